This is an optimization exercise on Yosys and OpenROAD, whose aim is small area and a short achievable clock period, not a production implementation.
RTL that was checked went through simulation tests only; none was proved equivalent to the original.
The runs stand in the order in which they began. Some may have run side by side, so a run need not build on the results above it, and the first need not be the original design.
The series may have gaps, and a smaller design here may also do less where the tests do not look.
For runs 7, 14, 17 to 19, 27, 34 to 36 and 39, only the layout was checked, not whether the RTL still works.
Power is estimated from default activity; no workload was simulated.

--- run.sh ---
#!/bin/bash
# synth_recipe.tcl (not shown) runs the flow's synth.tcl, then flattens the netlist and writes it again
# the make line also repeats each setting of config.mk as NAME=value (left out here)
make -C /OpenROAD-flow-scripts/flow DESIGN_CONFIG=/design/flow/config.mk WORK_HOME=/design/flow/orfs CLKGATE_MAP_FILE= SYNTH_SCRIPT=/design/flow/synth_recipe.tcl finish
--- config.mk ---
export PLATFORM = sky130hd
export DESIGN_NAME = fp_mul
export DESIGN_NICKNAME = fp_mul
export VERILOG_FILES = /design/flow/design.v
export SDC_FILE = /design/flow/constraint.sdc
export NUM_CORES = 4
export LEC_CHECK = 0
export CAP_MARGIN = 20
export CORE_MARGIN = 2
export CORE_UTILIZATION = 40
export SLEW_MARGIN = 20
--- constraint.sdc ---
create_clock -name core_clock -period 4.0 [get_ports {clk}]
set_input_delay 0.8000 -clock core_clock [delete_from_list [all_inputs] [get_ports {clk}]]
set_output_delay 0.8000 -clock core_clock [all_outputs]
set_load 0.01 [all_outputs]
--- design.v ---
module  unsigned_seq_multiplier #(parameter N = 24) ( input clk,
    input rst,
    input start_s ,
    input signed [N-1:0] a, b,
    output   [2*N-1:0] c);
    reg  [N-1:0] A_r, B_r ;
    reg   [N-1:0] Accumulator;
    reg  [N-1:0] A_n, B_n ;
    reg   [N:0] Acc_n;
    assign c = {Accumulator,B_r};
    always @(*)
    begin
        A_n = A_r;
        B_n = B_r;
        Acc_n = {1'b0, Accumulator};
        if(start_s)
        begin
            A_n = a;
            B_n = b;
            Acc_n = 0;
        end
        if (B_n[0] == 1)
        begin
            Acc_n = Acc_n + A_n;
        end
        {Acc_n,B_n} = {Acc_n,B_n} >> 1;
    end
    always @(posedge clk)
    begin
        if (rst==1'b1)
            Accumulator <= 0;
        else
        begin
            A_r <= A_n;
            B_r <= B_n;
            Accumulator <= Acc_n[N-1:0];
        end
    end
endmodule
module fp_mul(
    input clk,
    input rst,
    input [31:0] a_s,
    input [31:0] b_s,
    output reg [31:0] c_out,
    output reg overflow
);
    reg [31:0] a;
    reg [31:0] b;
    reg [31:0] c;
    wire of_s;
    wire [7:0] a_exp, b_exp;
    wire [23:0] a_mant, b_mant;
    wire a_sign, b_sign;
    assign a_exp = a[30:23];
    assign b_exp = b[30:23];
    assign a_mant = {1'b1,a[22:0]};
    assign b_mant = {1'b1,b[22:0]};
    assign a_sign = a[31];
    assign b_sign = b[31];
    wire[8:0] res_exp ;
    assign  res_exp = a_exp + b_exp - 127;
    wire res_sign;
    assign res_sign = a_sign ^ b_sign;
    wire [25:0] res_mant;
    wire [47:0] tmp;
    assign res_mant = tmp[47:22];
    assign of_s = (res_exp[8]) ||(res_mant[25] == 1 && res_exp[7:0] == 255) ;
    always @(*) begin
        if (a_exp == 0 || b_exp == 0) begin
            c = {a_sign, 8'h0, 23'h0};
        end else begin
            c[31] = res_sign;
            if(res_mant[25] == 1) begin
                c[30:23] = res_exp[7:0] + 1;
                c[22:0] = res_mant[24:2];
            end else begin
                c[30:23] = res_exp[7:0];
                c[22:0] = res_mant[23:1];
            end
        end
    end
    reg [4:0] counter;
    wire start;
    assign start = (counter ==  0);
    wire done;
    assign done = (counter ==  25);
    reg mul_start;
    unsigned_seq_multiplier
    #(
    .N (
    24 )
    )
    unsigned_seq_multiplier_dut (
        .start_s (mul_start ),
        .clk (clk ),
        .rst (rst),
        .a (a_mant ),
        .b (b_mant ),
        .c  ( tmp)
    );
    always @(posedge clk) begin
        if(rst) begin
            counter <= 0;
            c_out <= 0;
            overflow <= 0;
        end
        else begin
            mul_start <= start;
            if(start) begin
                a <= a_s;
                b <= b_s;
            end
            if(done) begin
                c_out <= c;
                overflow <= of_s;
                counter <= 0;
            end
            else
                counter <= counter+1;
        end
    end
endmodule
==> results of run 1 <==
-- power by group through the flow --
stage               clock (W)  sequential, W  combinational, W
floorplan                   0        0.00216          0.000567
global placement            0        0.00219          0.000775
detailed placement          0        0.00219          0.000786
CTS                   0.00167        0.00215          0.000792
global route          0.00175        0.00217          0.000880
finish                0.00163        0.00215          0.000787
-- synthesized netlist by cell type, types with 2 or more instances --
cell       instances  area, sq um
fa_1               2         40.0
a21o_1            10         75.1
clkbuf_1          23         86.3
dfxtp_1           62         1240
or2_2              4         25.0
nor4_1             2         12.5
mux2i_1           28          280
a21boi_0           3         22.5
mux2_2            45          507
nor2_1            25         93.8
a211o_1            2         17.5
a32o_1             4         40.0
o21a_1             4         30.0
xnor2_1           13          114
inv_1             19         71.3
edfxtp_1         113         3390
xor2_1            13          114
nand2_1           67          251
a21oi_1           29          145
nand3b_1           2         15.0
o211ai_1           4         30.0
buf_1              3         11.3
or3_1              7         43.8
a2111oi_0          2         17.5
nand2b_1           3         18.8
a31oi_1            6         37.5
nand3_1           15         75.1
nand4_1            6         37.5
o21ai_0           61          305
nor4b_1            2         17.5
or4_1              3         22.5
nand4b_1           2         17.5
nor3b_1            3         22.5
nor2b_1           28          175
nor3_1             7         35.0
ha_1              43          538
buf_2              3         15.0
and3_1             4         25.0
a211oi_1           6         45.0
and2_1             3         18.8
-- layer usage --
layer,wire [um],up-vias
met5,0,-
met4,212,0
met3,718,10
met2,8140,101
met1,8930,2692
li1,-,2787
-- flip-flops by register name (all words and copies together), names as in the netlist --
signal	cells
a	32
b	32
c_out	32
counter	5
mul_start	1
overflow	1
unsigned_seq_multiplier_dut.A_r	24
unsigned_seq_multiplier_dut.Accumulator	24
unsigned_seq_multiplier_dut.B_r	24
-- cells by family (layout without fill, tap and decap cells) --
| kind of cell | Yosys count | after routing |
|---|---|---|
| xor gates and xnor gates | 26 | 26 |
| buffers and inverters | 49 | 158 |
| muxes | 73 | 73 |
| DFF | 175 | 175 |
| AOI/OAI and AO/OA | 147 | 147 |
| and+or+nand+nor | 188 | 188 |
| adders and majority gates | 45 | 45 |
-- area by class of cell --
class                   count  area [sq um]  share of cell area, %
flip-flops and latches    175          4630                   45.5
clock inverters            15           163                   1.60
repair buffers            107          1070                   10.5
well taps                 270           338                   3.32
clock buffers              17           425                   4.18
inverters                  19          71.3                  0.701
multi-input cells         479          3480                   34.1
-- worst min-delay path, stage by stage (launching register included) --
cell and delay [ps]:
dfxtp_1 310, nand2_1 50, nand2_1 40
-- per-stage QoR --
step                instances  setup WS, ps  total power [W]
global route             1082           439          0.00480
detailed placement       1050           813          0.00298
finish                   1082           774          0.00457
floorplan                 703           110          0.00273
global placement         1050           863          0.00297
CTS                      1082           781          0.00461
-- worst min-delay path by stage --
stage	to	slack [ps]	cells after the start
after detailed placement	c_out[30]	440	2
after CTS	c_out[30]	450	2
after global routing	c_out[30]	460	2
after global placement	c_out[30]	440	2
final	c_out[30]	450	2
after floorplan	counter[0]	440	1
==> impl_metrics.py, run 1 <==
metrics = {
    "final_layout": {
        "layout-drive-gt1-share_pct": 12.7,
        "antennaDiodeCount": 0,
        "layout_commonest_cell": "edfxtp_1",
        "final_util_pct": 50.2,
        "final_cell_area_sq_um": 10200,
        "final_cell_mix": "edfxtp_1, clkdlybuf4s50_1, nand2_1",
        "area_growth_pct": 22.8,
        "nNetsFinal": 910,
        "fill_cells": 1843,
    },
    "grt": {
        "grt_busiest_layer": "met2",
        "grtUsageMet3_pct": 3.67,
        "grt_max_degree": 51,
        "track_usage_pct": 16.9,
        "use_met1_pct": 23.2,
        "antenna_found_initial": 0,
        "overflow": 0,
        "grt_use_met2_pct": 27.5,
        "grt_pass1_wl_um": 29400,
        "grt_pass1_vias": 5768,
    },
    "clock_tree": {
        "cts.sinks": 175,
        "htree_levels": 4,
        "clk_path_buf_depth": 2,
        "clkTransAtPathRegs_ps": 70,
        "tritoncts.num_buffers": 17,
        "cts_tree": "built",
        "post_cts_buffers": 0,
        "root_buffer": "clkbuf_16",
        "cts_resized": 0,
        "ctsHoldBuffers": 0,
        "clock_latency_ps": 420,
    },
    "logic_synthesis": {
        "ys_types": 62,
        "syn_area_sq_um": 8290,
        "async_reset_ff_share_pct": 0,
        "syn-instance-count": 703,
        "syn_area_per_cell_sq_um": 11.8,
        "synth_simple_gate_area_share_pct": 11.5,
        "ys_seq_elements": 175,
        "ys_seq_area_share_pct": 55.9,
        "synth_top_family_by_area": "simple AND/OR/NAND/NOR gates",
        "synthFlopType": "edfxtp_1",
        "synth_nets": 814,
        "synth_enable_flop_cells": 113,
        "synth_compound_area_share_pct": 11.1,
        "ys_warn_count": 2,
        "synth_mux_area_share_pct": 9.49,
        "synth_adder_area_share_pct": 6.97,
        "synth-xor-area-share_pct": 2.75,
    },
    "worst_hold_path": {
        "hold_path.class": "flop to flop",
        "min_from": "c_out[30]",
    },
    "power": {
        "p_int_w": 0.00328,
        "leakage_nw": 3.67,
        "p_clk_share_pct": 35.7,
        "p_switching_w": 0.00129,
        "power_frac_seq_pct": 47.1,
        "vdd_drop_max_mv": 0.315,
        "powerDensity_nw_per_um2": 449,
        "p_sw_share_pct": 28.2,
        "comb_power_share_pct": 17.2,
    },
    "timing": {
        "fin_crit_sh_pct": 80.7,
        "min_period_ps": 3230,
        "fmaxAchievable_mhz": 310,
        "worstMarginPinSlew_ps": 891,
        "holdWs_ps": 446,
        "setup_viol": 0,
        "rsz0062_at_grt": "no",
        "fin_tns_setup_ps": 0,
        "clock-skew-final_ps": 13.2,
        "finalHoldViolCount": 0,
        "slew_viol_final": 0,
        "slew-limit-headroom_pct": 40.3,
    },
    "detailed_routing": {
        "dr.pass1.iters": 4,
        "first_iter_violations": 388,
        "drc": 0,
        "wirelength_um": 18000,
        "ant_nets": 0,
        "post_drt_wl_per_cell_um": 16.6,
        "vias": 5590,
        "vias_per_cell": 5.17,
    },
    "critical_path": {
        "startpoint_type": "flop",
        "crit-reg2reg-capture": "unsigned_seq_multiplier_dut.Accumulator[21]",
        "critPathLaunch": "mul_start",
        "end_kind": "flop",
        "crit_fanout": 50,
        "path_delay_family": "compound AO/OA/AOI/OAI gates",
        "worstPathCellList": "buf_12 -> mux2_2 -> ha_1 -> and3_1 -> a221oi_1 -> o2111a_1 -> or3_1 -> a32o_1 -> a31o_2",
        "r2r_start": "mul_start",
        "critPathCapture": "unsigned_seq_multiplier_dut.Accumulator[21]",
        "path_buf_inv": 1,
        "cp_slowest_stage_delay_ps": 460,
        "path_depth": 9,
        "rrSetupSlack_ps": 770,
        "crit_required_ps": 4310,
        "slowest_stage": "edfxtp_1",
        "crit_type": "flop to flop",
        "worstPathArrival_ps": 3540,
        "reg2reg_depth": 9,
    },
    "floorplan": {
        "die_height_um": 148,
        "ios": 99,
        "die_area_sq_um": 21900,
        "initial_core_util_pct": 40.9,
        "die_w_um": 148,
        "placement_rows": 52,
        "fp.coreArea_sq_um": 20300,
    },
    "placed_design": {
        "detailed_place_hpwl_um": 12400,
        "portBuffers": 98,
        "gp_congestion": 0.887,
        "postPlaceCellArea_sq_um": 9590,
    },
    "outcome": {
        "status": "complete, no violations",
    },
    "flow_run": {
        "maxCapViolCount": 0,
    },
}
==> run 2: changes to the inputs <==
==> design.v (replaced) <==
module fp_mul(
    input clk,
    input rst,
    input [31:0] a_s,
    input [31:0] b_s,
    output reg [31:0] c_out,
    output reg overflow
);
    reg [4:0] cnt;
    wire start = (cnt == 5'd0);
    wire done  = (cnt == 5'd25);
    wire eadd  = (cnt != 5'd0) && (cnt <= 5'd8);
    reg [22:0] A;         
    reg [22:0] B;         
    reg [23:0] P;         
    reg        p23;       
    reg [7:0]  X;         
    reg [7:0]  Y;         
    reg        cy;        
    reg        Z;         
    reg        sx, sr;    
    wire [23:0] pp = B[0] ? {1'b1, A} : 24'd0;
    wire [24:0] T  = {1'b0, P} + {1'b0, pp};
    wire es = X[0] ^ Y[0] ^ (cy & eadd);
    wire ec = (X[0] & Y[0]) | (X[0] & cy) | (Y[0] & cy);
    always @(posedge clk) begin
        if (start) begin
            A  <= a_s[22:0];
            B  <= b_s[22:0];
            X  <= a_s[30:23];
            Y  <= b_s[30:23];
            cy <= 1'b1;
            sx <= a_s[31];
            sr <= a_s[31] ^ b_s[31];
            P  <= 24'd0;
        end else begin
            B  <= {1'b1, B[22:1]};
            X  <= {es, X[7:1]};
            Y  <= {1'b0, Y[7:1]};
            if (eadd) cy <= ec;
            P  <= T[24:1];
        end
        p23 <= T[0];
        if (cnt == 5'd1) Z <= (X == 8'd0) || (Y == 8'd0);
    end
    wire        p47 = P[23];
    wire [7:0]  e   = {~X[7], X[6:0]};
    wire        e8  = ~(cy ^ X[7]);
    wire [7:0]  eo  = e + {7'd0, p47};
    wire        of  = e8 | (p47 & (&e));
    wire [22:0] fr  = p47 ? P[22:0] : {P[21:0], p23};
    always @(posedge clk) begin
        if (rst || done)
            cnt <= 5'd0;
        else
            cnt <= cnt + 5'd1;
        if (rst) begin
            c_out    <= 32'd0;
            overflow <= 1'b0;
        end else if (done) begin
            c_out    <= Z ? {sx, 31'd0} : {sr, eo, fr};
            overflow <= of;
        end
    end
endmodule
==> run 2 against run 1 <==
  * Clock power is essentially flat
  * Power shrank 6.8%
  * Critical path type unchanged
  * Clock-buffer cell count grew 4
  * First-iteration DRC count shrank 35%
==> impl_metrics.py, run 2 <==
metrics = {
    "critical_path": {
        "end_kind": "flop",
        "worstPathArrival_ps": 3100,
        "startpoint_type": "flop",
        "crit_type": "flop to flop",
        "rrSetupSlack_ps": 1240,
        "crit_fanout": 24,
        "worstPathCellList": "and2_1 -> ha_1 -> fa_1 -> a21oi_2 -> o211ai_2 -> a41oi_2 -> o21a_1 -> or3_1 -> a21oi_1",
        "slowest_stage": "dfxtp_1",
        "cp_slowest_stage_delay_ps": 790,
        "path_buf_inv": 0,
        "path_delay_family": "compound AO/OA/AOI/OAI gates",
        "crit_required_ps": 4350,
    },
    "placed_design": {
        "portBuffers": 98,
        "gp_congestion": 0.866,
        "detailed_place_hpwl_um": 9410,
    },
    "detailed_routing": {
        "ant_nets": 0,
        "dr.pass1.iters": 4,
        "vias": 4690,
        "vias_per_cell": 5.00,
        "drc": 0,
        "first_iter_violations": 253,
        "wirelength_um": 13000,
        "post_drt_wl_per_cell_um": 13.8,
    },
    "timing": {
        "fin_tns_setup_ps": 0,
        "finalHoldViolCount": 0,
        "fmaxAchievable_mhz": 363,
        "min_period_ps": 2760,
        "fin_crit_sh_pct": 68.9,
        "rsz0062_at_grt": "no",
        "clock-skew-final_ps": 6.80,
        "slew_viol_final": 0,
        "setup_viol": 0,
        "worstMarginPinSlew_ps": 1020,
        "slew-limit-headroom_pct": 32.3,
    },
    "logic_synthesis": {
        "ys_seq_area_share_pct": 48.3,
        "synth-xor-area-share_pct": 3.57,
        "synth_adder_area_share_pct": 6.72,
        "ys_seq_elements": 129,
        "syn_area_sq_um": 5880,
        "synth_top_family_by_area": "simple AND/OR/NAND/NOR gates",
        "synth.top_cell.area_share_pct": 35.1,
        "synth_area_leader_cell": "dfxtp_1",
        "ys_warn_count": 1,
        "synth_compound_area_share_pct": 13.9,
        "synth_mux_area_share_pct": 4.26,
        "async_reset_ff_share_pct": 0,
        "syn-instance-count": 648,
        "synthFlopType": "dfxtp_1",
        "ys_types": 51,
        "synth_nets": 745,
        "synth_simple_gate_area_share_pct": 20.0,
        "synth_enable_flop_cells": 26,
        "netlist_top_cells_area": "dfxtp_1, edfxtp_1, nand2_1",
        "syn_area_per_cell_sq_um": 9.08,
        "yosysMostFrequentCell": "nand2_1",
        "netlist_top_cells_count": "nand2_1, dfxtp_1, a21oi_1",
    },
    "power": {
        "vdd_drop_max_mv": 0.272,
        "powerDensity_nw_per_um2": 559,
        "power_w": 0.00426,
        "leakage_nw": 3.08,
    },
    "grt": {
        "grt_pass1_wl_um": 21400,
        "overflow": 0,
        "grt_pass1_vias": 4602,
        "grt_max_degree": 88,
        "track_usage_pct": 17.0,
        "antenna_found_initial": 0,
    },
    "floorplan": {
        "die_area_sq_um": 15700,
        "ios": 99,
        "die_height_um": 125,
        "placement_rows": 44,
        "fp.coreArea_sq_um": 14400,
        "die_w_um": 125,
        "initial_core_util_pct": 40.8,
    },
    "clock_tree": {
        "clkTransAtPathRegs_ps": 60,
        "post_cts_buffers": 0,
        "clock_latency_ps": 420,
        "cts.sinks": 129,
        "htree_levels": 4,
        "root_buffer": "clkbuf_16",
        "clk_path_buf_depth": 2,
        "tritoncts.num_buffers": 17,
        "ctsHoldBuffers": 0,
        "cts_resized": 0,
        "cts_tree": "built",
    },
    "final_layout": {
        "final_cell_mix": "nand2_1, dfxtp_1, clkdlybuf4s50_1",
        "largest_register": "c_out",
        "layout-drive-gt1-share_pct": 6.63,
        "fill_cells": 1331,
        "area_growth_pct": 29.6,
        "final_util_pct": 52.8,
        "reg.largest.list": "c_out (32), P (24)",
        "nNetsFinal": 838,
        "largest_reg_flops": 32,
        "antennaDiodeCount": 0,
        "layout_commonest_cell": "nand2_1",
    },
    "flow_run": {
        "maxCapViolCount": 0,
    },
    "worst_hold_path": {
        "hold_path.class": "flop to flop",
    },
    "outcome": {
        "status": "complete, no violations",
    },
}
==> run 2: cell count changes in the layout (fill, tap and decap cells not counted), moves of 8 or more <==
cell      previous run  this run
nor2b_1             28         2
nor2_1              24        32
o21ai_0             61        22
nand2_1             67       166
edfxtp_1           113        26
dfxtp_1             62       103
and2_1               2        27
mux2_2              45         0
o21ai_1              0        25
ha_1                43        30
==> run 2: worst paths after layout <==
| kind | from | depth (start not counted) | end |
|---|---|---|---|
| max | B[0] | 9 | P[17] |
| min | B[5] | 2 | B[4] |
| max reg2reg | B[0] | 9 | P[17] |
| min reg2reg | B[5] | 2 | B[4] |
==> run 2: final cells by class <==
cell class | count | area, sq um | area share, %
sequential | 129 | 2840 | 37.3
tap | 184 | 230 | 3.02
clock buffer | 21 | 514 | 6.75
multi-input combinational | 480 | 2860 | 37.5
clock inverter | 11 | 118 | 1.54
timing repair buffer | 101 | 1000 | 13.2
inverter | 12 | 52.6 | 0.690
==> run 2: cell families after synthesis <==
logic type      after synthesis
flops                       129
simple gates                270
mux                          25
xor+xnor                     24
fa+ha+maj                    31
buf+inv                      39
compound gates              130
==> run 2: metal layers <==
layer	share of wire, %	wire length (um)	track usage [%]	vias up
met5	0	0	0	-
met4	1.7	215	6.34	0
met3	3.9	509	4.62	19
met2	47	6070	27.7	90
met1	48	6190	21.6	2166
li1	-	-	-	2415
==> run 2: per-stage QoR <==
step           cell area (sq um)  hold slack, ps  std cells  setup WS (ps)
6_report                    7620             417        938           1240
5_1_grt                     7620             439        938            999
3_5_place_dp                6990             404        906           1250
2_1_floorplan               5880             399        648           1790
3_3_place_gp                6990             403        906           1340
4_1_cts                     7620             419        938           1220
==> run 2: report_power, final <==
part	internal (W)	leakage [nW]	switching, W
registers	0.00154	1.10	0.000158
clock network	0.00104	0.312	0.000584
logic	0.000400	1.66	0.000535
==> run 2: tightest hold or removal path, cell delays in order, from the launching register on <==
cell and delay, ps:
dfxtp_1 300, nand2_1 40, nand2_1 50
==> run 3: changes to the inputs <==
--- a/config.mk
+++ b/config.mk
@@ -7,2 +7,3 @@
 export LEC_CHECK = 0
+export ABC_CLOCK_PERIOD_IN_PS = 2000
 export CAP_MARGIN = 20
@@ -10,2 +11,3 @@
 export CORE_UTILIZATION = 40
+export SETUP_SLACK_MARGIN = 1.8
 export SLEW_MARGIN = 20
==> run 3 against run 2 <==
  * Still clean
  * Core utilization grew 2.3 points
  * Fmax grew 26%
  * Cell area rose by 4.4%
  * Largest cell class unchanged
  * Largest power group unchanged
  * Highest routed layer unchanged
==> impl_metrics.py, run 3 <==
metrics = {
    "outcome": {
        "status": "complete, no violations",
    },
    "clock_tree": {
        "clock_latency_ps": 420,
        "clkTransAtPathRegs_ps": 60,
        "root_buffer": "clkbuf_16",
        "ctsHoldBuffers": 0,
        "htree_levels": 4,
        "clk_path_buf_depth": 2,
        "cts.sinks": 129,
        "tritoncts.num_buffers": 17,
        "cts_tree": "built",
    },
    "floorplan": {
        "die_height_um": 125,
        "initial_core_util_pct": 40.8,
        "fp.coreArea_sq_um": 14400,
        "placement_rows": 44,
        "ios": 99,
        "die_w_um": 125,
        "die_area_sq_um": 15700,
    },
    "timing": {
        "rsz0062_at_grt": "yes",
        "fin_crit_sh_pct": 54.8,
        "fmaxAchievable_mhz": 456,
        "slew-limit-headroom_pct": 65.6,
        "clock-skew-final_ps": 8.14,
        "finalHoldViolCount": 0,
        "worstMarginPinSlew_ps": 515,
        "fin_ws_ps": 1810,
        "min_period_ps": 2190,
        "setup_viol": 0,
        "fin_tns_setup_ps": 0,
        "slew_viol_final": 0,
    },
    "detailed_routing": {
        "ant_nets": 0,
        "wl_met3_um": 573,
        "top_layer_used": "met4",
        "drc": 0,
        "vias_per_cell": 4.99,
        "vias": 4731,
        "m1WireLength_um": 6350,
        "dr.pass1.iters": 4,
        "post_drt_wl_per_cell_um": 14.4,
        "wirelength_um": 13700,
        "first_iter_violations": 275,
        "wl_met2_um": 6510,
    },
    "logic_synthesis": {
        "ys_seq_elements": 129,
        "syn_area_per_cell_sq_um": 9.08,
        "syn_area_sq_um": 5880,
        "yosysMostFrequentCell": "nand2_1",
        "synthFlopType": "dfxtp_1",
        "async_reset_ff_share_pct": 0,
        "synth_nets": 745,
        "synth_area_leader_cell": "dfxtp_1",
        "netlist_top_cells_area": "dfxtp_1, edfxtp_1, nand2_1",
        "ys_seq_area_share_pct": 48.3,
        "synth.top_cell.area_share_pct": 35.1,
        "netlist_top_cells_count": "nand2_1, dfxtp_1, a21oi_1",
        "syn-instance-count": 648,
        "synth_enable_flop_cells": 26,
        "ys_types": 51,
        "ys_warn_count": 1,
    },
    "final_layout": {
        "fin_cells": 949,
        "regArea_sq_um": 2850,
        "reg.largest.list": "c_out (32), P (24)",
        "layout-drive-gt1-share_pct": 13.2,
        "layout_commonest_cell": "nand2_1",
        "nNetsFinal": 849,
        "largest_reg_flops": 32,
        "final_cell_mix": "nand2_1, dfxtp_1, clkdlybuf4s50_1",
        "antennaDiodeCount": 0,
        "fill_cells": 1336,
        "final_cell_area_sq_um": 7950,
        "multiInputGateArea_sq_um": 3200,
        "area_growth_pct": 35.3,
        "largest_register": "c_out",
    },
    "placed_design": {
        "dp_slack_ps": 1230,
        "detailed_place_hpwl_um": 9340,
        "portBuffers": 98,
        "postPlaceCellArea_sq_um": 6990,
        "gp_congestion": 0.869,
        "post-place-cells": 906,
    },
    "critical_path": {
        "path_buf_inv": 0,
        "startpoint_type": "flop",
        "path_delay_family": "compound AO/OA/AOI/OAI gates",
        "crit_required_ps": 4360,
        "cp_slowest_stage_delay_ps": 390,
        "crit_type": "flop to flop",
        "worstPathArrival_ps": 2550,
        "rrSetupSlack_ps": 1810,
        "crit_fanout": 4,
        "slowest_stage": "edfxtp_1",
        "worstPathCellList": "and2_4 -> ha_4 -> fa_2 -> a21oi_4 -> o211ai_4 -> a41oi_4 -> o211ai_1 -> a211o_1 -> nand2_1",
        "end_kind": "flop",
    },
    "grt": {
        "grt_max_degree": 88,
        "overflow": 0,
        "antenna_found_initial": 0,
        "grt_pass1_wl_um": 22200,
        "track_usage_pct": 17.6,
        "grt_pass1_vias": 4634,
    },
    "power": {
        "power_frac_seq_pct": 40.3,
        "p_switching_w": 0.00135,
        "powerDensity_nw_per_um2": 536,
        "power_w": 0.00426,
        "p_int_w": 0.00291,
        "leakage_nw": 3.10,
        "p_sw_share_pct": 31.7,
        "vdd_drop_max_mv": 0.305,
        "p_clk_share_pct": 32.0,
        "comb_power_share_pct": 27.7,
    },
    "flow_run": {
        "maxCapViolCount": 0,
    },
    "worst_hold_path": {
        "hold_path.class": "flop to flop",
    },
}
-- run 3: cell counts after synthesis --
Identical to the previous run, type by type.
-- run 3: power by group through the flow --
stage | clock [W] | combinational [W] | sequential, W
5_1_grt | 0.00145 | 0.00131 | 0.00174
4_1_cts | 0.00140 | 0.00106 | 0.00171
6_report | 0.00136 | 0.00118 | 0.00172
2_1_floorplan | 0 | 0.000731 | 0.00165
3_5_place_dp | 0 | 0.000929 | 0.00173
3_3_place_gp | 0 | 0.000914 | 0.00172
-- run 3: cell type report --
cell class	instances	share of cell area [%]
clock buffer	21	5.79
clock inverter	11	0.802
sequential	129	35.8
tap	184	2.89
timing repair buffer	112	13.9
inverter	12	0.661
multi-input combinational	480	40.2
-- run 3: logic make-up after synthesis --
| logic type | Yosys count | synth area share [%] |
|---|---|---|
| flops | 129 | 48.3 |
| mux | 25 | 4.26 |
| buf+inv | 39 | 3.17 |
| xor+xnor | 24 | 3.57 |
| compound gates | 130 | 13.9 |
| simple gates | 270 | 20.0 |
| fa+ha+maj | 31 | 6.72 |
-- run 3: worst paths after layout --
| kind | startpoint | to | depth (start not counted) |
|---|---|---|---|
| worst max-delay path | A[0] | P[21] | 9 |
| worst max register to register | A[0] | P[21] | 9 |
| worst min-delay path | B[13] | B[12] | 2 |
| worst min register to register | B[13] | B[12] | 2 |
-- run 3: what timing repair did --
item                                    CTS  global route
pin swaps                                18            13
gates resized for setup                  36            36
endpoints found under the hold margin     0             0
setup buffers                             6             5
endpoints found under the setup margin   21            42
-- run 3: per-layer routing --
layer	track usage [%]	vias to the layer above
li1	-	2430
met4	5.10	0
met2	29.0	76
met3	4.88	14
met1	22.7	2211
met5	0	-
-- run 3: worst reg2reg max path: stages (launching register included) --
cell      delay, ps
edfxtp_1        390
and2_4          160
ha_4            160
fa_2            370
a21oi_4         200
o211ai_4        130
a41oi_4         200
o211ai_1        180
a211o_1         290
nand2_1          60
-- run 3: metrics by stage --
stage               hold WS [ps]  utilization [%]
finish                       419             55.1
CTS                          423             53.8
floorplan                    399                -
detailed placement           409             48.5
global placement             401             48.5
global route                 435             55.1
==> run 4: changes to the inputs <==
--- a/config.mk
+++ b/config.mk
@@ -7,7 +7,6 @@
 export LEC_CHECK = 0
-export ABC_CLOCK_PERIOD_IN_PS = 2000
 export CAP_MARGIN = 20
 export CORE_MARGIN = 2
-export CORE_UTILIZATION = 40
-export SETUP_SLACK_MARGIN = 1.8
+export CORE_UTILIZATION = 60
+export CTS_BUF_LIST = sky130_fd_sc_hd__clkbuf_4 sky130_fd_sc_hd__clkbuf_8
 export SLEW_MARGIN = 20
==> run 4 against run 3 <==
  * Still clean on timing, DRC and antenna
  * First-iteration DRC count down 43%
  * Clock skew rose by 2.7 ps
  * Cell area is 7.5% lower
  * Clock-buffer cell count increased by 2
  * Sequential power down 2%
  * Register-to-register slack got worse by 540 ps
  * Largest cell class unchanged
  * Largest power group unchanged
==> impl_metrics.py, run 4 <==
metrics = {
    "logic_synthesis": {
        "ys_seq_elements": 129,
        "synth_enable_flop_cells": 26,
        "netlist_top_cells_count": "nand2_1, dfxtp_1, a21oi_1",
        "ys_warn_count": 1,
        "ys_types": 51,
        "async_reset_ff_share_pct": 0,
        "synth_area_leader_cell": "dfxtp_1",
        "synth_nets": 745,
        "syn-instance-count": 648,
        "syn_area_sq_um": 5880,
        "syn_area_per_cell_sq_um": 9.08,
        "yosysMostFrequentCell": "nand2_1",
        "netlist_top_cells_area": "dfxtp_1, edfxtp_1, nand2_1",
        "ys_seq_area_share_pct": 48.3,
        "synthFlopType": "dfxtp_1",
        "synth.top_cell.area_share_pct": 35.1,
    },
    "power": {
        "vdd_drop_max_mv": 0.351,
        "powerDensity_nw_per_um2": 518,
        "power_w": 0.00381,
        "leakage_nw": 3.00,
    },
    "clock_tree": {
        "clock_latency_ps": 450,
        "cts.sinks": 129,
        "cts_resized": 0,
        "post_cts_buffers": 0,
        "cts_tree": "built",
        "clkTransAtPathRegs_ps": 70,
        "clk_path_buf_depth": 2,
        "root_buffer": "clkbuf_8",
        "ctsHoldBuffers": 0,
        "htree_levels": 4,
        "tritoncts.num_buffers": 17,
    },
    "critical_path": {
        "reg2reg_depth": 9,
        "worstPathArrival_ps": 3070,
        "path_depth": 9,
        "startpoint_type": "flop",
        "crit_fanout": 24,
        "end_kind": "flop",
        "crit_type": "flop to flop",
        "crit_required_ps": 4340,
        "slowest_stage": "dfxtp_1",
        "worstPathCellList": "and2_1 -> ha_1 -> fa_1 -> a21oi_2 -> o211ai_2 -> a41oi_2 -> o211ai_1 -> a211oi_1 -> nor3_1",
        "path_delay_family": "compound AO/OA/AOI/OAI gates",
        "cp_slowest_stage_delay_ps": 540,
        "path_buf_inv": 0,
        "rrSetupSlack_ps": 1270,
    },
    "detailed_routing": {
        "ant_nets": 0,
        "first_iter_violations": 156,
        "vias": 4693,
        "dr.pass1.iters": 5,
        "vias_per_cell": 5.29,
        "drc": 0,
        "post_drt_wl_per_cell_um": 13.5,
        "wirelength_um": 12000,
    },
    "timing": {
        "setup_viol": 0,
        "holdWs_ps": 421,
        "rsz0062_at_grt": "no",
        "fin_crit_sh_pct": 68.4,
        "min_period_ps": 2730,
        "slew-limit-headroom_pct": 35.3,
        "slew_viol_final": 0,
        "fmaxAchievable_mhz": 366,
        "finalHoldViolCount": 0,
        "worstMarginPinSlew_ps": 971,
        "clock-skew-final_ps": 10.9,
        "fin_tns_setup_ps": 0,
    },
    "final_layout": {
        "layout-drive-gt1-share_pct": 6.63,
        "antennaDiodeCount": 0,
        "final_cell_mix": "nand2_1, dfxtp_1, clkdlybuf4s50_1",
        "nNetsFinal": 838,
        "largest_register": "c_out",
        "area_growth_pct": 25.1,
        "largest_reg_flops": 32,
        "reg.largest.list": "c_out (32), P (24)",
        "layout_commonest_cell": "nand2_1",
    },
    "grt": {
        "antenna_found_initial": 0,
        "track_usage_pct": 23.9,
        "grt_pass1_wl_um": 19300,
        "overflow": 0,
        "grt_max_degree": 88,
        "grt_pass1_vias": 4332,
    },
    "floorplan": {
        "die_w_um": 103,
        "ios": 99,
        "initial_core_util_pct": 61.0,
        "placement_rows": 36,
        "die_height_um": 103,
        "fp.coreArea_sq_um": 9640,
        "die_area_sq_um": 10600,
    },
    "placed_design": {
        "gp_congestion": 0.915,
        "detailed_place_hpwl_um": 8640,
        "portBuffers": 98,
    },
    "flow_run": {
        "maxCapViolCount": 0,
    },
    "outcome": {
        "status": "complete, no violations",
    },
    "worst_hold_path": {
        "hold_depth": 2,
        "hold_path.class": "flop to flop",
    },
}
run 4: cell types whose count changed in the layout (fill, tap and decap cells not counted), sizes merged:
cell / change
clkbuf: +2
bufinv: +3
inv: +2
buf: -11
clkinv: -7
run 4: power by group:
group          total, W  switching [W]  internal (W)
logic          0.000937       0.000536      0.000400
registers       0.00168       0.000147       0.00154
clock network   0.00119       0.000487      0.000704
total           0.00381        0.00117       0.00264
run 4: final timing paths:
kind	endpoint	from
max	P[23]	B[0]
min	B[3]	B[4]
max reg2reg	P[23]	B[0]
min reg2reg	B[3]	B[4]
run 4: final cells by class:
class                      instances  area [sq um]
clock buffer                      23           310
sequential                       129          2840
timing repair buffer             101          1000
inverter                          12          52.6
tap                              133           166
multi-input combinational        480          2860
fill                             717          2280
clock inverter                     9           124
run 4: cell families after synthesis:
group | synth area share, %
adder cells (fa/ha/maj) | 6.72
multiplexers | 4.26
XOR/XNOR | 3.57
buffers and inverters | 3.17
AND/OR/NAND/NOR | 20.0
AO/OA/AOI/OAI | 13.9
flip-flops | 48.3
run 4: through the flow:
stage / setup slack [ps] / utilization, % / cell area, sq um / std cells
2_1_floorplan: 1790 / - / 5880 / 648
3_3_place_gp: 1390 / 71.8 / 6920 / 855
3_5_place_dp: 1250 / 71.8 / 6920 / 855
4_1_cts: 1250 / 76.3 / 7360 / 887
5_1_grt: 1020 / 76.3 / 7360 / 887
6_report: 1270 / 76.3 / 7360 / 887
run 4: layer usage:
metal	GRT usage [%]	wire, um	up-vias
li1	-	-	2407
met1	29.8	5410	2136
met2	38.6	5620	128
met3	6.64	729	22
met4	11.0	227	0
met5	0	0	-
run 4: tightest hold or removal path, cell delays in order (launching register included):
cell	delay [ps]
dfxtp_1	310
nand2_1	40
nand2_1	50
==> run 5: changes to the inputs <==
==> flow/run.sh (new file) <==
#!/bin/bash
# Standard layout, with the port buffers made of sky130_fd_sc_hd__buf_1 cells.
set -euo pipefail
export BUFFER_PORTS_ARGS="-buffer_cell sky130_fd_sc_hd__buf_1"
bash standard.sh > standard_make.log 2>&1
==> standard.sh (new file) <==
#!/bin/bash
# synth_recipe.tcl (not shown) runs the flow's synth.tcl, then flattens the netlist and writes it again
# the make line also repeats each setting of config.mk as NAME=value (left out here)
make -C /OpenROAD-flow-scripts/flow DESIGN_CONFIG=/design/flow/config.mk WORK_HOME=/design/flow/orfs CLKGATE_MAP_FILE= SYNTH_SCRIPT=/design/flow/synth_recipe.tcl "${@:-finish}"
--- a/config.mk
+++ b/config.mk
@@ -7,6 +7,7 @@
 export LEC_CHECK = 0
+export ABC_CLOCK_PERIOD_IN_PS = 2000
 export CAP_MARGIN = 20
 export CORE_MARGIN = 2
-export CORE_UTILIZATION = 60
-export CTS_BUF_LIST = sky130_fd_sc_hd__clkbuf_4 sky130_fd_sc_hd__clkbuf_8
+export CORE_UTILIZATION = 40
+export SETUP_SLACK_MARGIN = 1.8
 export SLEW_MARGIN = 20
removed: run.sh
==> run 5 against run 4 <==
  * Still clean
  * Final cell count increased by 6.5%
  * Via count grew 0.75%
  * Non-clock buffer count up 7
  * Sequential share of layout area rose by 0.24 points
  * Worst hold slack lost 3.5 ps
  * Clock-buffer cell count up 1
==> impl_metrics.py, run 5 <==
metrics = {
    "timing": {
        "rsz0062_at_grt": "yes",
        "fmaxAchievable_mhz": 448,
        "slew_viol_final": 0,
        "slew-limit-headroom_pct": 62.9,
        "min_period_ps": 2230,
        "fin_tns_setup_ps": 0,
        "setup_viol": 0,
        "clock-skew-final_ps": 8.18,
        "fin_crit_sh_pct": 55.8,
        "finalHoldViolCount": 0,
        "worstMarginPinSlew_ps": 554,
    },
    "critical_path": {
        "crit_fanout": 8,
        "slowest_stage": "dfxtp_4",
        "worstPathArrival_ps": 2530,
        "end_kind": "flop",
        "crit_required_ps": 4300,
        "path_buf_inv": 1,
        "reg2reg_depth": 9,
        "worstPathCellList": "buf_6 -> and2_4 -> ha_4 -> o211ai_1 -> o211ai_2 -> a211o_1 -> a21oi_4 -> xor2_1 -> nor2_1",
        "crit_type": "flop to flop",
        "path_depth": 9,
        "cp_slowest_stage_delay_ps": 420,
        "startpoint_type": "flop",
        "path_delay_family": "compound AO/OA/AOI/OAI gates",
    },
    "logic_synthesis": {
        "synth_area_leader_cell": "dfxtp_1",
        "netlist_top_cells_area": "dfxtp_1, edfxtp_1, nand2_1",
        "ys_warn_count": 1,
        "ys_seq_elements": 129,
        "syn-instance-count": 648,
        "ys_types": 51,
        "syn_area_per_cell_sq_um": 9.08,
        "synth_nets": 745,
        "netlist_top_cells_count": "nand2_1, dfxtp_1, a21oi_1",
        "ys_seq_area_share_pct": 48.3,
        "syn_area_sq_um": 5880,
        "synthFlopType": "dfxtp_1",
        "synth_enable_flop_cells": 26,
        "async_reset_ff_share_pct": 0,
        "yosysMostFrequentCell": "nand2_1",
        "synth.top_cell.area_share_pct": 35.1,
    },
    "final_layout": {
        "largest_reg_flops": 32,
        "reg.largest.list": "c_out (32), P (24)",
        "largest_register": "c_out",
        "area_growth_pct": 24.5,
        "layout_commonest_cell": "nand2_1",
        "nNetsFinal": 845,
        "antennaDiodeCount": 0,
        "layout-drive-gt1-share_pct": 12.5,
        "final_cell_mix": "nand2_1, dfxtp_1, buf_1",
    },
    "placed_design": {
        "detailed_place_hpwl_um": 9260,
        "portBuffers": 98,
        "gp_congestion": 0.914,
    },
    "floorplan": {
        "ios": 99,
        "fp.coreArea_sq_um": 14400,
        "die_height_um": 125,
        "initial_core_util_pct": 40.8,
        "placement_rows": 44,
        "die_w_um": 125,
        "die_area_sq_um": 15700,
    },
    "grt": {
        "overflow": 0,
        "grt_pass1_vias": 4623,
        "track_usage_pct": 17.5,
        "grt_pass1_wl_um": 22100,
        "antenna_found_initial": 0,
        "grt_max_degree": 88,
    },
    "clock_tree": {
        "cts.sinks": 129,
        "root_buffer": "clkbuf_16",
        "cts_tree": "built",
        "tritoncts.num_buffers": 17,
        "clkTransAtPathRegs_ps": 60,
        "htree_levels": 4,
        "ctsHoldBuffers": 0,
        "clock_latency_ps": 430,
        "clk_path_buf_depth": 2,
    },
    "detailed_routing": {
        "dr.pass1.iters": 4,
        "first_iter_violations": 230,
        "wirelength_um": 13500,
        "post_drt_wl_per_cell_um": 14.3,
        "vias": 4728,
        "ant_nets": 0,
        "vias_per_cell": 5.00,
        "drc": 0,
    },
    "worst_hold_path": {
        "hold_depth": 2,
        "hold_path.class": "flop to flop",
    },
    "power": {
        "leakage_nw": 2.85,
        "vdd_drop_max_mv": 0.288,
        "powerDensity_nw_per_um2": 599,
        "power_w": 0.00439,
    },
    "outcome": {
        "status": "complete, no violations",
    },
    "flow_run": {
        "maxCapViolCount": 0,
    },
}
==> run 5: cell types whose count changed in the layout (fill, tap and decap cells not counted), sizes merged <==
cell / previous run / this run
buf: 3 / 108
bufinv: 3 / 1
clkbuf: 23 / 24
clkdlybuf4s50: 98 / 0
clkinv: 3 / 4
clkinvlp: 0 / 1
inv: 15 / 14
==> run 5: worst register-to-register path, delay by kind of cell (launching register included) <==
family	cells	cell delay, ps
buffers and inverters	1	150
adders and majority gates	1	210
and+or+nand+nor	2	210
DFF	1	420
xor gates and xnor gates	1	160
AOI/OAI and AO/OA	4	960
==> run 5: path summary, 6_finish.rpt <==
check / start / endpoint / slack (ps)
hold / removal: B[12] / B[11] / 420
setup reg to reg: B[0] / P[18] / 1770
setup / recovery: B[0] / P[18] / 1770
hold reg to reg: B[12] / B[11] / 420
==> run 5: area by class of cell <==
class / count / area [sq um]
Clock buffer: 24 / 557
Clock inverter: 8 / 83.8
Fill cell: 1357 / 7100
Inverter: 12 / 52.6
Multi-Input combinational cell: 480 / 3100
Sequential cell: 129 / 2850
Tap cell: 184 / 230
Timing Repair Buffer: 108 / 454
==> run 5: per-layer routing <==
layer | global-route usage [%] | share of wire [%]
met1 | 22.8 | 46
met2 | 27.5 | 46
met3 | 5.48 | 6.5
met4 | 6.34 | 1.3
met5 | 0 | 0
==> run 5: what timing repair did <==
action,CTS,global route
endpoints found under the setup margin,35,68
resized for setup,20,38
setup buffers,3,4
pin swaps,9,9
==> run 5: logic make-up (layout without fill, tap and decap cells) <==
logic type	after synthesis	count (layout)	share of synthesized area [%]
flip-flops	129	129	48.3
multiplexers	25	25	4.26
adder cells (fa/ha/maj)	31	31	6.72
AND/OR/NAND/NOR	270	270	20.0
AO/OA/AOI/OAI	130	130	13.9
buffers and inverters	39	152	3.17
XOR/XNOR	24	24	3.57
==> run 5: through the flow <==
step,hold WS [ps],instances,util (%),area (sq um),worst slack (ps)
after global placement,401,906,44.2,6380,1380
after CTS,422,941,49.5,7130,1740
final,418,945,50.8,7320,1770
after global routing,444,945,50.8,7320,1680
after floorplan,399,648,-,5880,1830
after detailed placement,407,906,44.2,6380,1310
==> run 5: report_power, final <==
| part | leakage, nW | switching (W) | total, W | internal (W) |
|---|---|---|---|---|
| registers | 1.10 | 0.000167 | 0.00171 | 0.00154 |
| clock network | 0.314 | 0.000587 | 0.00163 | 0.00104 |
| logic | 1.44 | 0.000588 | 0.00105 | 0.000465 |
==> run 6: changes to the inputs <==
==> flow/run.sh (replaced) <==
#!/bin/bash
# Standard layout, with the port buffers made of sky130_fd_sc_hd__buf_2 cells.
set -euo pipefail
export BUFFER_PORTS_ARGS="-buffer_cell sky130_fd_sc_hd__buf_2"
bash standard.sh > standard_make.log 2>&1
==> run 6 against run 5 <==
  * Die area is the same
  * Via count up 1.9%
  * Final cell count up 0.32%
  * Clock skew is 2.2 ps lower
  * Sequential cell count did not move
  * Worst setup slack worse by 36 ps
  * Sequential power barely moved
  * Non-clock buffer count is 3 higher
  * Largest cell class unchanged
  * Critical path type unchanged
  * Sequential share of layout area shrank 1.0 points
  * Highest routed layer unchanged
==> impl_metrics.py, run 6 <==
metrics = {
    "outcome": {
        "status": "complete, no violations",
    },
    "power": {
        "p_sw_share_pct": 31.5,
        "p_switching_w": 0.00138,
        "comb_power_share_pct": 26.7,
        "p_int_w": 0.00300,
        "p_clk_share_pct": 34.0,
        "leakage_nw": 3.18,
        "power_w": 0.00437,
        "vdd_drop_max_mv": 0.288,
        "powerDensity_nw_per_um2": 581,
        "power_frac_seq_pct": 39.3,
    },
    "timing": {
        "fin_tns_setup_ps": 0,
        "fmaxAchievable_mhz": 441,
        "setup_viol": 0,
        "fin_crit_sh_pct": 56.7,
        "clock-skew-final_ps": 5.97,
        "slew-limit-headroom_pct": 62.6,
        "worstMarginPinSlew_ps": 560,
        "rsz0062_at_grt": "yes",
        "slew_viol_final": 0,
        "holdWs_ps": 418,
        "finalHoldViolCount": 0,
        "min_period_ps": 2270,
    },
    "final_layout": {
        "regArea_sq_um": 2850,
        "reg.largest.list": "c_out (32), P (24)",
        "layout_commonest_cell": "nand2_1",
        "antennaDiodeCount": 0,
        "nNetsFinal": 848,
        "fill_cells": 1362,
        "area_growth_pct": 28.0,
        "largest_reg_flops": 32,
        "largest_register": "c_out",
        "layout-drive-gt1-share_pct": 26.2,
        "final_cell_mix": "nand2_1, dfxtp_1, buf_2",
        "multiInputGateArea_sq_um": 3210,
    },
    "logic_synthesis": {
        "syn_area_per_cell_sq_um": 9.08,
        "ys_types": 51,
        "ys_seq_elements": 129,
        "netlist_top_cells_area": "dfxtp_1, edfxtp_1, nand2_1",
        "ys_warn_count": 1,
        "async_reset_ff_share_pct": 0,
        "synth_area_leader_cell": "dfxtp_1",
        "synth-xor-area-share_pct": 3.57,
        "synth_nets": 745,
        "netlist_top_cells_count": "nand2_1, dfxtp_1, a21oi_1",
        "synth_compound_area_share_pct": 13.9,
        "synthFlopType": "dfxtp_1",
        "synth.top_cell.area_share_pct": 35.1,
        "synth_simple_gate_area_share_pct": 20.0,
        "ys_seq_area_share_pct": 48.3,
        "yosysMostFrequentCell": "nand2_1",
        "synth_mux_area_share_pct": 4.26,
        "synth_adder_area_share_pct": 6.72,
        "syn-instance-count": 648,
        "synth_top_family_by_area": "simple AND/OR/NAND/NOR gates",
        "synth_enable_flop_cells": 26,
        "syn_area_sq_um": 5880,
    },
    "critical_path": {
        "reg2reg_depth": 10,
        "end_kind": "flop",
        "rrSetupSlack_ps": 1730,
        "cp_slowest_stage_delay_ps": 370,
        "worstPathCellList": "buf_4 -> clkbuf_16 -> and2_1 -> ha_1 -> nand2_1 -> nor2_1 -> a211oi_2 -> o21ai_0 -> a211oi_1 -> nor3_1",
        "crit_type": "flop to flop",
        "crit_required_ps": 4310,
        "r2r_start": "B[0]",
        "path_delay_family": "compound AO/OA/AOI/OAI gates",
        "worstPathArrival_ps": 2580,
        "slowest_stage": "dfxtp_4",
        "crit-reg2reg-capture": "P[23]",
        "startpoint_type": "flop",
        "path_buf_inv": 2,
        "crit_fanout": 7,
    },
    "clock_tree": {
        "cts.sinks": 129,
        "root_buffer": "clkbuf_16",
        "ctsHoldBuffers": 0,
        "clock_latency_ps": 420,
        "tritoncts.num_buffers": 17,
        "cts_tree": "built",
        "htree_levels": 4,
        "clk_path_buf_depth": 2,
        "clkTransAtPathRegs_ps": 60,
    },
    "placed_design": {
        "detailed_place_hpwl_um": 9360,
        "gp_congestion": 0.904,
        "portBuffers": 98,
    },
    "detailed_routing": {
        "dr.pass1.iters": 4,
        "vias": 4817,
        "wirelength_um": 14200,
        "drc": 0,
        "ant_nets": 0,
        "vias_per_cell": 5.08,
        "first_iter_violations": 232,
        "post_drt_wl_per_cell_um": 15.0,
    },
    "grt": {
        "grt_max_degree": 88,
        "antenna_found_initial": 0,
        "grt_pass1_vias": 4621,
        "track_usage_pct": 17.9,
        "overflow": 0,
        "grt_pass1_wl_um": 22600,
    },
    "worst_hold_path": {
        "hold_depth": 2,
        "hold_end": "B[11]",
        "min_from": "B[12]",
        "hold_path.class": "flop to flop",
    },
    "floorplan": {
        "die_height_um": 125,
        "die_w_um": 125,
        "fp.coreArea_sq_um": 14400,
        "initial_core_util_pct": 40.8,
        "ios": 99,
        "placement_rows": 44,
        "die_area_sq_um": 15700,
    },
    "flow_run": {
        "maxCapViolCount": 0,
    },
}
run 6: worst max path at each step:
| stage | startpoint | end | slack (ps) | cells after the start |
|---|---|---|---|---|
| final | B[0] | P[23] | 1730 | 10 |
| after global routing | A[0] | P[23] | 1640 | 9 |
| after CTS | A[0] | P[23] | 1770 | 9 |
| after detailed placement | B[0] | P[17] | 1300 | 9 |
| after global placement | B[0] | P[17] | 1380 | 9 |
| after floorplan | B[0] | P[18] | 1830 | 9 |
run 6: area by class of cell:
type	instances	share of cell area [%]
multi-input cells	480	42.6
clock inverters	9	1.05
inverters	12	0.698
clock buffers	23	6.50
well taps	184	3.06
flip-flops and latches	129	37.8
repair buffers	111	8.25
run 6: worst reg2reg max path, stage by stage (launching register included):
cell and delay [ps]:
dfxtp_4 370, buf_4 160, clkbuf_16 150, and2_1 160, ha_1 370, nand2_1 100
nor2_1 50, a211oi_2 260, o21ai_0 190, a211oi_1 290, nor3_1 70
run 6: cells by family (layout without fill, tap and decap cells):
family,after synthesis,in the layout
xor gates and xnor gates,24,24
and+or+nand+nor,270,270
AOI/OAI and AO/OA,130,130
adders and majority gates,31,31
DFF,129,129
muxes,25,25
buffers and inverters,39,155
run 6: metrics by stage:
step / area (sq um) / instances / util (%) / setup slack (ps)
after floorplan: 5880 / 648 / - / 1830
after detailed placement: 6500 / 906 / 45.1 / 1300
final: 7520 / 948 / 52.2 / 1730
after global placement: 6500 / 906 / 45.1 / 1380
after CTS: 7310 / 943 / 50.7 / 1770
after global routing: 7520 / 948 / 52.2 / 1640
run 6: power groups by stage:
stage	clock network [W]	logic [W]	registers [W]
after floorplan	0	0.000731	0.00165
after CTS	0.00152	0.00103	0.00171
final	0.00149	0.00117	0.00172
after global placement	0	0.000880	0.00172
after detailed placement	0	0.000900	0.00172
after global routing	0.00158	0.00129	0.00175
run 6: repair_timing:
item                                    CTS  global route
gates cloned                              0             1
gates resized for setup                  37            35
pin swaps                                17            15
setup buffers                             5             4
endpoints found under the setup margin   27            40
hold endpoints to repair                  0             0
run 6: layer usage:
| layer | global-route usage [%] | wire, um | up-vias |
|---|---|---|---|
| met4 | 6.67 | 361 | 0 |
| met3 | 4.66 | 611 | 21 |
| met5 | 0 | 0 | - |
| met2 | 28.9 | 6670 | 113 |
| li1 | - | - | 2437 |
| met1 | 23.3 | 6530 | 2246 |
==> run 7: changes to the inputs <==
--- a/design.v
+++ b/design.v
@@ -21,4 +21,4 @@
     reg        sx, sr;    
-    wire [23:0] pp = B[0] ? {1'b1, A} : 24'd0;
-    wire [24:0] T  = {1'b0, P} + {1'b0, pp};
+    wire [24:0] T = {1'b0, P} + {2'b01, A};
+    wire [24:0] U = B[0] ? T : {1'b0, P};
     wire es = X[0] ^ Y[0] ^ (cy & eadd);
@@ -40,5 +40,5 @@
             if (eadd) cy <= ec;
-            P  <= T[24:1];
+            P  <= U[24:1];
         end
-        p23 <= T[0];
+        p23 <= U[0];
         if (cnt == 5'd1) Z <= (X == 8'd0) || (Y == 8'd0);
@@ -51,2 +51,3 @@
     wire [22:0] fr  = p47 ? P[22:0] : {P[21:0], p23};
+    wire        zr  = Z | rst;
     always @(posedge clk) begin
@@ -56,8 +57,7 @@
             cnt <= cnt + 5'd1;
-        if (rst) begin
-            c_out    <= 32'd0;
-            overflow <= 1'b0;
-        end else if (done) begin
-            c_out    <= Z ? {sx, 31'd0} : {sr, eo, fr};
-            overflow <= of;
+        if (rst || done) begin
+            c_out[31]    <= ~rst & (Z ? sx : sr);
+            c_out[30:23] <= zr ? 8'd0 : eo;
+            c_out[22:0]  <= zr ? 23'd0 : fr;
+            overflow     <= ~rst & of;
         end
==> flow/run.sh (replaced) <==
#!/bin/bash
# Standard layout, with the port buffers made of sky130_fd_sc_hd__buf_1 cells.
set -euo pipefail
export BUFFER_PORTS_ARGS="-buffer_cell sky130_fd_sc_hd__buf_1"
bash standard.sh > standard_make.log 2>&1
--- a/config.mk
+++ b/config.mk
@@ -7,3 +7,3 @@
 export LEC_CHECK = 0
-export ABC_CLOCK_PERIOD_IN_PS = 2000
+export ABC_CLOCK_PERIOD_IN_PS = 1800
 export CAP_MARGIN = 20
@@ -11,3 +11,3 @@
 export CORE_UTILIZATION = 40
-export SETUP_SLACK_MARGIN = 1.8
+export SETUP_SLACK_MARGIN = 2.2
 export SLEW_MARGIN = 20
==> run 7 against run 6 <==
  * Still clean on timing, DRC and antenna
  * Global-route usage is 0.83 points lower
  * Synthesized cell count down 6.8%
  * Clock skew up 8.1 ps
  * Area after synthesis is 2.3% higher
  * Sequential share of layout area grew 4.4 points
  * Critical path depth decreased by 1
  * Worst setup slack got worse by 110 ps
  * Routed wire length fell by 5.0%
  * Via count down 3.0%
  * Largest cell class is now registers
  * Largest power group unchanged
==> impl_metrics.py, run 7 <==
metrics = {
    "logic_synthesis": {
        "yosysMostFrequentCell": "nand2_1",
        "syn_area_sq_um": 6020,
        "synth_nets": 700,
        "synthFlopType": "dfxtp_1",
        "netlist_top_cells_count": "nand2_1, dfxtp_1, nor2_1",
        "syn_area_per_cell_sq_um": 9.96,
        "synth_area_leader_cell": "edfxtp_1",
        "ys_seq_area_share_pct": 52.7,
        "ys_types": 57,
        "async_reset_ff_share_pct": 0,
        "netlist_top_cells_area": "edfxtp_1, dfxtp_1, nand2_1",
        "ys_warn_count": 1,
        "ys_seq_elements": 129,
        "synth_enable_flop_cells": 59,
        "syn-instance-count": 604,
        "synth.top_cell.area_share_pct": 29.4,
    },
    "outcome": {
        "status": "complete, no violations",
    },
    "placed_design": {
        "detailed_place_hpwl_um": 8810,
        "gp_congestion": 0.848,
        "portBuffers": 98,
        "postPlaceCellArea_sq_um": 6610,
        "dp_slack_ps": 1510,
    },
    "detailed_routing": {
        "ant_nets": 0,
        "vias": 4672,
        "vias_per_cell": 5.16,
        "first_iter_violations": 282,
        "post_drt_wl_per_cell_um": 14.9,
        "wirelength_um": 13500,
        "dr.pass1.iters": 5,
        "drc": 0,
    },
    "floorplan": {
        "placement_rows": 44,
        "die_height_um": 127,
        "die_w_um": 127,
        "fp.coreArea_sq_um": 14600,
        "die_area_sq_um": 16000,
        "initial_core_util_pct": 41.1,
        "ios": 99,
    },
    "timing": {
        "fin_crit_sh_pct": 59.6,
        "rsz0062_at_grt": "yes",
        "fin_tns_setup_ps": 0,
        "slew-limit-headroom_pct": 59.5,
        "fin_ws_ps": 1620,
        "min_period_ps": 2380,
        "setup_viol": 0,
        "worstMarginPinSlew_ps": 607,
        "fmaxAchievable_mhz": 420,
        "clock-skew-final_ps": 14.1,
        "slew_viol_final": 0,
        "finalHoldViolCount": 0,
    },
    "power": {
        "powerDensity_nw_per_um2": 692,
        "vdd_drop_max_mv": 0.354,
        "leakage_nw": 3.00,
    },
    "grt": {
        "overflow": 0,
        "grt_pass1_wl_um": 21800,
        "track_usage_pct": 17.1,
        "grt_pass1_vias": 4507,
        "antenna_found_initial": 0,
        "grt_max_degree": 47,
    },
    "critical_path": {
        "crit_required_ps": 4310,
        "end_kind": "flop",
        "path_buf_inv": 0,
        "path_delay_family": "compound AO/OA/AOI/OAI gates",
        "worstPathCellList": "ha_2 -> fa_2 -> a211oi_2 -> nor2_2 -> o32a_4 -> o32ai_4 -> o21bai_2 -> xnor2_1 -> o21ai_1",
        "reg2reg_depth": 9,
        "r2r_start": "A[0]",
        "startpoint_type": "flop",
        "crit-reg2reg-capture": "P[15]",
        "slowest_stage": "edfxtp_1",
        "crit_type": "flop to flop",
        "rrSetupSlack_ps": 1620,
        "cp_slowest_stage_delay_ps": 390,
        "crit_fanout": 3,
        "worstPathArrival_ps": 2700,
    },
    "final_layout": {
        "final_cell_mix": "nand2_1, buf_1, dfxtp_1",
        "fill_cells": 1387,
        "antennaDiodeCount": 0,
        "final_cell_area_sq_um": 7530,
        "layout_commonest_cell": "nand2_1",
        "layout-drive-gt1-share_pct": 13.9,
        "regArea_sq_um": 3180,
        "area_growth_pct": 25.2,
        "reg.largest.list": "c_out (32), P (24)",
        "largest_register": "c_out",
        "largest_reg_flops": 32,
        "multiInputGateArea_sq_um": 2920,
        "nNetsFinal": 805,
    },
    "worst_hold_path": {
        "hold_end": "B[14]",
        "hold_path.class": "flop to flop",
        "hold_depth": 2,
        "min_from": "B[15]",
    },
    "clock_tree": {
        "cts.sinks": 129,
        "htree_levels": 4,
        "cts_tree": "built",
        "clkTransAtPathRegs_ps": 60,
        "ctsHoldBuffers": 0,
        "root_buffer": "clkbuf_16",
        "clock_latency_ps": 430,
        "clk_path_buf_depth": 2,
        "tritoncts.num_buffers": 17,
    },
    "flow_run": {
        "maxCapViolCount": 0,
    },
}
## run 7: cell types whose count changed in the layout (fill, tap and decap cells not counted), sizes merged, moves of 4 or more
cell    before  now
a21oi       39   26
and2        27    3
dfxtp      103   70
edfxtp      26   59
inv         13   17
mux2i       25   33
nand2      167  137
nor2        32   66
o211ai       6    1
o21ai       49   29
xnor2        8   14
## run 7: cell type report
| cell class | count | share of cell area, % |
|---|---|---|
| Tap cell | 184 | 3.06 |
| Timing Repair inverter | 1 | 0.116 |
| Clock inverter | 11 | 1.59 |
| Clock buffer | 21 | 6.54 |
| Sequential cell | 129 | 42.2 |
| Timing Repair Buffer | 112 | 6.89 |
| Multi-Input combinational cell | 437 | 38.8 |
| Inverter | 11 | 0.764 |
## run 7: tightest hold or removal path, stage by stage (launching register included)
cell and delay [ps]:
dfxtp_1 300, nand2_1 40, nand2_1 50
## run 7: kinds of logic after synthesis
logic type | count (synthesis) | share of synthesized area (%)
flops | 129 | 52.7
fa+ha+maj | 30 | 6.36
simple gates | 248 | 17.4
compound gates | 98 | 11.5
xor+xnor | 27 | 3.93
buf+inv | 38 | 2.47
mux | 34 | 5.68
## run 7: how the worst max path moves through the flow
stage / slack, ps / end / start / depth (start not counted)
detailed placement: 1510 / P[21] / A[0] / 9
global placement: 1600 / P[21] / A[0] / 9
finish: 1620 / P[15] / A[0] / 9
floorplan: 1720 / P[19] / A[0] / 9
CTS: 1610 / P[19] / A[0] / 9
global route: 1470 / P[15] / A[0] / 9
## run 7: through the flow
| step | cells | hold WS [ps] | power, W | utilization (%) |
|---|---|---|---|---|
| floorplan | 604 | 399 | 0.00306 | - |
| global placement | 863 | 401 | 0.00338 | 45.1 |
| detailed placement | 863 | 407 | 0.00341 | 45.1 |
| CTS | 901 | 424 | 0.00515 | 50.7 |
| global route | 906 | 443 | 0.00552 | 51.4 |
| finish | 906 | 418 | 0.00521 | 51.4 |
## run 7: timing repair
action | CTS | global route
cloned | 1 | 1
endpoints found under the setup margin | 90 | 78
resized for setup | 35 | 14
hold endpoints to repair | 0 | 0
buffers inserted | 5 | 4
pin swaps | 13 | 8
## run 7: metal layers
| layer | vias to the layer above | share of wire (%) | global-route usage [%] |
|---|---|---|---|
| met5 | - | 0 | 0 |
| met4 | 0 | 1.7 | 5.88 |
| met3 | 17 | 4.8 | 4.93 |
| met2 | 123 | 47 | 27.2 |
| met1 | 2209 | 47 | 22.5 |
| li1 | 2323 | - | - |
## run 7: where the power goes
group          leakage, nW  internal [W]  switching, W  total (W)
Sequential            1.18       0.00167      0.000221    0.00189
Combinational         1.51      0.000786      0.000947    0.00173
Clock                0.309       0.00101      0.000575    0.00158
==> run 8: changes to the inputs <==
--- a/design.v
+++ b/design.v
@@ -21,4 +21,4 @@
     reg        sx, sr;    
-    wire [24:0] T = {1'b0, P} + {2'b01, A};
-    wire [24:0] U = B[0] ? T : {1'b0, P};
+    wire [23:0] pp = B[0] ? {1'b1, A} : 24'd0;
+    wire [24:0] T  = {1'b0, P} + {1'b0, pp};
     wire es = X[0] ^ Y[0] ^ (cy & eadd);
@@ -40,5 +40,5 @@
             if (eadd) cy <= ec;
-            P  <= U[24:1];
+            P  <= T[24:1];
         end
-        p23 <= U[0];
+        p23 <= T[0];
         if (cnt == 5'd1) Z <= (X == 8'd0) || (Y == 8'd0);
@@ -51,3 +51,2 @@
     wire [22:0] fr  = p47 ? P[22:0] : {P[21:0], p23};
-    wire        zr  = Z | rst;
     always @(posedge clk) begin
@@ -57,7 +56,8 @@
             cnt <= cnt + 5'd1;
-        if (rst || done) begin
-            c_out[31]    <= ~rst & (Z ? sx : sr);
-            c_out[30:23] <= zr ? 8'd0 : eo;
-            c_out[22:0]  <= zr ? 23'd0 : fr;
-            overflow     <= ~rst & of;
+        if (rst) begin
+            c_out    <= 32'd0;
+            overflow <= 1'b0;
+        end else if (done) begin
+            c_out    <= Z ? {sx, 31'd0} : {sr, eo, fr};
+            overflow <= of;
         end
==> run 8 against run 7 <==
  * Non-clock buffer count up 15
  * Largest cell class is now multi-input combinational cells
  * Sequential cell count unchanged
  * Global-route usage increased by 1.3 points
  * Highest routed layer unchanged
  * Cell area increased by 2.4%
  * Critical path type unchanged
  * Still clean
==> impl_metrics.py, run 8 <==
metrics = {
    "outcome": {
        "status": "complete, no violations",
    },
    "final_layout": {
        "nNetsFinal": 869,
        "largest_reg_flops": 32,
        "antennaDiodeCount": 0,
        "layout-drive-gt1-share_pct": 17.3,
        "area_growth_pct": 31.2,
        "reg.largest.list": "c_out (32), P (24)",
        "final_cell_mix": "nand2_1, dfxtp_1, buf_1",
        "largest_register": "c_out",
        "layout_commonest_cell": "nand2_1",
    },
    "critical_path": {
        "worstPathCellList": "buf_12 -> and2_1 -> ha_4 -> nand2_1 -> o21ai_1 -> a211o_1 -> a21oi_4 -> a2111o_1 -> o21ai_2",
        "crit_required_ps": 4360,
        "crit_fanout": 10,
        "crit_type": "flop to flop",
        "slowest_stage": "a2111o_1",
        "end_kind": "flop",
        "worstPathArrival_ps": 2570,
        "cp_slowest_stage_delay_ps": 400,
        "startpoint_type": "flop",
    },
    "grt": {
        "overflow": 0,
        "grt_max_degree": 45,
        "antenna_found_initial": 0,
        "track_usage_pct": 18.4,
        "grt_pass1_wl_um": 23200,
        "grt_pass1_vias": 4782,
    },
    "clock_tree": {
        "cts_tree": "built",
        "ctsHoldBuffers": 0,
        "clk_path_buf_depth": 2,
        "clkTransAtPathRegs_ps": 60,
        "root_buffer": "clkbuf_16",
        "clock_latency_ps": 420,
        "htree_levels": 4,
        "cts.sinks": 129,
        "tritoncts.num_buffers": 17,
    },
    "logic_synthesis": {
        "syn_area_per_cell_sq_um": 9.08,
        "ys_seq_area_share_pct": 48.3,
        "synth.top_cell.area_share_pct": 35.1,
        "async_reset_ff_share_pct": 0,
        "synthFlopType": "dfxtp_1",
        "ys_warn_count": 1,
        "ys_types": 51,
        "ys_seq_elements": 129,
        "syn-instance-count": 648,
        "yosysMostFrequentCell": "nand2_1",
        "synth_enable_flop_cells": 26,
        "synth_area_leader_cell": "dfxtp_1",
        "synth_nets": 745,
        "syn_area_sq_um": 5880,
        "netlist_top_cells_area": "dfxtp_1, edfxtp_1, nand2_1",
        "netlist_top_cells_count": "nand2_1, dfxtp_1, a21oi_1",
    },
    "timing": {
        "setup_viol": 0,
        "min_period_ps": 2210,
        "rsz0062_at_grt": "yes",
        "worstMarginPinSlew_ps": 770,
        "fmaxAchievable_mhz": 453,
        "fin_tns_setup_ps": 0,
        "slew-limit-headroom_pct": 48.6,
        "clock-skew-final_ps": 6.77,
        "slew_viol_final": 0,
        "holdWs_ps": 416,
        "finalHoldViolCount": 0,
        "fin_ws_ps": 1790,
        "fin_crit_sh_pct": 55.2,
    },
    "floorplan": {
        "die_area_sq_um": 15700,
        "die_height_um": 125,
        "placement_rows": 44,
        "die_w_um": 125,
        "fp.coreArea_sq_um": 14400,
        "initial_core_util_pct": 40.8,
        "ios": 99,
    },
    "detailed_routing": {
        "dr.pass1.iters": 4,
        "post_drt_wl_per_cell_um": 15.4,
        "vias": 4981,
        "drc": 0,
        "first_iter_violations": 260,
        "wirelength_um": 14900,
        "vias_per_cell": 5.15,
        "ant_nets": 0,
    },
    "placed_design": {
        "gp_congestion": 0.862,
        "detailed_place_hpwl_um": 9220,
        "dp_slack_ps": 1470,
        "portBuffers": 98,
    },
    "power": {
        "powerDensity_nw_per_um2": 585,
        "leakage_nw": 3.02,
        "vdd_drop_max_mv": 0.320,
    },
    "flow_run": {
        "maxCapViolCount": 0,
    },
    "worst_hold_path": {
        "hold_path.class": "flop to flop",
    },
}
-- run 8: cell count changes after synthesis, moves of 7 or more --
cell      delta
dfxtp_1     +33
edfxtp_1    -33
nor2_1      -33
nand2_1     +29
and2_1      +25
o21ai_1     +23
a21oi_1     +12
mux2i_1      -8
clkbuf_1     -7
-- run 8: path summary, 6_finish.rpt --
path	end	depth (start not counted)	slack, ps	start
hold reg to reg	B[14]	2	420	B[15]
setup reg to reg	P[22]	9	1790	B[0]
hold / removal	B[14]	2	420	B[15]
setup / recovery	P[22]	9	1790	B[0]
-- run 8: cells by family (layout without fill, tap and decap cells) --
kind of cell             Yosys count  count (layout)  share of synthesized area (%)
AO/OA/AOI/OAI                    130             130                           13.9
XOR/XNOR                          24              24                           3.57
adder cells (fa/ha/maj)           31              31                           6.72
buffers and inverters             39             171                           3.17
flip-flops                       129             129                           48.3
multiplexers                      25              25                           4.26
AND/OR/NAND/NOR                  270             274                           20.0
-- run 8: worst max-delay path, delay by kind of cell (launching register included) --
family,cells,cell delay (ps)
flip-flops,1,370
AO/OA/AOI/OAI,5,1050
buffers and inverters,1,150
AND/OR/NAND/NOR,2,260
adder cells (fa/ha/maj),1,310
-- run 8: layout make-up --
type / instances / area [sq um]
repair buffers: 127 / 628
inverters: 12 / 61.3
fillers: 1330 / 6710
well taps: 184 / 230
multi-input cells: 484 / 3330
clock inverters: 5 / 33.8
repair inverters: 1 / 11.3
clock buffers: 26 / 574
flip-flops and latches: 129 / 2850
-- run 8: power by group --
| part | internal [W] | switching, W | total [W] | leakage, nW |
|---|---|---|---|---|
| clock network | 0.000988 | 0.000563 | 0.00155 | 0.304 |
| logic | 0.000582 | 0.000668 | 0.00125 | 1.61 |
| registers | 0.00154 | 0.000176 | 0.00171 | 1.10 |
-- run 8: layer usage --
layer  up-vias  part of all wire, %  track usage, %
li1       2483                    -               -
met1      2358                   44            22.6
met2       118                   50            31.5
met3        22                  4.2            5.09
met4         0                  1.9            6.14
met5         -                    0               0
-- run 8: stage by stage --
| step | instances | utilization [%] | cell area, sq um | power (W) |
|---|---|---|---|---|
| floorplan | 648 | - | 6030 | 0.00247 |
| global placement | 906 | 45.2 | 6520 | 0.00268 |
| detailed placement | 906 | 45.2 | 6520 | 0.00270 |
| CTS | 951 | 51.2 | 7380 | 0.00437 |
| global route | 968 | 53.5 | 7720 | 0.00475 |
| finish | 968 | 53.5 | 7720 | 0.00452 |
-- run 8: repair_timing --
action                                  4_1_cts  5_1_grt
cloned                                        3        2
endpoints found under the setup margin      118      109
buffers inserted                             11       15
pin swaps                                    24       26
gates resized for setup                      36       40
==> run 9: changes to the inputs <==
--- a/design.v
+++ b/design.v
@@ -8,2 +8,3 @@
 );
+    localparam M = 12;    
     reg [4:0] cnt;
@@ -15,3 +16,4 @@
     reg [23:0] P;         
-    reg        p23;       
+    reg        k;         
+    reg        q24, q23;  
     reg [7:0]  X;         
@@ -22,3 +24,9 @@
     wire [23:0] pp = B[0] ? {1'b1, A} : 24'd0;
-    wire [24:0] T  = {1'b0, P} + {1'b0, pp};
+    wire [M-1:0] lo  = {1'b0, P[M-2:0]} + {1'b0, pp[M-2:0]};
+    wire         s1  = P[M-1] ^ pp[M-1] ^ k;
+    wire         c1  = (P[M-1] & pp[M-1]) | (P[M-1] & k) | (pp[M-1] & k);
+    wire         sm  = s1 ^ lo[M-1];
+    wire         c2  = s1 & lo[M-1];
+    wire [24-M:0] hi = {1'b0, P[23:M]} + {1'b0, pp[23:M]} + {{(24-M){1'b0}}, c1};
+    wire [24:0]  U   = {hi, sm, lo[M-2:0]};
     wire es = X[0] ^ Y[0] ^ (cy & eadd);
@@ -28,3 +36,3 @@
             A  <= a_s[22:0];
-            B  <= b_s[22:0];
+            B  <= {1'b1, b_s[22:1]};
             X  <= a_s[30:23];
@@ -34,5 +42,6 @@
             sr <= a_s[31] ^ b_s[31];
-            P  <= 24'd0;
+            P  <= b_s[0] ? {1'b0, 1'b1, a_s[22:1]} : 24'd0;
+            k  <= 1'b0;
         end else begin
-            B  <= {1'b1, B[22:1]};
+            B  <= {1'b0, B[22:1]};
             X  <= {es, X[7:1]};
@@ -40,8 +49,10 @@
             if (eadd) cy <= ec;
-            P  <= T[24:1];
+            P  <= U[24:1];
+            k  <= c2;
         end
-        p23 <= T[0];
+        q24 <= U[0];
+        q23 <= q24;
         if (cnt == 5'd1) Z <= (X == 8'd0) || (Y == 8'd0);
     end
-    wire        p47 = P[23];
+    wire        p47 = P[22];
     wire [7:0]  e   = {~X[7], X[6:0]};
@@ -50,3 +61,4 @@
     wire        of  = e8 | (p47 & (&e));
-    wire [22:0] fr  = p47 ? P[22:0] : {P[21:0], p23};
+    wire [22:0] fr  = p47 ? {P[21:0], q24} : {P[20:0], q24, q23};
+    wire        zr  = Z | rst;
     always @(posedge clk) begin
@@ -56,8 +68,7 @@
             cnt <= cnt + 5'd1;
-        if (rst) begin
-            c_out    <= 32'd0;
-            overflow <= 1'b0;
-        end else if (done) begin
-            c_out    <= Z ? {sx, 31'd0} : {sr, eo, fr};
-            overflow <= of;
+        if (rst || done) begin
+            c_out[31]    <= ~rst & (Z ? sx : sr);
+            c_out[30:23] <= zr ? 8'd0 : eo;
+            c_out[22:0]  <= zr ? 23'd0 : fr;
+            overflow     <= ~rst & of;
         end
--- a/config.mk
+++ b/config.mk
@@ -7,3 +7,3 @@
 export LEC_CHECK = 0
-export ABC_CLOCK_PERIOD_IN_PS = 1800
+export ABC_AREA = 1
 export CAP_MARGIN = 20
==> run 9 against run 8 <==
  * Cell area increased by 4.4%
  * Synthesized cell count rose by 15%
  * Clock-buffer cell count is 2 higher
  * Sequential power is 14% higher
  * Routed wire length shrank 1.3%
  * Critical endpoint is now P[23]
==> impl_metrics.py, run 9 <==
metrics = {
    "detailed_routing": {
        "first_iter_violations": 471,
        "vias_per_cell": 4.84,
        "dr.pass1.iters": 4,
        "ant_nets": 0,
        "drc": 0,
        "post_drt_wl_per_cell_um": 13.5,
        "vias": 5272,
        "wirelength_um": 14700,
    },
    "critical_path": {
        "rrSetupSlack_ps": 1870,
        "crit_type": "flop to flop",
        "slowest_stage": "fa_2",
        "worstPathCellList": "buf_4 -> buf_6 -> buf_12 -> buf_4 -> nand2_1 -> inv_2 -> fa_2 -> nand2_2 -> nand3_2 -> nand2_2 -> inv_1 -> nand2_1 -> nand2_2 -> nand2_1 -> nand3_1 -> nand2_1 -> inv_1",
        "crit-reg2reg-capture": "P[23]",
        "r2r_start": "B[0]",
        "cp_slowest_stage_delay_ps": 380,
        "path_common_cell": "nand2_1",
        "crit_fanout": 8,
        "startpoint_type": "flop",
        "crit_required_ps": 4310,
        "reg2reg_depth": 17,
        "worstPathArrival_ps": 2440,
        "end_kind": "flop",
    },
    "worst_hold_path": {
        "hold_path.class": "flop to flop",
        "hold_depth": 0,
        "hold_end": "q23",
        "min_from": "q24",
    },
    "logic_synthesis": {
        "ys_warn_count": 1,
        "ys_types": 32,
        "ys_seq_elements": 131,
        "synthFlopType": "dfxtp_1",
        "netlist_top_cells_area": "edfxtp_1, dfxtp_1, nand2_1",
        "netlist_top_cells_count": "nand2_1, inv_1, dfxtp_1",
        "async_reset_ff_share_pct": 0,
        "syn-instance-count": 747,
        "synth_nets": 846,
        "synth.top_cell.area_share_pct": 28.9,
        "synth_enable_flop_cells": 59,
        "syn_area_sq_um": 6140,
        "syn_area_per_cell_sq_um": 8.22,
        "synth_area_leader_cell": "edfxtp_1",
        "yosysMostFrequentCell": "nand2_1",
        "ys_seq_area_share_pct": 52.3,
    },
    "clock_tree": {
        "clk_path_buf_depth": 2,
        "cts.sinks": 131,
        "htree_levels": 4,
        "clkTransAtPathRegs_ps": 50,
        "clock_latency_ps": 410,
        "ctsHoldBuffers": 0,
        "root_buffer": "clkbuf_16",
        "cts_tree": "built",
        "tritoncts.num_buffers": 17,
    },
    "final_layout": {
        "layout-drive-gt1-share_pct": 18.5,
        "antennaDiodeCount": 0,
        "nNetsFinal": 987,
        "fill_cells": 1435,
        "layout_commonest_cell": "nand2_1",
        "final_util_pct": 53.4,
        "reg.largest.list": "c_out (32), P (24)",
        "final_cell_mix": "nand2_1, buf_1, inv_1",
        "area_growth_pct": 31.2,
        "largest_register": "c_out",
        "largest_reg_flops": 32,
    },
    "power": {
        "powerDensity_nw_per_um2": 639,
        "vdd_drop_max_mv": 0.334,
        "leakage_nw": 3.69,
    },
    "timing": {
        "fin_tns_setup_ps": 0,
        "worstMarginPinSlew_ps": 826,
        "fin_crit_sh_pct": 53.2,
        "rsz0062_at_grt": "yes",
        "fmaxAchievable_mhz": 470,
        "finalHoldViolCount": 0,
        "clock-skew-final_ps": 5.71,
        "slew-limit-headroom_pct": 44.9,
        "setup_viol": 0,
        "slew_viol_final": 0,
        "min_period_ps": 2130,
    },
    "placed_design": {
        "detailed_place_hpwl_um": 9250,
        "portBuffers": 98,
        "gp_congestion": 0.860,
    },
    "grt": {
        "track_usage_pct": 18.5,
        "grt_pass1_wl_um": 23600,
        "grt_pass1_vias": 4989,
        "overflow": 0,
        "grt_max_degree": 53,
        "antenna_found_initial": 0,
    },
    "floorplan": {
        "initial_core_util_pct": 40.7,
        "fp.coreArea_sq_um": 15100,
        "die_area_sq_um": 16400,
        "die_w_um": 128,
        "ios": 99,
        "die_height_um": 128,
        "placement_rows": 45,
    },
    "flow_run": {
        "maxCapViolCount": 0,
    },
    "outcome": {
        "status": "complete, no violations",
    },
}
-- run 9: changes by cell type after synthesis, sizes merged, moves of 22 or more --
| cell | before | now |
|---|---|---|
| inv | 12 | 87 |
| mux2i | 25 | 0 |
| edfxtp | 26 | 59 |
| o21ai | 49 | 27 |
| nand2 | 167 | 294 |
| and2 | 27 | 0 |
| dfxtp | 103 | 72 |
-- run 9: metrics by stage --
step / hold slack (ps) / instances / power (W) / area, sq um / worst slack, ps
after floorplan: 351 / 747 / 0.00288 / 6200 / 1910
after global placement: 368 / 1016 / 0.00323 / 6710 / 1480
after detailed placement: 363 / 1016 / 0.00322 / 6710 / 1460
after CTS: 371 / 1076 / 0.00501 / 7810 / 1840
after global routing: 389 / 1089 / 0.00550 / 8060 / 1730
final: 370 / 1089 / 0.00515 / 8060 / 1870
-- run 9: power by group --
group / total, W / switching (W) / internal, W
sequential: 0.00195 / 0.000235 / 0.00171
combinational: 0.00175 / 0.000978 / 0.000771
clock: 0.00145 / 0.000540 / 0.000912
total: 0.00515 / 0.00175 / 0.00340
-- run 9: cell type report --
class                      instances  area [sq um]  share of cell area, %
timing repair buffer             140           749                   9.30
multi-input combinational        508          2930                   36.3
tap                              188           235                   2.92
clock inverter                     4          20.0                  0.248
clock buffer                      28           539                   6.69
timing repair inverter             2          13.8                  0.171
inverter                          88           352                   4.36
sequential                       131          3220                   40.0
-- run 9: routing by layer --
metal / up-vias / routed length (um) / share of wire [%] / track usage (%)
met5: - / 0 / 0 / 0
met4: 0 / 265 / 1.8 / 7.24
met3: 23 / 695 / 4.7 / 4.26
met2: 136 / 7050 / 48 / 30.7
met1: 2426 / 6730 / 46 / 23.4
li1: 2687 / - / - / -
-- run 9: how the worst max path moves through the flow --
stage / startpoint / end / cells past startpoint
floorplan: B[0] / P[23] / 16
global placement: rst / c_out[26] / 5
detailed placement: rst / c_out[26] / 5
CTS: A[11] / P[23] / 15
global route: A[11] / P[23] / 15
finish: B[0] / P[23] / 17
-- run 9: what timing repair did --
action | CTS | global route
resized for setup | 71 | 51
setup buffers | 27 | 12
gates cloned | 1 | 1
setup endpoints to repair | 126 | 78
hold endpoints to repair | 0 | 0
pin swaps | 32 | 27
-- run 9: worst max-delay path, delay by kind of cell (launching register included) --
kind	cells	cell delay, ps
and+or+nand+nor	9	620
DFF	1	360
buffers and inverters	7	660
adders and majority gates	1	380
-- run 9: cell families (layout without fill, tap and decap cells) --
kind of cell / after synthesis / count (layout) / synth area share, %
and+or+nand+nor: 386 / 386 / 25.1
buffers and inverters: 108 / 262 / 7.03
xor gates and xnor gates: 8 / 8 / 1.14
DFF: 131 / 131 / 52.3
adders and majority gates: 33 / 33 / 7.21
AOI/OAI and AO/OA: 81 / 81 / 7.21
==> run 10: changes to the inputs <==
--- a/config.mk
+++ b/config.mk
@@ -11,2 +11,5 @@
 export CORE_UTILIZATION = 40
+export CTS_BUF_LIST = sky130_fd_sc_hd__clkbuf_8 sky130_fd_sc_hd__clkbuf_16
+export CTS_CLUSTER_DIAMETER = 150
+export CTS_CLUSTER_SIZE = 40
 export SETUP_SLACK_MARGIN = 2.2
==> run 10 against run 9 <==
  * Clock skew rose by 0.97 ps
  * Still clean on timing, DRC and antenna
  * Worst setup slack got worse by 0.53 ps
  * Sequential share of layout area unchanged
  * Core utilization stayed put
  * Highest routed layer unchanged
  * Sequential power about the same
  * Global-route usage did not move
==> impl_metrics.py, run 10 <==
metrics = {
    "clock_tree": {
        "clk_path_buf_depth": 2,
        "clkTransAtPathRegs_ps": 50,
        "tritoncts.num_buffers": 17,
        "htree_levels": 4,
        "cts_tree": "built",
        "clock_latency_ps": 420,
        "cts.sinks": 131,
        "root_buffer": "clkbuf_16",
    },
    "final_layout": {
        "antennaDiodeCount": 0,
        "largest_reg_flops": 32,
        "fill_cells": 1435,
        "regArea_sq_um": 3220,
        "fin_cells": 1089,
        "area_growth_pct": 31.2,
        "layout-drive-gt1-share_pct": 18.5,
        "final_cell_mix": "nand2_1, buf_1, inv_1",
        "multiInputGateArea_sq_um": 2930,
        "largest_register": "c_out",
        "reg.largest.list": "c_out (32), P (24)",
        "nNetsFinal": 987,
        "layout_commonest_cell": "nand2_1",
        "final_util_pct": 53.4,
    },
    "detailed_routing": {
        "vias": 5261,
        "first_iter_violations": 463,
        "wl_met2_um": 7030,
        "wl_met3_um": 747,
        "top_layer_used": "met4",
        "m1WireLength_um": 6650,
        "drc": 0,
        "wirelength_um": 14700,
        "post_drt_wl_per_cell_um": 13.5,
        "dr.pass1.iters": 5,
        "vias_per_cell": 4.83,
        "ant_nets": 0,
    },
    "logic_synthesis": {
        "netlist_top_cells_count": "nand2_1, inv_1, dfxtp_1",
        "syn_area_sq_um": 6140,
        "synth.top_cell.area_share_pct": 28.9,
        "syn-instance-count": 747,
        "synth_enable_flop_cells": 59,
        "ys_types": 32,
        "ys_warn_count": 1,
        "ys_seq_elements": 131,
        "yosysMostFrequentCell": "nand2_1",
        "ys_seq_area_share_pct": 52.3,
        "synth_nets": 846,
        "netlist_top_cells_area": "edfxtp_1, dfxtp_1, nand2_1",
        "synthFlopType": "dfxtp_1",
        "synth_area_leader_cell": "edfxtp_1",
        "async_reset_ff_share_pct": 0,
        "syn_area_per_cell_sq_um": 8.22,
    },
    "critical_path": {
        "path_buf_inv": 7,
        "cp_slowest_stage_delay_ps": 380,
        "slowest_stage": "fa_2",
        "end_kind": "flop",
        "crit_required_ps": 4310,
        "reg2reg_depth": 17,
        "crit_fanout": 8,
        "worstPathArrival_ps": 2440,
        "crit_type": "flop to flop",
        "path_delay_family": "buffers and inverters",
        "path_common_cell": "nand2_1",
        "worstPathCellList": "buf_4 -> buf_6 -> buf_12 -> buf_4 -> nand2_1 -> inv_2 -> fa_2 -> nand2_2 -> nand3_2 -> nand2_2 -> inv_1 -> nand2_1 -> nand2_2 -> nand2_1 -> nand3_1 -> nand2_1 -> inv_1",
        "path_depth": 17,
        "startpoint_type": "flop",
    },
    "timing": {
        "finalHoldViolCount": 0,
        "slew-limit-headroom_pct": 44.4,
        "setup_viol": 0,
        "clock-skew-final_ps": 6.68,
        "slew_viol_final": 0,
        "fin_crit_sh_pct": 53.2,
        "fin_ws_ps": 1870,
        "fin_tns_setup_ps": 0,
        "worstMarginPinSlew_ps": 834,
        "fmaxAchievable_mhz": 470,
        "rsz0062_at_grt": "yes",
        "min_period_ps": 2130,
    },
    "floorplan": {
        "die_area_sq_um": 16400,
        "fp.coreArea_sq_um": 15100,
        "placement_rows": 45,
        "die_height_um": 128,
        "die_w_um": 128,
        "ios": 99,
        "initial_core_util_pct": 40.7,
    },
    "grt": {
        "track_usage_pct": 18.5,
        "overflow": 0,
        "grt_max_degree": 53,
        "grt_pass1_vias": 4989,
        "grt_pass1_wl_um": 23600,
        "antenna_found_initial": 0,
    },
    "worst_hold_path": {
        "hold_path.class": "flop to flop",
        "hold_depth": 0,
    },
    "placed_design": {
        "portBuffers": 98,
        "dp_slack_ps": 1460,
        "post-place-cells": 1016,
        "gp_congestion": 0.860,
        "detailed_place_hpwl_um": 9250,
    },
    "power": {
        "vdd_drop_max_mv": 0.335,
        "powerDensity_nw_per_um2": 637,
        "leakage_nw": 3.71,
        "power_w": 0.00514,
    },
    "flow_run": {
        "maxCapViolCount": 0,
    },
    "outcome": {
        "status": "complete, no violations",
    },
}
## run 10: changes by cell type in the layout (fill, tap and decap cells not counted), sizes merged
cell    before  now
inv         87   93
clkbuf      30   24
## run 10: where the power goes
group,leakage (nW),internal [W],switching [W]
combinational,2.21,0.000771,0.000976
sequential,1.20,0.00171,0.000235
clock,0.303,0.000896,0.000543
## run 10: worst paths after layout
path | start | to | slack (ps)
worst max register to register | B[0] | P[23] | 1870
worst min register to register | q24 | q23 | 370
worst max-delay path | B[0] | P[23] | 1870
worst min-delay path | q24 | q23 | 370
## run 10: area by class of cell
cell class                 instances  area share (%)
sequential                       131            40.0
multi-input combinational        508            36.3
timing repair buffer             140            9.30
clock buffer                      22            6.41
inverter                          88            4.36
tap                              188            2.92
clock inverter                    10           0.528
timing repair inverter             2           0.171
## run 10: cells by family after synthesis
kind of cell	Yosys count	synth area share [%]
and+or+nand+nor	386	25.1
DFF	131	52.3
AOI/OAI and AO/OA	81	7.21
adders and majority gates	33	7.21
buffers and inverters	108	7.03
xor gates and xnor gates	8	1.14
## run 10: timing repair
action,CTS,global route
resized for setup,71,51
endpoints found under the setup margin,126,78
cloned,1,1
hold buffers,0,0
pin swaps,32,27
buffers inserted,27,12
## run 10: per-layer routing
| layer | GRT usage (%) | vias up |
|---|---|---|
| li1 | - | 2687 |
| met1 | 23.4 | 2412 |
| met2 | 30.7 | 139 |
| met3 | 4.26 | 23 |
| met4 | 7.24 | 0 |
| met5 | 0 | - |
## run 10: metrics by stage
stage	cell area (sq um)	hold WS, ps
after CTS	7810	371
after floorplan	6200	351
after detailed placement	6710	363
final	8060	372
after global placement	6710	368
after global routing	8060	389
==> run 11: changes to the inputs <==
==> flow/run.sh (replaced) <==
#!/bin/bash
# Standard layout (standard.sh), with two changes:
#  - port buffers made of sky130_fd_sc_hd__buf_1 cells instead of the default pick;
#  - clock tree leaves of clkbuf_4 under a clkbuf_16 root, no dummy loads.
set -euo pipefail
export BUFFER_PORTS_ARGS="-buffer_cell sky130_fd_sc_hd__buf_1"
export CTS_ARGS="-sink_clustering_enable -repair_clock_nets -buf_list sky130_fd_sc_hd__clkbuf_4 -root_buf sky130_fd_sc_hd__clkbuf_16 -dont_use_dummy_load"
bash standard.sh > standard_make.log 2>&1
--- a/config.mk
+++ b/config.mk
@@ -7,3 +7,3 @@
 export LEC_CHECK = 0
-export ABC_AREA = 1
+export ABC_CLOCK_PERIOD_IN_PS = 1800
 export CAP_MARGIN = 20
@@ -11,5 +11,2 @@
 export CORE_UTILIZATION = 40
-export CTS_BUF_LIST = sky130_fd_sc_hd__clkbuf_8 sky130_fd_sc_hd__clkbuf_16
-export CTS_CLUSTER_DIAMETER = 150
-export CTS_CLUSTER_SIZE = 40
 export SETUP_SLACK_MARGIN = 2.2
==> run 11 against run 10 <==
  * Area after synthesis fell by 3.0%
  * Register-to-register slack got worse by 370 ps
  * Sequential share of layout area rose by 3.0 points
  * Routed wire length fell by 0.55%
  * Die area fell by 2.9%
  * Critical path type unchanged
  * Largest cell class unchanged
==> impl_metrics.py, run 11 <==
metrics = {
    "outcome": {
        "status": "complete, no violations",
    },
    "floorplan": {
        "placement_rows": 44,
        "die_w_um": 126,
        "initial_core_util_pct": 41.0,
        "die_area_sq_um": 15900,
        "die_height_um": 126,
        "fp.coreArea_sq_um": 14500,
        "ios": 99,
    },
    "logic_synthesis": {
        "synth_top_family_by_area": "simple AND/OR/NAND/NOR gates",
        "async_reset_ff_share_pct": 0,
        "synth-xor-area-share_pct": 3.24,
        "synth.top_cell.area_share_pct": 29.7,
        "ys_types": 46,
        "synth_mux_area_share_pct": 4.20,
        "netlist_top_cells_area": "edfxtp_1, dfxtp_1, nand2_1",
        "netlist_top_cells_count": "nand2_1, dfxtp_1, edfxtp_1",
        "synth_area_leader_cell": "edfxtp_1",
        "synth_nets": 697,
        "synth_compound_area_share_pct": 9.29,
        "synthFlopType": "dfxtp_1",
        "yosysMostFrequentCell": "nand2_1",
        "syn_area_per_cell_sq_um": 9.96,
        "synth_enable_flop_cells": 59,
        "syn-instance-count": 598,
        "syn_area_sq_um": 5960,
        "synth_adder_area_share_pct": 7.44,
        "ys_seq_area_share_pct": 53.9,
        "ys_warn_count": 1,
        "ys_seq_elements": 131,
        "synth_simple_gate_area_share_pct": 18.9,
    },
    "placed_design": {
        "post-place-cells": 857,
        "detailed_place_hpwl_um": 8780,
        "gp_congestion": 0.824,
        "portBuffers": 98,
        "postPlaceCellArea_sq_um": 6510,
    },
    "detailed_routing": {
        "dr.pass1.iters": 4,
        "vias": 4752,
        "ant_nets": 0,
        "wirelength_um": 14600,
        "first_iter_violations": 295,
        "drc": 0,
        "post_drt_wl_per_cell_um": 16.0,
        "vias_per_cell": 5.19,
    },
    "timing": {
        "fin_crit_sh_pct": 62.5,
        "slew-limit-headroom_pct": 35.6,
        "slew_viol_final": 0,
        "rsz0062_at_grt": "yes",
        "min_period_ps": 2500,
        "clock-skew-final_ps": 36.1,
        "fin_tns_setup_ps": 0,
        "setup_viol": 0,
        "fmaxAchievable_mhz": 400,
        "finalHoldViolCount": 0,
        "worstMarginPinSlew_ps": 966,
    },
    "critical_path": {
        "end_kind": "flop",
        "critPathLaunch": "B[0]",
        "crit_fanout": 4,
        "rrSetupSlack_ps": 1500,
        "r2r_start": "B[0]",
        "crit_type": "flop to flop",
        "reg2reg_depth": 11,
        "crit_required_ps": 4290,
        "worstPathArrival_ps": 2790,
        "crit-reg2reg-capture": "P[19]",
        "startpoint_type": "flop",
    },
    "final_layout": {
        "largest_reg_flops": 32,
        "final_cell_mix": "nand2_1, buf_1, dfxtp_1",
        "fill_cells": 1350,
        "layout_commonest_cell": "nand2_1",
        "area_growth_pct": 25.7,
        "regArea_sq_um": 3220,
        "reg.largest.list": "c_out (32), P (24)",
        "final_cell_area_sq_um": 7480,
        "largest_register": "c_out",
        "antennaDiodeCount": 0,
        "nNetsFinal": 832,
        "fin_cells": 915,
        "multiInputGateArea_sq_um": 3040,
        "layout-drive-gt1-share_pct": 18.3,
    },
    "clock_tree": {
        "clock_latency_ps": 380,
        "cts_tree": "built",
        "ctsHoldBuffers": 0,
        "clkTransAtPathRegs_ps": 110,
        "clk_path_buf_depth": 2,
        "cts.sinks": 131,
        "htree_levels": 4,
        "tritoncts.num_buffers": 17,
        "root_buffer": "clkbuf_16",
    },
    "grt": {
        "grt_pass1_wl_um": 22700,
        "overflow": 0,
        "grt_max_degree": 39,
        "grt_pass1_vias": 4555,
        "track_usage_pct": 18.3,
        "antenna_found_initial": 0,
    },
    "power": {
        "vdd_drop_max_mv": 0.226,
        "p_sw_share_pct": 36.2,
        "comb_power_share_pct": 42.1,
        "powerDensity_nw_per_um2": 604,
        "p_int_w": 0.00288,
        "p_switching_w": 0.00164,
        "leakage_nw": 3.02,
        "p_clk_share_pct": 14.2,
        "power_w": 0.00452,
        "power_frac_seq_pct": 43.6,
    },
    "worst_hold_path": {
        "hold_end": "q23",
        "min_from": "q24",
        "hold_path.class": "flop to flop",
        "hold_depth": 0,
    },
    "flow_run": {
        "maxCapViolCount": 0,
    },
}
-- run 11: changes by cell type after synthesis, moves of 6 or more --
cell	before	now
xnor2_1	1	10
mux2i_1	0	25
nand2_1	294	135
a21o_1	0	7
a21oi_1	42	28
inv_1	85	14
clkbuf_1	8	17
and2_1	0	25
nand3_1	28	22
-- run 11: cell families after synthesis --
logic type      after synthesis
compound gates               89
xor+xnor                     22
fa+ha+maj                    33
buf+inv                      43
flops                       131
mux                          25
simple gates                255
-- run 11: how the worst max path moves through the flow --
stage / end / slack, ps / cells past startpoint
global route: P[19] / 1430 / 11
finish: P[19] / 1500 / 11
floorplan: P[21] / 1620 / 11
global placement: P[20] / 1250 / 9
detailed placement: P[20] / 1130 / 9
CTS: P[21] / 1530 / 10
-- run 11: timing repair --
action,CTS,global route
resized for setup,72,34
endpoints found under the setup margin,93,88
gates cloned,3,0
buffers inserted,25,13
hold endpoints to repair,0,0
pin swaps,24,35
-- run 11: power by group through the flow --
stage | sequential [W] | combinational (W) | clock (W)
2_1_floorplan | 0.00191 | 0.00104 | 0
3_3_place_gp | 0.00198 | 0.00126 | 0
3_5_place_dp | 0.00199 | 0.00130 | 0
4_1_cts | 0.00197 | 0.00169 | 0.000663
5_1_grt | 0.00201 | 0.00207 | 0.000712
6_report | 0.00197 | 0.00190 | 0.000642
-- run 11: critical path: stages, from the launching register on --
cell	delay, ps
dfxtp_4	390
nand2_2	70
fa_2	190
inv_2	40
fa_2	360
fa_2	370
a21o_1	210
a311oi_4	290
buf_4	170
o31ai_2	70
xnor2_1	130
o21ai_0	140
-- run 11: final cells by class --
cell class | instances | area share, %
clock buffer | 17 | 1.94
inverter | 15 | 0.920
multi-input combinational | 426 | 40.6
sequential | 131 | 43.0
tap | 184 | 3.08
timing repair buffer | 141 | 10.3
timing repair inverter | 1 | 0.117
-- run 11: metrics by stage --
step                      hold slack [ps]  util, %  worst slack [ps]
after floorplan                       350        -              1620
after global placement                380     44.8              1250
after detailed placement              373     44.8              1130
after CTS                             365     49.8              1530
after global routing                  395     51.5              1430
final                                 365     51.5              1500
-- run 11: metal layers --
layer	track usage (%)	vias up	wire length, um
met1	22.5	2271	6540
met2	31.2	129	7150
met3	4.25	19	676
met4	7.18	0	249
met5	0	-	0
li1	-	2333	-
==> run 12: changes to the inputs <==
==> flow/run.sh (replaced) <==
#!/bin/bash
# Standard layout (standard.sh), with two changes:
#  - port buffers made of sky130_fd_sc_hd__buf_1 cells instead of the default pick;
#  - clock tree leaves of clkbuf_4 under a clkbuf_16 root, no dummy loads;
#  - no mapping of adders to full/half-adder cells (abc maps them).
set -euo pipefail
export BUFFER_PORTS_ARGS="-buffer_cell sky130_fd_sc_hd__buf_1"
export CTS_ARGS="-sink_clustering_enable -repair_clock_nets -buf_list sky130_fd_sc_hd__clkbuf_4 -root_buf sky130_fd_sc_hd__clkbuf_16 -dont_use_dummy_load"
bash standard.sh ADDER_MAP_FILE= finish > standard_make.log 2>&1
--- a/config.mk
+++ b/config.mk
@@ -7,3 +7,3 @@
 export LEC_CHECK = 0
-export ABC_CLOCK_PERIOD_IN_PS = 1800
+export ABC_CLOCK_PERIOD_IN_PS = 2500
 export CAP_MARGIN = 20
@@ -11,3 +11,3 @@
 export CORE_UTILIZATION = 40
-export SETUP_SLACK_MARGIN = 2.2
+export SETUP_SLACK_MARGIN = 1.8
 export SLEW_MARGIN = 20
==> run 12 against run 11 <==
  * Still clean
  * Synthesized cell count is 25% higher
  * Area after synthesis grew 13%
  * Cell area is 0.55% higher
  * Final cell count is 14% higher
  * Combinational power is 22% lower
  * Critical path depth is 4 lower
  * Sequential cell count unchanged
  * Critical path type unchanged
  * Largest power group unchanged
==> impl_metrics.py, run 12 <==
metrics = {
    "outcome": {
        "status": "complete, no violations",
    },
    "clock_tree": {
        "clk_path_buf_depth": 2,
        "clkTransAtPathRegs_ps": 110,
        "root_buffer": "clkbuf_16",
        "htree_levels": 4,
        "ctsHoldBuffers": 0,
        "cts_tree": "built",
        "tritoncts.num_buffers": 17,
        "clock_latency_ps": 370,
        "cts.sinks": 131,
    },
    "timing": {
        "fin_crit_sh_pct": 53.6,
        "worstMarginPinSlew_ps": 652,
        "clock-skew-final_ps": 30.2,
        "slew_viol_final": 0,
        "rsz0062_at_grt": "yes",
        "finalHoldViolCount": 0,
        "fmaxAchievable_mhz": 467,
        "min_period_ps": 2140,
        "slew-limit-headroom_pct": 56.5,
        "fin_tns_setup_ps": 0,
        "setup_viol": 0,
    },
    "grt": {
        "grt_pass1_wl_um": 24900,
        "overflow": 0,
        "grt_max_degree": 69,
        "antenna_found_initial": 0,
        "grt_pass1_vias": 5050,
        "track_usage_pct": 17.3,
    },
    "logic_synthesis": {
        "synth_compound_area_share_pct": 16.4,
        "ys_warn_count": 1,
        "synthFlopType": "dfxtp_1",
        "synth-xor-area-share_pct": 7.66,
        "netlist_top_cells_area": "edfxtp_1, dfxtp_1, nand2_1",
        "ys_seq_elements": 131,
        "synth.top_cell.area_share_pct": 26.3,
        "async_reset_ff_share_pct": 0,
        "syn_area_per_cell_sq_um": 9.00,
        "syn-instance-count": 749,
        "synth_enable_flop_cells": 59,
        "syn_area_sq_um": 6740,
        "synth_area_leader_cell": "edfxtp_1",
        "ys_types": 70,
        "yosysMostFrequentCell": "nand2_1",
        "synth_nets": 815,
        "synth_simple_gate_area_share_pct": 19.5,
        "netlist_top_cells_count": "nand2_1, dfxtp_1, edfxtp_1",
        "synth_mux_area_share_pct": 3.93,
        "synth_adder_area_share_pct": 0.612,
        "ys_seq_area_share_pct": 47.7,
        "synth_top_family_by_area": "simple AND/OR/NAND/NOR gates",
    },
    "floorplan": {
        "die_height_um": 134,
        "initial_core_util_pct": 40.8,
        "placement_rows": 47,
        "die_area_sq_um": 17900,
        "ios": 99,
        "die_w_um": 134,
        "fp.coreArea_sq_um": 16500,
    },
    "critical_path": {
        "crit_type": "flop to flop",
        "end_kind": "flop",
        "crit_fanout": 5,
        "startpoint_type": "flop",
        "worstPathArrival_ps": 2430,
        "crit_required_ps": 4280,
    },
    "detailed_routing": {
        "wirelength_um": 15300,
        "vias_per_cell": 5.21,
        "dr.pass1.iters": 5,
        "ant_nets": 0,
        "first_iter_violations": 428,
        "vias": 5453,
        "drc": 0,
        "post_drt_wl_per_cell_um": 14.6,
    },
    "power": {
        "power_w": 0.00422,
        "leakage_nw": 2.86,
        "powerDensity_nw_per_um2": 561,
        "vdd_drop_max_mv": 0.232,
    },
    "final_layout": {
        "nNetsFinal": 894,
        "layout_commonest_cell": "nand2_1",
        "regArea_sq_um": 3220,
        "layout-drive-gt1-share_pct": 8.72,
        "final_cell_mix": "nand2_1, buf_1, dfxtp_1",
        "fill_cells": 1639,
        "antennaDiodeCount": 0,
        "reg.largest.list": "c_out (32), P (24)",
        "multiInputGateArea_sq_um": 3300,
        "area_growth_pct": 11.6,
        "largest_register": "c_out",
        "largest_reg_flops": 32,
    },
    "placed_design": {
        "portBuffers": 98,
        "gp_congestion": 0.843,
        "detailed_place_hpwl_um": 9950,
    },
    "flow_run": {
        "maxCapViolCount": 0,
    },
    "worst_hold_path": {
        "hold_path.class": "flop to flop",
    },
}
-- run 12: cell count changes in the layout (fill, tap and decap cells not counted), moves of 12 or more --
cell	before	now
o21ai_1	17	2
nor2_1	44	56
xnor2_1	5	39
ha_1	15	0
buf_4	31	17
nand2_1	132	162
a21oi_1	17	42
o21ai_0	9	42
a31oi_1	0	12
-- run 12: kinds of logic after synthesis --
logic type | after synthesis
multiplexers | 26
adder cells (fa/ha/maj) | 4
buffers and inverters | 65
flip-flops | 131
AO/OA/AOI/OAI | 163
XOR/XNOR | 59
AND/OR/NAND/NOR | 301
-- run 12: metal layers --
metal  track usage [%]  vias up  share of wire (%)
li1                  -     2763                  -
met1              23.1     2557                 46
met2              27.7      114                 48
met3              3.48       19                4.3
met4              6.62        0                1.8
met5                 0        -                  0
-- run 12: final cells by class --
class | instances | area share [%]
multi-input combinational | 553 | 43.9
sequential | 131 | 42.8
timing repair buffer | 118 | 7.33
tap | 220 | 3.66
clock buffer | 17 | 1.93
inverter | 7 | 0.382
-- run 12: report_power, final --
| part | switching, W | internal [W] | total, W |
|---|---|---|---|
| combinational | 0.000771 | 0.000715 | 0.00149 |
| sequential | 0.000405 | 0.00169 | 0.00209 |
| clock | 0.000415 | 0.000232 | 0.000647 |
-- run 12: what timing repair did --
action                     4_1_cts  5_1_grt
resized for setup                4       19
setup endpoints to repair        6       46
gates cloned                     0        1
pin swaps                        0        6
setup buffers                    0       11
-- run 12: critical path, stage by stage (launching register included) --
cell	delay, ps
edfxtp_1	470
a21o_1	240
a2111oi_2	420
nor4_1	140
a21o_4	210
xnor2_1	130
or3_1	320
a31oi_1	160
-- run 12: worst paths after layout --
| path | start | depth (start not counted) | slack (ps) | end |
|---|---|---|---|---|
| worst max-delay path | A[3] | 7 | 1860 | P[6] |
| worst min-delay path | q24 | 0 | 350 | q23 |
| worst max register to register | A[3] | 7 | 1860 | P[6] |
| worst min register to register | q24 | 0 | 350 | q23 |
-- run 12: metrics by stage --
step	std cells	cell area, sq um	utilization, %	hold slack (ps)	setup WS (ps)
floorplan	749	6740	-	350	1980
global placement	1017	7190	43.5	361	1700
detailed placement	1017	7190	43.5	361	1660
CTS	1034	7350	44.5	351	1790
global route	1046	7520	45.5	364	1750
finish	1046	7520	45.5	354	1860
==> run 13: changes to the inputs <==
==> flow/run.sh (replaced) <==
#!/bin/bash
# Standard layout (standard.sh), with these changes:
#  - port buffers made of sky130_fd_sc_hd__buf_1 cells instead of the default pick;
#  - clock tree leaves of clkbuf_8 under a clkbuf_16 root, no dummy loads;
#  - no mapping of adders to full/half-adder cells (abc maps them);
#  - abc maps the logic with flow/abc.script (no abc-level buffering or sizing;
#    the resizer does that after placement). Everything else in ORFS's scripts
#    folder is used unchanged, from a copy.
set -euo pipefail
cp -r "$FLOW_HOME/scripts" scripts_mod
cp flow/abc.script scripts_mod/abc_speed.script
export SCRIPTS_DIR="$PWD/scripts_mod"
export BUFFER_PORTS_ARGS="-buffer_cell sky130_fd_sc_hd__buf_1"
export CTS_ARGS="-sink_clustering_enable -repair_clock_nets -buf_list sky130_fd_sc_hd__clkbuf_8 -root_buf sky130_fd_sc_hd__clkbuf_16 -dont_use_dummy_load"
bash standard.sh ADDER_MAP_FILE= finish > standard_make.log 2>&1
==> flow/abc.script (new file) <==
strash
&get -n
&fraig -x
&put
scorr
dc2
dretime
strash
&get -n
&dch -f
&nf {D}
&put
--- a/config.mk
+++ b/config.mk
@@ -7,3 +7,2 @@
 export LEC_CHECK = 0
-export ABC_CLOCK_PERIOD_IN_PS = 2500
 export CAP_MARGIN = 20
@@ -11,3 +10,3 @@
 export CORE_UTILIZATION = 40
-export SETUP_SLACK_MARGIN = 1.8
+export SETUP_SLACK_MARGIN = 2.0
 export SLEW_MARGIN = 20
==> run 13 against run 12 <==
  * Sequential power shrank 8%
  * Cell area shrank 14%
  * Synthesized cell count shrank 30%
  * Combinational power shrank 26%
  * Clock skew shrank 14 ps
  * Via count shrank 23%
  * Critical path depth grew 4
  * Global-route usage grew 0.68 points
  * Die area shrank 20%
  * Worst hold slack gained 20 ps
  * Power shrank 8.7%
  * Critical path type unchanged
  * Largest cell class is now registers
  * Largest power group unchanged
==> impl_metrics.py, run 13 <==
metrics = {
    "outcome": {
        "status": "complete, no violations",
    },
    "flow_run": {
        "maxCapViolCount": 0,
    },
    "floorplan": {
        "placement_rows": 42,
        "initial_core_util_pct": 40.6,
        "die_area_sq_um": 14300,
        "die_height_um": 119,
        "ios": 99,
        "fp.coreArea_sq_um": 13100,
        "die_w_um": 119,
    },
    "critical_path": {
        "rrSetupSlack_ps": 460,
        "crit_fanout": 3,
        "reg2reg_depth": 11,
        "crit_required_ps": 4250,
        "cp_slowest_stage_delay_ps": 420,
        "worstPathArrival_ps": 3790,
        "slowest_stage": "edfxtp_1",
        "critPathLaunch": "A[1]",
        "end_kind": "flop",
        "path_depth": 11,
        "path_buf_inv": 0,
        "crit-reg2reg-capture": "P[10]",
        "path_delay_family": "compound AO/OA/AOI/OAI gates",
        "r2r_start": "A[1]",
        "path_common_cell": "a211o_1",
        "startpoint_type": "flop",
        "crit_type": "flop to flop",
        "worstPathCellList": "and3_4 -> or3_4 -> a211o_1 -> a211o_1 -> a211o_1 -> a311o_1 -> a211o_1 -> a31o_1 -> o211a_1 -> or3_1 -> a32o_1",
        "critPathCapture": "P[10]",
    },
    "clock_tree": {
        "tritoncts.num_buffers": 17,
        "htree_levels": 4,
        "clkTransAtPathRegs_ps": 70,
        "cts_tree": "built",
        "ctsHoldBuffers": 0,
        "clock_latency_ps": 360,
        "clk_path_buf_depth": 2,
        "root_buffer": "clkbuf_16",
        "cts.sinks": 131,
    },
    "detailed_routing": {
        "wirelength_um": 12300,
        "ant_nets": 0,
        "vias": 4215,
        "vias_per_cell": 5.00,
        "first_iter_violations": 278,
        "top_layer_used": "met4",
        "wl_met2_um": 5910,
        "m1WireLength_um": 5560,
        "post_drt_wl_per_cell_um": 14.6,
        "dr.pass1.iters": 4,
        "wl_met3_um": 595,
        "drc": 0,
    },
    "timing": {
        "rsz0062_at_grt": "yes",
        "min_period_ps": 3540,
        "slew-limit-headroom_pct": 64.9,
        "worstMarginPinSlew_ps": 527,
        "slew_viol_final": 0,
        "setup_viol": 0,
        "fmaxAchievable_mhz": 283,
        "fin_crit_sh_pct": 88.5,
        "holdWs_ps": 374,
        "finalHoldViolCount": 0,
        "clock-skew-final_ps": 15.8,
        "fin_tns_setup_ps": 0,
    },
    "power": {
        "power_frac_seq_pct": 50.0,
        "leakage_nw": 2.63,
        "comb_power_share_pct": 28.6,
        "p_switching_w": 0.00124,
        "p_int_w": 0.00262,
        "powerDensity_nw_per_um2": 593,
        "vdd_drop_max_mv": 0.202,
        "p_clk_share_pct": 21.4,
        "p_sw_share_pct": 32.2,
    },
    "final_layout": {
        "largest_register": "c_out",
        "nNetsFinal": 735,
        "reg.largest.list": "c_out (32), P (24)",
        "area_growth_pct": 22.1,
        "layout_commonest_cell": "nand2_1",
        "fill_cells": 1291,
        "layout-drive-gt1-share_pct": 9.75,
        "largest_reg_flops": 32,
        "final_cell_mix": "nand2_1, buf_1, dfxtp_1",
        "antennaDiodeCount": 0,
    },
    "logic_synthesis": {
        "synth_area_leader_cell": "edfxtp_1",
        "syn_area_sq_um": 5330,
        "synth_enable_flop_cells": 59,
        "synth_nets": 589,
        "async_reset_ff_share_pct": 0,
        "netlist_top_cells_area": "edfxtp_1, dfxtp_1, nand2_1",
        "ys_types": 33,
        "yosysMostFrequentCell": "nand2_1",
        "syn_area_per_cell_sq_um": 10.2,
        "ys_seq_area_share_pct": 60.3,
        "netlist_top_cells_count": "nand2_1, dfxtp_1, edfxtp_1",
        "synth.top_cell.area_share_pct": 33.2,
        "ys_seq_elements": 131,
        "ys_warn_count": 1,
        "synthFlopType": "dfxtp_1",
        "syn-instance-count": 523,
    },
    "placed_design": {
        "detailed_place_hpwl_um": 7350,
        "gp_congestion": 0.820,
        "portBuffers": 98,
    },
    "grt": {
        "track_usage_pct": 18.0,
        "overflow": 0,
        "grt_pass1_vias": 4056,
        "antenna_found_initial": 0,
        "grt_pass1_wl_um": 19900,
        "grt_max_degree": 42,
    },
    "worst_hold_path": {
        "hold_path.class": "flop to flop",
    },
}
run 13: power by group through the flow:
stage	clock (W)	combinational [W]	sequential (W)
after floorplan	0	0.000691	0.00195
after global placement	0	0.000904	0.00197
after detailed placement	0	0.000925	0.00199
after CTS	0.000850	0.00103	0.00195
after global routing	0.000900	0.00123	0.00197
final	0.000824	0.00110	0.00193
run 13: layer usage:
layer / GRT usage, % / vias up
met5: 0 / -
met4: 7.50 / 0
met3: 4.55 / 21
met2: 30.0 / 96
met1: 22.1 / 1946
li1: - / 2152
run 13: logic make-up after synthesis:
logic type,after synthesis,synth area share [%]
AOI/OAI and AO/OA,96,11.3
buffers and inverters,5,0.352
muxes,24,4.50
DFF,131,60.3
xor gates and xnor gates,22,3.61
and+or+nand+nor,245,19.9
run 13: worst register-to-register path: stages, from the launching register on:
cell,delay (ps)
edfxtp_1,420
and3_4,200
or3_4,360
a211o_1,280
a211o_1,280
a211o_1,280
a311o_1,300
a211o_1,300
a31o_1,220
o211a_1,220
or3_1,320
a32o_1,260
run 13: through the flow:
stage               power (W)  cells  setup WS [ps]  instance area [sq um]  util (%)
detailed placement    0.00291    799            403                   5980      45.5
finish                0.00386    843            460                   6510      49.5
CTS                   0.00383    832            487                   6400      48.7
floorplan             0.00264    523            439                   5370         -
global placement      0.00288    799            494                   5980      45.5
global route          0.00410    843            374                   6510      49.5
run 13: worst min-delay path by stage:
stage                     from  end  slack [ps]  cells past startpoint
after detailed placement   q24  q23         360                      0
after CTS                  q24  q23         370                      0
after global routing       q24  q23         390                      0
final                      q24  q23         370                      0
after global placement     q24  q23         370                      0
after floorplan            q24  q23         350                      0
run 13: layout make-up:
class | instances | area (sq um) | share of cell area (%)
clock buffer | 17 | 245 | 3.77
multi-input combinational | 392 | 2210 | 33.9
sequential | 131 | 3220 | 49.5
tap | 176 | 220 | 3.38
timing repair buffer | 121 | 552 | 8.48
inverter | 5 | 45.0 | 0.692
timing repair inverter | 1 | 16.3 | 0.250
run 13: repair_timing:
action	CTS	global route
setup endpoints to repair	54	96
gates resized for setup	12	8
buffers inserted	11	10
gates cloned	5	1
pin swaps	8	6
==> run 14: changes to the inputs <==
--- a/design.v
+++ b/design.v
@@ -8,3 +8,2 @@
 );
-    localparam M = 12;    
     reg [4:0] cnt;
@@ -16,4 +15,3 @@
     reg [23:0] P;         
-    reg        k;         
-    reg        q24, q23;  
+    reg        p23;       
     reg [7:0]  X;         
@@ -23,10 +21,4 @@
     reg        sx, sr;    
-    wire [23:0] pp = B[0] ? {1'b1, A} : 24'd0;
-    wire [M-1:0] lo  = {1'b0, P[M-2:0]} + {1'b0, pp[M-2:0]};
-    wire         s1  = P[M-1] ^ pp[M-1] ^ k;
-    wire         c1  = (P[M-1] & pp[M-1]) | (P[M-1] & k) | (pp[M-1] & k);
-    wire         sm  = s1 ^ lo[M-1];
-    wire         c2  = s1 & lo[M-1];
-    wire [24-M:0] hi = {1'b0, P[23:M]} + {1'b0, pp[23:M]} + {{(24-M){1'b0}}, c1};
-    wire [24:0]  U   = {hi, sm, lo[M-2:0]};
+    wire [24:0] T = {1'b0, P} + {2'b01, A};
+    wire [24:0] U = B[0] ? T : {1'b0, P};
     wire es = X[0] ^ Y[0] ^ (cy & eadd);
@@ -36,3 +28,3 @@
             A  <= a_s[22:0];
-            B  <= {1'b1, b_s[22:1]};
+            B  <= b_s[22:0];
             X  <= a_s[30:23];
@@ -42,6 +34,5 @@
             sr <= a_s[31] ^ b_s[31];
-            P  <= b_s[0] ? {1'b0, 1'b1, a_s[22:1]} : 24'd0;
-            k  <= 1'b0;
+            P  <= 24'd0;
         end else begin
-            B  <= {1'b0, B[22:1]};
+            B  <= {1'b1, B[22:1]};
             X  <= {es, X[7:1]};
@@ -50,9 +41,7 @@
             P  <= U[24:1];
-            k  <= c2;
         end
-        q24 <= U[0];
-        q23 <= q24;
+        p23 <= U[0];
         if (cnt == 5'd1) Z <= (X == 8'd0) || (Y == 8'd0);
     end
-    wire        p47 = P[22];
+    wire        p47 = P[23];
     wire [7:0]  e   = {~X[7], X[6:0]};
@@ -61,3 +50,3 @@
     wire        of  = e8 | (p47 & (&e));
-    wire [22:0] fr  = p47 ? {P[21:0], q24} : {P[20:0], q24, q23};
+    wire [22:0] fr  = p47 ? P[22:0] : {P[21:0], p23};
     wire        zr  = Z | rst;
==> flow/abc.script (replaced) <==
&get -n
&st
&dch
&nf
&put
--- a/config.mk
+++ b/config.mk
@@ -10,3 +10,3 @@
 export CORE_UTILIZATION = 40
-export SETUP_SLACK_MARGIN = 2.0
+export SETUP_SLACK_MARGIN = 2.2
 export SLEW_MARGIN = 20
==> run 14 against run 13 <==
  * Clock power grew 0.6%
  * Sequential cell count shrank 2
  * Sequential power shrank 2%
  * Die area grew 7.0%
  * Cell area grew 15%
  * Clock skew grew 8.5 ps
  * Area after synthesis grew 7.2%
  * Clock-buffer cell count is the same
  * Critical path depth shrank 5
  * Global-route usage grew 2.2 points
  * Worst setup slack gained 1500 ps
  * Via count grew 15%
==> impl_metrics.py, run 14 <==
metrics = {
    "logic_synthesis": {
        "syn_area_per_cell_sq_um": 9.48,
        "ys_warn_count": 1,
        "synth_enable_flop_cells": 59,
        "netlist_top_cells_count": "nand2_1, nor2_1, dfxtp_1",
        "syn_area_sq_um": 5720,
        "netlist_top_cells_area": "edfxtp_1, dfxtp_1, nand2_1",
        "synth.top_cell.area_share_pct": 31.0,
        "synthFlopType": "dfxtp_1",
        "synth_top_family_by_area": "simple AND/OR/NAND/NOR gates",
        "async_reset_ff_share_pct": 0,
        "ys_types": 38,
        "synth_area_leader_cell": "edfxtp_1",
        "synth_nets": 669,
        "synth_simple_gate_area_share_pct": 19.6,
        "synth_adder_area_share_pct": 0,
        "ys_seq_area_share_pct": 55.5,
        "yosysMostFrequentCell": "nand2_1",
        "synth_compound_area_share_pct": 12.4,
        "synth_mux_area_share_pct": 4.38,
        "synth-xor-area-share_pct": 7.97,
        "ys_seq_elements": 129,
        "syn-instance-count": 603,
    },
    "clock_tree": {
        "cts.sinks": 129,
        "clock_latency_ps": 370,
        "clk_path_buf_depth": 2,
        "clkTransAtPathRegs_ps": 60,
        "ctsHoldBuffers": 0,
        "tritoncts.num_buffers": 17,
        "root_buffer": "clkbuf_16",
        "htree_levels": 4,
        "cts_tree": "built",
    },
    "worst_hold_path": {
        "min_from": "B[1]",
        "hold_end": "B[0]",
        "hold_path.class": "flop to flop",
        "hold_depth": 2,
    },
    "critical_path": {
        "crit_required_ps": 4240,
        "r2r_start": "A[5]",
        "crit_fanout": 6,
        "crit_type": "flop to flop",
        "crit-reg2reg-capture": "P[22]",
        "cp_slowest_stage_delay_ps": 480,
        "worstPathCellList": "xnor2_4 -> nor4_2 -> a311o_1 -> a41oi_4 -> o21a_1 -> o211a_1",
        "reg2reg_depth": 6,
        "rrSetupSlack_ps": 1940,
        "path_delay_family": "compound AO/OA/AOI/OAI gates",
        "slowest_stage": "edfxtp_1",
        "worstPathArrival_ps": 2300,
        "startpoint_type": "flop",
        "path_buf_inv": 0,
        "end_kind": "flop",
    },
    "detailed_routing": {
        "vias_per_cell": 5.21,
        "first_iter_violations": 282,
        "post_drt_wl_per_cell_um": 16.0,
        "ant_nets": 0,
        "vias": 4843,
        "wirelength_um": 14900,
        "drc": 0,
        "dr.pass1.iters": 5,
    },
    "grt": {
        "grt_pass1_vias": 4563,
        "track_usage_pct": 20.1,
        "overflow": 0,
        "grt_pass1_wl_um": 23200,
        "antenna_found_initial": 0,
        "grt_max_degree": 64,
    },
    "timing": {
        "worstMarginPinSlew_ps": 477,
        "min_period_ps": 2060,
        "fmaxAchievable_mhz": 486,
        "clock-skew-final_ps": 24.3,
        "finalHoldViolCount": 0,
        "fin_tns_setup_ps": 0,
        "slew-limit-headroom_pct": 68.0,
        "fin_crit_sh_pct": 51.4,
        "rsz0062_at_grt": "yes",
        "slew_viol_final": 0,
        "setup_viol": 0,
    },
    "power": {
        "power_frac_seq_pct": 42.3,
        "p_int_w": 0.00278,
        "vdd_drop_max_mv": 0.247,
        "p_clk_share_pct": 18.6,
        "p_sw_share_pct": 37.6,
        "powerDensity_nw_per_um2": 595,
        "comb_power_share_pct": 39.1,
        "p_switching_w": 0.00168,
        "power_w": 0.00446,
        "leakage_nw": 2.70,
    },
    "floorplan": {
        "die_w_um": 124,
        "initial_core_util_pct": 41.0,
        "die_height_um": 124,
        "die_area_sq_um": 15300,
        "fp.coreArea_sq_um": 13900,
        "placement_rows": 43,
        "ios": 99,
    },
    "final_layout": {
        "antennaDiodeCount": 0,
        "reg.largest.list": "c_out (32), P (24)",
        "area_growth_pct": 31.0,
        "largest_reg_flops": 32,
        "layout-drive-gt1-share_pct": 17.7,
        "nNetsFinal": 818,
        "layout_commonest_cell": "nand2_1",
        "final_cell_mix": "nand2_1, buf_1, dfxtp_1",
        "largest_register": "c_out",
    },
    "placed_design": {
        "gp_congestion": 0.927,
        "portBuffers": 98,
        "detailed_place_hpwl_um": 9370,
    },
    "outcome": {
        "status": "complete, no violations",
    },
    "flow_run": {
        "maxCapViolCount": 0,
    },
}
-- run 14: cell count changes after synthesis, moves of 7 or more --
cell | before | now
a32o_1 | 7 | 0
nor3_1 | 4 | 11
xnor2_1 | 15 | 43
a21oi_1 | 32 | 48
nand2_1 | 137 | 153
nand3_1 | 16 | 1
nor2_1 | 43 | 71
and3_1 | 20 | 6
o21ai_0 | 27 | 51
-- run 14: power by group through the flow --
stage | Combinational (W) | Sequential [W] | Clock, W
global route | 0.00190 | 0.00193 | 0.000905
global placement | 0.00126 | 0.00187 | 0
floorplan | 0.000918 | 0.00185 | 0
finish | 0.00174 | 0.00189 | 0.000829
detailed placement | 0.00126 | 0.00188 | 0
CTS | 0.00150 | 0.00186 | 0.000850
-- run 14: worst max path at each step --
stage,startpoint,endpoint,cells after the start,slack (ps)
2_1_floorplan,A[2],P[22],7,2080
6_report,A[5],P[22],6,1940
3_3_place_gp,A[19],P[23],7,1670
4_1_cts,A[2],P[22],7,1900
5_1_grt,A[5],P[22],7,1850
3_5_place_dp,A[2],P[22],7,1730
-- run 14: logic make-up after synthesis --
logic type / after synthesis
buf+inv: 2
mux: 25
xor+xnor: 52
flops: 129
simple gates: 270
compound gates: 125
-- run 14: per-stage QoR --
stage | setup slack [ps] | cells | area, sq um | util [%] | hold slack, ps
after CTS | 1900 | 917 | 7080 | 50.8 | 422
after floorplan | 2080 | 603 | 5830 | - | 399
after global placement | 1670 | 883 | 6440 | 46.2 | 403
final | 1940 | 930 | 7490 | 53.7 | 418
after global routing | 1850 | 930 | 7490 | 53.7 | 426
after detailed placement | 1730 | 883 | 6440 | 46.2 | 411
-- run 14: routing by layer --
metal	vias to the layer above	GRT usage, %	part of all wire [%]
li1	2436	-	-
met1	2254	27.1	47
met2	132	31.0	46
met3	21	4.75	5.6
met4	0	8.45	1.9
met5	-	0	0
-- run 14: worst reg2reg max path: stages, from the launching register on --
cell and delay (ps):
edfxtp_1 480, xnor2_4 220, nor4_2 390, a311o_1 250, a41oi_4 170, o21a_1 220
o211a_1 200
-- run 14: layout make-up --
type,instances,area [sq um]
fill,1321,6450
multi-input combinational,474,3190
sequential,129,3180
timing repair buffer,128,617
clock buffer,17,245
tap,180,225
inverter,2,33.8
-- run 14: repair_timing --
action                                 4_1_cts  5_1_grt
pin swaps                                   15       27
resized for setup                           45       62
gates cloned                                 1        1
endpoints found under the hold margin        0        0
setup buffers                               16       12
setup endpoints to repair                  118      108
==> run 15: changes to the inputs <==
--- a/design.v
+++ b/design.v
@@ -8,2 +8,3 @@
 );
+    localparam M = 12;    
     reg [4:0] cnt;
@@ -15,3 +16,4 @@
     reg [23:0] P;         
-    reg        p23;       
+    reg        k;         
+    reg        q24, q23;  
     reg [7:0]  X;         
@@ -21,4 +23,10 @@
     reg        sx, sr;    
-    wire [24:0] T = {1'b0, P} + {2'b01, A};
-    wire [24:0] U = B[0] ? T : {1'b0, P};
+    wire [23:0] pp = B[0] ? {1'b1, A} : 24'd0;
+    wire [M-1:0] lo  = {1'b0, P[M-2:0]} + {1'b0, pp[M-2:0]};
+    wire         s1  = P[M-1] ^ pp[M-1] ^ k;
+    wire         c1  = (P[M-1] & pp[M-1]) | (P[M-1] & k) | (pp[M-1] & k);
+    wire         sm  = s1 ^ lo[M-1];
+    wire         c2  = s1 & lo[M-1];
+    wire [24-M:0] hi = {1'b0, P[23:M]} + {1'b0, pp[23:M]} + {{(24-M){1'b0}}, c1};
+    wire [24:0]  U   = {hi, sm, lo[M-2:0]};
     wire es = X[0] ^ Y[0] ^ (cy & eadd);
@@ -28,3 +36,3 @@
             A  <= a_s[22:0];
-            B  <= b_s[22:0];
+            B  <= {1'b1, b_s[22:1]};
             X  <= a_s[30:23];
@@ -34,5 +42,6 @@
             sr <= a_s[31] ^ b_s[31];
-            P  <= 24'd0;
+            P  <= b_s[0] ? {1'b0, 1'b1, a_s[22:1]} : 24'd0;
+            k  <= 1'b0;
         end else begin
-            B  <= {1'b1, B[22:1]};
+            B  <= {1'b0, B[22:1]};
             X  <= {es, X[7:1]};
@@ -41,7 +50,9 @@
             P  <= U[24:1];
+            k  <= c2;
         end
-        p23 <= U[0];
+        q24 <= U[0];
+        q23 <= q24;
         if (cnt == 5'd1) Z <= (X == 8'd0) || (Y == 8'd0);
     end
-    wire        p47 = P[23];
+    wire        p47 = P[22];
     wire [7:0]  e   = {~X[7], X[6:0]};
@@ -50,3 +61,3 @@
     wire        of  = e8 | (p47 & (&e));
-    wire [22:0] fr  = p47 ? P[22:0] : {P[21:0], p23};
+    wire [22:0] fr  = p47 ? {P[21:0], q24} : {P[20:0], q24, q23};
     wire        zr  = Z | rst;
--- a/config.mk
+++ b/config.mk
@@ -10,3 +10,3 @@
 export CORE_UTILIZATION = 40
-export SETUP_SLACK_MARGIN = 2.2
+export SETUP_SLACK_MARGIN = 2.4
 export SLEW_MARGIN = 20
==> run 15 against run 14 <==
  * First-iteration DRC count did not move
  * Cell area fell by 1.6%
  * Clock power fell by 1%
  * Fmax rose by 1.5%
  * Still clean on timing, DRC and antenna
  * Combinational power fell by about 10%
  * Critical path depth rose by 2
  * Sequential cell count rose by 2
  * Area after synthesis fell by 2.2%
  * Largest power group unchanged
==> impl_metrics.py, run 15 <==
metrics = {
    "grt": {
        "track_usage_pct": 19.6,
        "grt_pass1_wl_um": 22200,
        "overflow": 0,
        "grt_pass1_vias": 4496,
        "grt_max_degree": 43,
        "antenna_found_initial": 0,
    },
    "logic_synthesis": {
        "netlist_top_cells_count": "nand2_1, dfxtp_1, nor2_1",
        "ys_warn_count": 1,
        "syn-instance-count": 584,
        "synth_area_leader_cell": "edfxtp_1",
        "ys_seq_elements": 131,
        "ys_types": 42,
        "syn_area_per_cell_sq_um": 9.58,
        "yosysMostFrequentCell": "nand2_1",
        "async_reset_ff_share_pct": 0,
        "ys_seq_area_share_pct": 57.4,
        "synthFlopType": "dfxtp_1",
        "syn_area_sq_um": 5590,
        "synth_nets": 650,
        "netlist_top_cells_area": "edfxtp_1, dfxtp_1, nand2_1",
        "synth_enable_flop_cells": 59,
        "synth.top_cell.area_share_pct": 31.7,
    },
    "worst_hold_path": {
        "min_from": "q24",
        "hold_path.class": "flop to flop",
        "hold_depth": 0,
        "hold_end": "q23",
    },
    "placed_design": {
        "portBuffers": 98,
        "detailed_place_hpwl_um": 8110,
        "post-place-cells": 862,
        "gp_congestion": 0.848,
    },
    "final_layout": {
        "final_cell_mix": "nand2_1, buf_1, dfxtp_1",
        "reg.largest.list": "c_out (32), P (24)",
        "layout-drive-gt1-share_pct": 23.0,
        "final_util_pct": 53.5,
        "fin_cells": 916,
        "layout_commonest_cell": "nand2_1",
        "area_growth_pct": 31.8,
        "regArea_sq_um": 3230,
        "fill_cells": 1282,
        "largest_register": "c_out",
        "multiInputGateArea_sq_um": 2930,
        "nNetsFinal": 804,
        "antennaDiodeCount": 0,
        "largest_reg_flops": 32,
    },
    "floorplan": {
        "die_height_um": 122,
        "fp.coreArea_sq_um": 13800,
        "ios": 99,
        "initial_core_util_pct": 40.6,
        "placement_rows": 43,
        "die_area_sq_um": 14900,
        "die_w_um": 122,
    },
    "critical_path": {
        "crit-reg2reg-capture": "P[19]",
        "crit_type": "flop to flop",
        "r2r_start": "B[0]",
        "crit_fanout": 8,
        "end_kind": "flop",
        "critPathLaunch": "B[0]",
        "reg2reg_depth": 8,
        "startpoint_type": "flop",
        "crit_required_ps": 4240,
        "rrSetupSlack_ps": 1970,
        "worstPathArrival_ps": 2260,
    },
    "detailed_routing": {
        "dr.pass1.iters": 5,
        "ant_nets": 0,
        "vias": 4764,
        "drc": 0,
        "wirelength_um": 14800,
        "post_drt_wl_per_cell_um": 16.2,
        "vias_per_cell": 5.20,
        "first_iter_violations": 282,
    },
    "clock_tree": {
        "ctsHoldBuffers": 0,
        "clkTransAtPathRegs_ps": 60,
        "cts.sinks": 131,
        "tritoncts.num_buffers": 17,
        "root_buffer": "clkbuf_16",
        "cts_tree": "built",
        "clock_latency_ps": 360,
        "htree_levels": 4,
        "clk_path_buf_depth": 2,
    },
    "timing": {
        "slew_viol_final": 0,
        "min_period_ps": 2030,
        "fin_crit_sh_pct": 50.7,
        "fmaxAchievable_mhz": 494,
        "finalHoldViolCount": 0,
        "clock-skew-final_ps": 23.2,
        "rsz0062_at_grt": "yes",
        "setup_viol": 0,
        "slew-limit-headroom_pct": 72.0,
        "worstMarginPinSlew_ps": 419,
        "fin_tns_setup_ps": 0,
    },
    "power": {
        "comb_power_share_pct": 36.1,
        "vdd_drop_max_mv": 0.261,
        "powerDensity_nw_per_um2": 588,
        "p_int_w": 0.00278,
        "power_frac_seq_pct": 45.0,
        "p_sw_share_pct": 35.8,
        "p_clk_share_pct": 18.9,
        "p_switching_w": 0.00155,
        "leakage_nw": 2.93,
    },
    "outcome": {
        "status": "complete, no violations",
    },
    "flow_run": {
        "maxCapViolCount": 0,
    },
}
run 15: cell count changes in the layout (fill, tap and decap cells not counted), sizes merged, moves of 5 or more:
| cell | change |
|---|---|
| xnor2 | -26 |
| buf | -27 |
| nor4 | -5 |
| a21oi | -14 |
| nor2 | -9 |
| clkbuf | +28 |
| a31oi | +5 |
| o21ai | -12 |
| nand3 | +18 |
| and3 | +16 |
run 15: power by group through the flow:
stage | registers (W) | logic [W] | clock network, W
detailed placement | 0.00202 | 0.00107 | 0
CTS | 0.00193 | 0.00136 | 0.000849
global placement | 0.00201 | 0.00105 | 0
floorplan | 0.00195 | 0.000816 | 0
global route | 0.00199 | 0.00171 | 0.000908
finish | 0.00195 | 0.00156 | 0.000819
run 15: repair_timing:
item,4_1_cts,5_1_grt
setup endpoints to repair,185,108
gates cloned,3,3
resized for setup,64,84
pin swaps,13,25
buffers inserted,17,14
run 15: area by class of cell:
cell class              count  share of cell area, %
well taps                 180                   3.06
repair inverters            1                  0.221
inverters                   2                  0.458
multi-input cells         456                   39.7
flip-flops and latches    131                   43.8
clock buffers              17                   3.33
repair buffers            129                   9.46
run 15: stage by stage:
step                worst slack (ps)  power [W]  hold slack, ps  area (sq um)
floorplan                       1900    0.00277             350          5700
global placement                1660    0.00306             357          6290
detailed placement              1610    0.00308             363          6290
CTS                             2090    0.00415             387          7000
global route                    1920    0.00461             404          7370
finish                          1970    0.00433             386          7370
run 15: worst max path at each step:
stage | depth (start not counted) | slack, ps | to
after global routing | 8 | 1920 | P[19]
after global placement | 7 | 1660 | P[19]
after detailed placement | 7 | 1610 | P[19]
after CTS | 7 | 2090 | P[19]
after floorplan | 7 | 1900 | P[19]
final | 8 | 1970 | P[19]
run 15: logic make-up (layout without fill, tap and decap cells):
logic type | Yosys count | in the layout | share of synthesized area (%)
mux | 24 | 24 | 4.30
compound gates | 104 | 105 | 10.9
xor+xnor | 30 | 30 | 4.70
flops | 131 | 131 | 57.4
simple gates | 293 | 297 | 22.6
buf+inv | 2 | 149 | 0.134
run 15: routing by layer:
layer  share of wire (%)  vias to the layer above  GRT usage (%)
met3                 6.3                       21           5.16
met1                  44                     2214           24.9
met5                   0                        -              0
li1                    -                     2385              -
met4                 2.3                        0           7.90
met2                  48                      144           31.6
run 15: critical path, stage by stage (launching register included):
cell and delay, ps:
dfxtp_4 430, buf_6 170, and3_1 220, nor2_4 80, nand2_2 110, a21oi_2 50, o2111a_1 270, or3_1 310
a32o_1 260
==> run 16: changes to the inputs <==
--- a/config.mk
+++ b/config.mk
@@ -10,3 +10,3 @@
 export CORE_UTILIZATION = 40
-export SETUP_SLACK_MARGIN = 2.4
+export SETUP_SLACK_MARGIN = 2.0
 export SLEW_MARGIN = 20
==> run 16 against run 15 <==
  * Worst hold slack got worse by 14 ps
  * Critical path depth stayed put
  * Still clean
  * Register-to-register slack got worse by 70 ps
==> impl_metrics.py, run 16 <==
metrics = {
    "outcome": {
        "status": "complete, no violations",
    },
    "timing": {
        "fmaxAchievable_mhz": 478,
        "clock-skew-final_ps": 17.9,
        "rsz0062_at_grt": "yes",
        "slew-limit-headroom_pct": 54.6,
        "slew_viol_final": 0,
        "worstMarginPinSlew_ps": 681,
        "min_period_ps": 2090,
        "finalHoldViolCount": 0,
        "fin_tns_setup_ps": 0,
        "fin_ws_ps": 1910,
        "setup_viol": 0,
        "fin_crit_sh_pct": 52.3,
    },
    "floorplan": {
        "die_area_sq_um": 14900,
        "ios": 99,
        "placement_rows": 43,
        "die_w_um": 122,
        "fp.coreArea_sq_um": 13800,
        "initial_core_util_pct": 40.6,
        "die_height_um": 122,
    },
    "power": {
        "comb_power_share_pct": 34.9,
        "p_sw_share_pct": 35.2,
        "p_switching_w": 0.00150,
        "leakage_nw": 2.72,
        "power_frac_seq_pct": 45.6,
        "p_clk_share_pct": 19.5,
        "vdd_drop_max_mv": 0.269,
        "powerDensity_nw_per_um2": 604,
        "p_int_w": 0.00275,
    },
    "detailed_routing": {
        "wl_met3_um": 800,
        "top_layer_used": "met4",
        "m1WireLength_um": 5780,
        "drc": 0,
        "ant_nets": 0,
        "first_iter_violations": 265,
        "dr.pass1.iters": 4,
        "post_drt_wl_per_cell_um": 14.9,
        "vias_per_cell": 5.16,
        "wirelength_um": 13500,
        "wl_met2_um": 6710,
        "vias": 4660,
    },
    "clock_tree": {
        "ctsHoldBuffers": 0,
        "tritoncts.num_buffers": 17,
        "root_buffer": "clkbuf_16",
        "cts.sinks": 131,
        "clk_path_buf_depth": 2,
        "clkTransAtPathRegs_ps": 70,
        "cts_tree": "built",
        "htree_levels": 4,
        "clock_latency_ps": 370,
    },
    "final_layout": {
        "reg.largest.list": "c_out (32), P (24)",
        "antennaDiodeCount": 0,
        "largest_reg_flops": 32,
        "layout-drive-gt1-share_pct": 13.8,
        "largest_register": "c_out",
        "fin_cells": 903,
        "area_growth_pct": 25.6,
        "fill_cells": 1365,
        "final_cell_mix": "nand2_1, buf_1, dfxtp_1",
        "nNetsFinal": 791,
        "layout_commonest_cell": "nand2_1",
    },
    "logic_synthesis": {
        "syn-instance-count": 584,
        "synth.top_cell.area_share_pct": 31.7,
        "synth_nets": 650,
        "synth_area_leader_cell": "edfxtp_1",
        "ys_warn_count": 1,
        "yosysMostFrequentCell": "nand2_1",
        "ys_seq_area_share_pct": 57.4,
        "netlist_top_cells_count": "nand2_1, dfxtp_1, nor2_1",
        "synthFlopType": "dfxtp_1",
        "ys_types": 42,
        "netlist_top_cells_area": "edfxtp_1, dfxtp_1, nand2_1",
        "syn_area_sq_um": 5590,
        "async_reset_ff_share_pct": 0,
        "ys_seq_elements": 131,
        "syn_area_per_cell_sq_um": 9.58,
        "synth_enable_flop_cells": 59,
    },
    "grt": {
        "track_usage_pct": 19.0,
        "antenna_found_initial": 0,
        "grt_pass1_wl_um": 21700,
        "grt_pass1_vias": 4558,
        "overflow": 0,
        "grt_max_degree": 85,
    },
    "critical_path": {
        "path_delay_family": "compound AO/OA/AOI/OAI gates",
        "slowest_stage": "dfxtp_4",
        "worstPathCellList": "buf_6 -> and3_4 -> a311oi_4 -> o21ai_2 -> a21oi_2 -> o2111a_2 -> or3_1 -> a32o_1",
        "crit_fanout": 7,
        "worstPathArrival_ps": 2340,
        "path_buf_inv": 1,
        "startpoint_type": "flop",
        "end_kind": "flop",
        "crit_type": "flop to flop",
        "cp_slowest_stage_delay_ps": 410,
        "crit_required_ps": 4250,
    },
    "placed_design": {
        "portBuffers": 98,
        "gp_congestion": 0.862,
        "detailed_place_hpwl_um": 8370,
        "post-place-cells": 864,
        "dp_slack_ps": 1550,
    },
    "flow_run": {
        "maxCapViolCount": 0,
    },
    "worst_hold_path": {
        "hold_path.class": "flop to flop",
    },
}
## run 16: kinds of logic after synthesis
family          share of synthesized area [%]
compound gates                           10.9
xor+xnor                                 4.70
buf+inv                                 0.134
flops                                    57.4
mux                                      4.30
simple gates                             22.6
## run 16: power by group through the flow
stage               Combinational, W  Sequential (W)  Clock (W)
global route                 0.00163         0.00198   0.000911
CTS                          0.00124         0.00195   0.000865
global placement             0.00104         0.00201          0
finish                       0.00148         0.00194   0.000829
floorplan                   0.000798         0.00195          0
detailed placement           0.00106         0.00201          0
## run 16: repair_timing
item	in CTS	in global routing
endpoints found under the setup margin	38	17
pin swaps	6	16
setup buffers	7	15
resized for setup	33	52
## run 16: metal layers
metal	GRT usage (%)	vias to the layer above
li1	-	2350
met1	23.3	2160
met2	31.8	134
met3	5.11	16
met4	7.54	0
met5	0	-
## run 16: path summary, 6_finish.rpt
path | to | startpoint | cells past startpoint | slack [ps]
hold reg to reg | q23 | q24 | 0 | 370
setup / recovery | P[19] | B[0] | 8 | 1910
hold / removal | q23 | q24 | 0 | 370
setup reg to reg | P[19] | B[0] | 8 | 1910
## run 16: cell type report
| cell class | instances | area, sq um | area share, % |
|---|---|---|---|
| Clock buffer | 17 | 245 | 3.49 |
| Inverter | 2 | 12.5 | 0.178 |
| Sequential cell | 131 | 3220 | 45.9 |
| Timing Repair Buffer | 122 | 616 | 8.76 |
| Multi-Input combinational cell | 451 | 2710 | 38.5 |
| Tap cell | 180 | 225 | 3.21 |
## run 16: per-stage QoR
step	hold slack, ps	cell area, sq um	total power, W	util, %
3_5_place_dp	364	6240	0.00307	45.3
4_1_cts	375	6700	0.00405	48.6
5_1_grt	388	7030	0.00452	51.0
6_report	371	7030	0.00425	51.0
2_1_floorplan	350	5630	0.00275	-
3_3_place_gp	356	6240	0.00304	45.3
==> run 17: changes to the inputs <==
--- a/design.v
+++ b/design.v
@@ -12,2 +12,3 @@
     wire done  = (cnt == 5'd25);
+    wire fin   = done | rst;    
     wire eadd  = (cnt != 5'd0) && (cnt <= 5'd8);
@@ -23,3 +24,4 @@
     reg        sx, sr;    
-    wire [23:0] pp = B[0] ? {1'b1, A} : 24'd0;
+    wire        b0 = start & b_s[0];
+    wire [23:0] pp = ({1'b1, a_s[22:0]} & {24{b0}}) | ({1'b1, A} & {24{B[0]}});
     wire [M-1:0] lo  = {1'b0, P[M-2:0]} + {1'b0, pp[M-2:0]};
@@ -36,3 +38,3 @@
             A  <= a_s[22:0];
-            B  <= {1'b1, b_s[22:1]};
+            B  <= {1'b1, b_s[22:2], b_s[1] & ~rst};
             X  <= a_s[30:23];
@@ -42,6 +44,4 @@
             sr <= a_s[31] ^ b_s[31];
-            P  <= b_s[0] ? {1'b0, 1'b1, a_s[22:1]} : 24'd0;
-            k  <= 1'b0;
         end else begin
-            B  <= {1'b0, B[22:1]};
+            B  <= {1'b0, B[22:2], B[1] & ~fin};
             X  <= {es, X[7:1]};
@@ -49,5 +49,5 @@
             if (eadd) cy <= ec;
-            P  <= U[24:1];
-            k  <= c2;
         end
+        P   <= fin ? 24'd0 : U[24:1];
+        k   <= ~fin & c2;
         q24 <= U[0];
@@ -64,3 +64,3 @@
     always @(posedge clk) begin
-        if (rst || done)
+        if (fin)
             cnt <= 5'd0;
@@ -68,3 +68,3 @@
             cnt <= cnt + 5'd1;
-        if (rst || done) begin
+        if (fin) begin
             c_out[31]    <= ~rst & (Z ? sx : sr);
--- a/config.mk
+++ b/config.mk
@@ -10,3 +10,3 @@
 export CORE_UTILIZATION = 40
-export SETUP_SLACK_MARGIN = 2.0
+export SETUP_SLACK_MARGIN = 2.3
 export SLEW_MARGIN = 20
==> run 17 against run 16 <==
  * Area after synthesis is 4.5% higher
  * Routed wire length is 31% higher
  * Non-clock buffer count is 59 higher
  * Combinational power hardly changed
  * Highest routed layer unchanged
==> impl_metrics.py, run 17 <==
metrics = {
    "detailed_routing": {
        "drc": 0,
        "first_iter_violations": 381,
        "post_drt_wl_per_cell_um": 19.3,
        "ant_nets": 0,
        "wirelength_um": 17600,
        "dr.pass1.iters": 5,
        "vias_per_cell": 5.49,
        "vias": 5012,
    },
    "timing": {
        "setup_viol": 0,
        "slew-limit-headroom_pct": 54.7,
        "worstMarginPinSlew_ps": 680,
        "finalHoldViolCount": 0,
        "fin_crit_sh_pct": 59.3,
        "min_period_ps": 2370,
        "fin_ws_ps": 1630,
        "fmaxAchievable_mhz": 421,
        "clock-skew-final_ps": 30.2,
        "fin_tns_setup_ps": 0,
        "rsz0062_at_grt": "yes",
        "slew_viol_final": 0,
    },
    "critical_path": {
        "crit_type": "flop to flop",
        "worstPathArrival_ps": 2660,
        "path_delay_family": "simple AND/OR/NAND/NOR gates",
        "slowest_stage": "dfxtp_4",
        "crit_fanout": 7,
        "crit_required_ps": 4290,
        "startpoint_type": "flop",
        "worstPathCellList": "nor3_4 -> buf_6 -> buf_6 -> and3_4 -> a22oi_2 -> xnor2_2 -> nand4_1 -> o211a_1 -> a211oi_2",
        "cp_slowest_stage_delay_ps": 360,
        "path_common_cell": "buf_6",
        "path_buf_inv": 2,
        "end_kind": "flop",
    },
    "clock_tree": {
        "tritoncts.num_buffers": 17,
        "cts_tree": "built",
        "ctsHoldBuffers": 0,
        "clock_latency_ps": 380,
        "clkTransAtPathRegs_ps": 80,
        "cts.sinks": 131,
        "root_buffer": "clkbuf_16",
        "clk_path_buf_depth": 2,
        "htree_levels": 4,
    },
    "final_layout": {
        "final_cell_mix": "buf_1, dfxtp_1, nor2_1",
        "nNetsFinal": 797,
        "layout-drive-gt1-share_pct": 32.2,
        "largest_register": "c_out",
        "layout_commonest_cell": "buf_1",
        "antennaDiodeCount": 0,
        "reg.largest.list": "c_out (32), P (24)",
        "area_growth_pct": 46.1,
        "largest_reg_flops": 32,
    },
    "floorplan": {
        "die_area_sq_um": 15600,
        "fp.coreArea_sq_um": 14400,
        "die_w_um": 125,
        "ios": 99,
        "placement_rows": 44,
        "initial_core_util_pct": 40.5,
        "die_height_um": 125,
    },
    "placed_design": {
        "gp_congestion": 0.873,
        "dp_slack_ps": 1150,
        "portBuffers": 98,
        "detailed_place_hpwl_um": 8720,
    },
    "logic_synthesis": {
        "ys_types": 42,
        "ys_seq_area_share_pct": 55.0,
        "synth_simple_gate_area_share_pct": 14.6,
        "synth_compound_area_share_pct": 12.3,
        "synth_nets": 589,
        "synth_mux_area_share_pct": 10.0,
        "syn_area_sq_um": 5840,
        "netlist_top_cells_area": "edfxtp_1, dfxtp_1, mux2_1",
        "ys_seq_elements": 131,
        "synth.top_cell.area_share_pct": 30.3,
        "synth_top_family_by_area": "simple AND/OR/NAND/NOR gates",
        "synth_adder_area_share_pct": 0.171,
        "synth_area_leader_cell": "edfxtp_1",
        "synth-xor-area-share_pct": 7.30,
        "netlist_top_cells_count": "dfxtp_1, nor2_1, edfxtp_1",
        "yosysMostFrequentCell": "dfxtp_1",
        "syn_area_per_cell_sq_um": 11.2,
        "async_reset_ff_share_pct": 0,
        "syn-instance-count": 523,
        "synthFlopType": "dfxtp_1",
        "ys_warn_count": 1,
        "synth_enable_flop_cells": 59,
    },
    "power": {
        "vdd_drop_max_mv": 0.271,
        "leakage_nw": 3.12,
        "powerDensity_nw_per_um2": 489,
    },
    "flow_run": {
        "maxCapViolCount": 0,
    },
    "worst_hold_path": {
        "hold_path.class": "flop to flop",
    },
    "grt": {
        "grt_pass1_vias": 4802,
        "track_usage_pct": 19.7,
        "antenna_found_initial": 0,
        "grt_max_degree": 64,
        "grt_pass1_wl_um": 24100,
        "overflow": 0,
    },
    "outcome": {
        "status": "complete, no violations",
    },
}
run 17: cells by family after synthesis:
family | Yosys count
AND/OR/NAND/NOR | 176
flip-flops | 131
AO/OA/AOI/OAI | 105
multiplexers | 54
XOR/XNOR | 47
buffers and inverters | 9
adder cells (fa/ha/maj) | 1
run 17: area by class of cell:
type	instances	area, sq um
tap	184	230
sequential	131	3240
inverter	9	47.5
clock buffer	17	245
timing repair inverter	1	8.76
timing repair buffer	181	1260
multi-input combinational	390	3500
fill	1188	5890
run 17: worst reg2reg max path, stage by stage, from the launching register on:
cell	delay [ps]
dfxtp_4	360
nor3_4	290
buf_6	210
buf_6	150
and3_4	210
a22oi_2	80
xnor2_2	330
nand4_1	240
o211a_1	280
a211oi_2	130
run 17: final timing paths:
kind	slack, ps	cells past startpoint	endpoint	startpoint
max reg2reg	1630	9	P[21]	cnt[2]
min reg2reg	380	0	q23	q24
min	380	0	q23	q24
max	1630	9	P[21]	cnt[2]
run 17: metal layers:
layer	vias to the layer above	wire length [um]	GRT usage, %
li1	2369	-	-
met4	0	309	7.39
met3	28	1160	6.53
met2	180	8410	31.1
met5	-	0	0
met1	2435	7720	25.1
run 17: through the flow:
step                      instances  total power (W)  area (sq um)  utilization [%]  hold slack, ps
after floorplan                 523          0.00249          6000                -             350
after global placement          808          0.00272          6620             45.9             356
after detailed placement        808          0.00273          6620             45.9             366
after CTS                       878          0.00389          7750             53.7             375
after global routing            913          0.00438          8540             59.2             380
final                           913          0.00418          8540             59.2             375
run 17: timing repair:
action	CTS	global route
buffers inserted	48	23
endpoints found under the setup margin	164	112
gates resized for setup	91	75
pin swaps	52	43
hold endpoints to repair	0	0
gates cloned	5	12
run 17: power breakdown:
group / switching, W / internal [W] / total, W
Clock: 0.000457 / 0.000399 / 0.000857
Combinational: 0.000741 / 0.000756 / 0.00150
Sequential: 0.000190 / 0.00163 / 0.00182
==> run 18: changes to the inputs <==
--- a/config.mk
+++ b/config.mk
@@ -10,3 +10,3 @@
 export CORE_UTILIZATION = 40
-export SETUP_SLACK_MARGIN = 2.3
+export SETUP_SLACK_MARGIN = 2.0
 export SLEW_MARGIN = 20
==> run 18 against run 17 <==
  * Sequential share of layout area is 2.7 points higher
  * First-iteration DRC count is 28% lower
  * Routed wire length is 13% lower
  * Core utilization is 3.9 points lower
  * Register-to-register slack better by 40 ps
  * Critical path type is now primary input to flop
==> impl_metrics.py, run 18 <==
metrics = {
    "timing": {
        "fin_crit_sh_pct": 59.3,
        "setup_viol": 0,
        "slew_viol_final": 0,
        "worstMarginPinSlew_ps": 517,
        "slew-limit-headroom_pct": 65.5,
        "finalHoldViolCount": 0,
        "clock-skew-final_ps": 24.3,
        "rsz0062_at_grt": "yes",
        "fin_tns_setup_ps": 0,
        "fmaxAchievable_mhz": 422,
        "min_period_ps": 2370,
    },
    "floorplan": {
        "ios": 99,
        "die_w_um": 125,
        "die_area_sq_um": 15600,
        "die_height_um": 125,
        "fp.coreArea_sq_um": 14400,
        "placement_rows": 44,
        "initial_core_util_pct": 40.5,
    },
    "final_layout": {
        "nNetsFinal": 773,
        "largest_reg_flops": 32,
        "final_cell_area_sq_um": 7970,
        "layout_commonest_cell": "buf_1",
        "final_cell_mix": "buf_1, dfxtp_1, nor2_1",
        "layout-drive-gt1-share_pct": 24.4,
        "reg.largest.list": "c_out (32), P (24)",
        "fill_cells": 1254,
        "area_growth_pct": 36.4,
        "fin_cells": 889,
        "largest_register": "c_out",
        "antennaDiodeCount": 0,
    },
    "critical_path": {
        "end_kind": "flop",
        "path_buf_inv": 3,
        "crit_type": "primary input to flop",
        "path_delay_family": "compound AO/OA/AOI/OAI gates",
        "cp_slowest_stage_delay_ps": 350,
        "rrSetupSlack_ps": 1670,
        "crit_fanout": 4,
        "worstPathArrival_ps": 2630,
        "crit_required_ps": 4260,
        "slowest_stage": "maj3_2",
        "startpoint_type": "primary input",
        "worstPathCellList": "buf_8 -> buf_6 -> a41o_1 -> maj3_2 -> a21oi_4 -> buf_6 -> o21ai_4 -> a21o_1 -> a21o_1 -> a211oi_2",
    },
    "clock_tree": {
        "ctsHoldBuffers": 0,
        "cts.sinks": 131,
        "tritoncts.num_buffers": 17,
        "clock_latency_ps": 370,
        "root_buffer": "clkbuf_16",
        "cts_tree": "built",
        "clkTransAtPathRegs_ps": 50,
        "htree_levels": 4,
        "clk_path_buf_depth": 2,
    },
    "logic_synthesis": {
        "synthFlopType": "dfxtp_1",
        "ys_warn_count": 1,
        "syn-instance-count": 523,
        "synth.top_cell.area_share_pct": 30.3,
        "syn_area_per_cell_sq_um": 11.2,
        "netlist_top_cells_area": "edfxtp_1, dfxtp_1, mux2_1",
        "ys_seq_area_share_pct": 55.0,
        "yosysMostFrequentCell": "dfxtp_1",
        "synth_area_leader_cell": "edfxtp_1",
        "synth_nets": 589,
        "netlist_top_cells_count": "dfxtp_1, nor2_1, edfxtp_1",
        "syn_area_sq_um": 5840,
        "ys_types": 42,
        "ys_seq_elements": 131,
        "async_reset_ff_share_pct": 0,
        "synth_enable_flop_cells": 59,
    },
    "grt": {
        "grt_max_degree": 48,
        "grtUsageMet3_pct": 6.01,
        "overflow": 0,
        "grt_use_met2_pct": 32.0,
        "track_usage_pct": 19.5,
        "grt_pass1_wl_um": 23900,
        "grt_pass1_vias": 4742,
        "grt_busiest_layer": "met2",
        "antenna_found_initial": 0,
        "use_met1_pct": 24.6,
    },
    "power": {
        "leakage_nw": 2.86,
        "powerDensity_nw_per_um2": 500,
        "vdd_drop_max_mv": 0.254,
    },
    "detailed_routing": {
        "vias_per_cell": 5.35,
        "dr.pass1.iters": 5,
        "wirelength_um": 15300,
        "ant_nets": 0,
        "vias": 4754,
        "first_iter_violations": 274,
        "post_drt_wl_per_cell_um": 17.2,
        "drc": 0,
    },
    "placed_design": {
        "gp_congestion": 0.883,
        "postPlaceCellArea_sq_um": 6600,
        "portBuffers": 98,
        "detailed_place_hpwl_um": 8820,
        "post-place-cells": 810,
    },
    "flow_run": {
        "maxCapViolCount": 0,
    },
    "outcome": {
        "status": "complete, no violations",
    },
    "worst_hold_path": {
        "hold_path.class": "flop to flop",
    },
}
[run 18: cell count changes in the layout (fill, tap and decap cells not counted), moves of 4 or more]
cell	change
a31o_4	-4
buf_4	-8
clkbuf_2	-10
buf_1	+11
[run 18: metal layers]
metal  part of all wire [%]  routed length, um
met1                     42               6370
met2                     50               7650
met3                    7.3               1120
met4                    1.1                163
met5                      0                  0
[run 18: final timing paths]
kind | depth (start not counted) | startpoint | to
hold / removal | 0 | q24 | q23
setup reg to reg | 10 | cnt[1] | P[22]
hold reg to reg | 0 | q24 | q23
setup / recovery | 10 | b_s[0] | P[22]
[run 18: metrics by stage]
stage / hold slack (ps) / power, W / utilization (%) / worst slack [ps]
floorplan: 350 / 0.00248 / - / 1590
global placement: 354 / 0.00270 / 45.7 / 1270
detailed placement: 359 / 0.00272 / 45.7 / 1200
CTS: 371 / 0.00385 / 52.9 / 1710
global route: 380 / 0.00419 / 55.2 / 1570
finish: 371 / 0.00398 / 55.2 / 1630
[run 18: cells by family (layout without fill, tap and decap cells)]
family	count (synthesis)	count (layout)	synth area share [%]
AOI/OAI and AO/OA	105	105	12.3
muxes	54	54	10.0
adders and majority gates	1	1	0.171
DFF	131	131	55.0
xor gates and xnor gates	47	47	7.30
and+or+nand+nor	176	177	14.6
buffers and inverters	9	190	0.578
[run 18: cell type report]
class	count	area [sq um]	share of cell area [%]
repair buffers	164	975	12.2
inverters	9	36.3	0.455
multi-input cells	384	3240	40.7
flip-flops and latches	131	3240	40.6
well taps	184	230	2.89
clock buffers	17	245	3.08
[run 18: repair_timing]
action,in CTS,in global routing
buffers inserted,43,14
gates cloned,5,0
setup endpoints to repair,87,35
gates resized for setup,80,41
pin swaps,38,30
[run 18: report_power, final]
group | internal, W | total, W | switching, W
sequential | 0.00163 | 0.00181 | 0.000178
clock | 0.000399 | 0.000829 | 0.000429
combinational | 0.000663 | 0.00134 | 0.000680
total | 0.00269 | 0.00398 | 0.00129
==> run 19: changes to the inputs <==
--- a/design.v
+++ b/design.v
@@ -10,4 +10,5 @@
     reg [4:0] cnt;
-    wire start = (cnt == 5'd0);
-    wire done  = (cnt == 5'd25);
+    reg  st, dn;                
+    wire start = st;
+    wire done  = dn;
     wire fin   = done | rst;    
@@ -68,2 +69,4 @@
             cnt <= cnt + 5'd1;
+        st <= fin;
+        dn <= ~rst & (cnt == 5'd24);
         if (fin) begin
==> run 19 against run 18 <==
  * Critical path type unchanged
  * Via count decreased by 9.6%
  * Clock skew decreased by 11 ps
  * Still clean
  * Sequential share of layout area is 4.1 points higher
  * Fmax is 2.8% lower
  * Global-route usage shrank 1.4 points
  * Power is 21% lower
==> impl_metrics.py, run 19 <==
metrics = {
    "placed_design": {
        "gp_congestion": 0.929,
        "portBuffers": 98,
        "dp_slack_ps": 1100,
        "detailed_place_hpwl_um": 8010,
        "post-place-cells": 764,
    },
    "final_layout": {
        "largest_register": "c_out",
        "fin_cells": 813,
        "nNetsFinal": 701,
        "antennaDiodeCount": 0,
        "final_util_pct": 52.7,
        "layout-drive-gt1-share_pct": 19.6,
        "final_cell_mix": "buf_1, dfxtp_1, edfxtp_1",
        "reg.largest.list": "c_out (32), P (24)",
        "area_growth_pct": 29.7,
        "layout_commonest_cell": "buf_1",
        "largest_reg_flops": 32,
    },
    "floorplan": {
        "die_area_sq_um": 15000,
        "initial_core_util_pct": 40.6,
        "placement_rows": 43,
        "die_height_um": 123,
        "die_w_um": 123,
        "ios": 99,
        "fp.coreArea_sq_um": 13800,
    },
    "logic_synthesis": {
        "netlist_top_cells_area": "edfxtp_1, dfxtp_1, mux2_1",
        "netlist_top_cells_count": "dfxtp_1, edfxtp_1, nor2_1",
        "synth_area_leader_cell": "edfxtp_1",
        "syn_area_sq_um": 5620,
        "ys_seq_elements": 133,
        "synth_nets": 546,
        "async_reset_ff_share_pct": 0,
        "synthFlopType": "dfxtp_1",
        "synth_enable_flop_cells": 59,
        "ys_types": 41,
        "synth.top_cell.area_share_pct": 31.5,
        "syn_area_per_cell_sq_um": 11.7,
        "ys_warn_count": 1,
        "syn-instance-count": 480,
        "ys_seq_area_share_pct": 57.9,
        "yosysMostFrequentCell": "dfxtp_1",
    },
    "timing": {
        "slew_viol_final": 0,
        "slew-limit-headroom_pct": 66.9,
        "fin_ws_ps": 1560,
        "fin_crit_sh_pct": 61.0,
        "rsz0062_at_grt": "yes",
        "min_period_ps": 2440,
        "fin_tns_setup_ps": 0,
        "holdWs_ps": 369,
        "finalHoldViolCount": 0,
        "setup_viol": 0,
        "fmaxAchievable_mhz": 410,
        "clock-skew-final_ps": 12.9,
        "worstMarginPinSlew_ps": 493,
    },
    "clock_tree": {
        "clkTransAtPathRegs_ps": 60,
        "tritoncts.num_buffers": 17,
        "cts_tree": "built",
        "root_buffer": "clkbuf_16",
        "cts.sinks": 133,
        "htree_levels": 4,
        "clk_path_buf_depth": 2,
        "clock_latency_ps": 370,
    },
    "worst_hold_path": {
        "hold_path.class": "flop to flop",
    },
    "detailed_routing": {
        "vias_per_cell": 5.29,
        "post_drt_wl_per_cell_um": 16.0,
        "ant_nets": 0,
        "dr.pass1.iters": 4,
        "vias": 4299,
        "wirelength_um": 13000,
        "first_iter_violations": 242,
        "drc": 0,
    },
    "power": {
        "vdd_drop_max_mv": 0.245,
        "leakage_nw": 2.57,
        "powerDensity_nw_per_um2": 434,
    },
    "critical_path": {
        "crit_fanout": 6,
        "crit_type": "primary input to flop",
        "startpoint_type": "primary input",
        "end_kind": "flop",
        "crit_required_ps": 4230,
        "worstPathArrival_ps": 2670,
    },
    "grt": {
        "overflow": 0,
        "grt_max_degree": 41,
        "track_usage_pct": 18.2,
        "antenna_found_initial": 0,
        "grt_pass1_wl_um": 20700,
        "grt_pass1_vias": 4213,
    },
    "flow_run": {
        "maxCapViolCount": 0,
    },
    "outcome": {
        "status": "complete, no violations",
    },
}
[run 19: area by class of cell]
type                       instances  area [sq um]
sequential                       133          3260
inverter                           2          12.5
fill                            1220          6540
timing repair buffer             135           697
clock buffer                      17           245
tap                              180           225
multi-input combinational        346          2850
[run 19: repair_timing]
| action | in CTS | in global routing |
|---|---|---|
| setup endpoints to repair | 21 | 35 |
| hold buffers | 0 | 0 |
| cloned | 2 | 0 |
| gates resized for setup | 62 | 26 |
| pin swaps | 24 | 20 |
| buffers inserted | 26 | 4 |
[run 19: cells by family (layout without fill, tap and decap cells)]
family	count (synthesis)	count (layout)	share of synthesized area (%)
adder cells (fa/ha/maj)	1	1	0.178
buffers and inverters	2	154	0.134
flip-flops	133	133	57.9
multiplexers	59	59	11.3
XOR/XNOR	39	39	6.35
AND/OR/NAND/NOR	123	124	10.5
AO/OA/AOI/OAI	123	123	13.6
[run 19: final timing paths]
| path | startpoint | end | slack [ps] | cells after the start |
|---|---|---|---|---|
| max reg2reg | st | P[21] | 1730 | 8 |
| min reg2reg | q24 | q23 | 370 | 0 |
| min | q24 | q23 | 370 | 0 |
| max | b_s[0] | P[21] | 1560 | 10 |
[run 19: routing by layer]
metal	GRT usage (%)	vias up	share of wire (%)
li1	-	2101	-
met5	0	-	0
met3	5.44	23	6.1
met1	22.4	2022	43
met4	8.26	0	2.1
met2	29.4	153	49
[run 19: power by group]
part | leakage [nW] | switching, W | internal [W]
combinational | 1.23 | 0.000341 | 0.000313
sequential | 1.21 | 0.000125 | 0.00156
clock | 0.127 | 0.000429 | 0.000399
total | 2.57 | 0.000895 | 0.00227
[run 19: worst max-delay path: stages]
cell and delay (ps):
buf_8 110, buf_12 140, a32oi_4 300, xor2_4 250
nor2_2 100, a211o_1 300, a31o_1 200, a211o_1 300
o21ai_1 120, a21oi_1 50
[run 19: through the flow]
step | total power (W) | cell area [sq um]
2_1_floorplan | 0.00203 | 5730
3_3_place_gp | 0.00216 | 6370
3_5_place_dp | 0.00218 | 6370
4_1_cts | 0.00313 | 7120
5_1_grt | 0.00333 | 7290
6_report | 0.00316 | 7290
==> run 20: changes to the inputs <==
--- a/design.v
+++ b/design.v
@@ -13,3 +13,2 @@
     wire done  = dn;
-    wire fin   = done | rst;    
     wire eadd  = (cnt != 5'd0) && (cnt <= 5'd8);
@@ -25,4 +24,3 @@
     reg        sx, sr;    
-    wire        b0 = start & b_s[0];
-    wire [23:0] pp = ({1'b1, a_s[22:0]} & {24{b0}}) | ({1'b1, A} & {24{B[0]}});
+    wire [23:0] pp = B[0] ? {1'b1, A} : 24'd0;
     wire [M-1:0] lo  = {1'b0, P[M-2:0]} + {1'b0, pp[M-2:0]};
@@ -39,3 +37,3 @@
             A  <= a_s[22:0];
-            B  <= {1'b1, b_s[22:2], b_s[1] & ~rst};
+            B  <= {1'b1, b_s[22:1]};
             X  <= a_s[30:23];
@@ -45,4 +43,6 @@
             sr <= a_s[31] ^ b_s[31];
+            P  <= b_s[0] ? {1'b0, 1'b1, a_s[22:1]} : 24'd0;
+            k  <= 1'b0;
         end else begin
-            B  <= {1'b0, B[22:2], B[1] & ~fin};
+            B  <= {1'b0, B[22:1]};
             X  <= {es, X[7:1]};
@@ -50,5 +50,5 @@
             if (eadd) cy <= ec;
+            P  <= U[24:1];
+            k  <= c2;
         end
-        P   <= fin ? 24'd0 : U[24:1];
-        k   <= ~fin & c2;
         q24 <= U[0];
@@ -65,3 +65,3 @@
     always @(posedge clk) begin
-        if (fin)
+        if (rst || done)
             cnt <= 5'd0;
@@ -69,5 +69,5 @@
             cnt <= cnt + 5'd1;
-        st <= fin;
+        st <= rst | done;
         dn <= ~rst & (cnt == 5'd24);
-        if (fin) begin
+        if (rst || done) begin
             c_out[31]    <= ~rst & (Z ? sx : sr);
==> run 20 against run 19 <==
  * Global-route usage decreased by 0.44 points
  * Clock power is 1% higher
  * Combinational power grew 22%
  * Cell area fell by 5.9%
  * Still clean on timing, DRC and antenna
  * Largest cell class unchanged
  * Via count grew 2.4%
  * Largest power group unchanged
  * Power rose by 5.9%
  * Worst hold slack gained 4.0 ps
==> impl_metrics.py, run 20 <==
metrics = {
    "worst_hold_path": {
        "hold_path.class": "flop to flop",
    },
    "detailed_routing": {
        "post_drt_wl_per_cell_um": 15.7,
        "wirelength_um": 12900,
        "m1WireLength_um": 5710,
        "dr.pass1.iters": 6,
        "vias": 4402,
        "vias_per_cell": 5.34,
        "first_iter_violations": 233,
        "wl_met3_um": 793,
        "wl_met2_um": 6090,
        "ant_nets": 0,
        "top_layer_used": "met4",
        "drc": 0,
    },
    "critical_path": {
        "path_buf_inv": 2,
        "crit_type": "flop to flop",
        "crit_fanout": 8,
        "startpoint_type": "flop",
        "slowest_stage": "dfxtp_4",
        "end_kind": "flop",
        "cp_slowest_stage_delay_ps": 390,
        "worstPathArrival_ps": 2300,
        "worstPathCellList": "buf_6 -> buf_4 -> a21oi_1 -> o21ai_2 -> a221oi_4 -> o21ai_2 -> a31oi_1 -> xor2_1 -> o21ai_1",
        "crit_required_ps": 4230,
        "path_delay_family": "compound AO/OA/AOI/OAI gates",
        "path_common_cell": "o21ai_2",
    },
    "timing": {
        "fmaxAchievable_mhz": 484,
        "holdWs_ps": 373,
        "rsz0062_at_grt": "yes",
        "slew_viol_final": 0,
        "worstMarginPinSlew_ps": 942,
        "min_period_ps": 2060,
        "finalHoldViolCount": 0,
        "clock-skew-final_ps": 24.0,
        "fin_crit_sh_pct": 51.6,
        "fin_tns_setup_ps": 0,
        "slew-limit-headroom_pct": 37.2,
        "setup_viol": 0,
    },
    "logic_synthesis": {
        "synth_area_leader_cell": "edfxtp_1",
        "synth_nets": 579,
        "ys_seq_elements": 133,
        "ys_warn_count": 1,
        "syn-instance-count": 513,
        "ys_seq_area_share_pct": 57.8,
        "synth.top_cell.area_share_pct": 31.5,
        "synthFlopType": "dfxtp_1",
        "syn_area_per_cell_sq_um": 11.0,
        "netlist_top_cells_count": "dfxtp_1, edfxtp_1, nor2_1",
        "syn_area_sq_um": 5630,
        "netlist_top_cells_area": "edfxtp_1, dfxtp_1, mux2_1",
        "yosysMostFrequentCell": "dfxtp_1",
        "async_reset_ff_share_pct": 0,
        "synth_enable_flop_cells": 59,
        "ys_types": 36,
    },
    "clock_tree": {
        "clk_path_buf_depth": 2,
        "clkTransAtPathRegs_ps": 70,
        "root_buffer": "clkbuf_16",
        "cts_tree": "built",
        "ctsHoldBuffers": 0,
        "clock_latency_ps": 370,
        "tritoncts.num_buffers": 17,
        "cts.sinks": 133,
        "htree_levels": 4,
    },
    "final_layout": {
        "area_growth_pct": 21.9,
        "layout-drive-gt1-share_pct": 11.8,
        "layout_commonest_cell": "buf_1",
        "final_cell_mix": "buf_1, dfxtp_1, edfxtp_1",
        "reg.largest.list": "c_out (32), P (24)",
        "nNetsFinal": 713,
        "antennaDiodeCount": 0,
        "largest_register": "c_out",
        "largest_reg_flops": 32,
    },
    "floorplan": {
        "placement_rows": 43,
        "die_w_um": 123,
        "die_height_um": 123,
        "initial_core_util_pct": 40.7,
        "fp.coreArea_sq_um": 13800,
        "die_area_sq_um": 15000,
        "ios": 99,
    },
    "grt": {
        "grt_pass1_vias": 4153,
        "antenna_found_initial": 0,
        "grt_max_degree": 60,
        "grt_pass1_wl_um": 20200,
        "track_usage_pct": 17.7,
        "overflow": 0,
    },
    "power": {
        "leakage_nw": 2.54,
        "vdd_drop_max_mv": 0.228,
        "powerDensity_nw_per_um2": 489,
    },
    "placed_design": {
        "gp_congestion": 0.878,
        "detailed_place_hpwl_um": 8020,
        "portBuffers": 98,
    },
    "outcome": {
        "status": "complete, no violations",
    },
    "flow_run": {
        "maxCapViolCount": 0,
    },
}
run 20: changes by cell type in the layout (fill, tap and decap cells not counted), moves of 7 or more:
cell,previous run,this run
nand3_1,2,23
o21ai_1,14,5
nor2b_1,12,1
xor2_2,7,0
nand2_1,17,47
xor2_1,9,18
o21ai_0,16,30
a21oi_1,31,24
buf_4,32,12
and3_1,7,15
nand2b_1,9,2
run 20: power by group:
part | switching, W | leakage (nW) | total (W) | internal (W)
clock | 0.000438 | 0.127 | 0.000837 | 0.000399
sequential | 0.000132 | 1.22 | 0.00172 | 0.00159
combinational | 0.000452 | 1.20 | 0.000795 | 0.000343
total | 0.00102 | 2.54 | 0.00335 | 0.00233
run 20: layer usage:
metal | vias to the layer above | track usage (%)
met5 | - | 0
met4 | 0 | 8.48
met3 | 24 | 4.88
met2 | 150 | 27.8
met1 | 2079 | 22.7
li1 | 2149 | -
run 20: cell families after synthesis:
kind of cell	Yosys count	synth area share, %
buffers and inverters	1	0.0666
DFF	133	57.8
muxes	60	11.5
xor gates and xnor gates	33	5.14
AOI/OAI and AO/OA	101	10.4
and+or+nand+nor	185	15.1
run 20: worst paths after layout:
path / cells after the start / slack (ps) / endpoint / start
worst min-delay path: 0 / 370 / q23 / q24
worst max register to register: 9 / 1940 / P[9] / B[0]
worst min register to register: 0 / 370 / q23 / q24
worst max-delay path: 9 / 1940 / P[9] / B[0]
run 20: area by class of cell:
cell class | instances | area, sq um
clock buffers | 17 | 245
fillers | 1317 | 6970
inverters | 1 | 3.75
multi-input cells | 379 | 2570
flip-flops and latches | 133 | 3270
well taps | 180 | 225
repair buffers | 115 | 551
run 20: timing repair:
action | CTS | global route
buffers inserted | 7 | 8
gates resized for setup | 18 | 38
pin swaps | 1 | 12
hold endpoints to repair | 0 | 0
setup endpoints to repair | 24 | 15
run 20: metrics by stage:
step | worst slack, ps | cells | total power [W] | cell area [sq um] | utilization [%]
final | 1940 | 825 | 0.00335 | 6860 | 49.6
after global routing | 1830 | 825 | 0.00353 | 6860 | 49.6
after CTS | 1930 | 817 | 0.00330 | 6660 | 48.1
after detailed placement | 1590 | 793 | 0.00239 | 6250 | 45.2
after global placement | 1680 | 793 | 0.00237 | 6250 | 45.2
after floorplan | 2000 | 513 | 0.00219 | 5640 | -
==> run 21: changes to the inputs <==
==> flow/abc.script (replaced) <==
strash
dch
map -B 0.9
topo
stime -c
buffer -c
upsize -c
dnsize -c
--- a/config.mk
+++ b/config.mk
@@ -10,3 +10,3 @@
 export CORE_UTILIZATION = 40
-export SETUP_SLACK_MARGIN = 2.0
+export SETUP_SLACK_MARGIN = 2.3
 export SLEW_MARGIN = 20
==> run 21 against run 20 <==
  * Via count is 21% higher
  * Critical endpoint is now k
  * Non-clock buffer count is 15 higher
  * Highest routed layer unchanged
  * Combinational power is 6.3% lower
  * Still clean
  * Cell area is 13% higher
==> impl_metrics.py, run 21 <==
metrics = {
    "outcome": {
        "status": "complete, no violations",
    },
    "logic_synthesis": {
        "synth_compound_area_share_pct": 10.8,
        "ys_types": 39,
        "ys_warn_count": 1,
        "yosysMostFrequentCell": "nand2_1",
        "syn_area_sq_um": 6170,
        "syn_area_per_cell_sq_um": 8.07,
        "ys_seq_elements": 133,
        "netlist_top_cells_count": "nand2_1, nor2_1, dfxtp_1",
        "synth_area_leader_cell": "edfxtp_1",
        "synth_top_family_by_area": "simple AND/OR/NAND/NOR gates",
        "synth_enable_flop_cells": 59,
        "ys_seq_area_share_pct": 52.7,
        "async_reset_ff_share_pct": 0,
        "synth.top_cell.area_share_pct": 28.7,
        "synth_simple_gate_area_share_pct": 28.7,
        "synth_mux_area_share_pct": 0,
        "synthFlopType": "dfxtp_1",
        "synth-xor-area-share_pct": 0.710,
        "synth_adder_area_share_pct": 0,
        "synth_nets": 831,
        "netlist_top_cells_area": "edfxtp_1, dfxtp_1, nand2_1",
        "syn-instance-count": 765,
    },
    "floorplan": {
        "die_height_um": 128,
        "ios": 99,
        "die_area_sq_um": 16400,
        "initial_core_util_pct": 40.8,
        "fp.coreArea_sq_um": 15100,
        "die_w_um": 128,
        "placement_rows": 45,
    },
    "critical_path": {
        "r2r_start": "B[0]",
        "cp_slowest_stage_delay_ps": 350,
        "reg2reg_depth": 11,
        "worstPathArrival_ps": 1990,
        "slowest_stage": "dfxtp_4",
        "crit_required_ps": 4210,
        "end_kind": "flop",
        "crit_fanout": 6,
        "rrSetupSlack_ps": 2220,
        "crit-reg2reg-capture": "k",
        "worstPathCellList": "buf_12 -> buf_12 -> buf_16 -> a21oi_2 -> nor2_4 -> a21oi_2 -> o21ai_2 -> nand2_1 -> nand3_1 -> nand2_1 -> nor2_1",
        "crit_type": "flop to flop",
        "startpoint_type": "flop",
    },
    "timing": {
        "slew_viol_final": 0,
        "finalHoldViolCount": 0,
        "worstMarginPinSlew_ps": 723,
        "fin_crit_sh_pct": 44.4,
        "setup_viol": 0,
        "min_period_ps": 1780,
        "holdWs_ps": 366,
        "slew-limit-headroom_pct": 51.8,
        "rsz0062_at_grt": "yes",
        "clock-skew-final_ps": 16.7,
        "fin_tns_setup_ps": 0,
        "fmaxAchievable_mhz": 563,
    },
    "clock_tree": {
        "htree_levels": 4,
        "root_buffer": "clkbuf_16",
        "ctsHoldBuffers": 0,
        "clock_latency_ps": 370,
        "clk_path_buf_depth": 2,
        "cts.sinks": 133,
        "cts_tree": "built",
        "tritoncts.num_buffers": 17,
        "clkTransAtPathRegs_ps": 70,
    },
    "final_layout": {
        "regArea_sq_um": 3270,
        "multiInputGateArea_sq_um": 2920,
        "final_cell_mix": "nand2_1, buf_1, dfxtp_1",
        "antennaDiodeCount": 0,
        "largest_register": "c_out",
        "area_growth_pct": 25.6,
        "fill_cells": 1488,
        "layout-drive-gt1-share_pct": 23.3,
        "largest_reg_flops": 32,
        "reg.largest.list": "c_out (32), P (24)",
        "nNetsFinal": 953,
        "layout_commonest_cell": "nand2_1",
        "fin_cells": 1073,
    },
    "power": {
        "leakage_nw": 3.36,
        "powerDensity_nw_per_um2": 416,
        "vdd_drop_max_mv": 0.211,
    },
    "detailed_routing": {
        "vias_per_cell": 4.96,
        "ant_nets": 0,
        "dr.pass1.iters": 4,
        "vias": 5317,
        "drc": 0,
        "post_drt_wl_per_cell_um": 14.3,
        "wirelength_um": 15300,
        "first_iter_violations": 323,
    },
    "grt": {
        "antenna_found_initial": 0,
        "overflow": 0,
        "grt_pass1_wl_um": 23900,
        "grt_max_degree": 63,
        "grt_pass1_vias": 4919,
        "track_usage_pct": 18.8,
    },
    "placed_design": {
        "gp_congestion": 0.830,
        "detailed_place_hpwl_um": 9730,
        "portBuffers": 98,
        "post-place-cells": 1029,
    },
    "worst_hold_path": {
        "hold_end": "q23",
        "min_from": "q24",
        "hold_path.class": "flop to flop",
        "hold_depth": 0,
    },
    "flow_run": {
        "maxCapViolCount": 0,
    },
}
[run 21: changes by cell type after synthesis, sizes merged, moves of 16 or more]
cell	change
and3	-18
mux2i	-24
nand2	+212
nor2	+31
a211oi	+18
inv	+73
clkbuf	+16
mux2	-36
[run 21: worst max-delay path: cells and delay by family (launching register included)]
kind / cells / cell delay, ps
AOI/OAI and AO/OA: 3 / 480
buffers and inverters: 3 / 410
DFF: 1 / 350
and+or+nand+nor: 5 / 380
[run 21: cell families (layout without fill, tap and decap cells)]
group | after synthesis | in the layout
buffers and inverters | 101 | 221
AND/OR/NAND/NOR | 416 | 416
XOR/XNOR | 5 | 5
AO/OA/AOI/OAI | 110 | 110
flip-flops | 133 | 133
[run 21: report_power, final]
| part | internal (W) | total [W] | leakage [nW] | switching (W) |
|---|---|---|---|---|
| clock | 0.000400 | 0.000844 | 0.127 | 0.000444 |
| sequential | 0.00155 | 0.00163 | 1.21 | 0.0000791 |
| combinational | 0.000286 | 0.000745 | 2.02 | 0.000459 |
| total | 0.00224 | 0.00322 | 3.36 | 0.000982 |
[run 21: worst max-delay path by stage]
| stage | slack (ps) | to | cells after the start | from |
|---|---|---|---|---|
| floorplan | 2380 | cnt[4] | 4 | rst |
| global placement | 1830 | c_out[10] | 5 | rst |
| detailed placement | 1770 | c_out[19] | 5 | rst |
| CTS | 2230 | P[20] | 10 | B[0] |
| global route | 2120 | P[9] | 13 | B[0] |
| finish | 2220 | k | 11 | B[0] |
[run 21: final cells by class]
class                      instances  area share, %
sequential                       133           42.1
multi-input combinational        531           37.7
timing repair buffer             130           10.3
inverter                          74           3.71
clock buffer                      17           3.16
tap                              188           3.04
[run 21: what timing repair did]
item | in CTS | in global routing
cloned | 5 | 1
setup endpoints to repair | 108 | 68
buffers inserted | 7 | 14
gates resized for setup | 68 | 112
pin swaps | 6 | 25
[run 21: routing by layer]
layer,track usage [%],up-vias,wire length [um]
met2,31.7,123,7520
li1,-,2738,-
met3,4.67,17,764
met4,4.98,0,189
met1,24.1,2439,6870
met5,0,-,0
[run 21: per-stage QoR]
step / utilization, % / instance area [sq um] / total power (W) / setup slack [ps]
finish: 51.2 / 7750 / 0.00322 / 2220
global route: 51.2 / 7750 / 0.00341 / 2120
CTS: 48.0 / 7270 / 0.00313 / 2230
detailed placement: 43.9 / 6660 / 0.00220 / 1770
global placement: 43.9 / 6660 / 0.00220 / 1830
floorplan: - / 6180 / 0.00206 / 2380
==> run 22: changes to the inputs <==
==> flow/abc.script (replaced) <==
strash
dch
map -B 0.9
topo
==> run 22 against run 21 <==
  * Sequential share of layout area down 0.69 points
  * Sequential cell count unchanged
  * Critical path depth increased by 6
  * Final cell count unchanged
  * Critical endpoint is now P[19]
  * First-iteration DRC count grew 36%
  * Clock skew is 4.9 ps higher
  * Non-clock buffer count is 4 higher
  * Routed wire length rose by 4.4%
  * Synthesized cell count fell by 3.5%
==> impl_metrics.py, run 22 <==
metrics = {
    "critical_path": {
        "rrSetupSlack_ps": 2240,
        "r2r_start": "B[0]",
        "critPathLaunch": "B[0]",
        "worstPathArrival_ps": 2020,
        "crit_fanout": 7,
        "crit_required_ps": 4260,
        "crit_type": "flop to flop",
        "end_kind": "flop",
        "startpoint_type": "flop",
    },
    "logic_synthesis": {
        "ys_types": 23,
        "synth.top_cell.area_share_pct": 30.0,
        "ys_seq_elements": 133,
        "synth_simple_gate_area_share_pct": 28.4,
        "async_reset_ff_share_pct": 0,
        "synth_nets": 804,
        "yosysMostFrequentCell": "nand2_1",
        "ys_warn_count": 1,
        "netlist_top_cells_count": "nand2_1, nor2_1, clkinv_1, dfxtp_1, edfxtp_1",
        "synth_mux_area_share_pct": 0,
        "synth_top_family_by_area": "simple AND/OR/NAND/NOR gates",
        "synth_compound_area_share_pct": 11.1,
        "synth_enable_flop_cells": 59,
        "ys_seq_area_share_pct": 55.1,
        "synth_area_leader_cell": "edfxtp_1",
        "synthFlopType": "dfxtp_1",
        "syn-instance-count": 738,
        "netlist_top_cells_area": "edfxtp_1, dfxtp_1, nand2_1",
        "syn_area_sq_um": 5910,
        "synth-xor-area-share_pct": 0.742,
        "syn_area_per_cell_sq_um": 8.00,
        "synth_adder_area_share_pct": 0,
    },
    "flow_run": {
        "maxCapViolCount": 0,
    },
    "detailed_routing": {
        "first_iter_violations": 438,
        "wirelength_um": 16000,
        "vias_per_cell": 5.04,
        "ant_nets": 0,
        "drc": 0,
        "vias": 5408,
        "dr.pass1.iters": 5,
        "post_drt_wl_per_cell_um": 14.9,
    },
    "final_layout": {
        "regArea_sq_um": 3270,
        "layout_commonest_cell": "nand2_1",
        "fill_cells": 1318,
        "antennaDiodeCount": 0,
        "area_growth_pct": 33.5,
        "multiInputGateArea_sq_um": 3050,
        "largest_register": "c_out",
        "final_cell_area_sq_um": 7890,
        "largest_reg_flops": 32,
        "final_cell_mix": "nand2_1, buf_1, dfxtp_1",
        "layout-drive-gt1-share_pct": 27.3,
        "nNetsFinal": 957,
        "reg.largest.list": "c_out (32), P (24)",
    },
    "placed_design": {
        "postPlaceCellArea_sq_um": 6550,
        "dp_slack_ps": 1850,
        "gp_congestion": 0.884,
        "portBuffers": 98,
        "detailed_place_hpwl_um": 9290,
    },
    "power": {
        "vdd_drop_max_mv": 0.219,
        "comb_power_share_pct": 24.4,
        "power_frac_seq_pct": 50.2,
        "powerDensity_nw_per_um2": 416,
        "p_int_w": 0.00226,
        "p_clk_share_pct": 25.4,
        "leakage_nw": 3.25,
        "p_sw_share_pct": 31.1,
        "p_switching_w": 0.00102,
    },
    "clock_tree": {
        "cts_tree": "built",
        "root_buffer": "clkbuf_16",
        "clk_path_buf_depth": 2,
        "clock_latency_ps": 370,
        "clkTransAtPathRegs_ps": 70,
        "tritoncts.num_buffers": 17,
        "ctsHoldBuffers": 0,
        "htree_levels": 4,
        "cts.sinks": 133,
    },
    "grt": {
        "grt_pass1_wl_um": 23400,
        "grt_pass1_vias": 4757,
        "antenna_found_initial": 0,
        "overflow": 0,
        "track_usage_pct": 19.0,
        "grt_max_degree": 52,
    },
    "timing": {
        "worstMarginPinSlew_ps": 560,
        "holdWs_ps": 371,
        "fin_crit_sh_pct": 44.1,
        "clock-skew-final_ps": 21.6,
        "min_period_ps": 1760,
        "setup_viol": 0,
        "fin_tns_setup_ps": 0,
        "fin_ws_ps": 2240,
        "finalHoldViolCount": 0,
        "slew_viol_final": 0,
        "slew-limit-headroom_pct": 62.7,
        "rsz0062_at_grt": "yes",
        "fmaxAchievable_mhz": 567,
    },
    "worst_hold_path": {
        "hold_path.class": "flop to flop",
        "min_from": "q24",
    },
    "floorplan": {
        "initial_core_util_pct": 40.8,
        "die_height_um": 126,
        "placement_rows": 44,
        "die_area_sq_um": 15800,
        "fp.coreArea_sq_um": 14500,
        "ios": 99,
        "die_w_um": 126,
    },
    "outcome": {
        "status": "complete, no violations",
    },
}
-- run 22: cell types whose count changed after synthesis, moves of 9 or more --
cell,before,now
clkinv_1,1,74
nor2_1,80,89
inv_1,72,0
clkbuf_1,16,0
o21ai_0,34,49
o21ai_1,14,0
-- run 22: final cells by class --
| type | instances | share of cell area [%] |
|---|---|---|
| inverters | 74 | 3.71 |
| multi-input cells | 531 | 38.7 |
| clock buffers | 17 | 3.11 |
| flip-flops and latches | 133 | 41.4 |
| well taps | 184 | 2.92 |
| repair buffers | 134 | 10.1 |
-- run 22: power by group through the flow --
stage	combinational (W)	sequential [W]	clock (W)
floorplan	0.000347	0.00167	0
global placement	0.000494	0.00168	0
detailed placement	0.000497	0.00168	0
CTS	0.000588	0.00163	0.000856
global route	0.000877	0.00166	0.000910
finish	0.000800	0.00164	0.000833
-- run 22: path summary, 6_finish.rpt --
check,to,cells after the start
min reg2reg,q23,0
min,q23,0
max,P[19],17
max reg2reg,P[19],17
-- run 22: critical path, cell delays in order, from the launching register on --
cell	delay (ps)
dfxtp_4	380
buf_12	130
buf_12	130
nand2_4	50
inv_2	50
nand2_2	50
nand2_2	90
nand2_4	70
nand2_4	70
nand2_4	60
nand2_4	90
nand2_2	60
nand2_2	90
nand2_2	70
nand2_2	60
nand2_1	50
nand3_1	70
nand2_1	60
-- run 22: metrics by stage --
step | total power (W) | cells | utilization [%]
after floorplan | 0.00202 | 738 | -
after global placement | 0.00218 | 1021 | 45.2
after detailed placement | 0.00218 | 1021 | 45.2
after CTS | 0.00308 | 1047 | 48.6
after global routing | 0.00345 | 1073 | 54.5
final | 0.00328 | 1073 | 54.5
-- run 22: cell families after synthesis --
family,Yosys count
AOI/OAI and AO/OA,110
xor gates and xnor gates,5
and+or+nand+nor,416
DFF,133
buffers and inverters,74
-- run 22: repair_timing --
action / CTS / global route
endpoints found under the hold margin: 0 / 0
endpoints found under the setup margin: 38 / 44
resized for setup: 51 / 206
pin swaps: 5 / 59
cloned: 0 / 4
buffers inserted: 9 / 22
-- run 22: routing by layer --
layer | GRT usage [%] | wire, um
met3 | 4.36 | 898
met1 | 25.0 | 7020
met4 | 7.52 | 382
met2 | 30.5 | 7730
met5 | 0 | 0
==> run 23: changes to the inputs <==
==> flow/abc.script (replaced) <==
strash
dch
map -B 0.9
topo
stime -c
buffer -c
upsize -c
dnsize -c
--- a/config.mk
+++ b/config.mk
@@ -10,3 +10,3 @@
 export CORE_UTILIZATION = 40
-export SETUP_SLACK_MARGIN = 2.3
+export SETUP_SLACK_MARGIN = 2.2
 export SLEW_MARGIN = 20
==> run 23 against run 22 <==
  * Sequential share of layout area up 1.6 points
  * Clock skew down 4.6 ps
  * Via count down 2.9%
  * Area after synthesis up 4.5%
  * Register-to-register slack better by 20 ps
  * Sequential cell count unchanged
==> impl_metrics.py, run 23 <==
metrics = {
    "timing": {
        "fmaxAchievable_mhz": 573,
        "clock-skew-final_ps": 17.0,
        "min_period_ps": 1750,
        "setup_viol": 0,
        "finalHoldViolCount": 0,
        "rsz0062_at_grt": "yes",
        "fin_crit_sh_pct": 43.6,
        "fin_tns_setup_ps": 0,
        "worstMarginPinSlew_ps": 541,
        "slew_viol_final": 0,
        "slew-limit-headroom_pct": 64.0,
    },
    "power": {
        "powerDensity_nw_per_um2": 421,
        "p_switching_w": 0.000973,
        "vdd_drop_max_mv": 0.277,
        "p_sw_share_pct": 30.5,
        "p_clk_share_pct": 26.3,
        "p_int_w": 0.00222,
        "power_frac_seq_pct": 51.2,
        "leakage_nw": 3.25,
        "comb_power_share_pct": 22.5,
    },
    "logic_synthesis": {
        "ys_warn_count": 1,
        "yosysMostFrequentCell": "nand2_1",
        "synth_mux_area_share_pct": 0,
        "synthFlopType": "dfxtp_1",
        "ys_seq_elements": 133,
        "syn-instance-count": 765,
        "synth.top_cell.area_share_pct": 28.7,
        "syn_area_per_cell_sq_um": 8.07,
        "synth_area_leader_cell": "edfxtp_1",
        "synth_top_family_by_area": "simple AND/OR/NAND/NOR gates",
        "synth_adder_area_share_pct": 0,
        "ys_seq_area_share_pct": 52.7,
        "netlist_top_cells_area": "edfxtp_1, dfxtp_1, nand2_1",
        "syn_area_sq_um": 6170,
        "async_reset_ff_share_pct": 0,
        "netlist_top_cells_count": "nand2_1, nor2_1, dfxtp_1",
        "synth_compound_area_share_pct": 10.8,
        "ys_types": 39,
        "synth-xor-area-share_pct": 0.710,
        "synth_simple_gate_area_share_pct": 28.7,
        "synth_nets": 831,
        "synth_enable_flop_cells": 59,
    },
    "clock_tree": {
        "cts.sinks": 133,
        "tritoncts.num_buffers": 17,
        "clk_path_buf_depth": 2,
        "htree_levels": 4,
        "clock_latency_ps": 370,
        "root_buffer": "clkbuf_16",
        "clkTransAtPathRegs_ps": 70,
        "cts_tree": "built",
    },
    "floorplan": {
        "die_w_um": 128,
        "placement_rows": 45,
        "fp.coreArea_sq_um": 15100,
        "ios": 99,
        "initial_core_util_pct": 40.8,
        "die_height_um": 128,
        "die_area_sq_um": 16400,
    },
    "detailed_routing": {
        "dr.pass1.iters": 4,
        "ant_nets": 0,
        "vias_per_cell": 4.92,
        "drc": 0,
        "wirelength_um": 15300,
        "first_iter_violations": 304,
        "vias": 5252,
        "post_drt_wl_per_cell_um": 14.3,
    },
    "critical_path": {
        "end_kind": "flop",
        "crit_type": "flop to flop",
        "startpoint_type": "flop",
        "crit_fanout": 5,
        "crit_required_ps": 4240,
        "worstPathArrival_ps": 1990,
    },
    "final_layout": {
        "largest_register": "c_out",
        "layout_commonest_cell": "nand2_1",
        "fin_cells": 1067,
        "final_cell_mix": "nand2_1, buf_1, dfxtp_1",
        "largest_reg_flops": 32,
        "reg.largest.list": "c_out (32), P (24)",
        "nNetsFinal": 947,
        "layout-drive-gt1-share_pct": 19.3,
        "antennaDiodeCount": 0,
        "area_growth_pct": 22.9,
    },
    "worst_hold_path": {
        "hold_path.class": "flop to flop",
    },
    "placed_design": {
        "detailed_place_hpwl_um": 9700,
        "portBuffers": 98,
        "gp_congestion": 0.879,
        "post-place-cells": 1030,
    },
    "grt": {
        "track_usage_pct": 18.1,
        "grt_pass1_vias": 4711,
        "antenna_found_initial": 0,
        "grt_pass1_wl_um": 23100,
        "overflow": 0,
        "grt_max_degree": 78,
    },
    "outcome": {
        "status": "complete, no violations",
    },
    "flow_run": {
        "maxCapViolCount": 0,
    },
}
==> run 23: final cells by class <==
type	instances	area (sq um)
multi-input combinational	531	2880
fill	1490	7560
inverter	74	289
timing repair buffer	123	672
clock buffer	17	245
tap	188	235
timing repair inverter	1	7.51
sequential	133	3260
==> run 23: final timing paths <==
| path | startpoint | endpoint | slack, ps | depth (start not counted) |
|---|---|---|---|---|
| setup / recovery | B[0] | P[22] | 2250 | 11 |
| hold / removal | q24 | q23 | 370 | 0 |
| setup reg to reg | B[0] | P[22] | 2250 | 11 |
| hold reg to reg | q24 | q23 | 370 | 0 |
==> run 23: power by group through the flow <==
stage	Sequential [W]	Clock (W)	Combinational (W)
4_1_cts	0.00163	0.000867	0.000583
6_report	0.00163	0.000840	0.000719
2_1_floorplan	0.00165	0	0.000410
3_3_place_gp	0.00166	0	0.000543
3_5_place_dp	0.00166	0	0.000546
5_1_grt	0.00165	0.000916	0.000805
==> run 23: what timing repair did <==
action	CTS	global route
pin swaps	0	41
hold buffers	0	0
cloned	0	3
resized for setup	13	134
hold endpoints to repair	0	0
endpoints found under the setup margin	41	69
setup buffers	8	9
==> run 23: worst max-delay path, cell delays in order (launching register included) <==
cell	delay [ps]
dfxtp_4	380
buf_4	140
buf_12	110
nand2_2	50
nor2_4	180
nor2_4	80
a21oi_4	180
o21ai_4	90
a21oi_2	150
nand3b_1	90
nand3_1	100
nand2_1	80
==> run 23: per-layer routing <==
layer  global-route usage (%)  wire length, um  vias to the layer above
met5                        0                0                        -
met4                     5.24              225                        0
met3                     4.97              628                       20
met2                     29.0             7410                      113
met1                     24.1             7020                     2408
li1                         -                -                     2711
==> run 23: through the flow <==
step | area (sq um) | utilization, % | power [W] | hold slack (ps) | setup slack, ps
4_1_cts | 7030 | 46.4 | 0.00308 | 355 | 2190
3_5_place_dp | 6660 | 44.0 | 0.00221 | 358 | 1480
6_report | 7590 | 50.1 | 0.00319 | 369 | 2250
3_3_place_gp | 6660 | 44.0 | 0.00221 | 358 | 1550
5_1_grt | 7590 | 50.1 | 0.00337 | 371 | 2120
2_1_floorplan | 6180 | - | 0.00206 | 351 | 2280
==> run 23: cell families (layout without fill, tap and decap cells) <==
kind of cell / Yosys count / in the layout
AOI/OAI and AO/OA: 110 / 110
xor gates and xnor gates: 5 / 5
DFF: 133 / 133
and+or+nand+nor: 416 / 416
buffers and inverters: 101 / 215
==> run 24: changes to the inputs <==
--- a/config.mk
+++ b/config.mk
@@ -10,3 +10,3 @@
 export CORE_UTILIZATION = 40
-export SETUP_SLACK_MARGIN = 2.2
+export SETUP_SLACK_MARGIN = 2.1
 export SLEW_MARGIN = 20
==> run 24 against run 23 <==
  * Still clean on timing, DRC and antenna
  * Clock skew rose by 5.2 ps
  * Final cell count fell by 0.94%
  * Via count fell by 3.6%
  * Power fell by 4.8%
  * Sequential share of layout area rose by 3.2 points
  * Routed wire length fell by 8.0%
  * Critical path depth did not move
  * Clock power fell by 0.8%
  * Combinational power fell by about 20%
  * Global-route usage fell by 0.71 points
  * Critical path type unchanged
  * Largest power group unchanged
==> impl_metrics.py, run 24 <==
metrics = {
    "outcome": {
        "status": "complete, no violations",
    },
    "grt": {
        "overflow": 0,
        "grt_busiest_layer": "met2",
        "antenna_found_initial": 0,
        "grtUsageMet3_pct": 4.80,
        "grt_pass1_wl_um": 22200,
        "grt_pass1_vias": 4632,
        "grt_max_degree": 60,
        "track_usage_pct": 17.4,
        "grt_use_met2_pct": 28.4,
        "use_met1_pct": 22.6,
    },
    "logic_synthesis": {
        "syn_area_per_cell_sq_um": 8.07,
        "synth_nets": 831,
        "synth_mux_area_share_pct": 0,
        "synth_area_leader_cell": "edfxtp_1",
        "synth_adder_area_share_pct": 0,
        "synth-xor-area-share_pct": 0.710,
        "ys_seq_elements": 133,
        "synth.top_cell.area_share_pct": 28.7,
        "syn_area_sq_um": 6170,
        "synth_simple_gate_area_share_pct": 28.7,
        "netlist_top_cells_count": "nand2_1, nor2_1, dfxtp_1",
        "synth_top_family_by_area": "simple AND/OR/NAND/NOR gates",
        "syn-instance-count": 765,
        "yosysMostFrequentCell": "nand2_1",
        "synth_enable_flop_cells": 59,
        "async_reset_ff_share_pct": 0,
        "ys_warn_count": 1,
        "ys_types": 39,
        "ys_seq_area_share_pct": 52.7,
        "synth_compound_area_share_pct": 10.8,
        "synthFlopType": "dfxtp_1",
        "netlist_top_cells_area": "edfxtp_1, dfxtp_1, nand2_1",
    },
    "power": {
        "leakage_nw": 3.10,
        "powerDensity_nw_per_um2": 431,
        "power_w": 0.00304,
        "vdd_drop_max_mv": 0.216,
    },
    "flow_run": {
        "maxCapViolCount": 0,
    },
    "final_layout": {
        "largest_register": "c_out",
        "final_cell_mix": "nand2_1, buf_1, nor2_1",
        "layout-drive-gt1-share_pct": 8.86,
        "layout_commonest_cell": "nand2_1",
        "largest_reg_flops": 32,
        "antennaDiodeCount": 0,
        "multiInputGateArea_sq_um": 2530,
        "fill_cells": 1552,
        "final_cell_area_sq_um": 7050,
        "nNetsFinal": 937,
        "reg.largest.list": "c_out (32), P (24)",
        "regArea_sq_um": 3260,
        "area_growth_pct": 14.3,
    },
    "critical_path": {
        "rrSetupSlack_ps": 2180,
        "reg2reg_depth": 11,
        "worstPathArrival_ps": 2060,
        "r2r_start": "B[0]",
        "crit_type": "flop to flop",
        "crit_fanout": 6,
        "crit_required_ps": 4240,
        "crit-reg2reg-capture": "P[18]",
        "startpoint_type": "flop",
        "end_kind": "flop",
    },
    "detailed_routing": {
        "post_drt_wl_per_cell_um": 13.3,
        "drc": 0,
        "vias_per_cell": 4.79,
        "dr.pass1.iters": 7,
        "first_iter_violations": 271,
        "wirelength_um": 14100,
        "vias": 5064,
        "ant_nets": 0,
    },
    "timing": {
        "setup_viol": 0,
        "fin_tns_setup_ps": 0,
        "fmaxAchievable_mhz": 550,
        "clock-skew-final_ps": 22.2,
        "finalHoldViolCount": 0,
        "fin_crit_sh_pct": 45.4,
        "rsz0062_at_grt": "yes",
        "holdWs_ps": 365,
        "fin_ws_ps": 2180,
        "min_period_ps": 1820,
        "slew_viol_final": 0,
        "slew-limit-headroom_pct": 35.9,
        "worstMarginPinSlew_ps": 961,
    },
    "floorplan": {
        "die_w_um": 128,
        "ios": 99,
        "fp.coreArea_sq_um": 15100,
        "placement_rows": 45,
        "initial_core_util_pct": 40.8,
        "die_area_sq_um": 16400,
        "die_height_um": 128,
    },
    "placed_design": {
        "gp_congestion": 0.864,
        "dp_slack_ps": 1560,
        "portBuffers": 98,
        "detailed_place_hpwl_um": 9820,
        "postPlaceCellArea_sq_um": 6660,
    },
    "clock_tree": {
        "htree_levels": 4,
        "clock_latency_ps": 360,
        "root_buffer": "clkbuf_16",
        "clkTransAtPathRegs_ps": 60,
        "cts.sinks": 133,
        "clk_path_buf_depth": 2,
        "tritoncts.num_buffers": 17,
        "cts_tree": "built",
    },
    "worst_hold_path": {
        "min_from": "q24",
        "hold_path.class": "flop to flop",
        "hold_end": "q23",
        "hold_depth": 0,
    },
}
## run 24: cell counts after synthesis
Identical to the previous run, type by type.
## run 24: layout make-up
class,count,share of cell area (%)
flip-flops and latches,133,46.2
multi-input cells,531,35.8
repair buffers,114,7.08
inverters,74,4.06
clock buffers,17,3.48
well taps,188,3.33
## run 24: routing by layer
layer,vias to the layer above,share of wire (%)
met3,14,3.7
met2,92,48
met4,0,1.2
li1,2688,-
met1,2270,48
met5,-,0
## run 24: critical path: stages, from the launching register on
cell     delay (ps)
dfxtp_4         420
buf_4           130
buf_4           130
nand2_2          60
nor2_4          130
nor2_2           70
a21oi_1         180
o21ai_1         140
a21oi_1         210
o21ai_1         100
nand2_1          70
o21ai_1          60
## run 24: logic make-up after synthesis
kind of cell / count (synthesis)
and+or+nand+nor: 416
DFF: 133
AOI/OAI and AO/OA: 110
buffers and inverters: 101
xor gates and xnor gates: 5
## run 24: through the flow
step                      instances  util [%]
after CTS                      1047      45.7
after global placement         1030      44.0
after floorplan                 765         -
final                          1057      46.6
after global routing           1057      46.6
after detailed placement       1030      44.0
## run 24: what timing repair did
action                     in CTS  in global routing
resized for setup               4                 21
hold buffers                    0                  0
pin swaps                       0                  1
setup buffers                   0                 10
setup endpoints to repair      33                 20
## run 24: worst max path at each step
stage               start  endpoint  slack, ps
global route         B[0]     P[20]       2040
global placement     B[0]      P[9]       1570
detailed placement   B[0]     P[20]       1560
CTS                  B[0]     P[20]       2090
finish               B[0]     P[18]       2180
floorplan              st     P[12]       2190
## run 24: where the power goes
part	internal (W)	switching, W
Combinational	0.000205	0.000372
Sequential	0.00155	0.0000778
Clock	0.000399	0.000434
Total	0.00216	0.000883
==> run 25: changes to the inputs <==
--- a/design.v
+++ b/design.v
@@ -60,6 +60,8 @@
     wire        e8  = ~(cy ^ X[7]);
-    wire [7:0]  eo  = e + {7'd0, p47};
     wire        of  = e8 | (p47 & (&e));
-    wire [22:0] fr  = p47 ? {P[21:0], q24} : {P[20:0], q24, q23};
     wire        zr  = Z | rst;
+    wire        n1  = ~zr & p47;
+    wire        n0  = ~zr & ~p47;
+    wire [7:0]  eo  = (e & {8{~zr}}) + {7'd0, n1};
+    wire [22:0] fr  = ({23{n1}} & {P[21:0], q24}) | ({23{n0}} & {P[20:0], q24, q23});
     always @(posedge clk) begin
@@ -73,4 +75,4 @@
             c_out[31]    <= ~rst & (Z ? sx : sr);
-            c_out[30:23] <= zr ? 8'd0 : eo;
-            c_out[22:0]  <= zr ? 23'd0 : fr;
+            c_out[30:23] <= eo;
+            c_out[22:0]  <= fr;
             overflow     <= ~rst & of;
--- a/flow/run.sh
+++ b/flow/run.sh
@@ -3,3 +3,3 @@
 #  - port buffers made of sky130_fd_sc_hd__buf_1 cells instead of the default pick;
-#  - clock tree leaves of clkbuf_8 under a clkbuf_16 root, no dummy loads;
+#  - clock tree leaves of clkbuf_4 under a clkbuf_16 root, no dummy loads;
 #  - no mapping of adders to full/half-adder cells (abc maps them);
@@ -13,3 +13,3 @@
 export BUFFER_PORTS_ARGS="-buffer_cell sky130_fd_sc_hd__buf_1"
-export CTS_ARGS="-sink_clustering_enable -repair_clock_nets -buf_list sky130_fd_sc_hd__clkbuf_8 -root_buf sky130_fd_sc_hd__clkbuf_16 -dont_use_dummy_load"
+export CTS_ARGS="-sink_clustering_enable -repair_clock_nets -buf_list sky130_fd_sc_hd__clkbuf_4 -root_buf sky130_fd_sc_hd__clkbuf_16 -dont_use_dummy_load"
 bash standard.sh ADDER_MAP_FILE= finish > standard_make.log 2>&1
--- a/config.mk
+++ b/config.mk
@@ -9,3 +9,3 @@
 export CORE_MARGIN = 2
-export CORE_UTILIZATION = 40
+export CORE_UTILIZATION = 55
 export SETUP_SLACK_MARGIN = 2.1
==> run 25 against run 24 <==
  * Still clean on timing, DRC and antenna
  * First-iteration DRC count shrank 1.8%
  * Routed wire length shrank 2.8%
  * Core utilization grew 18 points
  * Critical path type unchanged
==> impl_metrics.py, run 25 <==
metrics = {
    "outcome": {
        "status": "complete, no violations",
    },
    "logic_synthesis": {
        "ys_seq_elements": 133,
        "ys_seq_area_share_pct": 53.0,
        "async_reset_ff_share_pct": 0,
        "synth_nets": 826,
        "yosysMostFrequentCell": "nand2_1",
        "ys_warn_count": 1,
        "netlist_top_cells_count": "nand2_1, inv_1, dfxtp_1",
        "netlist_top_cells_area": "edfxtp_1, dfxtp_1, nand2_1",
        "syn_area_sq_um": 6140,
        "syn-instance-count": 760,
        "synth.top_cell.area_share_pct": 28.9,
        "synth_enable_flop_cells": 59,
        "ys_types": 37,
        "syn_area_per_cell_sq_um": 8.08,
        "synthFlopType": "dfxtp_1",
        "synth_area_leader_cell": "edfxtp_1",
    },
    "final_layout": {
        "layout_commonest_cell": "nand2_1",
        "fin_cells": 1005,
        "layout-drive-gt1-share_pct": 12.6,
        "final_cell_area_sq_um": 7020,
        "multiInputGateArea_sq_um": 2560,
        "nNetsFinal": 933,
        "largest_register": "c_out",
        "largest_reg_flops": 32,
        "reg.largest.list": "c_out (32), P (24)",
        "final_cell_mix": "nand2_1, buf_1, inv_1",
        "antennaDiodeCount": 0,
        "regArea_sq_um": 3260,
        "fill_cells": 1009,
        "area_growth_pct": 14.4,
    },
    "clock_tree": {
        "clock_latency_ps": 350,
        "htree_levels": 4,
        "ctsHoldBuffers": 0,
        "cts_tree": "built",
        "tritoncts.num_buffers": 17,
        "clk_path_buf_depth": 2,
        "root_buffer": "clkbuf_16",
        "clkTransAtPathRegs_ps": 90,
        "cts.sinks": 133,
    },
    "floorplan": {
        "ios": 99,
        "fp.coreArea_sq_um": 10900,
        "placement_rows": 38,
        "initial_core_util_pct": 56.4,
        "die_area_sq_um": 12000,
        "die_w_um": 110,
        "die_height_um": 110,
    },
    "flow_run": {
        "maxCapViolCount": 0,
    },
    "grt": {
        "overflow": 0,
        "grt_pass1_vias": 4667,
        "antenna_found_initial": 0,
        "grt_pass1_wl_um": 21000,
        "grt_max_degree": 45,
        "track_usage_pct": 23.1,
    },
    "critical_path": {
        "reg2reg_depth": 11,
        "slowest_stage": "dfxtp_4",
        "crit_required_ps": 4230,
        "worstPathCellList": "buf_12 -> buf_16 -> nand3_1 -> nand2_1 -> inv_1 -> nand2_1 -> nor2_2 -> a21oi_1 -> nand2_1 -> nand2_1 -> o21ai_1",
        "end_kind": "flop",
        "path_common_cell": "nand2_1",
        "r2r_start": "B[0]",
        "crit-reg2reg-capture": "P[6]",
        "startpoint_type": "flop",
        "cp_slowest_stage_delay_ps": 410,
        "crit_fanout": 22,
        "rrSetupSlack_ps": 2190,
        "critPathLaunch": "B[0]",
        "worstPathArrival_ps": 2040,
        "critPathCapture": "P[6]",
        "crit_type": "flop to flop",
    },
    "power": {
        "p_clk_share_pct": 21.9,
        "p_int_w": 0.00200,
        "leakage_nw": 3.10,
        "powerDensity_nw_per_um2": 405,
        "p_switching_w": 0.000848,
        "p_sw_share_pct": 29.8,
        "vdd_drop_max_mv": 0.260,
        "comb_power_share_pct": 21.3,
        "power_frac_seq_pct": 56.8,
    },
    "placed_design": {
        "postPlaceCellArea_sq_um": 6580,
        "portBuffers": 98,
        "gp_congestion": 0.885,
        "post-place-cells": 979,
        "detailed_place_hpwl_um": 9160,
    },
    "timing": {
        "slew-limit-headroom_pct": 59.0,
        "rsz0062_at_grt": "yes",
        "slew_viol_final": 0,
        "holdWs_ps": 363,
        "fin_tns_setup_ps": 0,
        "setup_viol": 0,
        "fin_crit_sh_pct": 45.2,
        "clock-skew-final_ps": 29.7,
        "worstMarginPinSlew_ps": 614,
        "finalHoldViolCount": 0,
        "fmaxAchievable_mhz": 553,
        "min_period_ps": 1810,
    },
    "detailed_routing": {
        "first_iter_violations": 266,
        "dr.pass1.iters": 5,
        "drc": 0,
        "wirelength_um": 13700,
        "vias": 5199,
        "vias_per_cell": 5.17,
        "post_drt_wl_per_cell_um": 13.6,
        "ant_nets": 0,
    },
    "worst_hold_path": {
        "hold_path.class": "flop to flop",
    },
}
==> run 25: changes by cell type after synthesis, sizes merged, moves of 4 or more <==
cell,previous run,this run
xor2,5,9
inv,73,84
a21o,6,0
buf,11,5
o21ai,49,53
o22ai,0,22
nor2,89,66
nor3,12,8
nand2,259,277
a211oi,19,0
==> run 25: worst min-delay path by stage <==
stage / from / end / slack [ps] / cells after the start
global placement: q24 / q23 / 340 / 0
CTS: q24 / q23 / 370 / 0
finish: q24 / q23 / 360 / 0
detailed placement: q24 / q23 / 360 / 0
floorplan: q24 / q23 / 330 / 0
global route: q24 / q23 / 370 / 0
==> run 25: layout make-up <==
class / count / area share (%)
flip-flops and latches: 133 / 46.4
multi-input cells: 519 / 36.4
repair buffers: 111 / 7.95
inverters: 85 / 4.63
well taps: 140 / 2.50
clock buffers: 17 / 2.07
==> run 25: metrics by stage <==
step                total power [W]  utilization, %  setup WS [ps]
floorplan                   0.00205               -           2130
global placement            0.00217            60.5           1800
detailed placement          0.00219            60.5           1690
CTS                         0.00281            62.3           2130
global route                0.00300            64.5           2060
finish                      0.00284            64.5           2190
==> run 25: what timing repair did <==
| action | 4_1_cts | 5_1_grt |
|---|---|---|
| gates resized for setup | 6 | 41 |
| pin swaps | 0 | 3 |
| buffers inserted | 0 | 6 |
| endpoints found under the setup margin | 55 | 59 |
| cloned | 1 | 2 |
==> run 25: critical path: cells and delay by family (launching register included) <==
family / cells / cell delay, ps
buffers and inverters: 3 / 370
DFF: 1 / 410
and+or+nand+nor: 6 / 620
AOI/OAI and AO/OA: 2 / 300
==> run 25: power by group through the flow <==
stage               sequential (W)  combinational, W  clock, W
global placement           0.00164          0.000535         0
CTS                        0.00161          0.000558  0.000638
global route               0.00163          0.000683  0.000688
finish                     0.00161          0.000606  0.000623
floorplan                  0.00164          0.000402         0
detailed placement         0.00164          0.000543         0
==> run 25: kinds of logic (layout without fill, tap and decap cells) <==
kind of cell | after synthesis | after routing | share of synthesized area [%]
flip-flops | 133 | 133 | 53.0
XOR/XNOR | 9 | 9 | 1.28
buffers and inverters | 108 | 213 | 7.42
AND/OR/NAND/NOR | 405 | 405 | 28.7
AO/OA/AOI/OAI | 105 | 105 | 9.64
==> run 25: routing by layer <==
layer | global-route usage [%] | part of all wire [%] | up-vias
li1 | - | - | 2674
met1 | 28.5 | 44 | 2378
met2 | 38.9 | 48 | 129
met3 | 6.40 | 6.4 | 18
met4 | 7.78 | 1.7 | 0
met5 | 0 | 0 | -
==> run 26: changes to the inputs <==
--- a/flow/run.sh
+++ b/flow/run.sh
@@ -3,3 +3,3 @@
 #  - port buffers made of sky130_fd_sc_hd__buf_1 cells instead of the default pick;
-#  - clock tree leaves of clkbuf_4 under a clkbuf_16 root, no dummy loads;
+#  - clock tree leaves of clkbuf_8 under a clkbuf_16 root, no dummy loads;
 #  - no mapping of adders to full/half-adder cells (abc maps them);
@@ -13,3 +13,3 @@
 export BUFFER_PORTS_ARGS="-buffer_cell sky130_fd_sc_hd__buf_1"
-export CTS_ARGS="-sink_clustering_enable -repair_clock_nets -buf_list sky130_fd_sc_hd__clkbuf_4 -root_buf sky130_fd_sc_hd__clkbuf_16 -dont_use_dummy_load"
+export CTS_ARGS="-sink_clustering_enable -repair_clock_nets -buf_list sky130_fd_sc_hd__clkbuf_8 -root_buf sky130_fd_sc_hd__clkbuf_16 -dont_use_dummy_load"
 bash standard.sh ADDER_MAP_FILE= finish > standard_make.log 2>&1
--- a/config.mk
+++ b/config.mk
@@ -9,3 +9,3 @@
 export CORE_MARGIN = 2
-export CORE_UTILIZATION = 55
+export CORE_UTILIZATION = 40
 export SETUP_SLACK_MARGIN = 2.1
==> run 26 against run 25 <==
  * Global-route usage is 5.7 points lower
  * Critical path type unchanged
  * Via count is 1.9% lower
  * Worst hold slack worse by 7.7 ps
  * Die area is 36% higher
  * Register-to-register slack better by 40 ps
  * Cell area is 0.93% lower
  * Critical path depth is 7 lower
==> impl_metrics.py, run 26 <==
metrics = {
    "final_layout": {
        "largest_register": "c_out",
        "area_growth_pct": 13.3,
        "nNetsFinal": 928,
        "layout-drive-gt1-share_pct": 8.95,
        "fin_cells": 1048,
        "final_cell_area_sq_um": 6960,
        "fill_cells": 1556,
        "largest_reg_flops": 32,
        "layout_commonest_cell": "nand2_1",
        "antennaDiodeCount": 0,
        "reg.largest.list": "c_out (32), P (24)",
        "final_cell_mix": "nand2_1, buf_1, inv_1",
    },
    "timing": {
        "min_period_ps": 1770,
        "worstMarginPinSlew_ps": 538,
        "rsz0062_at_grt": "yes",
        "setup_viol": 0,
        "fmaxAchievable_mhz": 564,
        "fin_crit_sh_pct": 44.3,
        "holdWs_ps": 356,
        "slew-limit-headroom_pct": 64.1,
        "finalHoldViolCount": 0,
        "fin_tns_setup_ps": 0,
        "slew_viol_final": 0,
        "clock-skew-final_ps": 20.6,
    },
    "floorplan": {
        "fp.coreArea_sq_um": 15100,
        "die_area_sq_um": 16400,
        "die_height_um": 128,
        "ios": 99,
        "die_w_um": 128,
        "placement_rows": 45,
        "initial_core_util_pct": 40.7,
    },
    "clock_tree": {
        "clkTransAtPathRegs_ps": 70,
        "root_buffer": "clkbuf_16",
        "cts.sinks": 133,
        "htree_levels": 4,
        "ctsHoldBuffers": 0,
        "clk_path_buf_depth": 2,
        "tritoncts.num_buffers": 17,
        "cts_tree": "built",
        "clock_latency_ps": 370,
    },
    "logic_synthesis": {
        "synth-xor-area-share_pct": 1.28,
        "synth_simple_gate_area_share_pct": 28.7,
        "synth_enable_flop_cells": 59,
        "synth_adder_area_share_pct": 0,
        "synthFlopType": "dfxtp_1",
        "synth_compound_area_share_pct": 9.64,
        "synth_area_leader_cell": "edfxtp_1",
        "synth_nets": 826,
        "ys_types": 37,
        "ys_seq_elements": 133,
        "ys_warn_count": 1,
        "synth.top_cell.area_share_pct": 28.9,
        "netlist_top_cells_count": "nand2_1, inv_1, dfxtp_1",
        "syn_area_sq_um": 6140,
        "synth_top_family_by_area": "simple AND/OR/NAND/NOR gates",
        "syn-instance-count": 760,
        "netlist_top_cells_area": "edfxtp_1, dfxtp_1, nand2_1",
        "synth_mux_area_share_pct": 0,
        "yosysMostFrequentCell": "nand2_1",
        "async_reset_ff_share_pct": 0,
        "syn_area_per_cell_sq_um": 8.08,
        "ys_seq_area_share_pct": 53.0,
    },
    "critical_path": {
        "critPathLaunch": "st",
        "crit_type": "flop to flop",
        "crit_fanout": 27,
        "worstPathArrival_ps": 2020,
        "startpoint_type": "flop",
        "r2r_start": "st",
        "crit_required_ps": 4250,
        "rrSetupSlack_ps": 2230,
        "end_kind": "flop",
        "crit-reg2reg-capture": "P[12]",
        "critPathCapture": "P[12]",
        "slowest_stage": "clkinvlp_4",
        "worstPathCellList": "buf_4 -> nand2_1 -> clkinvlp_4 -> a32o_1",
        "cp_slowest_stage_delay_ps": 440,
        "reg2reg_depth": 4,
    },
    "flow_run": {
        "maxCapViolCount": 0,
    },
    "grt": {
        "antenna_found_initial": 0,
        "grt_max_degree": 45,
        "grt_pass1_vias": 4717,
        "overflow": 0,
        "track_usage_pct": 17.4,
        "grt_pass1_wl_um": 22100,
    },
    "power": {
        "vdd_drop_max_mv": 0.215,
        "p_clk_share_pct": 27.7,
        "p_switching_w": 0.000866,
        "power_frac_seq_pct": 53.7,
        "p_int_w": 0.00214,
        "p_sw_share_pct": 28.8,
        "powerDensity_nw_per_um2": 432,
        "comb_power_share_pct": 18.6,
        "leakage_nw": 3.07,
    },
    "detailed_routing": {
        "wirelength_um": 13500,
        "first_iter_violations": 263,
        "vias_per_cell": 4.87,
        "dr.pass1.iters": 5,
        "vias": 5099,
        "post_drt_wl_per_cell_um": 12.9,
        "ant_nets": 0,
        "drc": 0,
    },
    "placed_design": {
        "portBuffers": 98,
        "detailed_place_hpwl_um": 9830,
        "postPlaceCellArea_sq_um": 6660,
        "gp_congestion": 0.845,
        "post-place-cells": 1029,
    },
    "outcome": {
        "status": "complete, no violations",
    },
    "worst_hold_path": {
        "hold_path.class": "flop to flop",
    },
}
==> run 26: changes by cell type in the layout (fill, tap and decap cells not counted), moves of 3 or more <==
cell	before	now
a21oi_2	7	3
o21ai_0	33	36
nand2_2	17	10
o21ai_2	5	2
clkbuf_8	0	16
a21oi_1	14	18
nand2_1	257	265
nor2_4	8	5
nor2_2	14	10
nor2_1	43	50
clkbuf_4	16	0
==> run 26: worst min path at each step <==
stage / startpoint / to / slack [ps] / cells after the start
floorplan: q24 / q23 / 330 / 0
global placement: q24 / q23 / 330 / 0
detailed placement: q24 / q23 / 340 / 0
CTS: q24 / q23 / 360 / 0
global route: q24 / q23 / 370 / 0
finish: q24 / q23 / 360 / 0
==> run 26: final cells by class <==
type                    instances  area (sq um)  share of cell area, %
clock buffers                  17           245                   3.53
inverters                      85           323                   4.64
multi-input cells             519          2450                   35.3
flip-flops and latches        133          3260                   46.8
well taps                     188           235                   3.38
repair buffers                106           440                   6.33
==> run 26: cells by family (layout without fill, tap and decap cells) <==
group,count (synthesis),after routing
buffers and inverters,108,208
and+or+nand+nor,405,405
AOI/OAI and AO/OA,105,105
DFF,133,133
xor gates and xnor gates,9,9
==> run 26: power groups by stage <==
stage / Combinational (W) / Sequential [W] / Clock, W
final: 0.000558 / 0.00161 / 0.000833
after global routing: 0.000639 / 0.00163 / 0.000918
after CTS: 0.000552 / 0.00162 / 0.000862
after detailed placement: 0.000549 / 0.00165 / 0
after global placement: 0.000544 / 0.00164 / 0
after floorplan: 0.000402 / 0.00164 / 0
==> run 26: repair_timing <==
action,in CTS,in global routing
pin swaps,0,0
endpoints found under the hold margin,0,0
buffers inserted,0,2
endpoints found under the setup margin,25,55
resized for setup,4,7
==> run 26: worst max-delay path: cells and delay by family, from the launching register on <==
family | cells | cell delay (ps)
buf+inv | 2 | 690
simple gates | 1 | 190
flops | 1 | 380
compound gates | 1 | 370
==> run 26: layer usage <==
layer | vias to the layer above | GRT usage (%) | share of wire, %
li1 | 2651 | - | -
met1 | 2309 | 22.4 | 46
met2 | 117 | 28.2 | 47
met3 | 22 | 4.26 | 4.9
met4 | 0 | 6.66 | 1.9
met5 | - | 0 | 0
==> run 26: through the flow <==
stage	total power (W)	utilization [%]	setup slack (ps)
2_1_floorplan	0.00205	-	2130
3_3_place_gp	0.00219	44.1	1790
3_5_place_dp	0.00219	44.1	1710
4_1_cts	0.00303	45.8	2110
5_1_grt	0.00318	46.1	2060
6_report	0.00300	46.1	2230
==> run 27: changes to the inputs <==
--- a/design.v
+++ b/design.v
@@ -25,3 +25,37 @@
     wire [23:0] pp = B[0] ? {1'b1, A} : 24'd0;
-    wire [M-1:0] lo  = {1'b0, P[M-2:0]} + {1'b0, pp[M-2:0]};
+    localparam NL = M - 1, NH = 24 - M;
+    wire [NL-1:0] lg [0:4];
+    wire [NL-1:0] lp [0:4];
+    wire [NH-1:0] hg [0:4];
+    wire [NH-1:0] hp [0:4];
+    wire [NL-1:0] lx = P[M-2:0] ^ pp[M-2:0];
+    wire [NH-1:0] hx = P[23:M] ^ pp[23:M];
+    assign lg[0] = P[M-2:0] & pp[M-2:0];
+    assign lp[0] = lx;
+    assign hg[0] = (P[23:M] & pp[23:M]) | {{(NH-1){1'b0}}, hx[0] & c1};
+    assign hp[0] = hx;
+    genvar gl, gi;
+    generate
+        for (gl = 0; gl < 4; gl = gl + 1) begin : ks
+            for (gi = 0; gi < NL; gi = gi + 1) begin : l
+                if (gi >= (1 << gl)) begin : c
+                    assign lg[gl+1][gi] = lg[gl][gi] | (lp[gl][gi] & lg[gl][gi-(1<<gl)]);
+                    assign lp[gl+1][gi] = lp[gl][gi] & lp[gl][gi-(1<<gl)];
+                end else begin : w
+                    assign lg[gl+1][gi] = lg[gl][gi];
+                    assign lp[gl+1][gi] = lp[gl][gi];
+                end
+            end
+            for (gi = 0; gi < NH; gi = gi + 1) begin : h
+                if (gi >= (1 << gl)) begin : c
+                    assign hg[gl+1][gi] = hg[gl][gi] | (hp[gl][gi] & hg[gl][gi-(1<<gl)]);
+                    assign hp[gl+1][gi] = hp[gl][gi] & hp[gl][gi-(1<<gl)];
+                end else begin : w
+                    assign hg[gl+1][gi] = hg[gl][gi];
+                    assign hp[gl+1][gi] = hp[gl][gi];
+                end
+            end
+        end
+    endgenerate
+    wire [M-1:0] lo  = {lg[4][NL-1], lx ^ {lg[4][NL-2:0], 1'b0}};
     wire         s1  = P[M-1] ^ pp[M-1] ^ k;
@@ -30,3 +64,3 @@
     wire         c2  = s1 & lo[M-1];
-    wire [24-M:0] hi = {1'b0, P[23:M]} + {1'b0, pp[23:M]} + {{(24-M){1'b0}}, c1};
+    wire [24-M:0] hi = {hg[4][NH-1], hx ^ {hg[4][NH-2:0], c1}};
     wire [24:0]  U   = {hi, sm, lo[M-2:0]};
==> flow/abc.script (replaced) <==
&get -n
&st
&dch
&nf
&put
==> run 27 against run 26 <==
  * Clock-buffer cell count unchanged
  * Sequential share of layout area fell by 0.28 points
  * Critical endpoint is now P[19]
  * Largest power group unchanged
  * Fmax is 8.3% lower
  * Routed wire length down 3.4%
==> impl_metrics.py, run 27 <==
metrics = {
    "critical_path": {
        "crit-reg2reg-capture": "P[19]",
        "path_buf_inv": 1,
        "crit_fanout": 6,
        "worstPathCellList": "buf_8 -> and3_4 -> a311oi_4 -> o21ai_2 -> a21oi_2 -> o2111a_1 -> o21a_1 -> o31ai_1",
        "path_delay_family": "compound AO/OA/AOI/OAI gates",
        "startpoint_type": "flop",
        "crit_type": "flop to flop",
        "worstPathArrival_ps": 2200,
        "r2r_start": "B[0]",
        "reg2reg_depth": 8,
        "cp_slowest_stage_delay_ps": 410,
        "end_kind": "flop",
        "crit_required_ps": 4270,
        "rrSetupSlack_ps": 2070,
        "slowest_stage": "dfxtp_4",
    },
    "floorplan": {
        "die_height_um": 122,
        "die_w_um": 122,
        "ios": 99,
        "die_area_sq_um": 14800,
        "fp.coreArea_sq_um": 13700,
        "placement_rows": 43,
        "initial_core_util_pct": 40.4,
    },
    "worst_hold_path": {
        "hold_end": "q23",
        "hold_depth": 0,
        "min_from": "q24",
        "hold_path.class": "flop to flop",
    },
    "detailed_routing": {
        "wirelength_um": 13100,
        "drc": 0,
        "vias": 4437,
        "vias_per_cell": 5.48,
        "post_drt_wl_per_cell_um": 16.2,
        "ant_nets": 0,
        "dr.pass1.iters": 5,
        "first_iter_violations": 501,
    },
    "logic_synthesis": {
        "syn_area_sq_um": 5540,
        "synth_area_leader_cell": "edfxtp_1",
        "synth_nets": 562,
        "syn_area_per_cell_sq_um": 11.2,
        "synth.top_cell.area_share_pct": 32.0,
        "ys_types": 37,
        "synthFlopType": "dfxtp_1",
        "ys_seq_elements": 133,
        "synth_enable_flop_cells": 59,
        "netlist_top_cells_area": "edfxtp_1, dfxtp_1, mux2_1",
        "ys_warn_count": 1,
        "ys_seq_area_share_pct": 58.7,
        "yosysMostFrequentCell": "dfxtp_1",
        "netlist_top_cells_count": "dfxtp_1, edfxtp_1, nand2_1",
        "async_reset_ff_share_pct": 0,
        "syn-instance-count": 496,
    },
    "power": {
        "powerDensity_nw_per_um2": 478,
        "leakage_nw": 2.52,
        "vdd_drop_max_mv": 0.262,
        "power_w": 0.00335,
    },
    "clock_tree": {
        "clock_latency_ps": 370,
        "cts.sinks": 133,
        "clk_path_buf_depth": 2,
        "tritoncts.num_buffers": 17,
        "root_buffer": "clkbuf_16",
        "clkTransAtPathRegs_ps": 60,
        "ctsHoldBuffers": 0,
        "htree_levels": 4,
        "cts_tree": "built",
    },
    "final_layout": {
        "nNetsFinal": 698,
        "final_cell_mix": "buf_1, dfxtp_1, edfxtp_1",
        "antennaDiodeCount": 0,
        "layout_commonest_cell": "buf_1",
        "reg.largest.list": "c_out (32), P (24)",
        "largest_reg_flops": 32,
        "fin_cells": 810,
        "largest_register": "c_out",
        "layout-drive-gt1-share_pct": 17.6,
        "area_growth_pct": 26.4,
    },
    "placed_design": {
        "post-place-cells": 776,
        "gp_congestion": 1.01,
        "portBuffers": 98,
        "detailed_place_hpwl_um": 7760,
    },
    "grt": {
        "track_usage_pct": 17.1,
        "antenna_found_initial": 0,
        "grt_pass1_vias": 4035,
        "grt_pass1_wl_um": 19500,
        "grt_max_degree": 93,
        "overflow": 0,
    },
    "timing": {
        "rsz0062_at_grt": "yes",
        "slew_viol_final": 0,
        "holdWs_ps": 379,
        "fin_crit_sh_pct": 48.3,
        "finalHoldViolCount": 0,
        "setup_viol": 0,
        "fin_tns_setup_ps": 0,
        "min_period_ps": 1930,
        "slew-limit-headroom_pct": 30.0,
        "worstMarginPinSlew_ps": 1050,
        "fmaxAchievable_mhz": 518,
        "clock-skew-final_ps": 15.0,
    },
    "flow_run": {
        "maxCapViolCount": 0,
    },
    "outcome": {
        "status": "complete, no violations",
    },
}
## run 27: cell types whose count changed in the layout (fill, tap and decap cells not counted), moves of 7 or more
cell | previous run | this run
o21ai_1 | 15 | 5
inv_1 | 77 | 0
and3_1 | 0 | 12
xor2_1 | 9 | 18
xnor2_1 | 0 | 14
nor2_1 | 50 | 17
o21ai_0 | 36 | 29
nand2_1 | 265 | 47
a21oi_2 | 3 | 14
mux2_1 | 0 | 35
o22ai_1 | 22 | 0
nand3_1 | 32 | 19
nand2_2 | 10 | 3
a22o_1 | 0 | 23
## run 27: cell type report
type	instances	area, sq um
fillers	1214	6720
well taps	180	225
inverters	1	3.75
clock buffers	17	245
multi-input cells	363	2710
flip-flops and latches	133	3260
repair buffers	116	557
## run 27: what timing repair did
action	in CTS	in global routing
buffers inserted	10	6
setup endpoints to repair	19	56
resized for setup	27	75
pin swaps	7	17
cloned	0	1
## run 27: report_power, final
| group | switching [W] | leakage [nW] | total, W | internal (W) |
|---|---|---|---|---|
| sequential | 0.000142 | 1.22 | 0.00173 | 0.00159 |
| clock | 0.000430 | 0.127 | 0.000830 | 0.000399 |
| combinational | 0.000450 | 1.17 | 0.000787 | 0.000337 |
| total | 0.00102 | 2.52 | 0.00335 | 0.00232 |
## run 27: worst max path at each step
stage	start	end	slack [ps]	cells past startpoint
2_1_floorplan	B[0]	P[19]	2080	7
6_report	B[0]	P[19]	2070	8
5_1_grt	B[0]	P[22]	1990	8
3_3_place_gp	B[0]	P[10]	1770	7
3_5_place_dp	B[0]	P[10]	1680	7
4_1_cts	B[0]	P[10]	2070	8
## run 27: layer usage
layer / global-route usage (%) / wire [um] / vias up
met5: 0 / 0 / -
met4: 6.39 / 361 / 0
met3: 5.20 / 844 / 34
met2: 27.8 / 6370 / 152
met1: 21.6 / 5510 / 2125
li1: - / - / 2126
## run 27: cell families after synthesis
group / share of synthesized area, %
AND/OR/NAND/NOR: 13.7
multiplexers: 7.29
XOR/XNOR: 5.22
AO/OA/AOI/OAI: 15.0
buffers and inverters: 0.0677
flip-flops: 58.7
## run 27: per-stage QoR
step           area (sq um)  setup slack, ps  utilization (%)
5_1_grt                7000             1990             51.0
6_report               7000             2070             51.0
2_1_floorplan          5600             2080                -
4_1_cts                6650             2070             48.4
3_5_place_dp           6210             1680             45.2
3_3_place_gp           6210             1770             45.2
==> run 28: changes to the inputs <==
--- a/design.v
+++ b/design.v
@@ -25,37 +25,3 @@
     wire [23:0] pp = B[0] ? {1'b1, A} : 24'd0;
-    localparam NL = M - 1, NH = 24 - M;
-    wire [NL-1:0] lg [0:4];
-    wire [NL-1:0] lp [0:4];
-    wire [NH-1:0] hg [0:4];
-    wire [NH-1:0] hp [0:4];
-    wire [NL-1:0] lx = P[M-2:0] ^ pp[M-2:0];
-    wire [NH-1:0] hx = P[23:M] ^ pp[23:M];
-    assign lg[0] = P[M-2:0] & pp[M-2:0];
-    assign lp[0] = lx;
-    assign hg[0] = (P[23:M] & pp[23:M]) | {{(NH-1){1'b0}}, hx[0] & c1};
-    assign hp[0] = hx;
-    genvar gl, gi;
-    generate
-        for (gl = 0; gl < 4; gl = gl + 1) begin : ks
-            for (gi = 0; gi < NL; gi = gi + 1) begin : l
-                if (gi >= (1 << gl)) begin : c
-                    assign lg[gl+1][gi] = lg[gl][gi] | (lp[gl][gi] & lg[gl][gi-(1<<gl)]);
-                    assign lp[gl+1][gi] = lp[gl][gi] & lp[gl][gi-(1<<gl)];
-                end else begin : w
-                    assign lg[gl+1][gi] = lg[gl][gi];
-                    assign lp[gl+1][gi] = lp[gl][gi];
-                end
-            end
-            for (gi = 0; gi < NH; gi = gi + 1) begin : h
-                if (gi >= (1 << gl)) begin : c
-                    assign hg[gl+1][gi] = hg[gl][gi] | (hp[gl][gi] & hg[gl][gi-(1<<gl)]);
-                    assign hp[gl+1][gi] = hp[gl][gi] & hp[gl][gi-(1<<gl)];
-                end else begin : w
-                    assign hg[gl+1][gi] = hg[gl][gi];
-                    assign hp[gl+1][gi] = hp[gl][gi];
-                end
-            end
-        end
-    endgenerate
-    wire [M-1:0] lo  = {lg[4][NL-1], lx ^ {lg[4][NL-2:0], 1'b0}};
+    wire [M-1:0] lo  = {1'b0, P[M-2:0]} + {1'b0, pp[M-2:0]};
     wire         s1  = P[M-1] ^ pp[M-1] ^ k;
@@ -64,3 +30,3 @@
     wire         c2  = s1 & lo[M-1];
-    wire [24-M:0] hi = {hg[4][NH-1], hx ^ {hg[4][NH-2:0], c1}};
+    wire [24-M:0] hi = {1'b0, P[23:M]} + {1'b0, pp[23:M]} + {{(24-M){1'b0}}, c1};
     wire [24:0]  U   = {hi, sm, lo[M-2:0]};
==> flow/abc.script (replaced) <==
strash
dch
map -D 1300 -B 0.9
topo
stime -c
buffer -c
upsize -c -D 1300
dnsize -c -D 1300
==> run 28 against run 27 <==
  * Still clean
  * Final cell count increased by 30%
  * Cell area up 1.4%
  * Register-to-register slack better by 150 ps
  * Worst setup slack better by 120 ps
  * Routed wire length grew 6.4%
  * Clock skew up 3.8 ps
  * Critical endpoint is now c_out[26]
  * Via count increased by 15%
  * First-iteration DRC count fell by 32%
  * Critical path depth stayed put
  * Sequential cell count unchanged
  * Area after synthesis rose by 7.8%
  * Clock power shrank 0.7%
  * Highest routed layer unchanged
==> impl_metrics.py, run 28 <==
metrics = {
    "outcome": {
        "status": "complete, no violations",
    },
    "logic_synthesis": {
        "synth_enable_flop_cells": 59,
        "synth_area_leader_cell": "edfxtp_1",
        "synth.top_cell.area_share_pct": 29.7,
        "synth_nets": 826,
        "syn-instance-count": 760,
        "ys_warn_count": 1,
        "ys_seq_elements": 133,
        "ys_types": 29,
        "netlist_top_cells_area": "edfxtp_1, dfxtp_1, nand2_1",
        "netlist_top_cells_count": "nand2_1, inv_1, dfxtp_1",
        "yosysMostFrequentCell": "nand2_1",
        "syn_area_sq_um": 5970,
        "ys_seq_area_share_pct": 54.5,
        "synthFlopType": "dfxtp_1",
        "async_reset_ff_share_pct": 0,
        "syn_area_per_cell_sq_um": 7.86,
    },
    "timing": {
        "rsz0062_at_grt": "yes",
        "min_period_ps": 1810,
        "clock-skew-final_ps": 18.8,
        "finalHoldViolCount": 0,
        "worstMarginPinSlew_ps": 588,
        "fin_tns_setup_ps": 0,
        "fin_ws_ps": 2190,
        "fmaxAchievable_mhz": 553,
        "fin_crit_sh_pct": 45.2,
        "holdWs_ps": 354,
        "setup_viol": 0,
        "slew_viol_final": 0,
        "slew-limit-headroom_pct": 60.8,
    },
    "critical_path": {
        "path_common_cell": "nand2_1",
        "end_kind": "flop",
        "startpoint_type": "primary input",
        "critPathLaunch": "rst",
        "crit_type": "primary input to flop",
        "r2r_start": "B[0]",
        "worstPathArrival_ps": 1930,
        "slowest_stage": "nor2_4",
        "cp_slowest_stage_delay_ps": 220,
        "crit_required_ps": 4120,
        "crit_fanout": 9,
        "worstPathCellList": "buf_1 -> nor2_4 -> nand2_4 -> inv_1 -> nand2_1 -> nor2_1 -> nand2_1 -> xor2_1",
    },
    "detailed_routing": {
        "vias": 5118,
        "first_iter_violations": 339,
        "ant_nets": 0,
        "dr.pass1.iters": 5,
        "post_drt_wl_per_cell_um": 13.3,
        "vias_per_cell": 4.87,
        "wirelength_um": 13900,
        "drc": 0,
    },
    "final_layout": {
        "reg.largest.list": "c_out (32), P (24)",
        "layout-drive-gt1-share_pct": 11.3,
        "multiInputGateArea_sq_um": 2500,
        "layout_commonest_cell": "nand2_1",
        "largest_reg_flops": 32,
        "area_growth_pct": 18.9,
        "final_cell_mix": "nand2_1, buf_1, inv_1",
        "final_util_pct": 48.7,
        "nNetsFinal": 934,
        "regArea_sq_um": 3260,
        "antennaDiodeCount": 0,
        "fill_cells": 1460,
        "largest_register": "c_out",
    },
    "flow_run": {
        "maxCapViolCount": 0,
    },
    "clock_tree": {
        "clk_path_buf_depth": 2,
        "cts_tree": "built",
        "clock_latency_ps": 370,
        "clkTransAtPathRegs_ps": 60,
        "htree_levels": 4,
        "root_buffer": "clkbuf_16",
        "tritoncts.num_buffers": 17,
        "cts.sinks": 133,
    },
    "floorplan": {
        "die_w_um": 126,
        "fp.coreArea_sq_um": 14600,
        "die_height_um": 126,
        "ios": 99,
        "initial_core_util_pct": 41.0,
        "placement_rows": 44,
        "die_area_sq_um": 15900,
    },
    "placed_design": {
        "portBuffers": 98,
        "detailed_place_hpwl_um": 9580,
        "dp_slack_ps": 1590,
        "gp_congestion": 0.857,
    },
    "power": {
        "powerDensity_nw_per_um2": 426,
        "power_w": 0.00303,
        "leakage_nw": 3.11,
        "vdd_drop_max_mv": 0.234,
    },
    "grt": {
        "overflow": 0,
        "grt_max_degree": 47,
        "antenna_found_initial": 0,
        "grt_pass1_vias": 4808,
        "grt_pass1_wl_um": 22900,
        "track_usage_pct": 18.0,
    },
    "worst_hold_path": {
        "hold_path.class": "flop to flop",
        "min_from": "q24",
    },
}
run 28: cell count changes after synthesis, moves of 18 or more:
cell	change
and3_1	-19
a21oi_1	-18
nand2_1	+226
a22o_1	-23
mux2_1	-35
inv_1	+83
o22ai_1	+22
nor2_1	+29
clkbuf_1	+18
run 28: cell type report:
class / instances / share of cell area, %
sequential: 133 / 45.9
multi-input combinational: 519 / 35.2
timing repair buffer: 112 / 7.65
inverter: 85 / 4.58
clock buffer: 17 / 3.45
tap: 184 / 3.24
run 28: logic make-up (layout without fill, tap and decap cells):
group,Yosys count,count (layout),share of synthesized area [%]
AO/OA/AOI/OAI,105,105,9.65
flip-flops,133,133,54.5
AND/OR/NAND/NOR,405,405,27.4
XOR/XNOR,9,9,1.32
buffers and inverters,108,214,7.16
run 28: worst paths after layout:
path / endpoint / slack (ps) / depth (start not counted)
worst min register to register: q23 / 350 / 0
worst min-delay path: q23 / 350 / 0
worst max-delay path: c_out[26] / 2190 / 8
worst max register to register: P[5] / 2220 / 13
run 28: repair_timing:
| action | 4_1_cts | 5_1_grt |
|---|---|---|
| pin swaps | 0 | 15 |
| buffers inserted | 0 | 7 |
| hold buffers | 0 | 0 |
| cloned | 1 | 1 |
| setup endpoints to repair | 58 | 82 |
| resized for setup | 10 | 68 |
run 28: critical path, delay by kind of cell:
kind                   cells  cell delay [ps]
buffers and inverters      2              260
XOR/XNOR                   1              140
AND/OR/NAND/NOR            5              720
run 28: where the power goes:
part	total [W]	leakage (nW)	internal, W	switching (W)
logic	0.000588	1.77	0.000202	0.000385
registers	0.00161	1.21	0.00155	0.0000595
clock network	0.000824	0.127	0.000399	0.000425
total	0.00303	3.11	0.00216	0.000870
run 28: layer usage:
metal	part of all wire (%)	up-vias	track usage (%)
met2	47	98	28.2
li1	-	2660	-
met4	0.90	0	6.53
met5	0	-	0
met1	47	2350	24.6
met3	5.3	10	4.08
run 28: through the flow:
stage,instance area [sq um],instances
2_1_floorplan,5980,760
3_3_place_gp,6510,1024
3_5_place_dp,6510,1024
4_1_cts,6820,1042
5_1_grt,7100,1050
6_report,7100,1050
==> run 29: changes to the inputs <==
==> flow/abc.script (replaced) <==
strash
dch
map -D 1600 -B 0.9
topo
stime -c
buffer -c
upsize -c -D 1600
dnsize -c -D 1600
==> run 29 against run 28 <==
  * Sequential share of layout area increased by 1.0 points
  * Combinational power down 6.3%
  * Fmax up 1.8%
  * Critical path depth increased by 8
  * Sequential cell count did not move
  * Synthesized cell count unchanged
  * Power shrank 0.67%
  * Final cell count is 0.67% lower
  * Area after synthesis shrank 0.57%
  * Worst hold slack improved by 1.3 ps
  * Critical path type is now flop to flop
  * Critical endpoint is now P[19]
==> impl_metrics.py, run 29 <==
metrics = {
    "final_layout": {
        "final_cell_area_sq_um": 6940,
        "multiInputGateArea_sq_um": 2400,
        "area_growth_pct": 16.9,
        "reg.largest.list": "c_out (32), P (24)",
        "regArea_sq_um": 3260,
        "layout_commonest_cell": "nand2_1",
        "fill_cells": 1481,
        "final_cell_mix": "nand2_1, buf_1, inv_1",
        "largest_register": "c_out",
        "layout-drive-gt1-share_pct": 7.10,
        "nNetsFinal": 927,
        "antennaDiodeCount": 0,
        "largest_reg_flops": 32,
    },
    "logic_synthesis": {
        "netlist_top_cells_area": "edfxtp_1, dfxtp_1, nand2_1",
        "synth_area_leader_cell": "edfxtp_1",
        "ys_seq_elements": 133,
        "syn_area_per_cell_sq_um": 7.82,
        "ys_types": 23,
        "synthFlopType": "dfxtp_1",
        "ys_seq_area_share_pct": 54.8,
        "ys_warn_count": 1,
        "syn-instance-count": 760,
        "syn_area_sq_um": 5940,
        "yosysMostFrequentCell": "nand2_1",
        "netlist_top_cells_count": "nand2_1, inv_1, dfxtp_1",
        "synth_nets": 826,
        "synth.top_cell.area_share_pct": 29.8,
        "synth_enable_flop_cells": 59,
        "async_reset_ff_share_pct": 0,
    },
    "power": {
        "leakage_nw": 3.06,
        "powerDensity_nw_per_um2": 433,
        "vdd_drop_max_mv": 0.198,
        "power_w": 0.00301,
    },
    "clock_tree": {
        "cts_tree": "built",
        "root_buffer": "clkbuf_16",
        "ctsHoldBuffers": 0,
        "htree_levels": 4,
        "clkTransAtPathRegs_ps": 70,
        "post_cts_buffers": 0,
        "tritoncts.num_buffers": 17,
        "clock_latency_ps": 370,
        "clk_path_buf_depth": 2,
        "cts.sinks": 133,
    },
    "floorplan": {
        "fp.coreArea_sq_um": 14500,
        "ios": 99,
        "die_area_sq_um": 15800,
        "die_height_um": 126,
        "die_w_um": 126,
        "placement_rows": 44,
        "initial_core_util_pct": 40.9,
    },
    "timing": {
        "clock-skew-final_ps": 24.5,
        "fmaxAchievable_mhz": 563,
        "fin_tns_setup_ps": 0,
        "slew-limit-headroom_pct": 58.9,
        "worstMarginPinSlew_ps": 617,
        "slew_viol_final": 0,
        "finalHoldViolCount": 0,
        "setup_viol": 0,
        "min_period_ps": 1780,
        "fin_crit_sh_pct": 44.4,
        "rsz0062_at_grt": "yes",
    },
    "critical_path": {
        "end_kind": "flop",
        "crit-reg2reg-capture": "P[19]",
        "critPathLaunch": "B[0]",
        "crit_type": "flop to flop",
        "startpoint_type": "flop",
        "critPathCapture": "P[19]",
        "reg2reg_depth": 16,
        "rrSetupSlack_ps": 2220,
        "r2r_start": "B[0]",
        "crit_required_ps": 4270,
        "worstPathArrival_ps": 2050,
        "crit_fanout": 6,
    },
    "flow_run": {
        "maxCapViolCount": 0,
    },
    "detailed_routing": {
        "ant_nets": 0,
        "wirelength_um": 13800,
        "vias_per_cell": 4.86,
        "dr.pass1.iters": 5,
        "post_drt_wl_per_cell_um": 13.2,
        "vias": 5071,
        "first_iter_violations": 364,
        "drc": 0,
    },
    "grt": {
        "grt_max_degree": 54,
        "overflow": 0,
        "track_usage_pct": 17.7,
        "grt_pass1_wl_um": 22300,
        "antenna_found_initial": 0,
        "grt_pass1_vias": 4672,
    },
    "placed_design": {
        "gp_congestion": 0.846,
        "portBuffers": 98,
        "postPlaceCellArea_sq_um": 6490,
        "detailed_place_hpwl_um": 9340,
    },
    "worst_hold_path": {
        "hold_path.class": "flop to flop",
    },
    "outcome": {
        "status": "complete, no violations",
    },
}
-- run 29: worst max-delay path, stage by stage (launching register included) --
cell and delay, ps:
dfxtp_4 420, buf_12 140, nand2_1 60, inv_1 70, nand2_1 50, nand2_1 70
nand2_1 90, nand2_2 90, nand2_1 80, nand2_2 120, nand2_1 70, nand2_2 80
nand2_1 80, nand2_1 90, nand2_1 50, nand3_1 80, nand2_1 60
-- run 29: how the worst min path moves through the flow --
stage	from	end	slack, ps	depth (start not counted)
after floorplan	q24	q23	330	0
after global placement	q24	q23	340	0
after detailed placement	q24	q23	340	0
after CTS	q24	q23	360	0
after global routing	q24	q23	370	0
final	q24	q23	360	0
-- run 29: logic make-up after synthesis --
| logic type | share of synthesized area [%] |
|---|---|
| simple gates | 27.3 |
| compound gates | 9.71 |
| flops | 54.8 |
| xor+xnor | 1.33 |
| buf+inv | 6.93 |
-- run 29: area by class of cell --
cell class / instances / share of cell area [%]
Clock buffer: 17 / 3.53
Inverter: 85 / 4.69
Timing Repair Buffer: 105 / 7.03
Multi-Input combinational cell: 519 / 34.5
Sequential cell: 133 / 46.9
Tap cell: 184 / 3.32
-- run 29: stage by stage --
step	hold WS, ps	worst slack, ps	instances	utilization [%]
after floorplan	331	2130	760	-
after global placement	340	1800	1023	44.6
after detailed placement	343	1740	1023	44.6
after CTS	356	2130	1041	46.7
after global routing	373	2040	1043	47.8
final	355	2220	1043	47.8
-- run 29: layer usage --
metal	global-route usage (%)	part of all wire [%]	vias to the layer above
li1	-	-	2650
met1	24.2	49	2301
met2	27.5	45	99
met3	3.82	4.1	21
met4	7.24	2.0	0
met5	0	0	-
-- run 29: power by group --
part / leakage, nW / switching, W / internal (W)
Sequential: 1.21 / 0.0000597 / 0.00155
Combinational: 1.72 / 0.000363 / 0.000188
Clock: 0.127 / 0.000441 / 0.000399
-- run 29: timing repair --
| action | CTS | global route |
|---|---|---|
| cloned | 1 | 2 |
| pin swaps | 0 | 2 |
| resized for setup | 11 | 39 |
| setup endpoints to repair | 54 | 101 |
==> run 30: changes to the inputs <==
==> flow/abc.script (replaced) <==
strash
dch
map -B 0.9
topo
stime -c
buffer -c
upsize -c
dnsize -c
--- a/config.mk
+++ b/config.mk
@@ -10,2 +10,3 @@
 export CORE_UTILIZATION = 40
+export PLACE_DENSITY = 0.8
 export SETUP_SLACK_MARGIN = 2.1
==> run 30 against run 29 <==
  * Critical path depth is 7 lower
  * First-iteration DRC count is 11% lower
  * Area after synthesis is 3.3% higher
  * Core utilization is 1.1 points lower
  * Die area is 3.2% higher
==> impl_metrics.py, run 30 <==
metrics = {
    "final_layout": {
        "largest_reg_flops": 32,
        "nNetsFinal": 934,
        "antennaDiodeCount": 0,
        "layout_commonest_cell": "nand2_1",
        "reg.largest.list": "c_out (32), P (24)",
        "largest_register": "c_out",
        "layout-drive-gt1-share_pct": 10.0,
        "fill_cells": 1465,
        "area_growth_pct": 14.6,
        "final_cell_mix": "nand2_1, buf_1, inv_1",
    },
    "clock_tree": {
        "ctsHoldBuffers": 0,
        "tritoncts.num_buffers": 17,
        "htree_levels": 4,
        "clkTransAtPathRegs_ps": 70,
        "clock_latency_ps": 370,
        "clk_path_buf_depth": 2,
        "cts_tree": "built",
        "cts.sinks": 133,
        "root_buffer": "clkbuf_16",
    },
    "timing": {
        "finalHoldViolCount": 0,
        "clock-skew-final_ps": 33.1,
        "worstMarginPinSlew_ps": 827,
        "rsz0062_at_grt": "yes",
        "fmaxAchievable_mhz": 538,
        "fin_crit_sh_pct": 46.4,
        "min_period_ps": 1860,
        "setup_viol": 0,
        "fin_tns_setup_ps": 0,
        "slew_viol_final": 0,
        "slew-limit-headroom_pct": 44.8,
    },
    "floorplan": {
        "die_height_um": 128,
        "placement_rows": 45,
        "die_w_um": 128,
        "fp.coreArea_sq_um": 15100,
        "ios": 99,
        "die_area_sq_um": 16400,
        "initial_core_util_pct": 40.7,
    },
    "logic_synthesis": {
        "netlist_top_cells_count": "nand2_1, inv_1, dfxtp_1",
        "synth_adder_area_share_pct": 0,
        "synthFlopType": "dfxtp_1",
        "synth_area_leader_cell": "edfxtp_1",
        "syn_area_per_cell_sq_um": 8.08,
        "ys_types": 37,
        "netlist_top_cells_area": "edfxtp_1, dfxtp_1, nand2_1",
        "synth_top_family_by_area": "simple AND/OR/NAND/NOR gates",
        "synth-xor-area-share_pct": 1.28,
        "synth_enable_flop_cells": 59,
        "ys_seq_elements": 133,
        "ys_warn_count": 1,
        "synth_simple_gate_area_share_pct": 28.7,
        "synth_nets": 826,
        "async_reset_ff_share_pct": 0,
        "synth.top_cell.area_share_pct": 28.9,
        "synth_mux_area_share_pct": 0,
        "syn-instance-count": 760,
        "synth_compound_area_share_pct": 9.64,
        "ys_seq_area_share_pct": 53.0,
        "syn_area_sq_um": 6140,
        "yosysMostFrequentCell": "nand2_1",
    },
    "power": {
        "p_sw_share_pct": 28.8,
        "leakage_nw": 3.11,
        "power_w": 0.00301,
        "vdd_drop_max_mv": 0.245,
        "p_int_w": 0.00214,
        "powerDensity_nw_per_um2": 428,
        "power_frac_seq_pct": 53.7,
        "comb_power_share_pct": 18.9,
        "p_switching_w": 0.000867,
        "p_clk_share_pct": 27.4,
    },
    "placed_design": {
        "portBuffers": 98,
        "detailed_place_hpwl_um": 9670,
        "gp_congestion": 0.904,
    },
    "critical_path": {
        "end_kind": "flop",
        "worstPathCellList": "clkbuf_2 -> nor2_4 -> buf_6 -> nand2_8 -> inv_4 -> nand2_1 -> nor2_2 -> nand2_1 -> xor2_1",
        "path_buf_inv": 3,
        "path_delay_family": "simple AND/OR/NAND/NOR gates",
        "path_common_cell": "nand2_1",
        "rrSetupSlack_ps": 2200,
        "crit_required_ps": 4120,
        "cp_slowest_stage_delay_ps": 210,
        "worstPathArrival_ps": 1980,
        "crit_type": "primary input to flop",
        "startpoint_type": "primary input",
        "slowest_stage": "nor2_4",
        "crit_fanout": 12,
    },
    "detailed_routing": {
        "wl_met2_um": 6300,
        "first_iter_violations": 325,
        "wl_met3_um": 923,
        "vias": 5212,
        "m1WireLength_um": 6090,
        "top_layer_used": "met5",
        "dr.pass1.iters": 5,
        "drc": 0,
        "vias_per_cell": 4.94,
        "post_drt_wl_per_cell_um": 12.8,
        "wirelength_um": 13500,
        "ant_nets": 0,
    },
    "grt": {
        "track_usage_pct": 16.5,
        "antenna_found_initial": 1,
        "grt_max_degree": 78,
        "grt_pass1_vias": 4774,
        "overflow": 0,
        "grt_pass1_wl_um": 21600,
    },
    "flow_run": {
        "maxCapViolCount": 0,
    },
    "outcome": {
        "status": "complete, no violations",
    },
    "worst_hold_path": {
        "hold_path.class": "flop to flop",
    },
}
==> run 30: worst reg2reg max path: cells and delay by family, from the launching register on <==
family | cells | cell delay [ps]
AOI/OAI and AO/OA | 2 | 270
buffers and inverters | 1 | 70
DFF | 1 | 430
and+or+nand+nor | 9 | 900
==> run 30: area by class of cell <==
cell class | count | area, sq um | share of cell area [%]
timing repair buffer | 111 | 489 | 6.95
tap | 188 | 235 | 3.34
multi-input combinational | 520 | 2480 | 35.3
clock buffer | 17 | 245 | 3.49
inverter | 85 | 327 | 4.64
sequential | 133 | 3260 | 46.3
==> run 30: worst paths after layout <==
check / startpoint / end / cells after the start
max reg2reg: B[0] / P[4] / 12
max: rst / c_out[30] / 9
min reg2reg: q24 / q23 / 0
min: q24 / q23 / 0
==> run 30: through the flow <==
step	hold WS (ps)	cell area [sq um]	std cells	setup slack (ps)	util, %
floorplan	331	6150	760	2130	-
finish	351	7040	1054	2140	46.6
CTS	349	6910	1044	2110	45.8
global placement	343	6640	1027	1420	44.0
global route	372	7040	1054	2060	46.6
detailed placement	344	6640	1027	1320	44.0
==> run 30: cell families (layout without fill, tap and decap cells) <==
logic type      after synthesis  in the layout
compound gates              105            105
flops                       133            133
xor+xnor                      9              9
buf+inv                     108            213
simple gates                405            406
==> run 30: power by group through the flow <==
stage	clock network, W	registers [W]	logic (W)
after floorplan	0	0.00164	0.000402
after global placement	0	0.00164	0.000527
after detailed placement	0	0.00165	0.000541
after CTS	0.000838	0.00162	0.000545
after global routing	0.000893	0.00163	0.000649
final	0.000824	0.00162	0.000570
==> run 30: repair_timing <==
item,CTS,global route
pin swaps,0,4
buffers inserted,0,9
resized for setup,7,13
endpoints found under the setup margin,42,26
cloned,0,1
==> run 30: per-layer routing <==
metal  vias to the layer above  GRT usage (%)
li1                       2668              -
met5                         -              0
met1                      2391           21.0
met3                        19           5.51
met4                         2           4.91
met2                       132           26.7
==> run 31: changes to the inputs <==
--- a/config.mk
+++ b/config.mk
@@ -9,4 +9,3 @@
 export CORE_MARGIN = 2
-export CORE_UTILIZATION = 40
-export PLACE_DENSITY = 0.8
+export CORE_UTILIZATION = 50
 export SETUP_SLACK_MARGIN = 2.1
==> run 31 against run 30 <==
  * Fmax rose by 3.8%
  * Still clean
  * Clock-buffer cell count did not move
  * Critical path type is now flop to flop
  * Clock power rose by 2%
  * Die area fell by 19%
  * Area after synthesis did not move
  * Cell area rose by 0.64%
  * Global-route usage rose by 5.0 points
  * Critical endpoint is now P[18]
  * Largest power group unchanged
  * Worst setup slack improved by 68 ps
  * Sequential power barely moved
==> impl_metrics.py, run 31 <==
metrics = {
    "outcome": {
        "status": "complete, no violations",
    },
    "timing": {
        "rsz0062_at_grt": "yes",
        "slew_viol_final": 0,
        "clock-skew-final_ps": 21.8,
        "slew-limit-headroom_pct": 63.5,
        "fin_crit_sh_pct": 44.7,
        "setup_viol": 0,
        "finalHoldViolCount": 0,
        "min_period_ps": 1790,
        "worstMarginPinSlew_ps": 547,
        "fin_tns_setup_ps": 0,
        "fmaxAchievable_mhz": 559,
    },
    "power": {
        "vdd_drop_max_mv": 0.262,
        "leakage_nw": 3.13,
        "powerDensity_nw_per_um2": 432,
    },
    "grt": {
        "overflow": 0,
        "grtUsageMet3_pct": 6.27,
        "grt_max_degree": 40,
        "grt_busiest_layer": "met2",
        "grt_pass1_vias": 4700,
        "antenna_found_initial": 0,
        "grt_use_met2_pct": 36.6,
        "track_usage_pct": 21.5,
        "use_met1_pct": 26.3,
        "grt_pass1_wl_um": 21700,
    },
    "detailed_routing": {
        "ant_nets": 0,
        "post_drt_wl_per_cell_um": 14.0,
        "first_iter_violations": 392,
        "wirelength_um": 14200,
        "vias": 5207,
        "vias_per_cell": 5.15,
        "dr.pass1.iters": 5,
        "drc": 0,
    },
    "placed_design": {
        "postPlaceCellArea_sq_um": 6600,
        "detailed_place_hpwl_um": 9250,
        "gp_congestion": 0.831,
        "portBuffers": 98,
    },
    "critical_path": {
        "startpoint_type": "flop",
        "crit_fanout": 11,
        "crit_required_ps": 4270,
        "crit_type": "flop to flop",
        "worstPathArrival_ps": 2060,
        "reg2reg_depth": 14,
        "end_kind": "flop",
    },
    "clock_tree": {
        "clk_path_buf_depth": 2,
        "htree_levels": 4,
        "cts_tree": "built",
        "clock_latency_ps": 380,
        "clkTransAtPathRegs_ps": 70,
        "cts.sinks": 133,
        "tritoncts.num_buffers": 17,
        "ctsHoldBuffers": 0,
        "root_buffer": "clkbuf_16",
    },
    "final_layout": {
        "nNetsFinal": 933,
        "layout-drive-gt1-share_pct": 12.0,
        "fill_cells": 1137,
        "regArea_sq_um": 3260,
        "largest_reg_flops": 32,
        "largest_register": "c_out",
        "area_growth_pct": 15.3,
        "layout_commonest_cell": "nand2_1",
        "multiInputGateArea_sq_um": 2520,
        "reg.largest.list": "c_out (32), P (24)",
        "final_cell_mix": "nand2_1, buf_1, inv_1",
        "antennaDiodeCount": 0,
        "final_cell_area_sq_um": 7080,
    },
    "logic_synthesis": {
        "syn-instance-count": 760,
        "async_reset_ff_share_pct": 0,
        "yosysMostFrequentCell": "nand2_1",
        "synthFlopType": "dfxtp_1",
        "netlist_top_cells_count": "nand2_1, inv_1, dfxtp_1",
        "synth_nets": 826,
        "ys_seq_area_share_pct": 53.0,
        "netlist_top_cells_area": "edfxtp_1, dfxtp_1, nand2_1",
        "ys_seq_elements": 133,
        "syn_area_per_cell_sq_um": 8.08,
        "synth.top_cell.area_share_pct": 28.9,
        "syn_area_sq_um": 6140,
        "ys_warn_count": 1,
        "synth_area_leader_cell": "edfxtp_1",
        "synth_enable_flop_cells": 59,
        "ys_types": 37,
    },
    "worst_hold_path": {
        "hold_path.class": "flop to flop",
        "hold_depth": 0,
    },
    "floorplan": {
        "die_height_um": 115,
        "placement_rows": 40,
        "initial_core_util_pct": 51.1,
        "ios": 99,
        "die_area_sq_um": 13200,
        "die_w_um": 115,
        "fp.coreArea_sq_um": 12000,
    },
    "flow_run": {
        "maxCapViolCount": 0,
    },
}
run 31: changes by cell type in the layout (fill, tap and decap cells not counted), moves of 3 or more:
cell / before / now
nand2_1: 264 / 256
nor2_2: 10 / 14
o21ai_0: 36 / 32
a21oi_1: 19 / 15
a21oi_2: 2 / 6
nor2_1: 50 / 45
buf_6: 4 / 1
nand2_2: 10 / 18
run 31: routing by layer:
layer | part of all wire (%) | vias to the layer above | wire length, um
li1 | - | 2673 | -
met1 | 46 | 2387 | 6510
met2 | 48 | 126 | 6810
met3 | 4.6 | 21 | 653
met4 | 1.4 | 0 | 196
met5 | 0 | - | 0
run 31: logic make-up after synthesis:
family / share of synthesized area (%)
flip-flops: 53.0
XOR/XNOR: 1.28
buffers and inverters: 7.42
AND/OR/NAND/NOR: 28.7
AO/OA/AOI/OAI: 9.64
run 31: cell type report:
class / count / share of cell area (%)
tap: 147 / 2.60
inverter: 85 / 4.58
sequential: 133 / 46.1
clock buffer: 17 / 3.46
timing repair inverter: 1 / 0.106
multi-input combinational: 519 / 35.6
timing repair buffer: 110 / 7.58
run 31: what timing repair did:
item / 4_1_cts / 5_1_grt
pin swaps: 0 / 2
gates resized for setup: 7 / 36
cloned: 2 / 2
setup endpoints to repair: 55 / 41
buffers inserted: 0 / 4
run 31: power breakdown:
part	switching [W]	leakage (nW)	internal (W)
combinational	0.000397	1.79	0.000207
sequential	0.0000596	1.21	0.00155
clock	0.000444	0.127	0.000399
total	0.000900	3.13	0.00216
run 31: path summary, 6_finish.rpt:
path	startpoint	slack [ps]	end
max	B[0]	2210	P[18]
min	q24	350	q23
max reg2reg	B[0]	2210	P[18]
min reg2reg	q24	350	q23
run 31: worst max-delay path, cell delays in order, from the launching register on:
cell     delay (ps)
dfxtp_4         370
buf_4           160
buf_16          150
nand2_1          70
nand2_1          70
nand2_1          90
inv_2            50
nand2_1          80
inv_1            40
nand2_1          70
nand2_2          80
a21oi_1         200
o21ai_1         100
nand2_1          70
o21ai_1          70
run 31: through the flow:
| step | setup slack, ps | util, % | std cells | power (W) | hold WS (ps) |
|---|---|---|---|---|---|
| 3_3_place_gp | 1820 | 54.9 | 987 | 0.00218 | 336 |
| 3_5_place_dp | 1770 | 54.9 | 987 | 0.00219 | 342 |
| 2_1_floorplan | 2130 | - | 760 | 0.00205 | 331 |
| 5_1_grt | 2070 | 58.9 | 1012 | 0.00322 | 365 |
| 4_1_cts | 2080 | 57.7 | 1006 | 0.00305 | 356 |
| 6_report | 2210 | 58.9 | 1012 | 0.00306 | 355 |
==> run 32: changes to the inputs <==
--- a/config.mk
+++ b/config.mk
@@ -9,4 +9,5 @@
 export CORE_MARGIN = 2
-export CORE_UTILIZATION = 50
-export SETUP_SLACK_MARGIN = 2.1
+export CORE_UTILIZATION = 40
+export SETUP_SLACK_MARGIN = 2.25
 export SLEW_MARGIN = 20
+export TNS_END_PERCENT = 0
==> run 32 against run 31 <==
  * Core utilization is 12 points lower
  * Routed wire length fell by 1.8%
  * Worst setup slack lost 27 ps
  * Area after synthesis is the same
  * Sequential cell count did not move
  * Non-clock buffer count increased by 2
  * Register-to-register slack about the same
  * Clock power about the same
  * Clock-buffer cell count is the same
  * Combinational power is 4.8% lower
  * Fmax down 1.5%
  * Still clean
  * Die area up 24%
==> impl_metrics.py, run 32 <==
metrics = {
    "grt": {
        "track_usage_pct": 17.7,
        "grt_pass1_vias": 4728,
        "grt_pass1_wl_um": 22500,
        "grt_max_degree": 78,
        "antenna_found_initial": 0,
        "overflow": 0,
    },
    "timing": {
        "min_period_ps": 1820,
        "clock-skew-final_ps": 15.0,
        "fmaxAchievable_mhz": 550,
        "fin_crit_sh_pct": 45.4,
        "slew-limit-headroom_pct": 63.6,
        "rsz0062_at_grt": "yes",
        "slew_viol_final": 0,
        "finalHoldViolCount": 0,
        "fin_ws_ps": 2180,
        "worstMarginPinSlew_ps": 543,
        "fin_tns_setup_ps": 0,
        "setup_viol": 0,
    },
    "detailed_routing": {
        "vias_per_cell": 4.85,
        "ant_nets": 0,
        "post_drt_wl_per_cell_um": 13.2,
        "first_iter_violations": 281,
        "dr.pass1.iters": 4,
        "drc": 0,
        "vias": 5115,
        "wirelength_um": 13900,
    },
    "logic_synthesis": {
        "syn-instance-count": 760,
        "syn_area_sq_um": 6140,
        "netlist_top_cells_count": "nand2_1, inv_1, dfxtp_1",
        "ys_warn_count": 1,
        "synthFlopType": "dfxtp_1",
        "syn_area_per_cell_sq_um": 8.08,
        "yosysMostFrequentCell": "nand2_1",
        "async_reset_ff_share_pct": 0,
        "synth_area_leader_cell": "edfxtp_1",
        "synth_enable_flop_cells": 59,
        "synth_nets": 826,
        "ys_types": 37,
        "netlist_top_cells_area": "edfxtp_1, dfxtp_1, nand2_1",
        "synth.top_cell.area_share_pct": 28.9,
        "ys_seq_elements": 133,
        "ys_seq_area_share_pct": 53.0,
    },
    "power": {
        "leakage_nw": 3.11,
        "vdd_drop_max_mv": 0.280,
        "powerDensity_nw_per_um2": 431,
    },
    "final_layout": {
        "final_cell_area_sq_um": 7020,
        "largest_reg_flops": 32,
        "reg.largest.list": "c_out (32), P (24)",
        "final_cell_mix": "nand2_1, buf_1, inv_1",
        "antennaDiodeCount": 0,
        "layout-drive-gt1-share_pct": 9.69,
        "layout_commonest_cell": "nand2_1",
        "nNetsFinal": 935,
        "fin_cells": 1055,
        "largest_register": "c_out",
        "area_growth_pct": 14.4,
    },
    "clock_tree": {
        "htree_levels": 4,
        "cts.sinks": 133,
        "tritoncts.num_buffers": 17,
        "clk_path_buf_depth": 2,
        "root_buffer": "clkbuf_16",
        "cts_tree": "built",
        "clkTransAtPathRegs_ps": 70,
        "clock_latency_ps": 370,
    },
    "floorplan": {
        "fp.coreArea_sq_um": 15100,
        "die_area_sq_um": 16400,
        "initial_core_util_pct": 40.7,
        "die_height_um": 128,
        "die_w_um": 128,
        "placement_rows": 45,
        "ios": 99,
    },
    "placed_design": {
        "portBuffers": 98,
        "postPlaceCellArea_sq_um": 6650,
        "gp_congestion": 0.890,
        "detailed_place_hpwl_um": 9580,
        "dp_slack_ps": 1590,
        "post-place-cells": 1028,
    },
    "critical_path": {
        "end_kind": "flop",
        "reg2reg_depth": 12,
        "startpoint_type": "primary input",
        "worstPathCellList": "buf_1 -> nor2_4 -> nand2_1 -> inv_1 -> nand2_1 -> nor2_1 -> nand2_1 -> xor2_1",
        "crit_fanout": 9,
        "crit_type": "primary input to flop",
        "crit_required_ps": 4120,
        "worstPathArrival_ps": 1930,
        "slowest_stage": "nor2_4",
        "path_common_cell": "nand2_1",
        "cp_slowest_stage_delay_ps": 230,
    },
    "outcome": {
        "status": "complete, no violations",
    },
    "flow_run": {
        "maxCapViolCount": 0,
    },
    "worst_hold_path": {
        "hold_path.class": "flop to flop",
        "hold_depth": 0,
    },
}
run 32: what timing repair did:
| item | in CTS | in global routing |
|---|---|---|
| hold buffers | 0 | 0 |
| setup buffers | 1 | 8 |
| pin swaps | 0 | 1 |
| gates resized for setup | 5 | 10 |
| setup endpoints to repair | 86 | 73 |
| gates cloned | 0 | 1 |
run 32: stage by stage:
step | power [W] | hold WS, ps | util [%]
6_report | 0.00303 | 355 | 46.5
5_1_grt | 0.00321 | 363 | 46.5
4_1_cts | 0.00304 | 355 | 45.8
3_5_place_dp | 0.00219 | 341 | 44.1
3_3_place_gp | 0.00219 | 337 | 44.1
2_1_floorplan | 0.00205 | 331 | -
run 32: cell families after synthesis:
family,synth area share [%]
xor+xnor,1.28
simple gates,28.7
buf+inv,7.42
compound gates,9.64
flops,53.0
run 32: final timing paths:
check             from  slack, ps        end
hold reg to reg    q24        360        q23
setup reg to reg  B[0]       2210      P[20]
setup / recovery   rst       2180  c_out[26]
hold / removal     q24        360        q23
run 32: final cells by class:
cell class | count | area (sq um)
clock buffers | 17 | 245
fillers | 1595 | 8070
inverters | 85 | 323
multi-input cells | 519 | 2450
flip-flops and latches | 133 | 3260
well taps | 188 | 235
repair buffers | 112 | 499
repair inverters | 1 | 7.51
run 32: critical path, delay by kind of cell:
kind	cells	cell delay [ps]
buffers and inverters	2	260
XOR/XNOR	1	150
AND/OR/NAND/NOR	5	720
run 32: report_power, final:
part / internal, W / total [W] / switching [W]
Combinational: 0.000192 / 0.000575 / 0.000383
Clock: 0.000400 / 0.000842 / 0.000442
Sequential: 0.00155 / 0.00161 / 0.0000556
Total: 0.00215 / 0.00303 / 0.000880
run 32: layer usage:
metal	track usage, %	part of all wire [%]
met1	22.6	48
met2	29.0	46
met3	4.92	4.2
met4	6.21	1.6
met5	0	0
==> run 33: changes to the inputs <==
--- a/config.mk
+++ b/config.mk
@@ -10,3 +10,3 @@
 export CORE_UTILIZATION = 40
-export SETUP_SLACK_MARGIN = 2.25
+export SETUP_SLACK_MARGIN = 2.3
 export SLEW_MARGIN = 20
==> run 33 against run 32 <==
  * Still clean
  * Register-to-register slack about the same
  * Worst setup slack did not move
  * Clock power is essentially flat
  * Die area unchanged
  * Area after synthesis did not move
  * Combinational power is essentially flat
  * Global-route usage is the same
  * Critical path depth unchanged
  * Core utilization unchanged
  * Via count did not move
  * Power is the same
  * Final cell count is the same
  * Largest power group unchanged
==> impl_metrics.py, run 33 <==
metrics = {
    "outcome": {
        "status": "complete, no violations",
    },
    "final_layout": {
        "final_cell_mix": "nand2_1, buf_1, inv_1",
        "antennaDiodeCount": 0,
        "reg.largest.list": "c_out (32), P (24)",
        "fin_cells": 1055,
        "layout_commonest_cell": "nand2_1",
        "largest_register": "c_out",
        "largest_reg_flops": 32,
        "layout-drive-gt1-share_pct": 9.69,
        "final_cell_area_sq_um": 7020,
        "area_growth_pct": 14.4,
        "nNetsFinal": 935,
    },
    "clock_tree": {
        "cts_tree": "built",
        "ctsHoldBuffers": 0,
        "clk_path_buf_depth": 2,
        "clkTransAtPathRegs_ps": 70,
        "clock_latency_ps": 370,
        "root_buffer": "clkbuf_16",
        "cts.sinks": 133,
        "htree_levels": 4,
        "tritoncts.num_buffers": 17,
    },
    "timing": {
        "fin_ws_ps": 2180,
        "rsz0062_at_grt": "yes",
        "fin_crit_sh_pct": 45.4,
        "setup_viol": 0,
        "fmaxAchievable_mhz": 550,
        "min_period_ps": 1820,
        "slew_viol_final": 0,
        "clock-skew-final_ps": 15.0,
        "fin_tns_setup_ps": 0,
        "worstMarginPinSlew_ps": 543,
        "slew-limit-headroom_pct": 63.6,
        "finalHoldViolCount": 0,
    },
    "critical_path": {
        "r2r_start": "B[0]",
        "crit-reg2reg-capture": "P[20]",
        "critPathCapture": "c_out[26]",
        "worstPathArrival_ps": 1930,
        "rrSetupSlack_ps": 2210,
        "crit_fanout": 9,
        "end_kind": "flop",
        "startpoint_type": "primary input",
        "crit_required_ps": 4120,
        "crit_type": "primary input to flop",
        "reg2reg_depth": 12,
        "critPathLaunch": "rst",
    },
    "logic_synthesis": {
        "ys_seq_elements": 133,
        "yosysMostFrequentCell": "nand2_1",
        "synth_simple_gate_area_share_pct": 28.7,
        "syn-instance-count": 760,
        "synth-xor-area-share_pct": 1.28,
        "netlist_top_cells_area": "edfxtp_1, dfxtp_1, nand2_1",
        "synth_enable_flop_cells": 59,
        "syn_area_sq_um": 6140,
        "synth_area_leader_cell": "edfxtp_1",
        "ys_types": 37,
        "netlist_top_cells_count": "nand2_1, inv_1, dfxtp_1",
        "synth_nets": 826,
        "synth_compound_area_share_pct": 9.64,
        "synthFlopType": "dfxtp_1",
        "syn_area_per_cell_sq_um": 8.08,
        "async_reset_ff_share_pct": 0,
        "synth.top_cell.area_share_pct": 28.9,
        "synth_mux_area_share_pct": 0,
        "synth_top_family_by_area": "simple AND/OR/NAND/NOR gates",
        "synth_adder_area_share_pct": 0,
        "ys_seq_area_share_pct": 53.0,
        "ys_warn_count": 1,
    },
    "power": {
        "p_clk_share_pct": 27.8,
        "powerDensity_nw_per_um2": 431,
        "p_int_w": 0.00215,
        "p_sw_share_pct": 29.1,
        "vdd_drop_max_mv": 0.280,
        "power_w": 0.00303,
        "power_frac_seq_pct": 53.2,
        "leakage_nw": 3.11,
        "comb_power_share_pct": 19.0,
        "p_switching_w": 0.000880,
    },
    "grt": {
        "track_usage_pct": 17.7,
        "grt_max_degree": 78,
        "grt_pass1_vias": 4728,
        "antenna_found_initial": 0,
        "grt_pass1_wl_um": 22500,
        "overflow": 0,
    },
    "detailed_routing": {
        "wirelength_um": 13900,
        "wl_met2_um": 6430,
        "wl_met3_um": 586,
        "first_iter_violations": 281,
        "m1WireLength_um": 6680,
        "vias": 5115,
        "post_drt_wl_per_cell_um": 13.2,
        "ant_nets": 0,
        "dr.pass1.iters": 4,
        "drc": 0,
        "top_layer_used": "met4",
        "vias_per_cell": 4.85,
    },
    "worst_hold_path": {
        "hold_path.class": "flop to flop",
    },
    "placed_design": {
        "postPlaceCellArea_sq_um": 6650,
        "post-place-cells": 1028,
        "gp_congestion": 0.890,
        "portBuffers": 98,
        "dp_slack_ps": 1590,
        "detailed_place_hpwl_um": 9580,
    },
    "flow_run": {
        "maxCapViolCount": 0,
    },
    "floorplan": {
        "die_area_sq_um": 16400,
        "die_height_um": 128,
        "fp.coreArea_sq_um": 15100,
        "placement_rows": 45,
        "die_w_um": 128,
        "ios": 99,
        "initial_core_util_pct": 40.7,
    },
}
[run 33: cell counts after synthesis]
Identical to the previous run, type by type.
[run 33: worst max-delay path: stages]
cell     delay [ps]
buf_1           150
nor2_4          230
nand2_1         100
inv_1           110
nand2_1         120
nor2_1          180
nand2_1          90
xor2_1          150
[run 33: cell families after synthesis]
logic type,after synthesis
AND/OR/NAND/NOR,405
flip-flops,133
buffers and inverters,108
AO/OA/AOI/OAI,105
XOR/XNOR,9
[run 33: final cells by class]
class,instances,area [sq um]
multi-input cells,519,2450
repair inverters,1,7.51
repair buffers,112,499
fillers,1595,8070
flip-flops and latches,133,3260
inverters,85,323
well taps,188,235
clock buffers,17,245
[run 33: through the flow]
stage,hold WS (ps),utilization (%)
final,355,46.5
after global routing,363,46.5
after detailed placement,341,44.1
after global placement,337,44.1
after floorplan,331,-
after CTS,355,45.8
[run 33: layer usage]
metal / global-route usage [%] / up-vias
met5: 0 / -
met4: 6.21 / 0
met3: 4.92 / 17
met2: 29.0 / 90
met1: 22.6 / 2341
li1: - / 2667
[run 33: power groups by stage]
stage          combinational, W  clock [W]  sequential (W)
6_report               0.000575   0.000842         0.00161
5_1_grt                0.000657   0.000930         0.00162
4_1_cts                0.000554   0.000868         0.00162
3_5_place_dp           0.000545          0         0.00165
3_3_place_gp           0.000543          0         0.00165
2_1_floorplan          0.000402          0         0.00164
[run 33: what timing repair did]
action / in CTS / in global routing
buffers inserted: 1 / 8
cloned: 0 / 1
resized for setup: 5 / 10
pin swaps: 0 / 1
setup endpoints to repair: 92 / 83
[run 33: worst min path at each step]
| stage | cells after the start | slack (ps) | to | start |
|---|---|---|---|---|
| CTS | 0 | 350 | q23 | q24 |
| floorplan | 0 | 330 | q23 | q24 |
| global placement | 0 | 340 | q23 | q24 |
| global route | 0 | 360 | q23 | q24 |
| detailed placement | 0 | 340 | q23 | q24 |
| finish | 0 | 360 | q23 | q24 |
==> run 34: changes to the inputs <==
--- a/design.v
+++ b/design.v
@@ -25,3 +25,37 @@
     wire [23:0] pp = B[0] ? {1'b1, A} : 24'd0;
-    wire [M-1:0] lo  = {1'b0, P[M-2:0]} + {1'b0, pp[M-2:0]};
+    localparam NL = M - 1, NH = 24 - M;
+    wire [NL-1:0] lg [0:4];
+    wire [NL-1:0] lp [0:4];
+    wire [NH-1:0] hg [0:4];
+    wire [NH-1:0] hp [0:4];
+    wire [NL-1:0] lx = P[M-2:0] ^ pp[M-2:0];
+    wire [NH-1:0] hx = P[23:M] ^ pp[23:M];
+    assign lg[0] = P[M-2:0] & pp[M-2:0];
+    assign lp[0] = lx;
+    assign hg[0] = (P[23:M] & pp[23:M]) | {{(NH-1){1'b0}}, hx[0] & c1};
+    assign hp[0] = hx;
+    genvar gl, gi;
+    generate
+        for (gl = 0; gl < 4; gl = gl + 1) begin : ks
+            for (gi = 0; gi < NL; gi = gi + 1) begin : l
+                if (gi >= (1 << gl)) begin : c
+                    assign lg[gl+1][gi] = lg[gl][gi] | (lp[gl][gi] & lg[gl][gi-(1<<gl)]);
+                    assign lp[gl+1][gi] = lp[gl][gi] & lp[gl][gi-(1<<gl)];
+                end else begin : w
+                    assign lg[gl+1][gi] = lg[gl][gi];
+                    assign lp[gl+1][gi] = lp[gl][gi];
+                end
+            end
+            for (gi = 0; gi < NH; gi = gi + 1) begin : h
+                if (gi >= (1 << gl)) begin : c
+                    assign hg[gl+1][gi] = hg[gl][gi] | (hp[gl][gi] & hg[gl][gi-(1<<gl)]);
+                    assign hp[gl+1][gi] = hp[gl][gi] & hp[gl][gi-(1<<gl)];
+                end else begin : w
+                    assign hg[gl+1][gi] = hg[gl][gi];
+                    assign hp[gl+1][gi] = hp[gl][gi];
+                end
+            end
+        end
+    endgenerate
+    wire [M-1:0] lo  = {lg[4][NL-1], lx ^ {lg[4][NL-2:0], 1'b0}};
     wire         s1  = P[M-1] ^ pp[M-1] ^ k;
@@ -30,3 +64,3 @@
     wire         c2  = s1 & lo[M-1];
-    wire [24-M:0] hi = {1'b0, P[23:M]} + {1'b0, pp[23:M]} + {{(24-M){1'b0}}, c1};
+    wire [24-M:0] hi = {hg[4][NH-1], hx ^ {hg[4][NH-2:0], c1}};
     wire [24:0]  U   = {hi, sm, lo[M-2:0]};
--- a/config.mk
+++ b/config.mk
@@ -10,4 +10,3 @@
 export CORE_UTILIZATION = 40
-export SETUP_SLACK_MARGIN = 2.3
+export SETUP_SLACK_MARGIN = 2.1
 export SLEW_MARGIN = 20
-export TNS_END_PERCENT = 0
==> run 34 against run 33 <==
  * Still clean on timing, DRC and antenna
  * Via count shrank 0.92%
  * Combinational power down 1%
  * Routed wire length up 1.1%
  * Core utilization hardly changed
  * Non-clock buffer count grew 1
  * Sequential cell count stayed put
  * Sequential share of layout area shrank 0.16 points
  * Worst setup slack worse by 52 ps
  * Critical path type unchanged
  * Highest routed layer unchanged
==> impl_metrics.py, run 34 <==
metrics = {
    "timing": {
        "worstMarginPinSlew_ps": 889,
        "fin_crit_sh_pct": 46.7,
        "fin_tns_setup_ps": 0,
        "min_period_ps": 1870,
        "holdWs_ps": 350,
        "finalHoldViolCount": 0,
        "setup_viol": 0,
        "slew-limit-headroom_pct": 40.7,
        "fmaxAchievable_mhz": 535,
        "rsz0062_at_grt": "yes",
        "clock-skew-final_ps": 23.7,
        "slew_viol_final": 0,
    },
    "power": {
        "leakage_nw": 3.12,
        "powerDensity_nw_per_um2": 429,
        "vdd_drop_max_mv": 0.233,
    },
    "logic_synthesis": {
        "synth_area_leader_cell": "edfxtp_1",
        "synth_enable_flop_cells": 59,
        "ys_seq_elements": 133,
        "ys_seq_area_share_pct": 52.8,
        "yosysMostFrequentCell": "nand2_1",
        "syn_area_per_cell_sq_um": 8.18,
        "ys_types": 38,
        "synth.top_cell.area_share_pct": 28.8,
        "netlist_top_cells_area": "edfxtp_1, dfxtp_1, nand2_1",
        "netlist_top_cells_count": "nand2_1, dfxtp_1, inv_1",
        "syn-instance-count": 753,
        "synthFlopType": "dfxtp_1",
        "ys_warn_count": 1,
        "async_reset_ff_share_pct": 0,
        "synth_nets": 819,
        "syn_area_sq_um": 6160,
    },
    "grt": {
        "grtUsageMet3_pct": 4.67,
        "grt_busiest_layer": "met2",
        "antenna_found_initial": 0,
        "track_usage_pct": 17.5,
        "grt_use_met2_pct": 28.8,
        "use_met1_pct": 22.4,
        "overflow": 0,
        "grt_pass1_vias": 4634,
        "grt_max_degree": 77,
        "grt_pass1_wl_um": 22200,
    },
    "placed_design": {
        "gp_congestion": 0.840,
        "postPlaceCellArea_sq_um": 6660,
        "post-place-cells": 1020,
        "detailed_place_hpwl_um": 9580,
        "portBuffers": 98,
    },
    "clock_tree": {
        "cts_tree": "built",
        "clock_latency_ps": 370,
        "ctsHoldBuffers": 0,
        "clk_path_buf_depth": 2,
        "cts.sinks": 133,
        "tritoncts.num_buffers": 17,
        "clkTransAtPathRegs_ps": 60,
        "htree_levels": 4,
        "root_buffer": "clkbuf_16",
    },
    "final_layout": {
        "area_growth_pct": 14.4,
        "final_cell_area_sq_um": 7050,
        "largest_reg_flops": 32,
        "layout-drive-gt1-share_pct": 11.2,
        "layout_commonest_cell": "nand2_1",
        "final_cell_mix": "nand2_1, buf_1, dfxtp_1",
        "largest_register": "c_out",
        "antennaDiodeCount": 0,
        "fin_cells": 1048,
        "nNetsFinal": 928,
        "reg.largest.list": "c_out (32), P (24)",
    },
    "critical_path": {
        "end_kind": "flop",
        "reg2reg_depth": 8,
        "rrSetupSlack_ps": 2180,
        "cp_slowest_stage_delay_ps": 230,
        "critPathLaunch": "rst",
        "r2r_start": "Z",
        "path_common_cell": "nor2_4",
        "crit_type": "primary input to flop",
        "worstPathArrival_ps": 1970,
        "crit-reg2reg-capture": "c_out[30]",
        "worstPathCellList": "buf_4 -> nor2_4 -> inv_4 -> nor4_4 -> nand2_1 -> nor2_2 -> nand3_2 -> nor2_4 -> xor2_1",
        "critPathCapture": "c_out[30]",
        "crit_required_ps": 4100,
        "crit_fanout": 5,
        "slowest_stage": "nor4_4",
        "startpoint_type": "primary input",
    },
    "outcome": {
        "status": "complete, no violations",
    },
    "detailed_routing": {
        "dr.pass1.iters": 4,
        "vias_per_cell": 4.84,
        "first_iter_violations": 278,
        "drc": 0,
        "post_drt_wl_per_cell_um": 13.4,
        "ant_nets": 0,
        "wirelength_um": 14100,
        "vias": 5068,
    },
    "floorplan": {
        "die_w_um": 128,
        "die_height_um": 128,
        "fp.coreArea_sq_um": 15100,
        "initial_core_util_pct": 40.7,
        "placement_rows": 45,
        "ios": 99,
        "die_area_sq_um": 16400,
    },
    "flow_run": {
        "maxCapViolCount": 0,
    },
    "worst_hold_path": {
        "hold_path.class": "flop to flop",
    },
}
==> run 34: cell count changes after synthesis, sizes merged, moves of 2 or more <==
cell    change
o21ai       -8
inv         -7
nand3       +3
a211oi      +2
a21oi       +2
a31oi       -2
nand2       -2
nor4        +2
xor2        -2
==> run 34: per-layer routing <==
layer	up-vias	routed length, um
met4	0	212
li1	2665	-
met5	-	0
met1	2282	6620
met2	101	6600
met3	20	639
==> run 34: repair_timing <==
item	CTS	global route
resized for setup	4	15
buffers inserted	2	9
pin swaps	1	6
endpoints found under the setup margin	81	39
==> run 34: cell families (layout without fill, tap and decap cells) <==
kind of cell / after synthesis / after routing / share of synthesized area [%]
buffers and inverters: 101 / 208 / 6.91
muxes: 1 / 1 / 0.163
AOI/OAI and AO/OA: 103 / 103 / 9.75
xor gates and xnor gates: 7 / 7 / 0.995
DFF: 133 / 133 / 52.8
and+or+nand+nor: 408 / 408 / 29.4
==> run 34: final cells by class <==
type	instances	area [sq um]
sequential	133	3260
clock buffer	17	245
fill	1532	8100
multi-input combinational	519	2520
tap	188	235
inverter	78	295
timing repair buffer	113	492
==> run 34: worst min path at each step <==
stage / cells past startpoint / from / slack, ps / endpoint
CTS: 0 / q24 / 350 / q23
detailed placement: 0 / q24 / 340 / q23
global route: 0 / q24 / 360 / q23
finish: 0 / q24 / 350 / q23
global placement: 0 / q24 / 340 / q23
floorplan: 0 / q24 / 330 / q23
==> run 34: through the flow <==
stage,total power [W],utilization [%],setup slack [ps]
after floorplan,0.00205,-,2030
after global placement,0.00219,44.0,1690
after detailed placement,0.00220,44.0,1610
after CTS,0.00304,45.8,2080
after global routing,0.00321,46.5,2020
final,0.00302,46.5,2130
==> run 34: worst max-delay path, delay by kind of cell <==
family / cells / cell delay [ps]
AND/OR/NAND/NOR: 6 / 900
buffers and inverters: 2 / 210
XOR/XNOR: 1 / 70
==> run 34: report_power, final <==
part	switching (W)	internal [W]	leakage [nW]	total, W
sequential	0.0000606	0.00155	1.21	0.00161
clock	0.000443	0.000400	0.127	0.000843
combinational	0.000378	0.000190	1.78	0.000568
==> run 35: changes to the inputs <==
==> design.v (replaced) <==
module fp_mul(
    input clk,
    input rst,
    input [31:0] a_s,
    input [31:0] b_s,
    output reg [31:0] c_out,
    output reg overflow
);
    localparam M = 12;    
    reg [4:0] cnt;
    reg  st, dn;                
    wire start = st;
    wire done  = dn;
    wire fin   = done | rst;
    wire eadd  = (cnt != 5'd0) && (cnt <= 5'd8);
    reg [22:0] A;         
    reg [22:0] B;         
    reg [23:0] P;         
    reg        k;         
    reg        p23;       
    reg [7:0]  X;         
    reg [7:0]  Y;         
    reg        cy;        
    reg        Z;         
    reg        sx, sr;    
    wire [23:0] pp = B[0] ? {1'b1, A} : 24'd0;
    wire [M-1:0] lo  = {1'b0, P[M-2:0]} + {1'b0, pp[M-2:0]};
    wire         s1  = P[M-1] ^ pp[M-1] ^ k;
    wire         c1  = (P[M-1] & pp[M-1]) | (P[M-1] & k) | (pp[M-1] & k);
    wire         sm  = s1 ^ lo[M-1];
    wire         c2  = s1 & lo[M-1];
    wire [24-M:0] hi = {1'b0, P[23:M]} + {1'b0, pp[23:M]} + {{(24-M){1'b0}}, c1};
    wire [24:0]  U   = {hi, sm, lo[M-2:0]};
    wire es = X[0] ^ Y[0] ^ (cy & eadd);
    wire ec = (X[0] & Y[0]) | (X[0] & cy) | (Y[0] & cy);
    always @(posedge clk) begin
        if (start) begin
            A  <= a_s[22:0];
            B  <= b_s[22:0];
            X  <= a_s[30:23];
            Y  <= b_s[30:23];
            cy <= 1'b1;
            sx <= a_s[31];
            sr <= a_s[31] ^ b_s[31];
        end else begin
            B  <= {1'b1, B[22:1]};
            X  <= {es, X[7:1]};
            Y  <= {1'b0, Y[7:1]};
            if (eadd) cy <= ec;
        end
        P   <= start ? 24'd0 : U[24:1];
        k   <= ~start & c2;
        p23 <= U[0];
        if (cnt == 5'd1) Z <= (X == 8'd0) || (Y == 8'd0);
    end
    wire [24-M:0] pre;
    genvar gi;
    generate
        for (gi = 0; gi <= 24 - M; gi = gi + 1) begin : pf
            if (gi == 0) begin : z
                assign pre[gi] = 1'b1;
            end else begin : n
                assign pre[gi] = &P[M-2+gi:M-1];
            end
        end
    endgenerate
    wire [23:0] PT = {P[23:M-1] ^ ({(25-M){k}} & pre), P[M-2:0]};
    wire        zr  = Z | rst;
    wire        p47 = PT[23];
    wire        n1  = ~zr & p47;
    wire        n0  = ~zr & ~p47;
    wire [7:0]  e   = {~X[7], X[6:0]};
    wire        e8  = ~(cy ^ X[7]);
    wire [7:0]  eo  = (e & {8{~zr}}) + {7'd0, n1};
    wire        of  = e8 | (p47 & (&e));
    wire [22:0] fr  = ({23{n1}} & PT[22:0]) | ({23{n0}} & {PT[21:0], p23});
    always @(posedge clk) begin
        if (fin)
            cnt <= 5'd0;
        else
            cnt <= cnt + 5'd1;
        st <= fin;
        dn <= ~rst & (cnt == 5'd24);
        if (fin) begin
            c_out[31]    <= ~rst & (Z ? sx : sr);
            c_out[30:23] <= eo;
            c_out[22:0]  <= fr;
            overflow     <= ~rst & of;
        end
    end
endmodule
==> run 35 against run 34 <==
  * Global-route usage down 0.53 points
  * Clock-buffer cell count unchanged
  * Clock power down 3.2%
  * Sequential cell count down 1
  * Still clean
  * Largest cell class unchanged
  * Via count down 0.36%
==> impl_metrics.py, run 35 <==
metrics = {
    "outcome": {
        "status": "complete, no violations",
    },
    "detailed_routing": {
        "dr.pass1.iters": 5,
        "ant_nets": 0,
        "vias_per_cell": 4.82,
        "first_iter_violations": 297,
        "wirelength_um": 13400,
        "drc": 0,
        "post_drt_wl_per_cell_um": 12.8,
        "vias": 5050,
    },
    "logic_synthesis": {
        "syn_area_per_cell_sq_um": 8.10,
        "ys_seq_elements": 132,
        "async_reset_ff_share_pct": 0,
        "ys_types": 38,
        "synth_enable_flop_cells": 59,
        "ys_warn_count": 1,
        "synth.top_cell.area_share_pct": 29.2,
        "ys_seq_area_share_pct": 53.3,
        "syn_area_sq_um": 6070,
        "syn-instance-count": 749,
        "synthFlopType": "dfxtp_1",
        "netlist_top_cells_count": "nand2_1, dfxtp_1, inv_1",
        "yosysMostFrequentCell": "nand2_1",
        "netlist_top_cells_area": "edfxtp_1, dfxtp_1, nand2_1",
        "synth_nets": 815,
        "synth_area_leader_cell": "edfxtp_1",
    },
    "clock_tree": {
        "root_buffer": "clkbuf_16",
        "cts.sinks": 132,
        "tritoncts.num_buffers": 17,
        "cts_tree": "built",
        "clock_latency_ps": 360,
        "clkTransAtPathRegs_ps": 60,
        "ctsHoldBuffers": 0,
        "clk_path_buf_depth": 2,
        "htree_levels": 4,
    },
    "final_layout": {
        "regArea_sq_um": 3240,
        "nNetsFinal": 927,
        "multiInputGateArea_sq_um": 2540,
        "reg.largest.list": "c_out (32), P (24)",
        "area_growth_pct": 16.3,
        "layout-drive-gt1-share_pct": 11.2,
        "largest_reg_flops": 32,
        "fin_cells": 1047,
        "final_cell_mix": "nand2_1, buf_1, dfxtp_1",
        "fill_cells": 1503,
        "layout_commonest_cell": "nand2_1",
        "largest_register": "c_out",
        "antennaDiodeCount": 0,
    },
    "critical_path": {
        "rrSetupSlack_ps": 2150,
        "reg2reg_depth": 11,
        "critPathLaunch": "P[11]",
        "crit-reg2reg-capture": "c_out[25]",
        "r2r_start": "P[11]",
        "end_kind": "flop",
        "crit_required_ps": 4120,
        "worstPathArrival_ps": 1970,
        "startpoint_type": "flop",
        "crit_fanout": 7,
        "crit_type": "flop to flop",
        "critPathCapture": "c_out[25]",
    },
    "floorplan": {
        "ios": 99,
        "fp.coreArea_sq_um": 15000,
        "die_height_um": 127,
        "placement_rows": 45,
        "initial_core_util_pct": 40.4,
        "die_w_um": 127,
        "die_area_sq_um": 16200,
    },
    "timing": {
        "fin_crit_sh_pct": 46.3,
        "min_period_ps": 1850,
        "slew-limit-headroom_pct": 44.3,
        "fin_ws_ps": 2150,
        "clock-skew-final_ps": 21.9,
        "finalHoldViolCount": 0,
        "fmaxAchievable_mhz": 540,
        "worstMarginPinSlew_ps": 836,
        "setup_viol": 0,
        "slew_viol_final": 0,
        "rsz0062_at_grt": "yes",
        "fin_tns_setup_ps": 0,
    },
    "power": {
        "leakage_nw": 2.98,
        "powerDensity_nw_per_um2": 399,
        "power_w": 0.00282,
        "vdd_drop_max_mv": 0.231,
    },
    "worst_hold_path": {
        "hold_path.class": "flop to flop",
    },
    "placed_design": {
        "detailed_place_hpwl_um": 9240,
        "dp_slack_ps": 1560,
        "post-place-cells": 1019,
        "gp_congestion": 0.865,
        "portBuffers": 98,
    },
    "grt": {
        "grt_max_degree": 78,
        "grt_pass1_vias": 4671,
        "antenna_found_initial": 0,
        "track_usage_pct": 16.9,
        "grt_pass1_wl_um": 21600,
        "overflow": 0,
    },
    "flow_run": {
        "maxCapViolCount": 0,
    },
}
## run 35: changes by cell type in the layout (fill, tap and decap cells not counted), sizes merged, moves of 4 or more
cell,previous run,this run
o21ai,45,52
nor2,67,63
nor3,8,12
a21oi,23,33
nand2,275,263
nand3,41,37
## run 35: worst min-delay path by stage
stage / startpoint / to / depth (start not counted)
3_3_place_gp: B[7] / B[6] / 2
4_1_cts: B[5] / B[4] / 2
3_5_place_dp: B[20] / B[19] / 2
5_1_grt: B[3] / B[2] / 2
6_report: B[5] / B[4] / 2
2_1_floorplan: B[1] / B[0] / 2
## run 35: cell families (layout without fill, tap and decap cells)
kind of cell	Yosys count	in the layout	synth area share [%]
xor+xnor	11	11	1.59
compound gates	114	114	10.4
flops	132	132	53.3
mux	1	1	0.165
buf+inv	98	207	6.78
simple gates	393	394	27.8
## run 35: report_power, final
part / switching (W) / internal, W
logic: 0.000282 / 0.000143
clock network: 0.000417 / 0.000399
registers: 0.0000542 / 0.00152
## run 35: cell type report
cell class,instances,share of cell area (%)
Timing Repair Buffer,112,6.99
Inverter,78,4.19
Multi-Input combinational cell,520,36.0
Sequential cell,132,46.0
Tap cell,188,3.33
Clock buffer,17,3.48
## run 35: routing by layer
metal,track usage [%],routed length (um),vias to the layer above
li1,-,-,2676
met1,21.8,6230,2245
met2,27.5,6290,114
met3,4.69,620,15
met4,6.01,223,0
met5,0,0,-
## run 35: metrics by stage
step | hold WS (ps) | area (sq um) | util (%)
after floorplan | 396 | 6080 | -
after detailed placement | 404 | 6590 | 43.8
final | 416 | 7050 | 46.9
after global placement | 399 | 6590 | 43.8
after global routing | 436 | 7050 | 46.9
after CTS | 420 | 6890 | 45.8
## run 35: critical path, cell delays in order, from the launching register on
cell	delay (ps)
dfxtp_2	350
nand2_1	90
nor3_4	190
nand2_2	100
nor2_4	130
nand3b_1	130
nand2_4	180
inv_4	110
nor2_4	110
nand2_1	80
nand2_1	60
o21ai_1	60
## run 35: what timing repair did
| item | in CTS | in global routing |
|---|---|---|
| gates resized for setup | 6 | 25 |
| buffers inserted | 3 | 7 |
| gates cloned | 0 | 1 |
| setup endpoints to repair | 47 | 77 |
| pin swaps | 1 | 7 |
==> run 36: changes to the inputs <==
--- a/design.v
+++ b/design.v
@@ -11,5 +11,5 @@
     reg  st, dn;                
+    reg  stp;                   
     wire start = st;
     wire done  = dn;
-    wire fin   = done | rst;
     wire eadd  = (cnt != 5'd0) && (cnt <= 5'd8);
@@ -19,3 +19,3 @@
     reg        k;         
-    reg        p23;       
+    reg        q24, q23;  
     reg [7:0]  X;         
@@ -38,3 +38,3 @@
             A  <= a_s[22:0];
-            B  <= b_s[22:0];
+            B  <= {1'b1, b_s[22:1]};
             X  <= a_s[30:23];
@@ -45,3 +45,3 @@
         end else begin
-            B  <= {1'b1, B[22:1]};
+            B  <= {1'b0, B[22:1]};
             X  <= {es, X[7:1]};
@@ -50,30 +50,24 @@
         end
-        P   <= start ? 24'd0 : U[24:1];
-        k   <= ~start & c2;
-        p23 <= U[0];
+        if (stp) begin
+            P  <= b_s[0] ? {1'b0, 1'b1, a_s[22:1]} : 24'd0;
+            k  <= 1'b0;
+        end else begin
+            P  <= U[24:1];
+            k  <= c2;
+        end
+        q24 <= U[0];
+        q23 <= q24;
         if (cnt == 5'd1) Z <= (X == 8'd0) || (Y == 8'd0);
     end
-    wire [24-M:0] pre;
-    genvar gi;
-    generate
-        for (gi = 0; gi <= 24 - M; gi = gi + 1) begin : pf
-            if (gi == 0) begin : z
-                assign pre[gi] = 1'b1;
-            end else begin : n
-                assign pre[gi] = &P[M-2+gi:M-1];
-            end
-        end
-    endgenerate
-    wire [23:0] PT = {P[23:M-1] ^ ({(25-M){k}} & pre), P[M-2:0]};
+    wire        p47 = P[22];
+    wire [7:0]  e   = {~X[7], X[6:0]};
+    wire        e8  = ~(cy ^ X[7]);
+    wire        of  = e8 | (p47 & (&e));
     wire        zr  = Z | rst;
-    wire        p47 = PT[23];
     wire        n1  = ~zr & p47;
     wire        n0  = ~zr & ~p47;
-    wire [7:0]  e   = {~X[7], X[6:0]};
-    wire        e8  = ~(cy ^ X[7]);
     wire [7:0]  eo  = (e & {8{~zr}}) + {7'd0, n1};
-    wire        of  = e8 | (p47 & (&e));
-    wire [22:0] fr  = ({23{n1}} & PT[22:0]) | ({23{n0}} & {PT[21:0], p23});
+    wire [22:0] fr  = ({23{n1}} & {P[21:0], q24}) | ({23{n0}} & {P[20:0], q24, q23});
     always @(posedge clk) begin
-        if (fin)
+        if (rst || done)
             cnt <= 5'd0;
@@ -81,5 +75,6 @@
             cnt <= cnt + 5'd1;
-        st <= fin;
+        st <= rst | done;
+        stp <= rst | (cnt == 5'd25);
         dn <= ~rst & (cnt == 5'd24);
-        if (fin) begin
+        if (rst || done) begin
             c_out[31]    <= ~rst & (Z ? sx : sr);
==> run 36 against run 35 <==
  * Power up 8.2%
  * Core utilization up 0.52 points
  * Sequential power up 4%
  * Sequential share of layout area down 0.17 points
  * First-iteration DRC count up 4.0%
  * Synthesized cell count unchanged
  * Die area up 0.78%
  * Non-clock buffer count up 4
  * Sequential cell count up 2
  * Combinational power up 36%
  * Routed wire length up 4.2%
  * Global-route usage up 0.58 points
  * Critical endpoint is now c_out[30]
==> impl_metrics.py, run 36 <==
metrics = {
    "placed_design": {
        "detailed_place_hpwl_um": 9390,
        "post-place-cells": 1016,
        "dp_slack_ps": 1460,
        "gp_congestion": 0.878,
        "portBuffers": 98,
    },
    "grt": {
        "grt_pass1_wl_um": 22300,
        "antenna_found_initial": 0,
        "grt_pass1_vias": 4659,
        "track_usage_pct": 17.5,
        "grt_max_degree": 51,
        "overflow": 0,
    },
    "final_layout": {
        "largest_register": "c_out",
        "layout-drive-gt1-share_pct": 13.0,
        "fin_cells": 1050,
        "nNetsFinal": 929,
        "largest_reg_flops": 32,
        "layout_commonest_cell": "nand2_1",
        "area_growth_pct": 17.1,
        "reg.largest.list": "c_out (32), P (24)",
        "final_cell_mix": "nand2_1, buf_1, dfxtp_1",
    },
    "clock_tree": {
        "cts.sinks": 134,
        "clk_path_buf_depth": 2,
        "ctsHoldBuffers": 0,
        "cts_tree": "built",
        "clkTransAtPathRegs_ps": 60,
        "clock_latency_ps": 370,
        "htree_levels": 4,
        "tritoncts.num_buffers": 17,
        "root_buffer": "clkbuf_16",
    },
    "floorplan": {
        "ios": 99,
        "die_height_um": 128,
        "initial_core_util_pct": 40.5,
        "placement_rows": 45,
        "die_area_sq_um": 16300,
        "fp.coreArea_sq_um": 15100,
        "die_w_um": 128,
    },
    "timing": {
        "setup_viol": 0,
        "slew-limit-headroom_pct": 35.0,
        "rsz0062_at_grt": "yes",
        "min_period_ps": 1880,
        "finalHoldViolCount": 0,
        "fin_tns_setup_ps": 0,
        "worstMarginPinSlew_ps": 975,
        "fin_crit_sh_pct": 47.0,
        "clock-skew-final_ps": 25.4,
        "fmaxAchievable_mhz": 532,
        "fin_ws_ps": 2120,
        "slew_viol_final": 0,
    },
    "logic_synthesis": {
        "netlist_top_cells_area": "edfxtp_1, dfxtp_1, nand2_1",
        "synth_area_leader_cell": "edfxtp_1",
        "syn_area_per_cell_sq_um": 8.17,
        "synthFlopType": "dfxtp_1",
        "syn-instance-count": 749,
        "yosysMostFrequentCell": "nand2_1",
        "syn_area_sq_um": 6120,
        "netlist_top_cells_count": "nand2_1, dfxtp_1, inv_1",
        "ys_warn_count": 1,
        "ys_seq_elements": 134,
        "ys_types": 40,
        "synth_nets": 815,
        "ys_seq_area_share_pct": 53.5,
        "async_reset_ff_share_pct": 0,
        "synth.top_cell.area_share_pct": 29.0,
        "synth_enable_flop_cells": 59,
    },
    "power": {
        "comb_power_share_pct": 19.0,
        "p_clk_share_pct": 27.3,
        "powerDensity_nw_per_um2": 426,
        "p_sw_share_pct": 28.7,
        "vdd_drop_max_mv": 0.246,
        "leakage_nw": 3.11,
        "p_switching_w": 0.000876,
        "p_int_w": 0.00217,
        "power_frac_seq_pct": 53.6,
    },
    "critical_path": {
        "crit_type": "primary input to flop",
        "startpoint_type": "primary input",
        "crit_fanout": 5,
        "end_kind": "flop",
        "cp_slowest_stage_delay_ps": 200,
        "crit_required_ps": 4110,
        "worstPathCellList": "buf_2 -> nor2_4 -> buf_6 -> inv_2 -> nor2_2 -> inv_2 -> nor2_4 -> and3_4 -> nand2_2 -> xor2_1",
        "worstPathArrival_ps": 1990,
        "path_buf_inv": 4,
        "path_delay_family": "simple AND/OR/NAND/NOR gates",
        "slowest_stage": "and3_4",
    },
    "detailed_routing": {
        "first_iter_violations": 309,
        "vias": 5079,
        "dr.pass1.iters": 4,
        "wl_met3_um": 663,
        "wirelength_um": 13900,
        "drc": 0,
        "wl_met2_um": 6410,
        "post_drt_wl_per_cell_um": 13.3,
        "vias_per_cell": 4.84,
        "top_layer_used": "met4",
        "ant_nets": 0,
        "m1WireLength_um": 6730,
    },
    "outcome": {
        "status": "complete, no violations",
    },
    "flow_run": {
        "maxCapViolCount": 0,
    },
    "worst_hold_path": {
        "hold_path.class": "flop to flop",
    },
}
[run 36: layer usage]
| layer | GRT usage (%) | vias to the layer above |
|---|---|---|
| li1 | - | 2670 |
| met1 | 22.9 | 2285 |
| met2 | 28.2 | 118 |
| met3 | 5.43 | 6 |
| met4 | 4.72 | 0 |
| met5 | 0 | - |
[run 36: worst register-to-register path: cells and delay by family (launching register included)]
family | cells | cell delay, ps
compound gates | 1 | 480
buf+inv | 1 | 650
flops | 1 | 600
[run 36: stage by stage]
stage	power, W	hold WS, ps	utilization, %	cell area [sq um]
after detailed placement	0.00219	349	43.9	6630
after CTS	0.00303	359	46.0	6940
after global routing	0.00323	366	47.4	7160
final	0.00305	363	47.4	7160
after global placement	0.00218	343	43.9	6630
after floorplan	0.00205	331	-	6140
[run 36: cells by family after synthesis]
| group | share of synthesized area [%] |
|---|---|
| simple gates | 28.1 |
| flops | 53.5 |
| compound gates | 10.5 |
| buf+inv | 6.91 |
| xor+xnor | 1.00 |
[run 36: path summary, 6_finish.rpt]
kind | startpoint | endpoint | slack (ps) | depth (start not counted)
hold reg to reg | q24 | q23 | 360 | 0
hold / removal | q24 | q23 | 360 | 0
setup / recovery | rst | c_out[30] | 2120 | 10
setup reg to reg | stp | P[12] | 2150 | 2
[run 36: cell type report]
type,instances,area (sq um)
fill,1494,7930
sequential,134,3280
multi-input combinational,516,2530
timing repair buffer,116,571
inverter,78,293
clock buffer,17,245
tap,188,235
antenna,1,2.50
[run 36: power by group through the flow]
| stage | sequential [W] | clock (W) | combinational (W) |
|---|---|---|---|
| 2_1_floorplan | 0.00166 | 0 | 0.000393 |
| 3_3_place_gp | 0.00166 | 0 | 0.000521 |
| 3_5_place_dp | 0.00166 | 0 | 0.000523 |
| 4_1_cts | 0.00164 | 0.000858 | 0.000535 |
| 5_1_grt | 0.00165 | 0.000915 | 0.000664 |
| 6_report | 0.00163 | 0.000833 | 0.000580 |
[run 36: timing repair]
item | CTS | global route
gates resized for setup | 7 | 34
pin swaps | 1 | 7
gates cloned | 1 | 1
setup endpoints to repair | 30 | 77
buffers inserted | 4 | 10
hold endpoints to repair | 0 | 0
==> run 37: changes to the inputs <==
--- a/design.v
+++ b/design.v
@@ -11,3 +11,2 @@
     reg  st, dn;                
-    reg  stp;                   
     wire start = st;
@@ -44,2 +43,4 @@
             sr <= a_s[31] ^ b_s[31];
+            P  <= b_s[0] ? {1'b0, 1'b1, a_s[22:1]} : 24'd0;
+            k  <= 1'b0;
         end else begin
@@ -49,7 +50,2 @@
             if (eadd) cy <= ec;
-        end
-        if (stp) begin
-            P  <= b_s[0] ? {1'b0, 1'b1, a_s[22:1]} : 24'd0;
-            k  <= 1'b0;
-        end else begin
             P  <= U[24:1];
@@ -76,3 +72,2 @@
         st <= rst | done;
-        stp <= rst | (cnt == 5'd25);
         dn <= ~rst & (cnt == 5'd24);
--- a/config.mk
+++ b/config.mk
@@ -10,3 +10,3 @@
 export CORE_UTILIZATION = 40
-export SETUP_SLACK_MARGIN = 2.1
+export SETUP_SLACK_MARGIN = 2.0
 export SLEW_MARGIN = 20
==> run 37 against run 36 <==
  * Largest power group unchanged
  * Core utilization decreased by 1.6 points
  * Critical path depth is 8 lower
  * Worst hold slack got worse by 11 ps
  * Area after synthesis up 0.37%
  * Clock power about the same
  * Combinational power shrank 5.7%
  * Largest cell class unchanged
  * Global-route usage shrank 0.36 points
  * Clock-buffer cell count unchanged
  * Sequential power about the same
  * Power decreased by 1.9%
  * Worst setup slack improved by 38 ps
  * Critical path type unchanged
  * Critical endpoint is now c_out[9]
==> impl_metrics.py, run 37 <==
metrics = {
    "logic_synthesis": {
        "synthFlopType": "dfxtp_1",
        "synth_simple_gate_area_share_pct": 28.7,
        "synth_mux_area_share_pct": 0,
        "ys_warn_count": 1,
        "yosysMostFrequentCell": "nand2_1",
        "synth.top_cell.area_share_pct": 28.9,
        "synth_enable_flop_cells": 59,
        "synth_top_family_by_area": "simple AND/OR/NAND/NOR gates",
        "ys_seq_elements": 133,
        "ys_seq_area_share_pct": 53.0,
        "synth_area_leader_cell": "edfxtp_1",
        "async_reset_ff_share_pct": 0,
        "synth_adder_area_share_pct": 0,
        "syn_area_sq_um": 6140,
        "syn-instance-count": 760,
        "synth-xor-area-share_pct": 1.28,
        "syn_area_per_cell_sq_um": 8.08,
        "netlist_top_cells_area": "edfxtp_1, dfxtp_1, nand2_1",
        "netlist_top_cells_count": "nand2_1, inv_1, dfxtp_1",
        "synth_nets": 826,
        "ys_types": 37,
        "synth_compound_area_share_pct": 9.64,
    },
    "critical_path": {
        "worstPathCellList": "buf_1 -> or2_2",
        "cp_slowest_stage_delay_ps": 770,
        "crit_fanout": 39,
        "worstPathArrival_ps": 1810,
        "end_kind": "flop",
        "slowest_stage": "or2_2",
        "path_delay_family": "simple AND/OR/NAND/NOR gates",
        "path_buf_inv": 1,
        "crit_type": "primary input to flop",
        "rrSetupSlack_ps": 2200,
        "startpoint_type": "primary input",
        "crit_required_ps": 3970,
    },
    "final_layout": {
        "nNetsFinal": 926,
        "layout_commonest_cell": "nand2_1",
        "area_growth_pct": 12.6,
        "final_cell_mix": "nand2_1, buf_1, inv_1",
        "antennaDiodeCount": 0,
        "final_cell_area_sq_um": 6910,
        "reg.largest.list": "c_out (32), P (24)",
        "layout-drive-gt1-share_pct": 8.28,
        "largest_register": "c_out",
        "largest_reg_flops": 32,
    },
    "timing": {
        "clock-skew-final_ps": 24.2,
        "slew_viol_final": 0,
        "fin_ws_ps": 2160,
        "setup_viol": 0,
        "slew-limit-headroom_pct": 39.3,
        "rsz0062_at_grt": "yes",
        "fmaxAchievable_mhz": 543,
        "fin_crit_sh_pct": 46.0,
        "finalHoldViolCount": 0,
        "fin_tns_setup_ps": 0,
        "worstMarginPinSlew_ps": 910,
        "min_period_ps": 1840,
    },
    "power": {
        "leakage_nw": 3.07,
        "vdd_drop_max_mv": 0.310,
        "powerDensity_nw_per_um2": 433,
    },
    "clock_tree": {
        "clock_latency_ps": 360,
        "ctsHoldBuffers": 0,
        "tritoncts.num_buffers": 17,
        "clk_path_buf_depth": 2,
        "root_buffer": "clkbuf_16",
        "clkTransAtPathRegs_ps": 60,
        "htree_levels": 4,
        "cts.sinks": 133,
        "cts_tree": "built",
    },
    "floorplan": {
        "fp.coreArea_sq_um": 15100,
        "ios": 99,
        "placement_rows": 45,
        "die_height_um": 128,
        "die_w_um": 128,
        "initial_core_util_pct": 40.7,
        "die_area_sq_um": 16400,
    },
    "detailed_routing": {
        "drc": 0,
        "first_iter_violations": 335,
        "dr.pass1.iters": 4,
        "vias_per_cell": 4.79,
        "post_drt_wl_per_cell_um": 12.8,
        "vias": 5009,
        "ant_nets": 0,
        "wirelength_um": 13400,
    },
    "placed_design": {
        "postPlaceCellArea_sq_um": 6650,
        "portBuffers": 98,
        "detailed_place_hpwl_um": 9430,
        "gp_congestion": 0.864,
        "dp_slack_ps": 1670,
    },
    "grt": {
        "overflow": 0,
        "grt_max_degree": 77,
        "antenna_found_initial": 0,
        "grt_pass1_vias": 4649,
        "grt_pass1_wl_um": 22100,
        "track_usage_pct": 17.2,
    },
    "worst_hold_path": {
        "hold_path.class": "flop to flop",
    },
    "flow_run": {
        "maxCapViolCount": 0,
    },
    "outcome": {
        "status": "complete, no violations",
    },
}
[run 37: layout make-up]
cell class	count	area [sq um]
clock buffers	17	245
fillers	1575	8180
inverters	85	319
multi-input cells	519	2440
flip-flops and latches	133	3260
well taps	188	235
repair buffers	104	417
[run 37: timing repair]
item / CTS / global route
endpoints found under the setup margin: 21 / 25
buffers inserted: 0 / 1
resized for setup: 2 / 2
[run 37: path summary, 6_finish.rpt]
| path | from | to | cells after the start |
|---|---|---|---|
| hold reg to reg | q24 | q23 | 0 |
| setup / recovery | rst | c_out[9] | 2 |
| setup reg to reg | B[0] | P[6] | 11 |
| hold / removal | q24 | q23 | 0 |
[run 37: cell families (layout without fill, tap and decap cells)]
group                  Yosys count  after routing
AO/OA/AOI/OAI                  105            105
XOR/XNOR                         9              9
buffers and inverters          108            206
flip-flops                     133            133
AND/OR/NAND/NOR                405            405
[run 37: power by group]
group | internal, W | switching (W) | total (W) | leakage, nW
combinational | 0.000180 | 0.000368 | 0.000547 | 1.73
clock | 0.000400 | 0.000430 | 0.000830 | 0.127
sequential | 0.00156 | 0.0000575 | 0.00161 | 1.21
total | 0.00213 | 0.000855 | 0.00299 | 3.07
[run 37: stage by stage]
stage / std cells / hold WS [ps] / total power (W) / utilization, %
after CTS: 1045 / 354 / 0.00302 / 45.7
after floorplan: 760 / 331 / 0.00205 / -
final: 1046 / 351 / 0.00299 / 45.8
after detailed placement: 1028 / 340 / 0.00219 / 44.1
after global placement: 1028 / 337 / 0.00218 / 44.1
after global routing: 1046 / 364 / 0.00318 / 45.8
[run 37: layer usage]
| layer | routed length, um | track usage, % |
|---|---|---|
| met5 | 0 | 0 |
| met4 | 136 | 4.72 |
| met3 | 614 | 4.88 |
| met2 | 6220 | 27.8 |
| met1 | 6400 | 22.5 |
==> run 38: changes to the inputs <==
--- a/config.mk
+++ b/config.mk
@@ -10,3 +10,3 @@
 export CORE_UTILIZATION = 40
-export SETUP_SLACK_MARGIN = 2.0
+export SETUP_SLACK_MARGIN = 2.15
 export SLEW_MARGIN = 20
==> run 38 against run 37 <==
  * Non-clock buffer count is 15 higher
  * Final cell count is 1.6% higher
  * Die area stayed put
  * Largest power group unchanged
  * Synthesized cell count stayed put
  * Critical endpoint is now c_out[30]
  * Power is 5.1% higher
  * Combinational power is 25% higher
  * Via count is 3.7% higher
==> impl_metrics.py, run 38 <==
metrics = {
    "logic_synthesis": {
        "ys_warn_count": 1,
        "synth_simple_gate_area_share_pct": 28.7,
        "netlist_top_cells_count": "nand2_1, inv_1, dfxtp_1",
        "syn_area_sq_um": 6140,
        "ys_seq_area_share_pct": 53.0,
        "async_reset_ff_share_pct": 0,
        "ys_types": 37,
        "synth_top_family_by_area": "simple AND/OR/NAND/NOR gates",
        "synth_enable_flop_cells": 59,
        "synth-xor-area-share_pct": 1.28,
        "syn-instance-count": 760,
        "syn_area_per_cell_sq_um": 8.08,
        "yosysMostFrequentCell": "nand2_1",
        "synth_mux_area_share_pct": 0,
        "synth_adder_area_share_pct": 0,
        "synth_area_leader_cell": "edfxtp_1",
        "ys_seq_elements": 133,
        "synth.top_cell.area_share_pct": 28.9,
        "synth_compound_area_share_pct": 9.64,
        "netlist_top_cells_area": "edfxtp_1, dfxtp_1, nand2_1",
        "synthFlopType": "dfxtp_1",
        "synth_nets": 826,
    },
    "power": {
        "comb_power_share_pct": 21.8,
        "p_switching_w": 0.000940,
        "p_clk_share_pct": 26.8,
        "vdd_drop_max_mv": 0.226,
        "power_frac_seq_pct": 51.4,
        "p_sw_share_pct": 29.9,
        "p_int_w": 0.00220,
        "powerDensity_nw_per_um2": 421,
        "leakage_nw": 3.23,
    },
    "floorplan": {
        "die_area_sq_um": 16400,
        "die_w_um": 128,
        "placement_rows": 45,
        "initial_core_util_pct": 40.7,
        "ios": 99,
        "die_height_um": 128,
        "fp.coreArea_sq_um": 15100,
    },
    "timing": {
        "clock-skew-final_ps": 25.9,
        "finalHoldViolCount": 0,
        "slew_viol_final": 0,
        "fin_ws_ps": 2220,
        "slew-limit-headroom_pct": 48.5,
        "fmaxAchievable_mhz": 561,
        "setup_viol": 0,
        "worstMarginPinSlew_ps": 767,
        "rsz0062_at_grt": "yes",
        "fin_crit_sh_pct": 44.5,
        "fin_tns_setup_ps": 0,
        "min_period_ps": 1780,
    },
    "clock_tree": {
        "cts_tree": "built",
        "clkTransAtPathRegs_ps": 60,
        "tritoncts.num_buffers": 17,
        "clk_path_buf_depth": 2,
        "root_buffer": "clkbuf_16",
        "clock_latency_ps": 370,
        "htree_levels": 4,
        "cts.sinks": 133,
    },
    "critical_path": {
        "rrSetupSlack_ps": 2220,
        "reg2reg_depth": 12,
        "crit-reg2reg-capture": "P[20]",
        "worstPathArrival_ps": 1900,
        "r2r_start": "B[0]",
        "crit_type": "primary input to flop",
        "crit_required_ps": 4110,
        "crit_fanout": 24,
        "startpoint_type": "primary input",
        "end_kind": "flop",
    },
    "grt": {
        "grt_pass1_vias": 4646,
        "grt_max_degree": 78,
        "overflow": 0,
        "track_usage_pct": 17.5,
        "antenna_found_initial": 0,
        "grt_pass1_wl_um": 22200,
    },
    "detailed_routing": {
        "wirelength_um": 14600,
        "top_layer_used": "met4",
        "vias_per_cell": 4.89,
        "dr.pass1.iters": 5,
        "wl_met2_um": 7140,
        "post_drt_wl_per_cell_um": 13.8,
        "ant_nets": 0,
        "drc": 0,
        "first_iter_violations": 421,
        "m1WireLength_um": 6670,
        "vias": 5193,
        "wl_met3_um": 690,
    },
    "final_layout": {
        "area_growth_pct": 21.7,
        "layout_commonest_cell": "nand2_1",
        "reg.largest.list": "c_out (32), P (24)",
        "layout-drive-gt1-share_pct": 18.6,
        "largest_register": "c_out",
        "final_cell_mix": "nand2_1, buf_1, dfxtp_1",
        "nNetsFinal": 943,
        "fin_cells": 1063,
        "largest_reg_flops": 32,
        "antennaDiodeCount": 0,
        "final_cell_area_sq_um": 7470,
    },
    "flow_run": {
        "maxCapViolCount": 0,
    },
    "placed_design": {
        "detailed_place_hpwl_um": 9260,
        "portBuffers": 98,
        "post-place-cells": 1026,
        "gp_congestion": 0.856,
        "dp_slack_ps": 1500,
        "postPlaceCellArea_sq_um": 6640,
    },
    "outcome": {
        "status": "complete, no violations",
    },
    "worst_hold_path": {
        "hold_end": "q23",
        "min_from": "q24",
        "hold_path.class": "flop to flop",
        "hold_depth": 0,
    },
}
-- run 38: cell counts after synthesis --
Identical to the previous run, type by type.
-- run 38: final cells by class --
class	instances	area (sq um)
tap	188	235
timing repair inverter	2	12.5
clock buffer	17	245
inverter	85	323
timing repair buffer	119	662
fill	1482	7620
multi-input combinational	519	2730
sequential	133	3260
-- run 38: power by group through the flow --
stage | combinational [W] | sequential [W] | clock (W)
floorplan | 0.000403 | 0.00164 | 0
global placement | 0.000546 | 0.00164 | 0
detailed placement | 0.000549 | 0.00164 | 0
CTS | 0.000579 | 0.00161 | 0.000859
global route | 0.000765 | 0.00163 | 0.000918
finish | 0.000686 | 0.00162 | 0.000842
-- run 38: how the worst max path moves through the flow --
stage | start | endpoint | slack (ps) | cells past startpoint
4_1_cts | B[0] | P[10] | 2150 | 12
6_report | rst | c_out[30] | 2220 | 8
3_3_place_gp | rst | c_out[26] | 1560 | 8
5_1_grt | B[0] | P[20] | 2110 | 13
3_5_place_dp | rst | c_out[26] | 1500 | 8
2_1_floorplan | rst | c_out[30] | 2160 | 7
-- run 38: repair_timing --
item,in CTS,in global routing
hold buffers,0,0
setup buffers,1,12
setup endpoints to repair,57,26
pin swaps,1,29
gates cloned,2,5
gates resized for setup,12,93
-- run 38: kinds of logic (layout without fill, tap and decap cells) --
kind of cell           count (synthesis)  after routing
XOR/XNOR                               9              9
AO/OA/AOI/OAI                        105            105
flip-flops                           133            133
AND/OR/NAND/NOR                      405            405
buffers and inverters                108            223
-- run 38: stage by stage --
step                      hold slack (ps)  util [%]  power [W]
final                                 354      49.5    0.00314
after global placement                343      44.0    0.00218
after detailed placement              343      44.0    0.00219
after global routing                  371      49.5    0.00331
after floorplan                       331         -    0.00205
after CTS                             355      46.4    0.00305
-- run 38: layer usage --
metal,global-route usage [%],up-vias
li1,-,2689
met1,22.4,2381
met2,29.2,114
met3,4.47,9
met4,5.30,0
met5,0,-
-- run 38: worst max-delay path: stages --
cell and delay, ps:
buf_1 140, nor2_4 200, nand2_8 160, inv_2 120, nand2_2 70, nor2_2 180, nand2_1 80, xor2_1 130
==> run 39: changes to the inputs <==
--- a/design.v
+++ b/design.v
@@ -13,3 +13,2 @@
     wire done  = dn;
-    wire eadd  = (cnt != 5'd0) && (cnt <= 5'd8);
     reg [22:0] A;         
@@ -19,5 +18,3 @@
     reg        q24, q23;  
-    reg [7:0]  X;         
-    reg [7:0]  Y;         
-    reg        cy;        
+    reg [8:0]  V;         
     reg        Z;         
@@ -32,4 +29,2 @@
     wire [24:0]  U   = {hi, sm, lo[M-2:0]};
-    wire es = X[0] ^ Y[0] ^ (cy & eadd);
-    wire ec = (X[0] & Y[0]) | (X[0] & cy) | (Y[0] & cy);
     always @(posedge clk) begin
@@ -38,5 +33,4 @@
             B  <= {1'b1, b_s[22:1]};
-            X  <= a_s[30:23];
-            Y  <= b_s[30:23];
-            cy <= 1'b1;
+            V  <= {1'b0, a_s[30:23]} + {1'b0, b_s[30:23]} + 9'd1;
+            Z  <= (a_s[30:23] == 8'd0) || (b_s[30:23] == 8'd0);
             sx <= a_s[31];
@@ -47,5 +41,2 @@
             B  <= {1'b0, B[22:1]};
-            X  <= {es, X[7:1]};
-            Y  <= {1'b0, Y[7:1]};
-            if (eadd) cy <= ec;
             P  <= U[24:1];
@@ -55,7 +46,6 @@
         q23 <= q24;
-        if (cnt == 5'd1) Z <= (X == 8'd0) || (Y == 8'd0);
     end
     wire        p47 = P[22];
-    wire [7:0]  e   = {~X[7], X[6:0]};
-    wire        e8  = ~(cy ^ X[7]);
+    wire [7:0]  e   = {~V[7], V[6:0]};
+    wire        e8  = ~(V[8] ^ V[7]);
     wire        of  = e8 | (p47 & (&e));
--- a/config.mk
+++ b/config.mk
@@ -10,3 +10,3 @@
 export CORE_UTILIZATION = 40
-export SETUP_SLACK_MARGIN = 2.15
+export SETUP_SLACK_MARGIN = 2.1
 export SLEW_MARGIN = 20
==> run 39 against run 38 <==
  * Still clean
  * Sequential cell count down 8
  * Register-to-register slack is essentially flat
  * Area after synthesis decreased by 2.0%
  * Fmax down 0.26%
  * Clock power shrank 2.7%
  * Critical path depth rose by 8
  * Synthesized cell count decreased by 3.6%
  * Routed wire length down 5.5%
  * Sequential share of layout area grew 2.4 points
  * Clock-buffer cell count did not move
  * First-iteration DRC count shrank 14%
  * Critical path type is now flop to flop
  * Critical endpoint is now P[19]
  * Largest cell class unchanged
==> impl_metrics.py, run 39 <==
metrics = {
    "outcome": {
        "status": "complete, no violations",
    },
    "clock_tree": {
        "tritoncts.num_buffers": 17,
        "clock_latency_ps": 370,
        "ctsHoldBuffers": 0,
        "htree_levels": 4,
        "cts.sinks": 125,
        "cts_tree": "built",
        "clk_path_buf_depth": 2,
        "clkTransAtPathRegs_ps": 70,
        "root_buffer": "clkbuf_16",
    },
    "final_layout": {
        "layout-drive-gt1-share_pct": 11.1,
        "nNetsFinal": 908,
        "largest_reg_flops": 32,
        "reg.largest.list": "c_out (32), P (24)",
        "final_cell_mix": "nand2_1, buf_1, inv_1",
        "layout_commonest_cell": "nand2_1",
        "fill_cells": 1456,
        "antennaDiodeCount": 0,
        "largest_register": "c_out",
        "area_growth_pct": 15.1,
    },
    "placed_design": {
        "dp_slack_ps": 1400,
        "portBuffers": 98,
        "gp_congestion": 0.896,
        "detailed_place_hpwl_um": 9930,
    },
    "grt": {
        "track_usage_pct": 17.8,
        "grt_max_degree": 40,
        "grt_pass1_vias": 4646,
        "antenna_found_initial": 0,
        "overflow": 0,
        "grt_pass1_wl_um": 22500,
    },
    "logic_synthesis": {
        "async_reset_ff_share_pct": 0,
        "ys_seq_area_share_pct": 52.9,
        "syn_area_per_cell_sq_um": 8.21,
        "netlist_top_cells_area": "edfxtp_1, dfxtp_1, nand2_1",
        "netlist_top_cells_count": "nand2_1, inv_1, edfxtp_1",
        "synth.top_cell.area_share_pct": 33.9,
        "synth_area_leader_cell": "edfxtp_1",
        "syn_area_sq_um": 6020,
        "ys_seq_elements": 125,
        "syn-instance-count": 733,
        "synth_nets": 799,
        "ys_warn_count": 1,
        "ys_types": 40,
        "yosysMostFrequentCell": "nand2_1",
        "synthFlopType": "edfxtp_1",
        "synth_enable_flop_cells": 68,
    },
    "critical_path": {
        "startpoint_type": "flop",
        "worstPathCellList": "buf_6 -> nand2_1 -> inv_1 -> nand2_1 -> nand2_1 -> nand2_2 -> nand2_2 -> nand2_2 -> nand2_4 -> nand2_1 -> nand2_1 -> nand2_1 -> nand2_1 -> nand2_1 -> nand3_1 -> nand2_1",
        "path_buf_inv": 2,
        "r2r_start": "B[0]",
        "crit_fanout": 6,
        "critPathLaunch": "B[0]",
        "path_common_cell": "nand2_1",
        "end_kind": "flop",
        "cp_slowest_stage_delay_ps": 410,
        "crit_type": "flop to flop",
        "crit_required_ps": 4250,
        "worstPathArrival_ps": 2040,
        "slowest_stage": "dfxtp_4",
        "path_delay_family": "simple AND/OR/NAND/NOR gates",
    },
    "detailed_routing": {
        "wirelength_um": 13800,
        "drc": 0,
        "dr.pass1.iters": 5,
        "post_drt_wl_per_cell_um": 13.5,
        "ant_nets": 0,
        "vias_per_cell": 4.84,
        "vias": 4959,
        "first_iter_violations": 361,
    },
    "timing": {
        "slew_viol_final": 0,
        "fmaxAchievable_mhz": 560,
        "rsz0062_at_grt": "yes",
        "slew-limit-headroom_pct": 63.8,
        "worstMarginPinSlew_ps": 543,
        "min_period_ps": 1790,
        "holdWs_ps": 353,
        "fin_tns_setup_ps": 0,
        "fin_crit_sh_pct": 44.7,
        "setup_viol": 0,
        "fin_ws_ps": 2210,
        "finalHoldViolCount": 0,
        "clock-skew-final_ps": 21.0,
    },
    "floorplan": {
        "initial_core_util_pct": 41.2,
        "placement_rows": 44,
        "ios": 99,
        "die_w_um": 127,
        "die_area_sq_um": 16000,
        "fp.coreArea_sq_um": 14600,
        "die_height_um": 127,
    },
    "power": {
        "powerDensity_nw_per_um2": 424,
        "vdd_drop_max_mv": 0.258,
        "leakage_nw": 2.98,
    },
    "worst_hold_path": {
        "hold_path.class": "flop to flop",
        "min_from": "q24",
    },
    "flow_run": {
        "maxCapViolCount": 0,
    },
}
[run 39: cell count changes after synthesis, moves of 3 or more]
cell,before,now
o21ai_0,36,31
xnor2_1,0,7
inv_1,78,71
nor2_1,52,56
nand3_1,32,36
edfxtp_1,59,68
inv_2,6,9
nand2_1,266,238
dfxtp_1,74,57
clkbuf_1,18,13
a21oi_1,19,25
[run 39: timing repair]
action | 4_1_cts | 5_1_grt
pin swaps | 0 | 1
buffers inserted | 1 | 6
endpoints found under the setup margin | 48 | 39
resized for setup | 6 | 15
[run 39: worst paths after layout]
path / end / slack, ps / depth (start not counted)
max: P[19] / 2210 / 16
min: q23 / 350 / 0
max reg2reg: P[19] / 2210 / 16
min reg2reg: q23 / 350 / 0
[run 39: routing by layer]
layer | vias up | wire length (um) | global-route usage [%]
li1 | 2608 | - | -
met1 | 2217 | 6360 | 23.1
met2 | 112 | 6450 | 29.0
met3 | 22 | 797 | 5.10
met4 | 0 | 222 | 5.49
met5 | - | 0 | 0
[run 39: kinds of logic (layout without fill, tap and decap cells)]
| family | count (synthesis) | after routing | synth area share (%) |
|---|---|---|---|
| flip-flops | 125 | 125 | 52.9 |
| AO/OA/AOI/OAI | 107 | 107 | 10.0 |
| XOR/XNOR | 16 | 16 | 2.33 |
| buffers and inverters | 101 | 208 | 7.15 |
| AND/OR/NAND/NOR | 384 | 384 | 27.6 |
[run 39: final cells by class]
cell class / instances / area [sq um] / share of cell area, %
Sequential cell: 125 / 3190 / 46.0
Multi-Input combinational cell: 507 / 2480 / 35.8
Timing Repair Buffer: 110 / 478 / 6.90
Inverter: 81 / 308 / 4.44
Clock buffer: 17 / 245 / 3.54
Tap cell: 184 / 230 / 3.32
[run 39: worst reg2reg max path, stage by stage, from the launching register on]
cell	delay (ps)
dfxtp_4	410
buf_6	140
nand2_1	70
inv_1	70
nand2_1	50
nand2_1	80
nand2_2	80
nand2_2	90
nand2_2	80
nand2_4	90
nand2_1	50
nand2_1	100
nand2_1	100
nand2_1	100
nand2_1	60
nand3_1	60
nand2_1	50
[run 39: power by group]
part	leakage [nW]	switching [W]	internal (W)	total, W
clock	0.127	0.000420	0.000399	0.000819
combinational	1.69	0.000376	0.000194	0.000571
sequential	1.16	0.0000614	0.00149	0.00155
total	2.98	0.000858	0.00208	0.00294
[run 39: per-stage QoR]
step / util [%] / cell area, sq um / std cells / total power, W
final: 47.5 / 6930 / 1024 / 0.00294
after floorplan: - / 6060 / 733 / 0.00197
after CTS: 46.8 / 6830 / 1018 / 0.00295
after global routing: 47.5 / 6930 / 1024 / 0.00311
after detailed placement: 45.0 / 6560 / 1000 / 0.00213
after global placement: 45.0 / 6560 / 1000 / 0.00212

## port drivers added, routing unchanged
In the flow no input, the clock included, has a driving cell. The finished layouts below were timed again as built, in two steps.
Step 1 (the two cells are an assumption about what drives the block):
set clk [get_ports {clk}]
set_driving_cell -lib_cell sky130_fd_sc_hd__clkbuf_16 $clk
set_driving_cell -lib_cell sky130_fd_sc_hd__buf_2 [delete_from_list [all_inputs] $clk]
Step 2 times the ports against the registers' clock, not the clock port: input delays grow and output delays shrink by t, the midpoint of the rising clock arrivals with the driver on.
Three values: ideal ports, drivers, drivers and shift; two values: the first two.
run	t (ns)	setup slack, ns	pins driven straight from the clock port
run 1	0.459	0.774 / 0.774 / 0.774	1
run 2	0.456	1.244 / 1.244 / 1.244	1
run 3	0.453	1.807 / 1.801 / 1.575	1
run 4	0.481	1.266 / 1.266 / 1.266	1
run 5	0.465	1.767 / 1.767 / 1.767	1
run 6	0.465	1.731 / 1.731 / 1.731	1
run 7	0.462	1.617 / 1.617 / 1.617	1
run 8	0.462	1.792 / 1.792 / 1.792	1
run 9	0.450	1.874 / 1.874 / 1.874	1
run 10	0.452	1.873 / 1.873 / 1.873	1
run 11	0.400	1.498 / 1.498 / 1.498	1
run 12	0.396	1.858 / 1.858 / 1.823	1
run 13	0.398	0.460 / 0.460 / 0.460	1
run 14	0.401	1.943 / 1.943 / 1.943	1
run 15	0.392	1.974 / 1.974 / 1.974	1
run 16	0.397	1.908 / 1.908 / 1.908	1
run 17	0.407	1.628 / 1.628 / 1.292	1
run 18	0.394	1.629 / 1.628 / 1.234	1
run 19	0.404	1.561 / 1.563 / 1.159	1
run 20	0.398	1.936 / 1.936 / 1.815	1
run 21	0.399	2.223 / 2.223 / 1.999	1
run 22	0.404	2.236 / 2.235 / 2.089	1
run 23	0.402	2.254 / 2.227 / 1.903	1
run 24	0.394	2.183 / 2.183 / 1.842	1
run 25	0.384	2.192 / 2.192 / 1.912	1
run 26	0.400	2.228 / 2.214 / 1.893	1
run 27	0.402	2.068 / 2.068 / 1.775	1
run 28	0.400	2.191 / 2.203 / 1.803	1
run 29	0.405	2.224 / 2.219 / 1.868	1
run 30	0.401	2.143 / 2.157 / 1.755	1
run 31	0.408	2.210 / 2.206 / 1.859	1
run 32	0.404	2.183 / 2.200 / 1.796	1
run 33	0.404	2.183 / 2.200 / 1.796	1
run 34	0.394	2.131 / 2.148 / 1.754	1
run 35	0.395	2.149 / 2.149 / 1.879	1
run 36	0.400	2.121 / 2.119 / 1.719	1
run 37	0.395	2.159 / 2.177 / 1.782	1
run 38	0.399	2.218 / 2.213 / 1.843	1
run 39	0.396	2.214 / 2.214 / 1.859	1
After both steps every run listed still meets setup and hold.
